This design comes from an exercise in tuning for small area and a short achievable clock period on the open sky130 flow, not from production work.
RTL that was checked went through simulation tests only; none was proved equivalent to the original.
Runs are listed by start time; runs that overlapped did not see each other's results, and the first one shown may already differ from the original design.
The series may have gaps, and a smaller design here may also do less where the tests do not look.
No functional check of the RTL was part of runs 1 to 9, 12 to 14 and 19 to 23.

===== flow/design.v =====
module MUX(input [31:0] DMAport, output reg [24:0] out0, out1, out2, out3, out4, out5);
	always @ (*) begin
		out0 = 25'b0;
		out1 = 25'b0;
		out2 = 25'b0;
		out3 = 25'b0;
		out4 = 25'b0;
		out5 = 25'b0;
		case(DMAport[2:0])
			3'b000: out0 = DMAport[31:7];
			3'b001: out1 = DMAport[31:7];
			3'b010: out2 = DMAport[31:7];
			3'b011: out3 = DMAport[31:7];
			3'b100: out4 = DMAport[31:7];
			3'b101: out5 = DMAport[31:7];
			default:;
		endcase
	end
endmodule
module Register(input clk, input rst, input enable, input [23:0] datain, output reg [23:0] dataout);
	always @ (posedge clk or posedge rst) begin
		if (rst)
			dataout <= 24'b0;
		else if(enable)
			dataout <= datain;
	end
endmodule
module Wallace_BaughWooley (
    input  signed [7:0] a,
    input  signed [7:0] b,
    output signed [15:0] prod
);
    assign prod = a * b;
endmodule
module ConvEngine (
    input         clk,
    input         rst,
    input  [31:0] DMAport,        
    input         acc_enable,     
    input         acc_clear,      
    output [31:0] result          
);
    wire [24:0] mux_out0, mux_out1, mux_out2, mux_out3, mux_out4, mux_out5;
    MUX demux (
        .DMAport(DMAport),
        .out0(mux_out0),
        .out1(mux_out1),
        .out2(mux_out2),
        .out3(mux_out3),
        .out4(mux_out4),
        .out5(mux_out5)
    );
    wire [23:0] reg_data [5:0];
    Register reg0 (
        .clk(clk),
        .rst(rst),
        .enable(mux_out0[0]),
        .datain(mux_out0[24:1]),
        .dataout(reg_data[0])
    );
    Register reg1 (
        .clk(clk),
        .rst(rst),
        .enable(mux_out1[0]),
        .datain(mux_out1[24:1]),
        .dataout(reg_data[1])
    );
    Register reg2 (
        .clk(clk),
        .rst(rst),
        .enable(mux_out2[0]),
        .datain(mux_out2[24:1]),
        .dataout(reg_data[2])
    );
    Register reg3 (
        .clk(clk),
        .rst(rst),
        .enable(mux_out3[0]),
        .datain(mux_out3[24:1]),
        .dataout(reg_data[3])
    );
    Register reg4 (
        .clk(clk),
        .rst(rst),
        .enable(mux_out4[0]),
        .datain(mux_out4[24:1]),
        .dataout(reg_data[4])
    );
    Register reg5 (
        .clk(clk),
        .rst(rst),
        .enable(mux_out5[0]),
        .datain(mux_out5[24:1]),
        .dataout(reg_data[5])
    );
    wire signed [7:0] pixel [8:0];
    wire signed [7:0] kernel [8:0];
    assign pixel[0] = reg_data[0][23:16];
    assign pixel[1] = reg_data[0][15:8];
    assign pixel[2] = reg_data[0][7:0];
    assign pixel[3] = reg_data[1][23:16];
    assign pixel[4] = reg_data[1][15:8];
    assign pixel[5] = reg_data[1][7:0];
    assign pixel[6] = reg_data[2][23:16];
    assign pixel[7] = reg_data[2][15:8];
    assign pixel[8] = reg_data[2][7:0];
    assign kernel[0] = reg_data[3][23:16];
    assign kernel[1] = reg_data[3][15:8];
    assign kernel[2] = reg_data[3][7:0];
    assign kernel[3] = reg_data[4][23:16];
    assign kernel[4] = reg_data[4][15:8];
    assign kernel[5] = reg_data[4][7:0];
    assign kernel[6] = reg_data[5][23:16];
    assign kernel[7] = reg_data[5][15:8];
    assign kernel[8] = reg_data[5][7:0];
    wire signed [15:0] prod [8:0];
    Wallace_BaughWooley mult0 (.a(pixel[0]), .b(kernel[0]), .prod(prod[0]));
    Wallace_BaughWooley mult1 (.a(pixel[1]), .b(kernel[1]), .prod(prod[1]));
    Wallace_BaughWooley mult2 (.a(pixel[2]), .b(kernel[2]), .prod(prod[2]));
    Wallace_BaughWooley mult3 (.a(pixel[3]), .b(kernel[3]), .prod(prod[3]));
    Wallace_BaughWooley mult4 (.a(pixel[4]), .b(kernel[4]), .prod(prod[4]));
    Wallace_BaughWooley mult5 (.a(pixel[5]), .b(kernel[5]), .prod(prod[5]));
    Wallace_BaughWooley mult6 (.a(pixel[6]), .b(kernel[6]), .prod(prod[6]));
    Wallace_BaughWooley mult7 (.a(pixel[7]), .b(kernel[7]), .prod(prod[7]));
    Wallace_BaughWooley mult8 (.a(pixel[8]), .b(kernel[8]), .prod(prod[8]));
    wire signed [31:0] prod_ext [8:0];
    assign prod_ext[0] = {{16{prod[0][15]}}, prod[0]};
    assign prod_ext[1] = {{16{prod[1][15]}}, prod[1]};
    assign prod_ext[2] = {{16{prod[2][15]}}, prod[2]};
    assign prod_ext[3] = {{16{prod[3][15]}}, prod[3]};
    assign prod_ext[4] = {{16{prod[4][15]}}, prod[4]};
    assign prod_ext[5] = {{16{prod[5][15]}}, prod[5]};
    assign prod_ext[6] = {{16{prod[6][15]}}, prod[6]};
    assign prod_ext[7] = {{16{prod[7][15]}}, prod[7]};
    assign prod_ext[8] = {{16{prod[8][15]}}, prod[8]};
    wire signed [31:0] sum_products;
    assign sum_products = prod_ext[0] + prod_ext[1] + prod_ext[2] +
                          prod_ext[3] + prod_ext[4] + prod_ext[5] +
                          prod_ext[6] + prod_ext[7] + prod_ext[8];
    reg signed [31:0] accumulator;
    always @(posedge clk or posedge rst) begin
        if (rst) begin
            accumulator <= 32'b0;
        end else if (acc_clear) begin
            accumulator <= 32'b0;
        end else if (acc_enable) begin
            accumulator <= accumulator + sum_products;
        end
    end
    assign result = accumulator;
endmodule

===== flow/constraint.sdc =====
create_clock -name core_clock -period 10.0 [get_ports {clk}]
set_input_delay 2.0000 -clock core_clock [delete_from_list [all_inputs] [get_ports {clk}]]
set_output_delay 2.0000 -clock core_clock [all_outputs]
set_load 0.01 [all_outputs]

===== flow/run.sh =====
#!/bin/bash
# synth_recipe.tcl (not shown) runs the flow's synth.tcl, then flattens the netlist and writes it again
# the make line also repeats each setting of config.mk as NAME=value (left out here)
make -C /OpenROAD-flow-scripts/flow DESIGN_CONFIG=/design/flow/config.mk WORK_HOME=/design/flow/orfs CLKGATE_MAP_FILE= SYNTH_SCRIPT=/design/flow/synth_recipe.tcl finish

===== flow/config.mk =====
export PLATFORM = sky130hd
export DESIGN_NAME = ConvEngine
export DESIGN_NICKNAME = ConvEngine
export VERILOG_FILES = /design/flow/design.v
export SDC_FILE = /design/flow/constraint.sdc
export NUM_CORES = 4
export LEC_CHECK = 0
export CAP_MARGIN = 20
export CORE_MARGIN = 2
export CORE_UTILIZATION = 40
export SLEW_MARGIN = 20

==> qor.yml, run 1 <==
outcome:
  status: "no timing/DRC/antenna violations"
global_routing:
  grt_pass1_wl_um: 142000
  grt_pass1_vias: 24200
  grt_overflow: 0
  grt_start_max_net_pins: 78
  antenna_found_initial: 4
  grt_usage: 0.209
sta:
  rsz0062_at_grt: "false"
  slew_viol_final: 0
  post-route-period-util: 0.935
  max_freq_mhz: 107
  clock_skew_ns: 0.0245
  tightest_slew_ns: 1.01
  fin_crit_ns: 9.35
  hold_viol_final: 0
  setup_viol_count_final: 0
  slew_headroom: 0.325
  setup_tns_ns: 0
yosys:
  netlist_instances: 3389
  synth_seq_cells: 176
  yosysTopAreaCellShare: 0.507
  synthSimpleGateAreaFrac: 0.102
  avgSynthCellArea_um2: 10.6
  synth_edf_count: 0
  synthMuxAreaShare: 0.0500
  async_flop_share: 1.00
  syn_area_mm2: 0.0358
  synth_cell_types: 58
  synthAdderAreaFrac: 0.582
  synth_seq_area_share: 0.123
  synth-main-ff-cell: "dfrtp_1"
  yosysWarnings: 3
  yosysTopAreaCell: "fa_1"
  yosys-top-cells-area: "fa_1 (51%), dfrtp_1 (12%), inv_1 (11%)"
  synth_top_family_by_area: "adder cells"
  synth-compound-area-share: 0.0189
  yosys.area_share.xor_xnor: 0.00758
cts:
  cts_setup_buffers: 0
  root_buffer: "clkbuf_16"
  cts.reportedPaths.clkPinSlew_ns: 0.08
  hold_buffers: 0
  cts.sinks: 176
  cts_tree: "built"
  numCtsBuffers: 17
  clockBufferDepth: 2
  htreeDepth: 4
  insertion_delay_ns: 0.54
  post_cts_resized: 0
finish:
  nFillCells: 8531
  final_layout_size_suffix_gt1_frac: 0.0659
  design_area_mm2: 0.0386
  fin_nets: 4605
  area_growth_pct: 7.59
drt:
  wl_um: 86900
  detail_route.vias_per_cell: 4.72
  first_iter_violations: 1355
  drt-wirelength-per-cell_um: 18.8
  remaining_drc_errors: 0
  drt_first_pass_iters: 7
  vias: 21800
  antenna_left: 0
worst_hold_path:
  worstHoldStart: "accumulator[3]"
  min_path_cells: 2
  hold_path_class: "reg -> reg"
setup_path:
  r2r-start: "reg5.dataout[17]"
  crit_path_end_kind: "register"
  r2r_slack_ns: 0.65
  critPathRequiredTime_ns: 10.41
  startpoint: "reg5.dataout[17]"
  crit_path_start_kind: "register"
  critPathMaxFanout: 9
  ff2ff_path_depth: 27
  arrival_ns: 9.76
  worstSetupPathType: "reg -> reg"
floorplan:
  initial_core_util: 0.404
  num_rows: 109
  die_area_mm2: 0.0920
  die-width_um: 303
  dieHeight_um: 303
  io_pins: 68
  core-area_mm2: 0.0886
placed_design:
  placed_area_mm2: 0.0380
  portBuffers: 63
  place_hpwl_um: 75700
  gp_congestion: 0.885
job:
  drv_cap: 0
critical path, stage by stage (launching register included):
cell      delay (ns)
dfrtp_1         0.54
and2_1          0.22
inv_1           0.07
fa_1            0.66
inv_1           0.20
fa_1            0.60
inv_1           0.11
fa_1            0.58
fa_1            0.50
fa_1            0.61
fa_1            0.47
fa_1            0.63
inv_1           0.39
fa_1            0.51
fa_1            0.49
inv_1           0.05
fa_1            0.47
inv_1           0.04
ha_1            0.36
nand4_1         0.19
nor3_1          0.27
o221ai_1        0.18
a211oi_1        0.23
buf_4           0.18
o41ai_2         0.09
a21oi_1         0.23
nor4b_1         0.08
a221o_1         0.27
per-stage QoR:
step,setup WS (ns),hold WS (ns),util,cells
final,0.653,0.577,0.435,4625
after global placement,0.736,0.537,0.428,4592
after floorplan,1.45,0.567,-,3389
after CTS,0.607,0.578,0.435,4624
after global routing,0.131,0.615,0.435,4624
after detailed placement,0.658,0.561,0.428,4592
synth_stat cells, drive strengths merged, types with 11 or more instances:
cell type / instances
ha: 215
and2: 306
a21oi: 25
nand2b: 30
o21ai: 16
dfrtp: 176
inv: 1048
xnor2: 20
a21o: 15
nor2: 42
mux2i: 16
xor2: 11
clkbuf: 54
nor3: 16
mux2: 145
nand2: 228
nand3: 11
nor2b: 36
fa: 908
cell usage in the layout (no fill, tap or decap), drive strengths merged, types with 4 or more instances in the layout:
cell type,netlist,routed
clkinvlp,0,4
nor3,16,16
mux2i,16,16
nand2b,30,30
nand3b,4,4
nor2b,36,36
a211oi,10,10
nand3,11,11
mux2,145,145
or3,5,5
clkbuf,54,18
xor2,11,11
and2,306,306
and3,4,4
buf,5,35
ha,215,215
xnor2,20,20
nand2,228,228
o21ai,16,16
clkdlybuf4s50,0,62
dfrtp,176,176
a21o,15,15
a31oi,4,4
inv,1048,1054
o21a,7,7
nor2,42,42
fa,908,908
a21oi,25,25
sequential cells by signal, indices dropped and copies added, names as in the netlist:
name          count
reg1.dataout     24
reg0.dataout     24
reg4.dataout     24
reg2.dataout     24
reg3.dataout     24
accumulator      32
reg5.dataout     24
logic make-up (layout without fill, tap and decap cells):
family	Yosys count	in the layout
simple gates	694	694
buf+inv	1107	1177
compound gates	97	97
flops	176	176
fa+ha+maj	1123	1123
mux	161	161
xor+xnor	31	31
other cells	0	1
routing by layer:
| metal | routed length, µm | part of all wire | track usage |
|---|---|---|---|
| met5 | 39 | 0.00045 | 0 |
| met1 | 36900 | 0.43 | 0.285 |
| met2 | 43300 | 0.50 | 0.345 |
| met4 | 2850 | 0.033 | 0.0676 |
| met3 | 3770 | 0.043 | 0.0299 |
area by class of cell:
class / instances / area [µm²] / area share
Multi-Input combinational cell: 2106 / 27300 / 0.707
Sequential cell: 176 / 4400 / 0.114
Inverter: 1048 / 3940 / 0.102
Tap cell: 1165 / 1460 / 0.0378
Timing Repair Buffer: 97 / 881 / 0.0228
Clock buffer: 18 / 439 / 0.0114
Clock inverter: 14 / 151 / 0.00393
Antenna cell: 1 / 2.50 / 0.0000649
path summary, 6_finish.rpt:
path / end
max reg2reg: accumulator[28]
min: accumulator[3]
min in group asynchronous: reg3.dataout[15]
max in group asynchronous: reg0.dataout[17]
min reg2reg: accumulator[3]
max: accumulator[28]
Power of run 1 is not shown: default switching activity piles up to over one toggle a cycle in this logic, so the estimate is an artifact.
==> inputs of run 2 (changes only) <==
==> flow/design.v (replaced) <==
module ConvEngine (
    input         clk,
    input         rst,
    input  [31:0] DMAport,
    input         acc_enable,
    input         acc_clear,
    output [31:0] result
);
  reg  [23:0] R0, R1, R2, R3, R4, R5;
  reg  [2:0]  lr;              
  reg  [16:0] P0, P1, P2;      
  reg  [31:0] acc_s, acc_c;    
  wire       wr  = DMAport[7];
  wire [2:0] sel = DMAport[2:0];
  wire [23:0] data = DMAport[31:8];
  always @(posedge clk or posedge rst) begin
    if (rst) begin
      R0 <= 24'd0; R1 <= 24'd0; R2 <= 24'd0; R3 <= 24'd0; R4 <= 24'd0; R5 <= 24'd0;
    end else if (wr) begin
      case (sel)
        3'd0: R0 <= data;
        3'd1: R1 <= data;
        3'd2: R2 <= data;
        3'd3: R3 <= data;
        3'd4: R4 <= data;
        3'd5: R5 <= data;
        default: ;
      endcase
    end
  end
  always @(posedge clk or posedge rst) begin
    if (rst)
      lr <= 3'b001;
    else if (wr) begin
      case (sel)
        3'd0, 3'd3: lr <= 3'b001;
        3'd1, 3'd4: lr <= 3'b010;
        3'd2, 3'd5: lr <= 3'b100;
        default: ;
      endcase
    end
  end
  wire [23:0] pix = ({24{lr[0]}} & R0) | ({24{lr[1]}} & R1) | ({24{lr[2]}} & R2);
  wire [23:0] ker = ({24{lr[0]}} & R3) | ({24{lr[1]}} & R4) | ({24{lr[2]}} & R5);
  wire [16:0] pa = lr[0] ? P1 : P0;
  wire [16:0] pb = lr[2] ? P1 : P2;
  wire [31:0] early = result + {{15{pa[16]}}, pa} + {{15{pb[16]}}, pb} - 32'h20000;
  wire n1 = (pix[16] & ker[16]);
  wire n2 = (pix[16] & ker[17]);
  wire n3 = (pix[16] & ker[18]);
  wire n4 = (pix[16] & ker[19]);
  wire n5 = (pix[16] & ker[20]);
  wire n6 = (pix[16] & ker[21]);
  wire n7 = (pix[16] & ker[22]);
  wire n8 = ~(pix[16] & ker[23]);
  wire n9 = (pix[17] & ker[16]);
  wire n10 = (pix[17] & ker[17]);
  wire n11 = (pix[17] & ker[18]);
  wire n12 = (pix[17] & ker[19]);
  wire n13 = (pix[17] & ker[20]);
  wire n14 = (pix[17] & ker[21]);
  wire n15 = (pix[17] & ker[22]);
  wire n16 = ~(pix[17] & ker[23]);
  wire n17 = (pix[18] & ker[16]);
  wire n18 = (pix[18] & ker[17]);
  wire n19 = (pix[18] & ker[18]);
  wire n20 = (pix[18] & ker[19]);
  wire n21 = (pix[18] & ker[20]);
  wire n22 = (pix[18] & ker[21]);
  wire n23 = (pix[18] & ker[22]);
  wire n24 = ~(pix[18] & ker[23]);
  wire n25 = (pix[19] & ker[16]);
  wire n26 = (pix[19] & ker[17]);
  wire n27 = (pix[19] & ker[18]);
  wire n28 = (pix[19] & ker[19]);
  wire n29 = (pix[19] & ker[20]);
  wire n30 = (pix[19] & ker[21]);
  wire n31 = (pix[19] & ker[22]);
  wire n32 = ~(pix[19] & ker[23]);
  wire n33 = (pix[20] & ker[16]);
  wire n34 = (pix[20] & ker[17]);
  wire n35 = (pix[20] & ker[18]);
  wire n36 = (pix[20] & ker[19]);
  wire n37 = (pix[20] & ker[20]);
  wire n38 = (pix[20] & ker[21]);
  wire n39 = (pix[20] & ker[22]);
  wire n40 = ~(pix[20] & ker[23]);
  wire n41 = (pix[21] & ker[16]);
  wire n42 = (pix[21] & ker[17]);
  wire n43 = (pix[21] & ker[18]);
  wire n44 = (pix[21] & ker[19]);
  wire n45 = (pix[21] & ker[20]);
  wire n46 = (pix[21] & ker[21]);
  wire n47 = (pix[21] & ker[22]);
  wire n48 = ~(pix[21] & ker[23]);
  wire n49 = (pix[22] & ker[16]);
  wire n50 = (pix[22] & ker[17]);
  wire n51 = (pix[22] & ker[18]);
  wire n52 = (pix[22] & ker[19]);
  wire n53 = (pix[22] & ker[20]);
  wire n54 = (pix[22] & ker[21]);
  wire n55 = (pix[22] & ker[22]);
  wire n56 = ~(pix[22] & ker[23]);
  wire n57 = ~(pix[23] & ker[16]);
  wire n58 = ~(pix[23] & ker[17]);
  wire n59 = ~(pix[23] & ker[18]);
  wire n60 = ~(pix[23] & ker[19]);
  wire n61 = ~(pix[23] & ker[20]);
  wire n62 = ~(pix[23] & ker[21]);
  wire n63 = ~(pix[23] & ker[22]);
  wire n64 = (pix[23] & ker[23]);
  wire n65 = (pix[8] & ker[8]);
  wire n66 = (pix[8] & ker[9]);
  wire n67 = (pix[8] & ker[10]);
  wire n68 = (pix[8] & ker[11]);
  wire n69 = (pix[8] & ker[12]);
  wire n70 = (pix[8] & ker[13]);
  wire n71 = (pix[8] & ker[14]);
  wire n72 = ~(pix[8] & ker[15]);
  wire n73 = (pix[9] & ker[8]);
  wire n74 = (pix[9] & ker[9]);
  wire n75 = (pix[9] & ker[10]);
  wire n76 = (pix[9] & ker[11]);
  wire n77 = (pix[9] & ker[12]);
  wire n78 = (pix[9] & ker[13]);
  wire n79 = (pix[9] & ker[14]);
  wire n80 = ~(pix[9] & ker[15]);
  wire n81 = (pix[10] & ker[8]);
  wire n82 = (pix[10] & ker[9]);
  wire n83 = (pix[10] & ker[10]);
  wire n84 = (pix[10] & ker[11]);
  wire n85 = (pix[10] & ker[12]);
  wire n86 = (pix[10] & ker[13]);
  wire n87 = (pix[10] & ker[14]);
  wire n88 = ~(pix[10] & ker[15]);
  wire n89 = (pix[11] & ker[8]);
  wire n90 = (pix[11] & ker[9]);
  wire n91 = (pix[11] & ker[10]);
  wire n92 = (pix[11] & ker[11]);
  wire n93 = (pix[11] & ker[12]);
  wire n94 = (pix[11] & ker[13]);
  wire n95 = (pix[11] & ker[14]);
  wire n96 = ~(pix[11] & ker[15]);
  wire n97 = (pix[12] & ker[8]);
  wire n98 = (pix[12] & ker[9]);
  wire n99 = (pix[12] & ker[10]);
  wire n100 = (pix[12] & ker[11]);
  wire n101 = (pix[12] & ker[12]);
  wire n102 = (pix[12] & ker[13]);
  wire n103 = (pix[12] & ker[14]);
  wire n104 = ~(pix[12] & ker[15]);
  wire n105 = (pix[13] & ker[8]);
  wire n106 = (pix[13] & ker[9]);
  wire n107 = (pix[13] & ker[10]);
  wire n108 = (pix[13] & ker[11]);
  wire n109 = (pix[13] & ker[12]);
  wire n110 = (pix[13] & ker[13]);
  wire n111 = (pix[13] & ker[14]);
  wire n112 = ~(pix[13] & ker[15]);
  wire n113 = (pix[14] & ker[8]);
  wire n114 = (pix[14] & ker[9]);
  wire n115 = (pix[14] & ker[10]);
  wire n116 = (pix[14] & ker[11]);
  wire n117 = (pix[14] & ker[12]);
  wire n118 = (pix[14] & ker[13]);
  wire n119 = (pix[14] & ker[14]);
  wire n120 = ~(pix[14] & ker[15]);
  wire n121 = ~(pix[15] & ker[8]);
  wire n122 = ~(pix[15] & ker[9]);
  wire n123 = ~(pix[15] & ker[10]);
  wire n124 = ~(pix[15] & ker[11]);
  wire n125 = ~(pix[15] & ker[12]);
  wire n126 = ~(pix[15] & ker[13]);
  wire n127 = ~(pix[15] & ker[14]);
  wire n128 = (pix[15] & ker[15]);
  wire n129 = (pix[0] & ker[0]);
  wire n130 = (pix[0] & ker[1]);
  wire n131 = (pix[0] & ker[2]);
  wire n132 = (pix[0] & ker[3]);
  wire n133 = (pix[0] & ker[4]);
  wire n134 = (pix[0] & ker[5]);
  wire n135 = (pix[0] & ker[6]);
  wire n136 = ~(pix[0] & ker[7]);
  wire n137 = (pix[1] & ker[0]);
  wire n138 = (pix[1] & ker[1]);
  wire n139 = (pix[1] & ker[2]);
  wire n140 = (pix[1] & ker[3]);
  wire n141 = (pix[1] & ker[4]);
  wire n142 = (pix[1] & ker[5]);
  wire n143 = (pix[1] & ker[6]);
  wire n144 = ~(pix[1] & ker[7]);
  wire n145 = (pix[2] & ker[0]);
  wire n146 = (pix[2] & ker[1]);
  wire n147 = (pix[2] & ker[2]);
  wire n148 = (pix[2] & ker[3]);
  wire n149 = (pix[2] & ker[4]);
  wire n150 = (pix[2] & ker[5]);
  wire n151 = (pix[2] & ker[6]);
  wire n152 = ~(pix[2] & ker[7]);
  wire n153 = (pix[3] & ker[0]);
  wire n154 = (pix[3] & ker[1]);
  wire n155 = (pix[3] & ker[2]);
  wire n156 = (pix[3] & ker[3]);
  wire n157 = (pix[3] & ker[4]);
  wire n158 = (pix[3] & ker[5]);
  wire n159 = (pix[3] & ker[6]);
  wire n160 = ~(pix[3] & ker[7]);
  wire n161 = (pix[4] & ker[0]);
  wire n162 = (pix[4] & ker[1]);
  wire n163 = (pix[4] & ker[2]);
  wire n164 = (pix[4] & ker[3]);
  wire n165 = (pix[4] & ker[4]);
  wire n166 = (pix[4] & ker[5]);
  wire n167 = (pix[4] & ker[6]);
  wire n168 = ~(pix[4] & ker[7]);
  wire n169 = (pix[5] & ker[0]);
  wire n170 = (pix[5] & ker[1]);
  wire n171 = (pix[5] & ker[2]);
  wire n172 = (pix[5] & ker[3]);
  wire n173 = (pix[5] & ker[4]);
  wire n174 = (pix[5] & ker[5]);
  wire n175 = (pix[5] & ker[6]);
  wire n176 = ~(pix[5] & ker[7]);
  wire n177 = (pix[6] & ker[0]);
  wire n178 = (pix[6] & ker[1]);
  wire n179 = (pix[6] & ker[2]);
  wire n180 = (pix[6] & ker[3]);
  wire n181 = (pix[6] & ker[4]);
  wire n182 = (pix[6] & ker[5]);
  wire n183 = (pix[6] & ker[6]);
  wire n184 = ~(pix[6] & ker[7]);
  wire n185 = ~(pix[7] & ker[0]);
  wire n186 = ~(pix[7] & ker[1]);
  wire n187 = ~(pix[7] & ker[2]);
  wire n188 = ~(pix[7] & ker[3]);
  wire n189 = ~(pix[7] & ker[4]);
  wire n190 = ~(pix[7] & ker[5]);
  wire n191 = ~(pix[7] & ker[6]);
  wire n192 = (pix[7] & ker[7]);
  wire n193 = n1 ^ n65 ^ n129;
  wire n194 = (n1 & n65) | (n1 & n129) | (n65 & n129);
  wire n195 = n2 ^ n9 ^ n66;
  wire n196 = (n2 & n9) | (n2 & n66) | (n9 & n66);
  wire n197 = n73 ^ n130 ^ n137;
  wire n198 = (n73 & n130) | (n73 & n137) | (n130 & n137);
  wire n199 = n194 ^ n195 ^ n197;
  wire n200 = (n194 & n195) | (n194 & n197) | (n195 & n197);
  wire n201 = n3 ^ n10 ^ n17;
  wire n202 = (n3 & n10) | (n3 & n17) | (n10 & n17);
  wire n203 = n67 ^ n74 ^ n81;
  wire n204 = (n67 & n74) | (n67 & n81) | (n74 & n81);
  wire n205 = n131 ^ n138 ^ n145;
  wire n206 = (n131 & n138) | (n131 & n145) | (n138 & n145);
  wire n207 = n196 ^ n198 ^ n201;
  wire n208 = (n196 & n198) | (n196 & n201) | (n198 & n201);
  wire n209 = n203 ^ n205 ^ n200;
  wire n210 = (n203 & n205) | (n203 & n200) | (n205 & n200);
  wire n211 = n4 ^ n11 ^ n18;
  wire n212 = (n4 & n11) | (n4 & n18) | (n11 & n18);
  wire n213 = n25 ^ n68 ^ n75;
  wire n214 = (n25 & n68) | (n25 & n75) | (n68 & n75);
  wire n215 = n82 ^ n89 ^ n132;
  wire n216 = (n82 & n89) | (n82 & n132) | (n89 & n132);
  wire n217 = n139 ^ n146 ^ n153;
  wire n218 = (n139 & n146) | (n139 & n153) | (n146 & n153);
  wire n219 = n202 ^ n204 ^ n206;
  wire n220 = (n202 & n204) | (n202 & n206) | (n204 & n206);
  wire n221 = n211 ^ n213 ^ n215;
  wire n222 = (n211 & n213) | (n211 & n215) | (n213 & n215);
  wire n223 = n217 ^ n208 ^ n219;
  wire n224 = (n217 & n208) | (n217 & n219) | (n208 & n219);
  wire n225 = n221 ^ n210 ^ n223;
  wire n226 = (n221 & n210) | (n221 & n223) | (n210 & n223);
  wire n227 = n5 ^ n12 ^ n19;
  wire n228 = (n5 & n12) | (n5 & n19) | (n12 & n19);
  wire n229 = n26 ^ n33 ^ n69;
  wire n230 = (n26 & n33) | (n26 & n69) | (n33 & n69);
  wire n231 = n76 ^ n83 ^ n90;
  wire n232 = (n76 & n83) | (n76 & n90) | (n83 & n90);
  wire n233 = n97 ^ n133 ^ n140;
  wire n234 = (n97 & n133) | (n97 & n140) | (n133 & n140);
  wire n235 = n147 ^ n154 ^ n161;
  wire n236 = (n147 & n154) | (n147 & n161) | (n154 & n161);
  wire n237 = n212 ^ n214 ^ n216;
  wire n238 = (n212 & n214) | (n212 & n216) | (n214 & n216);
  wire n239 = n218 ^ n227 ^ n229;
  wire n240 = (n218 & n227) | (n218 & n229) | (n227 & n229);
  wire n241 = n231 ^ n233 ^ n235;
  wire n242 = (n231 & n233) | (n231 & n235) | (n233 & n235);
  wire n243 = n220 ^ n222 ^ n237;
  wire n244 = (n220 & n222) | (n220 & n237) | (n222 & n237);
  wire n245 = n239 ^ n241 ^ n224;
  wire n246 = (n239 & n241) | (n239 & n224) | (n241 & n224);
  wire n247 = n243 ^ n226 ^ n245;
  wire n248 = (n243 & n226) | (n243 & n245) | (n226 & n245);
  wire n249 = n6 ^ n13 ^ n20;
  wire n250 = (n6 & n13) | (n6 & n20) | (n13 & n20);
  wire n251 = n27 ^ n34 ^ n41;
  wire n252 = (n27 & n34) | (n27 & n41) | (n34 & n41);
  wire n253 = n70 ^ n77 ^ n84;
  wire n254 = (n70 & n77) | (n70 & n84) | (n77 & n84);
  wire n255 = n91 ^ n98 ^ n105;
  wire n256 = (n91 & n98) | (n91 & n105) | (n98 & n105);
  wire n257 = n134 ^ n141 ^ n148;
  wire n258 = (n134 & n141) | (n134 & n148) | (n141 & n148);
  wire n259 = n155 ^ n162 ^ n169;
  wire n260 = (n155 & n162) | (n155 & n169) | (n162 & n169);
  wire n261 = n228 ^ n230 ^ n232;
  wire n262 = (n228 & n230) | (n228 & n232) | (n230 & n232);
  wire n263 = n234 ^ n236 ^ n249;
  wire n264 = (n234 & n236) | (n234 & n249) | (n236 & n249);
  wire n265 = n251 ^ n253 ^ n255;
  wire n266 = (n251 & n253) | (n251 & n255) | (n253 & n255);
  wire n267 = n257 ^ n259 ^ n238;
  wire n268 = (n257 & n259) | (n257 & n238) | (n259 & n238);
  wire n269 = n240 ^ n242 ^ n261;
  wire n270 = (n240 & n242) | (n240 & n261) | (n242 & n261);
  wire n271 = n263 ^ n265 ^ n244;
  wire n272 = (n263 & n265) | (n263 & n244) | (n265 & n244);
  wire n273 = n267 ^ n269 ^ n246;
  wire n274 = (n267 & n269) | (n267 & n246) | (n269 & n246);
  wire n275 = n271 ^ n248 ^ n273;
  wire n276 = (n271 & n248) | (n271 & n273) | (n248 & n273);
  wire n277 = n7 ^ n14 ^ n21;
  wire n278 = (n7 & n14) | (n7 & n21) | (n14 & n21);
  wire n279 = n28 ^ n35 ^ n42;
  wire n280 = (n28 & n35) | (n28 & n42) | (n35 & n42);
  wire n281 = n49 ^ n71 ^ n78;
  wire n282 = (n49 & n71) | (n49 & n78) | (n71 & n78);
  wire n283 = n85 ^ n92 ^ n99;
  wire n284 = (n85 & n92) | (n85 & n99) | (n92 & n99);
  wire n285 = n106 ^ n113 ^ n135;
  wire n286 = (n106 & n113) | (n106 & n135) | (n113 & n135);
  wire n287 = n142 ^ n149 ^ n156;
  wire n288 = (n142 & n149) | (n142 & n156) | (n149 & n156);
  wire n289 = n163 ^ n170 ^ n177;
  wire n290 = (n163 & n170) | (n163 & n177) | (n170 & n177);
  wire n291 = n250 ^ n252 ^ n254;
  wire n292 = (n250 & n252) | (n250 & n254) | (n252 & n254);
  wire n293 = n256 ^ n258 ^ n260;
  wire n294 = (n256 & n258) | (n256 & n260) | (n258 & n260);
  wire n295 = n277 ^ n279 ^ n281;
  wire n296 = (n277 & n279) | (n277 & n281) | (n279 & n281);
  wire n297 = n283 ^ n285 ^ n287;
  wire n298 = (n283 & n285) | (n283 & n287) | (n285 & n287);
  wire n299 = n289 ^ n262 ^ n264;
  wire n300 = (n289 & n262) | (n289 & n264) | (n262 & n264);
  wire n301 = n266 ^ n291 ^ n293;
  wire n302 = (n266 & n291) | (n266 & n293) | (n291 & n293);
  wire n303 = n295 ^ n297 ^ n268;
  wire n304 = (n295 & n297) | (n295 & n268) | (n297 & n268);
  wire n305 = n270 ^ n299 ^ n301;
  wire n306 = (n270 & n299) | (n270 & n301) | (n299 & n301);
  wire n307 = n303 ^ n272 ^ n305;
  wire n308 = (n303 & n272) | (n303 & n305) | (n272 & n305);
  wire n309 = n274 ^ n307 ^ n276;
  wire n310 = (n274 & n307) | (n274 & n276) | (n307 & n276);
  wire n311 = n8 ^ n15 ^ n22;
  wire n312 = (n8 & n15) | (n8 & n22) | (n15 & n22);
  wire n313 = n29 ^ n36 ^ n43;
  wire n314 = (n29 & n36) | (n29 & n43) | (n36 & n43);
  wire n315 = n50 ^ n57 ^ n72;
  wire n316 = (n50 & n57) | (n50 & n72) | (n57 & n72);
  wire n317 = n79 ^ n86 ^ n93;
  wire n318 = (n79 & n86) | (n79 & n93) | (n86 & n93);
  wire n319 = n100 ^ n107 ^ n114;
  wire n320 = (n100 & n107) | (n100 & n114) | (n107 & n114);
  wire n321 = n121 ^ n136 ^ n143;
  wire n322 = (n121 & n136) | (n121 & n143) | (n136 & n143);
  wire n323 = n150 ^ n157 ^ n164;
  wire n324 = (n150 & n157) | (n150 & n164) | (n157 & n164);
  wire n325 = n171 ^ n178 ^ n185;
  wire n326 = (n171 & n178) | (n171 & n185) | (n178 & n185);
  wire n327 = n278 ^ n280 ^ n282;
  wire n328 = (n278 & n280) | (n278 & n282) | (n280 & n282);
  wire n329 = n284 ^ n286 ^ n288;
  wire n330 = (n284 & n286) | (n284 & n288) | (n286 & n288);
  wire n331 = n290 ^ n311 ^ n313;
  wire n332 = (n290 & n311) | (n290 & n313) | (n311 & n313);
  wire n333 = n315 ^ n317 ^ n319;
  wire n334 = (n315 & n317) | (n315 & n319) | (n317 & n319);
  wire n335 = n321 ^ n323 ^ n325;
  wire n336 = (n321 & n323) | (n321 & n325) | (n323 & n325);
  wire n337 = n292 ^ n294 ^ n296;
  wire n338 = (n292 & n294) | (n292 & n296) | (n294 & n296);
  wire n339 = n298 ^ n327 ^ n329;
  wire n340 = (n298 & n327) | (n298 & n329) | (n327 & n329);
  wire n341 = n331 ^ n333 ^ n335;
  wire n342 = (n331 & n333) | (n331 & n335) | (n333 & n335);
  wire n343 = n300 ^ n302 ^ n337;
  wire n344 = (n300 & n302) | (n300 & n337) | (n302 & n337);
  wire n345 = n339 ^ n341 ^ n304;
  wire n346 = (n339 & n341) | (n339 & n304) | (n341 & n304);
  wire n347 = n306 ^ n343 ^ n345;
  wire n348 = (n306 & n343) | (n306 & n345) | (n343 & n345);
  wire n349 = n308 ^ n347 ^ n310;
  wire n350 = (n308 & n347) | (n308 & n310) | (n347 & n310);
  wire n351 = 1'b1 ^ n16 ^ n23;
  wire n352 = (1'b1 & n16) | (1'b1 & n23) | (n16 & n23);
  wire n353 = n30 ^ n37 ^ n44;
  wire n354 = (n30 & n37) | (n30 & n44) | (n37 & n44);
  wire n355 = n51 ^ n58 ^ n80;
  wire n356 = (n51 & n58) | (n51 & n80) | (n58 & n80);
  wire n357 = n87 ^ n94 ^ n101;
  wire n358 = (n87 & n94) | (n87 & n101) | (n94 & n101);
  wire n359 = n108 ^ n115 ^ n122;
  wire n360 = (n108 & n115) | (n108 & n122) | (n115 & n122);
  wire n361 = n144 ^ n151 ^ n158;
  wire n362 = (n144 & n151) | (n144 & n158) | (n151 & n158);
  wire n363 = n165 ^ n172 ^ n179;
  wire n364 = (n165 & n172) | (n165 & n179) | (n172 & n179);
  wire n365 = n186 ^ n312 ^ n314;
  wire n366 = (n186 & n312) | (n186 & n314) | (n312 & n314);
  wire n367 = n316 ^ n318 ^ n320;
  wire n368 = (n316 & n318) | (n316 & n320) | (n318 & n320);
  wire n369 = n322 ^ n324 ^ n326;
  wire n370 = (n322 & n324) | (n322 & n326) | (n324 & n326);
  wire n371 = n351 ^ n353 ^ n355;
  wire n372 = (n351 & n353) | (n351 & n355) | (n353 & n355);
  wire n373 = n357 ^ n359 ^ n361;
  wire n374 = (n357 & n359) | (n357 & n361) | (n359 & n361);
  wire n375 = n363 ^ n328 ^ n330;
  wire n376 = (n363 & n328) | (n363 & n330) | (n328 & n330);
  wire n377 = n332 ^ n334 ^ n336;
  wire n378 = (n332 & n334) | (n332 & n336) | (n334 & n336);
  wire n379 = n365 ^ n367 ^ n369;
  wire n380 = (n365 & n367) | (n365 & n369) | (n367 & n369);
  wire n381 = n371 ^ n373 ^ n338;
  wire n382 = (n371 & n373) | (n371 & n338) | (n373 & n338);
  wire n383 = n340 ^ n375 ^ n342;
  wire n384 = (n340 & n375) | (n340 & n342) | (n375 & n342);
  wire n385 = n377 ^ n379 ^ n344;
  wire n386 = (n377 & n379) | (n377 & n344) | (n379 & n344);
  wire n387 = n381 ^ n383 ^ n346;
  wire n388 = (n381 & n383) | (n381 & n346) | (n383 & n346);
  wire n389 = n385 ^ n348 ^ n387;
  wire n390 = (n385 & n348) | (n385 & n387) | (n348 & n387);
  wire n391 = 1'b1 ^ n24 ^ n31;
  wire n392 = (1'b1 & n24) | (1'b1 & n31) | (n24 & n31);
  wire n393 = n38 ^ n45 ^ n52;
  wire n394 = (n38 & n45) | (n38 & n52) | (n45 & n52);
  wire n395 = n59 ^ n88 ^ n95;
  wire n396 = (n59 & n88) | (n59 & n95) | (n88 & n95);
  wire n397 = n102 ^ n109 ^ n116;
  wire n398 = (n102 & n109) | (n102 & n116) | (n109 & n116);
  wire n399 = n123 ^ n152 ^ n159;
  wire n400 = (n123 & n152) | (n123 & n159) | (n152 & n159);
  wire n401 = n166 ^ n173 ^ n180;
  wire n402 = (n166 & n173) | (n166 & n180) | (n173 & n180);
  wire n403 = n187 ^ n352 ^ n354;
  wire n404 = (n187 & n352) | (n187 & n354) | (n352 & n354);
  wire n405 = n356 ^ n358 ^ n360;
  wire n406 = (n356 & n358) | (n356 & n360) | (n358 & n360);
  wire n407 = n362 ^ n364 ^ n391;
  wire n408 = (n362 & n364) | (n362 & n391) | (n364 & n391);
  wire n409 = n393 ^ n395 ^ n397;
  wire n410 = (n393 & n395) | (n393 & n397) | (n395 & n397);
  wire n411 = n399 ^ n401 ^ n366;
  wire n412 = (n399 & n401) | (n399 & n366) | (n401 & n366);
  wire n413 = n368 ^ n370 ^ n372;
  wire n414 = (n368 & n370) | (n368 & n372) | (n370 & n372);
  wire n415 = n374 ^ n403 ^ n405;
  wire n416 = (n374 & n403) | (n374 & n405) | (n403 & n405);
  wire n417 = n407 ^ n409 ^ n376;
  wire n418 = (n407 & n409) | (n407 & n376) | (n409 & n376);
  wire n419 = n378 ^ n380 ^ n411;
  wire n420 = (n378 & n380) | (n378 & n411) | (n380 & n411);
  wire n421 = n413 ^ n415 ^ n417;
  wire n422 = (n413 & n415) | (n413 & n417) | (n415 & n417);
  wire n423 = n382 ^ n384 ^ n419;
  wire n424 = (n382 & n384) | (n382 & n419) | (n384 & n419);
  wire n425 = n421 ^ n386 ^ n423;
  wire n426 = (n421 & n386) | (n421 & n423) | (n386 & n423);
  wire n427 = n388 ^ n425 ^ n390;
  wire n428 = (n388 & n425) | (n388 & n390) | (n425 & n390);
  wire n429 = n32 ^ n39 ^ n46;
  wire n430 = (n32 & n39) | (n32 & n46) | (n39 & n46);
  wire n431 = n53 ^ n60 ^ n96;
  wire n432 = (n53 & n60) | (n53 & n96) | (n60 & n96);
  wire n433 = n103 ^ n110 ^ n117;
  wire n434 = (n103 & n110) | (n103 & n117) | (n110 & n117);
  wire n435 = n124 ^ n160 ^ n167;
  wire n436 = (n124 & n160) | (n124 & n167) | (n160 & n167);
  wire n437 = n174 ^ n181 ^ n188;
  wire n438 = (n174 & n181) | (n174 & n188) | (n181 & n188);
  wire n439 = n392 ^ n394 ^ n396;
  wire n440 = (n392 & n394) | (n392 & n396) | (n394 & n396);
  wire n441 = n398 ^ n400 ^ n402;
  wire n442 = (n398 & n400) | (n398 & n402) | (n400 & n402);
  wire n443 = n429 ^ n431 ^ n433;
  wire n444 = (n429 & n431) | (n429 & n433) | (n431 & n433);
  wire n445 = n435 ^ n437 ^ n404;
  wire n446 = (n435 & n437) | (n435 & n404) | (n437 & n404);
  wire n447 = n406 ^ n408 ^ n410;
  wire n448 = (n406 & n408) | (n406 & n410) | (n408 & n410);
  wire n449 = n439 ^ n441 ^ n443;
  wire n450 = (n439 & n441) | (n439 & n443) | (n441 & n443);
  wire n451 = n412 ^ n414 ^ n416;
  wire n452 = (n412 & n414) | (n412 & n416) | (n414 & n416);
  wire n453 = n445 ^ n447 ^ n449;
  wire n454 = (n445 & n447) | (n445 & n449) | (n447 & n449);
  wire n455 = n418 ^ n420 ^ n451;
  wire n456 = (n418 & n420) | (n418 & n451) | (n420 & n451);
  wire n457 = n453 ^ n422 ^ n424;
  wire n458 = (n453 & n422) | (n453 & n424) | (n422 & n424);
  wire n459 = n455 ^ n426 ^ n457;
  wire n460 = (n455 & n426) | (n455 & n457) | (n426 & n457);
  wire n461 = n40 ^ n47 ^ n54;
  wire n462 = (n40 & n47) | (n40 & n54) | (n47 & n54);
  wire n463 = n61 ^ n104 ^ n111;
  wire n464 = (n61 & n104) | (n61 & n111) | (n104 & n111);
  wire n465 = n118 ^ n125 ^ n168;
  wire n466 = (n118 & n125) | (n118 & n168) | (n125 & n168);
  wire n467 = n175 ^ n182 ^ n189;
  wire n468 = (n175 & n182) | (n175 & n189) | (n182 & n189);
  wire n469 = n430 ^ n432 ^ n434;
  wire n470 = (n430 & n432) | (n430 & n434) | (n432 & n434);
  wire n471 = n436 ^ n438 ^ n461;
  wire n472 = (n436 & n438) | (n436 & n461) | (n438 & n461);
  wire n473 = n463 ^ n465 ^ n467;
  wire n474 = (n463 & n465) | (n463 & n467) | (n465 & n467);
  wire n475 = n440 ^ n442 ^ n444;
  wire n476 = (n440 & n442) | (n440 & n444) | (n442 & n444);
  wire n477 = n469 ^ n471 ^ n473;
  wire n478 = (n469 & n471) | (n469 & n473) | (n471 & n473);
  wire n479 = n446 ^ n448 ^ n450;
  wire n480 = (n446 & n448) | (n446 & n450) | (n448 & n450);
  wire n481 = n475 ^ n477 ^ n452;
  wire n482 = (n475 & n477) | (n475 & n452) | (n477 & n452);
  wire n483 = n454 ^ n479 ^ n456;
  wire n484 = (n454 & n479) | (n454 & n456) | (n479 & n456);
  wire n485 = n481 ^ n458 ^ n483;
  wire n486 = (n481 & n458) | (n481 & n483) | (n458 & n483);
  wire n487 = n48 ^ n55 ^ n62;
  wire n488 = (n48 & n55) | (n48 & n62) | (n55 & n62);
  wire n489 = n112 ^ n119 ^ n126;
  wire n490 = (n112 & n119) | (n112 & n126) | (n119 & n126);
  wire n491 = n176 ^ n183 ^ n190;
  wire n492 = (n176 & n183) | (n176 & n190) | (n183 & n190);
  wire n493 = n462 ^ n464 ^ n466;
  wire n494 = (n462 & n464) | (n462 & n466) | (n464 & n466);
  wire n495 = n468 ^ n487 ^ n489;
  wire n496 = (n468 & n487) | (n468 & n489) | (n487 & n489);
  wire n497 = n491 ^ n470 ^ n472;
  wire n498 = (n491 & n470) | (n491 & n472) | (n470 & n472);
  wire n499 = n474 ^ n493 ^ n495;
  wire n500 = (n474 & n493) | (n474 & n495) | (n493 & n495);
  wire n501 = n476 ^ n478 ^ n497;
  wire n502 = (n476 & n478) | (n476 & n497) | (n478 & n497);
  wire n503 = n499 ^ n480 ^ n501;
  wire n504 = (n499 & n480) | (n499 & n501) | (n480 & n501);
  wire n505 = n482 ^ n503 ^ n484;
  wire n506 = (n482 & n503) | (n482 & n484) | (n503 & n484);
  wire n507 = n56 ^ n63 ^ n120;
  wire n508 = (n56 & n63) | (n56 & n120) | (n63 & n120);
  wire n509 = n127 ^ n184 ^ n191;
  wire n510 = (n127 & n184) | (n127 & n191) | (n184 & n191);
  wire n511 = n488 ^ n490 ^ n492;
  wire n512 = (n488 & n490) | (n488 & n492) | (n490 & n492);
  wire n513 = n507 ^ n509 ^ n494;
  wire n514 = (n507 & n509) | (n507 & n494) | (n509 & n494);
  wire n515 = n496 ^ n511 ^ n498;
  wire n516 = (n496 & n511) | (n496 & n498) | (n511 & n498);
  wire n517 = n513 ^ n500 ^ n502;
  wire n518 = (n513 & n500) | (n513 & n502) | (n500 & n502);
  wire n519 = n515 ^ n517 ^ n504;
  wire n520 = (n515 & n517) | (n515 & n504) | (n517 & n504);
  wire n521 = n64 ^ n128 ^ n192;
  wire n522 = (n64 & n128) | (n64 & n192) | (n128 & n192);
  wire n523 = n508 ^ n510 ^ n521;
  wire n524 = (n508 & n510) | (n508 & n521) | (n510 & n521);
  wire n525 = n512 ^ n523 ^ n514;
  wire n526 = (n512 & n523) | (n512 & n514) | (n523 & n514);
  wire n527 = n525 ^ n516 ^ n518;
  wire n528 = (n525 & n516) | (n525 & n518) | (n516 & n518);
  wire n529 = 1'b1 ^ n522 ^ n524;
  wire n530 = (1'b1 & n522) | (1'b1 & n524) | (n522 & n524);
  wire n531 = n529 ^ n526 ^ n528;
  wire n532 = (n529 & n526) | (n529 & n528) | (n526 & n528);
  wire [18:0] t1a = {1'b0, 1'b0, n530, n531, n527, n519, n486, n460, n459, n427, n389, n349, n309, n275, n247, n225, n207, n199, n193};
  wire [18:0] t1b = {1'b0, 1'b0, n532, 1'b0, n520, n506, n505, n485, n428, 1'b0, n350, 1'b0, 1'b0, 1'b0, 1'b0, 1'b0, n209, 1'b0, 1'b0};
  wire n533 = early[2] ^ n207 ^ n209;
  wire n534 = (early[2] & n207) | (early[2] & n209) | (n207 & n209);
  wire n535 = early[3] ^ n534 ^ n225;
  wire n536 = (early[3] & n534) | (early[3] & n225) | (n534 & n225);
  wire n537 = early[4] ^ n247 ^ n536;
  wire n538 = (early[4] & n247) | (early[4] & n536) | (n247 & n536);
  wire n539 = early[5] ^ n275 ^ n538;
  wire n540 = (early[5] & n275) | (early[5] & n538) | (n275 & n538);
  wire n541 = early[6] ^ n309 ^ n540;
  wire n542 = (early[6] & n309) | (early[6] & n540) | (n309 & n540);
  wire n543 = early[7] ^ n349 ^ n542;
  wire n544 = (early[7] & n349) | (early[7] & n542) | (n349 & n542);
  wire n545 = early[8] ^ n389 ^ n350;
  wire n546 = (early[8] & n389) | (early[8] & n350) | (n389 & n350);
  wire n547 = early[9] ^ n427 ^ n546;
  wire n548 = (early[9] & n427) | (early[9] & n546) | (n427 & n546);
  wire n549 = early[10] ^ n459 ^ n428;
  wire n550 = (early[10] & n459) | (early[10] & n428) | (n459 & n428);
  wire n551 = early[11] ^ n460 ^ n485;
  wire n552 = (early[11] & n460) | (early[11] & n485) | (n460 & n485);
  wire n553 = early[12] ^ n486 ^ n505;
  wire n554 = (early[12] & n486) | (early[12] & n505) | (n486 & n505);
  wire n555 = early[13] ^ n519 ^ n506;
  wire n556 = (early[13] & n519) | (early[13] & n506) | (n519 & n506);
  wire n557 = early[14] ^ n527 ^ n520;
  wire n558 = (early[14] & n527) | (early[14] & n520) | (n527 & n520);
  wire n559 = early[15] ^ n531 ^ n558;
  wire n560 = (early[15] & n531) | (early[15] & n558) | (n531 & n558);
  wire n561 = early[16] ^ n530 ^ n532;
  wire n562 = (early[16] & n530) | (early[16] & n532) | (n530 & n532);
  wire [31:0] t2a = {early[31], early[30], early[29], early[28], early[27], early[26], early[25], early[24], early[23], early[22], early[21], early[20], early[19], early[18], early[17], n561, n559, n557, n554, n552, n551, n549, n547, n545, n543, n541, n539, n537, n535, n533, early[1], early[0]};
  wire [31:0] t2b = {1'b0, 1'b0, 1'b0, 1'b0, 1'b0, 1'b0, 1'b0, 1'b0, 1'b0, 1'b0, 1'b0, 1'b0, 1'b0, 1'b0, n562, n560, 1'b0, n556, n555, n553, n550, n548, 1'b0, n544, 1'b0, 1'b0, 1'b0, 1'b0, 1'b0, 1'b0, n199, n193};
  wire [16:0] dot = t1a[16:0] + t1b[16:0];
  always @(posedge clk or posedge rst) begin
    if (rst) begin
      P0 <= 17'd0; P1 <= 17'd0; P2 <= 17'd0;
    end else begin
      if (lr[0]) P0 <= dot;
      if (lr[1]) P1 <= dot;
      if (lr[2]) P2 <= dot;
    end
  end
  always @(posedge clk or posedge rst) begin
    if (rst) begin
      acc_s <= 32'd0;
      acc_c <= 32'd0;
    end else if (acc_clear) begin
      acc_s <= 32'd0;
      acc_c <= 32'd0;
    end else if (acc_enable) begin
      acc_s <= t2a;
      acc_c <= t2b;
    end
  end
  assign result = acc_s + acc_c;
endmodule
==> qor.yml, run 2 <==
finish:
  final_core_util: 0.462
  final_cell_mix: "dfrtp_1 (237), inv_1 (221), fa_1 (215)"
  antenna_cells: 0
  regMostFlops: "acc_s"
  area_growth_pct: 13.3
  largest_reg_flops: 32
  fin_nets: 2201
  final_common_cell: "dfrtp_1"
  final_layout_size_suffix_gt1_frac: 0.185
drt:
  antenna_left: 0
  detail_route.vias_per_cell: 5.25
  dr.max_layer_used: "met4"
  remaining_drc_errors: 0
  route.met2.wl_um: 21700
  first_iter_violations: 912
  drt_first_pass_iters: 7
  vias: 13100
  met1_length_um: 21200
  wl_um: 46200
  drt-wirelength-per-cell_um: 18.5
  wl_met3_um: 2130
outcome:
  status: "no timing/DRC/antenna violations"
yosys:
  synth_edf_count: 0
  yosysTopAreaCellShare: 0.314
  synth-main-ff-cell: "dfrtp_1"
  async_flop_share: 1.00
  yosys-top-cells-area: "dfrtp_1 (31%), fa_1 (23%), mux2_2 (10%)"
  synth_most_common_cell: "dfrtp_1"
  synth_seq_cells: 240
  synth_cell_types: 70
  netlist_instances: 1784
  avgSynthCellArea_um2: 10.7
  synth_seq_area_share: 0.315
  yosysTopAreaCell: "dfrtp_1"
  syn_area_mm2: 0.0191
  yosysWarnings: 1
  synthTopCellsByCount: "dfrtp_1 (239), inv_1 (222), fa_1 (215), nor2_1 (186), mux2_2 (177)"
cts:
  clockBufferDepth: 3
  insertion_delay_ns: 0.59
  root_buffer: "clkbuf_16"
  post_cts_resized: 0
  cts_setup_buffers: 0
  hold_buffers: 0
  cts.reportedPaths.clkPinSlew_ns: 0.06
  cts.sinks: 240
  cts_tree: "built"
  htreeDepth: 1
  numCtsBuffers: 29
sta:
  max_freq_mhz: 127
  post-route-period-util: 0.788
  fin_crit_ns: 7.88
  slew_headroom: 0.297
  hold_viol_final: 0
  setup_tns_ns: 0
  clock_skew_ns: 0.0250
  slew_viol_final: 0
  rsz0062_at_grt: "false"
  setup_viol_count_final: 0
  tightest_slew_ns: 1.05
floorplan:
  io_pins: 68
  die_area_mm2: 0.0494
  die-width_um: 222
  dieHeight_um: 222
  initial_core_util: 0.408
  num_rows: 79
  core-area_mm2: 0.0468
placed_design:
  portBuffers: 63
  gp_congestion: 0.942
  place_hpwl_um: 34800
setup_path:
  worstSetupPathType: "reg -> reg"
  critPathRequiredTime_ns: 10.42
  crit_path_start_kind: "register"
  critPathMaxFanout: 52
  r2r-start: "lr[0]"
  regToRegEndpoint: "P0[15]"
  crit_path_end_kind: "register"
  arrival_ns: 8.30
  r2r_slack_ns: 2.12
  ff2ff_path_depth: 25
job:
  drv_cap: 0
worst_hold_path:
  worstHoldStart: "P2[1]"
  hold_path_end: "P2[1]"
  hold_path_class: "reg -> reg"
  min_path_cells: 2
global_routing:
  grt_pass1_vias: 14000
  grt_usage: 0.194
  grt_start_max_net_pins: 147
  antenna_found_initial: 0
  grt_pass1_wl_um: 76600
  grt_overflow: 0
## run 2: how the worst max path moves through the flow
stage               slack, ns     end  cells after the start  start
floorplan                1.41   P0[0]                      1    rst
global placement         1.97  P0[15]                     22  lr[2]
detailed placement       2.04  P0[15]                     25  lr[0]
CTS                      2.00  P1[15]                     25  lr[0]
global route             1.57  P2[15]                     25  lr[0]
finish                   2.12  P0[15]                     25  lr[0]
## run 2: kinds of logic (layout without fill, tap and decap cells)
family	Yosys count	count (layout)	synth area share
compound gates	205	205	0.0799
xor+xnor	70	70	0.0322
fa+ha+maj	296	296	0.279
buf+inv	282	390	0.0559
flops	240	240	0.315
mux	207	207	0.121
simple gates	484	484	0.117
## run 2: area by class of cell
| cell class | count | area [µm²] |
|---|---|---|
| fill | 4357 | 25100 |
| timing repair buffer | 114 | 998 |
| clock buffer | 40 | 797 |
| multi-input combinational | 1262 | 12000 |
| tap | 607 | 759 |
| clock inverter | 14 | 166 |
| sequential | 240 | 6020 |
| inverter | 222 | 846 |
## run 2: layer usage
layer  track usage  vias to the layer above
met5             0                        -
met4        0.0453                        0
met3        0.0235                       79
met2         0.322                      291
met1         0.272                     6685
li1              -                     6073
## run 2: worst max-delay path: stages (launching register included)
cell and delay, ns:
dfstp_4 0.96, buf_4 0.57, a22oi_1 0.23, nand2_1 0.25, nand2_1 0.11, fa_1 0.49, inv_1 0.05, fa_1 0.44
fa_1 0.51, fa_1 0.40, fa_1 0.44, fa_1 0.42, fa_1 0.37, inv_1 0.09, fa_1 0.17, inv_1 0.07
ha_1 0.31, inv_1 0.06, o41ai_1 0.63, a31oi_1 0.23, o21bai_1 0.19, a21oi_1 0.12, o21bai_1 0.14, a21oi_1 0.09
xnor2_1 0.27, a21oi_1 0.11
## run 2: through the flow
| stage | instance area (µm²) | worst slack [ns] | hold WS (ns) | instances |
|---|---|---|---|---|
| finish | 21600 | 2.12 | 0.473 | 2499 |
| global route | 21600 | 1.57 | 0.505 | 2499 |
| CTS | 21600 | 2.00 | 0.478 | 2499 |
| detailed placement | 20600 | 2.04 | 0.464 | 2445 |
| global placement | 20600 | 1.97 | 0.457 | 2439 |
| floorplan | 19100 | 1.41 | 0.442 | 1784 |
Power of run 2 is left out for the same reason.
==> inputs of run 3 (changes only) <==
--- a/flow/config.mk
+++ b/flow/config.mk
@@ -5,7 +5,9 @@
 export SDC_FILE = /design/flow/constraint.sdc
 export NUM_CORES = 4
 export LEC_CHECK = 0
+export ABC_CLOCK_PERIOD_IN_PS = 5000
 export CAP_MARGIN = 20
 export CORE_MARGIN = 2
 export CORE_UTILIZATION = 40
+export SETUP_SLACK_MARGIN = 5
 export SLEW_MARGIN = 20
==> qor.yml, run 3 <==
yosys:
  async_flop_share: 1.00
  synth_seq_cells: 240
  yosys-top-cells-area: "dfrtp_1 (31%), fa_1 (23%), mux2_2 (10%)"
  synth_cell_types: 70
  synth_most_common_cell: "dfrtp_1"
  synthTopCellsByCount: "dfrtp_1 (239), inv_1 (222), fa_1 (215), nor2_1 (186), mux2_2 (177)"
  yosysWarnings: 1
  netlist_instances: 1784
  yosysTopAreaCell: "dfrtp_1"
  synth_seq_area_share: 0.315
  avgSynthCellArea_um2: 10.7
  yosysTopAreaCellShare: 0.314
  synth-main-ff-cell: "dfrtp_1"
  syn_area_mm2: 0.0191
  synth_edf_count: 0
worst_hold_path:
  hold_path_class: "reg -> reg"
global_routing:
  grt_start_max_net_pins: 151
  grt_pass1_vias: 14800
  grt_pass1_wl_um: 80600
  grt_usage: 0.205
  antenna_found_initial: 1
  grt_overflow: 0
finish:
  nFillCells: 4193
  final_common_cell: "dfrtp_1"
  antenna_cells: 0
  final_layout_size_suffix_gt1_frac: 0.356
  area_growth_pct: 24.9
  fin_nets: 2305
  final_cell_mix: "dfrtp_1 (237), inv_1 (187), nor2_1 (179)"
  largest_reg_flops: 32
  regMostFlops: "acc_s"
setup_path:
  path_cells: "buf_12 > buf_6 > a222oi_1 > buf_4 > nor2_1 > fa_1 > fa_2 > inv_1 > fa_2 > inv_1 > fa_2 > fa_2 > fa_2 > inv_2 > fa_2 > o41a_1 > o31ai_2 > a21oi_2 > nor2b_2 > o31a_1 > o21bai_1 > xor2_1 > buf_4 > a21oi_2"
  crit_path_end_kind: "register"
  critical-path-max-stage-delay_ns: 0.59
  crit_path_start_kind: "register"
  crit_family: "adder cells"
  crit_buf_inv: 7
  crit_path_frequent_cell: "fa_2"
  critPathMaxFanout: 6
  arrival_ns: 7.21
  critPathRequiredTime_ns: 10.49
  cp_slowest_cell: "a222oi_1"
  worstSetupPathType: "reg -> reg"
cts:
  htreeDepth: 1
  numCtsBuffers: 28
  cts_tree: "built"
  cts.reportedPaths.clkPinSlew_ns: 0.06
  clockBufferDepth: 3
  hold_buffers: 0
  insertion_delay_ns: 0.58
  root_buffer: "clkbuf_16"
  cts.sinks: 240
floorplan:
  io_pins: 68
  dieHeight_um: 222
  num_rows: 79
  die-width_um: 222
  initial_core_util: 0.408
  core-area_mm2: 0.0468
  die_area_mm2: 0.0494
outcome:
  status: "no timing/DRC/antenna violations"
sta:
  post-route-period-util: 0.672
  tightest_slew_ns: 1.06
  rsz0062_at_grt: "true"
  slew_viol_final: 0
  hold_viol_final: 0
  max_freq_mhz: 149
  fin_crit_ns: 6.72
  clock_skew_ns: 0.0229
  slew_headroom: 0.295
  setup_ws_ns: 3.28
  setup_viol_count_final: 0
  setup_tns_ns: 0
drt:
  wl_um: 50800
  drt-wirelength-per-cell_um: 19.5
  remaining_drc_errors: 0
  drt_first_pass_iters: 8
  vias: 13700
  antenna_left: 0
  first_iter_violations: 910
  detail_route.vias_per_cell: 5.28
placed_design:
  portBuffers: 63
  gp_congestion: 0.935
  post-place-ws_ns: 2.52
  place_hpwl_um: 34600
job:
  drv_cap: 0
## run 3: cell counts after synthesis
Identical to the previous run, type by type.
## run 3: layer usage
metal	up-vias	GRT usage	part of all wire
met5	-	0	0.00022
met4	2	0.0715	0.035
met3	91	0.0329	0.052
met2	335	0.336	0.47
met1	7025	0.277	0.44
li1	6273	-	-
## run 3: path summary, 6_finish.rpt
check	startpoint	end	slack, ns	cells past startpoint
max	lr[0]	P2[16]	3.28	24
min	P2[13]	P2[13]	0.47	2
max reg2reg	lr[0]	P2[16]	3.28	24
min reg2reg	P2[13]	P2[13]	0.47	2
max in group asynchronous	rst	R2[0]	6.77	4
min in group asynchronous	rst	P2[2]	1.98	3
## run 3: final cells by class
| type | instances | area, µm² | area share |
|---|---|---|---|
| sequential | 240 | 6020 | 0.253 |
| clock buffer | 42 | 833 | 0.0350 |
| clock inverter | 9 | 113 | 0.00473 |
| timing repair buffer | 219 | 2040 | 0.0858 |
| multi-input combinational | 1262 | 13200 | 0.555 |
| tap | 607 | 759 | 0.0319 |
| inverter | 222 | 840 | 0.0353 |
## run 3: repair_timing
action	4_1_cts	5_1_grt
cloned	0	4
pin swaps	77	92
gates resized for setup	180	133
endpoints found under the setup margin	91	89
setup buffers	70	32
## run 3: through the flow
stage | std cells | hold slack (ns) | instance area [µm²] | utilization
detailed placement | 2444 | 0.463 | 20900 | 0.447
CTS | 2565 | 0.474 | 22900 | 0.490
global route | 2601 | 0.499 | 23800 | 0.509
global placement | 2443 | 0.455 | 20900 | 0.447
floorplan | 1784 | 0.442 | 19400 | -
finish | 2601 | 0.468 | 23800 | 0.509
## run 3: worst register-to-register path: cells and delay by family, from the launching register on
| kind | cells | cell delay [ns] |
|---|---|---|
| and+or+nand+nor | 2 | 0.22 |
| adders and majority gates | 7 | 3.08 |
| xor gates and xnor gates | 1 | 0.14 |
| AOI/OAI and AO/OA | 7 | 1.83 |
| buffers and inverters | 7 | 0.89 |
| DFF | 1 | 0.49 |
## run 3: logic make-up after synthesis
family	after synthesis	share of synthesized area
compound gates	205	0.0799
xor+xnor	70	0.0322
fa+ha+maj	296	0.279
buf+inv	282	0.0559
flops	240	0.315
mux	207	0.121
simple gates	484	0.117
Power of run 3 is left out for the same reason.
==> inputs of run 4 (changes only) <==
--- a/flow/config.mk
+++ b/flow/config.mk
@@ -5,9 +5,9 @@
 export SDC_FILE = /design/flow/constraint.sdc
 export NUM_CORES = 4
 export LEC_CHECK = 0
-export ABC_CLOCK_PERIOD_IN_PS = 5000
+export ABC_CLOCK_PERIOD_IN_PS = 7000
 export CAP_MARGIN = 20
 export CORE_MARGIN = 2
 export CORE_UTILIZATION = 40
-export SETUP_SLACK_MARGIN = 5
+export SETUP_SLACK_MARGIN = 3
 export SLEW_MARGIN = 20
==> qor.yml, run 4 <==
yosys:
  async_flop_share: 1.00
  yosysWarnings: 1
  synth_most_common_cell: "dfrtp_1"
  yosys.area_share.xor_xnor: 0.0322
  netlist_instances: 1784
  synth_edf_count: 0
  syn_area_mm2: 0.0191
  synth_seq_cells: 240
  yosys-top-cells-area: "dfrtp_1 (31%), fa_1 (23%), mux2_2 (10%)"
  synth_seq_area_share: 0.315
  yosysTopAreaCellShare: 0.314
  synthAdderAreaFrac: 0.279
  avgSynthCellArea_um2: 10.7
  synth_top_family_by_area: "adder cells"
  synth_cell_types: 70
  synth-compound-area-share: 0.0799
  synthMuxAreaShare: 0.121
  synthTopCellsByCount: "dfrtp_1 (239), inv_1 (222), fa_1 (215), nor2_1 (186), mux2_2 (177)"
  synth-main-ff-cell: "dfrtp_1"
  yosysTopAreaCell: "dfrtp_1"
  synthSimpleGateAreaFrac: 0.117
cts:
  insertion_delay_ns: 0.58
  htreeDepth: 1
  root_buffer: "clkbuf_16"
  cts_tree: "built"
  clockBufferDepth: 3
  cts.reportedPaths.clkPinSlew_ns: 0.06
  numCtsBuffers: 29
  cts.sinks: 240
global_routing:
  gr-usage-met3: 0.0294
  antenna_found_initial: 0
  grt_start_max_net_pins: 166
  grt_pass1_vias: 14200
  grt_pass1_wl_um: 79200
  globalRouteMet1Util: 0.283
  use_met2: 0.329
  grt_usage: 0.203
  grt_overflow: 0
  busiest_layer: "met2"
floorplan:
  initial_core_util: 0.408
  dieHeight_um: 222
  die-width_um: 222
  num_rows: 79
  core-area_mm2: 0.0468
  io_pins: 68
  die_area_mm2: 0.0494
setup_path:
  crit_path_start_kind: "register"
  arrival_ns: 7.23
  startpoint: "lr[0]"
  r2r-start: "lr[0]"
  critPathMaxFanout: 12
  critPathRequiredTime_ns: 10.44
  worstSetupPathType: "reg -> reg"
  crit_path_end_kind: "register"
placed_design:
  portBuffers: 63
  gp_congestion: 0.926
  place_hpwl_um: 34400
sta:
  setup_viol_count_final: 0
  setup_tns_ns: 0
  post-route-period-util: 0.679
  slew_headroom: 0.312
  hold_viol_final: 0
  slew_viol_final: 0
  fin_crit_ns: 6.79
  tightest_slew_ns: 1.03
  clock_skew_ns: 0.0178
  max_freq_mhz: 147
  rsz0062_at_grt: "false"
finish:
  area_growth_pct: 16.9
  fin_nets: 2242
  largest_reg_flops: 32
  final_cell_mix: "dfrtp_1 (237), inv_1 (217), fa_1 (193)"
  nFillCells: 4337
  antenna_cells: 0
  final_common_cell: "dfrtp_1"
  final_layout_size_suffix_gt1_frac: 0.222
  regMostFlops: "acc_s"
drt:
  detail_route.vias_per_cell: 5.24
  drt-wirelength-per-cell_um: 19.3
  vias: 13300
  remaining_drc_errors: 0
  antenna_left: 0
  first_iter_violations: 830
  drt_first_pass_iters: 6
  wl_um: 49100
job:
  drv_cap: 0
worst_hold_path:
  worstHoldStart: "P0[11]"
  hold_path_class: "reg -> reg"
outcome:
  status: "no timing/DRC/antenna violations"
## run 4: cell count changes in the layout (fill, tap and decap cells not counted), moves of 22 or more
cell / delta
buf_4: -47
fa_1: +56
inv_1: +30
inv_2: -29
fa_2: -56
a21oi_1: +24
xnor2_2: -22
xnor2_1: +28
buf_6: -22
## run 4: per-layer routing
metal | share of wire | wire, µm | up-vias
li1 | - | - | 6156
met1 | 0.46 | 22500 | 6721
met2 | 0.46 | 22600 | 357
met3 | 0.054 | 2660 | 82
met4 | 0.028 | 1360 | 0
met5 | 0 | 0 | -
## run 4: worst paths after layout
kind                            slack (ns)         to  depth (start not counted)
max in group asynchronous             6.79  acc_s[30]                          4
worst min register to register        0.47     P0[11]                          2
worst max-delay path                  3.21     P1[16]                         24
min in group asynchronous             1.95      lr[1]                          3
worst max register to register        3.21     P1[16]                         24
worst min-delay path                  0.47     P0[11]                          2
## run 4: final cells by class
| class | count | area (µm²) | area share |
|---|---|---|---|
| inverter | 222 | 837 | 0.0376 |
| clock inverter | 13 | 196 | 0.00881 |
| timing repair buffer | 155 | 1530 | 0.0686 |
| tap | 607 | 759 | 0.0341 |
| sequential | 240 | 6020 | 0.270 |
| multi-input combinational | 1262 | 12100 | 0.545 |
| clock buffer | 41 | 801 | 0.0359 |
## run 4: stage by stage
stage                     instances  hold slack, ns   util  instance area [µm²]  worst slack, ns
after floorplan                1784           0.442      -                19100             3.18
final                          2540           0.472  0.477                22300             3.21
after CTS                      2526           0.478  0.471                22000             3.01
after global routing           2540           0.502  0.477                22300             3.00
after global placement         2438           0.457  0.441                20600             2.19
after detailed placement       2444           0.461  0.441                20600             2.10
## run 4: logic make-up after synthesis
family,count (synthesis)
adders and majority gates,296
muxes,207
xor gates and xnor gates,70
AOI/OAI and AO/OA,205
buffers and inverters,282
DFF,240
and+or+nand+nor,484
## run 4: repair_timing
action                                 4_1_cts  5_1_grt
setup buffers                               28       12
endpoints found under the hold margin        0        0
gates resized for setup                     26       30
cloned                                       0        2
hold buffers                                 0        0
pin swaps                                   14       27
setup endpoints to repair                   21       15
## run 4: critical path, stage by stage, from the launching register on
cell and delay [ns]:
dfstp_4 0.49, buf_12 0.16, buf_16 0.16, a222oi_1 0.40, buf_4 0.21, buf_4 0.16
nor2_1 0.08, fa_1 0.55, fa_1 0.47, fa_2 0.40, fa_2 0.56, inv_1 0.05
fa_1 0.49, inv_1 0.06, fa_2 0.51, ha_4 0.29, inv_1 0.07, o41a_1 0.41
o31ai_2 0.25, a21oi_2 0.11, nor2b_2 0.14, o31a_1 0.15, o21bai_1 0.11, xor2_1 0.24
a21oi_1 0.11
Power of run 4 is left out for the same reason.
## Run 5: large edit since run 4, in outline
flow/design.v: 637 -> 656 lines; modules unchanged: 0
  ConvEngine: edited, 637 -> 656 lines, shown in part
==> module ConvEngine, changes in run 5, first 56 of 830 lines <==
@@ -8,7 +8,9 @@
 );
   reg  [23:0] R0, R1, R2, R3, R4, R5;
   reg  [2:0]  lr;              
-  reg  [16:0] P0, P1, P2;      
+  reg  [2:0]  lrp;             
+  reg  [17:0] P0, P1, P2;      
+  reg  [18:0] Ds, Dc;        
   reg  [31:0] acc_s, acc_c;    
   wire       wr  = DMAport[7];
   wire [2:0] sel = DMAport[2:0];
@@ -29,22 +31,27 @@
     end
   end
   always @(posedge clk or posedge rst) begin
-    if (rst)
+    if (rst) begin
       lr <= 3'b001;
-    else if (wr) begin
-      case (sel)
-        3'd0, 3'd3: lr <= 3'b001;
-        3'd1, 3'd4: lr <= 3'b010;
-        3'd2, 3'd5: lr <= 3'b100;
-        default: ;
-      endcase
+      lrp <= 3'b001;
+    end else begin
+      lrp <= lr;
+      if (wr) begin
+        case (sel)
+          3'd0, 3'd3: lr <= 3'b001;
+          3'd1, 3'd4: lr <= 3'b010;
+          3'd2, 3'd5: lr <= 3'b100;
+          default: ;
+        endcase
+      end
     end
   end
   wire [23:0] pix = ({24{lr[0]}} & R0) | ({24{lr[1]}} & R1) | ({24{lr[2]}} & R2);
   wire [23:0] ker = ({24{lr[0]}} & R3) | ({24{lr[1]}} & R4) | ({24{lr[2]}} & R5);
-  wire [16:0] pa = lr[0] ? P1 : P0;
-  wire [16:0] pb = lr[2] ? P1 : P2;
-  wire [31:0] early = result + {{15{pa[16]}}, pa} + {{15{pb[16]}}, pb} - 32'h20000;
+  wire [2:0]  m = ~(lr | lrp);
+  wire        g = (lr != lrp);
+  wire [31:0] early = acc_s + acc_c + ({18{m[0]}} & P0) + ({18{m[1]}} & P1) + ({18{m[2]}} & P2)
+                    + ({(18+1){g}} & Ds) + ({(18+1){g}} & Dc) - 32'h60000;
   wire n1 = (pix[16] & ker[16]);
   wire n2 = (pix[16] & ker[17]);
   wire n3 = (pix[16] & ker[18]);
@@ -237,388 +244,400 @@
   wire n190 = ~(pix[7] & ker[5]);
   wire n191 = ~(pix[7] & ker[6]);
   wire n192 = (pix[7] & ker[7]);
-  wire n193 = n1 ^ n65 ^ n129;
-  wire n194 = (n1 & n65) | (n1 & n129) | (n65 & n129);
--- a/flow/config.mk
+++ b/flow/config.mk
@@ -5,9 +5,9 @@
 export SDC_FILE = /design/flow/constraint.sdc
 export NUM_CORES = 4
 export LEC_CHECK = 0
-export ABC_CLOCK_PERIOD_IN_PS = 7000
+export ABC_CLOCK_PERIOD_IN_PS = 5000
 export CAP_MARGIN = 20
 export CORE_MARGIN = 2
 export CORE_UTILIZATION = 40
-export SETUP_SLACK_MARGIN = 3
+export SETUP_SLACK_MARGIN = 5
 export SLEW_MARGIN = 20
==> qor.yml, run 5 <==
outcome:
  status: "no timing/DRC/antenna violations"
setup_path:
  regToRegEndpoint: "acc_s[30]"
  r2r_slack_ns: 3.85
  critPathMaxFanout: 5
  critical-path-max-stage-delay_ns: 0.57
  worstSetupPathType: "reg -> reg"
  critPathRequiredTime_ns: 10.42
  path_cells: "ha_4 > fa_2 > a21o_1 > a21oi_4 > nor4_2 > o41a_1 > nor2_2 > xnor2_2 > fa_1 > inv_2 > fa_1 > fa_1 > inv_2 > ha_4 > nand4_1 > buf_4 > nor2_4 > a211oi_4 > or3_4 > o211a_4 > or3_4 > a31oi_4 > xnor2_1 > o21ai_1"
  crit_path_frequent_cell: "fa_1"
  arrival_ns: 6.57
  crit_path_start_kind: "register"
  r2r-start: "acc_c[1]"
  cp_slowest_cell: "fa_1"
  crit_path_end_kind: "register"
  ff2ff_path_depth: 24
sta:
  hold_viol_final: 0
  setup_viol_count_final: 0
  rsz0062_at_grt: "true"
  slew_viol_final: 0
  slew_headroom: 0.341
  setup_tns_ns: 0
  tightest_slew_ns: 0.988
  max_freq_mhz: 163
  post-route-period-util: 0.615
  clock_skew_ns: 0.0234
  fin_crit_ns: 6.15
yosys:
  synth_cell_types: 64
  synthAdderAreaFrac: 0.284
  yosysTopAreaCellShare: 0.282
  synth_top_family_by_area: "adder cells"
  yosysWarnings: 1
  synth-main-ff-cell: "dfrtp_1"
  synthSimpleGateAreaFrac: 0.119
  yosysTopAreaCell: "dfrtp_1"
  yosys-top-cells-area: "dfrtp_1 (28%), fa_1 (23%), mux2_2 (9.7%)"
  netlist_instances: 2106
  synth-compound-area-share: 0.0786
  async_flop_share: 0.882
  synth_most_common_cell: "inv_1"
  synthTopCellsByCount: "inv_1 (294), dfrtp_1 (248), fa_1 (248), nand2_1 (208), mux2_2 (189)"
  synth_seq_area_share: 0.319
  syn_area_mm2: 0.0220
  yosys.area_share.xor_xnor: 0.0291
  avgSynthCellArea_um2: 10.4
  synthMuxAreaShare: 0.108
  synth_seq_cells: 287
  synth_edf_count: 0
drt:
  first_iter_violations: 1027
  antenna_left: 0
  drt-wirelength-per-cell_um: 20.8
  wl_um: 63300
  drt_first_pass_iters: 6
  detail_route.vias_per_cell: 5.28
  vias: 16100
  remaining_drc_errors: 0
finish:
  fin_nets: 2712
  largest_reg_flops: 32
  antenna_cells: 0
  design_area_mm2: 0.0274
  stdcell_count: 3043
  area_growth_pct: 24.7
  multi_input_area_mm2: 0.0148
  final_common_cell: "inv_1"
  seq_area_mm2: 0.00703
  final_cell_mix: "inv_1 (266), dfrtp_1 (245), fa_1 (207)"
  regMostFlops: "acc_s"
  final_layout_size_suffix_gt1_frac: 0.309
  nFillCells: 4811
floorplan:
  num_rows: 85
  die-width_um: 239
  io_pins: 68
  die_area_mm2: 0.0569
  dieHeight_um: 239
  core-area_mm2: 0.0541
  initial_core_util: 0.406
global_routing:
  grt_overflow: 0
  grt_pass1_wl_um: 99600
  grt_start_max_net_pins: 82
  grt_usage: 0.229
  antenna_found_initial: 2
  grt_pass1_vias: 17300
cts:
  hold_buffers: 0
  root_buffer: "clkbuf_16"
  cts.reportedPaths.clkPinSlew_ns: 0.07
  numCtsBuffers: 35
  cts.sinks: 287
  insertion_delay_ns: 0.55
  htreeDepth: 2
  cts_tree: "built"
  clockBufferDepth: 3
placed_design:
  placed_cells: 2833
  portBuffers: 63
  gp_congestion: 0.922
  placed_area_mm2: 0.0238
  place_hpwl_um: 44000
worst_hold_path:
  min_path_cells: 2
  hold_path_end: "P0[16]"
  worstHoldStart: "P0[16]"
  hold_path_class: "reg -> reg"
job:
  drv_cap: 0
[run 5: cell types whose count changed after synthesis, moves of 33 or more]
cell,change
inv_1,+72
dfxtp_1,+34
fa_1,+33
nand2_1,+76
or2_2,-33
and2_1,+52
[run 5: repair_timing]
item / 4_1_cts / 5_1_grt
setup buffers: 99 / 40
gates cloned: 11 / 1
pin swaps: 106 / 103
setup endpoints to repair: 85 / 65
gates resized for setup: 263 / 114
[run 5: stage by stage]
stage          worst slack [ns]  hold WS [ns]  utilization
2_1_floorplan              4.40         0.353            -
3_3_place_gp               3.48         0.460        0.440
3_5_place_dp               3.41         0.470        0.440
4_1_cts                    3.88         0.486        0.493
5_1_grt                    3.65         0.509        0.507
6_report                   3.85         0.482        0.507
[run 5: how the worst max path moves through the flow]
stage,start,endpoint,slack (ns)
CTS,acc_s[1],acc_s[24],3.88
floorplan,lr[0],acc_c[12],4.40
finish,acc_c[1],acc_s[30],3.85
global route,acc_s[1],acc_s[31],3.65
global placement,lrp[0],acc_c[12],3.48
detailed placement,lrp[0],acc_c[12],3.41
[run 5: kinds of logic (layout without fill, tap and decap cells)]
family / Yosys count / after routing
compound gates: 247 / 247
xor+xnor: 73 / 73
fa+ha+maj: 351 / 351
buf+inv: 362 / 603
flops: 287 / 287
mux: 213 / 213
simple gates: 573 / 573
[run 5: worst max-delay path: cells and delay by family (launching register included)]
family                   cells  cell delay [ns]
AO/OA/AOI/OAI                7             1.37
XOR/XNOR                     2             0.25
adder cells (fa/ha/maj)      6             2.45
buffers and inverters        3             0.28
flip-flops                   1             0.41
AND/OR/NAND/NOR              6             1.27
[run 5: area by class of cell]
class,instances,area share
repair buffers,250,0.0903
multi-input cells,1457,0.540
clock buffers,51,0.0367
clock inverters,8,0.00451
well taps,696,0.0317
inverters,294,0.0407
flip-flops and latches,287,0.256
[run 5: per-layer routing]
| metal | up-vias | global-route usage | share of wire |
|---|---|---|---|
| met5 | - | 0 | 0 |
| met2 | 359 | 0.375 | 0.47 |
| met3 | 105 | 0.0299 | 0.043 |
| met4 | 0 | 0.0788 | 0.030 |
| li1 | 7285 | - | - |
| met1 | 8315 | 0.314 | 0.45 |
Power of run 5 is left out for the same reason.
==> inputs of run 6 (changes only) <==
--- a/flow/design.v
+++ b/flow/design.v
@@ -7,6 +7,7 @@
     output [31:0] result
 );
   reg  [23:0] R0, R1, R2, R3, R4, R5;
+  reg  [5:0]  z;               
   reg  [2:0]  lr;              
   reg  [2:0]  lrp;             
   reg  [17:0] P0, P1, P2;      
@@ -15,10 +16,8 @@
   wire       wr  = DMAport[7];
   wire [2:0] sel = DMAport[2:0];
   wire [23:0] data = DMAport[31:8];
-  always @(posedge clk or posedge rst) begin
-    if (rst) begin
-      R0 <= 24'd0; R1 <= 24'd0; R2 <= 24'd0; R3 <= 24'd0; R4 <= 24'd0; R5 <= 24'd0;
-    end else if (wr) begin
+  always @(posedge clk) begin
+    if (wr) begin
       case (sel)
         3'd0: R0 <= data;
         3'd1: R1 <= data;
@@ -32,26 +31,44 @@
   end
   always @(posedge clk or posedge rst) begin
     if (rst) begin
+      z <= 6'b111111;
       lr <= 3'b001;
       lrp <= 3'b001;
     end else begin
       lrp <= lr;
       if (wr) begin
         case (sel)
-          3'd0, 3'd3: lr <= 3'b001;
-          3'd1, 3'd4: lr <= 3'b010;
-          3'd2, 3'd5: lr <= 3'b100;
+          3'd0: begin z[0] <= 1'b0; lr <= 3'b001; end
+          3'd1: begin z[1] <= 1'b0; lr <= 3'b010; end
+          3'd2: begin z[2] <= 1'b0; lr <= 3'b100; end
+          3'd3: begin z[3] <= 1'b0; lr <= 3'b001; end
+          3'd4: begin z[4] <= 1'b0; lr <= 3'b010; end
+          3'd5: begin z[5] <= 1'b0; lr <= 3'b100; end
           default: ;
         endcase
       end
     end
   end
-  wire [23:0] pix = ({24{lr[0]}} & R0) | ({24{lr[1]}} & R1) | ({24{lr[2]}} & R2);
-  wire [23:0] ker = ({24{lr[0]}} & R3) | ({24{lr[1]}} & R4) | ({24{lr[2]}} & R5);
-  wire [2:0]  m = ~(lr | lrp);
-  wire        g = (lr != lrp);
-  wire [31:0] early = acc_s + acc_c + ({18{m[0]}} & P0) + ({18{m[1]}} & P1) + ({18{m[2]}} & P2)
-                    + ({(18+1){g}} & Ds) + ({(18+1){g}} & Dc) - 32'h60000;
+  wire [2:0] sp = lr & ~z[2:0];
+  wire [2:0] sk = lr & ~z[5:3];
+  wire [23:0] pix = ({24{sp[0]}} & R0) | ({24{sp[1]}} & R1) | ({24{sp[2]}} & R2);
+  wire [23:0] ker = ({24{sk[0]}} & R3) | ({24{sk[1]}} & R4) | ({24{sk[2]}} & R5);
+  wire [2:0]  m  = ~(lr | lrp);           
+  wire        g  = (lr != lrp);           
+  wire [2:0]  zz = z[2:0] & z[5:3];       
+  wire [2:0]  xs = {~m[0] & ~m[1], ~m[0] & m[1], m[0]};
+  wire [2:0]  ys = {~g & m[2], ~g & ~m[2], 1'b0};
+  wire [17:0] P0v = zz[0] ? 18'h20000 : P0;
+  wire [17:0] P1v = zz[1] ? 18'h20000 : P1;
+  wire [17:0] P2v = zz[2] ? 18'h20000 : P2;
+  wire [17:0] X  = ({18{xs[0]}} & P0v) | ({18{xs[1]}} & P1v) | ({18{xs[2]}} & P2v);
+  wire [18:0] Y  = ({(18+1){g}} & Ds) | ({(18+1){ys[1]}} & {1'b0, P1v}) | ({(18+1){ys[2]}} & {1'b0, P2v});
+  wire [18:0] Zr = {(18+1){g}} & Dc;
+  wire        en = acc_enable;
+  wire [17:0] Xg = {18{en}} & X;
+  wire [18:0] Yg = {(18+1){en}} & Y;
+  wire [18:0] Zg = {(18+1){en}} & Zr;
+  wire [31:0] early;
   wire n1 = (pix[16] & ker[16]);
   wire n2 = (pix[16] & ker[17]);
   wire n3 = (pix[16] & ker[18]);
@@ -590,66 +607,264 @@
   wire n536 = (n503 & n474) | (n503 & n502) | (n474 & n502);
   wire [18:0] t1a = {1'b0, 1'b0, n504, n535, n533, n531, n529, n527, n525, n523, n521, n519, n517, n515, n513, n511, n509, n507, n505};
   wire [18:0] t1b = {1'b0, 1'b0, n536, n534, n532, n530, n528, n526, n524, n522, n520, n518, n516, n514, n512, n510, n508, n506, n129};
-  wire n537 = n505 ^ n129 ^ early[0];
-  wire n538 = (n505 & n129) | (n505 & early[0]) | (n129 & early[0]);
-  wire n539 = n507 ^ n506 ^ early[1];
-  wire n540 = (n507 & n506) | (n507 & early[1]) | (n506 & early[1]);
-  wire n541 = n509 ^ n508 ^ early[2];
-  wire n542 = (n509 & n508) | (n509 & early[2]) | (n508 & early[2]);
-  wire n543 = n511 ^ n510 ^ early[3];
-  wire n544 = (n511 & n510) | (n511 & early[3]) | (n510 & early[3]);
-  wire n545 = n513 ^ n512 ^ early[4];
-  wire n546 = (n513 & n512) | (n513 & early[4]) | (n512 & early[4]);
-  wire n547 = n515 ^ n514 ^ early[5];
-  wire n548 = (n515 & n514) | (n515 & early[5]) | (n514 & early[5]);
-  wire n549 = n517 ^ n516 ^ early[6];
-  wire n550 = (n517 & n516) | (n517 & early[6]) | (n516 & early[6]);
-  wire n551 = n519 ^ n518 ^ early[7];
-  wire n552 = (n519 & n518) | (n519 & early[7]) | (n518 & early[7]);
-  wire n553 = n521 ^ n520 ^ early[8];
-  wire n554 = (n521 & n520) | (n521 & early[8]) | (n520 & early[8]);
-  wire n555 = n523 ^ n522 ^ early[9];
-  wire n556 = (n523 & n522) | (n523 & early[9]) | (n522 & early[9]);
-  wire n557 = n525 ^ n524 ^ early[10];
-  wire n558 = (n525 & n524) | (n525 & early[10]) | (n524 & early[10]);
-  wire n559 = n527 ^ n526 ^ early[11];
-  wire n560 = (n527 & n526) | (n527 & early[11]) | (n526 & early[11]);
-  wire n561 = n529 ^ n528 ^ early[12];
-  wire n562 = (n529 & n528) | (n529 & early[12]) | (n528 & early[12]);
-  wire n563 = n531 ^ n530 ^ early[13];
-  wire n564 = (n531 & n530) | (n531 & early[13]) | (n530 & early[13]);
-  wire n565 = n533 ^ n532 ^ early[14];
-  wire n566 = (n533 & n532) | (n533 & early[14]) | (n532 & early[14]);
-  wire n567 = n535 ^ n534 ^ early[15];
-  wire n568 = (n535 & n534) | (n535 & early[15]) | (n534 & early[15]);
-  wire n569 = n504 ^ n536 ^ early[16];
-  wire n570 = (n504 & n536) | (n504 & early[16]) | (n536 & early[16]);
-  wire [31:0] t2a = {early[31], early[30], early[29], early[28], early[27], early[26], early[25], early[24], early[23], early[22], early[21], early[20], early[19], early[18], n570, n568, n566, n564, n562, n560, n558, n556, n554, n552, n550, n548, n546, n544, n542, n540, n538, n537};
-  wire [31:0] t2b = {1'b0, 1'b0, 1'b0, 1'b0, 1'b0, 1'b0, 1'b0, 1'b0, 1'b0, 1'b0, 1'b0, 1'b0, 1'b0, 1'b0, early[17], n569, n567, n565, n563, n561, n559, n557, n555, n553, n551, n549, n547, n545, n543, n541, n539, 1'b0};
+  wire n537 = acc_s[0] ^ acc_c[0];
+  wire n538 = acc_s[0] & acc_c[0];
+  wire n539 = acc_s[1] ^ acc_c[1] ^ Xg[1];
+  wire n540 = (acc_s[1] & acc_c[1]) | (acc_s[1] & Xg[1]) | (acc_c[1] & Xg[1]);
+  wire n541 = acc_s[2] ^ acc_c[2] ^ Xg[2];
+  wire n542 = (acc_s[2] & acc_c[2]) | (acc_s[2] & Xg[2]) | (acc_c[2] & Xg[2]);
+  wire n543 = acc_s[3] ^ acc_c[3] ^ Xg[3];
+  wire n544 = (acc_s[3] & acc_c[3]) | (acc_s[3] & Xg[3]) | (acc_c[3] & Xg[3]);
+  wire n545 = acc_s[4] ^ acc_c[4] ^ Xg[4];
+  wire n546 = (acc_s[4] & acc_c[4]) | (acc_s[4] & Xg[4]) | (acc_c[4] & Xg[4]);
+  wire n547 = acc_s[5] ^ acc_c[5] ^ Xg[5];
+  wire n548 = (acc_s[5] & acc_c[5]) | (acc_s[5] & Xg[5]) | (acc_c[5] & Xg[5]);
+  wire n549 = acc_s[6] ^ acc_c[6] ^ Xg[6];
+  wire n550 = (acc_s[6] & acc_c[6]) | (acc_s[6] & Xg[6]) | (acc_c[6] & Xg[6]);
+  wire n551 = acc_s[7] ^ acc_c[7] ^ Xg[7];
+  wire n552 = (acc_s[7] & acc_c[7]) | (acc_s[7] & Xg[7]) | (acc_c[7] & Xg[7]);
+  wire n553 = acc_s[8] ^ acc_c[8] ^ Xg[8];
+  wire n554 = (acc_s[8] & acc_c[8]) | (acc_s[8] & Xg[8]) | (acc_c[8] & Xg[8]);
+  wire n555 = acc_s[9] ^ acc_c[9] ^ Xg[9];
+  wire n556 = (acc_s[9] & acc_c[9]) | (acc_s[9] & Xg[9]) | (acc_c[9] & Xg[9]);
+  wire n557 = acc_s[10] ^ acc_c[10] ^ Xg[10];
+  wire n558 = (acc_s[10] & acc_c[10]) | (acc_s[10] & Xg[10]) | (acc_c[10] & Xg[10]);
+  wire n559 = acc_s[11] ^ acc_c[11] ^ Xg[11];
+  wire n560 = (acc_s[11] & acc_c[11]) | (acc_s[11] & Xg[11]) | (acc_c[11] & Xg[11]);
+  wire n561 = acc_s[12] ^ acc_c[12] ^ Xg[12];
+  wire n562 = (acc_s[12] & acc_c[12]) | (acc_s[12] & Xg[12]) | (acc_c[12] & Xg[12]);
+  wire n563 = acc_s[13] ^ acc_c[13] ^ Xg[13];
+  wire n564 = (acc_s[13] & acc_c[13]) | (acc_s[13] & Xg[13]) | (acc_c[13] & Xg[13]);
+  wire n565 = acc_s[14] ^ acc_c[14] ^ Xg[14];
+  wire n566 = (acc_s[14] & acc_c[14]) | (acc_s[14] & Xg[14]) | (acc_c[14] & Xg[14]);
+  wire n567 = acc_s[15] ^ acc_c[15] ^ Xg[15];
+  wire n568 = (acc_s[15] & acc_c[15]) | (acc_s[15] & Xg[15]) | (acc_c[15] & Xg[15]);
+  wire n569 = acc_s[16] ^ acc_c[16] ^ Xg[16];
+  wire n570 = (acc_s[16] & acc_c[16]) | (acc_s[16] & Xg[16]) | (acc_c[16] & Xg[16]);
+  wire n571 = acc_s[17] ^ acc_c[17] ^ en;
+  wire n572 = (acc_s[17] & acc_c[17]) | (acc_s[17] & en) | (acc_c[17] & en);
+  wire n573 = Xg[17] ^ Yg[17];
+  wire n574 = Xg[17] & Yg[17];
+  wire n575 = acc_s[18] ^ acc_c[18] ^ Yg[18];
+  wire n576 = (acc_s[18] & acc_c[18]) | (acc_s[18] & Yg[18]) | (acc_c[18] & Yg[18]);
+  wire n577 = Xg[0] ^ Yg[0];
+  wire n578 = Xg[0] & Yg[0];
+  wire n579 = Yg[1] ^ Zg[1] ^ n538;
+  wire n580 = (Yg[1] & Zg[1]) | (Yg[1] & n538) | (Zg[1] & n538);
+  wire n581 = Yg[2] ^ Zg[2] ^ n540;
+  wire n582 = (Yg[2] & Zg[2]) | (Yg[2] & n540) | (Zg[2] & n540);
+  wire n583 = Yg[3] ^ Zg[3] ^ n542;
+  wire n584 = (Yg[3] & Zg[3]) | (Yg[3] & n542) | (Zg[3] & n542);
+  wire n585 = Yg[4] ^ Zg[4] ^ n544;
+  wire n586 = (Yg[4] & Zg[4]) | (Yg[4] & n544) | (Zg[4] & n544);
+  wire n587 = Yg[5] ^ Zg[5] ^ n546;
+  wire n588 = (Yg[5] & Zg[5]) | (Yg[5] & n546) | (Zg[5] & n546);
+  wire n589 = Yg[6] ^ Zg[6] ^ n548;
+  wire n590 = (Yg[6] & Zg[6]) | (Yg[6] & n548) | (Zg[6] & n548);
+  wire n591 = Yg[7] ^ Zg[7] ^ n550;
+  wire n592 = (Yg[7] & Zg[7]) | (Yg[7] & n550) | (Zg[7] & n550);
+  wire n593 = Yg[8] ^ Zg[8] ^ n552;
+  wire n594 = (Yg[8] & Zg[8]) | (Yg[8] & n552) | (Zg[8] & n552);
+  wire n595 = Yg[9] ^ Zg[9] ^ n554;
+  wire n596 = (Yg[9] & Zg[9]) | (Yg[9] & n554) | (Zg[9] & n554);
+  wire n597 = Yg[10] ^ Zg[10] ^ n556;
+  wire n598 = (Yg[10] & Zg[10]) | (Yg[10] & n556) | (Zg[10] & n556);
+  wire n599 = Yg[11] ^ Zg[11] ^ n558;
+  wire n600 = (Yg[11] & Zg[11]) | (Yg[11] & n558) | (Zg[11] & n558);
+  wire n601 = Yg[12] ^ Zg[12] ^ n560;
+  wire n602 = (Yg[12] & Zg[12]) | (Yg[12] & n560) | (Zg[12] & n560);
+  wire n603 = Yg[13] ^ Zg[13] ^ n562;
+  wire n604 = (Yg[13] & Zg[13]) | (Yg[13] & n562) | (Zg[13] & n562);
+  wire n605 = Yg[14] ^ Zg[14] ^ n564;
+  wire n606 = (Yg[14] & Zg[14]) | (Yg[14] & n564) | (Zg[14] & n564);
+  wire n607 = Yg[15] ^ Zg[15] ^ n566;
+  wire n608 = (Yg[15] & Zg[15]) | (Yg[15] & n566) | (Zg[15] & n566);
+  wire n609 = Yg[16] ^ Zg[16] ^ n568;
+  wire n610 = (Yg[16] & Zg[16]) | (Yg[16] & n568) | (Zg[16] & n568);
+  wire n611 = Zg[17] ^ n573 ^ n571;
+  wire n612 = (Zg[17] & n573) | (Zg[17] & n571) | (n573 & n571);
+  wire n613 = Zg[18] ^ n574 ^ n572;
+  wire n614 = (Zg[18] & n574) | (Zg[18] & n572) | (n574 & n572);
+  wire n615 = acc_s[19] ^ acc_c[19] ^ en;
+  wire n616 = (acc_s[19] & acc_c[19]) | (acc_s[19] & en) | (acc_c[19] & en);
+  wire n617 = acc_s[20] ^ acc_c[20];
+  wire n618 = acc_s[20] & acc_c[20];
+  wire n619 = acc_s[21] ^ acc_c[21];
+  wire n620 = acc_s[21] & acc_c[21];
+  wire n621 = acc_s[22] ^ acc_c[22];
+  wire n622 = acc_s[22] & acc_c[22];
+  wire n623 = acc_s[23] ^ acc_c[23];
+  wire n624 = acc_s[23] & acc_c[23];
+  wire n625 = acc_s[24] ^ acc_c[24];
+  wire n626 = acc_s[24] & acc_c[24];
+  wire n627 = acc_s[25] ^ acc_c[25];
+  wire n628 = acc_s[25] & acc_c[25];
+  wire n629 = acc_s[26] ^ acc_c[26];
+  wire n630 = acc_s[26] & acc_c[26];
+  wire n631 = acc_s[27] ^ acc_c[27];
+  wire n632 = acc_s[27] & acc_c[27];
+  wire n633 = acc_s[28] ^ acc_c[28];
+  wire n634 = acc_s[28] & acc_c[28];
+  wire n635 = acc_s[29] ^ acc_c[29];
+  wire n636 = acc_s[29] & acc_c[29];
+  wire n637 = acc_s[30] ^ acc_c[30];
+  wire n638 = acc_s[30] & acc_c[30];
+  wire n639 = acc_s[31] ^ acc_c[31];
+  wire n640 = acc_s[31] & acc_c[31];
+  wire n641 = Zg[0] ^ n537;
+  wire n642 = Zg[0] & n537;
+  wire n643 = n578 ^ n579 ^ n539;
+  wire n644 = (n578 & n579) | (n578 & n539) | (n579 & n539);
+  wire n645 = n580 ^ n541 ^ n581;
+  wire n646 = (n580 & n541) | (n580 & n581) | (n541 & n581);
+  wire n647 = n543 ^ n582 ^ n583;
+  wire n648 = (n543 & n582) | (n543 & n583) | (n582 & n583);
+  wire n649 = n545 ^ n584 ^ n585;
+  wire n650 = (n545 & n584) | (n545 & n585) | (n584 & n585);
+  wire n651 = n547 ^ n586 ^ n587;
+  wire n652 = (n547 & n586) | (n547 & n587) | (n586 & n587);
+  wire n653 = n549 ^ n588 ^ n589;
+  wire n654 = (n549 & n588) | (n549 & n589) | (n588 & n589);
+  wire n655 = n551 ^ n590 ^ n591;
+  wire n656 = (n551 & n590) | (n551 & n591) | (n590 & n591);
+  wire n657 = n553 ^ n592 ^ n593;
+  wire n658 = (n553 & n592) | (n553 & n593) | (n592 & n593);
+  wire n659 = n555 ^ n594 ^ n595;
+  wire n660 = (n555 & n594) | (n555 & n595) | (n594 & n595);
+  wire n661 = n557 ^ n596 ^ n597;
+  wire n662 = (n557 & n596) | (n557 & n597) | (n596 & n597);
+  wire n663 = n559 ^ n598 ^ n599;
+  wire n664 = (n559 & n598) | (n559 & n599) | (n598 & n599);
+  wire n665 = n561 ^ n600 ^ n601;
+  wire n666 = (n561 & n600) | (n561 & n601) | (n600 & n601);
+  wire n667 = n563 ^ n602 ^ n603;
+  wire n668 = (n563 & n602) | (n563 & n603) | (n602 & n603);
+  wire n669 = n565 ^ n604 ^ n605;
+  wire n670 = (n565 & n604) | (n565 & n605) | (n604 & n605);
+  wire n671 = n567 ^ n606 ^ n607;
+  wire n672 = (n567 & n606) | (n567 & n607) | (n606 & n607);
+  wire n673 = n569 ^ n608 ^ n609;
+  wire n674 = (n569 & n608) | (n569 & n609) | (n608 & n609);
+  wire n675 = n570 ^ n611 ^ n610;
+  wire n676 = (n570 & n611) | (n570 & n610) | (n611 & n610);
+  wire n677 = n575 ^ n613 ^ n612;
+  wire n678 = (n575 & n613) | (n575 & n612) | (n613 & n612);
+  wire n679 = n615 ^ n576 ^ n614;
+  wire n680 = (n615 & n576) | (n615 & n614) | (n576 & n614);
+  wire n681 = en ^ n617 ^ n616;
+  wire n682 = (en & n617) | (en & n616) | (n617 & n616);
+  wire n683 = en ^ n618 ^ n619;
+  wire n684 = (en & n618) | (en & n619) | (n618 & n619);
+  wire n685 = en ^ n620 ^ n621;
+  wire n686 = (en & n620) | (en & n621) | (n620 & n621);
+  wire n687 = en ^ n622 ^ n623;
+  wire n688 = (en & n622) | (en & n623) | (n622 & n623);
+  wire n689 = en ^ n624 ^ n625;
+  wire n690 = (en & n624) | (en & n625) | (n624 & n625);
+  wire n691 = en ^ n626 ^ n627;
+  wire n692 = (en & n626) | (en & n627) | (n626 & n627);
+  wire n693 = en ^ n628 ^ n629;
+  wire n694 = (en & n628) | (en & n629) | (n628 & n629);
+  wire n695 = en ^ n630 ^ n631;
+  wire n696 = (en & n630) | (en & n631) | (n630 & n631);
+  wire n697 = en ^ n632 ^ n633;
+  wire n698 = (en & n632) | (en & n633) | (n632 & n633);
+  wire n699 = en ^ n634 ^ n635;
+  wire n700 = (en & n634) | (en & n635) | (n634 & n635);
+  wire n701 = en ^ n636 ^ n637;
+  wire n702 = (en & n636) | (en & n637) | (n636 & n637);
+  wire n703 = en ^ n638 ^ n639;
+  wire n704 = (en & n638) | (en & n639) | (n638 & n639);
+  wire [31:0] e_a = {n703, n701, n699, n697, n695, n693, n691, n689, n687, n685, n683, n681, n679, n677, n675, n673, n671, n669, n667, n665, n663, n661, n659, n657, n655, n653, n651, n649, n647, n645, n643, n641};
+  wire [31:0] e_b = {n702, n700, n698, n696, n694, n692, n690, n688, n686, n684, n682, n680, n678, n676, n674, n672, n670, n668, n666, n664, n662, n660, n658, n656, n654, n652, n650, n648, n646, n644, n642, n577};
+  wire n705 = acc_enable & n505;
+  wire n706 = acc_enable & n129;
+  wire n707 = acc_enable & n507;
+  wire n708 = acc_enable & n506;
+  wire n709 = acc_enable & n509;
+  wire n710 = acc_enable & n508;
+  wire n711 = acc_enable & n511;
+  wire n712 = acc_enable & n510;
+  wire n713 = acc_enable & n513;
+  wire n714 = acc_enable & n512;
+  wire n715 = acc_enable & n515;
+  wire n716 = acc_enable & n514;
+  wire n717 = acc_enable & n517;
+  wire n718 = acc_enable & n516;
+  wire n719 = acc_enable & n519;
+  wire n720 = acc_enable & n518;
+  wire n721 = acc_enable & n521;
+  wire n722 = acc_enable & n520;
+  wire n723 = acc_enable & n523;
+  wire n724 = acc_enable & n522;
+  wire n725 = acc_enable & n525;
+  wire n726 = acc_enable & n524;
+  wire n727 = acc_enable & n527;
+  wire n728 = acc_enable & n526;
+  wire n729 = acc_enable & n529;
+  wire n730 = acc_enable & n528;
+  wire n731 = acc_enable & n531;
+  wire n732 = acc_enable & n530;
+  wire n733 = acc_enable & n533;
+  wire n734 = acc_enable & n532;
+  wire n735 = acc_enable & n535;
+  wire n736 = acc_enable & n534;
+  wire n737 = acc_enable & n504;
+  wire n738 = acc_enable & n536;
+  wire n739 = n705 ^ n706 ^ early[0];
+  wire n740 = (n705 & n706) | (n705 & early[0]) | (n706 & early[0]);
+  wire n741 = n707 ^ n708 ^ early[1];
+  wire n742 = (n707 & n708) | (n707 & early[1]) | (n708 & early[1]);
+  wire n743 = n709 ^ n710 ^ early[2];
+  wire n744 = (n709 & n710) | (n709 & early[2]) | (n710 & early[2]);
+  wire n745 = n711 ^ n712 ^ early[3];
+  wire n746 = (n711 & n712) | (n711 & early[3]) | (n712 & early[3]);
+  wire n747 = n713 ^ n714 ^ early[4];
+  wire n748 = (n713 & n714) | (n713 & early[4]) | (n714 & early[4]);
+  wire n749 = n715 ^ n716 ^ early[5];
+  wire n750 = (n715 & n716) | (n715 & early[5]) | (n716 & early[5]);
+  wire n751 = n717 ^ n718 ^ early[6];
+  wire n752 = (n717 & n718) | (n717 & early[6]) | (n718 & early[6]);
+  wire n753 = n719 ^ n720 ^ early[7];
+  wire n754 = (n719 & n720) | (n719 & early[7]) | (n720 & early[7]);
+  wire n755 = n721 ^ n722 ^ early[8];
+  wire n756 = (n721 & n722) | (n721 & early[8]) | (n722 & early[8]);
+  wire n757 = n723 ^ n724 ^ early[9];
+  wire n758 = (n723 & n724) | (n723 & early[9]) | (n724 & early[9]);
+  wire n759 = n725 ^ n726 ^ early[10];
+  wire n760 = (n725 & n726) | (n725 & early[10]) | (n726 & early[10]);
+  wire n761 = n727 ^ n728 ^ early[11];
+  wire n762 = (n727 & n728) | (n727 & early[11]) | (n728 & early[11]);
+  wire n763 = n729 ^ n730 ^ early[12];
+  wire n764 = (n729 & n730) | (n729 & early[12]) | (n730 & early[12]);
+  wire n765 = n731 ^ n732 ^ early[13];
+  wire n766 = (n731 & n732) | (n731 & early[13]) | (n732 & early[13]);
+  wire n767 = n733 ^ n734 ^ early[14];
+  wire n768 = (n733 & n734) | (n733 & early[14]) | (n734 & early[14]);
+  wire n769 = n735 ^ n736 ^ early[15];
+  wire n770 = (n735 & n736) | (n735 & early[15]) | (n736 & early[15]);
+  wire n771 = n737 ^ n738 ^ early[16];
+  wire n772 = (n737 & n738) | (n737 & early[16]) | (n738 & early[16]);
+  wire [31:0] t2a = {early[31], early[30], early[29], early[28], early[27], early[26], early[25], early[24], early[23], early[22], early[21], early[20], early[19], early[18], n772, n770, n768, n766, n764, n762, n760, n758, n756, n754, n752, n750, n748, n746, n744, n742, n740, n739};
+  wire [31:0] t2b = {1'b0, 1'b0, 1'b0, 1'b0, 1'b0, 1'b0, 1'b0, 1'b0, 1'b0, 1'b0, 1'b0, 1'b0, 1'b0, 1'b0, early[17], n771, n769, n767, n765, n763, n761, n759, n757, n755, n753, n751, n749, n747, n745, n743, n741, 1'b0};
   always @(posedge clk) begin
     Ds <= t1a;
     Dc <= t1b;
   end
+  assign early = e_a + e_b;
   wire [17:0] dres = Ds + Dc;
-  always @(posedge clk or posedge rst) begin
-    if (rst) begin
-      P0 <= 18'h20000; P1 <= 18'h20000; P2 <= 18'h20000;
-    end else begin
-      if (lrp[0]) P0 <= dres;
-      if (lrp[1]) P1 <= dres;
-      if (lrp[2]) P2 <= dres;
-    end
+  always @(posedge clk) begin
+    if (lrp[0]) P0 <= dres;
+    if (lrp[1]) P1 <= dres;
+    if (lrp[2]) P2 <= dres;
   end
   always @(posedge clk or posedge rst) begin
     if (rst) begin
       acc_s <= 32'd0;
       acc_c <= 32'd0;
-    end else if (acc_clear) begin
-      acc_s <= 32'd0;
-      acc_c <= 32'd0;
-    end else if (acc_enable) begin
-      acc_s <= t2a;
-      acc_c <= t2b;
+    end else begin
+      acc_s <= {32{~acc_clear}} & t2a;
+      acc_c <= {32{~acc_clear}} & t2b;
     end
   end
   assign result = acc_s + acc_c;
--- a/flow/config.mk
+++ b/flow/config.mk
@@ -5,9 +5,9 @@
 export SDC_FILE = /design/flow/constraint.sdc
 export NUM_CORES = 4
 export LEC_CHECK = 0
-export ABC_CLOCK_PERIOD_IN_PS = 5000
+export ABC_CLOCK_PERIOD_IN_PS = 6000
 export CAP_MARGIN = 20
 export CORE_MARGIN = 2
 export CORE_UTILIZATION = 40
-export SETUP_SLACK_MARGIN = 5
+export SETUP_SLACK_MARGIN = 4
 export SLEW_MARGIN = 20
==> qor.yml, run 6 <==
drt:
  detail_route.vias_per_cell: 5.28
  antenna_left: 0
  remaining_drc_errors: 0
  route.met2.wl_um: 27200
  wl_um: 56600
  first_iter_violations: 1058
  met1_length_um: 25100
  drt_first_pass_iters: 5
  dr.max_layer_used: "met4"
  wl_met3_um: 2810
  vias: 14200
  drt-wirelength-per-cell_um: 21.1
sta:
  hold_viol_final: 0
  clock_skew_ns: 0.0220
  slew_viol_final: 0
  slew_headroom: 0.312
  max_freq_mhz: 170
  setup_tns_ns: 0
  fin_crit_ns: 5.87
  setup_viol_count_final: 0
  post-route-period-util: 0.587
  tightest_slew_ns: 1.03
  rsz0062_at_grt: "true"
global_routing:
  grt_start_max_net_pins: 62
  grt_pass1_wl_um: 86800
  antenna_found_initial: 0
  grt_overflow: 0
  grt_pass1_vias: 14900
  grt_usage: 0.214
finish:
  regMostFlops: "acc_s"
  final_common_cell: "fa_1"
  area_growth_pct: 16.4
  nFillCells: 4693
  final_cell_mix: "fa_1 (223), inv_1 (212), nand2_1 (208)"
  largest_reg_flops: 32
  antenna_cells: 0
  final_layout_size_suffix_gt1_frac: 0.111
  stdcell_count: 2685
  fin_nets: 2345
placed_design:
  gp_congestion: 0.967
  place_hpwl_um: 41600
  placed_cells: 2588
  portBuffers: 63
floorplan:
  dieHeight_um: 231
  die-width_um: 231
  num_rows: 83
  initial_core_util: 0.404
  io_pins: 68
  core-area_mm2: 0.0512
  die_area_mm2: 0.0535
setup_path:
  critPathRequiredTime_ns: 10.38
  ff2ff_path_depth: 18
  critPathMaxFanout: 12
  arrival_ns: 6.25
  crit_path_start_kind: "register"
  crit_path_end_kind: "register"
  worstSetupPathType: "reg -> reg"
cts:
  insertion_delay_ns: 0.54
  numCtsBuffers: 34
  htreeDepth: 2
  clockBufferDepth: 3
  cts_tree: "built"
  root_buffer: "clkbuf_16"
  cts.sinks: 293
  cts.reportedPaths.clkPinSlew_ns: 0.05
yosys:
  yosys-top-cells-area: "edfxtp_1 (29%), fa_1 (22%), dfrtp_1 (6.4%)"
  netlist_instances: 1871
  yosysTopAreaCellShare: 0.288
  avgSynthCellArea_um2: 11.1
  synth_most_common_cell: "fa_1"
  synth_seq_cells: 293
  synth_cell_types: 74
  synth-main-ff-cell: "edfxtp_1"
  synth_edf_count: 198
  yosysTopAreaCell: "edfxtp_1"
  synthTopCellsByCount: "fa_1 (229), inv_1 (216), nand2_1 (212), edfxtp_1 (198), nor2_1 (164)"
  syn_area_mm2: 0.0207
  async_flop_share: 0.208
  yosysWarnings: 1
  synth_seq_area_share: 0.395
outcome:
  status: "no timing/DRC/antenna violations"
worst_hold_path:
  hold_path_class: "reg -> reg"
  min_path_cells: 0
job:
  drv_cap: 0
## run 6: path summary, 6_finish.rpt
check	from	to	slack, ns
setup / recovery	z[2]	acc_c[10]	4.13
hold / removal	lr[0]	lrp[0]	0.39
setup reg to reg	z[2]	acc_c[10]	4.13
hold reg to reg	lr[0]	lrp[0]	0.39
max in group asynchronous	rst	lrp[1]	7.29
min in group asynchronous	rst	acc_s[27]	2.00
## run 6: cells by family after synthesis
group | count (synthesis) | share of synthesized area
buffers and inverters | 262 | 0.0485
adder cells (fa/ha/maj) | 328 | 0.282
multiplexers | 6 | 0.00351
flip-flops | 293 | 0.395
AO/OA/AOI/OAI | 315 | 0.107
AND/OR/NAND/NOR | 597 | 0.135
XOR/XNOR | 70 | 0.0297
## run 6: repair_timing
| item | in CTS | in global routing |
|---|---|---|
| pin swaps | 6 | 10 |
| setup endpoints to repair | 42 | 30 |
| setup buffers | 14 | 15 |
| hold buffers | 0 | 0 |
| gates cloned | 4 | 4 |
| resized for setup | 50 | 57 |
## run 6: critical path: stages, from the launching register on
cell     delay (ns)
dfstp_2        0.71
nor2_4         0.16
buf_4          0.18
a22oi_1        0.17
and2_1         0.29
nor2_1         0.08
ha_1           0.22
fa_1           0.59
inv_1          0.08
fa_2           0.35
inv_1          0.08
fa_1           0.44
fa_1           0.52
inv_1          0.05
fa_1           0.51
fa_2           0.49
and2_1         0.20
fa_1           0.46
nor2b_1        0.13
## run 6: metal layers
metal | GRT usage | vias to the layer above
li1 | - | 6528
met2 | 0.356 | 376
met4 | 0.0633 | 0
met5 | 0 | -
met3 | 0.0247 | 79
met1 | 0.295 | 7191
## run 6: layout make-up
cell class              count  area, µm²  area share
multi-input cells        1319      11900       0.494
flip-flops and latches    293       8180       0.340
repair buffers            117       1210      0.0504
clock buffers              50        961      0.0399
well taps                 680        851      0.0354
inverters                 216        818      0.0340
clock inverters            10        148     0.00614
## run 6: per-stage QoR
stage	setup slack, ns	util	area (µm²)	hold slack [ns]
after floorplan	4.20	-	20700	0.354
after global placement	2.91	0.433	22200	0.361
after detailed placement	2.83	0.433	22200	0.361
after CTS	3.97	0.462	23600	0.381
after global routing	3.96	0.470	24100	0.397
final	4.13	0.470	24100	0.386
Power of run 6 is not shown: the default activity estimate is doubtful for this run.
==> inputs of run 7 (changes only) <==
--- a/flow/config.mk
+++ b/flow/config.mk
@@ -5,9 +5,9 @@
 export SDC_FILE = /design/flow/constraint.sdc
 export NUM_CORES = 4
 export LEC_CHECK = 0
-export ABC_CLOCK_PERIOD_IN_PS = 6000
+export ABC_CLOCK_PERIOD_IN_PS = 4000
 export CAP_MARGIN = 20
 export CORE_MARGIN = 2
 export CORE_UTILIZATION = 40
-export SETUP_SLACK_MARGIN = 4
+export SETUP_SLACK_MARGIN = 5
 export SLEW_MARGIN = 20
==> qor.yml, run 7 <==
floorplan:
  core-area_mm2: 0.0512
  initial_core_util: 0.404
  io_pins: 68
  die-width_um: 231
  die_area_mm2: 0.0535
  dieHeight_um: 231
  num_rows: 83
cts:
  insertion_delay_ns: 0.56
  numCtsBuffers: 35
  root_buffer: "clkbuf_16"
  htreeDepth: 2
  hold_buffers: 0
  clockBufferDepth: 3
  cts.reportedPaths.clkPinSlew_ns: 0.05
  cts.sinks: 293
  cts_tree: "built"
sta:
  fin_crit_ns: 5.63
  max_freq_mhz: 178
  setup_tns_ns: 0
  rsz0062_at_grt: "true"
  hold_viol_final: 0
  slew_viol_final: 0
  setup_viol_count_final: 0
  tightest_slew_ns: 1.10
  clock_skew_ns: 0.0266
  slew_headroom: 0.266
  post-route-period-util: 0.563
outcome:
  status: "no timing/DRC/antenna violations"
setup_path:
  crit_path_end_kind: "register"
  critPathRequiredTime_ns: 10.40
  r2r-start: "z[3]"
  crit_path_start_kind: "register"
  critPathMaxFanout: 6
  arrival_ns: 6.03
  startpoint: "z[3]"
  worstSetupPathType: "reg -> reg"
global_routing:
  globalRouteMet1Util: 0.300
  grt_pass1_wl_um: 92300
  use_met2: 0.385
  grt_start_max_net_pins: 62
  grt_pass1_vias: 16000
  antenna_found_initial: 0
  grt_usage: 0.226
  busiest_layer: "met2"
  grt_overflow: 0
  gr-usage-met3: 0.0265
finish:
  largest_reg_flops: 32
  fin_nets: 2483
  final_layout_size_suffix_gt1_frac: 0.295
  final_common_cell: "edfxtp_1"
  final_cell_mix: "edfxtp_1 (198), inv_1 (188), nand2_1 (182)"
  antenna_cells: 0
  nFillCells: 4340
  area_growth_pct: 29.8
  regMostFlops: "acc_s"
yosys:
  yosysTopAreaCellShare: 0.288
  yosys-top-cells-area: "edfxtp_1 (29%), fa_1 (22%), dfrtp_1 (6.4%)"
  yosysWarnings: 1
  async_flop_share: 0.208
  synth_seq_area_share: 0.395
  synth-main-ff-cell: "edfxtp_1"
  synth_edf_count: 198
  synthTopCellsByCount: "fa_1 (229), inv_1 (216), nand2_1 (212), edfxtp_1 (198), nor2_1 (164)"
  synth_most_common_cell: "fa_1"
  syn_area_mm2: 0.0207
  synth_seq_cells: 293
  synth_cell_types: 74
  yosysTopAreaCell: "edfxtp_1"
  avgSynthCellArea_um2: 11.1
  netlist_instances: 1871
drt:
  remaining_drc_errors: 0
  drt_first_pass_iters: 8
  wl_um: 58600
  detail_route.vias_per_cell: 5.26
  drt-wirelength-per-cell_um: 20.8
  vias: 14900
  antenna_left: 0
  first_iter_violations: 1159
worst_hold_path:
  worstHoldStart: "lr[2]"
  hold_path_class: "reg -> reg"
job:
  drv_cap: 0
placed_design:
  gp_congestion: 0.944
  portBuffers: 63
  place_hpwl_um: 40800
run 7: timing repair:
action	in CTS	in global routing
cloned	11	0
setup buffers	127	37
pin swaps	127	88
gates resized for setup	282	142
setup endpoints to repair	82	63
run 7: layout make-up:
| class | instances | area (µm²) | share of cell area |
|---|---|---|---|
| Sequential cell | 293 | 8190 | 0.305 |
| Clock buffer | 39 | 901 | 0.0336 |
| Tap cell | 680 | 851 | 0.0317 |
| Inverter | 216 | 822 | 0.0306 |
| Timing Repair Buffer | 253 | 2610 | 0.0973 |
| Clock inverter | 22 | 262 | 0.00974 |
| Multi-Input combinational cell | 1320 | 13200 | 0.492 |
run 7: worst paths after layout:
path	to	slack [ns]	cells after the start
setup / recovery	acc_c[10]	4.37	18
hold / removal	lrp[2]	0.40	0
setup reg to reg	acc_c[10]	4.37	18
hold reg to reg	lrp[2]	0.40	0
max in group asynchronous	lrp[2]	7.25	3
min in group asynchronous	acc_s[22]	2.00	3
run 7: kinds of logic after synthesis:
kind of cell | synth area share
fa+ha+maj | 0.282
xor+xnor | 0.0297
compound gates | 0.107
simple gates | 0.135
buf+inv | 0.0485
flops | 0.395
mux | 0.00351
run 7: critical path, stage by stage (launching register included):
cell and delay, ns:
dfstp_2 0.59, nor2_4 0.06, buf_12 0.12, a22o_4 0.24
a21oi_4 0.27, buf_6 0.15, buf_6 0.09, nor2_2 0.04
fa_2 0.55, inv_2 0.04, fa_1 0.57, fa_2 0.44
fa_1 0.50, inv_1 0.04, fa_1 0.46, fa_2 0.61
and2_4 0.16, fa_2 0.40, nor2b_1 0.13
run 7: stage by stage:
step | instances | area (µm²) | hold WS (ns) | utilization | worst slack (ns)
finish | 2823 | 26800 | 0.404 | 0.524 | 4.37
global placement | 2587 | 22600 | 0.365 | 0.441 | 2.86
CTS | 2786 | 26200 | 0.405 | 0.511 | 4.35
global route | 2823 | 26800 | 0.428 | 0.524 | 4.23
floorplan | 1871 | 21200 | 0.354 | - | 4.40
detailed placement | 2587 | 22600 | 0.373 | 0.441 | 2.83
run 7: metal layers:
metal / vias to the layer above / part of all wire
li1: 6822 / -
met1: 7536 / 0.44
met2: 405 / 0.49
met3: 99 / 0.046
met4: 0 / 0.031
met5: - / 0
Power of run 7 is left out: the tool's default activity adds up to more than one toggle a clock period on the data nets, which glitch-free logic cannot reach.
==> inputs of run 8 (changes only) <==
--- a/flow/design.v
+++ b/flow/design.v
@@ -36,23 +36,41 @@
       lrp <= 3'b001;
     end else begin
       lrp <= lr;
+      lr <= lrn;
       if (wr) begin
         case (sel)
-          3'd0: begin z[0] <= 1'b0; lr <= 3'b001; end
-          3'd1: begin z[1] <= 1'b0; lr <= 3'b010; end
-          3'd2: begin z[2] <= 1'b0; lr <= 3'b100; end
-          3'd3: begin z[3] <= 1'b0; lr <= 3'b001; end
-          3'd4: begin z[4] <= 1'b0; lr <= 3'b010; end
-          3'd5: begin z[5] <= 1'b0; lr <= 3'b100; end
+          3'd0: z[0] <= 1'b0;
+          3'd1: z[1] <= 1'b0;
+          3'd2: z[2] <= 1'b0;
+          3'd3: z[3] <= 1'b0;
+          3'd4: z[4] <= 1'b0;
+          3'd5: z[5] <= 1'b0;
           default: ;
         endcase
       end
     end
   end
-  wire [2:0] sp = lr & ~z[2:0];
-  wire [2:0] sk = lr & ~z[5:3];
-  wire [23:0] pix = ({24{sp[0]}} & R0) | ({24{sp[1]}} & R1) | ({24{sp[2]}} & R2);
-  wire [23:0] ker = ({24{sk[0]}} & R3) | ({24{sk[1]}} & R4) | ({24{sk[2]}} & R5);
+  wire       valid = wr & (sel < 3'd6);
+  wire [2:0] lrn = valid ? ((sel == 3'd0 || sel == 3'd3) ? 3'b001 :
+                            (sel == 3'd1 || sel == 3'd4) ? 3'b010 : 3'b100) : lr;
+  wire       wp = valid & (sel < 3'd3);      
+  wire       wk = valid & (sel >= 3'd3);     
+  wire [2:0] qp = {3{~wp}} & lrn & ~z[2:0];
+  wire [2:0] qk = {3{~wk}} & lrn & ~z[5:3];
+  wire [23:0] xp_n = ({24{wp}} & data) | ({24{qp[0]}} & R0) | ({24{qp[1]}} & R1) | ({24{qp[2]}} & R2);
+  wire [23:0] xk_n = ({24{wk}} & data) | ({24{qk[0]}} & R3) | ({24{qk[1]}} & R4) | ({24{qk[2]}} & R5);
+  reg  [23:0] XP, XK;
+  always @(posedge clk or posedge rst) begin
+    if (rst) begin
+      XP <= 24'd0;
+      XK <= 24'd0;
+    end else begin
+      XP <= xp_n;
+      XK <= xk_n;
+    end
+  end
+  wire [23:0] pix = XP;
+  wire [23:0] ker = XK;
   wire [2:0]  m  = ~(lr | lrp);           
   wire        g  = (lr != lrp);           
   wire [2:0]  zz = z[2:0] & z[5:3];       
--- a/flow/config.mk
+++ b/flow/config.mk
@@ -5,9 +5,9 @@
 export SDC_FILE = /design/flow/constraint.sdc
 export NUM_CORES = 4
 export LEC_CHECK = 0
-export ABC_CLOCK_PERIOD_IN_PS = 4000
+export ABC_CLOCK_PERIOD_IN_PS = 6000
 export CAP_MARGIN = 20
 export CORE_MARGIN = 2
 export CORE_UTILIZATION = 40
-export SETUP_SLACK_MARGIN = 5
+export SETUP_SLACK_MARGIN = 4
 export SLEW_MARGIN = 20
==> qor.yml, run 8 <==
outcome:
  status: "no timing/DRC/antenna violations"
yosys:
  synth-main-ff-cell: "edfxtp_1"
  async_flop_share: 0.320
  netlist_instances: 1900
  yosysTopAreaCellShare: 0.267
  synth_most_common_cell: "inv_1"
  synth_edf_count: 198
  yosys-top-cells-area: "edfxtp_1 (27%), fa_1 (21%), dfrtp_1 (11%)"
  syn_area_mm2: 0.0223
  yosysWarnings: 1
  synth_seq_cells: 341
  avgSynthCellArea_um2: 11.7
  synth_cell_types: 77
  yosysTopAreaCell: "edfxtp_1"
  synthTopCellsByCount: "inv_1 (231), fa_1 (229), edfxtp_1 (198), nand2_1 (179), and2_1 (128)"
  synth_seq_area_share: 0.420
cts:
  clockBufferDepth: 3
  insertion_delay_ns: 0.57
  cts.sinks: 341
  cts_tree: "built"
  htreeDepth: 2
  cts.reportedPaths.clkPinSlew_ns: 0.06
  root_buffer: "clkbuf_16"
  numCtsBuffers: 39
placed_design:
  place_hpwl_um: 39800
  gp_congestion: 0.911
  portBuffers: 63
finish:
  final_layout_size_suffix_gt1_frac: 0.0672
  seq_area_mm2: 0.00938
  area_growth_pct: 12.7
  fin_nets: 2341
  largest_reg_flops: 32
  nFillCells: 5120
  regMostFlops: "acc_s"
  antenna_cells: 0
  multi_input_area_mm2: 0.0119
  final_common_cell: "inv_1"
  final_core_util: 0.456
  final_cell_mix: "inv_1 (230), fa_1 (229), edfxtp_1 (198)"
sta:
  max_freq_mhz: 174
  slew_headroom: 0.280
  rsz0062_at_grt: "true"
  tightest_slew_ns: 1.08
  clock_skew_ns: 0.0268
  post-route-period-util: 0.573
  fin_crit_ns: 5.73
  slew_viol_final: 0
  setup_tns_ns: 0
  setup_viol_count_final: 0
  hold_viol_final: 0
setup_path:
  critPathRequiredTime_ns: 10.40
  startpoint: "acc_enable"
  arrival_ns: 6.14
  worstSetupPathType: "in -> reg"
  regToRegEndpoint: "acc_c[15]"
  critPathMaxFanout: 49
  crit_path_end_kind: "register"
  r2r_slack_ns: 4.28
  critPathCapture: "acc_c[15]"
  ff2ff_path_depth: 20
  crit_path_start_kind: "input pin"
  r2r-start: "lrp[0]"
worst_hold_path:
  hold_path_class: "reg -> reg"
floorplan:
  num_rows: 86
  initial_core_util: 0.405
  die_area_mm2: 0.0576
  dieHeight_um: 240
  core-area_mm2: 0.0551
  die-width_um: 240
  io_pins: 68
job:
  drv_cap: 0
global_routing:
  grt_start_max_net_pins: 58
  antenna_found_initial: 1
  grt_usage: 0.196
  grt_pass1_vias: 15500
  grt_overflow: 0
  grt_pass1_wl_um: 87100
drt:
  drt-wirelength-per-cell_um: 19.7
  wl_um: 54400
  antenna_left: 0
  first_iter_violations: 992
  drt_first_pass_iters: 5
  vias: 14500
  remaining_drc_errors: 0
  detail_route.vias_per_cell: 5.28
## run 8: changes by cell type after synthesis, sizes merged, moves of 33 or more
cell and change:
a221o +51, a22o +35, a22oi -35, and2 +73, dfrtp +48, nand2 -33
nor2 -85
## run 8: cell type report
cell class	instances	share of cell area
inverter	231	0.0346
clock inverter	24	0.00802
clock buffer	48	0.0406
tap	748	0.0373
sequential	341	0.373
timing repair buffer	90	0.0335
multi-input combinational	1274	0.473
## run 8: logic make-up after synthesis
logic type / after synthesis / synth area share
adders and majority gates: 328 / 0.261
AOI/OAI and AO/OA: 340 / 0.116
muxes: 8 / 0.00410
DFF: 341 / 0.420
and+or+nand+nor: 531 / 0.121
buffers and inverters: 285 / 0.0510
xor gates and xnor gates: 67 / 0.0263
## run 8: worst max-delay path, cell delays in order
cell     delay, ns
buf_6         0.17
buf_12        0.23
nor2b_1       0.17
fa_1          0.41
fa_1          0.51
fa_1          0.49
ha_1          0.37
nand2_1       0.15
nor3_1        0.19
o21ai_0       0.21
a21oi_1       0.30
nor2_1        0.11
xnor2_2       0.16
fa_1          0.48
nor2b_1       0.14
## run 8: metrics by stage
stage | hold slack [ns] | setup WS, ns | instance area [µm²] | cells
floorplan | 0.354 | 4.05 | 22300 | 1900
global placement | 0.358 | 3.17 | 23800 | 2675
detailed placement | 0.374 | 3.00 | 23800 | 2675
CTS | 0.386 | 4.02 | 25000 | 2752
global route | 0.397 | 3.93 | 25100 | 2756
finish | 0.380 | 4.27 | 25100 | 2756
## run 8: how the worst min path moves through the flow
stage	cells after the start	slack, ns	startpoint	endpoint
after CTS	0	0.39	lr[2]	lrp[2]
after global routing	0	0.40	lr[2]	lrp[2]
after detailed placement	0	0.37	lr[2]	lrp[2]
after global placement	0	0.36	lr[2]	lrp[2]
after floorplan	0	0.35	lr[2]	lrp[2]
final	0	0.38	lr[2]	lrp[2]
## run 8: timing repair
action / in CTS / in global routing
gates resized for setup: 10 / 15
pin swaps: 1 / 2
endpoints found under the hold margin: 0 / 0
buffers inserted: 5 / 4
hold buffers: 0 / 0
endpoints found under the setup margin: 33 / 15
## run 8: routing by layer
metal	part of all wire	GRT usage	wire length (µm)	vias to the layer above
met4	0.024	0.0602	1290	0
met3	0.046	0.0219	2510	95
met2	0.47	0.323	25600	385
met1	0.46	0.272	25000	7388
li1	-	-	-	6672
met5	0	0	0	-
Power of run 8 is not shown: the default activity estimate is doubtful for this run.
==> inputs of run 9 (changes only) <==
--- a/flow/config.mk
+++ b/flow/config.mk
@@ -5,9 +5,9 @@
 export SDC_FILE = /design/flow/constraint.sdc
 export NUM_CORES = 4
 export LEC_CHECK = 0
-export ABC_CLOCK_PERIOD_IN_PS = 6000
+export ABC_CLOCK_PERIOD_IN_PS = 2500
 export CAP_MARGIN = 20
 export CORE_MARGIN = 2
 export CORE_UTILIZATION = 40
-export SETUP_SLACK_MARGIN = 4
+export SETUP_SLACK_MARGIN = 4.5
 export SLEW_MARGIN = 20
==> qor.yml, run 9 <==
drt:
  drt_first_pass_iters: 6
  antenna_left: 0
  wl_um: 54800
  detail_route.vias_per_cell: 5.24
  vias: 14500
  first_iter_violations: 1011
  drt-wirelength-per-cell_um: 19.9
  remaining_drc_errors: 0
yosys:
  synthAdderAreaFrac: 0.261
  syn_area_mm2: 0.0223
  synth_seq_cells: 341
  synthMuxAreaShare: 0.00410
  yosys-top-cells-area: "edfxtp_1 (27%), fa_1 (21%), dfrtp_1 (11%)"
  synthSimpleGateAreaFrac: 0.121
  async_flop_share: 0.320
  synth_seq_area_share: 0.420
  synth_edf_count: 198
  synth_cell_types: 77
  synthTopCellsByCount: "inv_1 (231), fa_1 (229), edfxtp_1 (198), nand2_1 (179), and2_1 (128)"
  synth_top_family_by_area: "adder cells"
  yosysTopAreaCellShare: 0.267
  yosys.area_share.xor_xnor: 0.0263
  yosysWarnings: 1
  synth_most_common_cell: "inv_1"
  avgSynthCellArea_um2: 11.7
  synth-compound-area-share: 0.116
  yosysTopAreaCell: "edfxtp_1"
  netlist_instances: 1900
  synth-main-ff-cell: "edfxtp_1"
finish:
  nFillCells: 5001
  regMostFlops: "acc_s"
  fin_nets: 2345
  final_layout_size_suffix_gt1_frac: 0.0999
  area_growth_pct: 14.7
  final_common_cell: "inv_1"
  largest_reg_flops: 32
  antenna_cells: 0
  final_cell_mix: "inv_1 (229), fa_1 (220), edfxtp_1 (198)"
floorplan:
  initial_core_util: 0.405
  dieHeight_um: 240
  die_area_mm2: 0.0576
  io_pins: 68
  num_rows: 86
  die-width_um: 240
  core-area_mm2: 0.0551
setup_path:
  crit_path_frequent_cell: "fa_1"
  startpoint: "acc_enable"
  ff2ff_path_depth: 17
  r2r-start: "lrp[0]"
  regToRegEndpoint: "acc_c[14]"
  critical-path-max-stage-delay_ns: 0.54
  worstSetupPathType: "in -> reg"
  r2r_slack_ns: 4.65
  crit_path_start_kind: "input pin"
  critPathCapture: "acc_c[15]"
  critPathRequiredTime_ns: 10.42
  crit_path_end_kind: "register"
  arrival_ns: 5.84
  path_cells: "buf_12 > buf_8 > nor2b_4 > fa_2 > fa_1 > fa_1 > ha_4 > nand2_2 > o21ai_1 > a21oi_2 > a21oi_2 > nor2_1 > xnor2_2 > fa_1 > nor2b_1"
  critPathMaxFanout: 34
  cp_slowest_cell: "fa_1"
placed_design:
  gp_congestion: 0.927
  place_hpwl_um: 40000
  portBuffers: 63
global_routing:
  grt_start_max_net_pins: 58
  grt_usage: 0.196
  antenna_found_initial: 0
  grt_pass1_vias: 15400
  grt_pass1_wl_um: 86700
  grt_overflow: 0
sta:
  clock_skew_ns: 0.0255
  fin_crit_ns: 5.41
  post-route-period-util: 0.541
  setup_viol_count_final: 0
  hold_viol_final: 0
  max_freq_mhz: 185
  tightest_slew_ns: 0.975
  slew_headroom: 0.348
  slew_viol_final: 0
  rsz0062_at_grt: "true"
  setup_tns_ns: 0
cts:
  numCtsBuffers: 39
  root_buffer: "clkbuf_16"
  cts.reportedPaths.clkPinSlew_ns: 0.06
  clockBufferDepth: 3
  htreeDepth: 2
  cts.sinks: 341
  insertion_delay_ns: 0.57
  cts_tree: "built"
worst_hold_path:
  min_path_cells: 0
  hold_path_class: "reg -> reg"
job:
  drv_cap: 0
outcome:
  status: "no timing/DRC/antenna violations"
==> run 9: cell counts after synthesis <==
Identical to the previous run, type by type.
==> run 9: stage by stage <==
stage	std cells	worst slack [ns]	area [µm²]	hold slack [ns]	util
after floorplan	1900	4.45	22500	0.354	-
after global placement	2678	3.44	24000	0.359	0.435
after detailed placement	2678	3.37	24000	0.369	0.435
after CTS	2752	4.42	25400	0.383	0.460
after global routing	2760	4.45	25600	0.389	0.464
final	2760	4.59	25600	0.381	0.464
==> run 9: how the worst min path moves through the flow <==
stage / from / end
2_1_floorplan: lr[2] / lrp[2]
3_3_place_gp: lr[2] / lrp[2]
3_5_place_dp: lr[2] / lrp[2]
4_1_cts: lr[2] / lrp[2]
5_1_grt: lr[2] / lrp[2]
6_report: lr[2] / lrp[2]
==> run 9: area by class of cell <==
type / instances / area, µm² / share of cell area
clock buffer: 50 / 1080 / 0.0421
clock inverter: 22 / 229 / 0.00896
inverter: 231 / 870 / 0.0340
multi-input combinational: 1274 / 12200 / 0.476
sequential: 341 / 9380 / 0.367
tap: 748 / 936 / 0.0366
timing repair buffer: 94 / 910 / 0.0356
==> run 9: worst max-delay path: cells and delay by family <==
family | cells | cell delay [ns]
and+or+nand+nor | 4 | 0.46
adders and majority gates | 5 | 2.13
AOI/OAI and AO/OA | 3 | 0.68
xor gates and xnor gates | 1 | 0.20
buffers and inverters | 2 | 0.33
==> run 9: timing repair <==
action                                 in CTS  in global routing
resized for setup                          27                 31
setup buffers                               2                  8
pin swaps                                   5                  7
setup endpoints to repair                  54                 31
endpoints found under the hold margin       0                  0
hold buffers                                0                  0
==> run 9: cell families after synthesis <==
| logic type | Yosys count |
|---|---|
| and+or+nand+nor | 531 |
| DFF | 341 |
| AOI/OAI and AO/OA | 340 |
| adders and majority gates | 328 |
| buffers and inverters | 285 |
| xor gates and xnor gates | 67 |
| muxes | 8 |
==> run 9: metal layers <==
layer,wire [µm],share of wire,GRT usage
met1,24500,0.45,0.268
met2,25800,0.47,0.324
met3,3120,0.057,0.0284
met4,1340,0.025,0.0629
met5,0,0,0
Power of run 9 is not shown: the default activity estimate is doubtful for this run.
--- run 10: outline of the changes from run 9 ---
flow/design.v: 889 -> 640 lines; modules unchanged: 0
  ConvEngine: edited, 889 -> 640 lines, shown in part
==> module ConvEngine, changes in run 10, first 53 of 1426 lines <==
@@ -16,6 +16,7 @@
   wire       wr  = DMAport[7];
   wire [2:0] sel = DMAport[2:0];
   wire [23:0] data = DMAport[31:8];
+  wire       valid = wr & (sel < 3'd6);
   always @(posedge clk) begin
     if (wr) begin
       case (sel)
@@ -29,842 +30,589 @@
       endcase
     end
   end
+  wire [2:0] lrn = valid ? ((sel == 3'd0 || sel == 3'd3) ? 3'b001 :
+                            (sel == 3'd1 || sel == 3'd4) ? 3'b010 : 3'b100) : lr;
+  wire [5:0] zn = z & ~({5'd0, valid} << sel);
   always @(posedge clk or posedge rst) begin
     if (rst) begin
       z <= 6'b111111;
       lr <= 3'b001;
       lrp <= 3'b001;
     end else begin
-      lrp <= lr;
+      z <= zn;
       lr <= lrn;
-      if (wr) begin
-        case (sel)
-          3'd0: z[0] <= 1'b0;
-          3'd1: z[1] <= 1'b0;
-          3'd2: z[2] <= 1'b0;
-          3'd3: z[3] <= 1'b0;
-          3'd4: z[4] <= 1'b0;
-          3'd5: z[5] <= 1'b0;
-          default: ;
-        endcase
-      end
+      lrp <= lr;
     end
   end
-  wire       valid = wr & (sel < 3'd6);
-  wire [2:0] lrn = valid ? ((sel == 3'd0 || sel == 3'd3) ? 3'b001 :
-                            (sel == 3'd1 || sel == 3'd4) ? 3'b010 : 3'b100) : lr;
   wire       wp = valid & (sel < 3'd3);      
   wire       wk = valid & (sel >= 3'd3);     
   wire [2:0] qp = {3{~wp}} & lrn & ~z[2:0];
   wire [2:0] qk = {3{~wk}} & lrn & ~z[5:3];
   wire [23:0] xp_n = ({24{wp}} & data) | ({24{qp[0]}} & R0) | ({24{qp[1]}} & R1) | ({24{qp[2]}} & R2);
   wire [23:0] xk_n = ({24{wk}} & data) | ({24{qk[0]}} & R3) | ({24{qk[1]}} & R4) | ({24{qk[2]}} & R5);
-  reg  [23:0] XP, XK;
+  wire [11:0] bo_n, bt_n, bn_n;
+  genvar gm, gi;
+  generate
+    for (gm = 0; gm < 3; gm = gm + 1) begin : enc
+      wire [7:0] k = xk_n[16 - 8 * gm +: 8];
--- a/flow/config.mk
+++ b/flow/config.mk
@@ -5,9 +5,9 @@
 export SDC_FILE = /design/flow/constraint.sdc
 export NUM_CORES = 4
 export LEC_CHECK = 0
-export ABC_CLOCK_PERIOD_IN_PS = 2500
+export ABC_CLOCK_PERIOD_IN_PS = 1500
 export CAP_MARGIN = 20
 export CORE_MARGIN = 2
 export CORE_UTILIZATION = 40
-export SETUP_SLACK_MARGIN = 4.5
+export SETUP_SLACK_MARGIN = 5
 export SLEW_MARGIN = 20
==> qor.yml, run 10 <==
floorplan:
  core-area_mm2: 0.0540
  die_area_mm2: 0.0568
  initial_core_util: 0.406
  io_pins: 68
  num_rows: 85
  die-width_um: 238
  dieHeight_um: 238
setup_path:
  critPathMaxFanout: 7
  path_cells: "ha_2 > inv_2 > fa_2 > nor2b_4 > o31a_1 > o31a_1 > o41a_1 > a41o_1 > o41a_4 > and3_4 > xnor2_2 > buf_2"
  crit_path_frequent_cell: "o31a_1"
  critPathRequiredTime_ns: 8.00
  crit_buf_inv: 2
  critical-path-max-stage-delay_ns: 0.42
  ff2ff_path_depth: 19
  regToRegEndpoint: "acc_c[15]"
  crit_path_start_kind: "register"
  cp_slowest_cell: "o41a_4"
  r2r_slack_ns: 5.02
  worstSetupPathType: "reg -> out"
  arrival_ns: 3.47
  r2r-start: "sx[0]"
  crit_family: "compound AO/OA/AOI/OAI gates"
  crit_path_end_kind: "primary output"
global_routing:
  grt_pass1_vias: 14800
  grt_usage: 0.182
  grt_start_max_net_pins: 70
  grt_overflow: 0
  grt_pass1_wl_um: 81000
  antenna_found_initial: 0
drt:
  detail_route.vias_per_cell: 5.36
  wl_um: 51300
  drt_first_pass_iters: 6
  vias: 14400
  remaining_drc_errors: 0
  drt-wirelength-per-cell_um: 19.0
  antenna_left: 0
  first_iter_violations: 1049
yosys:
  yosys.area_share.xor_xnor: 0.0721
  synthAdderAreaFrac: 0.196
  synth-compound-area-share: 0.136
  async_flop_share: 0.363
  yosysTopAreaCell: "edfxtp_1"
  synthMuxAreaShare: 0.0129
  netlist_instances: 1918
  yosysWarnings: 1
  synthSimpleGateAreaFrac: 0.0730
  avgSynthCellArea_um2: 11.4
  syn_area_mm2: 0.0220
  yosys-top-cells-area: "edfxtp_1 (27%), fa_1 (14%), dfrtp_1 (14%)"
  synth-main-ff-cell: "edfxtp_1"
  synth_seq_area_share: 0.450
  synth_cell_types: 67
  yosysTopAreaCellShare: 0.271
  synth_edf_count: 198
  synthTopCellsByCount: "inv_1 (239), edfxtp_1 (198), fa_1 (155), nand2_1 (129), dfrtp_1 (121)"
  synth_top_family_by_area: "adder cells"
  synth_seq_cells: 361
  synth_most_common_cell: "inv_1"
cts:
  cts.reportedPaths.clkPinSlew_ns: 0.06
  insertion_delay_ns: 0.58
  root_buffer: "clkbuf_16"
  cts_tree: "built"
  numCtsBuffers: 42
  hold_buffers: 0
  htreeDepth: 2
  cts.sinks: 361
  clockBufferDepth: 3
finish:
  final_common_cell: "inv_1"
  final_core_util: 0.470
  antenna_cells: 0
  fin_nets: 2254
  largest_reg_flops: 32
  design_area_mm2: 0.0254
  final_cell_mix: "inv_1 (233), edfxtp_1 (198), fa_1 (151)"
  area_growth_pct: 15.6
  nFillCells: 4860
  regMostFlops: "acc_s"
  final_layout_size_suffix_gt1_frac: 0.119
placed_design:
  place_hpwl_um: 36900
  placed_area_mm2: 0.0232
  gp_congestion: 0.889
  portBuffers: 63
sta:
  rsz0062_at_grt: "true"
  slew_headroom: 0.288
  post-route-period-util: 0.547
  tightest_slew_ns: 1.07
  clock_skew_ns: 0.0171
  max_freq_mhz: 183
  hold_viol_final: 0
  fin_crit_ns: 5.47
  slew_viol_final: 0
  hold-worst-slack_ns: 0.395
  setup_viol_count_final: 0
  setup_tns_ns: 0
worst_hold_path:
  worstHoldStart: "lr[0]"
  min_path_cells: 0
  hold_path_class: "reg -> reg"
  hold_path_end: "lrp[0]"
job:
  drv_cap: 0
outcome:
  status: "no timing/DRC/antenna violations"
run 10: cell count changes after synthesis, moves of 25 or more:
cell / previous run / this run
a22oi_1: 12 / 86
a22o_1: 49 / 21
a222oi_1: 17 / 60
buf_1: 0 / 25
xnor2_1: 46 / 100
nor2b_1: 46 / 6
nand2_1: 179 / 129
clkbuf_1: 34 / 79
xor2_1: 21 / 79
and2_1: 128 / 22
fa_1: 229 / 155
a221o_1: 52 / 5
run 10: kinds of logic (layout without fill, tap and decap cells):
logic type	count (synthesis)	after routing
AOI/OAI and AO/OA	400	400
xor gates and xnor gates	180	180
adders and majority gates	251	251
buffers and inverters	349	432
DFF	361	361
muxes	28	28
and+or+nand+nor	349	349
run 10: routing by layer:
metal,global-route usage,part of all wire,up-vias
li1,-,-,6811
met1,0.253,0.46,7217
met2,0.300,0.47,328
met3,0.0224,0.041,91
met4,0.0504,0.023,0
met5,0,0,-
run 10: layout make-up:
cell class,instances,area [µm²],area share
clock inverter,27,324,0.0128
tap,696,871,0.0343
clock buffer,51,1080,0.0427
multi-input combinational,1208,11300,0.445
timing repair buffer,114,1000,0.0394
sequential,361,9900,0.390
inverter,240,905,0.0356
run 10: worst max-delay path by stage:
stage / start / to / slack (ns) / depth (start not counted)
detailed placement: acc_s[3] / result[30] / 4.04 / 10
finish: acc_s[1] / result[21] / 4.53 / 12
global placement: acc_s[3] / result[30] / 4.07 / 10
floorplan: DMAport[2] / bc[0] / 5.08 / 9
CTS: acc_c[1] / result[21] / 4.25 / 12
global route: acc_s[1] / result[21] / 4.41 / 12
run 10: through the flow:
| stage | instances | worst slack [ns] |
|---|---|---|
| finish | 2697 | 4.53 |
| global route | 2697 | 4.41 |
| CTS | 2678 | 4.25 |
| detailed placement | 2581 | 4.04 |
| global placement | 2581 | 4.07 |
| floorplan | 1918 | 5.08 |
run 10: what timing repair did:
action	4_1_cts	5_1_grt
setup endpoints to repair	43	38
resized for setup	96	70
endpoints found under the hold margin	0	0
buffers inserted	19	17
pin swaps	20	41
Power of run 10 is not shown: default switching activity piles up to over one toggle a cycle in this logic, so the estimate is an artifact.
==> inputs of run 11 (changes only) <==
--- a/flow/config.mk
+++ b/flow/config.mk
@@ -5,9 +5,9 @@
 export SDC_FILE = /design/flow/constraint.sdc
 export NUM_CORES = 4
 export LEC_CHECK = 0
-export ABC_CLOCK_PERIOD_IN_PS = 1500
+export ABC_CLOCK_PERIOD_IN_PS = 2500
 export CAP_MARGIN = 20
 export CORE_MARGIN = 2
 export CORE_UTILIZATION = 40
-export SETUP_SLACK_MARGIN = 5
+export SETUP_SLACK_MARGIN = 4.5
 export SLEW_MARGIN = 20
==> qor.yml, run 11 <==
sta:
  fin_crit_ns: 5.50
  max_freq_mhz: 182
  hold_viol_final: 0
  slew_viol_final: 0
  setup_viol_count_final: 0
  tightest_slew_ns: 1.08
  setup_tns_ns: 0
  hold-worst-slack_ns: 0.401
  clock_skew_ns: 0.0173
  slew_headroom: 0.281
  rsz0062_at_grt: "true"
  post-route-period-util: 0.550
yosys:
  yosysWarnings: 1
  yosysTopAreaCell: "edfxtp_1"
  yosys-top-cells-area: "edfxtp_1 (27%), fa_1 (14%), dfrtp_1 (14%)"
  synth_seq_cells: 361
  synth-main-ff-cell: "edfxtp_1"
  synth_most_common_cell: "inv_1"
  yosysTopAreaCellShare: 0.271
  netlist_instances: 1918
  synthTopCellsByCount: "inv_1 (239), edfxtp_1 (198), fa_1 (155), nand2_1 (129), dfrtp_1 (121)"
  async_flop_share: 0.363
  synth_edf_count: 198
  synth_seq_area_share: 0.450
  syn_area_mm2: 0.0220
  avgSynthCellArea_um2: 11.4
  synth_cell_types: 67
drt:
  detail_route.vias_per_cell: 5.33
  remaining_drc_errors: 0
  route.met2.wl_um: 23800
  vias: 14200
  drt_first_pass_iters: 8
  antenna_left: 0
  wl_um: 50800
  met1_length_um: 23500
  dr.max_layer_used: "met4"
  first_iter_violations: 1428
  drt-wirelength-per-cell_um: 19.0
  wl_met3_um: 2200
worst_hold_path:
  worstHoldStart: "lr[0]"
  min_path_cells: 0
  hold_path_class: "reg -> reg"
  hold_path_end: "lrp[0]"
setup_path:
  cp_slowest_cell: "o41a_4"
  r2r-start: "sx[1]"
  path_cells: "inv_1 > fa_2 > nor2b_4 > o31a_1 > o31a_1 > o41a_1 > a41o_1 > o41a_4 > and3_4 > xnor2_2 > buf_2"
  critPathMaxFanout: 7
  critical-path-max-stage-delay_ns: 0.42
  ff2ff_path_depth: 14
  worstSetupPathType: "reg -> out"
  r2r_slack_ns: 4.77
  regToRegEndpoint: "acc_s[28]"
  crit_path_frequent_cell: "o31a_1"
  critPathRequiredTime_ns: 8.00
  crit_path_end_kind: "primary output"
  arrival_ns: 3.50
  startpoint: "acc_s[2]"
  crit_path_start_kind: "register"
outcome:
  status: "no timing/DRC/antenna violations"
global_routing:
  grt_start_max_net_pins: 72
  grt_usage: 0.184
  antenna_found_initial: 0
  grt_overflow: 0
  grt_pass1_vias: 14600
  grt_pass1_wl_um: 81600
finish:
  area_growth_pct: 12.7
  nFillCells: 4953
  multi_input_area_mm2: 0.0110
  final_cell_mix: "inv_1 (234), edfxtp_1 (198), fa_1 (154)"
  seq_area_mm2: 0.00988
  largest_reg_flops: 32
  final_common_cell: "inv_1"
  regMostFlops: "acc_s"
  final_core_util: 0.458
  fin_nets: 2226
  final_layout_size_suffix_gt1_frac: 0.0771
  antenna_cells: 0
floorplan:
  num_rows: 85
  die-width_um: 238
  die_area_mm2: 0.0568
  dieHeight_um: 238
  core-area_mm2: 0.0540
  initial_core_util: 0.406
  io_pins: 68
cts:
  root_buffer: "clkbuf_16"
  cts.reportedPaths.clkPinSlew_ns: 0.06
  insertion_delay_ns: 0.56
  htreeDepth: 2
  numCtsBuffers: 41
  cts_tree: "built"
  clockBufferDepth: 3
  cts.sinks: 361
placed_design:
  place_hpwl_um: 36900
  portBuffers: 63
  gp_congestion: 0.886
job:
  drv_cap: 0
==> run 11: cell counts after synthesis <==
Identical to the previous run, type by type.
==> run 11: area by class of cell <==
class / count / share of cell area
Inverter: 240 / 0.0366
Tap cell: 696 / 0.0352
Multi-Input combinational cell: 1208 / 0.443
Clock buffer: 53 / 0.0445
Clock inverter: 22 / 0.0103
Sequential cell: 361 / 0.399
Timing Repair Buffer: 87 / 0.0308
==> run 11: worst max-delay path by stage <==
| stage | to | slack [ns] | cells past startpoint |
|---|---|---|---|
| CTS | result[21] | 4.20 | 12 |
| global placement | result[30] | 4.08 | 10 |
| detailed placement | result[30] | 4.08 | 10 |
| global route | result[21] | 4.38 | 12 |
| floorplan | XP[0] | 4.52 | 1 |
| finish | result[21] | 4.50 | 11 |
==> run 11: per-layer routing <==
layer  vias to the layer above  global-route usage
met1                      7041               0.262
met3                        76              0.0207
li1                       6752                   -
met5                         -                   0
met4                         0              0.0576
met2                       351               0.296
==> run 11: cells by family after synthesis <==
group	Yosys count	synth area share
buffers and inverters	349	0.0601
flip-flops	361	0.450
adder cells (fa/ha/maj)	251	0.196
AO/OA/AOI/OAI	400	0.136
AND/OR/NAND/NOR	349	0.0730
XOR/XNOR	180	0.0721
multiplexers	28	0.0129
==> run 11: worst max-delay path, delay by kind of cell (launching register included) <==
kind | cells | cell delay, ns
AND/OR/NAND/NOR | 2 | 0.23
XOR/XNOR | 1 | 0.11
adder cells (fa/ha/maj) | 1 | 0.28
buffers and inverters | 2 | 0.32
flip-flops | 1 | 0.40
AO/OA/AOI/OAI | 5 | 1.60
==> run 11: metrics by stage <==
| step | std cells | instance area (µm²) | setup WS (ns) |
|---|---|---|---|
| final | 2667 | 24700 | 4.50 |
| after global routing | 2667 | 24700 | 4.38 |
| after CTS | 2664 | 24600 | 4.20 |
| after detailed placement | 2580 | 23200 | 4.08 |
| after global placement | 2580 | 23200 | 4.08 |
| after floorplan | 1918 | 22000 | 4.52 |
==> run 11: repair_timing <==
item / CTS / global route
pin swaps: 10 / 13
cloned: 0 / 0
buffers inserted: 9 / 3
gates resized for setup: 55 / 15
hold buffers: 0 / 0
setup endpoints to repair: 19 / 26
Power of run 11 is left out for the same reason.
--- run 12: outline of the changes from run 11 ---
flow/design.v: 640 -> 588 lines; modules unchanged: 0
  ConvEngine: edited, 640 -> 588 lines, shown in part
==> module ConvEngine, changes in run 12, first 62 of 461 lines <==
@@ -9,9 +9,7 @@
   reg  [23:0] R0, R1, R2, R3, R4, R5;
   reg  [5:0]  z;               
   reg  [2:0]  lr;              
-  reg  [2:0]  lrp;             
   reg  [17:0] P0, P1, P2;      
-  reg  [18:0] Ds, Dc;        
   reg  [31:0] acc_s, acc_c;    
   wire       wr  = DMAport[7];
   wire [2:0] sel = DMAport[2:0];
@@ -37,11 +35,9 @@
     if (rst) begin
       z <= 6'b111111;
       lr <= 3'b001;
-      lrp <= 3'b001;
     end else begin
       z <= zn;
       lr <= lrn;
-      lrp <= lr;
     end
   end
   wire       wp = valid & (sel < 3'd3);      
@@ -64,16 +60,14 @@
     end
   endgenerate
   wire [1:0] bc_n = xk_n[23] + xk_n[15] + xk_n[7];
-  wire [2:0] mn  = ~(lrn | lr);
-  wire       gn  = (lrn != lr);
   wire [2:0] zzn = zn[2:0] & zn[5:3];
-  wire [2:0] xsn = {~mn[0] & ~mn[1], ~mn[0] & mn[1], mn[0]};
-  wire [2:0] ysn = {~gn & mn[2], ~gn & ~mn[2], 1'b0};
+  wire [2:0] xsn = {1'b0, lrn[0], ~lrn[0]};
+  wire [2:0] ysn = {~lrn[2], lrn[2], 1'b0};
   reg  [23:0] XP;
   reg  [11:0] bo, bt, bn;
   reg  [1:0]  bc;
   reg  [2:0]  sx, sy;
-  reg         sxc, syc, sg;
+  reg         sxc, syc;
   always @(posedge clk or posedge rst) begin
     if (rst) begin
       XP <= 24'd0;
@@ -85,7 +79,6 @@
       sy <= 3'd0;
       sxc <= 1'b1;
       syc <= 1'b1;
-      sg <= 1'b0;
     end else begin
       XP <= xp_n;
       bo <= bo_n;
@@ -96,14 +89,11 @@
       sy <= ysn & ~zzn;
       sxc <= |(xsn & zzn);
       syc <= |(ysn & zzn);
-      sg <= gn;
     end
   end
   wire [23:0] pix = XP;
   wire [17:0] X = ({18{sx[0]}} & P0) | ({18{sx[1]}} & P1) | ({18{sx[2]}} & P2) | {sxc, 17'd0};
-  wire [18:0] Y = ({(18+1){sg}} & Ds) | ({(18+1){sy[1]}} & {1'b0, P1}) | ({(18+1){sy[2]}} & {1'b0, P2})
-                | {{(18-17){1'b0}}, syc, 17'd0};
-  wire [18:0] Z = {(18+1){sg}} & Dc;
==> qor.yml, run 12 <==
sta:
  fin_crit_ns: 5.40
  rsz0062_at_grt: "true"
  post-route-period-util: 0.540
  tightest_slew_ns: 1.01
  clock_skew_ns: 0.0205
  max_freq_mhz: 185
  setup_viol_count_final: 0
  hold_viol_final: 0
  slew_viol_final: 0
  slew_headroom: 0.326
  setup_tns_ns: 0
yosys:
  yosysTopAreaCell: "edfxtp_1"
  yosysWarnings: 1
  synth_seq_cells: 324
  async_flop_share: 0.389
  avgSynthCellArea_um2: 11.4
  yosys-top-cells-area: "edfxtp_1 (29%), dfrtp_1 (14%), fa_1 (13%)"
  syn_area_mm2: 0.0208
  synth-main-ff-cell: "edfxtp_1"
  netlist_instances: 1827
  synthTopCellsByCount: "inv_1 (223), edfxtp_1 (198), a22oi_1 (148), fa_1 (138), dfrtp_1 (117)"
  synth_edf_count: 198
  synth_cell_types: 76
  yosysTopAreaCellShare: 0.286
  synth_seq_area_share: 0.439
  synth_most_common_cell: "inv_1"
floorplan:
  dieHeight_um: 232
  die_area_mm2: 0.0537
  initial_core_util: 0.405
  num_rows: 83
  core-area_mm2: 0.0513
  io_pins: 68
  die-width_um: 232
setup_path:
  critical-path-max-stage-delay_ns: 0.55
  worstSetupPathType: "reg -> out"
  crit_family: "compound AO/OA/AOI/OAI gates"
  crit_path_start_kind: "register"
  critPathRequiredTime_ns: 8.00
  cp_slowest_cell: "clkdlybuf4s50_1"
  path_cells: "ha_1 > a21oi_2 > a21oi_1 > a31oi_2 > a31oi_2 > a21oi_2 > o21ai_2 > and3_4 > and4_1 > xnor2_1 > clkdlybuf4s50_1"
  crit_buf_inv: 1
  critPathMaxFanout: 6
  crit_path_end_kind: "primary output"
  arrival_ns: 3.40
outcome:
  status: "no timing/DRC/antenna violations"
global_routing:
  grt_pass1_vias: 13600
  grt_usage: 0.175
  grt_pass1_wl_um: 74200
  antenna_found_initial: 0
  grt_overflow: 0
  grt_start_max_net_pins: 76
cts:
  numCtsBuffers: 37
  htreeDepth: 2
  clockBufferDepth: 3
  cts.reportedPaths.clkPinSlew_ns: 0.06
  insertion_delay_ns: 0.56
  hold_buffers: 0
  cts_tree: "built"
  cts.sinks: 324
  root_buffer: "clkbuf_16"
drt:
  wl_um: 46400
  first_iter_violations: 841
  drt_first_pass_iters: 5
  antenna_left: 0
  vias: 13400
  remaining_drc_errors: 0
  drt-wirelength-per-cell_um: 18.1
  detail_route.vias_per_cell: 5.22
placed_design:
  gp_congestion: 0.920
  place_hpwl_um: 34100
  portBuffers: 63
finish:
  final_common_cell: "inv_1"
  fin_nets: 2121
  final_cell_mix: "inv_1 (222), edfxtp_1 (198), a22oi_1 (132)"
  final_layout_size_suffix_gt1_frac: 0.142
  antenna_cells: 0
  seq_area_mm2: 0.00917
  largest_reg_flops: 32
  regMostFlops: "acc_s"
  nFillCells: 4767
  area_growth_pct: 14.3
  multi_input_area_mm2: 0.0107
job:
  drv_cap: 0
worst_hold_path:
  hold_path_class: "reg -> reg"
-- run 12: changes by cell type in the layout (fill, tap and decap cells not counted), sizes merged, moves of 18 or more --
cell,before,now
a22oi,86,148
a222oi,60,3
dfxtp,32,0
nand2,129,99
a22o,21,39
and2,22,4
-- run 12: cell families (layout without fill, tap and decap cells) --
logic type / count (synthesis) / count (layout) / share of synthesized area
AO/OA/AOI/OAI: 431 / 431 / 0.156
adder cells (fa/ha/maj): 226 / 226 / 0.186
multiplexers: 21 / 21 / 0.0102
buffers and inverters: 340 / 401 / 0.0632
XOR/XNOR: 185 / 185 / 0.0781
flip-flops: 324 / 324 / 0.439
AND/OR/NAND/NOR: 300 / 300 / 0.0679
-- run 12: layer usage --
layer | part of all wire | GRT usage | vias up | wire (µm)
li1 | - | - | 6416 | -
met3 | 0.036 | 0.0210 | 67 | 1660
met1 | 0.48 | 0.249 | 6653 | 22100
met5 | 0 | 0 | - | 0
met2 | 0.46 | 0.279 | 258 | 21500
met4 | 0.026 | 0.0561 | 0 | 1220
-- run 12: through the flow --
stage	util	hold slack, ns	setup WS, ns	std cells	instance area (µm²)
final	0.462	0.464	4.60	2568	23700
after global routing	0.462	0.487	4.42	2568	23700
after floorplan	-	0.438	4.66	1827	20800
after CTS	0.454	0.468	4.43	2545	23300
after global placement	0.428	0.446	4.35	2476	22000
after detailed placement	0.428	0.457	4.23	2476	22000
-- run 12: layout make-up --
cell class | count | area share
Multi-Input combinational cell | 1163 | 0.450
Sequential cell | 324 | 0.387
Clock buffer | 50 | 0.0449
Timing Repair Buffer | 101 | 0.0376
Inverter | 232 | 0.0368
Tap cell | 680 | 0.0359
Clock inverter | 18 | 0.00807
-- run 12: path summary, 6_finish.rpt --
| path | slack (ns) | endpoint | startpoint | cells past startpoint |
|---|---|---|---|---|
| min in group asynchronous | 1.98 | lr[2] | rst | 2 |
| max in group asynchronous | 6.77 | acc_s[23] | rst | 3 |
| max reg2reg | 4.71 | P1[15] | XP[10] | 19 |
| min reg2reg | 0.46 | XP[16] | R1[16] | 2 |
| max | 4.60 | result[30] | acc_s[9] | 11 |
| min | 0.46 | XP[16] | R1[16] | 2 |
-- run 12: worst reg2reg max path: cells and delay by family (launching register included) --
kind                       cells  cell delay [ns]
adders and majority gates      6             2.72
AOI/OAI and AO/OA              5             0.88
and+or+nand+nor                3             0.58
DFF                            1             0.46
buffers and inverters          4             0.26
xor gates and xnor gates       1             0.16
-- run 12: what timing repair did --
item	4_1_cts	5_1_grt
gates resized for setup	31	91
pin swaps	3	18
hold endpoints to repair	0	0
buffers inserted	1	23
endpoints found under the setup margin	27	32
cloned	0	0
Power of run 12 is left out for the same reason.
==> inputs of run 13 (changes only) <==
--- a/flow/design.v
+++ b/flow/design.v
@@ -9,7 +9,6 @@
   reg  [23:0] R0, R1, R2, R3, R4, R5;
   reg  [5:0]  z;               
   reg  [2:0]  lr;              
-  reg  [17:0] P0, P1, P2;      
   reg  [31:0] acc_s, acc_c;    
   wire       wr  = DMAport[7];
   wire [2:0] sel = DMAport[2:0];
@@ -60,14 +59,9 @@
     end
   endgenerate
   wire [1:0] bc_n = xk_n[23] + xk_n[15] + xk_n[7];
-  wire [2:0] zzn = zn[2:0] & zn[5:3];
-  wire [2:0] xsn = {1'b0, lrn[0], ~lrn[0]};
-  wire [2:0] ysn = {~lrn[2], lrn[2], 1'b0};
   reg  [23:0] XP;
   reg  [11:0] bo, bt, bn;
   reg  [1:0]  bc;
-  reg  [2:0]  sx, sy;
-  reg         sxc, syc;
   always @(posedge clk or posedge rst) begin
     if (rst) begin
       XP <= 24'd0;
@@ -75,25 +69,15 @@
       bt <= 12'd0;
       bn <= 12'd0;
       bc <= 2'd0;
-      sx <= 3'd0;
-      sy <= 3'd0;
-      sxc <= 1'b1;
-      syc <= 1'b1;
     end else begin
       XP <= xp_n;
       bo <= bo_n;
       bt <= bt_n;
       bn <= bn_n;
       bc <= bc_n;
-      sx <= xsn & ~zzn;
-      sy <= ysn & ~zzn;
-      sxc <= |(xsn & zzn);
-      syc <= |(ysn & zzn);
     end
   end
   wire [23:0] pix = XP;
-  wire [17:0] X = ({18{sx[0]}} & P0) | ({18{sx[1]}} & P1) | ({18{sx[2]}} & P2) | {sxc, 17'd0};
-  wire [17:0] Y = ({18{sy[1]}} & P1) | ({18{sy[2]}} & P2) | {syc, 17'd0};
   wire [31:0] early;
   wire n1 = (((bo[0] & pix[16])) ^ bn[0]);
   wire n2 = (((bo[0] & pix[17]) | (bt[0] & pix[16])) ^ bn[0]);
@@ -567,10 +551,19 @@
   wire [31:0] t2b = {1'b0, 1'b0, 1'b0, 1'b0, 1'b0, 1'b0, 1'b0, 1'b0, 1'b0, 1'b0, 1'b0, 1'b0, 1'b0, 1'b0, early[17], n463, n461, n459, n457, n455, n453, n451, n449, n447, n445, n443, n441, n439, n437, n435, n433, 1'b0};
   assign early = e_a + e_b;
   wire [17:0] dres = t1a[17:0] + t1b[17:0];
-  always @(posedge clk) begin
-    if (lr[0]) P0 <= dres;
-    if (lr[1]) P1 <= dres;
-    if (lr[2]) P2 <= dres;
+  reg  [17:0] X, Y;
+  wire [2:0] lc = ~(lr | lrn);                      
+  wire       c_in_x = (lc[0] | (lc[1] & lrn[2]));   
+  wire [17:0] pc = c_in_x ? X : Y;
+  wire       a_low = (lr[0] | (lr[1] & lc[2]));     
+  always @(posedge clk or posedge rst) begin
+    if (rst) begin
+      X <= 18'h20000;
+      Y <= 18'h20000;
+    end else if (lrn != lr) begin
+      X <= a_low ? dres : pc;
+      Y <= a_low ? pc : dres;
+    end
   end
   always @(posedge clk or posedge rst) begin
     if (rst) begin
==> qor.yml, run 13 <==
outcome:
  status: "no timing/DRC/antenna violations"
floorplan:
  die_area_mm2: 0.0519
  io_pins: 68
  initial_core_util: 0.403
  num_rows: 82
  core-area_mm2: 0.0498
  die-width_um: 228
  dieHeight_um: 228
cts:
  numCtsBuffers: 35
  insertion_delay_ns: 0.56
  clockBufferDepth: 3
  root_buffer: "clkbuf_16"
  htreeDepth: 2
  hold_buffers: 0
  cts.reportedPaths.clkPinSlew_ns: 0.06
  cts_tree: "built"
  cts.sinks: 300
finish:
  fin_nets: 2101
  area_growth_pct: 12.8
  largest_reg_flops: 32
  final_common_cell: "inv_1"
  final_cell_mix: "inv_1 (177), edfxtp_1 (144), fa_1 (140)"
  antenna_cells: 0
  regMostFlops: "acc_s"
  final_layout_size_suffix_gt1_frac: 0.104
sta:
  rsz0062_at_grt: "false"
  post-route-period-util: 0.534
  tightest_slew_ns: 0.929
  max_freq_mhz: 187
  fin_crit_ns: 5.34
  hold_viol_final: 0
  setup_tns_ns: 0
  slew_headroom: 0.374
  setup_viol_count_final: 0
  clock_skew_ns: 0.0138
  slew_viol_final: 0
setup_path:
  critPathRequiredTime_ns: 8.00
  arrival_ns: 3.34
  path_cells: "ha_1 > a21o_1 > a21oi_2 > o21ai_1 > a2111oi_2 > o21ba_2 > o21ai_1 > a21o_1 > buf_4 > nand3_1 > xnor2_1 > dlygate4sd2_1"
  r2r_slack_ns: 4.70
  crit_buf_inv: 2
  crit_path_start_kind: "register"
  crit_path_end_kind: "primary output"
  critPathMaxFanout: 4
  cp_slowest_cell: "dfrtp_2"
  worstSetupPathType: "reg -> out"
  crit_family: "compound AO/OA/AOI/OAI gates"
  critical-path-max-stage-delay_ns: 0.44
drt:
  drt-wirelength-per-cell_um: 18.8
  wl_um: 47700
  first_iter_violations: 1112
  vias: 13600
  antenna_left: 0
  drt_first_pass_iters: 7
  detail_route.vias_per_cell: 5.37
  remaining_drc_errors: 0
job:
  drv_cap: 0
yosys:
  synth_edf_count: 144
  synth_seq_cells: 300
  yosys-top-cells-area: "edfxtp_1 (22%), dfrtp_1 (18%), fa_1 (14%)"
  yosysTopAreaCell: "edfxtp_1"
  synth_most_common_cell: "inv_1"
  synth_cell_types: 87
  yosysTopAreaCellShare: 0.216
  avgSynthCellArea_um2: 11.1
  synth_seq_area_share: 0.411
  synthTopCellsByCount: "inv_1 (182), dfrtp_1 (147), edfxtp_1 (144), fa_1 (140), nand2_1 (127)"
  async_flop_share: 0.520
  syn_area_mm2: 0.0200
  synth-main-ff-cell: "dfrtp_1"
  yosysWarnings: 1
  netlist_instances: 1809
worst_hold_path:
  hold_path_class: "reg -> reg"
placed_design:
  portBuffers: 63
  place_hpwl_um: 35300
  gp_congestion: 0.896
global_routing:
  grt_overflow: 0
  antenna_found_initial: 0
  grt_usage: 0.186
  grt_pass1_vias: 13800
  grt_pass1_wl_um: 77300
  grt_start_max_net_pins: 72
-- run 13: layout make-up --
type / instances / area [µm²]
well taps: 672 / 841
inverters: 182 / 687
clock inverters: 14 / 164
flip-flops and latches: 300 / 8270
fillers: 4625 / 27200
repair buffers: 98 / 868
multi-input cells: 1217 / 10800
clock buffers: 50 / 993
-- run 13: tightest hold or removal path, delay by kind of cell, from the launching register on --
kind / cells / cell delay (ns)
flops: 1 / 0.32
simple gates: 2 / 0.09
-- run 13: layer usage --
metal	GRT usage	vias up	share of wire
met4	0.0559	0	0.024
li1	-	6414	-
met2	0.300	361	0.46
met3	0.0228	65	0.049
met1	0.264	6761	0.46
met5	0	-	0
-- run 13: cells by family after synthesis --
kind of cell	count (synthesis)	share of synthesized area
compound gates	442	0.161
simple gates	320	0.0730
flops	300	0.411
buf+inv	292	0.0586
fa+ha+maj	231	0.197
xor+xnor	187	0.0817
mux	37	0.0185
-- run 13: timing repair --
| item | 4_1_cts | 5_1_grt |
|---|---|---|
| endpoints found under the setup margin | 27 | 24 |
| pin swaps | 7 | 6 |
| resized for setup | 27 | 47 |
| setup buffers | 7 | 8 |
-- run 13: per-stage QoR --
stage	setup slack (ns)	hold slack [ns]	util	instances	instance area [µm²]
finish	4.66	0.444	0.454	2533	22600
global route	4.49	0.468	0.454	2533	22600
CTS	4.35	0.448	0.451	2525	22500
detailed placement	4.36	0.434	0.427	2454	21200
global placement	4.37	0.425	0.427	2454	21200
floorplan	4.78	0.422	-	1809	20000
-- run 13: worst paths after layout --
check,endpoint,from,cells past startpoint
setup / recovery,result[28],acc_s[2],12
hold / removal,XP[10],R0[10],2
setup reg to reg,Y[11],XP[9],18
hold reg to reg,XP[10],R0[10],2
max in group asynchronous,bn[1],rst,3
min in group asynchronous,X[0],rst,2
Power of run 13 is left out for the same reason.
--- run 14: outline of the changes from run 13 ---
flow/design.v: 581 -> 897 lines; modules unchanged: 0
  ConvEngine: edited, 581 -> 897 lines, shown in part
==> module ConvEngine as of run 14, first 55 of 897 lines <==
module ConvEngine (
    input         clk,
    input         rst,
    input  [31:0] DMAport,
    input         acc_enable,
    input         acc_clear,
    output [31:0] result
);
  reg  [23:0] R0, R1, R2, R3, R4, R5;
  reg  [5:0]  z;               
  reg  [2:0]  lr;              
  reg  [31:0] acc_p, acc_g;    
  wire       wr  = DMAport[7];
  wire [2:0] sel = DMAport[2:0];
  wire [23:0] data = DMAport[31:8];
  wire       valid = wr & (sel < 3'd6);
  always @(posedge clk) begin
    if (wr) begin
      case (sel)
        3'd0: R0 <= data;
        3'd1: R1 <= data;
        3'd2: R2 <= data;
        3'd3: R3 <= data;
        3'd4: R4 <= data;
        3'd5: R5 <= data;
        default: ;
      endcase
    end
  end
  wire [2:0] lrn = valid ? ((sel == 3'd0 || sel == 3'd3) ? 3'b001 :
                            (sel == 3'd1 || sel == 3'd4) ? 3'b010 : 3'b100) : lr;
  wire [5:0] zn = z & ~({5'd0, valid} << sel);
  always @(posedge clk or posedge rst) begin
    if (rst) begin
      z <= 6'b111111;
      lr <= 3'b001;
    end else begin
      z <= zn;
      lr <= lrn;
    end
  end
  wire       wp = valid & (sel < 3'd3);      
  wire       wk = valid & (sel >= 3'd3);     
  wire [2:0] qp = {3{~wp}} & lrn & ~z[2:0];
  wire [2:0] qk = {3{~wk}} & lrn & ~z[5:3];
  wire [23:0] xp_n = ({24{wp}} & data) | ({24{qp[0]}} & R0) | ({24{qp[1]}} & R1) | ({24{qp[2]}} & R2);
  wire [23:0] xk_n = ({24{wk}} & data) | ({24{qk[0]}} & R3) | ({24{qk[1]}} & R4) | ({24{qk[2]}} & R5);
  wire [11:0] bo_n, bt_n, bn_n;
  genvar gm, gi;
  generate
    for (gm = 0; gm < 3; gm = gm + 1) begin : enc
      wire [7:0] k = xk_n[16 - 8 * gm +: 8];
      wire [8:0] kx = {k, 1'b0};
      for (gi = 0; gi < 4; gi = gi + 1) begin : dig
        assign bo_n[4 * gm + gi] = kx[2 * gi + 1] ^ kx[2 * gi];
==> qor.yml, run 14 <==
cts:
  root_buffer: "clkbuf_16"
  clockBufferDepth: 3
  insertion_delay_ns: 0.57
  cts_tree: "built"
  numCtsBuffers: 34
  cts.sinks: 300
  cts.reportedPaths.clkPinSlew_ns: 0.06
  htreeDepth: 2
floorplan:
  core-area_mm2: 0.0478
  num_rows: 80
  die_area_mm2: 0.0503
  initial_core_util: 0.406
  io_pins: 68
  die-width_um: 224
  dieHeight_um: 224
sta:
  slew_viol_final: 0
  slew_headroom: 0.384
  clock_skew_ns: 0.0398
  hold_viol_final: 0
  post-route-period-util: 0.535
  max_freq_mhz: 187
  setup_viol_count_final: 0
  tightest_slew_ns: 0.924
  setup_tns_ns: 0
  fin_crit_ns: 5.35
  rsz0062_at_grt: "true"
yosys:
  yosysWarnings: 1
  synthMuxAreaShare: 0.0233
  yosys.area_share.xor_xnor: 0.0776
  netlist_instances: 1733
  synth-compound-area-share: 0.134
  synth_most_common_cell: "inv_1"
  syn_area_mm2: 0.0194
  synth_top_family_by_area: "adder cells"
  async_flop_share: 0.520
  synthAdderAreaFrac: 0.209
  synth_seq_area_share: 0.424
  yosysTopAreaCellShare: 0.223
  yosys-top-cells-area: "edfxtp_1 (22%), dfrtp_1 (19%), fa_1 (15%)"
  yosysTopAreaCell: "edfxtp_1"
  synth_cell_types: 72
  synthTopCellsByCount: "inv_1 (185), dfrtp_1 (147), edfxtp_1 (144), fa_1 (142), nor2_1 (131)"
  synth_seq_cells: 300
  synth-main-ff-cell: "dfrtp_1"
  synthSimpleGateAreaFrac: 0.0753
  avgSynthCellArea_um2: 11.2
  synth_edf_count: 144
drt:
  drt-wirelength-per-cell_um: 18.9
  first_iter_violations: 1136
  drt_first_pass_iters: 8
  vias: 13200
  remaining_drc_errors: 0
  detail_route.vias_per_cell: 5.45
  wl_um: 45900
  antenna_left: 0
finish:
  final_cell_mix: "inv_1 (178), edfxtp_1 (144), fa_1 (138)"
  antenna_cells: 0
  largest_reg_flops: 32
  regMostFlops: "acc_p"
  final_layout_size_suffix_gt1_frac: 0.132
  final_common_cell: "inv_1"
  stdcell_count: 2429
  multi_input_area_mm2: 0.0104
  area_growth_pct: 15.0
  seq_area_mm2: 0.00828
  fin_nets: 2063
  nFillCells: 4342
global_routing:
  grt_usage: 0.184
  grt_pass1_wl_um: 72400
  grt_start_max_net_pins: 65
  grt_pass1_vias: 13100
  grt_overflow: 0
  antenna_found_initial: 0
placed_design:
  gp_congestion: 0.878
  placed_cells: 2330
  portBuffers: 63
  place_hpwl_um: 32900
setup_path:
  cp_slowest_cell: "fa_1"
  worstSetupPathType: "reg -> reg"
  critical-path-max-stage-delay_ns: 0.54
  critPathRequiredTime_ns: 10.48
  crit_path_end_kind: "register"
  arrival_ns: 5.83
  crit_path_start_kind: "register"
  critPathMaxFanout: 6
  path_cells: "buf_4 > a22oi_2 > xor2_2 > fa_1 > fa_1 > inv_1 > fa_2 > fa_1 > inv_1 > fa_1 > inv_2 > ha_4 > a21o_1 > a211oi_2 > o21ai_2 > nor2_2 > a21boi_0 > xnor2_1 > o22ai_1 > a21oi_1"
  crit_path_frequent_cell: "fa_1"
outcome:
  status: "no timing/DRC/antenna violations"
worst_hold_path:
  hold_path_class: "reg -> reg"
job:
  drv_cap: 0
## run 14: cell types whose count changed in the layout (fill, tap and decap cells not counted), sizes merged, moves of 9 or more
cell    change
nor2       +38
a21o       -20
a221oi     +11
a32oi       -9
nand2b     -10
a222oi     -12
o21ai      -27
a21boi     -13
a21oi      -28
nand2      -10
buf        +21
a22oi      +17
xor2        -9
## run 14: cell type report
cell class,instances,area share
clock inverter,18,0.00880
tap,615,0.0345
inverter,185,0.0313
multi-input combinational,1147,0.465
sequential,300,0.371
clock buffer,44,0.0430
timing repair buffer,120,0.0464
## run 14: kinds of logic after synthesis
group,Yosys count
AOI/OAI and AO/OA,355
xor gates and xnor gates,172
adders and majority gates,239
buffers and inverters,286
DFF,300
muxes,45
and+or+nand+nor,336
## run 14: worst paths after layout
check	startpoint	to	slack (ns)	cells past startpoint
worst max-delay path	XP[21]	Y[13]	4.65	20
max in group asynchronous	rst	acc_p[3]	6.80	3
worst min-delay path	R0[23]	XP[23]	0.44	2
min in group asynchronous	rst	acc_p[16]	1.90	2
worst min register to register	R0[23]	XP[23]	0.44	2
worst max register to register	XP[21]	Y[13]	4.65	20
## run 14: per-stage QoR
step	cell area, µm²	setup WS, ns	util	hold slack, ns
6_report	22300	4.65	0.467	0.444
5_1_grt	22300	4.44	0.467	0.466
4_1_cts	22100	4.51	0.461	0.446
3_5_place_dp	20600	4.15	0.431	0.430
3_3_place_gp	20600	4.15	0.431	0.429
2_1_floorplan	19400	4.64	-	0.422
## run 14: what timing repair did
item                       4_1_cts  5_1_grt
pin swaps                        9       31
resized for setup               64       45
hold buffers                     0        0
setup endpoints to repair       27       14
buffers inserted                26       11
## run 14: worst max-delay path: cells and delay by family, from the launching register on
| family | cells | cell delay, ns |
|---|---|---|
| adder cells (fa/ha/maj) | 6 | 2.72 |
| flip-flops | 1 | 0.46 |
| AO/OA/AOI/OAI | 7 | 1.29 |
| XOR/XNOR | 2 | 0.31 |
| buffers and inverters | 4 | 0.32 |
| AND/OR/NAND/NOR | 1 | 0.16 |
## run 14: metal layers
layer / vias up / part of all wire / GRT usage
li1: 6149 / - / -
met1: 6632 / 0.45 / 0.257
met2: 368 / 0.47 / 0.295
met3: 98 / 0.049 / 0.0282
met4: 0 / 0.029 / 0.0583
met5: - / 0 / 0
Power of run 14 is left out for the same reason.
==> run 15: too many edits to list; what changed since run 14 <==
flow/design.v: 897 -> 967 lines; modules unchanged: 0
  ConvEngine: edited, 897 -> 967 lines, shown in part
==> module ConvEngine as of run 15, first 55 of 967 lines <==
module ConvEngine (
    input         clk,
    input         rst,
    input  [31:0] DMAport,
    input         acc_enable,
    input         acc_clear,
    output [31:0] result
);
  reg  [23:0] R0, R1, R2, R3, R4, R5;
  reg  [5:0]  z;               
  reg  [2:0]  lr;              
  reg  [31:0] acc_p, acc_g;    
  wire       wr  = DMAport[7];
  wire [2:0] sel = DMAport[2:0];
  wire [23:0] data = DMAport[31:8];
  wire       valid = wr & (sel < 3'd6);
  always @(posedge clk) begin
    if (wr) begin
      case (sel)
        3'd0: R0 <= data;
        3'd1: R1 <= data;
        3'd2: R2 <= data;
        3'd3: R3 <= data;
        3'd4: R4 <= data;
        3'd5: R5 <= data;
        default: ;
      endcase
    end
  end
  wire [2:0] lrn = valid ? ((sel == 3'd0 || sel == 3'd3) ? 3'b001 :
                            (sel == 3'd1 || sel == 3'd4) ? 3'b010 : 3'b100) : lr;
  wire [5:0] zn = z & ~({5'd0, valid} << sel);
  always @(posedge clk or posedge rst) begin
    if (rst) begin
      z <= 6'b111111;
      lr <= 3'b001;
    end else begin
      z <= zn;
      lr <= lrn;
    end
  end
  wire       wp = valid & (sel < 3'd3);      
  wire       wk = valid & (sel >= 3'd3);     
  wire [2:0] qp = {3{~wp}} & lrn & ~z[2:0];
  wire [2:0] qk = {3{~wk}} & lrn & ~z[5:3];
  wire [23:0] xp_n = ({24{wp}} & data) | ({24{qp[0]}} & R0) | ({24{qp[1]}} & R1) | ({24{qp[2]}} & R2);
  wire [23:0] xk_n = ({24{wk}} & data) | ({24{qk[0]}} & R3) | ({24{qk[1]}} & R4) | ({24{qk[2]}} & R5);
  wire [11:0] bo_n, bt_n, bn_n;
  genvar gm, gi;
  generate
    for (gm = 0; gm < 3; gm = gm + 1) begin : enc
      wire [7:0] k = xk_n[16 - 8 * gm +: 8];
      wire [8:0] kx = {k, 1'b0};
      for (gi = 0; gi < 4; gi = gi + 1) begin : dig
        assign bo_n[4 * gm + gi] = kx[2 * gi + 1] ^ kx[2 * gi];
==> qor.yml, run 15 <==
outcome:
  status: "no timing/DRC/antenna violations"
finish:
  antenna_cells: 0
  final_core_util: 0.465
  fin_nets: 2045
  regMostFlops: "acc_p"
  largest_reg_flops: 32
  nFillCells: 4310
  area_growth_pct: 14.6
  final_cell_mix: "inv_1 (174), edfxtp_1 (144), fa_1 (141)"
  seq_area_mm2: 0.00828
  final_common_cell: "inv_1"
  final_layout_size_suffix_gt1_frac: 0.123
  multi_input_area_mm2: 0.0104
sta:
  fin_crit_ns: 5.43
  slew_viol_final: 0
  slew_headroom: 0.368
  tightest_slew_ns: 0.948
  setup_tns_ns: 0
  clock_skew_ns: 0.0291
  setup_viol_count_final: 0
  max_freq_mhz: 184
  hold-worst-slack_ns: 0.460
  post-route-period-util: 0.543
  rsz0062_at_grt: "true"
  hold_viol_final: 0
floorplan:
  num_rows: 80
  die-width_um: 225
  io_pins: 68
  core-area_mm2: 0.0479
  dieHeight_um: 225
  initial_core_util: 0.406
  die_area_mm2: 0.0505
yosys:
  synthAdderAreaFrac: 0.211
  synth_seq_area_share: 0.423
  yosys-top-cells-area: "edfxtp_1 (22%), dfrtp_1 (19%), fa_1 (15%)"
  yosys.area_share.xor_xnor: 0.0746
  synth_cell_types: 76
  yosysTopAreaCellShare: 0.222
  async_flop_share: 0.520
  netlist_instances: 1726
  synth_most_common_cell: "inv_1"
  yosysTopAreaCell: "edfxtp_1"
  synth_edf_count: 144
  synthSimpleGateAreaFrac: 0.0744
  synth-main-ff-cell: "dfrtp_1"
  synth-compound-area-share: 0.139
  synth_seq_cells: 300
  synthMuxAreaShare: 0.0217
  synth_top_family_by_area: "adder cells"
  yosysWarnings: 1
  avgSynthCellArea_um2: 11.3
  synthTopCellsByCount: "inv_1 (178), a22oi_1 (148), dfrtp_1 (147), fa_1 (145), edfxtp_1 (144)"
  syn_area_mm2: 0.0195
cts:
  insertion_delay_ns: 0.56
  clockBufferDepth: 3
  htreeDepth: 2
  root_buffer: "clkbuf_16"
  cts_tree: "built"
  cts.sinks: 300
  cts.reportedPaths.clkPinSlew_ns: 0.06
  hold_buffers: 0
  numCtsBuffers: 35
global_routing:
  grt_pass1_wl_um: 72400
  antenna_found_initial: 0
  grt_overflow: 0
  grt_usage: 0.182
  grt_start_max_net_pins: 75
  grt_pass1_vias: 13100
setup_path:
  critPathRequiredTime_ns: 8.00
  r2r-start: "bo[5]"
  crit_path_start_kind: "register"
  crit_path_end_kind: "primary output"
  startpoint: "acc_g[4]"
  arrival_ns: 3.43
  critPathMaxFanout: 4
  worstSetupPathType: "reg -> out"
placed_design:
  portBuffers: 63
  gp_congestion: 0.884
  place_hpwl_um: 32500
drt:
  wl_um: 45000
  vias: 13000
  drt_first_pass_iters: 5
  antenna_left: 0
  drt-wirelength-per-cell_um: 18.7
  remaining_drc_errors: 0
  first_iter_violations: 1068
  detail_route.vias_per_cell: 5.41
job:
  drv_cap: 0
worst_hold_path:
  worstHoldStart: "R1[0]"
  hold_path_class: "reg -> reg"
==> run 15: cell count changes after synthesis, moves of 5 or more <==
cell / change
a22oi_1: +47
nor2_1: -24
clkbuf_1: +6
a222oi_1: -24
o21a_1: -5
nand2_1: -19
o21ai_1: +5
a21o_1: +11
inv_1: -7
o22ai_1: -5
nand3b_1: +7
o21ai_0: -5
==> run 15: timing repair <==
item                                    in CTS  in global routing
pin swaps                                    7                  8
buffers inserted                            22                  4
gates resized for setup                     38                 50
endpoints found under the setup margin      26                 25
gates cloned                                 1                  0
==> run 15: final timing paths <==
kind | to | slack, ns | cells past startpoint
min | XP[0] | 0.46 | 2
max in group asynchronous | acc_p[3] | 6.74 | 3
max | result[16] | 4.57 | 10
min reg2reg | XP[0] | 0.46 | 2
max reg2reg | X[15] | 4.68 | 20
min in group asynchronous | bn[8] | 1.87 | 2
==> run 15: metrics by stage <==
| stage | area (µm²) | std cells | worst slack (ns) |
|---|---|---|---|
| after CTS | 22100 | 2406 | 4.50 |
| after global routing | 22300 | 2410 | 4.43 |
| after detailed placement | 20700 | 2319 | 4.32 |
| after global placement | 20700 | 2319 | 4.34 |
| final | 22300 | 2410 | 4.57 |
| after floorplan | 19500 | 1726 | 4.67 |
==> run 15: layout make-up <==
| class | count | share of cell area |
|---|---|---|
| well taps | 615 | 0.0345 |
| clock buffers | 48 | 0.0461 |
| repair buffers | 108 | 0.0434 |
| inverters | 181 | 0.0306 |
| multi-input cells | 1142 | 0.466 |
| clock inverters | 16 | 0.00796 |
| flip-flops and latches | 300 | 0.371 |
==> run 15: worst max-delay path: stages, from the launching register on <==
cell,delay [ns]
dfrtp_2,0.44
ha_1,0.21
or2_2,0.34
o2111ai_4,0.22
o211ai_1,0.17
a41oi_2,0.19
buf_6,0.16
nor2b_1,0.06
a211o_1,0.31
ha_1,0.28
clkdlybuf4s50_1,0.53
==> run 15: cell families after synthesis <==
group | count (synthesis)
XOR/XNOR | 166
AO/OA/AOI/OAI | 379
adder cells (fa/ha/maj) | 241
AND/OR/NAND/NOR | 313
flip-flops | 300
buffers and inverters | 285
multiplexers | 42
==> run 15: layer usage <==
metal  part of all wire  global-route usage
met5                  0                   0
met4              0.025              0.0592
met3              0.043              0.0257
met2               0.48               0.294
met1               0.46               0.254
Power of run 15 is left out for the same reason.
==> inputs of run 16 (changes only) <==
--- a/flow/config.mk
+++ b/flow/config.mk
@@ -5,9 +5,9 @@
 export SDC_FILE = /design/flow/constraint.sdc
 export NUM_CORES = 4
 export LEC_CHECK = 0
-export ABC_CLOCK_PERIOD_IN_PS = 2500
+export ABC_CLOCK_PERIOD_IN_PS = 2000
 export CAP_MARGIN = 20
 export CORE_MARGIN = 2
 export CORE_UTILIZATION = 40
-export SETUP_SLACK_MARGIN = 4.5
+export SETUP_SLACK_MARGIN = 5
 export SLEW_MARGIN = 20
==> qor.yml, run 16 <==
finish:
  nFillCells: 4223
  final_cell_mix: "inv_1 (167), edfxtp_1 (144), fa_1 (134)"
  final_common_cell: "inv_1"
  antenna_cells: 0
  final_layout_size_suffix_gt1_frac: 0.190
  area_growth_pct: 17.9
  final_core_util: 0.479
  regMostFlops: "acc_p"
  fin_nets: 2084
  largest_reg_flops: 32
outcome:
  status: "no timing/DRC/antenna violations"
yosys:
  synth_cell_types: 76
  yosysTopAreaCellShare: 0.222
  yosysWarnings: 1
  synth_most_common_cell: "inv_1"
  netlist_instances: 1726
  yosysTopAreaCell: "edfxtp_1"
  synth-main-ff-cell: "dfrtp_1"
  avgSynthCellArea_um2: 11.3
  synthTopCellsByCount: "inv_1 (178), a22oi_1 (148), dfrtp_1 (147), fa_1 (145), edfxtp_1 (144)"
  synth_edf_count: 144
  synth_seq_area_share: 0.423
  async_flop_share: 0.520
  syn_area_mm2: 0.0195
  synth_seq_cells: 300
  yosys-top-cells-area: "edfxtp_1 (22%), dfrtp_1 (19%), fa_1 (15%)"
global_routing:
  grt_pass1_wl_um: 74600
  use_met2: 0.308
  grt_pass1_vias: 13700
  busiest_layer: "met2"
  grt_usage: 0.187
  gr-usage-met3: 0.0240
  grt_overflow: 0
  globalRouteMet1Util: 0.259
  antenna_found_initial: 0
  grt_start_max_net_pins: 66
cts:
  htreeDepth: 2
  cts.reportedPaths.clkPinSlew_ns: 0.06
  cts_tree: "built"
  clockBufferDepth: 3
  insertion_delay_ns: 0.54
  root_buffer: "clkbuf_16"
  hold_buffers: 0
  numCtsBuffers: 35
  cts.sinks: 300
setup_path:
  critPathMaxFanout: 5
  worstSetupPathType: "reg -> reg"
  arrival_ns: 5.63
  critPathRequiredTime_ns: 10.41
  crit_path_end_kind: "register"
  r2r_slack_ns: 4.78
  crit_path_start_kind: "register"
sta:
  rsz0062_at_grt: "true"
  clock_skew_ns: 0.0134
  setup_tns_ns: 0
  fin_crit_ns: 5.22
  setup_ws_ns: 4.78
  tightest_slew_ns: 0.954
  hold_viol_final: 0
  slew_viol_final: 0
  post-route-period-util: 0.522
  setup_viol_count_final: 0
  max_freq_mhz: 192
  slew_headroom: 0.362
placed_design:
  place_hpwl_um: 32500
  gp_congestion: 0.873
  portBuffers: 63
  post-place-ws_ns: 4.45
drt:
  wl_um: 46300
  drt-wirelength-per-cell_um: 18.9
  vias: 13300
  remaining_drc_errors: 0
  detail_route.vias_per_cell: 5.43
  first_iter_violations: 1042
  drt_first_pass_iters: 5
  antenna_left: 0
floorplan:
  die-width_um: 225
  die_area_mm2: 0.0505
  num_rows: 80
  core-area_mm2: 0.0479
  initial_core_util: 0.406
  io_pins: 68
  dieHeight_um: 225
worst_hold_path:
  hold_path_class: "reg -> reg"
job:
  drv_cap: 0
[run 16: final cells by class]
class	count	area (µm²)	area share
inverter	181	686	0.0299
clock buffer	46	947	0.0413
multi-input combinational	1142	10700	0.468
tap	615	769	0.0335
clock inverter	17	289	0.0126
timing repair buffer	147	1220	0.0530
sequential	300	8300	0.362
[run 16: metrics by stage]
| stage | cells | hold WS (ns) | area, µm² |
|---|---|---|---|
| finish | 2448 | 0.463 | 23000 |
| global route | 2448 | 0.484 | 23000 |
| global placement | 2317 | 0.447 | 20700 |
| floorplan | 1726 | 0.438 | 19600 |
| detailed placement | 2317 | 0.451 | 20700 |
| CTS | 2443 | 0.463 | 22700 |
[run 16: per-layer routing]
layer  up-vias  routed length (µm)
met1      6717               20900
met4         0                1060
li1       6191                   -
met2       326               22400
met5         -                   0
met3        63                1970
[run 16: final timing paths]
kind | start | to | depth (start not counted)
max | XP[14] | X[15] | 19
min | R0[6] | XP[6] | 2
max reg2reg | XP[14] | X[15] | 19
min reg2reg | R0[6] | XP[6] | 2
max in group asynchronous | rst | acc_p[3] | 3
min in group asynchronous | rst | bt[9] | 2
[run 16: worst max-delay path, cell delays in order, from the launching register on]
cell and delay [ns]:
dfrtp_2 0.46, a22oi_2 0.26, xnor2_2 0.15, fa_2 0.24, inv_1 0.06, fa_1 0.57, inv_1 0.07, fa_1 0.49
fa_1 0.51, inv_1 0.05, fa_1 0.54, inv_2 0.07, ha_4 0.29, and3_4 0.19, nand3_2 0.05, or3_4 0.37
a21oi_4 0.17, nor2_2 0.07, xnor2_2 0.15, a221o_1 0.33
[run 16: kinds of logic (layout without fill, tap and decap cells)]
logic type / after synthesis / after routing / synth area share
compound gates: 379 / 379 / 0.139
xor+xnor: 166 / 166 / 0.0746
fa+ha+maj: 241 / 241 / 0.211
buf+inv: 285 / 391 / 0.0561
flops: 300 / 300 / 0.423
mux: 42 / 42 / 0.0217
simple gates: 313 / 314 / 0.0744
[run 16: timing repair]
action                                  CTS  global route
resized for setup                       182            56
pin swaps                                43            21
cloned                                    1             0
buffers inserted                         62             5
endpoints found under the setup margin   42            44
Power of run 16 is left out for the same reason.
==> inputs of run 17 (changes only) <==
--- a/flow/config.mk
+++ b/flow/config.mk
@@ -5,9 +5,10 @@
 export SDC_FILE = /design/flow/constraint.sdc
 export NUM_CORES = 4
 export LEC_CHECK = 0
-export ABC_CLOCK_PERIOD_IN_PS = 2000
+export ABC_CLOCK_PERIOD_IN_PS = 2500
 export CAP_MARGIN = 20
 export CORE_MARGIN = 2
 export CORE_UTILIZATION = 40
-export SETUP_SLACK_MARGIN = 5
+export CTS_BUF_LIST = sky130_fd_sc_hd__clkbuf_8
+export SETUP_SLACK_MARGIN = 4.5
 export SLEW_MARGIN = 20
==> qor.yml, run 17 <==
setup_path:
  worstSetupPathType: "reg -> out"
  cp_slowest_cell: "dfrtp_2"
  crit_path_frequent_cell: "ha_1"
  path_cells: "ha_1 > or2_2 > o2111ai_2 > o211ai_1 > a41oi_2 > buf_6 > nor2b_1 > a211o_1 > ha_1 > nor2_1 > xnor2_1 > clkdlybuf4s15_2"
  critical-path-max-stage-delay_ns: 0.40
  critPathRequiredTime_ns: 8.00
  r2r-start: "XP[20]"
  startpoint: "acc_p[5]"
  crit_path_start_kind: "register"
  crit_path_end_kind: "primary output"
  arrival_ns: 3.37
  critPathMaxFanout: 3
yosys:
  synth_seq_cells: 300
  yosys-top-cells-area: "edfxtp_1 (22%), dfrtp_1 (19%), fa_1 (15%)"
  synth_top_family_by_area: "adder cells"
  yosys.area_share.xor_xnor: 0.0746
  synthAdderAreaFrac: 0.211
  synthTopCellsByCount: "inv_1 (178), a22oi_1 (148), dfrtp_1 (147), fa_1 (145), edfxtp_1 (144)"
  synth_edf_count: 144
  yosysTopAreaCell: "edfxtp_1"
  synth-compound-area-share: 0.139
  async_flop_share: 0.520
  yosysWarnings: 1
  synth_seq_area_share: 0.423
  synth_cell_types: 76
  synthMuxAreaShare: 0.0217
  synth_most_common_cell: "inv_1"
  netlist_instances: 1726
  synthSimpleGateAreaFrac: 0.0744
  yosysTopAreaCellShare: 0.222
  synth-main-ff-cell: "dfrtp_1"
  syn_area_mm2: 0.0195
  avgSynthCellArea_um2: 11.3
placed_design:
  portBuffers: 63
  gp_congestion: 0.884
  place_hpwl_um: 32500
floorplan:
  num_rows: 80
  die_area_mm2: 0.0505
  initial_core_util: 0.406
  die-width_um: 225
  dieHeight_um: 225
  core-area_mm2: 0.0479
  io_pins: 68
drt:
  drt-wirelength-per-cell_um: 18.5
  dr.max_layer_used: "met4"
  first_iter_violations: 1014
  wl_um: 45300
  detail_route.vias_per_cell: 5.36
  remaining_drc_errors: 0
  drt_first_pass_iters: 5
  met1_length_um: 20800
  route.met2.wl_um: 21400
  wl_met3_um: 1880
  antenna_left: 0
  vias: 13100
cts:
  cts.sinks: 300
  htreeDepth: 2
  insertion_delay_ns: 0.66
  cts.reportedPaths.clkPinSlew_ns: 0.06
  cts_tree: "built"
  numCtsBuffers: 51
  root_buffer: "clkbuf_8"
  clockBufferDepth: 3
finish:
  final_cell_mix: "inv_1 (189), edfxtp_1 (144), fa_1 (141)"
  antenna_cells: 0
  area_growth_pct: 14.0
  final_layout_size_suffix_gt1_frac: 0.132
  largest_reg_flops: 32
  final_common_cell: "inv_1"
  fin_nets: 2063
  regMostFlops: "acc_p"
worst_hold_path:
  hold_path_class: "reg -> reg"
  worstHoldStart: "R0[0]"
sta:
  rsz0062_at_grt: "true"
  setup_tns_ns: 0
  hold_viol_final: 0
  slew_viol_final: 0
  slew_headroom: 0.350
  setup_viol_count_final: 0
  post-route-period-util: 0.537
  max_freq_mhz: 186
  tightest_slew_ns: 0.974
  clock_skew_ns: 0.0408
  fin_crit_ns: 5.37
global_routing:
  grt_pass1_wl_um: 72800
  grt_pass1_vias: 13300
  grt_usage: 0.183
  antenna_found_initial: 0
  grt_overflow: 0
  grt_start_max_net_pins: 75
outcome:
  status: "no timing/DRC/antenna violations"
job:
  drv_cap: 0
==> run 17: layout make-up <==
type | instances | area [µm²]
Timing Repair Buffer | 110 | 963
Fill cell | 4359 | 25700
Inverter | 181 | 683
Multi-Input combinational cell | 1142 | 10400
Tap cell | 615 | 769
Sequential cell | 300 | 8280
Clock inverter | 35 | 292
Clock buffer | 60 | 826
==> run 17: final timing paths <==
check	to	slack, ns	depth (start not counted)
max reg2reg	X[15]	4.70	19
min	XP[0]	0.45	2
min in group asynchronous	acc_p[16]	1.78	2
min reg2reg	XP[0]	0.45	2
max	result[17]	4.63	12
max in group asynchronous	acc_p[3]	6.84	3
==> run 17: logic make-up (layout without fill, tap and decap cells) <==
group | after synthesis | in the layout
xor+xnor | 166 | 166
buf+inv | 285 | 386
fa+ha+maj | 241 | 241
simple gates | 313 | 314
mux | 42 | 42
compound gates | 379 | 379
flops | 300 | 300
==> run 17: stage by stage <==
step	util	area (µm²)	hold slack (ns)	setup slack, ns	std cells
floorplan	-	19500	0.438	4.67	1726
global placement	0.431	20700	0.445	4.34	2319
detailed placement	0.431	20700	0.454	4.32	2319
CTS	0.460	22000	0.440	4.51	2442
global route	0.463	22200	0.491	4.42	2443
finish	0.463	22200	0.448	4.63	2443
==> run 17: worst max-delay path: cells and delay by family, from the launching register on <==
family	cells	cell delay, ns
DFF	1	0.40
adders and majority gates	2	0.39
buffers and inverters	2	0.40
AOI/OAI and AO/OA	4	0.93
and+or+nand+nor	3	0.49
xor gates and xnor gates	1	0.13
==> run 17: repair_timing <==
| item | CTS | global route |
|---|---|---|
| gates resized for setup | 47 | 45 |
| cloned | 1 | 0 |
| pin swaps | 7 | 10 |
| hold buffers | 0 | 0 |
| setup buffers | 27 | 1 |
| setup endpoints to repair | 28 | 18 |
==> run 17: routing by layer <==
metal,up-vias,GRT usage
met3,77,0.0253
li1,6145,-
met5,-,0
met1,6520,0.254
met4,0,0.0626
met2,343,0.294
Power of run 17 is left out for the same reason.
==> inputs of run 18 (changes only) <==
==> flow/flow/run.sh (new file) <==
#!/bin/bash
# The standard layout, with plain buffers (not delay cells) on the ports.
set -euo pipefail
bash standard.sh "BUFFER_PORTS_ARGS=-buffer_cell sky130_fd_sc_hd__buf_2" finish > flow_make.log 2>&1
==> flow/standard.sh (new file) <==
#!/bin/bash
# synth_recipe.tcl (not shown) runs the flow's synth.tcl, then flattens the netlist and writes it again
# the make line also repeats each setting of config.mk as NAME=value (left out here)
make -C /OpenROAD-flow-scripts/flow DESIGN_CONFIG=/design/flow/config.mk WORK_HOME=/design/flow/orfs CLKGATE_MAP_FILE= SYNTH_SCRIPT=/design/flow/synth_recipe.tcl "${@:-finish}"
==> flow/config.mk (replaced) <==
export PLATFORM = sky130hd
export DESIGN_NAME = ConvEngine
export DESIGN_NICKNAME = ConvEngine
export VERILOG_FILES = /design/flow/design.v
export SDC_FILE = /design/flow/constraint.sdc
export NUM_CORES = 4
export LEC_CHECK = 0
export ABC_CLOCK_PERIOD_IN_PS = 2000
export CAP_MARGIN = 20
export CORE_MARGIN = 2
export CORE_UTILIZATION = 40
export CTS_BUF_LIST = sky130_fd_sc_hd__clkbuf_8
export SETUP_SLACK_MARGIN = 5
export SLEW_MARGIN = 20
removed: flow/run.sh
==> qor.yml, run 18 <==
finish:
  regMostFlops: "acc_p"
  final_layout_size_suffix_gt1_frac: 0.234
  final_common_cell: "inv_1"
  nFillCells: 4257
  final_cell_mix: "inv_1 (184), edfxtp_1 (144), fa_1 (130)"
  design_area_mm2: 0.0228
  largest_reg_flops: 32
  antenna_cells: 0
  area_growth_pct: 16.9
  fin_nets: 2104
drt:
  antenna_left: 0
  drt_first_pass_iters: 6
  first_iter_violations: 1105
  wl_um: 46900
  remaining_drc_errors: 0
  drt-wirelength-per-cell_um: 18.9
  vias: 13400
  detail_route.vias_per_cell: 5.37
sta:
  setup_tns_ns: 0
  clock_skew_ns: 0.0695
  fin_crit_ns: 5.25
  hold_viol_final: 0
  post-route-period-util: 0.525
  slew_headroom: 0.281
  slew_viol_final: 0
  rsz0062_at_grt: "true"
  tightest_slew_ns: 1.08
  max_freq_mhz: 190
  setup_viol_count_final: 0
cts:
  cts.sinks: 300
  cts_tree: "built"
  numCtsBuffers: 52
  root_buffer: "clkbuf_8"
  cts.reportedPaths.clkPinSlew_ns: 0.07
  htreeDepth: 2
  insertion_delay_ns: 0.68
  hold_buffers: 0
  clockBufferDepth: 3
job:
  drv_cap: 0
global_routing:
  grt_start_max_net_pins: 75
  grt_pass1_vias: 13500
  antenna_found_initial: 0
  grt_overflow: 0
  grt_pass1_wl_um: 74200
  grt_usage: 0.186
placed_design:
  gp_congestion: 0.880
  portBuffers: 63
  placed_area_mm2: 0.0204
  place_hpwl_um: 32600
setup_path:
  cp_slowest_cell: "fa_1"
  critical-path-max-stage-delay_ns: 0.57
  critPathMaxFanout: 8
  ff2ff_path_depth: 21
  arrival_ns: 5.75
  crit_buf_inv: 5
  crit_path_end_kind: "register"
  critPathCapture: "Y[13]"
  crit_path_start_kind: "register"
  r2r_slack_ns: 4.75
  worstSetupPathType: "reg -> reg"
  startpoint: "XP[20]"
  crit_family: "adder cells"
  r2r-start: "XP[20]"
  crit_path_frequent_cell: "fa_1"
  path_cells: "a22oi_2 > xnor2_2 > fa_2 > fa_1 > inv_2 > fa_1 > inv_2 > fa_1 > inv_1 > fa_1 > inv_2 > ha_4 > buf_6 > a21oi_2 > o21ai_1 > a21o_1 > a21oi_4 > a21boi_2 > or3_1 > nand2_2 > o31ai_1"
  regToRegEndpoint: "Y[13]"
  cp.depth: 21
  critPathRequiredTime_ns: 10.50
yosys:
  synth-main-ff-cell: "dfrtp_1"
  netlist_instances: 1726
  syn_area_mm2: 0.0195
  async_flop_share: 0.520
  yosysTopAreaCell: "edfxtp_1"
  avgSynthCellArea_um2: 11.3
  synth_cell_types: 76
  synth_seq_area_share: 0.423
  yosys-top-cells-area: "edfxtp_1 (22%), dfrtp_1 (19%), fa_1 (15%)"
  yosysTopAreaCellShare: 0.222
  synthTopCellsByCount: "inv_1 (178), a22oi_1 (148), dfrtp_1 (147), fa_1 (145), edfxtp_1 (144)"
  synth_seq_cells: 300
  synth_most_common_cell: "inv_1"
  yosysWarnings: 1
  synth_edf_count: 144
worst_hold_path:
  hold_path_class: "reg -> reg"
  min_path_cells: 2
  worstHoldStart: "R1[23]"
floorplan:
  die-width_um: 225
  initial_core_util: 0.406
  io_pins: 68
  die_area_mm2: 0.0505
  dieHeight_um: 225
  num_rows: 80
  core-area_mm2: 0.0479
outcome:
  status: "no timing/DRC/antenna violations"
==> run 18: cell counts after synthesis <==
Identical to the previous run, type by type.
==> run 18: layout make-up <==
type | instances | area, µm² | share of cell area
clock inverter | 33 | 249 | 0.0109
inverter | 181 | 683 | 0.0300
sequential | 300 | 8300 | 0.364
clock buffer | 65 | 895 | 0.0393
tap | 615 | 769 | 0.0338
timing repair buffer | 150 | 1030 | 0.0452
multi-input combinational | 1142 | 10800 | 0.476
==> run 18: worst register-to-register path: stages (launching register included) <==
cell and delay [ns]:
dfrtp_2 0.50, a22oi_2 0.19, xnor2_2 0.09, fa_2 0.41, fa_1 0.57, inv_2 0.04, fa_1 0.49, inv_2 0.04
fa_1 0.53, inv_1 0.05, fa_1 0.53, inv_2 0.07, ha_4 0.25, buf_6 0.11, a21oi_2 0.12, o21ai_1 0.08
a21o_1 0.22, a21oi_4 0.20, a21boi_2 0.10, or3_1 0.32, nand2_2 0.10, o31ai_1 0.07
==> run 18: repair_timing <==
action / in CTS / in global routing
setup endpoints to repair: 37 / 41
cloned: 1 / 0
buffers inserted: 50 / 20
gates resized for setup: 124 / 77
pin swaps: 53 / 50
==> run 18: how the worst min path moves through the flow <==
stage / endpoint
2_1_floorplan: XP[0]
3_3_place_gp: XP[4]
3_5_place_dp: XP[4]
4_1_cts: XP[23]
5_1_grt: XP[14]
6_report: XP[23]
==> run 18: layer usage <==
metal / wire, µm / track usage / vias up
li1: - / - / 6228
met1: 21000 / 0.254 / 6716
met2: 22600 / 0.305 / 327
met3: 1990 / 0.0304 / 83
met4: 1290 / 0.0600 / 0
met5: 0 / 0 / -
==> run 18: cell families (layout without fill, tap and decap cells) <==
family	Yosys count	in the layout	share of synthesized area
compound gates	379	379	0.139
flops	300	300	0.423
buf+inv	285	429	0.0561
mux	42	42	0.0217
simple gates	313	314	0.0744
fa+ha+maj	241	241	0.211
xor+xnor	166	166	0.0746
==> run 18: stage by stage <==
step	std cells	hold WS [ns]	setup WS (ns)	utilization
floorplan	1726	0.438	4.89	-
global placement	2317	0.444	4.49	0.425
detailed placement	2317	0.455	4.43	0.425
CTS	2466	0.460	4.72	0.465
global route	2486	0.467	4.55	0.475
finish	2486	0.456	4.75	0.475
Power of run 18 is left out for the same reason.
==> inputs of run 19 (changes only) <==
--- a/flow/design.v
+++ b/flow/design.v
@@ -937,20 +937,30 @@
   wire n851 = n819 | (n820 & n803);
   wire n852 = n820 & n804;
   wire [31:0] result_sum = {(acc_p[31] ^ n849), (acc_p[30] ^ n847), (acc_p[29] ^ n845), (acc_p[28] ^ n843), (acc_p[27] ^ n841), (acc_p[26] ^ n839), (acc_p[25] ^ n837), (acc_p[24] ^ n835), (acc_p[23] ^ n833), (acc_p[22] ^ n831), (acc_p[21] ^ n829), (acc_p[20] ^ n827), (acc_p[19] ^ n825), (acc_p[18] ^ n823), (acc_p[17] ^ n821), (acc_p[16] ^ n803), (acc_p[15] ^ n801), (acc_p[14] ^ n799), (acc_p[13] ^ n797), (acc_p[12] ^ n795), (acc_p[11] ^ n793), (acc_p[10] ^ n791), (acc_p[9] ^ n789), (acc_p[8] ^ n763), (acc_p[7] ^ n761), (acc_p[6] ^ n759), (acc_p[5] ^ n757), (acc_p[4] ^ n727), (acc_p[3] ^ n725), (acc_p[2] ^ n693), (acc_p[1] ^ acc_g[0]), acc_p[0]};
-  reg  [17:0] X, Y;
-  wire [2:0] lc = ~(lr | lrn);                      
-  wire       c_in_x = (lc[0] | (lc[1] & lrn[2]));   
-  wire [17:0] pc = c_in_x ? X : Y;
-  wire       a_low = (lr[0] | (lr[1] & lc[2]));     
+  reg  [17:0] W, V;
+  reg  [2:0]  wrow;
+  reg         wv, vv;
+  wire        lchg = (lrn != lr);
+  wire        v_from_w = ~|(wrow & lrn);           
+  always @(posedge clk) begin
+    if (lchg) begin
+      W <= dres;
+      V <= v_from_w ? W : V;
+    end
+  end
   always @(posedge clk or posedge rst) begin
     if (rst) begin
-      X <= 18'h20000;
-      Y <= 18'h20000;
-    end else if (lrn != lr) begin
-      X <= a_low ? dres : pc;
-      Y <= a_low ? pc : dres;
+      wrow <= 3'b010;
+      wv <= 1'b0;
+      vv <= 1'b0;
+    end else if (lchg) begin
+      wrow <= lr;
+      wv <= 1'b1;
+      vv <= v_from_w ? wv : vv;
     end
   end
+  wire [17:0] X = {W[17] | ~wv, W[16:0] & {17{wv}}};
+  wire [17:0] Y = {V[17] | ~vv, V[16:0] & {17{vv}}};
   always @(posedge clk or posedge rst) begin
     if (rst) begin
       acc_p <= 32'd0;
==> flow/run.sh (new file) <==
#!/bin/bash
# synth_recipe.tcl (not shown) runs the flow's synth.tcl, then flattens the netlist and writes it again
# the make line also repeats each setting of config.mk as NAME=value (left out here)
make -C /OpenROAD-flow-scripts/flow DESIGN_CONFIG=/design/flow/config.mk WORK_HOME=/design/flow/orfs CLKGATE_MAP_FILE= SYNTH_SCRIPT=/design/flow/synth_recipe.tcl finish
--- a/flow/config.mk
+++ b/flow/config.mk
@@ -5,10 +5,10 @@
 export SDC_FILE = /design/flow/constraint.sdc
 export NUM_CORES = 4
 export LEC_CHECK = 0
-export ABC_CLOCK_PERIOD_IN_PS = 2000
+export ABC_CLOCK_PERIOD_IN_PS = 2500
 export CAP_MARGIN = 20
 export CORE_MARGIN = 2
 export CORE_UTILIZATION = 40
 export CTS_BUF_LIST = sky130_fd_sc_hd__clkbuf_8
-export SETUP_SLACK_MARGIN = 5
+export SETUP_SLACK_MARGIN = 4.5
 export SLEW_MARGIN = 20
removed: flow/flow/run.sh
removed: flow/standard.sh
==> qor.yml, run 19 <==
outcome:
  status: "no timing/DRC/antenna violations"
placed_design:
  gp_congestion: 0.864
  portBuffers: 63
  place_hpwl_um: 30600
finish:
  fin_nets: 1965
  area_growth_pct: 14.9
  regMostFlops: "acc_p"
  final_cell_mix: "inv_1 (197), edfxtp_1 (180), fa_1 (141)"
  final_common_cell: "inv_1"
  final_core_util: 0.467
  final_layout_size_suffix_gt1_frac: 0.150
  largest_reg_flops: 32
  nFillCells: 4376
drt:
  vias: 12300
  wl_um: 44100
  drt_first_pass_iters: 6
  first_iter_violations: 878
  drt-wirelength-per-cell_um: 18.7
  antenna_left: 0
  remaining_drc_errors: 0
  detail_route.vias_per_cell: 5.22
floorplan:
  dieHeight_um: 224
  num_rows: 80
  core-area_mm2: 0.0477
  die-width_um: 224
  initial_core_util: 0.406
  die_area_mm2: 0.0502
  io_pins: 68
cts:
  cts.sinks: 305
  cts_tree: "built"
  insertion_delay_ns: 0.64
  htreeDepth: 2
  cts.reportedPaths.clkPinSlew_ns: 0.06
  hold_buffers: 0
  clockBufferDepth: 3
  root_buffer: "clkbuf_8"
  numCtsBuffers: 51
global_routing:
  grt_pass1_vias: 12800
  grt_usage: 0.181
  antenna_found_initial: 0
  grt_pass1_wl_um: 71400
  grt_overflow: 0
  grt_start_max_net_pins: 76
sta:
  setup_tns_ns: 0
  slew_headroom: 0.305
  setup_viol_count_final: 0
  rsz0062_at_grt: "true"
  fin_crit_ns: 5.39
  post-route-period-util: 0.539
  max_freq_mhz: 185
  slew_viol_final: 0
  clock_skew_ns: 0.0291
  hold_viol_final: 0
  tightest_slew_ns: 1.04
worst_hold_path:
  worstHoldStart: "W[4]"
  hold_path_class: "reg -> reg"
  min_path_cells: 0
  hold_path_end: "V[4]"
setup_path:
  crit_path_start_kind: "register"
  path_cells: "ha_1 > a311o_1 > a311o_1 > buf_4 > and2_1 > a211o_1 > ha_1 > clkdlybuf4s50_1"
  crit_buf_inv: 2
  critical-path-max-stage-delay_ns: 0.53
  arrival_ns: 3.39
  regToRegEndpoint: "W[17]"
  cp_slowest_cell: "clkdlybuf4s50_1"
  critPathMaxFanout: 3
  crit_path_end_kind: "primary output"
  crit_family: "compound AO/OA/AOI/OAI gates"
  ff2ff_path_depth: 19
  worstSetupPathType: "reg -> out"
  critPathRequiredTime_ns: 8.00
  r2r_slack_ns: 4.64
  r2r-start: "bo[1]"
yosys:
  synth_most_common_cell: "inv_1"
  synth_top_family_by_area: "adder cells"
  yosysTopAreaCellShare: 0.279
  synthAdderAreaFrac: 0.210
  synth_edf_count: 180
  netlist_instances: 1615
  syn_area_mm2: 0.0194
  async_flop_share: 0.410
  yosysWarnings: 1
  synthMuxAreaShare: 0.0269
  avgSynthCellArea_um2: 12.0
  synth-compound-area-share: 0.123
  synthTopCellsByCount: "inv_1 (187), edfxtp_1 (180), fa_1 (145), dfrtp_1 (117), ha_1 (93)"
  yosysTopAreaCell: "edfxtp_1"
  synth-main-ff-cell: "edfxtp_1"
  yosys.area_share.xor_xnor: 0.0741
  synth_cell_types: 65
  synth_seq_cells: 305
  yosys-top-cells-area: "edfxtp_1 (28%), dfrtp_1 (15%), fa_1 (15%)"
  synthSimpleGateAreaFrac: 0.0697
  synth_seq_area_share: 0.441
job:
  drv_cap: 0
-- run 19: changes by cell type after synthesis, moves of 36 or more --
cell      previous run  this run
nand2_1             98        50
edfxtp_1           144       180
a22oi_1            148        85
and2_1               4        42
a221o_1              5        47
-- run 19: how the worst max path moves through the flow --
stage / start / to / slack (ns) / cells after the start
6_report: acc_p[3] / result[8] / 4.61 / 8
5_1_grt: acc_p[3] / result[17] / 4.45 / 11
4_1_cts: acc_p[3] / result[27] / 4.37 / 11
3_5_place_dp: bn[1] / W[17] / 3.97 / 18
3_3_place_gp: bn[1] / W[17] / 4.04 / 18
2_1_floorplan: bn[1] / W[17] / 4.51 / 19
-- run 19: area by class of cell --
cell class / instances / area [µm²] / share of cell area
clock inverter: 29 / 211 / 0.00949
tap: 615 / 769 / 0.0345
inverter: 187 / 704 / 0.0316
timing repair buffer: 116 / 1000 / 0.0450
sequential: 305 / 8610 / 0.386
multi-input combinational: 1030 / 10100 / 0.452
clock buffer: 67 / 922 / 0.0414
antenna: 1 / 2.50 / 0.000112
-- run 19: stage by stage --
step / std cells / hold slack, ns / instance area (µm²) / worst slack, ns
6_report: 2350 / 0.440 / 22300 / 4.61
2_1_floorplan: 1615 / 0.417 / 19400 / 4.51
5_1_grt: 2349 / 0.444 / 22300 / 4.45
3_5_place_dp: 2212 / 0.425 / 20600 / 3.97
4_1_cts: 2344 / 0.441 / 22100 / 4.37
3_3_place_gp: 2212 / 0.422 / 20600 / 4.04
-- run 19: what timing repair did --
action / in CTS / in global routing
buffers inserted: 35 / 5
gates resized for setup: 94 / 34
cloned: 1 / 0
pin swaps: 14 / 16
endpoints found under the setup margin: 25 / 13
-- run 19: routing by layer --
layer | global-route usage | vias to the layer above | wire length [µm]
met5 | 0 | - | 0
met4 | 0.0527 | 0 | 904
met3 | 0.0272 | 57 | 1880
met2 | 0.294 | 269 | 21200
met1 | 0.253 | 6182 | 20000
li1 | - | 5768 | -
-- run 19: cell families (layout without fill, tap and decap cells) --
group / Yosys count / after routing
flops: 305 / 305
compound gates: 306 / 307
other cells: 0 / 1
buf+inv: 281 / 399
xor+xnor: 164 / 164
simple gates: 270 / 270
mux: 51 / 51
fa+ha+maj: 238 / 238
-- run 19: worst register-to-register path: cells and delay by family (launching register included) --
| kind | cells | cell delay, ns |
|---|---|---|
| compound gates | 7 | 1.48 |
| buf+inv | 4 | 0.21 |
| fa+ha+maj | 6 | 2.68 |
| xor+xnor | 1 | 0.10 |
| simple gates | 1 | 0.18 |
| flops | 1 | 0.46 |
Power of run 19 is left out for the same reason.
==> inputs of run 20 (changes only) <==
==> flow/flow/run.sh (new file) <==
#!/bin/bash
# The standard layout, with plain buffers (not delay cells) on the ports.
set -euo pipefail
bash standard.sh "BUFFER_PORTS_ARGS=-buffer_cell sky130_fd_sc_hd__buf_2" finish > flow_make.log 2>&1
==> flow/standard.sh (new file) <==
#!/bin/bash
# synth_recipe.tcl (not shown) runs the flow's synth.tcl, then flattens the netlist and writes it again
# the make line also repeats each setting of config.mk as NAME=value (left out here)
make -C /OpenROAD-flow-scripts/flow DESIGN_CONFIG=/design/flow/config.mk WORK_HOME=/design/flow/orfs CLKGATE_MAP_FILE= SYNTH_SCRIPT=/design/flow/synth_recipe.tcl "${@:-finish}"
==> flow/config.mk (replaced) <==
export PLATFORM = sky130hd
export DESIGN_NAME = ConvEngine
export DESIGN_NICKNAME = ConvEngine
export VERILOG_FILES = /design/flow/design.v
export SDC_FILE = /design/flow/constraint.sdc
export NUM_CORES = 4
export LEC_CHECK = 0
export ABC_CLOCK_PERIOD_IN_PS = 1000
export CAP_MARGIN = 20
export CORE_MARGIN = 2
export CORE_UTILIZATION = 40
export CTS_BUF_LIST = sky130_fd_sc_hd__clkbuf_8
export SETUP_SLACK_MARGIN = 5
export SLEW_MARGIN = 20
removed: flow/run.sh
==> qor.yml, run 20 <==
finish:
  design_area_mm2: 0.0222
  area_growth_pct: 14.5
  largest_reg_flops: 32
  final_common_cell: "inv_1"
  final_layout_size_suffix_gt1_frac: 0.206
  regMostFlops: "acc_p"
  antenna_cells: 0
  final_cell_mix: "inv_1 (204), edfxtp_1 (180), fa_1 (138)"
  fin_nets: 1981
floorplan:
  core-area_mm2: 0.0477
  die_area_mm2: 0.0502
  dieHeight_um: 224
  die-width_um: 224
  initial_core_util: 0.406
  num_rows: 80
  io_pins: 68
global_routing:
  globalRouteMet1Util: 0.242
  use_met2: 0.307
  grt_overflow: 0
  grt_usage: 0.182
  busiest_layer: "met2"
  antenna_found_initial: 0
  grt_pass1_wl_um: 71900
  grt_start_max_net_pins: 76
  gr-usage-met3: 0.0285
  grt_pass1_vias: 13200
sta:
  rsz0062_at_grt: "true"
  slew_viol_final: 0
  hold-worst-slack_ns: 0.438
  max_freq_mhz: 187
  post-route-period-util: 0.536
  setup_viol_count_final: 0
  hold_viol_final: 0
  slew_headroom: 0.295
  clock_skew_ns: 0.0203
  tightest_slew_ns: 1.06
  setup_tns_ns: 0
  fin_crit_ns: 5.36
drt:
  remaining_drc_errors: 0
  drt-wirelength-per-cell_um: 18.8
  vias: 12300
  antenna_left: 0
  wl_um: 44500
  drt_first_pass_iters: 5
  detail_route.vias_per_cell: 5.20
  first_iter_violations: 819
yosys:
  avgSynthCellArea_um2: 12.0
  synthTopCellsByCount: "inv_1 (187), edfxtp_1 (180), fa_1 (145), dfrtp_1 (117), ha_1 (93)"
  yosysWarnings: 1
  syn_area_mm2: 0.0194
  yosysTopAreaCellShare: 0.279
  yosysTopAreaCell: "edfxtp_1"
  synth_seq_cells: 305
  netlist_instances: 1615
  yosys-top-cells-area: "edfxtp_1 (28%), dfrtp_1 (15%), fa_1 (15%)"
  synth_most_common_cell: "inv_1"
  synth-main-ff-cell: "edfxtp_1"
  async_flop_share: 0.410
  synth_edf_count: 180
  synth_seq_area_share: 0.441
  synth_cell_types: 65
worst_hold_path:
  hold_path_class: "reg -> reg"
setup_path:
  crit_path_start_kind: "register"
  critPathMaxFanout: 4
  critPathCapture: "W[17]"
  r2r-start: "XP[11]"
  arrival_ns: 5.73
  r2r_slack_ns: 4.64
  crit_path_end_kind: "register"
  startpoint: "XP[11]"
  ff2ff_path_depth: 19
  critPathRequiredTime_ns: 10.37
  worstSetupPathType: "reg -> reg"
  regToRegEndpoint: "W[17]"
outcome:
  status: "no timing/DRC/antenna violations"
cts:
  insertion_delay_ns: 0.63
  cts.reportedPaths.clkPinSlew_ns: 0.06
  root_buffer: "clkbuf_8"
  cts.sinks: 305
  cts_tree: "built"
  htreeDepth: 2
  clockBufferDepth: 3
  numCtsBuffers: 52
placed_design:
  gp_congestion: 0.856
  placed_area_mm2: 0.0203
  portBuffers: 63
  place_hpwl_um: 31000
job:
  drv_cap: 0
==> run 20: cell counts after synthesis <==
No cell type changed its count.
==> run 20: area by class of cell <==
| type | instances | area (µm²) |
|---|---|---|
| flip-flops and latches | 305 | 8610 |
| multi-input cells | 1029 | 10200 |
| repair buffers | 132 | 857 |
| fillers | 4340 | 25600 |
| inverters | 187 | 706 |
| well taps | 615 | 769 |
| clock inverters | 38 | 198 |
| clock buffers | 60 | 826 |
==> run 20: worst min-delay path by stage <==
stage	start	end	cells past startpoint
global placement	W[11]	V[11]	0
global route	W[3]	V[3]	0
finish	W[11]	V[11]	0
detailed placement	W[11]	V[11]	0
floorplan	W[8]	V[8]	0
CTS	W[11]	V[11]	0
==> run 20: repair_timing <==
| action | CTS | global route |
|---|---|---|
| cloned | 1 | 0 |
| setup endpoints to repair | 35 | 41 |
| gates resized for setup | 101 | 33 |
| hold buffers | 0 | 0 |
| pin swaps | 52 | 30 |
| buffers inserted | 47 | 6 |
==> run 20: cells by family (layout without fill, tap and decap cells) <==
kind of cell             Yosys count  in the layout  synth area share
buffers and inverters            281            417            0.0558
multiplexers                      51             51            0.0269
AND/OR/NAND/NOR                  270            270            0.0697
adder cells (fa/ha/maj)          238            238             0.210
XOR/XNOR                         164            164            0.0741
flip-flops                       305            305             0.441
AO/OA/AOI/OAI                    306            306             0.123
==> run 20: critical path, stage by stage (launching register included) <==
cell and delay [ns]:
dfrtp_2 0.40, buf_4 0.13, a22oi_2 0.15, xor2_1 0.21, fa_1 0.51, fa_1 0.53
inv_2 0.05, fa_2 0.38, fa_1 0.49, inv_1 0.05, fa_2 0.54, inv_2 0.06
ha_4 0.16, a21oi_4 0.15, nor3b_2 0.18, o211ai_1 0.18, a311o_1 0.40, a31oi_2 0.24
o21bai_2 0.13, a21o_1 0.17
==> run 20: layer usage <==
| metal | vias to the layer above | part of all wire |
|---|---|---|
| met1 | 6167 | 0.45 |
| met5 | - | 0 |
| met4 | 0 | 0.023 |
| met3 | 66 | 0.040 |
| li1 | 5805 | - |
| met2 | 272 | 0.49 |
==> run 20: stage by stage <==
stage,instances,util,setup slack [ns]
floorplan,1615,-,4.87
global route,2366,0.465,4.49
detailed placement,2214,0.426,4.32
finish,2366,0.465,4.64
CTS,2360,0.461,4.58
global placement,2214,0.426,4.38
Power of run 20 is left out for the same reason.
==> inputs of run 21 (changes only) <==
--- a/flow/design.v
+++ b/flow/design.v
@@ -1,3 +1,171 @@
+module PrefixAdd32 (
+    input  [31:0] p,
+    input  [31:0] g,
+    output [31:0] sum
+);
+  wire m1 = g[1] | (p[1] & g[0]);
+  wire m2 = p[1] & p[0];
+  wire m3 = g[3] | (p[3] & g[2]);
+  wire m4 = p[3] & p[2];
+  wire m5 = g[5] | (p[5] & g[4]);
+  wire m6 = p[5] & p[4];
+  wire m7 = g[7] | (p[7] & g[6]);
+  wire m8 = p[7] & p[6];
+  wire m9 = g[9] | (p[9] & g[8]);
+  wire m10 = p[9] & p[8];
+  wire m11 = g[11] | (p[11] & g[10]);
+  wire m12 = p[11] & p[10];
+  wire m13 = g[13] | (p[13] & g[12]);
+  wire m14 = p[13] & p[12];
+  wire m15 = g[15] | (p[15] & g[14]);
+  wire m16 = p[15] & p[14];
+  wire m17 = g[17] | (p[17] & g[16]);
+  wire m18 = p[17] & p[16];
+  wire m19 = g[19] | (p[19] & g[18]);
+  wire m20 = p[19] & p[18];
+  wire m21 = g[21] | (p[21] & g[20]);
+  wire m22 = p[21] & p[20];
+  wire m23 = g[23] | (p[23] & g[22]);
+  wire m24 = p[23] & p[22];
+  wire m25 = g[25] | (p[25] & g[24]);
+  wire m26 = p[25] & p[24];
+  wire m27 = g[27] | (p[27] & g[26]);
+  wire m28 = p[27] & p[26];
+  wire m29 = g[29] | (p[29] & g[28]);
+  wire m30 = p[29] & p[28];
+  wire m31 = g[31] | (p[31] & g[30]);
+  wire m32 = p[31] & p[30];
+  wire m33 = g[2] | (p[2] & m1);
+  wire m34 = p[2] & m2;
+  wire m35 = m3 | (m4 & m1);
+  wire m36 = m4 & m2;
+  wire m37 = g[6] | (p[6] & m5);
+  wire m38 = p[6] & m6;
+  wire m39 = m7 | (m8 & m5);
+  wire m40 = m8 & m6;
+  wire m41 = g[10] | (p[10] & m9);
+  wire m42 = p[10] & m10;
+  wire m43 = m11 | (m12 & m9);
+  wire m44 = m12 & m10;
+  wire m45 = g[14] | (p[14] & m13);
+  wire m46 = p[14] & m14;
+  wire m47 = m15 | (m16 & m13);
+  wire m48 = m16 & m14;
+  wire m49 = g[18] | (p[18] & m17);
+  wire m50 = p[18] & m18;
+  wire m51 = m19 | (m20 & m17);
+  wire m52 = m20 & m18;
+  wire m53 = g[22] | (p[22] & m21);
+  wire m54 = p[22] & m22;
+  wire m55 = m23 | (m24 & m21);
+  wire m56 = m24 & m22;
+  wire m57 = g[26] | (p[26] & m25);
+  wire m58 = p[26] & m26;
+  wire m59 = m27 | (m28 & m25);
+  wire m60 = m28 & m26;
+  wire m61 = g[30] | (p[30] & m29);
+  wire m62 = p[30] & m30;
+  wire m63 = m31 | (m32 & m29);
+  wire m64 = m32 & m30;
+  wire m65 = g[4] | (p[4] & m35);
+  wire m66 = p[4] & m36;
+  wire m67 = m5 | (m6 & m35);
+  wire m68 = m6 & m36;
+  wire m69 = m37 | (m38 & m35);
+  wire m70 = m38 & m36;
+  wire m71 = m39 | (m40 & m35);
+  wire m72 = m40 & m36;
+  wire m73 = g[12] | (p[12] & m43);
+  wire m74 = p[12] & m44;
+  wire m75 = m13 | (m14 & m43);
+  wire m76 = m14 & m44;
+  wire m77 = m45 | (m46 & m43);
+  wire m78 = m46 & m44;
+  wire m79 = m47 | (m48 & m43);
+  wire m80 = m48 & m44;
+  wire m81 = g[20] | (p[20] & m51);
+  wire m82 = p[20] & m52;
+  wire m83 = m21 | (m22 & m51);
+  wire m84 = m22 & m52;
+  wire m85 = m53 | (m54 & m51);
+  wire m86 = m54 & m52;
+  wire m87 = m55 | (m56 & m51);
+  wire m88 = m56 & m52;
+  wire m89 = g[28] | (p[28] & m59);
+  wire m90 = p[28] & m60;
+  wire m91 = m29 | (m30 & m59);
+  wire m92 = m30 & m60;
+  wire m93 = m61 | (m62 & m59);
+  wire m94 = m62 & m60;
+  wire m95 = m63 | (m64 & m59);
+  wire m96 = m64 & m60;
+  wire m97 = g[8] | (p[8] & m71);
+  wire m98 = p[8] & m72;
+  wire m99 = m9 | (m10 & m71);
+  wire m100 = m10 & m72;
+  wire m101 = m41 | (m42 & m71);
+  wire m102 = m42 & m72;
+  wire m103 = m43 | (m44 & m71);
+  wire m104 = m44 & m72;
+  wire m105 = m73 | (m74 & m71);
+  wire m106 = m74 & m72;
+  wire m107 = m75 | (m76 & m71);
+  wire m108 = m76 & m72;
+  wire m109 = m77 | (m78 & m71);
+  wire m110 = m78 & m72;
+  wire m111 = m79 | (m80 & m71);
+  wire m112 = m80 & m72;
+  wire m113 = g[24] | (p[24] & m87);
+  wire m114 = p[24] & m88;
+  wire m115 = m25 | (m26 & m87);
+  wire m116 = m26 & m88;
+  wire m117 = m57 | (m58 & m87);
+  wire m118 = m58 & m88;
+  wire m119 = m59 | (m60 & m87);
+  wire m120 = m60 & m88;
+  wire m121 = m89 | (m90 & m87);
+  wire m122 = m90 & m88;
+  wire m123 = m91 | (m92 & m87);
+  wire m124 = m92 & m88;
+  wire m125 = m93 | (m94 & m87);
+  wire m126 = m94 & m88;
+  wire m127 = m95 | (m96 & m87);
+  wire m128 = m96 & m88;
+  wire m129 = g[16] | (p[16] & m111);
+  wire m130 = p[16] & m112;
+  wire m131 = m17 | (m18 & m111);
+  wire m132 = m18 & m112;
+  wire m133 = m49 | (m50 & m111);
+  wire m134 = m50 & m112;
+  wire m135 = m51 | (m52 & m111);
+  wire m136 = m52 & m112;
+  wire m137 = m81 | (m82 & m111);
+  wire m138 = m82 & m112;
+  wire m139 = m83 | (m84 & m111);
+  wire m140 = m84 & m112;
+  wire m141 = m85 | (m86 & m111);
+  wire m142 = m86 & m112;
+  wire m143 = m87 | (m88 & m111);
+  wire m144 = m88 & m112;
+  wire m145 = m113 | (m114 & m111);
+  wire m146 = m114 & m112;
+  wire m147 = m115 | (m116 & m111);
+  wire m148 = m116 & m112;
+  wire m149 = m117 | (m118 & m111);
+  wire m150 = m118 & m112;
+  wire m151 = m119 | (m120 & m111);
+  wire m152 = m120 & m112;
+  wire m153 = m121 | (m122 & m111);
+  wire m154 = m122 & m112;
+  wire m155 = m123 | (m124 & m111);
+  wire m156 = m124 & m112;
+  wire m157 = m125 | (m126 & m111);
+  wire m158 = m126 & m112;
+  wire m159 = m127 | (m128 & m111);
+  wire m160 = m128 & m112;
+  wire [31:0] s_int = {(p[31] ^ m157), (p[30] ^ m155), (p[29] ^ m153), (p[28] ^ m151), (p[27] ^ m149), (p[26] ^ m147), (p[25] ^ m145), (p[24] ^ m143), (p[23] ^ m141), (p[22] ^ m139), (p[21] ^ m137), (p[20] ^ m135), (p[19] ^ m133), (p[18] ^ m131), (p[17] ^ m129), (p[16] ^ m111), (p[15] ^ m109), (p[14] ^ m107), (p[13] ^ m105), (p[12] ^ m103), (p[11] ^ m101), (p[10] ^ m99), (p[9] ^ m97), (p[8] ^ m71), (p[7] ^ m69), (p[6] ^ m67), (p[5] ^ m65), (p[4] ^ m35), (p[3] ^ m33), (p[2] ^ m1), (p[1] ^ g[0]), p[0]};
+  assign sum = s_int;
+endmodule
 module ConvEngine (
     input         clk,
     input         rst,
@@ -776,167 +944,6 @@
   wire n692 = 1'b1 & early[16];
   wire [31:0] t2p = {early[31], early[30], early[29], early[28], early[27], early[26], early[25], early[24], early[23], early[22], early[21], early[20], early[19], early[18], (n692 ^ early[17]), (n690 ^ n691), (n688 ^ n689), (n686 ^ n687), (n684 ^ n685), (n682 ^ n683), (n680 ^ n681), (n678 ^ n679), (n676 ^ n677), (n674 ^ n675), (n672 ^ n673), (n670 ^ n671), (n668 ^ n669), (n666 ^ n667), (n664 ^ n665), (n662 ^ n663), (n660 ^ n661), n659};
   wire [31:0] t2g = {1'b0, 1'b0, 1'b0, 1'b0, 1'b0, 1'b0, 1'b0, 1'b0, 1'b0, 1'b0, 1'b0, 1'b0, 1'b0, 1'b0, (n692 & early[17]), (n690 & n691), (n688 & n689), (n686 & n687), (n684 & n685), (n682 & n683), (n680 & n681), (n678 & n679), (n676 & n677), (n674 & n675), (n672 & n673), (n670 & n671), (n668 & n669), (n666 & n667), (n664 & n665), (n662 & n663), (n660 & n661), 1'b0};
-  wire n693 = acc_g[1] | (acc_p[1] & acc_g[0]);
-  wire n694 = acc_p[1] & acc_p[0];
-  wire n695 = acc_g[3] | (acc_p[3] & acc_g[2]);
-  wire n696 = acc_p[3] & acc_p[2];
-  wire n697 = acc_g[5] | (acc_p[5] & acc_g[4]);
-  wire n698 = acc_p[5] & acc_p[4];
-  wire n699 = acc_g[7] | (acc_p[7] & acc_g[6]);
-  wire n700 = acc_p[7] & acc_p[6];
-  wire n701 = acc_g[9] | (acc_p[9] & acc_g[8]);
-  wire n702 = acc_p[9] & acc_p[8];
-  wire n703 = acc_g[11] | (acc_p[11] & acc_g[10]);
-  wire n704 = acc_p[11] & acc_p[10];
-  wire n705 = acc_g[13] | (acc_p[13] & acc_g[12]);
-  wire n706 = acc_p[13] & acc_p[12];
-  wire n707 = acc_g[15] | (acc_p[15] & acc_g[14]);
-  wire n708 = acc_p[15] & acc_p[14];
-  wire n709 = acc_g[17] | (acc_p[17] & acc_g[16]);
-  wire n710 = acc_p[17] & acc_p[16];
-  wire n711 = acc_g[19] | (acc_p[19] & acc_g[18]);
-  wire n712 = acc_p[19] & acc_p[18];
-  wire n713 = acc_g[21] | (acc_p[21] & acc_g[20]);
-  wire n714 = acc_p[21] & acc_p[20];
-  wire n715 = acc_g[23] | (acc_p[23] & acc_g[22]);
-  wire n716 = acc_p[23] & acc_p[22];
-  wire n717 = acc_g[25] | (acc_p[25] & acc_g[24]);
-  wire n718 = acc_p[25] & acc_p[24];
-  wire n719 = acc_g[27] | (acc_p[27] & acc_g[26]);
-  wire n720 = acc_p[27] & acc_p[26];
-  wire n721 = acc_g[29] | (acc_p[29] & acc_g[28]);
-  wire n722 = acc_p[29] & acc_p[28];
-  wire n723 = acc_g[31] | (acc_p[31] & acc_g[30]);
-  wire n724 = acc_p[31] & acc_p[30];
-  wire n725 = acc_g[2] | (acc_p[2] & n693);
-  wire n726 = acc_p[2] & n694;
-  wire n727 = n695 | (n696 & n693);
-  wire n728 = n696 & n694;
-  wire n729 = acc_g[6] | (acc_p[6] & n697);
-  wire n730 = acc_p[6] & n698;
-  wire n731 = n699 | (n700 & n697);
-  wire n732 = n700 & n698;
-  wire n733 = acc_g[10] | (acc_p[10] & n701);
-  wire n734 = acc_p[10] & n702;
-  wire n735 = n703 | (n704 & n701);
-  wire n736 = n704 & n702;
-  wire n737 = acc_g[14] | (acc_p[14] & n705);
-  wire n738 = acc_p[14] & n706;
-  wire n739 = n707 | (n708 & n705);
-  wire n740 = n708 & n706;
-  wire n741 = acc_g[18] | (acc_p[18] & n709);
-  wire n742 = acc_p[18] & n710;
-  wire n743 = n711 | (n712 & n709);
-  wire n744 = n712 & n710;
-  wire n745 = acc_g[22] | (acc_p[22] & n713);
-  wire n746 = acc_p[22] & n714;
-  wire n747 = n715 | (n716 & n713);
-  wire n748 = n716 & n714;
-  wire n749 = acc_g[26] | (acc_p[26] & n717);
-  wire n750 = acc_p[26] & n718;
-  wire n751 = n719 | (n720 & n717);
-  wire n752 = n720 & n718;
-  wire n753 = acc_g[30] | (acc_p[30] & n721);
-  wire n754 = acc_p[30] & n722;
-  wire n755 = n723 | (n724 & n721);
-  wire n756 = n724 & n722;
-  wire n757 = acc_g[4] | (acc_p[4] & n727);
-  wire n758 = acc_p[4] & n728;
-  wire n759 = n697 | (n698 & n727);
-  wire n760 = n698 & n728;
-  wire n761 = n729 | (n730 & n727);
-  wire n762 = n730 & n728;
-  wire n763 = n731 | (n732 & n727);
-  wire n764 = n732 & n728;
-  wire n765 = acc_g[12] | (acc_p[12] & n735);
-  wire n766 = acc_p[12] & n736;
-  wire n767 = n705 | (n706 & n735);
-  wire n768 = n706 & n736;
-  wire n769 = n737 | (n738 & n735);
-  wire n770 = n738 & n736;
-  wire n771 = n739 | (n740 & n735);
-  wire n772 = n740 & n736;
-  wire n773 = acc_g[20] | (acc_p[20] & n743);
-  wire n774 = acc_p[20] & n744;
-  wire n775 = n713 | (n714 & n743);
-  wire n776 = n714 & n744;
-  wire n777 = n745 | (n746 & n743);
-  wire n778 = n746 & n744;
-  wire n779 = n747 | (n748 & n743);
-  wire n780 = n748 & n744;
-  wire n781 = acc_g[28] | (acc_p[28] & n751);
-  wire n782 = acc_p[28] & n752;
-  wire n783 = n721 | (n722 & n751);
-  wire n784 = n722 & n752;
-  wire n785 = n753 | (n754 & n751);
-  wire n786 = n754 & n752;
-  wire n787 = n755 | (n756 & n751);
-  wire n788 = n756 & n752;
-  wire n789 = acc_g[8] | (acc_p[8] & n763);
-  wire n790 = acc_p[8] & n764;
-  wire n791 = n701 | (n702 & n763);
-  wire n792 = n702 & n764;
-  wire n793 = n733 | (n734 & n763);
-  wire n794 = n734 & n764;
-  wire n795 = n735 | (n736 & n763);
-  wire n796 = n736 & n764;
-  wire n797 = n765 | (n766 & n763);
-  wire n798 = n766 & n764;
-  wire n799 = n767 | (n768 & n763);
-  wire n800 = n768 & n764;
-  wire n801 = n769 | (n770 & n763);
-  wire n802 = n770 & n764;
-  wire n803 = n771 | (n772 & n763);
-  wire n804 = n772 & n764;
-  wire n805 = acc_g[24] | (acc_p[24] & n779);
-  wire n806 = acc_p[24] & n780;
-  wire n807 = n717 | (n718 & n779);
-  wire n808 = n718 & n780;
-  wire n809 = n749 | (n750 & n779);
-  wire n810 = n750 & n780;
-  wire n811 = n751 | (n752 & n779);
-  wire n812 = n752 & n780;
-  wire n813 = n781 | (n782 & n779);
-  wire n814 = n782 & n780;
-  wire n815 = n783 | (n784 & n779);
-  wire n816 = n784 & n780;
-  wire n817 = n785 | (n786 & n779);
-  wire n818 = n786 & n780;
-  wire n819 = n787 | (n788 & n779);
-  wire n820 = n788 & n780;
-  wire n821 = acc_g[16] | (acc_p[16] & n803);
-  wire n822 = acc_p[16] & n804;
-  wire n823 = n709 | (n710 & n803);
-  wire n824 = n710 & n804;
-  wire n825 = n741 | (n742 & n803);
-  wire n826 = n742 & n804;
-  wire n827 = n743 | (n744 & n803);
-  wire n828 = n744 & n804;
-  wire n829 = n773 | (n774 & n803);
-  wire n830 = n774 & n804;
-  wire n831 = n775 | (n776 & n803);
-  wire n832 = n776 & n804;
-  wire n833 = n777 | (n778 & n803);
-  wire n834 = n778 & n804;
-  wire n835 = n779 | (n780 & n803);
-  wire n836 = n780 & n804;
-  wire n837 = n805 | (n806 & n803);
-  wire n838 = n806 & n804;
-  wire n839 = n807 | (n808 & n803);
-  wire n840 = n808 & n804;
-  wire n841 = n809 | (n810 & n803);
-  wire n842 = n810 & n804;
-  wire n843 = n811 | (n812 & n803);
-  wire n844 = n812 & n804;
-  wire n845 = n813 | (n814 & n803);
-  wire n846 = n814 & n804;
-  wire n847 = n815 | (n816 & n803);
-  wire n848 = n816 & n804;
-  wire n849 = n817 | (n818 & n803);
-  wire n850 = n818 & n804;
-  wire n851 = n819 | (n820 & n803);
-  wire n852 = n820 & n804;
-  wire [31:0] result_sum = {(acc_p[31] ^ n849), (acc_p[30] ^ n847), (acc_p[29] ^ n845), (acc_p[28] ^ n843), (acc_p[27] ^ n841), (acc_p[26] ^ n839), (acc_p[25] ^ n837), (acc_p[24] ^ n835), (acc_p[23] ^ n833), (acc_p[22] ^ n831), (acc_p[21] ^ n829), (acc_p[20] ^ n827), (acc_p[19] ^ n825), (acc_p[18] ^ n823), (acc_p[17] ^ n821), (acc_p[16] ^ n803), (acc_p[15] ^ n801), (acc_p[14] ^ n799), (acc_p[13] ^ n797), (acc_p[12] ^ n795), (acc_p[11] ^ n793), (acc_p[10] ^ n791), (acc_p[9] ^ n789), (acc_p[8] ^ n763), (acc_p[7] ^ n761), (acc_p[6] ^ n759), (acc_p[5] ^ n757), (acc_p[4] ^ n727), (acc_p[3] ^ n725), (acc_p[2] ^ n693), (acc_p[1] ^ acc_g[0]), acc_p[0]};
   reg  [17:0] W, V;
   reg  [2:0]  wrow;
   reg         wv, vv;
@@ -973,5 +980,5 @@
       acc_g <= t2g;
     end
   end
-  assign result = result_sum;
+  PrefixAdd32 result_adder (.p(acc_p), .g(acc_g), .sum(result));
 endmodule
==> flow/run.sh (new file) <==
#!/bin/bash
# synth_recipe.tcl (not shown) runs the flow's synth.tcl, then flattens the netlist and writes it again
# the make line also repeats each setting of config.mk as NAME=value (left out here)
make -C /OpenROAD-flow-scripts/flow DESIGN_CONFIG=/design/flow/config.mk WORK_HOME=/design/flow/orfs CLKGATE_MAP_FILE= SYNTH_SCRIPT=/design/flow/synth_recipe.tcl finish
==> flow/config.mk (replaced) <==
export PLATFORM = sky130hd
export DESIGN_NAME = ConvEngine
export DESIGN_NICKNAME = ConvEngine
export VERILOG_FILES = /design/flow/design.v
export SDC_FILE = /design/flow/constraint.sdc
export NUM_CORES = 4
export LEC_CHECK = 0
export CAP_MARGIN = 20
export CORE_MARGIN = 2
export CORE_UTILIZATION = 40
export CTS_BUF_LIST = sky130_fd_sc_hd__clkbuf_8
export SETUP_SLACK_MARGIN = 4.5
export SLEW_MARGIN = 20
export SYNTH_HIERARCHICAL = 1
export SYNTH_MINIMUM_KEEP_SIZE = 0
removed: flow/flow/run.sh
removed: flow/standard.sh
==> qor.yml, run 21 <==
outcome:
  status: "no timing/DRC/antenna violations"
cts:
  cts_tree: "built"
  numCtsBuffers: 53
  htreeDepth: 2
  cts.sinks: 305
  hold_buffers: 0
  insertion_delay_ns: 0.65
  clockBufferDepth: 3
  cts.reportedPaths.clkPinSlew_ns: 0.06
  root_buffer: "clkbuf_8"
sta:
  hold_viol_final: 0
  clock_skew_ns: 0.0613
  tightest_slew_ns: 0.964
  slew_headroom: 0.357
  setup_tns_ns: 0
  post-route-period-util: 0.531
  setup_ws_ns: 4.69
  hold-worst-slack_ns: 0.436
  setup_viol_count_final: 0
  rsz0062_at_grt: "false"
  max_freq_mhz: 188
  fin_crit_ns: 5.31
  slew_viol_final: 0
drt:
  antenna_left: 0
  drt-wirelength-per-cell_um: 17.9
  remaining_drc_errors: 0
  wl_um: 43000
  vias: 12600
  drt_first_pass_iters: 6
  first_iter_violations: 915
  detail_route.vias_per_cell: 5.22
yosys:
  yosysTopAreaCell: "edfxtp_1"
  synth_seq_cells: 305
  async_flop_share: 0.410
  synth-compound-area-share: 0.125
  synthTopCellsByCount: "inv_1 (193), edfxtp_1 (180), fa_1 (145), dfrtp_1 (117), nand2_1 (106)"
  synth_seq_area_share: 0.439
  netlist_instances: 1669
  syn_area_mm2: 0.0195
  synth_edf_count: 180
  yosysWarnings: 7
  yosysTopAreaCellShare: 0.278
  synth_most_common_cell: "inv_1"
  synth-main-ff-cell: "edfxtp_1"
  synthAdderAreaFrac: 0.202
  synth_top_family_by_area: "adder cells"
  avgSynthCellArea_um2: 11.7
  yosys-top-cells-area: "edfxtp_1 (28%), dfrtp_1 (15%), fa_1 (15%)"
  yosys.area_share.xor_xnor: 0.0738
  synth_cell_types: 75
  synthSimpleGateAreaFrac: 0.0791
  synthMuxAreaShare: 0.0247
global_routing:
  grt_overflow: 0
  antenna_found_initial: 1
  grt_pass1_vias: 12600
  grt_usage: 0.174
  grt_start_max_net_pins: 75
  grt_pass1_wl_um: 69100
finish:
  final_common_cell: "inv_1"
  area_growth_pct: 14.1
  fin_nets: 2006
  seq_area_mm2: 0.00860
  nFillCells: 4409
  largest_reg_flops: 32
  final_layout_size_suffix_gt1_frac: 0.133
  regMostFlops: "acc_p"
  final_cell_mix: "inv_1 (208), edfxtp_1 (180), fa_1 (141)"
  multi_input_area_mm2: 0.0101
placed_design:
  place_hpwl_um: 30800
  gp_congestion: 0.859
  post-place-ws_ns: 4.04
  portBuffers: 63
setup_path:
  crit_path_end_kind: "register"
  crit_path_frequent_cell: "fa_1"
  path_cells: "a22oi_2 > xnor2_1 > fa_2 > fa_1 > inv_1 > fa_1 > inv_1 > fa_1 > inv_1 > fa_1 > inv_2 > ha_4 > nand3_1 > or3b_4 > o221ai_4 > o211a_1 > o21a_1 > o21a_1 > nor2_1"
  cp_slowest_cell: "fa_1"
  arrival_ns: 5.72
  critPathRequiredTime_ns: 10.41
  crit_buf_inv: 4
  critPathMaxFanout: 9
  crit_family: "adder cells"
  critical-path-max-stage-delay_ns: 0.54
  crit_path_start_kind: "register"
  worstSetupPathType: "reg -> reg"
floorplan:
  die-width_um: 225
  initial_core_util: 0.407
  die_area_mm2: 0.0504
  dieHeight_um: 225
  core-area_mm2: 0.0478
  num_rows: 80
  io_pins: 68
worst_hold_path:
  hold_path_class: "reg -> reg"
job:
  drv_cap: 0
-- run 21: cell count changes after synthesis, moves of 10 or more --
cell,before,now
nand2_1,50,106
a221o_1,47,7
a22o_1,50,12
a222oi_1,0,37
nand2b_1,23,10
ha_1,93,82
a21oi_1,27,37
-- run 21: per-module statistics from Yosys (local to each module, per instance) --
module       flip-flops and latches  cells  area (µm²)
ConvEngine                      305   1552       18600
PrefixAdd32                       0    117         853
-- run 21: cell type report --
cell class | instances | share of cell area
antenna | 1 | 0.000113
clock buffer | 66 | 0.0409
clock inverter | 33 | 0.00963
inverter | 193 | 0.0327
multi-input combinational | 1096 | 0.456
sequential | 305 | 0.387
tap | 615 | 0.0346
timing repair buffer | 94 | 0.0385
-- run 21: stage by stage --
stage               cells  utilization  cell area, µm²
floorplan            1690            -           19500
global placement     2284        0.433           20700
detailed placement   2284        0.433           20700
CTS                  2388        0.458           21900
global route         2403        0.464           22200
finish               2403        0.464           22200
-- run 21: logic make-up (layout without fill, tap and decap cells) --
logic type | after synthesis | in the layout
xor gates and xnor gates | 164 | 164
buffers and inverters | 289 | 386
AOI/OAI and AO/OA | 312 | 312
other | 1 | 23
DFF | 305 | 305
muxes | 47 | 47
and+or+nand+nor | 324 | 324
adders and majority gates | 227 | 227
-- run 21: path summary, 6_finish.rpt --
kind / from / slack (ns) / to / depth (start not counted)
max reg2reg: bo[0] / 4.69 / W[15] / 19
min: W[3] / 0.44 / V[3] / 0
max in group asynchronous: rst / 6.70 / XP[11] / 3
max: bo[0] / 4.69 / W[15] / 19
min reg2reg: W[3] / 0.44 / V[3] / 0
min in group asynchronous: rst / 1.79 / acc_p[15] / 2
-- run 21: metal layers --
layer / GRT usage / vias to the layer above / share of wire
met5: 0 / - / 0
met4: 0.0534 / 0 / 0.023
met3: 0.0250 / 66 / 0.041
met2: 0.292 / 270 / 0.49
met1: 0.235 / 6309 / 0.45
li1: - / 5907 / -
-- run 21: repair_timing --
action                                  4_1_cts  5_1_grt
endpoints found under the setup margin        6       13
setup buffers                                 5       14
pin swaps                                     4       15
resized for setup                            22       60
Power of run 21 is left out for the same reason.
## Run 22: large edit since run 21, in outline
flow/design.v: 984 -> 869 lines; modules unchanged: 0
  PrefixAdd32: edited, 168 -> 169 lines
  ConvEngine: edited, 816 -> 700 lines, shown in part
==> module PrefixAdd32, changes in run 22 <==
@@ -3,6 +3,7 @@
     input  [31:0] g,
     output [31:0] sum
 );
+  wire [31:0] s_int;
   wire m1 = g[1] | (p[1] & g[0]);
   wire m2 = p[1] & p[0];
   wire m3 = g[3] | (p[3] & g[2]);
@@ -163,6 +164,6 @@
   wire m158 = m126 & m112;
   wire m159 = m127 | (m128 & m111);
   wire m160 = m128 & m112;
-  wire [31:0] s_int = {(p[31] ^ m157), (p[30] ^ m155), (p[29] ^ m153), (p[28] ^ m151), (p[27] ^ m149), (p[26] ^ m147), (p[25] ^ m145), (p[24] ^ m143), (p[23] ^ m141), (p[22] ^ m139), (p[21] ^ m137), (p[20] ^ m135), (p[19] ^ m133), (p[18] ^ m131), (p[17] ^ m129), (p[16] ^ m111), (p[15] ^ m109), (p[14] ^ m107), (p[13] ^ m105), (p[12] ^ m103), (p[11] ^ m101), (p[10] ^ m99), (p[9] ^ m97), (p[8] ^ m71), (p[7] ^ m69), (p[6] ^ m67), (p[5] ^ m65), (p[4] ^ m35), (p[3] ^ m33), (p[2] ^ m1), (p[1] ^ g[0]), p[0]};
+  assign s_int = {(p[31] ^ m157), (p[30] ^ m155), (p[29] ^ m153), (p[28] ^ m151), (p[27] ^ m149), (p[26] ^ m147), (p[25] ^ m145), (p[24] ^ m143), (p[23] ^ m141), (p[22] ^ m139), (p[21] ^ m137), (p[20] ^ m135), (p[19] ^ m133), (p[18] ^ m131), (p[17] ^ m129), (p[16] ^ m111), (p[15] ^ m109), (p[14] ^ m107), (p[13] ^ m105), (p[12] ^ m103), (p[11] ^ m101), (p[10] ^ m99), (p[9] ^ m97), (p[8] ^ m71), (p[7] ^ m69), (p[6] ^ m67), (p[5] ^ m65), (p[4] ^ m35), (p[3] ^ m33), (p[2] ^ m1), (p[1] ^ g[0]), p[0]};
   assign sum = s_int;
 endmodule
==> module ConvEngine, changes in run 22, first 60 of 730 lines <==
@@ -10,6 +10,13 @@
   reg  [5:0]  z;               
   reg  [2:0]  lr;              
   reg  [31:0] acc_p, acc_g;    
+  reg  [17:0] Ws, Wc, V;       
+  reg  [2:0]  wrow;            
+  reg         wv, vv;          
+  wire [18:0] t1a, t1b;        
+  wire [31:0] early;           
+  wire [31:0] t2p, t2g;        
+  wire [17:0] wres;            
   wire       wr  = DMAport[7];
   wire [2:0] sel = DMAport[2:0];
   wire [23:0] data = DMAport[31:8];
@@ -78,6 +85,42 @@
     end
   end
   wire [23:0] pix = XP;
+  wire        lchg = (lrn != lr);
+  wire        v_from_w = ~|(wrow & lrn);           
+  always @(posedge clk) begin
+    if (lchg) begin
+      Ws <= t1a[17:0];
+      Wc <= t1b[17:0];
+      V <= v_from_w ? wres : V;
+    end
+  end
+  always @(posedge clk or posedge rst) begin
+    if (rst) begin
+      wrow <= 3'b010;
+      wv <= 1'b0;
+      vv <= 1'b0;
+    end else if (lchg) begin
+      wrow <= lr;
+      wv <= 1'b1;
+      vv <= v_from_w ? wv : vv;
+    end
+  end
+  wire [17:0] Xs = {Ws[17] | ~wv, Ws[16:0] & {17{wv}}};
+  wire [17:0] Xc = Wc & {18{wv}};
+  wire [17:0] Y = {V[17] | ~vv, V[16:0] & {17{vv}}};
+  always @(posedge clk or posedge rst) begin
+    if (rst) begin
+      acc_p <= 32'd0;
+      acc_g <= 32'd0;
+    end else if (acc_clear) begin
+      acc_p <= 32'd0;
+      acc_g <= 32'd0;
+    end else if (acc_enable) begin
+      acc_p <= t2p;
+      acc_g <= t2g;
+    end
+  end
+  PrefixAdd32 result_adder (.p(acc_p), .g(acc_g), .sum(result));
   wire n1 = (((bo[0] & pix[16])) ^ bn[0]);
   wire n2 = (((bo[0] & pix[17]) | (bt[0] & pix[16])) ^ bn[0]);
   wire n3 = (((bo[0] & pix[18]) | (bt[0] & pix[17])) ^ bn[0]);
@@ -378,60 +421,60 @@
   wire n298 = (n238 & n267) | (n238 & n266) | (n267 & n266);
   wire n299 = n240 ^ n269 ^ n268;
==> qor.yml, run 22 <==
outcome:
  status: "no timing/DRC/antenna violations"
drt:
  vias: 13700
  remaining_drc_errors: 0
  antenna_left: 0
  drt-wirelength-per-cell_um: 19.1
  first_iter_violations: 856
  drt_first_pass_iters: 5
  wl_um: 50000
  detail_route.vias_per_cell: 5.24
setup_path:
  crit_path_start_kind: "register"
  crit_path_end_kind: "primary output"
  crit_family: "compound AO/OA/AOI/OAI gates"
  path_cells: "o211ai_1 > buf_4 > a211oi_4 > o2111ai_1 > o211ai_4 > nand3_2 > o211ai_2 > a21oi_1 > xnor2_1 > clkdlybuf4s50_1"
  r2r_slack_ns: 4.78
  cp_slowest_cell: "clkdlybuf4s50_1"
  critPathRequiredTime_ns: 8.00
  ff2ff_path_depth: 24
  arrival_ns: 3.27
  r2r-start: "wv"
  worstSetupPathType: "reg -> out"
  regToRegEndpoint: "acc_p[9]"
  crit_buf_inv: 2
  critical-path-max-stage-delay_ns: 0.59
  critPathMaxFanout: 5
finish:
  seq_area_mm2: 0.00897
  final_layout_size_suffix_gt1_frac: 0.0966
  regMostFlops: "acc_p"
  final_cell_mix: "inv_1 (272), edfxtp_1 (194), fa_1 (156)"
  final_common_cell: "inv_1"
  largest_reg_flops: 32
  final_core_util: 0.451
  nFillCells: 4886
  multi_input_area_mm2: 0.0110
  area_growth_pct: 11.7
  fin_nets: 2161
  antenna_cells: 0
cts:
  root_buffer: "clkbuf_8"
  cts_tree: "built"
  clockBufferDepth: 3
  numCtsBuffers: 55
  insertion_delay_ns: 0.65
  cts.sinks: 319
  htreeDepth: 2
  hold_buffers: 0
  cts.reportedPaths.clkPinSlew_ns: 0.06
worst_hold_path:
  worstHoldStart: "R1[17]"
  min_path_cells: 2
  hold_path_end: "XP[17]"
  hold_path_class: "reg -> reg"
sta:
  post-route-period-util: 0.527
  setup_tns_ns: 0
  fin_crit_ns: 5.27
  hold_viol_final: 0
  slew_viol_final: 0
  tightest_slew_ns: 1.00
  setup_ws_ns: 4.73
  setup_viol_count_final: 0
  max_freq_mhz: 190
  slew_headroom: 0.332
  clock_skew_ns: 0.0251
  rsz0062_at_grt: "true"
global_routing:
  antenna_found_initial: 1
  grt_overflow: 0
  grt_pass1_vias: 14400
  grt_usage: 0.189
  grt_pass1_wl_um: 79800
  grt_start_max_net_pins: 68
yosys:
  async_flop_share: 0.392
  yosysTopAreaCell: "edfxtp_1"
  synth_seq_area_share: 0.422
  synthTopCellsByCount: "inv_1 (248), edfxtp_1 (194), fa_1 (156), a22oi_1 (132), dfrtp_1 (117)"
  yosysWarnings: 7
  synth_seq_cells: 319
  synth_edf_count: 194
  avgSynthCellArea_um2: 11.7
  synth_cell_types: 82
  yosysTopAreaCellShare: 0.274
  synth_most_common_cell: "inv_1"
  syn_area_mm2: 0.0212
  yosys-top-cells-area: "edfxtp_1 (27%), fa_1 (15%), dfrtp_1 (14%)"
  synth-main-ff-cell: "edfxtp_1"
  netlist_instances: 1822
floorplan:
  dieHeight_um: 234
  num_rows: 84
  io_pins: 68
  die_area_mm2: 0.0549
  core-area_mm2: 0.0526
  initial_core_util: 0.404
  die-width_um: 234
placed_design:
  portBuffers: 63
  post-place-ws_ns: 4.56
  place_hpwl_um: 37000
  gp_congestion: 0.860
job:
  drv_cap: 0
-- run 22: changes by cell type after synthesis, moves of 14 or more --
| cell | change |
|---|---|
| a22oi_1 | +46 |
| mux2i_1 | +19 |
| a222oi_1 | -37 |
| edfxtp_1 | +14 |
| a32o_1 | +29 |
| inv_1 | +55 |
-- run 22: metrics by stage --
| stage | cells | hold WS, ns | area, µm² |
|---|---|---|---|
| 6_report | 2613 | 0.462 | 23700 |
| 4_1_cts | 2609 | 0.466 | 23600 |
| 3_5_place_dp | 2504 | 0.463 | 22500 |
| 5_1_grt | 2613 | 0.477 | 23700 |
| 3_3_place_gp | 2503 | 0.471 | 22500 |
| 2_1_floorplan | 1843 | 0.438 | 21300 |
-- run 22: routing by layer --
layer	wire length, µm	vias up	global-route usage
li1	-	6390	-
met1	21300	6929	0.239
met2	24800	282	0.322
met3	2090	97	0.0303
met4	1810	0	0.0763
met5	0	-	0
-- run 22: per-module statistics from Yosys, one instance, submodules excluded --
| module | cell area (µm²) | times used | cells |
|---|---|---|---|
| PrefixAdd32 | 853 | 2 | 117 |
| ConvEngine | 19500 | 1 | 1588 |
-- run 22: worst max-delay path by stage --
stage	cells past startpoint	slack, ns	start	end
final	10	4.73	acc_p[3]	result[29]
after global routing	23	4.50	wv	acc_p[9]
after CTS	10	4.53	acc_p[3]	result[9]
after detailed placement	20	4.56	wv	acc_p[14]
after global placement	22	4.62	wv	acc_p[9]
after floorplan	1	4.69	rst	XP[0]
-- run 22: final cells by class --
class	instances	area share
flip-flops and latches	319	0.378
well taps	688	0.0363
clock buffers	57	0.0331
repair buffers	85	0.0336
multi-input cells	1168	0.466
clock inverters	46	0.0131
inverters	250	0.0398
-- run 22: kinds of logic (layout without fill, tap and decap cells) --
kind of cell | count (synthesis) | count (layout) | share of synthesized area
muxes | 62 | 62 | 0.0295
adders and majority gates | 246 | 246 | 0.200
DFF | 319 | 319 | 0.422
other | 1 | 22 | 0.000177
AOI/OAI and AO/OA | 364 | 364 | 0.138
and+or+nand+nor | 293 | 293 | 0.0701
xor gates and xnor gates | 181 | 181 | 0.0747
buffers and inverters | 356 | 438 | 0.0652
-- run 22: repair_timing --
item / CTS / global route
setup endpoints to repair: 7 / 23
pin swaps: 2 / 3
gates resized for setup: 4 / 16
setup buffers: 2 / 4
-- run 22: worst min-delay path, stage by stage, from the launching register on --
cell and delay [ns]:
edfxtp_1 0.32, a22oi_1 0.06, nand2_1 0.06
Power of run 22 is left out for the same reason.
==> inputs of run 23 (changes only) <==
--- a/flow/design.v
+++ b/flow/design.v
@@ -827,43 +827,201 @@
   wire n532 = (1'b1 & n466) | (1'b1 & n467) | (n466 & n467);
   wire n533 = 1'b1 ^ n468 ^ n469;
   wire n534 = (1'b1 & n468) | (1'b1 & n469) | (n468 & n469);
-  wire [31:0] early_p = {((n533) ^ (n532)), ((n531) ^ (n530)), ((n529) ^ (n528)), ((n527) ^ (n526)), ((n525) ^ (n524)), ((n523) ^ (n522)), ((n521) ^ (n520)), ((n519) ^ (n518)), ((n517) ^ (n516)), ((n515) ^ (n514)), ((n513) ^ (n512)), ((n511) ^ (n510)), ((n509) ^ (n508)), ((n507) ^ (n506)), ((n505) ^ (n504)), ((n503) ^ (n502)), ((n501) ^ (n500)), ((n499) ^ (n498)), ((n497) ^ (n496)), ((n495) ^ (n494)), ((n493) ^ (n492)), ((n491) ^ (n490)), ((n489) ^ (n488)), ((n487) ^ (n486)), ((n485) ^ (n484)), ((n483) ^ (n482)), ((n481) ^ (n480)), ((n479) ^ (n478)), ((n477) ^ (n476)), ((n475) ^ (n474)), ((n473) ^ (n472)), ((n471) ^ (n407))};
-  wire [31:0] early_g = {((n533) & (n532)), ((n531) & (n530)), ((n529) & (n528)), ((n527) & (n526)), ((n525) & (n524)), ((n523) & (n522)), ((n521) & (n520)), ((n519) & (n518)), ((n517) & (n516)), ((n515) & (n514)), ((n513) & (n512)), ((n511) & (n510)), ((n509) & (n508)), ((n507) & (n506)), ((n505) & (n504)), ((n503) & (n502)), ((n501) & (n500)), ((n499) & (n498)), ((n497) & (n496)), ((n495) & (n494)), ((n493) & (n492)), ((n491) & (n490)), ((n489) & (n488)), ((n487) & (n486)), ((n485) & (n484)), ((n483) & (n482)), ((n481) & (n480)), ((n479) & (n478)), ((n477) & (n476)), ((n475) & (n474)), ((n473) & (n472)), ((n471) & (n407))};
-  PrefixAdd32 early_adder (.p(early_p), .g(early_g), .sum(early));
-  wire n535 = n271 ^ n241 ^ early[0];
-  wire n536 = (n271 & n241) | (n271 & early[0]) | (n241 & early[0]);
-  wire n537 = n273 ^ n272 ^ early[1];
-  wire n538 = (n273 & n272) | (n273 & early[1]) | (n272 & early[1]);
-  wire n539 = n275 ^ n274 ^ early[2];
-  wire n540 = (n275 & n274) | (n275 & early[2]) | (n274 & early[2]);
-  wire n541 = n277 ^ n276 ^ early[3];
-  wire n542 = (n277 & n276) | (n277 & early[3]) | (n276 & early[3]);
-  wire n543 = n279 ^ n278 ^ early[4];
-  wire n544 = (n279 & n278) | (n279 & early[4]) | (n278 & early[4]);
-  wire n545 = n281 ^ n280 ^ early[5];
-  wire n546 = (n281 & n280) | (n281 & early[5]) | (n280 & early[5]);
-  wire n547 = n283 ^ n282 ^ early[6];
-  wire n548 = (n283 & n282) | (n283 & early[6]) | (n282 & early[6]);
-  wire n549 = n285 ^ n284 ^ early[7];
-  wire n550 = (n285 & n284) | (n285 & early[7]) | (n284 & early[7]);
-  wire n551 = n287 ^ n286 ^ early[8];
-  wire n552 = (n287 & n286) | (n287 & early[8]) | (n286 & early[8]);
-  wire n553 = n289 ^ n288 ^ early[9];
-  wire n554 = (n289 & n288) | (n289 & early[9]) | (n288 & early[9]);
-  wire n555 = n291 ^ n290 ^ early[10];
-  wire n556 = (n291 & n290) | (n291 & early[10]) | (n290 & early[10]);
-  wire n557 = n293 ^ n292 ^ early[11];
-  wire n558 = (n293 & n292) | (n293 & early[11]) | (n292 & early[11]);
-  wire n559 = n295 ^ n294 ^ early[12];
-  wire n560 = (n295 & n294) | (n295 & early[12]) | (n294 & early[12]);
-  wire n561 = n297 ^ n296 ^ early[13];
-  wire n562 = (n297 & n296) | (n297 & early[13]) | (n296 & early[13]);
-  wire n563 = n299 ^ n298 ^ early[14];
-  wire n564 = (n299 & n298) | (n299 & early[14]) | (n298 & early[14]);
-  wire n565 = n270 ^ n300 ^ early[15];
-  wire n566 = (n270 & n300) | (n270 & early[15]) | (n300 & early[15]);
-  wire n567 = 1'b1 ^ early[16];
-  wire n568 = 1'b1 & early[16];
-  assign t2p = {early[31], early[30], early[29], early[28], early[27], early[26], early[25], early[24], early[23], early[22], early[21], early[20], early[19], early[18], (n568 ^ early[17]), (n566 ^ n567), (n564 ^ n565), (n562 ^ n563), (n560 ^ n561), (n558 ^ n559), (n556 ^ n557), (n554 ^ n555), (n552 ^ n553), (n550 ^ n551), (n548 ^ n549), (n546 ^ n547), (n544 ^ n545), (n542 ^ n543), (n540 ^ n541), (n538 ^ n539), (n536 ^ n537), n535};
-  assign t2g = {1'b0, 1'b0, 1'b0, 1'b0, 1'b0, 1'b0, 1'b0, 1'b0, 1'b0, 1'b0, 1'b0, 1'b0, 1'b0, 1'b0, (n568 & early[17]), (n566 & n567), (n564 & n565), (n562 & n563), (n560 & n561), (n558 & n559), (n556 & n557), (n554 & n555), (n552 & n553), (n550 & n551), (n548 & n549), (n546 & n547), (n544 & n545), (n542 & n543), (n540 & n541), (n538 & n539), (n536 & n537), 1'b0};
+  wire n535 = ((n473) & (n472)) | (((n473) ^ (n472)) & ((n471) & (n407)));
+  wire n536 = ((n473) ^ (n472)) & ((n471) ^ (n407));
+  wire n537 = ((n477) & (n476)) | (((n477) ^ (n476)) & ((n475) & (n474)));
+  wire n538 = ((n477) ^ (n476)) & ((n475) ^ (n474));
+  wire n539 = ((n481) & (n480)) | (((n481) ^ (n480)) & ((n479) & (n478)));
+  wire n540 = ((n481) ^ (n480)) & ((n479) ^ (n478));
+  wire n541 = ((n485) & (n484)) | (((n485) ^ (n484)) & ((n483) & (n482)));
+  wire n542 = ((n485) ^ (n484)) & ((n483) ^ (n482));
+  wire n543 = ((n489) & (n488)) | (((n489) ^ (n488)) & ((n487) & (n486)));
+  wire n544 = ((n489) ^ (n488)) & ((n487) ^ (n486));
+  wire n545 = ((n493) & (n492)) | (((n493) ^ (n492)) & ((n491) & (n490)));
+  wire n546 = ((n493) ^ (n492)) & ((n491) ^ (n490));
+  wire n547 = ((n497) & (n496)) | (((n497) ^ (n496)) & ((n495) & (n494)));
+  wire n548 = ((n497) ^ (n496)) & ((n495) ^ (n494));
+  wire n549 = ((n501) & (n500)) | (((n501) ^ (n500)) & ((n499) & (n498)));
+  wire n550 = ((n501) ^ (n500)) & ((n499) ^ (n498));
+  wire n551 = ((n505) & (n504)) | (((n505) ^ (n504)) & ((n503) & (n502)));
+  wire n552 = ((n505) ^ (n504)) & ((n503) ^ (n502));
+  wire n553 = ((n509) & (n508)) | (((n509) ^ (n508)) & ((n507) & (n506)));
+  wire n554 = ((n509) ^ (n508)) & ((n507) ^ (n506));
+  wire n555 = ((n513) & (n512)) | (((n513) ^ (n512)) & ((n511) & (n510)));
+  wire n556 = ((n513) ^ (n512)) & ((n511) ^ (n510));
+  wire n557 = ((n517) & (n516)) | (((n517) ^ (n516)) & ((n515) & (n514)));
+  wire n558 = ((n517) ^ (n516)) & ((n515) ^ (n514));
+  wire n559 = ((n521) & (n520)) | (((n521) ^ (n520)) & ((n519) & (n518)));
+  wire n560 = ((n521) ^ (n520)) & ((n519) ^ (n518));
+  wire n561 = ((n525) & (n524)) | (((n525) ^ (n524)) & ((n523) & (n522)));
+  wire n562 = ((n525) ^ (n524)) & ((n523) ^ (n522));
+  wire n563 = ((n529) & (n528)) | (((n529) ^ (n528)) & ((n527) & (n526)));
+  wire n564 = ((n529) ^ (n528)) & ((n527) ^ (n526));
+  wire n565 = ((n533) & (n532)) | (((n533) ^ (n532)) & ((n531) & (n530)));
+  wire n566 = ((n533) ^ (n532)) & ((n531) ^ (n530));
+  wire n567 = ((n475) & (n474)) | (((n475) ^ (n474)) & n535);
+  wire n568 = ((n475) ^ (n474)) & n536;
+  wire n569 = n537 | (n538 & n535);
+  wire n570 = n538 & n536;
+  wire n571 = ((n483) & (n482)) | (((n483) ^ (n482)) & n539);
+  wire n572 = ((n483) ^ (n482)) & n540;
+  wire n573 = n541 | (n542 & n539);
+  wire n574 = n542 & n540;
+  wire n575 = ((n491) & (n490)) | (((n491) ^ (n490)) & n543);
+  wire n576 = ((n491) ^ (n490)) & n544;
+  wire n577 = n545 | (n546 & n543);
+  wire n578 = n546 & n544;
+  wire n579 = ((n499) & (n498)) | (((n499) ^ (n498)) & n547);
+  wire n580 = ((n499) ^ (n498)) & n548;
+  wire n581 = n549 | (n550 & n547);
+  wire n582 = n550 & n548;
+  wire n583 = ((n507) & (n506)) | (((n507) ^ (n506)) & n551);
+  wire n584 = ((n507) ^ (n506)) & n552;
+  wire n585 = n553 | (n554 & n551);
+  wire n586 = n554 & n552;
+  wire n587 = ((n515) & (n514)) | (((n515) ^ (n514)) & n555);
+  wire n588 = ((n515) ^ (n514)) & n556;
+  wire n589 = n557 | (n558 & n555);
+  wire n590 = n558 & n556;
+  wire n591 = ((n523) & (n522)) | (((n523) ^ (n522)) & n559);
+  wire n592 = ((n523) ^ (n522)) & n560;
+  wire n593 = n561 | (n562 & n559);
+  wire n594 = n562 & n560;
+  wire n595 = ((n531) & (n530)) | (((n531) ^ (n530)) & n563);
+  wire n596 = ((n531) ^ (n530)) & n564;
+  wire n597 = n565 | (n566 & n563);
+  wire n598 = n566 & n564;
+  wire n599 = ((n479) & (n478)) | (((n479) ^ (n478)) & n569);
+  wire n600 = ((n479) ^ (n478)) & n570;
+  wire n601 = n539 | (n540 & n569);
+  wire n602 = n540 & n570;
+  wire n603 = n571 | (n572 & n569);
+  wire n604 = n572 & n570;
+  wire n605 = n573 | (n574 & n569);
+  wire n606 = n574 & n570;
+  wire n607 = ((n495) & (n494)) | (((n495) ^ (n494)) & n577);
+  wire n608 = ((n495) ^ (n494)) & n578;
+  wire n609 = n547 | (n548 & n577);
+  wire n610 = n548 & n578;
+  wire n611 = n579 | (n580 & n577);
+  wire n612 = n580 & n578;
+  wire n613 = n581 | (n582 & n577);
+  wire n614 = n582 & n578;
+  wire n615 = ((n511) & (n510)) | (((n511) ^ (n510)) & n585);
+  wire n616 = ((n511) ^ (n510)) & n586;
+  wire n617 = n555 | (n556 & n585);
+  wire n618 = n556 & n586;
+  wire n619 = n587 | (n588 & n585);
+  wire n620 = n588 & n586;
+  wire n621 = n589 | (n590 & n585);
+  wire n622 = n590 & n586;
+  wire n623 = ((n527) & (n526)) | (((n527) ^ (n526)) & n593);
+  wire n624 = ((n527) ^ (n526)) & n594;
+  wire n625 = n563 | (n564 & n593);
+  wire n626 = n564 & n594;
+  wire n627 = n595 | (n596 & n593);
+  wire n628 = n596 & n594;
+  wire n629 = n597 | (n598 & n593);
+  wire n630 = n598 & n594;
+  wire n631 = ((n487) & (n486)) | (((n487) ^ (n486)) & n605);
+  wire n632 = ((n487) ^ (n486)) & n606;
+  wire n633 = n543 | (n544 & n605);
+  wire n634 = n544 & n606;
+  wire n635 = n575 | (n576 & n605);
+  wire n636 = n576 & n606;
+  wire n637 = n577 | (n578 & n605);
+  wire n638 = n578 & n606;
+  wire n639 = n607 | (n608 & n605);
+  wire n640 = n608 & n606;
+  wire n641 = n609 | (n610 & n605);
+  wire n642 = n610 & n606;
+  wire n643 = n611 | (n612 & n605);
+  wire n644 = n612 & n606;
+  wire n645 = n613 | (n614 & n605);
+  wire n646 = n614 & n606;
+  wire n647 = ((n519) & (n518)) | (((n519) ^ (n518)) & n621);
+  wire n648 = ((n519) ^ (n518)) & n622;
+  wire n649 = n559 | (n560 & n621);
+  wire n650 = n560 & n622;
+  wire n651 = n591 | (n592 & n621);
+  wire n652 = n592 & n622;
+  wire n653 = n593 | (n594 & n621);
+  wire n654 = n594 & n622;
+  wire n655 = n623 | (n624 & n621);
+  wire n656 = n624 & n622;
+  wire n657 = n625 | (n626 & n621);
+  wire n658 = n626 & n622;
+  wire n659 = n627 | (n628 & n621);
+  wire n660 = n628 & n622;
+  wire n661 = n629 | (n630 & n621);
+  wire n662 = n630 & n622;
+  wire n663 = ((n503) & (n502)) | (((n503) ^ (n502)) & n645);
+  wire n664 = ((n503) ^ (n502)) & n646;
+  wire n665 = n551 | (n552 & n645);
+  wire n666 = n552 & n646;
+  wire n667 = n583 | (n584 & n645);
+  wire n668 = n584 & n646;
+  wire n669 = n585 | (n586 & n645);
+  wire n670 = n586 & n646;
+  wire n671 = n615 | (n616 & n645);
+  wire n672 = n616 & n646;
+  wire n673 = n617 | (n618 & n645);
+  wire n674 = n618 & n646;
+  wire n675 = n619 | (n620 & n645);
+  wire n676 = n620 & n646;
+  wire n677 = n621 | (n622 & n645);
+  wire n678 = n622 & n646;
+  wire n679 = n647 | (n648 & n645);
+  wire n680 = n648 & n646;
+  wire n681 = n649 | (n650 & n645);
+  wire n682 = n650 & n646;
+  wire n683 = n651 | (n652 & n645);
+  wire n684 = n652 & n646;
+  wire n685 = n653 | (n654 & n645);
+  wire n686 = n654 & n646;
+  wire n687 = n655 | (n656 & n645);
+  wire n688 = n656 & n646;
+  wire n689 = n657 | (n658 & n645);
+  wire n690 = n658 & n646;
+  wire n691 = n659 | (n660 & n645);
+  wire n692 = n660 & n646;
+  wire n693 = n661 | (n662 & n645);
+  wire n694 = n662 & n646;
+  assign early = {(((n533) ^ (n532)) ^ n691), (((n531) ^ (n530)) ^ n689), (((n529) ^ (n528)) ^ n687), (((n527) ^ (n526)) ^ n685), (((n525) ^ (n524)) ^ n683), (((n523) ^ (n522)) ^ n681), (((n521) ^ (n520)) ^ n679), (((n519) ^ (n518)) ^ n677), (((n517) ^ (n516)) ^ n675), (((n515) ^ (n514)) ^ n673), (((n513) ^ (n512)) ^ n671), (((n511) ^ (n510)) ^ n669), (((n509) ^ (n508)) ^ n667), (((n507) ^ (n506)) ^ n665), (((n505) ^ (n504)) ^ n663), (((n503) ^ (n502)) ^ n645), (((n501) ^ (n500)) ^ n643), (((n499) ^ (n498)) ^ n641), (((n497) ^ (n496)) ^ n639), (((n495) ^ (n494)) ^ n637), (((n493) ^ (n492)) ^ n635), (((n491) ^ (n490)) ^ n633), (((n489) ^ (n488)) ^ n631), (((n487) ^ (n486)) ^ n605), (((n485) ^ (n484)) ^ n603), (((n483) ^ (n482)) ^ n601), (((n481) ^ (n480)) ^ n599), (((n479) ^ (n478)) ^ n569), (((n477) ^ (n476)) ^ n567), (((n475) ^ (n474)) ^ n535), (((n473) ^ (n472)) ^ ((n471) & (n407))), ((n471) ^ (n407))};
+  wire n695 = n271 ^ n241 ^ early[0];
+  wire n696 = (n271 & n241) | (n271 & early[0]) | (n241 & early[0]);
+  wire n697 = n273 ^ n272 ^ early[1];
+  wire n698 = (n273 & n272) | (n273 & early[1]) | (n272 & early[1]);
+  wire n699 = n275 ^ n274 ^ early[2];
+  wire n700 = (n275 & n274) | (n275 & early[2]) | (n274 & early[2]);
+  wire n701 = n277 ^ n276 ^ early[3];
+  wire n702 = (n277 & n276) | (n277 & early[3]) | (n276 & early[3]);
+  wire n703 = n279 ^ n278 ^ early[4];
+  wire n704 = (n279 & n278) | (n279 & early[4]) | (n278 & early[4]);
+  wire n705 = n281 ^ n280 ^ early[5];
+  wire n706 = (n281 & n280) | (n281 & early[5]) | (n280 & early[5]);
+  wire n707 = n283 ^ n282 ^ early[6];
+  wire n708 = (n283 & n282) | (n283 & early[6]) | (n282 & early[6]);
+  wire n709 = n285 ^ n284 ^ early[7];
+  wire n710 = (n285 & n284) | (n285 & early[7]) | (n284 & early[7]);
+  wire n711 = n287 ^ n286 ^ early[8];
+  wire n712 = (n287 & n286) | (n287 & early[8]) | (n286 & early[8]);
+  wire n713 = n289 ^ n288 ^ early[9];
+  wire n714 = (n289 & n288) | (n289 & early[9]) | (n288 & early[9]);
+  wire n715 = n291 ^ n290 ^ early[10];
+  wire n716 = (n291 & n290) | (n291 & early[10]) | (n290 & early[10]);
+  wire n717 = n293 ^ n292 ^ early[11];
+  wire n718 = (n293 & n292) | (n293 & early[11]) | (n292 & early[11]);
+  wire n719 = n295 ^ n294 ^ early[12];
+  wire n720 = (n295 & n294) | (n295 & early[12]) | (n294 & early[12]);
+  wire n721 = n297 ^ n296 ^ early[13];
+  wire n722 = (n297 & n296) | (n297 & early[13]) | (n296 & early[13]);
+  wire n723 = n299 ^ n298 ^ early[14];
+  wire n724 = (n299 & n298) | (n299 & early[14]) | (n298 & early[14]);
+  wire n725 = n270 ^ n300 ^ early[15];
+  wire n726 = (n270 & n300) | (n270 & early[15]) | (n300 & early[15]);
+  wire n727 = 1'b1 ^ early[16];
+  wire n728 = 1'b1 & early[16];
+  assign t2p = {early[31], early[30], early[29], early[28], early[27], early[26], early[25], early[24], early[23], early[22], early[21], early[20], early[19], early[18], (n728 ^ early[17]), (n726 ^ n727), (n724 ^ n725), (n722 ^ n723), (n720 ^ n721), (n718 ^ n719), (n716 ^ n717), (n714 ^ n715), (n712 ^ n713), (n710 ^ n711), (n708 ^ n709), (n706 ^ n707), (n704 ^ n705), (n702 ^ n703), (n700 ^ n701), (n698 ^ n699), (n696 ^ n697), n695};
+  assign t2g = {1'b0, 1'b0, 1'b0, 1'b0, 1'b0, 1'b0, 1'b0, 1'b0, 1'b0, 1'b0, 1'b0, 1'b0, 1'b0, 1'b0, (n728 & early[17]), (n726 & n727), (n724 & n725), (n722 & n723), (n720 & n721), (n718 & n719), (n716 & n717), (n714 & n715), (n712 & n713), (n710 & n711), (n708 & n709), (n706 & n707), (n704 & n705), (n702 & n703), (n700 & n701), (n698 & n699), (n696 & n697), 1'b0};
 endmodule
==> qor.yml, run 23 <==
yosys:
  synth_edf_count: 194
  synth-main-ff-cell: "edfxtp_1"
  yosysTopAreaCell: "edfxtp_1"
  netlist_instances: 1758
  yosysTopAreaCellShare: 0.286
  avgSynthCellArea_um2: 11.6
  syn_area_mm2: 0.0203
  synth_seq_cells: 319
  synth_cell_types: 70
  synth_seq_area_share: 0.441
  synthTopCellsByCount: "inv_1 (244), edfxtp_1 (194), fa_1 (161), nand2_1 (150), dfrtp_1 (117)"
  yosysWarnings: 7
  async_flop_share: 0.392
  synth_most_common_cell: "inv_1"
  yosys-top-cells-area: "edfxtp_1 (29%), fa_1 (16%), dfrtp_1 (14%)"
sta:
  hold_viol_final: 0
  rsz0062_at_grt: "true"
  fin_crit_ns: 5.28
  max_freq_mhz: 189
  clock_skew_ns: 0.0259
  setup_tns_ns: 0
  tightest_slew_ns: 1.02
  setup_viol_count_final: 0
  post-route-period-util: 0.528
  slew_headroom: 0.322
  slew_viol_final: 0
job:
  drv_cap: 0
finish:
  antenna_cells: 0
  design_area_mm2: 0.0229
  final_cell_mix: "inv_1 (266), edfxtp_1 (194), fa_1 (161)"
  stdcell_count: 2539
  largest_reg_flops: 32
  final_common_cell: "inv_1"
  fin_nets: 2101
  regMostFlops: "acc_p"
  final_layout_size_suffix_gt1_frac: 0.0814
  area_growth_pct: 12.5
floorplan:
  io_pins: 68
  num_rows: 82
  die_area_mm2: 0.0527
  die-width_um: 229
  core-area_mm2: 0.0502
  dieHeight_um: 229
  initial_core_util: 0.405
cts:
  hold_buffers: 0
  cts_tree: "built"
  cts.sinks: 319
  htreeDepth: 2
  numCtsBuffers: 54
  insertion_delay_ns: 0.65
  root_buffer: "clkbuf_8"
  cts.reportedPaths.clkPinSlew_ns: 0.06
  clockBufferDepth: 3
drt:
  vias: 12900
  drt-wirelength-per-cell_um: 18.4
  remaining_drc_errors: 0
  antenna_left: 0
  first_iter_violations: 969
  drt_first_pass_iters: 6
  detail_route.vias_per_cell: 5.07
  wl_um: 46600
global_routing:
  grt_pass1_vias: 13600
  grt_pass1_wl_um: 74700
  grt_start_max_net_pins: 65
  antenna_found_initial: 0
  grt_usage: 0.179
  grt_overflow: 0
worst_hold_path:
  hold_path_class: "reg -> reg"
outcome:
  status: "no timing/DRC/antenna violations"
placed_design:
  placed_area_mm2: 0.0217
  portBuffers: 63
  gp_congestion: 0.921
  placed_cells: 2435
  place_hpwl_um: 33800
setup_path:
  crit_path_start_kind: "register"
  cp_slowest_cell: "clkdlybuf4s50_1"
  path_cells: "a21oi_2 > o211ai_2 > a221oi_4 > o211ai_4 > a31oi_4 > nor2b_2 > a31o_1 > xor2_1 > clkdlybuf4s50_1"
  worstSetupPathType: "reg -> out"
  critPathMaxFanout: 6
  critPathRequiredTime_ns: 8.00
  crit_path_end_kind: "primary output"
  arrival_ns: 3.28
  critical-path-max-stage-delay_ns: 0.55
[run 23: cells by family (layout without fill, tap and decap cells)]
group,Yosys count,in the layout,synth area share
buffers and inverters,339,427,0.0634
AND/OR/NAND/NOR,331,331,0.0737
flip-flops,319,319,0.441
AO/OA/AOI/OAI,314,314,0.119
adder cells (fa/ha/maj),244,244,0.210
XOR/XNOR,167,167,0.0719
multiplexers,43,43,0.0215
other,1,22,0.000184
[run 23: through the flow]
stage / hold WS, ns / worst slack, ns / utilization
CTS: 0.450 / 4.50 / 0.455
global route: 0.462 / 4.48 / 0.456
floorplan: 0.422 / 4.53 / -
detailed placement: 0.432 / 4.21 / 0.433
global placement: 0.429 / 4.26 / 0.433
finish: 0.446 / 4.72 / 0.456
[run 23: path summary, 6_finish.rpt]
kind	to	startpoint	slack, ns	cells after the start
max	result[27]	acc_p[11]	4.72	9
max reg2reg	acc_p[15]	vv	4.80	17
min reg2reg	XP[8]	R0[8]	0.45	2
min in group asynchronous	wrow[2]	rst	1.91	2
min	XP[8]	R0[8]	0.45	2
max in group asynchronous	bo[11]	rst	6.77	3
[run 23: per-layer routing]
metal  part of all wire  global-route usage
met5                  0                   0
met4              0.025              0.0566
met3              0.039              0.0242
met2               0.50               0.305
met1               0.44               0.238
[run 23: worst max-delay path, delay by kind of cell (launching register included)]
family          cells  cell delay [ns]
flops               1             0.50
simple gates        1             0.08
buf+inv             1             0.55
compound gates      6             1.39
xor+xnor            1             0.12
[run 23: per-module statistics from Yosys, one instance, submodules excluded]
module / cells / flip-flops and latches / copies in the design
ConvEngine: 1641 / 319 / 1
PrefixAdd32: 117 / 0 / 1
[run 23: layout make-up]
cell class | instances | area [µm²]
Inverter | 244 | 918
Fill cell | 4617 | 27300
Multi-Input combinational cell | 1121 | 10300
Sequential cell | 319 | 8970
Clock buffer | 68 | 936
Clock inverter | 34 | 201
Timing Repair Buffer | 81 | 756
Tap cell | 672 | 841
[run 23: repair_timing]
action | 4_1_cts | 5_1_grt
resized for setup | 2 | 8
pin swaps | 0 | 2
cloned | 0 | 0
setup endpoints to repair | 9 | 18
setup buffers | 0 | 2
Power of run 23 is left out for the same reason.
==> inputs of run 24 (changes only) <==
--- a/flow/design.v
+++ b/flow/design.v
@@ -181,7 +181,6 @@
   reg  [31:0] acc_p, acc_g;    
   reg  [17:0] Ws, Wc, V;       
   reg  [2:0]  wrow;            
-  reg         wv, vv;          
   wire [18:0] t1a, t1b;        
   wire [31:0] early;           
   wire [31:0] t2p, t2g;        
@@ -256,27 +255,22 @@
   wire [23:0] pix = XP;
   wire        lchg = (lrn != lr);
   wire        v_from_w = ~|(wrow & lrn);           
-  always @(posedge clk) begin
-    if (lchg) begin
-      Ws <= t1a[17:0];
-      Wc <= t1b[17:0];
-      V <= v_from_w ? wres : V;
-    end
-  end
   always @(posedge clk or posedge rst) begin
     if (rst) begin
+      Ws <= 18'h20000;
+      Wc <= 18'd0;
+      V <= 18'h20000;
       wrow <= 3'b010;
-      wv <= 1'b0;
-      vv <= 1'b0;
     end else if (lchg) begin
+      Ws <= t1a[17:0];
+      Wc <= t1b[17:0];
+      V <= v_from_w ? wres : V;
       wrow <= lr;
-      wv <= 1'b1;
-      vv <= v_from_w ? wv : vv;
     end
   end
-  wire [17:0] Xs = {Ws[17] | ~wv, Ws[16:0] & {17{wv}}};
-  wire [17:0] Xc = Wc & {18{wv}};
-  wire [17:0] Y = {V[17] | ~vv, V[16:0] & {17{vv}}};
+  wire [17:0] Xs = Ws;
+  wire [17:0] Xc = Wc;
+  wire [17:0] Y = V;
   always @(posedge clk or posedge rst) begin
     if (rst) begin
       acc_p <= 32'd0;
--- a/flow/config.mk
+++ b/flow/config.mk
@@ -9,7 +9,7 @@
 export CORE_MARGIN = 2
 export CORE_UTILIZATION = 40
 export CTS_BUF_LIST = sky130_fd_sc_hd__clkbuf_8
-export SETUP_SLACK_MARGIN = 4.5
+export SETUP_SLACK_MARGIN = 5
 export SLEW_MARGIN = 20
 export SYNTH_HIERARCHICAL = 1
 export SYNTH_MINIMUM_KEEP_SIZE = 0
==> qor.yml, run 24 <==
outcome:
  status: "no timing/DRC/antenna violations"
finish:
  fin_nets: 2174
  regMostFlops: "acc_p"
  area_growth_pct: 13.4
  final_core_util: 0.462
  largest_reg_flops: 32
  antenna_cells: 0
  final_common_cell: "inv_1"
  final_cell_mix: "inv_1 (271), fa_1 (159), dfrtp_1 (153)"
  final_layout_size_suffix_gt1_frac: 0.122
job:
  drv_cap: 0
global_routing:
  grt_overflow: 0
  grt_pass1_wl_um: 74600
  antenna_found_initial: 0
  grt_pass1_vias: 13800
  grt_start_max_net_pins: 176
  grt_usage: 0.177
sta:
  tightest_slew_ns: 0.981
  clock_skew_ns: 0.0363
  fin_crit_ns: 4.93
  setup_viol_count_final: 0
  rsz0062_at_grt: "true"
  setup_tns_ns: 0
  slew_headroom: 0.346
  post-route-period-util: 0.493
  max_freq_mhz: 203
  hold_viol_final: 0
  slew_viol_final: 0
cts:
  root_buffer: "clkbuf_8"
  numCtsBuffers: 55
  htreeDepth: 2
  cts.reportedPaths.clkPinSlew_ns: 0.06
  cts.sinks: 319
  clockBufferDepth: 3
  hold_buffers: 0
  insertion_delay_ns: 0.67
  cts_tree: "built"
drt:
  antenna_left: 0
  vias: 13300
  drt_first_pass_iters: 6
  wl_um: 45800
  remaining_drc_errors: 0
  drt-wirelength-per-cell_um: 17.5
  detail_route.vias_per_cell: 5.10
  first_iter_violations: 986
setup_path:
  arrival_ns: 2.93
  crit_path_start_kind: "register"
  cp_slowest_cell: "dfrtp_1"
  crit_path_end_kind: "primary output"
  startpoint: "acc_g[1]"
  regToRegEndpoint: "acc_p[15]"
  r2r-start: "acc_p[7]"
  path_cells: "o211ai_1 > a211oi_2 > buf_4 > o2111ai_4 > o211ai_4 > a31oi_4 > nor2b_2 > a31o_1 > xor2_1 > dlygate4sd2_1"
  ff2ff_path_depth: 20
  critPathMaxFanout: 4
  worstSetupPathType: "reg -> out"
  critPathRequiredTime_ns: 8.00
  r2r_slack_ns: 5.22
  critical-path-max-stage-delay_ns: 0.38
floorplan:
  core-area_mm2: 0.0504
  die_area_mm2: 0.0531
  num_rows: 82
  dieHeight_um: 230
  io_pins: 68
  initial_core_util: 0.407
  die-width_um: 230
worst_hold_path:
  min_path_cells: 2
  hold_path_end: "XP[6]"
  worstHoldStart: "R0[6]"
  hold_path_class: "reg -> reg"
yosys:
  synth_seq_cells: 319
  avgSynthCellArea_um2: 11.3
  synth_cell_types: 86
  syn_area_mm2: 0.0205
  synth_seq_area_share: 0.425
  synth-main-ff-cell: "dfrtp_1"
  yosys-top-cells-area: "edfxtp_1 (21%), dfrtp_1 (20%), fa_1 (16%)"
  netlist_instances: 1814
  yosysTopAreaCellShare: 0.211
  synth_edf_count: 144
  yosysWarnings: 7
  yosysTopAreaCell: "edfxtp_1"
  synth_most_common_cell: "inv_1"
  synthTopCellsByCount: "inv_1 (259), dfrtp_1 (165), fa_1 (161), edfxtp_1 (144), nor2_1 (114)"
  async_flop_share: 0.549
placed_design:
  gp_congestion: 0.884
  place_hpwl_um: 33100
  portBuffers: 63
-- run 24: cell types whose count changed after synthesis, sizes merged, moves of 8 or more --
| cell | previous run | this run |
|---|---|---|
| a222oi | 40 | 25 |
| a221oi | 9 | 17 |
| xor2 | 85 | 72 |
| nor2 | 78 | 115 |
| nand2 | 150 | 111 |
| edfxtp | 194 | 144 |
| a22oi | 85 | 97 |
| inv | 244 | 259 |
| a21oi | 41 | 71 |
| a21boi | 12 | 2 |
| dfrtp | 117 | 165 |
| and2 | 13 | 5 |
-- run 24: worst max-delay path by stage --
stage / end / cells after the start / slack, ns
after floorplan: Wc[10] / 10 / 5.25
after global placement: V[6] / 10 / 4.68
after detailed placement: V[6] / 11 / 4.64
after CTS: result[28] / 8 / 4.85
after global routing: result[27] / 10 / 4.85
final: result[27] / 10 / 5.07
-- run 24: cell families after synthesis --
group	count (synthesis)	share of synthesized area
simple gates	329	0.0739
buf+inv	359	0.0673
other cells	1	0.000183
mux	52	0.0261
compound gates	348	0.131
xor+xnor	161	0.0687
fa+ha+maj	245	0.208
flops	319	0.425
-- run 24: repair_timing --
| item | CTS | global route |
|---|---|---|
| pin swaps | 5 | 19 |
| setup endpoints to repair | 23 | 26 |
| gates resized for setup | 36 | 37 |
| cloned | 0 | 0 |
| setup buffers | 13 | 7 |
-- run 24: layout make-up --
class,instances,area (µm²)
fillers,4570,27100
multi-input cells,1157,10700
flip-flops and latches,319,8730
inverters,259,976
repair buffers,101,901
clock buffers,62,853
well taps,672,841
clock inverters,39,225
-- run 24: metal layers --
layer / GRT usage / wire [µm] / up-vias
met5: 0 / 0 / -
met4: 0.0637 / 1250 / 0
met3: 0.0250 / 1790 / 74
met2: 0.293 / 22200 / 286
met1: 0.238 / 20500 / 6642
li1: - / - / 6315
-- run 24: modules after synthesis (local to each module, per instance) --
module       flip-flops and latches  copies in the design  cell area [µm²]
PrefixAdd32                       0                     1              853
ConvEngine                      319                     1            19700
-- run 24: per-stage QoR --
stage          instance area (µm²)  cells  worst slack (ns)  hold WS [ns]
2_1_floorplan                20600   1835              5.25         0.422
3_3_place_gp                 21900   2488              4.68         0.428
3_5_place_dp                 21900   2488              4.64         0.431
4_1_cts                      23100   2602              4.85         0.416
5_1_grt                      23300   2609              4.85         0.450
6_report                     23300   2609              5.07         0.423
-- run 24: critical path, delay by kind of cell, from the launching register on --
family / cells / cell delay, ns
flops: 1 / 0.38
xor+xnor: 1 / 0.14
simple gates: 1 / 0.07
compound gates: 6 / 1.21
buf+inv: 2 / 0.47
Power of run 24 is left out for the same reason.
==> inputs of run 25 (changes only) <==
==> flow/flow/run.sh (new file) <==
#!/bin/bash
# The standard layout, with plain buffers (not delay cells) on the ports and repair aiming at
# 5.5 ns of setup slack.
set -euo pipefail
bash standard.sh "BUFFER_PORTS_ARGS=-buffer_cell sky130_fd_sc_hd__buf_2" SETUP_SLACK_MARGIN=5.5 finish > flow_make.log 2>&1
==> flow/standard.sh (new file) <==
#!/bin/bash
# synth_recipe.tcl (not shown) runs the flow's synth.tcl, then flattens the netlist and writes it again
# the make line also repeats each setting of config.mk as NAME=value (left out here)
make -C /OpenROAD-flow-scripts/flow DESIGN_CONFIG=/design/flow/config.mk WORK_HOME=/design/flow/orfs CLKGATE_MAP_FILE= SYNTH_SCRIPT=/design/flow/synth_recipe.tcl "${@:-finish}"
--- a/flow/config.mk
+++ b/flow/config.mk
@@ -8,7 +8,6 @@
 export CAP_MARGIN = 20
 export CORE_MARGIN = 2
 export CORE_UTILIZATION = 40
-export CTS_BUF_LIST = sky130_fd_sc_hd__clkbuf_8
 export SETUP_SLACK_MARGIN = 5
 export SLEW_MARGIN = 20
 export SYNTH_HIERARCHICAL = 1
removed: flow/run.sh
==> qor.yml, run 25 <==
yosys:
  synth-main-ff-cell: "dfrtp_1"
  synthSimpleGateAreaFrac: 0.0739
  synth_seq_cells: 319
  synth_top_family_by_area: "adder cells"
  synth_seq_area_share: 0.425
  async_flop_share: 0.549
  synthAdderAreaFrac: 0.208
  synthMuxAreaShare: 0.0261
  yosysTopAreaCellShare: 0.211
  yosys.area_share.xor_xnor: 0.0687
  synthTopCellsByCount: "inv_1 (259), dfrtp_1 (165), fa_1 (161), edfxtp_1 (144), nor2_1 (114)"
  yosys-top-cells-area: "edfxtp_1 (21%), dfrtp_1 (20%), fa_1 (16%)"
  yosysWarnings: 7
  synth_cell_types: 86
  netlist_instances: 1814
  synth_most_common_cell: "inv_1"
  synth-compound-area-share: 0.131
  avgSynthCellArea_um2: 11.3
  syn_area_mm2: 0.0205
  synth_edf_count: 144
  yosysTopAreaCell: "edfxtp_1"
cts:
  htreeDepth: 2
  numCtsBuffers: 37
  clockBufferDepth: 3
  cts.reportedPaths.clkPinSlew_ns: 0.06
  cts_tree: "built"
  root_buffer: "clkbuf_16"
  cts.sinks: 319
  insertion_delay_ns: 0.56
placed_design:
  portBuffers: 63
  gp_congestion: 0.879
  place_hpwl_um: 33200
setup_path:
  ff2ff_path_depth: 16
  critical-path-max-stage-delay_ns: 0.60
  r2r-start: "XP[20]"
  crit_buf_inv: 5
  path_cells: "buf_4 > a22oi_2 > xnor2_2 > fa_2 > inv_2 > fa_2 > inv_2 > fa_2 > fa_1 > inv_1 > fa_2 > inv_2 > fa_2 > ha_1 > mux2i_1 > nor2_1"
  r2r_slack_ns: 5.31
  critPathMaxFanout: 6
  crit_path_end_kind: "register"
  crit_path_start_kind: "register"
  worstSetupPathType: "reg -> reg"
  crit_family: "adder cells"
  arrival_ns: 5.10
  critPathRequiredTime_ns: 10.42
  regToRegEndpoint: "acc_p[8]"
  cp_slowest_cell: "fa_2"
  crit_path_frequent_cell: "fa_2"
worst_hold_path:
  hold_path_end: "XP[12]"
  min_path_cells: 2
  worstHoldStart: "R0[12]"
  hold_path_class: "reg -> reg"
global_routing:
  grt_pass1_wl_um: 78000
  grt_start_max_net_pins: 176
  grt_usage: 0.186
  grt_pass1_vias: 14100
  antenna_found_initial: 0
  grt_overflow: 0
sta:
  slew_viol_final: 0
  setup_viol_count_final: 0
  max_freq_mhz: 213
  setup_tns_ns: 0
  hold_viol_final: 0
  rsz0062_at_grt: "true"
  post-route-period-util: 0.469
  fin_crit_ns: 4.69
  slew_headroom: 0.289
  tightest_slew_ns: 1.07
  clock_skew_ns: 0.0182
floorplan:
  core-area_mm2: 0.0504
  dieHeight_um: 230
  die-width_um: 230
  num_rows: 82
  io_pins: 68
  die_area_mm2: 0.0531
  initial_core_util: 0.407
finish:
  antenna_cells: 0
  area_growth_pct: 21.1
  final_core_util: 0.493
  fin_nets: 2279
  regMostFlops: "acc_p"
  largest_reg_flops: 32
  final_cell_mix: "inv_1 (222), edfxtp_1 (144), buf_4 (137)"
  final_common_cell: "inv_1"
  final_layout_size_suffix_gt1_frac: 0.298
  nFillCells: 4433
outcome:
  status: "no timing/DRC/antenna violations"
drt:
  met1_length_um: 22000
  wl_met3_um: 1890
  drt_first_pass_iters: 6
  dr.max_layer_used: "met4"
  antenna_left: 0
  remaining_drc_errors: 0
  route.met2.wl_um: 24500
  vias: 13900
  detail_route.vias_per_cell: 5.15
  drt-wirelength-per-cell_um: 18.3
  first_iter_violations: 976
  wl_um: 49400
job:
  drv_cap: 0
## run 25: cell types whose count changed in the layout (fill, tap and decap cells not counted), moves of 20 or more
cell and change:
dfrtp_1 -54, clkdlybuf4s50_1 -41, buf_2 +60, a22oi_1 -32, dfrtp_2 +52, clkbuf_16 +38, fa_1 -30, fa_2 +30
buf_4 +99, inv_2 +36, a22oi_2 +32, buf_6 +20, inv_1 -49, clkbuf_8 -56
## run 25: timing repair
item,CTS,global route
gates resized for setup,178,116
setup endpoints to repair,48,61
pin swaps,108,112
hold buffers,0,0
setup buffers,100,45
## run 25: cell type report
type	instances	area, µm²	area share
multi-input cells	1157	11400	0.459
repair buffers	224	1660	0.0670
clock buffers	49	1050	0.0424
inverters	259	976	0.0393
well taps	672	841	0.0338
flip-flops and latches	319	8800	0.354
clock inverters	16	106	0.00428
## run 25: cell families after synthesis
family,count (synthesis)
AOI/OAI and AO/OA,348
xor gates and xnor gates,161
adders and majority gates,245
buffers and inverters,359
DFF,319
muxes,52
other,1
and+or+nand+nor,329
## run 25: worst register-to-register path, cell delays in order (launching register included)
cell	delay, ns
dfrtp_2	0.47
buf_4	0.16
a22oi_2	0.16
xnor2_2	0.12
fa_2	0.60
inv_2	0.05
fa_2	0.57
inv_2	0.04
fa_2	0.33
fa_1	0.48
inv_1	0.05
fa_2	0.55
inv_2	0.05
fa_2	0.52
ha_1	0.23
mux2i_1	0.14
nor2_1	0.05
## run 25: layer usage
layer  vias up  track usage
li1       6506            -
met1      7029        0.247
met2       294        0.319
met3        64       0.0238
met4         0       0.0502
met5         -            0
## run 25: worst max path at each step
stage                    start         end  slack [ns]  depth (start not counted)
finish                  XP[20]    acc_p[8]        5.31                         16
global route         acc_p[12]  result[31]        5.18                          9
CTS                   acc_p[3]  result[31]        5.26                         10
detailed placement  DMAport[2]        V[6]        4.81                         12
global placement    DMAport[2]        V[6]        4.87                         12
floorplan           DMAport[0]       bc[0]        5.41                         10
## run 25: per-stage QoR
| stage | instance area, µm² | setup slack [ns] | hold slack (ns) | cells |
|---|---|---|---|---|
| finish | 24800 | 5.31 | 0.440 | 2696 |
| global route | 24800 | 5.18 | 0.466 | 2696 |
| CTS | 24100 | 5.26 | 0.440 | 2651 |
| detailed placement | 21600 | 4.81 | 0.434 | 2486 |
| global placement | 21600 | 4.87 | 0.430 | 2486 |
| floorplan | 20700 | 5.41 | 0.422 | 1835 |
## run 25: per-module statistics from Yosys (local to each module, per instance)
| module | copies in the design | cells | cell area, µm² | flops+latches |
|---|---|---|---|---|
| ConvEngine | 1 | 1697 | 19700 | 319 |
| PrefixAdd32 | 1 | 117 | 853 | 0 |
Power of run 25 is left out for the same reason.
==> inputs of run 26 (changes only) <==
==> flow/flow/run.sh (replaced) <==
#!/bin/bash
# The standard layout, with plain buffers (not delay cells) on the ports and repair aiming at
# 6.0 ns of setup slack.
set -euo pipefail
bash standard.sh "BUFFER_PORTS_ARGS=-buffer_cell sky130_fd_sc_hd__buf_2" SETUP_SLACK_MARGIN=6.0 finish > flow_make.log 2>&1
==> qor.yml, run 26 <==
placed_design:
  placed_area_mm2: 0.0219
  placed_cells: 2487
  portBuffers: 63
  place_hpwl_um: 33100
  gp_congestion: 0.881
setup_path:
  critPathMaxFanout: 4
  crit_buf_inv: 4
  ff2ff_path_depth: 15
  arrival_ns: 2.68
  cp.depth: 12
  crit_path_end_kind: "primary output"
  r2r_slack_ns: 5.35
  critPathRequiredTime_ns: 8.00
  critPathCapture: "result[31]"
  crit_path_start_kind: "register"
  r2r-start: "XP[20]"
  regToRegEndpoint: "acc_p[7]"
  path_cells: "buf_12 > nand4_1 > buf_6 > a211oi_4 > buf_6 > o2111ai_4 > o211ai_4 > nand3_2 > o211ai_2 > a31oi_1 > xnor2_1 > buf_2"
  worstSetupPathType: "reg -> out"
  critical-path-max-stage-delay_ns: 0.39
  startpoint: "acc_p[9]"
  crit_family: "compound AO/OA/AOI/OAI gates"
  cp_slowest_cell: "dfrtp_2"
  crit_path_frequent_cell: "buf_6"
sta:
  fin_crit_ns: 4.68
  rsz0062_at_grt: "true"
  clock_skew_ns: 0.0216
  hold_viol_final: 0
  max_freq_mhz: 214
  slew_headroom: 0.341
  setup_viol_count_final: 0
  tightest_slew_ns: 0.987
  post-route-period-util: 0.468
  slew_viol_final: 0
  setup_tns_ns: 0
cts:
  clockBufferDepth: 3
  cts.reportedPaths.clkPinSlew_ns: 0.06
  root_buffer: "clkbuf_16"
  cts_tree: "built"
  numCtsBuffers: 36
  insertion_delay_ns: 0.55
  hold_buffers: 0
  cts.sinks: 319
  htreeDepth: 2
finish:
  area_growth_pct: 22.4
  antenna_cells: 0
  regMostFlops: "acc_p"
  design_area_mm2: 0.0251
  stdcell_count: 2667
  final_layout_size_suffix_gt1_frac: 0.301
  largest_reg_flops: 32
  final_common_cell: "inv_1"
  fin_nets: 2249
  final_cell_mix: "inv_1 (220), edfxtp_1 (144), fa_1 (125)"
worst_hold_path:
  hold_path_class: "reg -> reg"
drt:
  remaining_drc_errors: 0
  drt_first_pass_iters: 6
  antenna_left: 0
  vias: 13900
  detail_route.vias_per_cell: 5.20
  first_iter_violations: 955
  drt-wirelength-per-cell_um: 18.7
  wl_um: 49800
outcome:
  status: "no timing/DRC/antenna violations"
yosys:
  synth_edf_count: 144
  async_flop_share: 0.549
  synth-main-ff-cell: "dfrtp_1"
  yosysTopAreaCellShare: 0.211
  synthTopCellsByCount: "inv_1 (259), dfrtp_1 (165), fa_1 (161), edfxtp_1 (144), nor2_1 (114)"
  avgSynthCellArea_um2: 11.3
  synth_seq_area_share: 0.425
  synth_cell_types: 86
  syn_area_mm2: 0.0205
  yosysTopAreaCell: "edfxtp_1"
  synth_seq_cells: 319
  yosys-top-cells-area: "edfxtp_1 (21%), dfrtp_1 (20%), fa_1 (16%)"
  netlist_instances: 1814
  synth_most_common_cell: "inv_1"
  yosysWarnings: 7
floorplan:
  num_rows: 82
  core-area_mm2: 0.0504
  initial_core_util: 0.407
  dieHeight_um: 230
  io_pins: 68
  die_area_mm2: 0.0531
  die-width_um: 230
global_routing:
  antenna_found_initial: 0
  grt_pass1_wl_um: 79100
  grt_pass1_vias: 14300
  grt_start_max_net_pins: 75
  grt_overflow: 0
  grt_usage: 0.189
job:
  drv_cap: 0
-- run 26: worst min path at each step --
stage | to | slack [ns] | startpoint | cells past startpoint
after detailed placement | XP[6] | 0.43 | R0[6] | 2
after global routing | XP[10] | 0.47 | R0[10] | 2
after global placement | XP[23] | 0.43 | R0[23] | 2
after CTS | XP[7] | 0.44 | R0[7] | 2
final | XP[8] | 0.44 | R0[8] | 2
after floorplan | XP[0] | 0.42 | R0[0] | 2
-- run 26: what timing repair did --
item / CTS / global route
pin swaps: 108 / 115
endpoints found under the setup margin: 126 / 158
gates cloned: 1 / 3
resized for setup: 206 / 100
buffers inserted: 89 / 22
hold endpoints to repair: 0 / 0
-- run 26: area by class of cell --
class | count | area [µm²]
Timing Repair Buffer | 194 | 1570
Multi-Input combinational cell | 1158 | 11800
Clock buffer | 50 | 1010
Clock inverter | 15 | 126
Tap cell | 672 | 841
Sequential cell | 319 | 8810
Fill cell | 4437 | 25300
Inverter | 259 | 976
-- run 26: per-layer routing --
layer | track usage | vias up | share of wire | wire, µm
met5 | 0 | - | 0 | 0
met4 | 0.0659 | 0 | 0.032 | 1570
met3 | 0.0285 | 95 | 0.044 | 2210
met2 | 0.313 | 336 | 0.48 | 24100
met1 | 0.254 | 6966 | 0.44 | 21900
li1 | - | 6462 | - | -
-- run 26: stage by stage --
step | util | hold slack, ns | setup slack (ns)
2_1_floorplan | - | 0.422 | 5.42
3_3_place_gp | 0.435 | 0.428 | 4.68
3_5_place_dp | 0.435 | 0.429 | 4.62
4_1_cts | 0.484 | 0.445 | 5.31
5_1_grt | 0.499 | 0.474 | 5.16
6_report | 0.499 | 0.441 | 5.32
-- run 26: per-module statistics from Yosys, one instance, submodules excluded --
module,copies in the design,cells inside
ConvEngine,1,1697
PrefixAdd32,1,117
-- run 26: logic make-up (layout without fill, tap and decap cells) --
group / Yosys count / in the layout / synth area share
xor+xnor: 161 / 161 / 0.0687
buf+inv: 359 / 518 / 0.0673
other cells: 1 / 22 / 0.000183
simple gates: 329 / 330 / 0.0739
mux: 52 / 52 / 0.0261
fa+ha+maj: 245 / 245 / 0.208
compound gates: 348 / 348 / 0.131
flops: 319 / 319 / 0.425
-- run 26: tightest hold or removal path: stages (launching register included) --
cell	delay, ns
edfxtp_1	0.32
nand2_1	0.04
nand2_1	0.05
Power of run 26 is left out for the same reason.
==> inputs of run 27 (changes only) <==
==> flow/flow/run.sh (replaced) <==
#!/bin/bash
# The standard layout, with plain buffers (not delay cells) on the ports.
set -euo pipefail
bash standard.sh "BUFFER_PORTS_ARGS=-buffer_cell sky130_fd_sc_hd__buf_2" finish > flow_make.log 2>&1
==> qor.yml, run 27 <==
global_routing:
  antenna_found_initial: 0
  grt_overflow: 0
  grt_start_max_net_pins: 176
  grt_pass1_vias: 13400
  grt_usage: 0.178
  grt_pass1_wl_um: 74400
cts:
  cts.sinks: 319
  htreeDepth: 2
  numCtsBuffers: 36
  insertion_delay_ns: 0.56
  root_buffer: "clkbuf_16"
  cts_tree: "built"
  cts.reportedPaths.clkPinSlew_ns: 0.06
  clockBufferDepth: 3
sta:
  hold_viol_final: 0
  hold-worst-slack_ns: 0.440
  fin_crit_ns: 4.83
  max_freq_mhz: 207
  slew_headroom: 0.366
  setup_viol_count_final: 0
  slew_viol_final: 0
  clock_skew_ns: 0.0155
  tightest_slew_ns: 0.951
  rsz0062_at_grt: "true"
  post-route-period-util: 0.483
  setup_tns_ns: 0
setup_path:
  critPathRequiredTime_ns: 8.00
  path_cells: "o211ai_1 > buf_4 > a211oi_2 > buf_4 > o2111ai_2 > o211ai_4 > a31oi_4 > nor2b_2 > a31o_1 > xor2_1 > buf_2"
  crit_path_start_kind: "register"
  crit_path_frequent_cell: "buf_4"
  critical-path-max-stage-delay_ns: 0.44
  critPathMaxFanout: 4
  crit_path_end_kind: "primary output"
  worstSetupPathType: "reg -> out"
  cp_slowest_cell: "dfrtp_2"
  arrival_ns: 2.83
drt:
  drt-wirelength-per-cell_um: 18.1
  antenna_left: 0
  wl_um: 46300
  remaining_drc_errors: 0
  vias: 13200
  drt_first_pass_iters: 10
  first_iter_violations: 881
  detail_route.vias_per_cell: 5.14
yosys:
  yosysWarnings: 7
  synth_seq_cells: 319
  synth_seq_area_share: 0.425
  synth_most_common_cell: "inv_1"
  avgSynthCellArea_um2: 11.3
  yosysTopAreaCell: "edfxtp_1"
  yosysTopAreaCellShare: 0.211
  synth-main-ff-cell: "dfrtp_1"
  synth_cell_types: 86
  syn_area_mm2: 0.0205
  netlist_instances: 1814
  synthTopCellsByCount: "inv_1 (259), dfrtp_1 (165), fa_1 (161), edfxtp_1 (144), nor2_1 (114)"
  synth_edf_count: 144
  async_flop_share: 0.549
  yosys-top-cells-area: "edfxtp_1 (21%), dfrtp_1 (20%), fa_1 (16%)"
finish:
  antenna_cells: 0
  regMostFlops: "acc_p"
  fin_nets: 2139
  nFillCells: 4649
  seq_area_mm2: 0.00872
  largest_reg_flops: 32
  multi_input_area_mm2: 0.0106
  final_cell_mix: "inv_1 (258), fa_1 (161), dfrtp_1 (158)"
  final_layout_size_suffix_gt1_frac: 0.121
  area_growth_pct: 11.1
  final_common_cell: "inv_1"
floorplan:
  num_rows: 82
  dieHeight_um: 230
  core-area_mm2: 0.0504
  io_pins: 68
  die_area_mm2: 0.0531
  initial_core_util: 0.407
  die-width_um: 230
outcome:
  status: "no timing/DRC/antenna violations"
placed_design:
  place_hpwl_um: 33000
  portBuffers: 63
  gp_congestion: 0.881
job:
  drv_cap: 0
worst_hold_path:
  hold_path_class: "reg -> reg"
[run 27: cell count changes in the layout (fill, tap and decap cells not counted), sizes merged]
cell / delta
buf: -105
clkinv: -3
bufinv: -1
inv: +1
nor2: -1
[run 27: per-layer routing]
metal / share of wire / vias up / track usage
met5: 0 / - / 0
met4: 0.022 / 0 / 0.0508
met3: 0.046 / 63 / 0.0272
met2: 0.48 / 319 / 0.295
met1: 0.45 / 6552 / 0.242
li1: - / 6216 / -
[run 27: worst max-delay path, delay by kind of cell, from the launching register on]
family	cells	cell delay (ns)
AOI/OAI and AO/OA	6	1.16
buffers and inverters	3	0.45
DFF	1	0.44
xor gates and xnor gates	1	0.13
and+or+nand+nor	1	0.08
[run 27: stage by stage]
| step | worst slack [ns] | cell area (µm²) | util | instances |
|---|---|---|---|---|
| finish | 5.17 | 22800 | 0.453 | 2558 |
| global route | 4.97 | 22800 | 0.453 | 2558 |
| CTS | 5.03 | 22700 | 0.451 | 2554 |
| detailed placement | 4.85 | 21600 | 0.428 | 2487 |
| global placement | 4.90 | 21600 | 0.428 | 2487 |
| floorplan | 5.25 | 20600 | - | 1835 |
[run 27: layout make-up]
| cell class | count | share of cell area |
|---|---|---|
| Inverter | 259 | 0.0428 |
| Sequential cell | 319 | 0.383 |
| Clock inverter | 12 | 0.00412 |
| Multi-Input combinational cell | 1157 | 0.466 |
| Timing Repair Buffer | 85 | 0.0217 |
| Clock buffer | 54 | 0.0456 |
| Tap cell | 672 | 0.0369 |
[run 27: cells by family after synthesis]
kind of cell | share of synthesized area
compound gates | 0.131
flops | 0.425
simple gates | 0.0739
other cells | 0.000183
xor+xnor | 0.0687
mux | 0.0261
buf+inv | 0.0673
fa+ha+maj | 0.208
[run 27: worst paths after layout]
check	from	end	slack, ns	cells after the start
min in group asynchronous	rst	lr[1]	1.71	3
max in group asynchronous	rst	acc_p[6]	7.55	3
max reg2reg	acc_g[3]	acc_p[9]	5.24	17
min	R0[5]	XP[5]	0.44	2
max	acc_g[1]	result[27]	5.17	11
min reg2reg	R0[5]	XP[5]	0.44	2
[run 27: per-module statistics from Yosys (local to each module, per instance)]
module	cell area, µm²	flops+latches	times used	cells inside
PrefixAdd32	853	0	1	117
ConvEngine	19700	319	1	1697
[run 27: repair_timing]
item                       CTS  global route
gates resized for setup      1            17
pin swaps                    0             4
hold buffers                 0             0
setup endpoints to repair    2            18
setup buffers                1             4
Power of run 27 is left out for the same reason.
==> inputs of run 28 (changes only) <==
==> flow/flow/run.sh (replaced) <==
#!/bin/bash
# The standard layout, with two changes: plain buffers (not delay cells) on the ports, and, between
# synthesis and floorplan, flow/polarity.py removes the inverters that Yosys's full-adder
# extraction leaves between full adders (it flips full adders, which are self-dual, instead).
set -euo pipefail
PORTBUF="BUFFER_PORTS_ARGS=-buffer_cell sky130_fd_sc_hd__buf_2"
bash standard.sh "$PORTBUF" synth > flow_synth.log 2>&1
NET=orfs/results/sky130hd/ConvEngine/base/1_2_yosys.v
cp "$NET" 1_2_yosys_before_polarity.v
python3 flow/polarity.py "$NET" > flow_polarity.log 2>&1
sleep 1
touch "$NET"
bash standard.sh "$PORTBUF" finish > flow_make.log 2>&1
==> flow/flow/polarity.py (new file) <==
#!/usr/bin/env python3
"""Removes inverters around full adders in a flat sky130 gate-level netlist by flipping the
polarity of full adders (a full adder is self-dual: FA(~a,~b,~c) = (~sum, ~cout)).

usage: polarity.py NETLIST.v   (rewrites the file in place; prints a summary)

Every inverter (not driving a port) is removed and its loads read (base net, polarity); each
full adder may be flipped, which complements its input pins and its outputs; flips are chosen by
local search to minimise the number of nets that still need an inverted copy; one inv_1 per such
net is then added. Registers and all other cells are left as they are."""
import re
import sys

OUT_PINS = {"X", "Y", "Q", "Q_N", "SUM", "COUT", "HI", "LO", "GCLK"}
INV = re.compile(r"sky130_fd_sc_hd__(clk)?inv_\d+$")
FA = re.compile(r"sky130_fd_sc_hd__fa_\d+$")


def main():
    path = sys.argv[1]
    text = open(path).read()
    m = re.search(r"^module ConvEngine\(.*?^endmodule", text, re.S | re.M)
    body = m.group(0)
    cell_re = re.compile(r"^(\s*)(sky130_fd_sc_hd__\w+)\s+(\S+)\s*\((.*?)\);\n", re.S | re.M)
    cells = []
    for cm in cell_re.finditer(body):
        pins = [(p, n.strip()) for p, n in re.findall(r"\.(\w+)\(([^()]*)\)", cm.group(4))]
        cells.append({"type": cm.group(2), "name": cm.group(3), "pins": pins, "span": cm.span()})
    outports = set()
    for decl in re.findall(r"^\s*output\s+(\[\d+:\d+\])?\s*(\S+);", body, re.M):
        rng, nm = decl
        if rng:
            hi, lo = map(int, rng[1:-1].split(":"))
            for i in range(min(hi, lo), max(hi, lo) + 1):
                outports.add(f"{nm}[{i}]")
        else:
            outports.add(nm)
    driver = {}
    for c in cells:
        for p, n in c["pins"]:
            if p in OUT_PINS:
                driver[n] = (c, p)
    # inverters that can go: not driving a port, input not a constant
    removable = set()
    for c in cells:
        if INV.match(c["type"]):
            pins = dict(c["pins"])
            if pins.get("Y") in outports or "'" in pins.get("A", "'"):
                continue
            removable.add(c["name"])

    def base(n):
        pol = 0
        while n in driver and driver[n][0]["name"] in removable:
            n = dict(driver[n][0]["pins"])["A"]
            pol ^= 1
        return n, pol

    fa_of_net = {}
    fas = [c for c in cells if FA.match(c["type"])]
    for i, c in enumerate(fas):
        c["fa"] = i
        for p, n in c["pins"]:
            if p in ("SUM", "COUT"):
                fa_of_net[n] = i
    # loads: (cell, pin index, base, pol)
    loads = []
    for c in cells:
        if c["name"] in removable:
            continue
        for k, (p, n) in enumerate(c["pins"]):
            if p in OUT_PINS or "'" in n:
                continue
            b, pol = base(n)
            loads.append((c, k, b, pol))
    for n in outports:
        pass  # port nets keep their drivers (inverters driving ports are kept)
    by_base = {}
    for ld in loads:
        by_base.setdefault(ld[2], []).append(ld)
    f = [0] * len(fas)

    def need(ld):
        c, k, b, pol = ld
        v = pol ^ (f[fa_of_net[b]] if b in fa_of_net else 0)
        if "fa" in c:
            v ^= f[c["fa"]]
        return v

    def base_cost(b):
        return 1 if any(need(ld) for ld in by_base.get(b, [])) else 0

    # bases touched by each FA: its outputs and the bases of its inputs
    touch = []
    for c in fas:
        s = set()
        for p, n in c["pins"]:
            if p in ("SUM", "COUT"):
                s.add(n)
            else:
                s.add(base(n)[0])
        touch.append(s)
    before = sum(base_cost(b) for b in by_base)
    improved = True
    rounds = 0
    while improved and rounds < 50:
        improved = False
        rounds += 1
        for i in range(len(fas)):
            old = sum(base_cost(b) for b in touch[i])
            f[i] ^= 1
            new = sum(base_cost(b) for b in touch[i])
            if new < old:
                improved = True
            else:
                f[i] ^= 1
    after = sum(base_cost(b) for b in by_base)
    # rewrite; the output nets of flipped full adders are renamed (they now carry the complement)
    ren = {}
    for c in fas:
        if f[c["fa"]]:
            for k, (p, n) in enumerate(c["pins"]):
                if p in ("SUM", "COUT"):
                    ren[n] = f"polflip_{len(ren)}"
                    c["pins"][k] = (p, ren[n])
    newnets = {}
    newcells = []
    for b, lds in by_base.items():
        if any(need(ld) for ld in lds):
            nn = f"polinv_{len(newnets)}"
            newnets[b] = nn
            bb = ren.get(b, b)
            bb = bb + " " if bb.startswith("\\") else bb
            newcells.append(f"  sky130_fd_sc_hd__inv_1 {nn}_cell (\n    .A({bb}),\n    .Y({nn})\n  );\n")
    for ld in loads:
        c, k, b, pol = ld
        p, _ = c["pins"][k]
        c["pins"][k] = (p, newnets[b] if need(ld) else ren.get(b, b))
    for c in fas:
        if f[c["fa"]]:
            pass  # outputs keep their nets; their meaning is complemented, accounted for in need()
    out = []
    pos = 0
    for c in cells:
        s, e = c["span"]
        out.append(body[pos:s])
        pos = e
        if c["name"] in removable:
            continue
        pins = ",\n".join(f"    .{p}({n + ' ' if n.startswith(chr(92)) else n})" for p, n in c["pins"])
        out.append(f"  {c['type']} {c['name']} (\n{pins}\n  );\n")
    rest = body[pos:]
    decl = "".join(f"  wire {nn};\n" for nn in list(newnets.values()) + list(ren.values()))
    newbody = "".join(out)
    # declarations go right after the module header line
    hdr_end = newbody.index(";\n") + 2
    newbody = newbody[:hdr_end] + decl + newbody[hdr_end:] + "".join(newcells) + rest
    # drop declarations of nets nothing connects to any more (outputs of removed inverters)
    used = set()
    for c in cells:
        if c["name"] not in removable:
            used.update(n for p, n in c["pins"])
    dead = set()
    for c in cells:
        if c["name"] in removable:
            y = dict(c["pins"])["Y"]
            if y not in used and y not in outports:
                dead.add(y)
    def keep(line):
        dm = re.match(r"^\s*wire\s+(\S+)\s*;\s*$", line)
        if dm:
            nm = dm.group(1)
            return not (nm in dead or (nm.startswith("\\") and nm in dead))
        return True
    lines = newbody.split("\n")
    newbody = "\n".join(l for l in lines if keep(l))
    text = text[:m.start()] + newbody + text[m.end():]
    open(path, "w").write(text)
    print(f"full adders {len(fas)}, flipped {sum(f)}; inverters removed {len(removable)}, "
          f"added {len(newnets)} (before flipping {before}); rounds {rounds}")


if __name__ == "__main__":
    main()
==> qor.yml, run 28 <==
outcome:
  status: "no timing/DRC/antenna violations"
global_routing:
  antenna_found_initial: 1
  grt_usage: 0.177
  grt_pass1_wl_um: 73500
  grt_pass1_vias: 13400
  grt_overflow: 0
  grt_start_max_net_pins: 176
setup_path:
  crit_path_start_kind: "register"
  crit_buf_inv: 2
  arrival_ns: 2.83
  critical-path-max-stage-delay_ns: 0.43
  path_cells: "o211ai_1 > buf_4 > a211oi_4 > o2111ai_1 > o211ai_4 > nand3_2 > o211ai_2 > a31oi_1 > xnor2_1 > buf_2"
  cp.depth: 10
  crit_family: "compound AO/OA/AOI/OAI gates"
  crit_path_end_kind: "primary output"
  cp_slowest_cell: "dfrtp_1"
  critPathMaxFanout: 4
  ff2ff_path_depth: 11
  worstSetupPathType: "reg -> out"
  critPathRequiredTime_ns: 8.00
drt:
  vias: 12800
  first_iter_violations: 1015
  antenna_left: 0
  drt-wirelength-per-cell_um: 18.5
  drt_first_pass_iters: 5
  detail_route.vias_per_cell: 5.28
  wl_um: 45000
  remaining_drc_errors: 0
finish:
  final_cell_mix: "fa_1 (160), dfrtp_1 (158), edfxtp_1 (144)"
  final_layout_size_suffix_gt1_frac: 0.130
  regMostFlops: "acc_p"
  largest_reg_flops: 32
  area_growth_pct: 11.6
  final_common_cell: "fa_1"
  fin_nets: 2010
  antenna_cells: 0
  final_core_util: 0.449
floorplan:
  die_area_mm2: 0.0519
  initial_core_util: 0.403
  dieHeight_um: 228
  num_rows: 82
  core-area_mm2: 0.0498
  io_pins: 68
  die-width_um: 228
cts:
  insertion_delay_ns: 0.55
  cts.reportedPaths.clkPinSlew_ns: 0.06
  root_buffer: "clkbuf_16"
  cts.sinks: 319
  numCtsBuffers: 37
  clockBufferDepth: 3
  htreeDepth: 2
  cts_tree: "built"
placed_design:
  gp_congestion: 0.844
  portBuffers: 63
  place_hpwl_um: 32200
sta:
  clock_skew_ns: 0.0160
  max_freq_mhz: 207
  fin_crit_ns: 4.83
  hold-worst-slack_ns: 0.447
  slew_headroom: 0.347
  slew_viol_final: 0
  post-route-period-util: 0.483
  setup_viol_count_final: 0
  hold_viol_final: 0
  rsz0062_at_grt: "true"
  setup_tns_ns: 0
  tightest_slew_ns: 0.979
yosys:
  yosysWarnings: 7
  syn_area_mm2: 0.0200
  avgSynthCellArea_um2: 11.9
  netlist_instances: 1688
worst_hold_path:
  hold_path_class: "reg -> reg"
  min_path_cells: 2
job:
  drv_cap: 0
==> run 28: worst paths after layout <==
| kind | start | end | slack, ns |
|---|---|---|---|
| hold reg to reg | R0[17] | XP[17] | 0.45 |
| min in group asynchronous | rst | acc_p[20] | 1.68 |
| hold / removal | R0[17] | XP[17] | 0.45 |
| setup / recovery | acc_p[2] | result[31] | 5.17 |
| max in group asynchronous | rst | acc_p[6] | 7.52 |
| setup reg to reg | bn[10] | acc_p[9] | 5.18 |
==> run 28: per-layer routing <==
metal / GRT usage / share of wire
met1: 0.247 / 0.45
met2: 0.288 / 0.48
met3: 0.0253 / 0.045
met4: 0.0518 / 0.022
met5: 0 / 0.00029
==> run 28: area by class of cell <==
| cell class | instances | area (µm²) |
|---|---|---|
| Fill cell | 4511 | 27400 |
| Multi-Input combinational cell | 1157 | 10600 |
| Sequential cell | 319 | 8720 |
| Clock buffer | 54 | 1080 |
| Tap cell | 672 | 841 |
| Inverter | 133 | 503 |
| Timing Repair Buffer | 81 | 465 |
| Clock inverter | 13 | 141 |
==> run 28: stage by stage <==
step | instances | cell area (µm²) | worst slack [ns]
2_1_floorplan | 1709 | 20100 | 5.11
3_3_place_gp | 2360 | 21100 | 4.92
3_5_place_dp | 2360 | 21100 | 4.88
4_1_cts | 2427 | 22300 | 5.02
5_1_grt | 2429 | 22400 | 4.96
6_report | 2429 | 22400 | 5.17
==> run 28: what timing repair did <==
item / in CTS / in global routing
endpoints found under the setup margin: 1 / 10
pin swaps: 0 / 5
hold buffers: 0 / 0
resized for setup: 2 / 13
setup buffers: 0 / 2
==> run 28: worst register-to-register path: stages, from the launching register on <==
cell,delay (ns)
dfrtp_1,0.75
xor2_1,0.21
fa_1,0.58
inv_1,0.08
fa_1,0.51
fa_1,0.47
fa_1,0.57
fa_1,0.51
fa_1,0.57
ha_1,0.22
mux2i_1,0.13
nor2_1,0.05
Power of run 28 is left out for the same reason.
==> inputs of run 29 (changes only) <==
--- a/flow/flow/polarity.py
+++ b/flow/flow/polarity.py
@@ -8,6 +8,7 @@
 full adder may be flipped, which complements its input pins and its outputs; flips are chosen by
 local search to minimise the number of nets that still need an inverted copy; one inv_1 per such
 net is then added. Registers and all other cells are left as they are."""
+import random
 import re
 import sys
 
@@ -101,19 +102,35 @@
                 s.add(base(n)[0])
         touch.append(s)
     before = sum(base_cost(b) for b in by_base)
-    improved = True
+    rng = random.Random(1)
+
+    def descend():
+        rounds = 0
+        improved = True
+        while improved and rounds < 100:
+            improved = False
+            rounds += 1
+            for i in range(len(fas)):
+                old = sum(base_cost(b) for b in touch[i])
+                f[i] ^= 1
+                new = sum(base_cost(b) for b in touch[i])
+                if new < old or (new == old and rng.random() < 0.3):
+                    improved = improved or new < old
+                else:
+                    f[i] ^= 1
+        return sum(base_cost(b) for b in by_base)
+
+    best, bestf = descend(), list(f)
+    for attempt in range(60):
+        f[:] = [rng.randint(0, 1) if attempt % 2 else x for x in bestf]
+        if attempt % 2 == 0:
+            for _ in range(8):
+                f[rng.randrange(len(f))] ^= 1
+        cost = descend()
+        if cost < best:
+            best, bestf = cost, list(f)
+    f[:] = bestf
     rounds = 0
-    while improved and rounds < 50:
-        improved = False
-        rounds += 1
-        for i in range(len(fas)):
-            old = sum(base_cost(b) for b in touch[i])
-            f[i] ^= 1
-            new = sum(base_cost(b) for b in touch[i])
-            if new < old:
-                improved = True
-            else:
-                f[i] ^= 1
     after = sum(base_cost(b) for b in by_base)
     # rewrite; the output nets of flipped full adders are renamed (they now carry the complement)
     ren = {}
==> qor.yml, run 29 <==
placed_design:
  gp_congestion: 0.848
  place_hpwl_um: 33000
  portBuffers: 63
  post-place-ws_ns: 4.83
setup_path:
  critPathRequiredTime_ns: 8.00
  crit_path_start_kind: "register"
  crit_path_end_kind: "primary output"
  worstSetupPathType: "reg -> out"
  r2r_slack_ns: 5.21
  arrival_ns: 2.88
  critPathMaxFanout: 5
drt:
  antenna_left: 0
  drt_first_pass_iters: 6
  drt-wirelength-per-cell_um: 18.7
  detail_route.vias_per_cell: 5.22
  wl_um: 45400
  vias: 12700
  first_iter_violations: 1003
  remaining_drc_errors: 0
sta:
  tightest_slew_ns: 0.982
  clock_skew_ns: 0.0145
  setup_viol_count_final: 0
  rsz0062_at_grt: "true"
  max_freq_mhz: 205
  post-route-period-util: 0.488
  hold_viol_final: 0
  setup_ws_ns: 5.12
  slew_headroom: 0.345
  setup_tns_ns: 0
  fin_crit_ns: 4.88
  slew_viol_final: 0
finish:
  final_layout_size_suffix_gt1_frac: 0.131
  final_common_cell: "fa_1"
  largest_reg_flops: 32
  regMostFlops: "acc_p"
  final_cell_mix: "fa_1 (161), dfrtp_1 (158), edfxtp_1 (144)"
  area_growth_pct: 11.8
  fin_nets: 2010
  antenna_cells: 0
worst_hold_path:
  hold_path_class: "reg -> reg"
cts:
  cts.reportedPaths.clkPinSlew_ns: 0.06
  htreeDepth: 2
  numCtsBuffers: 37
  insertion_delay_ns: 0.56
  hold_buffers: 0
  cts.sinks: 319
  root_buffer: "clkbuf_16"
  cts_tree: "built"
  clockBufferDepth: 3
outcome:
  status: "no timing/DRC/antenna violations"
global_routing:
  grt_pass1_vias: 13300
  antenna_found_initial: 0
  grt_pass1_wl_um: 73800
  grt_start_max_net_pins: 176
  grt_overflow: 0
  grt_usage: 0.179
yosys:
  yosysWarnings: 7
  syn_area_mm2: 0.0200
  netlist_instances: 1686
  avgSynthCellArea_um2: 11.9
floorplan:
  initial_core_util: 0.403
  die-width_um: 228
  core-area_mm2: 0.0498
  die_area_mm2: 0.0519
  dieHeight_um: 228
  num_rows: 82
  io_pins: 68
job:
  drv_cap: 0
[run 29: stage by stage]
stage	cell area, µm²	hold slack (ns)	instances	util
2_1_floorplan	20100	0.422	1707	-
3_3_place_gp	21100	0.427	2358	0.424
3_5_place_dp	21100	0.430	2358	0.424
4_1_cts	22300	0.444	2426	0.448
5_1_grt	22400	0.468	2430	0.450
6_report	22400	0.442	2430	0.450
[run 29: worst max-delay path, cell delays in order, from the launching register on]
cell       delay, ns
dfrtp_1         0.47
o211ai_1        0.13
buf_4           0.16
a211oi_4        0.34
o2111ai_2       0.18
o211ai_4        0.18
a31oi_4         0.15
nor2b_2         0.16
a31o_1          0.17
xor2_1          0.20
buf_2           0.17
[run 29: final cells by class]
type                            instances  area [µm²]
Timing Repair Buffer                   83         480
Fill cell                            4584       27400
Multi-Input combinational cell       1157       10600
Sequential cell                       319        8720
Clock inverter                         13         171
Tap cell                              672         841
Clock buffer                           55        1050
Inverter                              131         495
[run 29: repair_timing]
action | 4_1_cts | 5_1_grt
gates resized for setup | 2 | 16
buffers inserted | 0 | 4
pin swaps | 0 | 5
endpoints found under the setup margin | 1 | 16
[run 29: worst paths after layout]
path                               start         end  depth (start not counted)
worst max register to register     bn[4]   acc_p[10]                         12
max in group asynchronous            rst    acc_p[2]                          3
worst min register to register     R0[5]       XP[5]                          2
worst max-delay path            acc_p[3]  result[27]                         10
worst min-delay path               R0[5]       XP[5]                          2
min in group asynchronous            rst       lr[1]                          3
[run 29: layer usage]
metal | global-route usage | wire, µm
met3 | 0.0274 | 1720
met4 | 0.0518 | 980
met5 | 0 | 0
met1 | 0.242 | 20200
met2 | 0.299 | 22500
Power of run 29 is left out for the same reason.
==> inputs of run 30 (changes only) <==
--- a/flow/config.mk
+++ b/flow/config.mk
@@ -7,7 +7,7 @@
 export LEC_CHECK = 0
 export CAP_MARGIN = 20
 export CORE_MARGIN = 2
-export CORE_UTILIZATION = 40
+export CORE_UTILIZATION = 55
 export SETUP_SLACK_MARGIN = 5
 export SLEW_MARGIN = 20
 export SYNTH_HIERARCHICAL = 1
==> qor.yml, run 30 <==
sta:
  rsz0062_at_grt: "true"
  hold-worst-slack_ns: 0.447
  fin_crit_ns: 4.91
  tightest_slew_ns: 0.941
  post-route-period-util: 0.491
  clock_skew_ns: 0.0176
  setup_viol_count_final: 0
  slew_viol_final: 0
  hold_viol_final: 0
  max_freq_mhz: 204
  slew_headroom: 0.372
  setup_tns_ns: 0
global_routing:
  antenna_found_initial: 0
  grt_overflow: 0
  busiest_layer: "met2"
  grt_usage: 0.246
  gr-usage-met3: 0.0304
  globalRouteMet1Util: 0.362
  grt_pass1_vias: 13100
  grt_start_max_net_pins: 76
  use_met2: 0.386
  grt_pass1_wl_um: 72400
finish:
  final_cell_mix: "fa_1 (161), edfxtp_1 (144), dfrtp_1 (144)"
  area_growth_pct: 11.4
  antenna_cells: 0
  final_common_cell: "fa_1"
  final_layout_size_suffix_gt1_frac: 0.149
  fin_nets: 2023
  final_core_util: 0.625
  largest_reg_flops: 32
  regMostFlops: "acc_p"
drt:
  first_iter_violations: 966
  drt_first_pass_iters: 8
  vias: 12800
  antenna_left: 0
  remaining_drc_errors: 0
  detail_route.vias_per_cell: 5.76
  wl_um: 45100
  drt-wirelength-per-cell_um: 20.2
yosys:
  yosysWarnings: 7
  syn_area_mm2: 0.0200
  avgSynthCellArea_um2: 11.9
  netlist_instances: 1686
cts:
  htreeDepth: 2
  cts_tree: "built"
  numCtsBuffers: 36
  hold_buffers: 0
  cts.reportedPaths.clkPinSlew_ns: 0.06
  clockBufferDepth: 3
  root_buffer: "clkbuf_16"
  insertion_delay_ns: 0.57
  cts.sinks: 319
setup_path:
  critPathRequiredTime_ns: 8.00
  worstSetupPathType: "reg -> out"
  path_cells: "o211ai_1 > buf_4 > a211oi_4 > o2111ai_2 > o211ai_4 > buf_6 > a31oi_4 > nor2b_2 > a31o_1 > xor2_1 > buf_2"
  critical-path-max-stage-delay_ns: 0.45
  crit_buf_inv: 3
  arrival_ns: 2.91
  critPathMaxFanout: 5
  crit_path_start_kind: "register"
  cp_slowest_cell: "dfrtp_2"
  crit_family: "compound AO/OA/AOI/OAI gates"
  crit_path_end_kind: "primary output"
placed_design:
  place_hpwl_um: 32200
  portBuffers: 63
  gp_congestion: 0.854
floorplan:
  core-area_mm2: 0.0357
  io_pins: 68
  die_area_mm2: 0.0380
  num_rows: 69
  initial_core_util: 0.560
  dieHeight_um: 195
  die-width_um: 195
outcome:
  status: "no timing/DRC/antenna violations"
job:
  drv_cap: 0
worst_hold_path:
  hold_path_class: "reg -> reg"
run 30: worst register-to-register path: stages (launching register included):
cell and delay, ns:
dfrtp_2 0.48, a22oi_1 0.24, xor2_1 0.23, fa_1 0.49
fa_1 0.48, fa_1 0.52, fa_1 0.53, fa_1 0.66
inv_1 0.09, fa_1 0.54, ha_1 0.22, mux2i_1 0.13
nor2_1 0.05
run 30: routing by layer:
layer  wire length, µm  up-vias
met1             20800     6474
met2             21200      318
met4              1080        0
met5                 0        -
li1                  -     5993
met3              2090       58
run 30: repair_timing:
| item | 4_1_cts | 5_1_grt |
|---|---|---|
| setup buffers | 3 | 11 |
| endpoints found under the setup margin | 7 | 19 |
| resized for setup | 8 | 37 |
| pin swaps | 3 | 17 |
run 30: cell type report:
type / count / area (µm²)
clock buffer: 46 / 970
clock inverter: 18 / 244
fill: 2871 / 13400
inverter: 131 / 495
multi-input combinational: 1157 / 10700
sequential: 319 / 8740
tap: 461 / 577
timing repair buffer: 97 / 587
run 30: worst paths after layout:
path	cells past startpoint	startpoint	slack [ns]	endpoint
min	2	R0[20]	0.45	XP[20]
min in group asynchronous	2	rst	1.62	acc_p[26]
max reg2reg	12	XP[20]	5.20	acc_p[11]
max in group asynchronous	3	rst	6.89	XP[22]
max	11	acc_p[3]	5.09	result[27]
min reg2reg	2	R0[20]	0.45	XP[20]
run 30: through the flow:
stage / area [µm²] / setup WS (ns) / cells
floorplan: 20100 / 5.11 / 1707
global placement: 20800 / 5.10 / 2151
detailed placement: 20800 / 5.05 / 2151
CTS: 22100 / 4.97 / 2218
global route: 22300 / 4.95 / 2229
finish: 22300 / 5.09 / 2229
Power of run 30 is left out for the same reason.
==> inputs of run 31 (changes only) <==
--- a/flow/config.mk
+++ b/flow/config.mk
@@ -7,7 +7,9 @@
 export LEC_CHECK = 0
 export CAP_MARGIN = 20
 export CORE_MARGIN = 2
-export CORE_UTILIZATION = 55
+export CORE_UTILIZATION = 40
+export CTS_CLUSTER_DIAMETER = 80
+export CTS_CLUSTER_SIZE = 25
 export SETUP_SLACK_MARGIN = 5
 export SLEW_MARGIN = 20
 export SYNTH_HIERARCHICAL = 1
==> qor.yml, run 31 <==
outcome:
  status: "no timing/DRC/antenna violations"
setup_path:
  r2r_slack_ns: 5.20
  crit_path_end_kind: "primary output"
  worstSetupPathType: "reg -> out"
  critPathRequiredTime_ns: 8.00
  critPathMaxFanout: 4
  arrival_ns: 2.84
  ff2ff_path_depth: 15
  crit_path_start_kind: "register"
global_routing:
  grt_usage: 0.175
  grt_overflow: 0
  grt_pass1_wl_um: 72900
  grt_pass1_vias: 13100
  antenna_found_initial: 0
  grt_start_max_net_pins: 176
drt:
  remaining_drc_errors: 0
  antenna_left: 0
  drt_first_pass_iters: 6
  detail_route.vias_per_cell: 5.25
  vias: 12600
  drt-wirelength-per-cell_um: 18.8
  wl_um: 45000
  first_iter_violations: 945
job:
  drv_cap: 0
sta:
  setup_tns_ns: 0
  hold_viol_final: 0
  slew_headroom: 0.366
  hold-worst-slack_ns: 0.455
  slew_viol_final: 0
  setup_viol_count_final: 0
  fin_crit_ns: 4.84
  rsz0062_at_grt: "true"
  max_freq_mhz: 206
  tightest_slew_ns: 0.952
  clock_skew_ns: 0.0356
  post-route-period-util: 0.484
yosys:
  avgSynthCellArea_um2: 11.9
  yosysWarnings: 7
  syn_area_mm2: 0.0200
  netlist_instances: 1686
placed_design:
  place_hpwl_um: 33000
  placed_area_mm2: 0.0211
  gp_congestion: 0.848
  portBuffers: 63
finish:
  final_common_cell: "fa_1"
  largest_reg_flops: 32
  fin_nets: 1994
  final_layout_size_suffix_gt1_frac: 0.122
  final_core_util: 0.438
  area_growth_pct: 8.84
  antenna_cells: 0
  regMostFlops: "acc_p"
  design_area_mm2: 0.0218
  final_cell_mix: "fa_1 (161), dfrtp_1 (156), edfxtp_1 (144)"
floorplan:
  dieHeight_um: 228
  die_area_mm2: 0.0519
  initial_core_util: 0.403
  io_pins: 68
  die-width_um: 228
  core-area_mm2: 0.0498
  num_rows: 82
cts:
  clockBufferDepth: 3
  hold_buffers: 0
  numCtsBuffers: 20
  cts_tree: "built"
  insertion_delay_ns: 0.55
  htreeDepth: 1
  root_buffer: "clkbuf_16"
  cts.reportedPaths.clkPinSlew_ns: 0.09
  cts.sinks: 319
worst_hold_path:
  hold_path_class: "reg -> reg"
  min_path_cells: 2
[run 31: changes by cell type in the layout (fill, tap and decap cells not counted), sizes merged]
cell,change
clkbuf,-21
buf,-13
bufinv,-5
clkinv,-5
inv,+4
clkinvlp,-1
[run 31: routing by layer]
| layer | vias up | wire length, µm | track usage |
|---|---|---|---|
| met2 | 242 | 22300 | 0.296 |
| met1 | 6379 | 20200 | 0.241 |
| met3 | 50 | 1570 | 0.0226 |
| li1 | 5919 | - | - |
| met5 | - | 0 | 0 |
| met4 | 0 | 968 | 0.0393 |
[run 31: critical path: stages (launching register included)]
cell and delay [ns]:
dfrtp_1 0.46, o211ai_1 0.12, buf_4 0.16, a211oi_4 0.34, o2111ai_2 0.18, o211ai_4 0.18, a31oi_4 0.15, nor2b_2 0.16
a31o_1 0.17, xor2_1 0.20, buf_2 0.17
[run 31: final cells by class]
type | instances | area (µm²)
Inverter | 131 | 495
Sequential cell | 319 | 8730
Clock buffer | 25 | 519
Timing Repair Buffer | 84 | 488
Multi-Input combinational cell | 1157 | 10600
Fill cell | 4623 | 28000
Tap cell | 672 | 841
Clock inverter | 11 | 118
[run 31: timing repair]
item                       in CTS  in global routing
pin swaps                       0                  4
gates resized for setup         2                 16
setup buffers                   0                  5
setup endpoints to repair       1                 16
[run 31: path summary, 6_finish.rpt]
path / endpoint / start
setup / recovery: result[27] / acc_p[2]
hold / removal: XP[16] / R0[16]
setup reg to reg: acc_p[9] / acc_p[4]
hold reg to reg: XP[16] / R0[16]
max in group asynchronous: acc_p[9] / rst
min in group asynchronous: wrow[2] / rst
[run 31: through the flow]
stage / instances / setup slack [ns]
2_1_floorplan: 1707 / 5.11
3_3_place_gp: 2358 / 4.93
3_5_place_dp: 2358 / 4.83
4_1_cts: 2394 / 5.01
5_1_grt: 2399 / 4.98
6_report: 2399 / 5.16
Power of run 31 is left out for the same reason.
==> inputs of run 32 (changes only) <==
--- a/flow/flow/run.sh
+++ b/flow/flow/run.sh
@@ -10,4 +10,4 @@
 python3 flow/polarity.py "$NET" > flow_polarity.log 2>&1
 sleep 1
 touch "$NET"
-bash standard.sh "$PORTBUF" finish > flow_make.log 2>&1
+bash standard.sh "$PORTBUF" SETUP_SLACK_MARGIN=5.2 finish > flow_make.log 2>&1
--- a/flow/config.mk
+++ b/flow/config.mk
@@ -8,9 +8,8 @@
 export CAP_MARGIN = 20
 export CORE_MARGIN = 2
 export CORE_UTILIZATION = 40
-export CTS_CLUSTER_DIAMETER = 80
-export CTS_CLUSTER_SIZE = 25
 export SETUP_SLACK_MARGIN = 5
 export SLEW_MARGIN = 20
 export SYNTH_HIERARCHICAL = 1
 export SYNTH_MINIMUM_KEEP_SIZE = 0
+export TNS_END_PERCENT = 5
==> qor.yml, run 32 <==
outcome:
  status: "no timing/DRC/antenna violations"
floorplan:
  die-width_um: 228
  initial_core_util: 0.403
  dieHeight_um: 228
  core-area_mm2: 0.0498
  die_area_mm2: 0.0519
  num_rows: 82
  io_pins: 68
drt:
  drt-wirelength-per-cell_um: 18.9
  vias: 12900
  wl_um: 46100
  antenna_left: 0
  detail_route.vias_per_cell: 5.26
  first_iter_violations: 1077
  remaining_drc_errors: 0
  drt_first_pass_iters: 7
finish:
  final_common_cell: "fa_1"
  final_layout_size_suffix_gt1_frac: 0.169
  final_cell_mix: "fa_1 (156), edfxtp_1 (144), inv_1 (130)"
  antenna_cells: 0
  area_growth_pct: 12.9
  regMostFlops: "acc_p"
  fin_nets: 2024
  nFillCells: 4548
  largest_reg_flops: 32
setup_path:
  arrival_ns: 2.77
  critPathMaxFanout: 5
  crit_path_start_kind: "register"
  critPathRequiredTime_ns: 8.00
  worstSetupPathType: "reg -> out"
  crit_path_end_kind: "primary output"
global_routing:
  grt_pass1_wl_um: 74800
  gr-usage-met3: 0.0240
  grt_usage: 0.181
  grt_overflow: 0
  grt_pass1_vias: 13300
  grt_start_max_net_pins: 176
  antenna_found_initial: 0
  busiest_layer: "met2"
  globalRouteMet1Util: 0.253
  use_met2: 0.296
sta:
  tightest_slew_ns: 0.936
  fin_crit_ns: 4.77
  hold_viol_final: 0
  setup_viol_count_final: 0
  slew_viol_final: 0
  rsz0062_at_grt: "true"
  setup_tns_ns: 0
  clock_skew_ns: 0.0149
  post-route-period-util: 0.477
  max_freq_mhz: 210
  slew_headroom: 0.376
job:
  drv_cap: 0
cts:
  numCtsBuffers: 38
  htreeDepth: 2
  cts.sinks: 319
  cts_tree: "built"
  insertion_delay_ns: 0.55
  hold_buffers: 0
  cts.reportedPaths.clkPinSlew_ns: 0.06
  clockBufferDepth: 3
  root_buffer: "clkbuf_16"
placed_design:
  place_hpwl_um: 32700
  portBuffers: 63
  gp_congestion: 0.870
worst_hold_path:
  hold_path_class: "reg -> reg"
yosys:
  yosysWarnings: 7
  netlist_instances: 1686
  avgSynthCellArea_um2: 11.9
  syn_area_mm2: 0.0200
## run 32: cell types whose count changed in the layout (fill, tap and decap cells not counted), moves of 5 or more
cell / before / now
clkinv_2: 3 / 10
dfrtp_2: 9 / 41
buf_4: 21 / 33
clkbuf_16: 20 / 38
dfrtp_1: 156 / 124
fa_1: 161 / 156
fa_2: 0 / 5
## run 32: worst paths after layout
path | start | endpoint | slack (ns) | depth (start not counted)
setup / recovery | acc_p[3] | result[26] | 5.23 | 10
hold / removal | R0[0] | XP[0] | 0.43 | 2
setup reg to reg | bo[4] | acc_p[9] | 5.30 | 13
hold reg to reg | R0[0] | XP[0] | 0.43 | 2
max in group asynchronous | rst | acc_p[11] | 7.53 | 3
min in group asynchronous | rst | lr[1] | 1.75 | 3
## run 32: through the flow
| stage | instances | setup slack [ns] | instance area (µm²) | utilization | hold slack [ns] |
|---|---|---|---|---|---|
| final | 2443 | 5.23 | 22600 | 0.455 | 0.433 |
| after global routing | 2443 | 5.12 | 22600 | 0.455 | 0.470 |
| after CTS | 2432 | 5.16 | 22400 | 0.450 | 0.441 |
| after detailed placement | 2358 | 4.85 | 21100 | 0.423 | 0.430 |
| after global placement | 2358 | 4.92 | 21100 | 0.423 | 0.429 |
| after floorplan | 1707 | 4.31 | 20100 | - | 0.422 |
## run 32: critical path, stage by stage, from the launching register on
cell	delay, ns
dfrtp_2	0.44
o211ai_1	0.11
buf_4	0.16
a211oi_2	0.18
buf_4	0.18
o2111ai_4	0.12
o211ai_4	0.18
a31oi_4	0.15
o21ai_1	0.22
xor2_1	0.28
buf_2	0.19
## run 32: what timing repair did
action                                 CTS  global route
pin swaps                                4            14
gates cloned                             0             0
setup buffers                            6            11
endpoints found under the hold margin    0             0
resized for setup                       14            58
setup endpoints to repair               15            33
## run 32: cell type report
type,count,area [µm²],share of cell area
Inverter,131,495,0.0219
Clock buffer,45,997,0.0441
Sequential cell,319,8770,0.388
Tap cell,672,841,0.0372
Timing Repair Buffer,96,578,0.0256
Multi-Input combinational cell,1157,10700,0.474
Clock inverter,23,225,0.00996
## run 32: routing by layer
metal,wire length [µm],share of wire,vias to the layer above
li1,-,-,6009
met1,20800,0.45,6489
met2,22300,0.48,297
met3,1960,0.043,59
met4,1080,0.023,0
met5,0,0,-
Power of run 32 is left out for the same reason.
==> inputs of run 33 (changes only) <==
--- a/flow/flow/run.sh
+++ b/flow/flow/run.sh
@@ -10,4 +10,4 @@
 python3 flow/polarity.py "$NET" > flow_polarity.log 2>&1
 sleep 1
 touch "$NET"
-bash standard.sh "$PORTBUF" SETUP_SLACK_MARGIN=5.2 finish > flow_make.log 2>&1
+bash standard.sh "$PORTBUF" finish > flow_make.log 2>&1
--- a/flow/config.mk
+++ b/flow/config.mk
@@ -8,8 +8,9 @@
 export CAP_MARGIN = 20
 export CORE_MARGIN = 2
 export CORE_UTILIZATION = 40
+export CTS_CLUSTER_DIAMETER = 90
+export CTS_CLUSTER_SIZE = 30
 export SETUP_SLACK_MARGIN = 5
 export SLEW_MARGIN = 20
 export SYNTH_HIERARCHICAL = 1
 export SYNTH_MINIMUM_KEEP_SIZE = 0
-export TNS_END_PERCENT = 5
==> qor.yml, run 33 <==
outcome:
  status: "no timing/DRC/antenna violations"
cts:
  htreeDepth: 1
  cts_tree: "built"
  hold_buffers: 0
  numCtsBuffers: 18
  cts.sinks: 319
  insertion_delay_ns: 0.55
  cts.reportedPaths.clkPinSlew_ns: 0.10
  root_buffer: "clkbuf_16"
  clockBufferDepth: 3
setup_path:
  arrival_ns: 2.82
  critical-path-max-stage-delay_ns: 0.45
  critPathRequiredTime_ns: 8.00
  path_cells: "o211ai_1 > buf_4 > a211oi_4 > o2111ai_2 > o211ai_4 > a31oi_4 > nor2b_2 > a31o_1 > xor2_1 > buf_2"
  critPathMaxFanout: 4
  worstSetupPathType: "reg -> out"
  crit_path_end_kind: "primary output"
  cp_slowest_cell: "dfrtp_1"
  crit_path_start_kind: "register"
drt:
  first_iter_violations: 954
  antenna_left: 0
  drt_first_pass_iters: 6
  remaining_drc_errors: 0
  wl_um: 45000
  drt-wirelength-per-cell_um: 18.8
  detail_route.vias_per_cell: 5.26
  vias: 12600
floorplan:
  core-area_mm2: 0.0498
  num_rows: 82
  io_pins: 68
  initial_core_util: 0.403
  dieHeight_um: 228
  die_area_mm2: 0.0519
  die-width_um: 228
worst_hold_path:
  hold_path_class: "reg -> reg"
placed_design:
  place_hpwl_um: 33000
  gp_congestion: 0.848
  placed_cells: 2358
  portBuffers: 63
finish:
  fin_nets: 1995
  final_core_util: 0.439
  final_common_cell: "fa_1"
  largest_reg_flops: 32
  regMostFlops: "acc_p"
  final_cell_mix: "fa_1 (161), dfrtp_1 (154), edfxtp_1 (144)"
  stdcell_count: 2398
  area_growth_pct: 8.93
  nFillCells: 4634
  antenna_cells: 0
  final_layout_size_suffix_gt1_frac: 0.122
sta:
  setup_viol_count_final: 0
  slew_viol_final: 0
  rsz0062_at_grt: "true"
  slew_headroom: 0.365
  setup_tns_ns: 0
  fin_crit_ns: 4.82
  clock_skew_ns: 0.0401
  tightest_slew_ns: 0.953
  hold-worst-slack_ns: 0.457
  hold_viol_final: 0
  max_freq_mhz: 207
  post-route-period-util: 0.482
global_routing:
  grt_pass1_wl_um: 72900
  grt_usage: 0.175
  antenna_found_initial: 0
  grt_pass1_vias: 13100
  grt_start_max_net_pins: 176
  grt_overflow: 0
yosys:
  syn_area_mm2: 0.0200
  yosysWarnings: 7
  avgSynthCellArea_um2: 11.9
  netlist_instances: 1686
job:
  drv_cap: 0
[run 33: critical path: cells and delay by family (launching register included)]
family          cells  cell delay [ns]
flops               1             0.45
compound gates      6             1.15
buf+inv             2             0.33
xor+xnor            1             0.20
simple gates        1             0.16
[run 33: area by class of cell]
cell class | count | area [µm²] | share of cell area
repair buffers | 87 | 510 | 0.0234
multi-input cells | 1157 | 10600 | 0.487
flip-flops and latches | 319 | 8730 | 0.400
clock buffers | 26 | 513 | 0.0235
inverters | 131 | 495 | 0.0227
well taps | 672 | 841 | 0.0385
clock inverters | 6 | 106 | 0.00487
[run 33: worst paths after layout]
kind	slack (ns)	depth (start not counted)	start	end
hold / removal	0.46	2	R0[16]	XP[16]
setup reg to reg	5.23	12	bn[4]	acc_p[9]
max in group asynchronous	7.50	3	rst	acc_p[9]
setup / recovery	5.18	10	acc_p[2]	result[27]
hold reg to reg	0.46	2	R0[16]	XP[16]
min in group asynchronous	1.76	3	rst	wrow[2]
[run 33: per-layer routing]
metal / global-route usage / share of wire / vias up
met5: 0 / 0 / -
met4: 0.0409 / 0.023 / 0
met3: 0.0214 / 0.036 / 51
met2: 0.296 / 0.49 / 245
met1: 0.242 / 0.45 / 6392
li1: - / - / 5916
[run 33: through the flow]
stage / setup slack (ns) / cell area [µm²]
after global placement: 4.93 / 21100
after CTS: 5.01 / 21700
after floorplan: 5.11 / 20100
final: 5.18 / 21800
after global routing: 4.95 / 21800
after detailed placement: 4.83 / 21100
[run 33: timing repair]
action,4_1_cts,5_1_grt
setup endpoints to repair,0,17
gates resized for setup,0,20
buffers inserted,0,8
Power of run 33 is left out for the same reason.
==> inputs of run 34 (changes only) <==
--- a/flow/flow/run.sh
+++ b/flow/flow/run.sh
@@ -10,4 +10,4 @@
 python3 flow/polarity.py "$NET" > flow_polarity.log 2>&1
 sleep 1
 touch "$NET"
-bash standard.sh "$PORTBUF" finish > flow_make.log 2>&1
+bash standard.sh "$PORTBUF" SETUP_SLACK_MARGIN=5.2 finish > flow_make.log 2>&1
--- a/flow/config.mk
+++ b/flow/config.mk
@@ -8,9 +8,10 @@
 export CAP_MARGIN = 20
 export CORE_MARGIN = 2
 export CORE_UTILIZATION = 40
-export CTS_CLUSTER_DIAMETER = 90
-export CTS_CLUSTER_SIZE = 30
+export CTS_CLUSTER_DIAMETER = 80
+export CTS_CLUSTER_SIZE = 25
 export SETUP_SLACK_MARGIN = 5
 export SLEW_MARGIN = 20
 export SYNTH_HIERARCHICAL = 1
 export SYNTH_MINIMUM_KEEP_SIZE = 0
+export TNS_END_PERCENT = 5
==> qor.yml, run 34 <==
floorplan:
  die-width_um: 228
  die_area_mm2: 0.0519
  dieHeight_um: 228
  io_pins: 68
  core-area_mm2: 0.0498
  initial_core_util: 0.403
  num_rows: 82
setup_path:
  ff2ff_path_depth: 13
  arrival_ns: 2.73
  critPathMaxFanout: 4
  crit_path_start_kind: "register"
  crit_path_end_kind: "primary output"
  regToRegEndpoint: "acc_p[9]"
  r2r_slack_ns: 5.27
  worstSetupPathType: "reg -> out"
  critPathRequiredTime_ns: 8.00
  r2r-start: "bo[1]"
placed_design:
  placed_cells: 2358
  portBuffers: 63
  place_hpwl_um: 32700
  gp_congestion: 0.870
drt:
  drt-wirelength-per-cell_um: 18.8
  wl_um: 45500
  remaining_drc_errors: 0
  detail_route.vias_per_cell: 5.25
  drt_first_pass_iters: 5
  antenna_left: 0
  vias: 12700
  first_iter_violations: 1102
sta:
  max_freq_mhz: 211
  setup_viol_count_final: 0
  slew_viol_final: 0
  clock_skew_ns: 0.0338
  rsz0062_at_grt: "true"
  slew_headroom: 0.375
  tightest_slew_ns: 0.935
  hold_viol_final: 0
  fin_crit_ns: 4.73
  post-route-period-util: 0.473
  setup_tns_ns: 0
global_routing:
  grt_pass1_wl_um: 73900
  grt_usage: 0.178
  grt_pass1_vias: 13100
  grt_overflow: 0
  grt_start_max_net_pins: 176
  antenna_found_initial: 0
cts:
  cts.sinks: 319
  numCtsBuffers: 21
  clockBufferDepth: 3
  cts.reportedPaths.clkPinSlew_ns: 0.10
  htreeDepth: 1
  insertion_delay_ns: 0.55
  root_buffer: "clkbuf_16"
  hold_buffers: 0
  cts_tree: "built"
finish:
  final_common_cell: "fa_1"
  stdcell_count: 2412
  antenna_cells: 0
  final_layout_size_suffix_gt1_frac: 0.159
  nFillCells: 4580
  fin_nets: 2006
  largest_reg_flops: 32
  regMostFlops: "acc_p"
  area_growth_pct: 10.3
  final_cell_mix: "fa_1 (157), edfxtp_1 (144), inv_1 (130)"
worst_hold_path:
  worstHoldStart: "R0[0]"
  hold_path_end: "XP[0]"
  min_path_cells: 2
  hold_path_class: "reg -> reg"
job:
  drv_cap: 0
yosys:
  syn_area_mm2: 0.0200
  yosysWarnings: 7
  netlist_instances: 1686
  avgSynthCellArea_um2: 11.9
outcome:
  status: "no timing/DRC/antenna violations"
==> run 34: final cells by class <==
| cell class | instances | area, µm² | share of cell area |
|---|---|---|---|
| well taps | 672 | 841 | 0.0381 |
| clock buffers | 27 | 591 | 0.0267 |
| inverters | 131 | 495 | 0.0224 |
| clock inverters | 11 | 115 | 0.00521 |
| flip-flops and latches | 319 | 8770 | 0.397 |
| multi-input cells | 1157 | 10700 | 0.485 |
| repair buffers | 95 | 571 | 0.0258 |
==> run 34: metrics by stage <==
step	utilization	area, µm²	setup WS, ns	hold slack, ns
6_report	0.444	22100	5.27	0.454
5_1_grt	0.444	22100	5.11	0.480
3_3_place_gp	0.423	21100	4.92	0.429
3_5_place_dp	0.423	21100	4.85	0.430
4_1_cts	0.440	21900	5.19	0.456
2_1_floorplan	-	20100	4.31	0.422
==> run 34: repair_timing <==
action,CTS,global route
buffers inserted,6,10
pin swaps,5,12
endpoints found under the setup margin,15,32
gates cloned,0,0
resized for setup,22,52
==> run 34: worst max path at each step <==
| stage | startpoint | endpoint | slack, ns | depth (start not counted) |
|---|---|---|---|---|
| after floorplan | DMAport[0] | bc[0] | 4.31 | 8 |
| after global placement | DMAport[2] | V[6] | 4.92 | 12 |
| after detailed placement | DMAport[2] | V[6] | 4.85 | 12 |
| after CTS | acc_g[1] | result[27] | 5.19 | 11 |
| after global routing | acc_g[1] | result[27] | 5.11 | 11 |
| final | acc_g[1] | result[27] | 5.27 | 11 |
==> run 34: critical path, cell delays in order (launching register included) <==
cell and delay [ns]:
dfrtp_2 0.44, o211ai_1 0.19, buf_4 0.15, a211oi_2 0.06, buf_4 0.16, o2111ai_4 0.20
o211ai_4 0.16, a31oi_4 0.23, nor2b_2 0.07, a31o_1 0.23, xor2_2 0.15, buf_2 0.15
==> run 34: layer usage <==
metal / GRT usage / vias to the layer above / share of wire
met3: 0.0185 / 53 / 0.039
met1: 0.251 / 6377 / 0.45
li1: - / 5957 / -
met2: 0.294 / 280 / 0.49
met5: 0 / - / 0
met4: 0.0465 / 0 / 0.023
Power of run 34 is left out for the same reason.
==> inputs of run 35 (changes only) <==
--- a/flow/flow/run.sh
+++ b/flow/flow/run.sh
@@ -10,4 +10,4 @@
 python3 flow/polarity.py "$NET" > flow_polarity.log 2>&1
 sleep 1
 touch "$NET"
-bash standard.sh "$PORTBUF" SETUP_SLACK_MARGIN=5.2 finish > flow_make.log 2>&1
+bash standard.sh "$PORTBUF" SETUP_SLACK_MARGIN=5.35 finish > flow_make.log 2>&1
==> qor.yml, run 35 <==
outcome:
  status: "no timing/DRC/antenna violations"
placed_design:
  portBuffers: 63
  gp_congestion: 0.870
  placed_cells: 2358
  place_hpwl_um: 32700
finish:
  stdcell_count: 2412
  regMostFlops: "acc_p"
  final_cell_mix: "fa_1 (157), edfxtp_1 (144), inv_1 (130)"
  antenna_cells: 0
  final_common_cell: "fa_1"
  area_growth_pct: 10.4
  final_layout_size_suffix_gt1_frac: 0.161
  fin_nets: 2006
  largest_reg_flops: 32
drt:
  drt_first_pass_iters: 5
  remaining_drc_errors: 0
  detail_route.vias_per_cell: 5.26
  drt-wirelength-per-cell_um: 18.9
  first_iter_violations: 1049
  vias: 12700
  antenna_left: 0
  wl_um: 45600
cts:
  clockBufferDepth: 3
  htreeDepth: 1
  cts.sinks: 319
  insertion_delay_ns: 0.55
  cts.reportedPaths.clkPinSlew_ns: 0.10
  numCtsBuffers: 21
  root_buffer: "clkbuf_16"
  hold_buffers: 0
  cts_tree: "built"
sta:
  fin_crit_ns: 4.74
  slew_viol_final: 0
  setup_viol_count_final: 0
  clock_skew_ns: 0.0331
  hold_viol_final: 0
  max_freq_mhz: 211
  tightest_slew_ns: 0.940
  setup_tns_ns: 0
  slew_headroom: 0.373
  post-route-period-util: 0.474
  rsz0062_at_grt: "true"
yosys:
  syn_area_mm2: 0.0200
  netlist_instances: 1686
  yosysWarnings: 7
  avgSynthCellArea_um2: 11.9
setup_path:
  worstSetupPathType: "reg -> out"
  critPathMaxFanout: 4
  ff2ff_path_depth: 13
  crit_path_end_kind: "primary output"
  crit_path_start_kind: "register"
  critPathRequiredTime_ns: 8.00
  arrival_ns: 2.74
global_routing:
  antenna_found_initial: 0
  grt_pass1_wl_um: 73900
  grt_start_max_net_pins: 176
  grt_pass1_vias: 13100
  grt_overflow: 0
  grt_usage: 0.178
floorplan:
  die-width_um: 228
  num_rows: 82
  die_area_mm2: 0.0519
  io_pins: 68
  dieHeight_um: 228
  initial_core_util: 0.403
  core-area_mm2: 0.0498
worst_hold_path:
  hold_path_class: "reg -> reg"
  min_path_cells: 2
job:
  drv_cap: 0
[run 35: final timing paths]
| check | from | to | slack [ns] |
|---|---|---|---|
| worst min-delay path | R0[0] | XP[0] | 0.45 |
| worst min register to register | R0[0] | XP[0] | 0.45 |
| max in group asynchronous | rst | acc_p[14] | 7.50 |
| worst max register to register | bo[1] | acc_p[9] | 5.26 |
| min in group asynchronous | rst | lr[1] | 1.74 |
| worst max-delay path | acc_g[1] | result[27] | 5.26 |
[run 35: what timing repair did]
action | 4_1_cts | 5_1_grt
resized for setup | 22 | 56
buffers inserted | 6 | 10
endpoints found under the hold margin | 0 | 0
setup endpoints to repair | 33 | 53
pin swaps | 5 | 13
[run 35: critical path, stage by stage (launching register included)]
cell,delay [ns]
dfrtp_2,0.44
o211ai_1,0.19
buf_4,0.15
a211oi_2,0.06
buf_4,0.16
o2111ai_4,0.20
o211ai_4,0.16
a31oi_4,0.24
nor2b_2,0.07
a31o_1,0.23
xor2_2,0.15
buf_2,0.15
[run 35: through the flow]
| stage | utilization | cell area [µm²] | setup slack, ns | hold slack, ns |
|---|---|---|---|---|
| floorplan | - | 20100 | 4.31 | 0.422 |
| finish | 0.444 | 22100 | 5.26 | 0.453 |
| CTS | 0.440 | 21900 | 5.19 | 0.456 |
| global route | 0.444 | 22100 | 5.11 | 0.480 |
| global placement | 0.423 | 21100 | 4.92 | 0.429 |
| detailed placement | 0.423 | 21100 | 4.85 | 0.430 |
[run 35: final cells by class]
type	count	area, µm²
clock buffer	27	591
clock inverter	11	115
fill	4580	27600
inverter	131	495
multi-input combinational	1157	10700
sequential	319	8770
tap	672	841
timing repair buffer	95	571
[run 35: metal layers]
layer	track usage	wire [µm]	vias to the layer above	share of wire
met5	0	0	-	0
met4	0.0465	1060	0	0.023
met3	0.0185	1650	54	0.036
met2	0.294	22100	290	0.48
met1	0.251	20800	6393	0.46
li1	-	-	5959	-
Power of run 35 is left out for the same reason.
==> inputs of run 36 (changes only) <==
--- a/flow/flow/run.sh
+++ b/flow/flow/run.sh
@@ -10,4 +10,4 @@
 python3 flow/polarity.py "$NET" > flow_polarity.log 2>&1
 sleep 1
 touch "$NET"
-bash standard.sh "$PORTBUF" SETUP_SLACK_MARGIN=5.35 finish > flow_make.log 2>&1
+bash standard.sh "$PORTBUF" SETUP_SLACK_MARGIN=5.2 finish > flow_make.log 2>&1
--- a/flow/config.mk
+++ b/flow/config.mk
@@ -5,6 +5,7 @@
 export SDC_FILE = /design/flow/constraint.sdc
 export NUM_CORES = 4
 export LEC_CHECK = 0
+export ABC_AREA = 1
 export CAP_MARGIN = 20
 export CORE_MARGIN = 2
 export CORE_UTILIZATION = 40
==> qor.yml, run 36 <==
global_routing:
  antenna_found_initial: 2
  grt_start_max_net_pins: 70
  grt_pass1_wl_um: 79300
  grt_pass1_vias: 15000
  grt_overflow: 0
  grt_usage: 0.183
cts:
  clockBufferDepth: 3
  numCtsBuffers: 23
  hold_buffers: 0
  cts.reportedPaths.clkPinSlew_ns: 0.09
  insertion_delay_ns: 0.56
  htreeDepth: 1
  root_buffer: "clkbuf_16"
  cts_tree: "built"
  cts.sinks: 319
setup_path:
  ff2ff_path_depth: 11
  critPathRequiredTime_ns: 10.44
  startpoint: "bn[5]"
  crit_path_start_kind: "register"
  r2r-start: "bn[5]"
  regToRegEndpoint: "acc_p[10]"
  critPathMaxFanout: 6
  worstSetupPathType: "reg -> reg"
  arrival_ns: 5.16
  crit_path_end_kind: "register"
  critPathCapture: "acc_p[10]"
  r2r_slack_ns: 5.28
drt:
  vias: 15000
  remaining_drc_errors: 0
  detail_route.vias_per_cell: 5.01
  first_iter_violations: 996
  antenna_left: 0
  drt_first_pass_iters: 5
  wl_um: 48400
  drt-wirelength-per-cell_um: 16.2
sta:
  slew_viol_final: 0
  setup_tns_ns: 0
  clock_skew_ns: 0.0232
  rsz0062_at_grt: "true"
  fin_crit_ns: 4.72
  max_freq_mhz: 212
  tightest_slew_ns: 0.981
  hold_viol_final: 0
  post-route-period-util: 0.472
  slew_headroom: 0.342
  setup_viol_count_final: 0
finish:
  area_growth_pct: 9.14
  antenna_cells: 0
  largest_reg_flops: 32
  regMostFlops: "acc_p"
  final_layout_size_suffix_gt1_frac: 0.0830
  final_common_cell: "nand2_1"
  final_cell_mix: "nand2_1 (555), inv_1 (309), dfrtp_1 (160), nand3_1 (160), fa_1 (160)"
  fin_nets: 2564
floorplan:
  die_area_mm2: 0.0546
  die-width_um: 234
  initial_core_util: 0.403
  dieHeight_um: 234
  io_pins: 68
  core-area_mm2: 0.0523
  num_rows: 84
outcome:
  status: "no timing/DRC/antenna violations"
yosys:
  yosysWarnings: 7
  avgSynthCellArea_um2: 9.54
  netlist_instances: 2212
  syn_area_mm2: 0.0211
worst_hold_path:
  hold_path_class: "reg -> reg"
  worstHoldStart: "z[1]"
placed_design:
  gp_congestion: 0.885
  place_hpwl_um: 37500
  portBuffers: 63
job:
  drv_cap: 0
## run 36: cell count changes in the layout (fill, tap and decap cells not counted), sizes merged, moves of 40 or more
cell | previous run | this run
mux2i | 40 | 0
nand2 | 111 | 581
a22oi | 97 | 0
inv | 133 | 314
xor2 | 72 | 122
o22ai | 1 | 86
nand4 | 3 | 49
nand3 | 16 | 162
xnor2 | 89 | 16
## run 36: per-stage QoR
| stage | instances | cell area (µm²) | util | setup slack [ns] | hold WS [ns] |
|---|---|---|---|---|---|
| after floorplan | 2227 | 21200 | - | 5.42 | 0.424 |
| after global placement | 2941 | 22200 | 0.424 | 5.21 | 0.430 |
| after detailed placement | 2943 | 22200 | 0.424 | 5.19 | 0.432 |
| after CTS | 2985 | 23000 | 0.439 | 5.19 | 0.446 |
| after global routing | 2988 | 23000 | 0.440 | 5.11 | 0.481 |
| final | 2988 | 23000 | 0.440 | 5.28 | 0.449 |
## run 36: cell type report
cell class | instances | area [µm²]
clock buffers | 31 | 626
clock inverters | 11 | 144
fillers | 5023 | 29300
inverters | 313 | 1180
multi-input cells | 1546 | 11000
flip-flops and latches | 319 | 8720
well taps | 688 | 861
repair buffers | 80 | 470
## run 36: how the worst min path moves through the flow
stage          depth (start not counted)    to
4_1_cts                                2  z[1]
3_3_place_gp                           2  z[1]
3_5_place_dp                           2  z[1]
5_1_grt                                2  z[2]
2_1_floorplan                          2  z[2]
6_report                               2  z[1]
## run 36: per-layer routing
metal	routed length, µm	global-route usage	vias up
li1	-	-	7342
met1	23000	0.264	7248
met2	22200	0.295	309
met3	2190	0.0236	55
met4	845	0.0346	4
met5	24	0	-
## run 36: timing repair
item	4_1_cts	5_1_grt
gates resized for setup	1	8
setup endpoints to repair	2	13
setup buffers	0	2
gates cloned	0	0
## run 36: critical path: stages (launching register included)
cell and delay, ns:
dfrtp_1 0.55, inv_1 0.26, xor2_1 0.24, fa_1 0.47, fa_1 0.54, inv_1 0.05, fa_1 0.44, fa_1 0.52
fa_2 0.66, fa_1 0.41, ha_1 0.27, a22o_1 0.19
Power of run 36 is left out for the same reason.
==> inputs of run 37 (changes only) <==
--- a/flow/config.mk
+++ b/flow/config.mk
@@ -5,12 +5,11 @@
 export SDC_FILE = /design/flow/constraint.sdc
 export NUM_CORES = 4
 export LEC_CHECK = 0
-export ABC_AREA = 1
 export CAP_MARGIN = 20
 export CORE_MARGIN = 2
 export CORE_UTILIZATION = 40
-export CTS_CLUSTER_DIAMETER = 80
-export CTS_CLUSTER_SIZE = 25
+export CTS_CLUSTER_DIAMETER = 100
+export CTS_CLUSTER_SIZE = 30
 export SETUP_SLACK_MARGIN = 5
 export SLEW_MARGIN = 20
 export SYNTH_HIERARCHICAL = 1
==> qor.yml, run 37 <==
setup_path:
  worstSetupPathType: "reg -> out"
  crit_family: "compound AO/OA/AOI/OAI gates"
  critPathMaxFanout: 5
  arrival_ns: 2.76
  r2r_slack_ns: 5.29
  cp_slowest_cell: "dfrtp_2"
  path_cells: "buf_4 > a21oi_4 > a211oi_2 > buf_4 > o2111ai_4 > o211ai_4 > a31oi_4 > nor2b_2 > a31o_1 > xor2_2 > buf_2"
  crit_path_end_kind: "primary output"
  crit_path_start_kind: "register"
  regToRegEndpoint: "acc_p[9]"
  critical-path-max-stage-delay_ns: 0.46
  crit_path_frequent_cell: "buf_4"
  ff2ff_path_depth: 13
  startpoint: "acc_p[3]"
  r2r-start: "bo[4]"
  cp.depth: 11
  critPathCapture: "result[27]"
  crit_buf_inv: 3
  critPathRequiredTime_ns: 8.00
cts:
  cts.reportedPaths.clkPinSlew_ns: 0.10
  numCtsBuffers: 17
  insertion_delay_ns: 0.54
  hold_buffers: 0
  cts_tree: "built"
  clockBufferDepth: 3
  cts.sinks: 319
  htreeDepth: 1
  root_buffer: "clkbuf_16"
job:
  drv_cap: 0
drt:
  detail_route.vias_per_cell: 5.26
  drt_first_pass_iters: 6
  antenna_left: 0
  drt-wirelength-per-cell_um: 18.8
  vias: 12600
  remaining_drc_errors: 0
  first_iter_violations: 992
  wl_um: 45300
global_routing:
  grt_start_max_net_pins: 176
  grt_pass1_vias: 13100
  antenna_found_initial: 0
  grt_overflow: 0
  grt_usage: 0.177
  grt_pass1_wl_um: 73600
sta:
  setup_viol_count_final: 0
  clock_skew_ns: 0.0270
  slew_viol_final: 0
  slew_headroom: 0.372
  hold_viol_final: 0
  post-route-period-util: 0.476
  max_freq_mhz: 210
  rsz0062_at_grt: "true"
  fin_crit_ns: 4.76
  tightest_slew_ns: 0.942
  setup_tns_ns: 0
placed_design:
  place_hpwl_um: 32700
  portBuffers: 63
  gp_congestion: 0.870
yosys:
  syn_area_mm2: 0.0200
  netlist_instances: 1686
  yosysWarnings: 7
  avgSynthCellArea_um2: 11.9
finish:
  final_common_cell: "fa_1"
  regMostFlops: "acc_p"
  antenna_cells: 0
  fin_nets: 2004
  final_cell_mix: "fa_1 (157), edfxtp_1 (144), inv_1 (130)"
  area_growth_pct: 9.74
  largest_reg_flops: 32
  final_core_util: 0.442
  final_layout_size_suffix_gt1_frac: 0.155
worst_hold_path:
  hold_path_class: "reg -> reg"
floorplan:
  die-width_um: 228
  initial_core_util: 0.403
  num_rows: 82
  core-area_mm2: 0.0498
  io_pins: 68
  die_area_mm2: 0.0519
  dieHeight_um: 228
outcome:
  status: "no timing/DRC/antenna violations"
-- run 37: final cells by class --
type	count	area, µm²
fillers	4601	27800
multi-input cells	1157	10700
flip-flops and latches	319	8770
well taps	672	841
repair buffers	97	598
inverters	131	495
clock buffers	22	454
clock inverters	8	95.1
-- run 37: repair_timing --
action | CTS | global route
gates resized for setup | 12 | 62
setup buffers | 3 | 15
endpoints found under the setup margin | 14 | 33
pin swaps | 2 | 10
-- run 37: worst min-delay path by stage --
stage | start | cells past startpoint | end
after floorplan | R0[0] | 2 | XP[0]
after global placement | R0[16] | 2 | XP[16]
after detailed placement | R0[16] | 2 | XP[16]
after CTS | R0[0] | 2 | XP[0]
after global routing | R0[14] | 2 | XP[14]
final | R0[0] | 2 | XP[0]
-- run 37: worst register-to-register path: stages (launching register included) --
cell and delay, ns:
dfrtp_1 0.56, o21ai_0 0.17, xor2_1 0.18, fa_1 0.56
inv_1 0.06, fa_1 0.46, fa_1 0.46, fa_1 0.51
fa_1 0.56, inv_1 0.08, fa_1 0.54, ha_1 0.23
mux2i_1 0.14, nor2_1 0.06
-- run 37: stage by stage --
step	cells	hold slack [ns]	worst slack (ns)	cell area, µm²
finish	2406	0.453	5.24	22000
CTS	2391	0.448	5.15	21700
global route	2406	0.476	5.11	22000
global placement	2358	0.429	4.92	21100
floorplan	1707	0.422	4.31	20100
detailed placement	2358	0.430	4.85	21100
-- run 37: routing by layer --
layer	wire (µm)	vias up	global-route usage
met5	0	-	0
met4	909	0	0.0376
met3	1810	43	0.0185
met2	22000	286	0.294
met1	20500	6379	0.251
li1	-	5937	-
Power of run 37 is left out for the same reason.
==> inputs of run 38 (changes only) <==
--- a/flow/config.mk
+++ b/flow/config.mk
@@ -7,9 +7,9 @@
 export LEC_CHECK = 0
 export CAP_MARGIN = 20
 export CORE_MARGIN = 2
-export CORE_UTILIZATION = 40
-export CTS_CLUSTER_DIAMETER = 100
-export CTS_CLUSTER_SIZE = 30
+export CORE_UTILIZATION = 45
+export CTS_CLUSTER_DIAMETER = 80
+export CTS_CLUSTER_SIZE = 25
 export SETUP_SLACK_MARGIN = 5
 export SLEW_MARGIN = 20
 export SYNTH_HIERARCHICAL = 1
==> qor.yml, run 38 <==
outcome:
  status: "no timing/DRC/antenna violations"
yosys:
  avgSynthCellArea_um2: 11.9
  syn_area_mm2: 0.0200
  netlist_instances: 1686
  yosysWarnings: 7
global_routing:
  grt_usage: 0.196
  grt_start_max_net_pins: 75
  grt_overflow: 0
  grt_pass1_vias: 12900
  globalRouteMet1Util: 0.271
  use_met2: 0.337
  busiest_layer: "met2"
  antenna_found_initial: 0
  grt_pass1_wl_um: 72000
  gr-usage-met3: 0.0192
setup_path:
  critPathMaxFanout: 4
  crit_path_end_kind: "primary output"
  regToRegEndpoint: "acc_p[9]"
  r2r_slack_ns: 5.29
  crit_path_start_kind: "register"
  startpoint: "acc_g[1]"
  arrival_ns: 2.72
  critPathRequiredTime_ns: 8.00
  ff2ff_path_depth: 15
  r2r-start: "acc_g[3]"
  critPathCapture: "result[26]"
  worstSetupPathType: "reg -> out"
finish:
  final_layout_size_suffix_gt1_frac: 0.175
  fin_nets: 2032
  final_common_cell: "fa_1"
  area_growth_pct: 10.8
  design_area_mm2: 0.0222
  regMostFlops: "acc_p"
  antenna_cells: 0
  nFillCells: 3913
  largest_reg_flops: 32
  final_cell_mix: "fa_1 (155), edfxtp_1 (144), inv_1 (130)"
cts:
  root_buffer: "clkbuf_16"
  clockBufferDepth: 3
  cts_tree: "built"
  insertion_delay_ns: 0.55
  cts.sinks: 319
  cts.reportedPaths.clkPinSlew_ns: 0.10
  htreeDepth: 1
  numCtsBuffers: 21
sta:
  slew_headroom: 0.349
  setup_tns_ns: 0
  slew_viol_final: 0
  fin_crit_ns: 4.72
  setup_viol_count_final: 0
  hold_viol_final: 0
  tightest_slew_ns: 0.974
  post-route-period-util: 0.472
  clock_skew_ns: 0.0423
  max_freq_mhz: 212
  rsz0062_at_grt: "true"
floorplan:
  num_rows: 77
  initial_core_util: 0.454
  dieHeight_um: 215
  core-area_mm2: 0.0441
  io_pins: 68
  die-width_um: 215
  die_area_mm2: 0.0462
drt:
  first_iter_violations: 915
  remaining_drc_errors: 0
  wl_um: 44900
  drt-wirelength-per-cell_um: 19.1
  detail_route.vias_per_cell: 5.36
  antenna_left: 0
  vias: 12600
  drt_first_pass_iters: 7
worst_hold_path:
  min_path_cells: 2
  hold_path_class: "reg -> reg"
placed_design:
  placed_area_mm2: 0.0210
  portBuffers: 63
  gp_congestion: 0.907
  place_hpwl_um: 32600
job:
  drv_cap: 0
run 38: area by class of cell:
type	count	area, µm²	share of cell area
well taps	592	741	0.0334
clock buffers	27	558	0.0251
multi-input cells	1157	10700	0.483
clock inverters	11	134	0.00603
repair buffers	121	763	0.0344
flip-flops and latches	319	8780	0.395
inverters	131	495	0.0223
run 38: stage by stage:
| step | util | std cells | setup WS [ns] | hold slack (ns) |
|---|---|---|---|---|
| after floorplan | - | 1707 | 4.31 | 0.422 |
| after detailed placement | 0.475 | 2280 | 5.03 | 0.435 |
| final | 0.503 | 2358 | 5.28 | 0.454 |
| after CTS | 0.494 | 2323 | 5.17 | 0.451 |
| after global routing | 0.503 | 2358 | 5.11 | 0.472 |
| after global placement | 0.475 | 2280 | 5.14 | 0.430 |
run 38: per-layer routing:
layer / share of wire / vias up
li1: - / 6001
met1: 0.45 / 6359
met2: 0.49 / 233
met3: 0.032 / 50
met4: 0.020 / 0
met5: 0 / -
run 38: worst min-delay path by stage:
| stage | slack (ns) | from | end |
|---|---|---|---|
| floorplan | 0.42 | R0[0] | XP[0] |
| global placement | 0.43 | R0[21] | XP[21] |
| detailed placement | 0.44 | R0[4] | XP[4] |
| CTS | 0.45 | R0[0] | XP[0] |
| global route | 0.47 | R0[4] | XP[4] |
| finish | 0.45 | R0[4] | XP[4] |
run 38: worst max-delay path, stage by stage, from the launching register on:
cell and delay [ns]:
dfrtp_1 0.42, o211ai_1 0.12, buf_4 0.17, a211oi_4 0.34
o2111ai_2 0.20, o211ai_4 0.18, a31oi_4 0.14, buf_4 0.17
o21ai_1 0.15, xor2_1 0.17, buf_2 0.15
run 38: repair_timing:
| item | 4_1_cts | 5_1_grt |
|---|---|---|
| pin swaps | 7 | 23 |
| hold buffers | 0 | 0 |
| buffers inserted | 5 | 34 |
| gates resized for setup | 19 | 66 |
| setup endpoints to repair | 22 | 27 |
Power of run 38 is left out for the same reason.
==> inputs of run 39 (changes only) <==
==> flow/flow/run.sh (replaced) <==
#!/bin/bash
# The standard layout (standard.sh, same synthesis and steps), with three changes:
#  - plain buffers (buf_2), not delay cells, on the ports;
#  - between synthesis and floorplan, flow/polarity.py removes the inverters that Yosys's
#    full-adder extraction leaves between full adders, by flipping full adders instead (a full
#    adder is self-dual); registers are untouched;
#  - repair aims at 5.2 ns of setup slack (config.mk's TNS_END_PERCENT keeps it to the worst
#    endpoints).
# Each tool's output goes to a log file of its own in this folder.
set -euo pipefail
PORTBUF="BUFFER_PORTS_ARGS=-buffer_cell sky130_fd_sc_hd__buf_2"
bash standard.sh "$PORTBUF" synth > flow_synth.log 2>&1
NET=orfs/results/sky130hd/ConvEngine/base/1_2_yosys.v
cp "$NET" 1_2_yosys_before_polarity.v
python3 flow/polarity.py "$NET" > flow_polarity.log 2>&1
sleep 1
touch "$NET"
bash standard.sh "$PORTBUF" SETUP_SLACK_MARGIN=5.2 finish > flow_make.log 2>&1
--- a/flow/config.mk
+++ b/flow/config.mk
@@ -7,9 +7,10 @@
 export LEC_CHECK = 0
 export CAP_MARGIN = 20
 export CORE_MARGIN = 2
-export CORE_UTILIZATION = 45
-export CTS_CLUSTER_DIAMETER = 80
-export CTS_CLUSTER_SIZE = 25
+export CORE_UTILIZATION = 40
+export CTS_CLUSTER_DIAMETER = 100
+export CTS_CLUSTER_SIZE = 30
+export GPL_TIMING_DRIVEN = 0
 export SETUP_SLACK_MARGIN = 5
 export SLEW_MARGIN = 20
 export SYNTH_HIERARCHICAL = 1
==> qor.yml, run 39 <==
outcome:
  status: "no timing/DRC/antenna violations"
finish:
  final_layout_size_suffix_gt1_frac: 0.161
  regMostFlops: "acc_p"
  area_growth_pct: 12.2
  nFillCells: 4544
  fin_nets: 2100
  final_cell_mix: "fa_1 (159), dfrtp_1 (148), edfxtp_1 (144)"
  largest_reg_flops: 32
  final_common_cell: "fa_1"
  antenna_cells: 0
global_routing:
  grt_overflow: 0
  grt_pass1_vias: 13600
  grt_start_max_net_pins: 35
  grt_pass1_wl_um: 78800
  antenna_found_initial: 0
  grt_usage: 0.193
floorplan:
  dieHeight_um: 228
  die-width_um: 228
  num_rows: 82
  core-area_mm2: 0.0498
  initial_core_util: 0.403
  die_area_mm2: 0.0519
  io_pins: 68
sta:
  tightest_slew_ns: 0.965
  rsz0062_at_grt: "true"
  max_freq_mhz: 208
  clock_skew_ns: 0.0348
  setup_tns_ns: 0
  post-route-period-util: 0.480
  fin_crit_ns: 4.80
  slew_viol_final: 0
  slew_headroom: 0.356
  hold_viol_final: 0
  setup_viol_count_final: 0
job:
  drv_cap: 0
cts:
  cts_tree: "built"
  cts.sinks: 319
  root_buffer: "clkbuf_16"
  cts.reportedPaths.clkPinSlew_ns: 0.12
  numCtsBuffers: 16
  insertion_delay_ns: 0.56
  htreeDepth: 1
  clockBufferDepth: 3
setup_path:
  arrival_ns: 2.80
  critPathRequiredTime_ns: 8.00
  crit_path_end_kind: "primary output"
  critPathMaxFanout: 4
  crit_path_start_kind: "register"
  worstSetupPathType: "reg -> out"
drt:
  drt-wirelength-per-cell_um: 20.0
  detail_route.vias_per_cell: 5.26
  antenna_left: 0
  first_iter_violations: 1063
  vias: 13200
  remaining_drc_errors: 0
  drt_first_pass_iters: 7
  wl_um: 49900
placed_design:
  gp_congestion: 0.866
  portBuffers: 61
  place_hpwl_um: 38900
yosys:
  yosysWarnings: 7
  netlist_instances: 1686
  avgSynthCellArea_um2: 11.9
  syn_area_mm2: 0.0200
worst_hold_path:
  hold_path_class: "reg -> reg"
run 39: cell types whose count changed in the layout (fill, tap and decap cells not counted), sizes merged:
cell,change
inv,-1
clkbuf,+64
buf,+4
bufinv,-2
clkinv,-2
run 39: per-stage QoR:
stage | cell area (µm²) | std cells | setup slack, ns | util | hold WS (ns)
6_report | 22500 | 2501 | 5.20 | 0.452 | 0.456
5_1_grt | 22500 | 2501 | 5.07 | 0.452 | 0.477
4_1_cts | 22200 | 2490 | 5.18 | 0.447 | 0.457
3_5_place_dp | 21600 | 2456 | 4.93 | 0.434 | 0.430
3_3_place_gp | 21300 | 2440 | 1.96 | 0.427 | 0.432
2_1_floorplan | 20100 | 1707 | 4.31 | - | 0.422
run 39: per-layer routing:
layer,up-vias,part of all wire,GRT usage
met4,0,0.022,0.0405
met5,-,0,0
li1,6139,-,-
met1,6684,0.44,0.259
met3,51,0.034,0.0173
met2,288,0.51,0.341
run 39: final timing paths:
kind / endpoint / slack (ns) / cells past startpoint / startpoint
worst max register to register: acc_p[10] / 5.26 / 13 / bt[9]
min in group asynchronous: lr[2] / 1.49 / 2 / rst
worst min register to register: XP[12] / 0.46 / 2 / R0[12]
worst min-delay path: XP[12] / 0.46 / 2 / R0[12]
max in group asynchronous: acc_p[15] / 7.53 / 5 / rst
worst max-delay path: result[27] / 5.20 / 11 / acc_g[1]
run 39: layout make-up:
class	instances	area, µm²	share of cell area
plain buffers	100	468	0.0208
clock buffers	22	433	0.0193
clock inverters	6	92.6	0.00412
inverters	131	495	0.0220
multi-input cells	1157	10700	0.477
flip-flops and latches	319	8740	0.389
well taps	672	841	0.0374
repair buffers	94	697	0.0310
run 39: timing repair:
item	4_1_cts	5_1_grt
hold endpoints to repair	0	0
buffers inserted	6	11
pin swaps	10	24
setup endpoints to repair	29	33
hold buffers	0	0
resized for setup	42	76
run 39: critical path: stages, from the launching register on:
cell and delay (ns):
dfrtp_2 0.46, o211ai_1 0.19, buf_4 0.15, a211oi_2 0.05, buf_4 0.16, o2111ai_4 0.22
o211ai_4 0.17, a31oi_4 0.26, nor2b_2 0.07, a31o_1 0.22, xor2_1 0.13, buf_2 0.15
Power of run 39 is left out for the same reason.
==> inputs of run 40 (changes only) <==
--- a/flow/config.mk
+++ b/flow/config.mk
@@ -10,7 +10,7 @@
 export CORE_UTILIZATION = 40
 export CTS_CLUSTER_DIAMETER = 100
 export CTS_CLUSTER_SIZE = 30
-export GPL_TIMING_DRIVEN = 0
+export PLACE_DENSITY = 0.75
 export SETUP_SLACK_MARGIN = 5
 export SLEW_MARGIN = 20
 export SYNTH_HIERARCHICAL = 1
==> qor.yml, run 40 <==
outcome:
  status: "no timing/DRC/antenna violations"
cts:
  cts_tree: "built"
  cts.sinks: 319
  root_buffer: "clkbuf_16"
  clockBufferDepth: 3
  cts.reportedPaths.clkPinSlew_ns: 0.12
  insertion_delay_ns: 0.53
  htreeDepth: 1
  numCtsBuffers: 15
setup_path:
  critPathRequiredTime_ns: 10.39
  r2r_slack_ns: 5.24
  critPathMaxFanout: 10
  worstSetupPathType: "reg -> reg"
  r2r-start: "bn[10]"
  crit_path_start_kind: "register"
  ff2ff_path_depth: 11
  regToRegEndpoint: "acc_p[9]"
  arrival_ns: 5.15
  crit_path_end_kind: "register"
finish:
  fin_nets: 1999
  seq_area_mm2: 0.00876
  nFillCells: 4498
  multi_input_area_mm2: 0.0107
  regMostFlops: "acc_p"
  final_common_cell: "fa_1"
  largest_reg_flops: 32
  final_layout_size_suffix_gt1_frac: 0.145
  area_growth_pct: 8.89
  final_cell_mix: "fa_1 (157), edfxtp_1 (144), inv_1 (130)"
drt:
  vias: 12900
  remaining_drc_errors: 0
  detail_route.vias_per_cell: 5.36
  drt_first_pass_iters: 6
  first_iter_violations: 996
  drt-wirelength-per-cell_um: 18.1
  antenna_left: 0
  wl_um: 43300
placed_design:
  portBuffers: 63
  gp_congestion: 0.911
  place_hpwl_um: 31500
global_routing:
  grt_pass1_wl_um: 71400
  grt_usage: 0.169
  antenna_found_initial: 1
  grt_start_max_net_pins: 176
  grt_pass1_vias: 13400
  grt_overflow: 0
job:
  drv_cap: 0
sta:
  clock_skew_ns: 0.0193
  setup_tns_ns: 0
  hold_viol_final: 0
  post-route-period-util: 0.476
  fin_crit_ns: 4.76
  tightest_slew_ns: 1.11
  rsz0062_at_grt: "true"
  setup_viol_count_final: 0
  slew_viol_final: 0
  slew_headroom: 0.257
  max_freq_mhz: 210
floorplan:
  io_pins: 68
  core-area_mm2: 0.0498
  initial_core_util: 0.403
  dieHeight_um: 228
  die-width_um: 228
  num_rows: 82
  die_area_mm2: 0.0519
worst_hold_path:
  min_path_cells: 2
  hold_path_class: "reg -> reg"
  worstHoldStart: "R0[23]"
  hold_path_end: "XP[23]"
yosys:
  syn_area_mm2: 0.0200
  yosysWarnings: 7
  avgSynthCellArea_um2: 11.9
  netlist_instances: 1686
run 40: final cells by class:
| cell class | instances | area share |
|---|---|---|
| multi-input combinational | 1157 | 0.490 |
| tap | 672 | 0.0385 |
| sequential | 319 | 0.402 |
| inverter | 131 | 0.0227 |
| antenna | 1 | 0.000115 |
| clock inverter | 6 | 0.00252 |
| timing repair buffer | 94 | 0.0264 |
| clock buffer | 20 | 0.0181 |
run 40: worst max path at each step:
stage	depth (start not counted)	from	slack (ns)	end
2_1_floorplan	8	DMAport[0]	4.31	bc[0]
3_3_place_gp	12	DMAport[2]	5.06	V[6]
3_5_place_dp	12	DMAport[2]	4.93	V[6]
4_1_cts	15	acc_p[4]	5.11	acc_p[9]
5_1_grt	10	acc_g[1]	5.05	result[9]
6_report	11	bn[10]	5.24	acc_p[9]
run 40: critical path: stages, from the launching register on:
cell and delay [ns]:
dfrtp_1 0.73, xor2_1 0.18, fa_1 0.59, fa_1 0.54, fa_1 0.46, fa_1 0.51, fa_1 0.58, inv_1 0.08
fa_1 0.53, ha_1 0.23, mux2i_1 0.14, nor2_1 0.05
run 40: timing repair:
item | 4_1_cts | 5_1_grt
setup endpoints to repair | 16 | 31
pin swaps | 2 | 16
hold buffers | 0 | 0
gates resized for setup | 9 | 57
endpoints found under the hold margin | 0 | 0
buffers inserted | 1 | 15
run 40: through the flow:
step	area (µm²)	utilization	setup WS (ns)	hold slack [ns]	std cells
after global placement	21000	0.423	5.06	0.429	2355
final	21800	0.438	5.24	0.457	2400
after detailed placement	21100	0.423	4.93	0.432	2356
after CTS	21500	0.433	5.11	0.459	2383
after global routing	21800	0.438	5.05	0.486	2400
after floorplan	20100	-	4.31	0.422	1707
run 40: per-layer routing:
metal	GRT usage	wire (µm)
met1	0.231	19300
met2	0.285	21200
met3	0.0206	1880
met4	0.0413	955
met5	0	0
Power of run 40 is left out for the same reason.

-- afterwards: timing with drivers on the ports --
The results above use ideal ports. As a check the final layouts listed here were re-extracted and re-timed, cells and wires unchanged.
Step 1: set_driving_cell puts a clkbuf_16 on clk and a buf_2 on each other input, an assumption about the parent block.
Step 2, shift: input delay + t, output delay - t, t = (earliest + latest rising clock arrival at the registers) / 2. This alone moves slack from input paths to output paths.
Slacks: no drivers / after step 1 / after step 2; pairs: no drivers / after step 1.
| run | t (ns) | setup WS [ns] | hold WS [ns] | worst data-port slew with drivers (ns) |
|---|---|---|---|---|
| run 1 | 0.597 | 0.653 / 0.653 / 0.653 | 0.577 / 0.577 / 0.577 | 0.07 |
| run 2 | 0.629 | 2.119 / 2.119 / 2.119 | 0.473 / 0.473 / 0.473 | 0.05 |
| run 3 | 0.619 | 3.275 / 3.275 / 3.275 | 0.468 / 0.468 / 0.468 | 0.06 |
| run 4 | 0.627 | 3.209 / 3.209 / 3.209 | 0.472 / 0.472 / 0.472 | 0.05 |
| run 5 | 0.595 | 3.847 / 3.847 / 3.847 | 0.482 / 0.482 / 0.482 | 0.05 |
| run 6 | 0.584 | 4.130 / 4.130 / 3.598 | 0.386 / 0.386 / 0.386 | 0.10 |
| run 7 | 0.599 | 4.368 / 4.368 / 3.793 | 0.404 / 0.404 / 0.404 | 0.21 |
| run 8 | 0.612 | 4.267 / 4.252 / 3.674 | 0.380 / 0.380 / 0.380 | 0.05 |
| run 9 | 0.613 | 4.589 / 4.590 / 3.977 | 0.381 / 0.381 / 0.381 | 0.07 |
| run 10 | 0.627 | 4.527 / 4.473 / 4.690 | 0.395 / 0.395 / 0.395 | 0.05 |
| run 11 | 0.607 | 4.499 / 4.446 / 4.687 | 0.401 / 0.401 / 0.401 | 0.05 |
| run 12 | 0.595 | 4.602 / 4.552 / 4.589 | 0.464 / 0.464 / 0.464 | 0.05 |
| run 13 | 0.611 | 4.662 / 4.602 / 4.643 | 0.444 / 0.444 / 0.444 | 0.05 |
| run 14 | 0.613 | 4.651 / 4.647 / 4.290 | 0.444 / 0.444 / 0.444 | 0.06 |
| run 15 | 0.601 | 4.567 / 4.510 / 4.500 | 0.460 / 0.460 / 0.460 | 0.05 |
| run 16 | 0.589 | 4.778 / 4.761 / 4.542 | 0.463 / 0.463 / 0.463 | 0.06 |
| run 17 | 0.697 | 4.628 / 4.574 / 4.467 | 0.448 / 0.448 / 0.448 | 0.06 |
| run 18 | 0.700 | 4.745 / 4.744 / 4.745 | 0.456 / 0.456 / 0.456 | 0.06 |
| run 19 | 0.678 | 4.607 / 4.555 / 4.558 | 0.440 / 0.440 / 0.440 | 0.04 |
| run 20 | 0.675 | 4.642 / 4.611 / 4.642 | 0.438 / 0.438 / 0.438 | 0.06 |
| run 21 | 0.678 | 4.686 / 4.670 / 4.383 | 0.436 / 0.436 / 0.436 | 0.06 |
| run 22 | 0.688 | 4.728 / 4.677 / 4.611 | 0.462 / 0.462 / 0.462 | 0.05 |
| run 23 | 0.692 | 4.720 / 4.668 / 4.644 | 0.446 / 0.446 / 0.446 | 0.05 |
| run 24 | 0.702 | 5.069 / 5.016 / 4.674 | 0.423 / 0.423 / 0.423 | 0.05 |
| run 25 | 0.613 | 5.314 / 5.265 / 5.209 | 0.440 / 0.440 / 0.440 | 0.05 |
| run 26 | 0.597 | 5.319 / 5.267 / 5.353 | 0.441 / 0.441 / 0.441 | 0.05 |
| run 27 | 0.604 | 5.172 / 5.116 / 4.924 | 0.440 / 0.440 / 0.440 | 0.06 |
| run 28 | 0.599 | 5.175 / 5.119 / 4.887 | 0.447 / 0.447 / 0.447 | 0.06 |
| run 29 | 0.611 | 5.121 / 5.065 / 4.852 | 0.442 / 0.442 / 0.442 | 0.06 |
| run 30 | 0.613 | 5.093 / 5.040 / 5.201 | 0.447 / 0.447 / 0.447 | 0.05 |
| run 31 | 0.589 | 5.157 / 5.102 / 4.862 | 0.455 / 0.455 / 0.455 | 0.06 |
| run 32 | 0.604 | 5.234 / 5.178 / 4.879 | 0.433 / 0.433 / 0.433 | 0.06 |
| run 33 | 0.584 | 5.177 / 5.121 / 4.851 | 0.457 / 0.457 / 0.457 | 0.06 |
| run 34 | 0.597 | 5.268 / 5.211 / 4.875 | 0.454 / 0.454 / 0.454 | 0.06 |
| run 35 | 0.596 | 5.261 / 5.204 / 4.878 | 0.453 / 0.453 / 0.453 | 0.06 |
| run 36 | 0.601 | 5.276 / 5.276 / 5.107 | 0.449 / 0.449 / 0.449 | 0.08 |
| run 37 | 0.587 | 5.236 / 5.180 / 4.899 | 0.453 / 0.453 / 0.453 | 0.05 |
| run 38 | 0.591 | 5.276 / 5.218 / 5.291 | 0.454 / 0.454 / 0.454 | 0.05 |
| run 39 | 0.597 | 5.196 / 5.141 / 4.963 | 0.456 / 0.456 / 0.456 | 0.05 |
| run 40 | 0.577 | 5.241 / 5.192 / 4.990 | 0.457 / 0.457 / 0.457 | 0.05 |
After both steps every run listed still meets setup and hold. The setup slack of run 9, which loses most, moves by +0.001 ns with the drivers and by -0.612 ns with both steps.
